This design comes from an exercise in tuning for small area and a short achievable clock period on the open sky130 flow, not from production work. At most, simulation tests tie the RTL to the original design; equivalence was not proved. Runs are listed by start time; runs that overlapped did not see each other's results, and the first one shown may already differ from the original design. Not every run is shown, and edits may drop behaviour that the tests do not exercise. Only the layout flow was run in runs 5 to 15, 17, 22, 25, 32, 34 and 35; the RTL was not checked for function there. In runs 18 to 36 the design's own scripts or RTL, not TritonCTS, make the clock network. No driver is modelled on the clock port, so clock power and skew are understated where the tree is cut down; a real chip needs a root buffer or a tree. Power figures rest on the tool's default switching activity, not on a simulated workload.

$ cat flow/run.sh
#!/bin/bash
# synth_recipe.tcl (not shown) runs the flow's synth.tcl, then flattens the netlist and writes it again
# the make line also repeats each setting of config.mk as NAME=value (left out here)
make -C /OpenROAD-flow-scripts/flow DESIGN_CONFIG=/design/flow/config.mk WORK_HOME=/design/flow/orfs CLKGATE_MAP_FILE= SYNTH_SCRIPT=/design/flow/synth_recipe.tcl finish
$ cat flow/config.mk
export PLATFORM = sky130hd
export DESIGN_NAME = radix_2_butterfly
export DESIGN_NICKNAME = radix_2_butterfly
export VERILOG_FILES = /design/flow/design.v
export SDC_FILE = /design/flow/constraint.sdc
export NUM_CORES = 4
export LEC_CHECK = 0
export CAP_MARGIN = 20
export CORE_MARGIN = 2
export CORE_UTILIZATION = 40
export SLEW_MARGIN = 20
$ cat flow/constraint.sdc
create_clock -name core_clock -period 3.0 [get_ports {clkIn}]
set_input_delay 0.6000 -clock core_clock [delete_from_list [all_inputs] [get_ports {clkIn}]]
set_output_delay 0.6000 -clock core_clock [all_outputs]
set_load 0.01 [all_outputs]
$ cat flow/design.v
parameter REAL_DATA_WIDTH = 32;
typedef logic[REAL_DATA_WIDTH-1:0] RealDataType;
function automatic RealDataType unpackReal(input RealDataType arg, input int NUM_BITS);
    if (NUM_BITS > REAL_DATA_WIDTH) begin
        $error("Attempted to grab %d bits from %d bit RealDataType", NUM_BITS, REAL_DATA_WIDTH);
    end
    unpackReal = arg >> (REAL_DATA_WIDTH - NUM_BITS);
endfunction
function automatic RealDataType packReal(input RealDataType arg, input int NUM_BITS);
    if (NUM_BITS > REAL_DATA_WIDTH) begin
        $error("Attempted to pack %d bits in %d bit RealDataType", NUM_BITS, REAL_DATA_WIDTH);
    end
    packReal = arg << (REAL_DATA_WIDTH - NUM_BITS);
endfunction
typedef struct packed {
    RealDataType re;
    RealDataType im;
} ComplexType;
typedef logic[2*REAL_DATA_WIDTH-1:0] ComplexLogicType;
function automatic ComplexLogicType complexToLogic(input ComplexType arg);
    complexToLogic = {arg.im, arg.re};
endfunction
function automatic ComplexType logicToComplex(input ComplexLogicType arg);
    logicToComplex = {arg[2*REAL_DATA_WIDTH-1:REAL_DATA_WIDTH], arg[REAL_DATA_WIDTH-1:0]};
endfunction
`timescale 1ns/1ns
module radix_2_butterfly #(
    parameter DATA_WIDTH = 16
) (
    input  logic       clkIn,
    input  logic       rstIn,
    input  logic       enIn,
    input  logic       validIn,
    input  ComplexType dataIn,
    output logic       validOut,
    output ComplexType dataOut
);
    typedef enum {DATA_0, DATA_1} StateType;
    logic [2:0] validR;
    StateType stateR;
    always @(posedge clkIn) begin
        if (rstIn) begin
            stateR <= DATA_0;
            validR <= 3'b000;
        end else begin
            if (enIn) begin
                case (stateR)
                    DATA_0 : begin
                        if (validIn) begin
                            stateR <= DATA_1;
                        end
                    end
                    DATA_1 : begin
                        if (validIn) begin
                            stateR <= DATA_0;
                        end
                    end
                endcase
                validR <= {validR[1:0], validIn};
            end
        end
    end
    logic [DATA_WIDTH-1:0] dataRe;
    logic [DATA_WIDTH-1:0] dataIm;
    assign dataRe = unpackReal(dataIn.re, DATA_WIDTH);
    assign dataIm = unpackReal(dataIn.im, DATA_WIDTH);
    logic signed [DATA_WIDTH:0] dataExtendRe;
    logic signed [DATA_WIDTH:0] dataExtendIm;
    assign dataExtendRe = {dataRe[DATA_WIDTH-1], dataRe};
    assign dataExtendIm = {dataIm[DATA_WIDTH-1], dataIm};
    logic signed [DATA_WIDTH:0] dataExtendReR;
    logic signed [DATA_WIDTH:0] dataExtendImR;
    logic signed [1:0][DATA_WIDTH:0] dataReR;
    logic signed [1:0][DATA_WIDTH:0] dataImR;
    logic signed [DATA_WIDTH:0] dataOutReR;
    logic signed [DATA_WIDTH:0] dataOutImR;
    always @(posedge clkIn) begin
        if (enIn) begin
            case (stateR)
                DATA_0 : begin
                    dataExtendReR   <= dataExtendRe;
                    dataExtendImR   <= dataExtendIm;
                    dataReR[1]      <= -dataReR[1];
                    dataImR[1]      <= -dataImR[1];
                end
                DATA_1 : begin
                    dataReR[0]      <= dataExtendReR;
                    dataImR[0]      <= dataExtendImR;
                    dataReR[1]      <= dataExtendRe;
                    dataImR[1]      <= dataExtendIm;
                end
            endcase
            dataOutReR              <= dataReR[0] + dataReR[1];
            dataOutImR              <= dataImR[0] + dataImR[1];
        end
    end
    assign dataOut.re = packReal($unsigned(dataOutReR), DATA_WIDTH+1);
    assign dataOut.im = packReal($unsigned(dataOutImR), DATA_WIDTH+1);
    assign validOut   = validR[2];
endmodule
==> run summary, run 1 <==
area of the core=around 16000 um^2; r2r worst-path depth=9; Worst-path clk slew=0.06 ns; Final Wtd Congestion=roughly 0.88; Initial Util=0.406; CTS Sinks=about 140; H-tree depth=4; drt pass-1 iters=5; worst r2r src=dataImR[17]; RSZ-0062 raised after global routing=no; ys flop type=edfxtp_1; Distinct cells, synth=between 40 and 50; arrival time at the worst endpoint=between 2 and 3 ns; Max Clock Freq=around 370 MHz; synth warn=1; gr usage total=0.152; Worst setup EP type=flip-flop; initial antenna violation count=0; Hold Fails Final Rpt=0; synth top area cells=edfxtp_1 59%, ha_1 6.4%, xor2_1 4.2%, buf_4 3.4%, xnor2_1 3.3%; first-pass GRT wire length=~21000 um; largest net degree at the start of global routing=between 60 and 70; Worst Hold Launch=dataExtendReR[1]; post-synthesis sequential area ratio=0.607; hold path depth=0; ys async rst share=0; Residual DRC=0; most common cell after layout, fill and taps aside=edfxtp_1; worst hold slack=slightly above 0.4 ns; Synth area leader=edfxtp_1; final setup violation count=0; Tmin final=between 2 and 3 ns; CTS tree=built; drt total wl=about 13000 um; Post-CTS Resized=0; Worst-Skew Late Latency=between 0.4 and 0.5 ns; nets=slightly above 700; remaining global-route overflow=0; Crit. Startpoint=dataImR[17]; post-synthesis cell area=between 6000 and 7000 um^2; Die ar.=between 15000 and 20000 um^2; worst vdd rail ir drop=just under 400 uV; CP Launch Type=flip-flop; Post-CTS Hold Fix Bufs=0; CTS Buf Count=17; width of the die=133 um; pwr dens=roughly 650 nW/um^2; clk_skew=0.00832 ns; number of placement rows=47; Avg Cell Area, Syn=between 10 and 15 um^2; Max FO, Critical Path=5; share of post-route cells with drive strength above 1=0.0754; Hold WC Path Type=reg -> reg; area post-placement=roughly 7500 um^2; ANT nets after route=0; leak pwr=about 3 nW; kind of critical path=reg -> reg; Post-DP HPWL=about 8800 um; synthesized flop and latch total=around 140; Root Driver=clkbuf_16; average wire per standard cell=15.1 um; DR vias/cell=between 4 and 5; Final Max Slew Viols=0; overall power=~5.3 mW; vias=between 4000 and 5000; Slew Limit Headroom=0.429; status=timing/DRC/antenna clean; Port Buffers=70; CTS Buffer Depth=2; number of global-route vias before repair=4118; Post-CTS Setup Bufs=0; Final Cell Area=just over 8000 um^2; Gate Count Post-Synth=approximately 530; Boundary Pins=~130; worst-margin pin slew=0.857 ns; period utilization=0.893; most frequent cells in the layout=132 x edfxtp_1, 69 x clkdlybuf4s50_1, 45 x nand2_1; Chip Height=133 um; area delta synth->final=21.7%; total negative setup slack=0 ns; Synth top area share=0.595; CP required=3.16 ns; Max-Cap Viols=0; diode count=0; Post-synth EDFFs=roughly 130; Iter 0 DRT Violations=between 200 and 250
-- kinds of logic (layout without fill, tap and decap cells) --
family | after synthesis | count (layout) | share of synthesized area
DFF | 136 | 136 | 0.607
buffers and inverters | 56 | 122 | 0.0484
other | 1 | 30 | 0.000563
adders and majority gates | 36 | 36 | 0.0698
AOI/OAI and AO/OA | 106 | 106 | 0.0916
muxes | 4 | 4 | 0.00638
xor gates and xnor gates | 57 | 57 | 0.0749
and+or+nand+nor | 132 | 132 | 0.102
-- worst paths after layout --
| kind | slack (ns) | end |
|---|---|---|
| setup / recovery | 0.32 | dataOutImR[16] |
| hold / removal | 0.41 | dataReR[1] |
| setup reg to reg | 0.32 | dataOutImR[16] |
| hold reg to reg | 0.41 | dataReR[1] |
-- synthesized netlist by cell type, types with 3 or more instances --
cell	number
inv_1	14
nand2b_1	5
buf_4	30
a21o_1	6
nand4_1	7
or4_1	4
xor2_1	32
and2_1	5
a21oi_1	36
nor2b_1	6
or3_1	3
nor4_2	3
xnor2_1	25
o21ai_1	3
nand3_1	5
clkbuf_1	12
nand2_1	45
or4_4	3
nor3_1	13
o21a_1	4
nor2_1	25
nor4_1	3
edfxtp_1	132
o21ai_0	40
a211oi_1	3
ha_1	34
dfxtp_1	4
-- critical path: stages (launching register included) --
cell	delay, ns
edfxtp_1	0.45
ha_1	0.25
fa_1	0.42
a21oi_1	0.23
o21ai_0	0.19
a221oi_1	0.30
buf_4	0.19
nor3_1	0.05
nor3_1	0.23
xnor2_1	0.11
-- sequential cells by signal, indices dropped and copies added (netlist names) --
register,flops
dataReR,33
dataOutImR,17
dataExtendImR,16
dataImR,33
validR,3
dataOutReR,17
dataExtendReR,16
stateR,1
-- through the flow --
step,utilization,worst slack [ns],instances
after floorplan,-,0.528,557
after global placement,0.460,0.373,811
after detailed placement,0.460,0.327,811
after CTS,0.495,0.339,843
after global routing,0.495,0.129,843
final,0.495,0.322,843
-- area by class of cell --
class | count | area [um^2]
inverter | 14 | 52.6
fill | 1434 | 8290
multi-input combinational | 365 | 2410
timing repair buffer | 76 | 753
sequential | 136 | 4050
clock buffer | 30 | 564
clock inverter | 2 | 8.76
tap | 220 | 275
-- where the power goes --
group	internal [mW]	switching (mW)
registers	2.34	0.112
clock network	1.25	0.722
logic	0.419	0.434
total	4.01	1.27
-- metal layers --
layer / track usage / share of wire / up-vias
met5: 0 / 0 / -
li1: - / - / 2053
met2: 0.239 / 0.46 / 118
met1: 0.202 / 0.47 / 1985
met4: 0.0687 / 0.020 / 0
met3: 0.0349 / 0.051 / 15
==> run 2: changes to the inputs <==
==> flow/design.v (replaced) <==
parameter REAL_DATA_WIDTH = 32;
typedef logic[REAL_DATA_WIDTH-1:0] RealDataType;
function automatic RealDataType unpackReal(input RealDataType arg, input int NUM_BITS);
    if (NUM_BITS > REAL_DATA_WIDTH) begin
        $error("Attempted to grab %d bits from %d bit RealDataType", NUM_BITS, REAL_DATA_WIDTH);
    end
    unpackReal = arg >> (REAL_DATA_WIDTH - NUM_BITS);
endfunction
function automatic RealDataType packReal(input RealDataType arg, input int NUM_BITS);
    if (NUM_BITS > REAL_DATA_WIDTH) begin
        $error("Attempted to pack %d bits in %d bit RealDataType", NUM_BITS, REAL_DATA_WIDTH);
    end
    packReal = arg << (REAL_DATA_WIDTH - NUM_BITS);
endfunction
typedef struct packed {
    RealDataType re;
    RealDataType im;
} ComplexType;
typedef logic[2*REAL_DATA_WIDTH-1:0] ComplexLogicType;
function automatic ComplexLogicType complexToLogic(input ComplexType arg);
    complexToLogic = {arg.im, arg.re};
endfunction
function automatic ComplexType logicToComplex(input ComplexLogicType arg);
    logicToComplex = {arg[2*REAL_DATA_WIDTH-1:REAL_DATA_WIDTH], arg[REAL_DATA_WIDTH-1:0]};
endfunction
`timescale 1ns/1ns
module radix_2_butterfly #(
    parameter DATA_WIDTH = 16
) (
    input  logic       clkIn,
    input  logic       rstIn,
    input  logic       enIn,
    input  logic       validIn,
    input  ComplexType dataIn,
    output logic       validOut,
    output ComplexType dataOut
);
    logic       stateR;      
    logic [2:0] validR;
    always_ff @(posedge clkIn) begin
        if (rstIn) begin
            stateR <= 1'b0;
            validR <= 3'b000;
        end else if (enIn) begin
            if (validIn) stateR <= ~stateR;
            validR <= {validR[1:0], validIn};
        end
    end
    logic sumSel;
    assign sumSel = validR[0] & ~stateR;
    logic signed [DATA_WIDTH-1:0] inRe, inIm;
    assign inRe = dataIn[63 -: DATA_WIDTH];
    assign inIm = dataIn[31 -: DATA_WIDTH];
    logic signed [DATA_WIDTH-1:0] x0ReR, x0ImR, x1ReR, x1ImR;
    logic signed [DATA_WIDTH:0]   outReR, outImR;
    always_ff @(posedge clkIn) begin
        if (enIn) begin
            if (stateR) begin
                x1ReR <= inRe;
                x1ImR <= inIm;
            end else begin
                x0ReR <= inRe;
                x0ImR <= inIm;
            end
            if (sumSel) begin
                outReR <= {x0ReR[DATA_WIDTH-1], x0ReR} + {x1ReR[DATA_WIDTH-1], x1ReR};
                outImR <= {x0ImR[DATA_WIDTH-1], x0ImR} + {x1ImR[DATA_WIDTH-1], x1ImR};
            end else begin
                outReR <= {outReR[DATA_WIDTH:1] - x1ReR, outReR[0]};
                outImR <= {outImR[DATA_WIDTH:1] - x1ImR, outImR[0]};
            end
        end
    end
    assign dataOut.re = {outReR, {(32-DATA_WIDTH-1){1'b0}}};
    assign dataOut.im = {outImR, {(32-DATA_WIDTH-1){1'b0}}};
    assign validOut   = validR[2];
endmodule
==> run 2 against run 1 <==
  * Still clean
  * Area after synthesis down 1.5%
  * Sequential power fell by 18%
  * Die area is 1.4% lower
  * Global-route usage up 1.6 points
  * Worst hold slack gained 0.091 ns
  * Wire length is 9.9% higher
  * Total power grew 3.1%
  * Setup slack got worse by 0.18 ns
  * Synthesized cell count increased by 15%
  * Sequential cell count shrank 34
==> run summary, run 2 <==
post-synthesis cell area=6570 um^2 (-1.5%); width of the die=132 um (-0.72%); Max-Cap Viols=0 (unchanged); most frequent cells in the layout=98 x edfxtp_1, 69 x clkdlybuf4s50_1, 62 x ha_1; Post-synth EDFFs=98 (-26%); Commonest cells post-synth=98 x edfxtp_1, 62 x ha_1, 49 x a21oi_1; CTS tree=built; pwr dens=699 nW/um^2 (+7.5%); diode count=0 (unchanged); Max Clock Freq=350 MHz (-6.4%); Chip Height=132 um (-0.72%); final setup violation count=0 (unchanged); Boundary Pins=133 (unchanged); worst r2r src=x1ReR[0]; synth warn=1 (unchanged); Worst setup EP type=flip-flop; Iter 0 DRT Violations=296 (+32%); synthesized flop and latch total=102 (-25%); CP Launch Type=flip-flop; highest routed metal layer=met4; Residual DRC=0 (unchanged); most common cell after layout, fill and taps aside=edfxtp_1; CTS Buf Count=9 (-8); Worst-path clk slew=0.07 ns (about the same); worst vdd rail ir drop=259 uV (-34%); met2 wire length=6390 um (+8.0%); Initial Util=0.412 (+0.00563); Hold WC Path Type=reg -> reg; number of global-route vias before repair=4770 (+16%); post-synthesis sequential area ratio=0.460 (-0.146); r2r endpoint=outReR[12]; average wire per standard cell=15.5 um (+2.1%); leak pwr=3.12 nW (+4.4%); M1 wire length=6730 um (+13%); Worst Hold Launch=validR[1]; share of post-route cells with drive strength above 1=0.0492 (-0.0262); initial antenna violation count=1 (+1); gr usage total=0.168 (+0.0160); arrival time at the worst endpoint=2.96 ns (+0.12 ns); H-tree depth=3 (-1); Avg Cell Area, Syn=10.8 um^2 (-14%); Distinct cells, synth=58 (+26%); drt pass-1 iters=5 (unchanged); Tmin final=2.86 ns (+0.182 ns); status=timing/DRC/antenna clean; top-count cell post-synth=edfxtp_1; largest net degree at the start of global routing=29 (-55%); hold path depth=2 (+2); Final Wtd Congestion=0.872 (-0.74%); clk_skew=0.0119 ns (+0.00357 ns); r2r worst-path depth=9 (unchanged); number of placement rows=46 (-2.1%); remaining global-route overflow=0 (unchanged); Worst-Skew Late Latency=0.35 ns (-0.07 ns); ANT nets after route=0 (unchanged); kind of critical path=reg -> reg; Root Driver=clkbuf_16; period utilization=0.953 (+0.0607); drt total wl=14000 um (+9.9%); Synth top area share=0.448 (-0.147); ys async rst share=0 (unchanged); nets=820 (+15%); area delta synth->final=18.5%; Port Buffers=70 (unchanged); Synth area leader=edfxtp_1; CP required=3.10 ns (-0.06 ns); vias=4725 (+13%); Final Max Slew Viols=0 (unchanged); Max FO, Critical Path=3 (-2); overall power=5.44 mW (+3.1%); worst reg-to-reg setup slack=0.14 ns (-0.18 ns); Hold Fails Final Rpt=0 (unchanged); fin cells=907 (+7.6%); CTS Buffer Depth=2 (unchanged); Die ar.=17500 um^2 (-1.4%); DR vias/cell=5.21 (+5.3%); biggest regs=outImR x17, outReR x17; first-pass GRT wire length=23400 um (+12%); ys flop type=edfxtp_1; Slew Limit Headroom=0.630 (+0.201); total negative setup slack=0 ns (unchanged); area of the core=15900 um^2 (-2.8%); worst-margin pin slew=0.552 ns (-0.304 ns); Hold Path End=validR[2]; metal3 WL=690 um (+5.8%); placed insts=890 (+9.7%); Post-DP HPWL=10700 um (+21%); Gate Count Post-Synth=606 (+15%); CTS Sinks=102 (-25%); synth top area cells=edfxtp_1 45%, ha_1 12%, a21oi_1 3.7%, buf_4 3.4%, xnor2_1 3.3%
## run 2: cell count changes in the layout (fill, tap and decap cells not counted), sizes merged, moves of 8 or more
cell and delta:
nor2 +10, nand2 -11, inv +26, a211oi +8, clkbuf -20, ha +28
edfxtp -34, a21oi +14
## run 2: worst max-delay path, cell delays in order (launching register included)
cell and delay, ns:
edfxtp_1 0.40, ha_1 0.24, fa_2 0.38, a211o_1 0.33, a2111o_1 0.41, a21oi_2 0.19
or2_1 0.14, o21ai_0 0.10, xnor2_1 0.15, mux2_2 0.26
## run 2: timing repair
action	CTS	global route
setup buffers	0	1
hold endpoints to repair	0	0
endpoints found under the setup margin	0	3
gates resized for setup	0	1
hold buffers	0	0
## run 2: cell families (layout without fill, tap and decap cells)
family / Yosys count / in the layout / synth area share
and+or+nand+nor: 128 / 128 / 0.0941
AOI/OAI and AO/OA: 169 / 169 / 0.167
adders and majority gates: 66 / 66 / 0.130
xor gates and xnor gates: 50 / 50 / 0.0667
muxes: 11 / 11 / 0.0179
buffers and inverters: 79 / 135 / 0.0635
other: 1 / 30 / 0.000571
DFF: 102 / 102 / 0.460
## run 2: report_power, final
part / switching, mW / leakage [nW] / internal [mW]
Clock: 0.504 / 0.149 / 0.722
Combinational: 1.11 / 2.01 / 1.09
Sequential: 0.139 / 0.964 / 1.88
Total: 1.75 / 3.12 / 3.69
## run 2: final cells by class
type	count	area, um^2
flip-flops and latches	102	3020
inverters	40	150
multi-input cells	454	3250
well taps	216	270
fillers	1450	8160
clock buffers	10	229
clock inverters	6	76.3
repair buffers	79	788
## run 2: how the worst max path moves through the flow
stage | start | endpoint | slack [ns]
final | x1ReR[0] | outReR[12] | 0.14
after floorplan | x1ReR[0] | outReR[12] | 0.28
after CTS | x1ReR[0] | outReR[12] | 0.07
after detailed placement | x1ReR[0] | outReR[12] | 0.13
after global placement | x1ReR[0] | outReR[12] | 0.15
after global routing | x1ImR[0] | outImR[14] | -0.0007
## run 2: routing by layer
| layer | vias to the layer above | track usage |
|---|---|---|
| li1 | 2348 | - |
| met1 | 2233 | 0.229 |
| met2 | 130 | 0.266 |
| met3 | 14 | 0.0369 |
| met4 | 0 | 0.0574 |
| met5 | - | 0 |
## run 2: metrics by stage
stage | hold slack, ns | worst slack, ns | instance area [um^2] | utilization
floorplan | 0.460 | 0.285 | 6680 | -
global placement | 0.478 | 0.149 | 7470 | 0.468
detailed placement | 0.489 | 0.131 | 7470 | 0.468
CTS | 0.513 | 0.0739 | 7770 | 0.488
global route | 0.539 | -0.000703 | 7780 | 0.488
finish | 0.505 | 0.140 | 7780 | 0.488
==> run 3: changes to the inputs <==
--- a/flow/config.mk
+++ b/flow/config.mk
@@ -10,2 +10,3 @@
 export CORE_UTILIZATION = 40
+export SETUP_SLACK_MARGIN = 1.5
 export SLEW_MARGIN = 20
==> run 3 against run 2 <==
  * Still clean
  * Setup slack better by 0.15 ns
  * Area after synthesis stayed put
  * Core utilization grew 5.5 points
  * Total power rose by 8.2%
  * Largest power group unchanged
==> run summary, run 3 <==
pwr dens=679 nW/um^2 (-2.9%); post-synthesis cell area=6570 um^2 (unchanged); CTS Buffer Depth=2 (unchanged); Max FO, Critical Path=2 (-1); arrival time at the worst endpoint=2.82 ns (-0.14 ns); worst reg-to-reg setup slack=0.29 ns (+0.15 ns); critical-path cell list=ha_2 -> fa_2 -> a211o_1 -> a2111o_1 -> a21oi_2 -> or2_1 -> o21ai_0 -> xnor2_1 -> mux2_2; final setup margin=0.286 ns (+0.146 ns); average wire per standard cell=16.0 um (+3.4%); worst vdd rail ir drop=275 uV (+6.1%); remaining global-route overflow=0 (unchanged); worst-margin pin slew=0.572 ns (+0.0200 ns); CP Buf/Inv Count=0 (unchanged); overall power=5.88 mW (+8.2%); initial antenna violation count=1 (unchanged); Worst-Skew Late Latency=0.35 ns (about the same); CP peak stage delay=0.40 ns (about the same); area delta synth->final=32.0%; Commonest cells post-synth=98 x edfxtp_1, 62 x ha_1, 49 x a21oi_1; Tmin final=2.71 ns (-0.146 ns); Fill cells=1379 (-4.9%); Initial Util=0.412 (unchanged); Synth top area share=0.448 (unchanged); CTS Sinks=102 (unchanged); multi-input combinational cell area=3650 um^2 (+13%); nets=877 (+7.0%); Die ar.=17500 um^2 (unchanged); ys async rst share=0 (unchanged); first-pass GRT wire length=24500 um (+4.9%); synth top area cells=edfxtp_1 45%, ha_1 12%, a21oi_1 3.7%, buf_4 3.4%, xnor2_1 3.3%; period utilization=0.905 (-0.0485); Port Buffers=70 (unchanged); Residual DRC=0 (unchanged); status=timing/DRC/antenna clean; Boundary Pins=133 (unchanged); CP required=3.11 ns (about the same); total negative setup slack=0 ns (unchanged); width of the die=132 um (unchanged); Synth area leader=edfxtp_1; kind of critical path=reg -> reg; final setup violation count=0 (unchanged); sequential cell area=3020 um^2 (unchanged); vias=5023 (+6.3%); most common cell after layout, fill and taps aside=edfxtp_1; Hold Fails Final Rpt=0 (unchanged); Worst setup EP type=flip-flop; CTS tree=built; area of the core=15900 um^2 (unchanged); Avg Cell Area, Syn=10.8 um^2 (unchanged); ANT nets after route=0 (unchanged); largest net degree at the start of global routing=33 (+14%); most frequent cells in the layout=98 x edfxtp_1, 53 x ha_1, 53 x buf_6; biggest regs=outImR x17, outReR x17; DR vias/cell=5.21 (about the same); synth warn=1 (unchanged); Iter 0 DRT Violations=289 (-2.4%); clk_skew=0.00793 ns (-0.00396 ns); Gate Count Post-Synth=606 (unchanged); Root Driver=clkbuf_16; worst hold slack=0.500 ns (-0.00515 ns); number of placement rows=46 (unchanged); ys flop type=edfxtp_1; drt pass-1 iters=4 (-1); Post-DP HPWL=10600 um (-0.94%); Slew Limit Headroom=0.618 (-0.0111); Crit path max-delay family=compound AO/OA/AOI/OAI gates; Hold WC Path Type=reg -> reg; number of global-route vias before repair=4963 (+4.0%); gr usage total=0.177 (+0.00860); Final Wtd Congestion=0.862 (-1.2%); CP Launch Type=flip-flop; synthesized flop and latch total=102 (unchanged); leak pwr=3.55 nW (+14%); top-count cell post-synth=edfxtp_1; Distinct cells, synth=58 (unchanged); Crit-path slowest cell=a2111o_1; Worst-path clk slew=0.07 ns (about the same); share of post-route cells with drive strength above 1=0.261 (+0.211); Max-Cap Viols=0 (unchanged); H-tree depth=3 (unchanged); RSZ-0062 raised after global routing=yes; Final Max Slew Viols=0 (unchanged); drt total wl=15400 um (+10%); CTS Buf Count=9 (unchanged); diode count=0 (unchanged); Post-synth EDFFs=98 (unchanged); Placement Setup Slack=0.210 ns (+0.0789 ns); Chip Height=132 um (unchanged); post-synthesis sequential area ratio=0.460 (unchanged); Max Clock Freq=368 MHz (+5.4%)
## run 3: cell count changes in the layout (fill, tap and decap cells not counted), sizes merged
cell | before | now
buf | 10 | 99
bufinv | 2 | 1
clkbuf | 10 | 14
clkdlybuf4s15 | 0 | 1
clkdlybuf4s50 | 69 | 34
clkinv | 4 | 2
clkinvlp | 0 | 1
## run 3: final cells by class
| type | instances | area share |
|---|---|---|
| clock buffers | 12 | 0.0284 |
| multi-input cells | 454 | 0.422 |
| repair buffers | 136 | 0.147 |
| well taps | 216 | 0.0312 |
| inverters | 40 | 0.0173 |
| clock inverters | 4 | 0.00549 |
| flip-flops and latches | 102 | 0.349 |
## run 3: path summary, 6_finish.rpt
kind	startpoint	to	cells after the start
max	x1ReR[0]	outReR[12]	9
min	validR[1]	validR[1]	2
max reg2reg	x1ReR[0]	outReR[12]	9
min reg2reg	validR[1]	validR[1]	2
## run 3: repair_timing
action / CTS / global route
pin swaps: 29 / 30
setup endpoints to repair: 118 / 65
resized for setup: 205 / 47
setup buffers: 42 / 20
hold buffers: 0 / 0
gates cloned: 0 / 0
## run 3: through the flow
| step | instance area, um^2 | instances | utilization |
|---|---|---|---|
| after global routing | 8670 | 964 | 0.544 |
| final | 8670 | 964 | 0.544 |
| after CTS | 8370 | 944 | 0.525 |
| after detailed placement | 7550 | 886 | 0.474 |
| after floorplan | 6820 | 635 | - |
| after global placement | 7550 | 886 | 0.474 |
## run 3: power breakdown
part	internal (mW)	leakage, nW	switching, mW
logic	1.37	2.44	1.31
registers	1.88	0.964	0.141
clock network	0.668	0.143	0.521
total	3.91	3.55	1.97
## run 3: worst register-to-register path, cell delays in order, from the launching register on
cell and delay [ns]:
edfxtp_1 0.39, ha_2 0.20, fa_2 0.35, a211o_1 0.30, a2111o_1 0.40, a21oi_2 0.18
or2_1 0.14, o21ai_0 0.09, xnor2_1 0.15, mux2_2 0.27
## run 3: cells by family (layout without fill, tap and decap cells)
group	Yosys count	in the layout	share of synthesized area
AO/OA/AOI/OAI	169	169	0.167
XOR/XNOR	50	50	0.0667
adder cells (fa/ha/maj)	66	66	0.130
buffers and inverters	79	192	0.0635
flip-flops	102	102	0.460
multiplexers	11	11	0.0179
other	1	30	0.000571
AND/OR/NAND/NOR	128	128	0.0941
## run 3: layer usage
| layer | global-route usage | share of wire | up-vias |
|---|---|---|---|
| li1 | - | - | 2459 |
| met1 | 0.236 | 0.45 | 2409 |
| met2 | 0.286 | 0.47 | 133 |
| met3 | 0.0296 | 0.052 | 22 |
| met4 | 0.0737 | 0.023 | 0 |
| met5 | 0 | 0 | - |
==> run 4: changes to the inputs <==
--- a/flow/config.mk
+++ b/flow/config.mk
@@ -7,2 +7,3 @@
 export LEC_CHECK = 0
+export ABC_CLOCK_PERIOD_IN_PS = 1500
 export CAP_MARGIN = 20
==> run 4 against run 3 <==
  * Still clean
  * Sequential share of layout area stayed put
  * Global-route usage unchanged
  * Area after synthesis stayed put
  * Clock power hardly changed
  * First-iteration DRC count stayed put
  * Core utilization did not move
  * Sequential power barely moved
  * Combinational power barely moved
  * Worst hold slack is the same
  * Count of clock-buffer cells in the layout stayed put
==> run summary, run 4 <==
Distinct cells, synth=58 (unchanged); multi-input combinational cell area=3650 um^2 (unchanged); Die ar.=17500 um^2 (unchanged); most common cell after layout, fill and taps aside=edfxtp_1; Crit-path slowest cell=a2111o_1; CTS Sinks=102 (unchanged); post-synthesis cell area=6570 um^2 (unchanged); r2r endpoint=outReR[12]; Fill cells=1379 (unchanged); synth warn=1 (unchanged); ys flop type=edfxtp_1; hold path depth=2 (unchanged); vias=5023 (unchanged); Final Max Slew Viols=0 (unchanged); Max Clock Freq=368 MHz (unchanged); ANT nets after route=0 (unchanged); share of post-route cells with drive strength above 1=0.261 (unchanged); CP Buf/Inv Count=0 (unchanged); CTS Buffer Depth=2 (unchanged); Tmin final=2.71 ns (unchanged); leak pwr=3.55 nW (unchanged); critical-path cell list=ha_2 -> fa_2 -> a211o_1 -> a2111o_1 -> a21oi_2 -> or2_1 -> o21ai_0 -> xnor2_1 -> mux2_2; fin cells=964 (unchanged); CTS Buf Count=9 (unchanged); DR vias/cell=5.21 (unchanged); r2r worst-path depth=9 (unchanged); gr usage total=0.177 (unchanged); drt total wl=15400 um (unchanged); most frequent cells in the layout=98 x edfxtp_1, 53 x ha_1, 53 x buf_6; width of the die=132 um (unchanged); final setup violation count=0 (unchanged); post-synthesis sequential area ratio=0.460 (unchanged); clk_skew=0.00793 ns (unchanged); area delta synth->final=32.0% (unchanged); number of global-route vias before repair=4963 (unchanged); worst reg-to-reg setup slack=0.29 ns (about the same); CP required=3.11 ns (about the same); Initial Util=0.412 (unchanged); sequential cell area=3020 um^2 (unchanged); Iter 0 DRT Violations=289 (unchanged); Root Driver=clkbuf_16; period utilization=0.905 (unchanged); ys async rst share=0 (unchanged); CP peak stage delay=0.40 ns (about the same); largest net degree at the start of global routing=33 (unchanged); Hold Path End=validR[1]; Hold WC Path Type=reg -> reg; placed insts=886 (unchanged); Post-DP HPWL=10600 um (unchanged); pwr dens=679 nW/um^2 (unchanged); top-count cell post-synth=edfxtp_1; Port Buffers=70 (unchanged); kind of critical path=reg -> reg; Worst setup EP type=flip-flop; CTS tree=built; Chip Height=132 um (unchanged); worst vdd rail ir drop=275 uV (unchanged); Hold Fails Final Rpt=0 (unchanged); synth top area cells=edfxtp_1 45%, ha_1 12%, a21oi_1 3.7%, buf_4 3.4%, xnor2_1 3.3%; Commonest cells post-synth=98 x edfxtp_1, 62 x ha_1, 49 x a21oi_1; initial antenna violation count=1 (unchanged); Crit. Startpoint=x1ReR[0]; RSZ-0062 raised after global routing=yes; nets=877 (unchanged); Synth top area share=0.448 (unchanged); CP Launch Type=flip-flop; Gate Count Post-Synth=606 (unchanged); Worst Hold Launch=validR[1]; total negative setup slack=0 ns (unchanged); Worst-Skew Late Latency=0.35 ns (about the same); Final Wtd Congestion=0.862 (unchanged); Core Util, Final=0.544 (unchanged); Crit path max-delay family=compound AO/OA/AOI/OAI gates; Residual DRC=0 (unchanged); Boundary Pins=133 (unchanged); number of placement rows=46 (unchanged); status=timing/DRC/antenna clean; synthesized flop and latch total=102 (unchanged); Slew Limit Headroom=0.618 (unchanged); Worst-path clk slew=0.07 ns (about the same); worst-margin pin slew=0.572 ns (unchanged); Max FO, Critical Path=2 (unchanged); Max-Cap Viols=0 (unchanged); arrival time at the worst endpoint=2.82 ns (about the same); worst r2r src=x1ReR[0]; area of the core=15900 um^2 (unchanged); drt pass-1 iters=4 (unchanged); biggest regs=outImR x17, outReR x17; Avg Cell Area, Syn=10.8 um^2 (unchanged); diode count=0 (unchanged); Post-synth EDFFs=98 (unchanged); H-tree depth=3 (unchanged); average wire per standard cell=16.0 um (unchanged); first-pass GRT wire length=24500 um (unchanged); Post-CTS Hold Fix Bufs=0 (unchanged); remaining global-route overflow=0 (unchanged); Synth area leader=edfxtp_1
run 4: cell counts in the layout (fill, tap and decap cells not counted):
Identical to the previous run, type by type.
run 4: metrics by stage:
| stage | area [um^2] | total power, mW | setup slack, ns | hold WS (ns) |
|---|---|---|---|---|
| floorplan | 6820 | 3.62 | 0.389 | 0.460 |
| global placement | 7550 | 4.25 | 0.240 | 0.477 |
| detailed placement | 7550 | 4.29 | 0.210 | 0.488 |
| CTS | 8370 | 5.75 | 0.256 | 0.504 |
| global route | 8670 | 6.25 | 0.176 | 0.548 |
| finish | 8670 | 5.88 | 0.286 | 0.500 |
run 4: worst max-delay path by stage:
stage	end	slack, ns	depth (start not counted)
after floorplan	outReR[12]	0.39	9
final	outReR[12]	0.29	9
after CTS	outReR[12]	0.26	9
after detailed placement	outReR[12]	0.21	9
after global routing	outReR[12]	0.18	9
after global placement	outReR[12]	0.24	9
run 4: repair_timing:
action / CTS / global route
buffers inserted: 42 / 20
pin swaps: 29 / 30
gates resized for setup: 205 / 47
setup endpoints to repair: 118 / 65
run 4: kinds of logic (layout without fill, tap and decap cells):
kind of cell | after synthesis | after routing | share of synthesized area
simple gates | 128 | 128 | 0.0941
buf+inv | 79 | 192 | 0.0635
compound gates | 169 | 169 | 0.167
fa+ha+maj | 66 | 66 | 0.130
mux | 11 | 11 | 0.0179
other cells | 1 | 30 | 0.000571
xor+xnor | 50 | 50 | 0.0667
flops | 102 | 102 | 0.460
run 4: metal layers:
layer  vias to the layer above  track usage  part of all wire
li1                       2459            -                 -
met1                      2409        0.236              0.45
met2                       133        0.286              0.47
met3                        22       0.0296             0.052
met4                         0       0.0737             0.023
met5                         -            0                 0
run 4: power by group:
group | leakage, nW | switching, mW | internal, mW
Combinational | 2.44 | 1.31 | 1.37
Clock | 0.143 | 0.521 | 0.668
Sequential | 0.964 | 0.141 | 1.88
Total | 3.55 | 1.97 | 3.91
run 4: area by class of cell:
cell class | count | share of cell area
multi-input cells | 454 | 0.422
flip-flops and latches | 102 | 0.349
repair buffers | 136 | 0.147
well taps | 216 | 0.0312
clock buffers | 12 | 0.0284
inverters | 40 | 0.0173
clock inverters | 4 | 0.00549
run 4: tightest hold or removal path, stage by stage (launching register included):
cell and delay, ns:
dfxtp_1 0.33, mux2i_1 0.06, nor2_1 0.08
==> run 5: changes to the inputs <==
--- a/flow/design.v
+++ b/flow/design.v
@@ -55,2 +55,31 @@
     logic signed [DATA_WIDTH:0]   outReR, outImR;
+    localparam int AW = DATA_WIDTH + 1;
+    function automatic logic [AW-1:0] prefixAdd(input logic [AW-1:0] a,
+                                                  input logic [AW-1:0] b,
+                                                  input logic cin);
+        logic [AW-1:0] p, g, gg, pp, gn, pn;
+        p  = a ^ b;
+        g  = a & b;
+        gg = g;
+        pp = p;
+        gg[0] = g[0] | (p[0] & cin);
+        for (int l = 0; (1 << l) < AW; l++) begin
+            gn = gg;
+            pn = pp;
+            for (int i = 0; i < AW; i++) begin
+                if ((i >> l) & 1) begin
+                    gn[i] = gg[i] | (pp[i] & gg[((i >> l) << l) - 1]);
+                    pn[i] = pp[i] & pp[((i >> l) << l) - 1];
+                end
+            end
+            gg = gn;
+            pp = pn;
+        end
+        prefixAdd = p ^ {gg[AW-2:0], cin};
+    endfunction
+    logic [DATA_WIDTH:0] opARe, opAIm, opBRe, opBIm;
+    assign opARe = sumSel ? {x0ReR[DATA_WIDTH-1], x0ReR} : outReR;
+    assign opAIm = sumSel ? {x0ImR[DATA_WIDTH-1], x0ImR} : outImR;
+    assign opBRe = sumSel ? {x1ReR[DATA_WIDTH-1], x1ReR} : {~x1ReR, 1'b1};
+    assign opBIm = sumSel ? {x1ImR[DATA_WIDTH-1], x1ImR} : {~x1ImR, 1'b1};
     always_ff @(posedge clkIn) begin
@@ -64,9 +93,4 @@
             end
-            if (sumSel) begin
-                outReR <= {x0ReR[DATA_WIDTH-1], x0ReR} + {x1ReR[DATA_WIDTH-1], x1ReR};
-                outImR <= {x0ImR[DATA_WIDTH-1], x0ImR} + {x1ImR[DATA_WIDTH-1], x1ImR};
-            end else begin
-                outReR <= {outReR[DATA_WIDTH:1] - x1ReR, outReR[0]};
-                outImR <= {outImR[DATA_WIDTH:1] - x1ImR, outImR[0]};
-            end
+            outReR <= prefixAdd(opARe, opBRe, ~sumSel);
+            outImR <= prefixAdd(opAIm, opBIm, ~sumSel);
         end
--- a/flow/config.mk
+++ b/flow/config.mk
@@ -7,3 +7,2 @@
 export LEC_CHECK = 0
-export ABC_CLOCK_PERIOD_IN_PS = 1500
 export CAP_MARGIN = 20
@@ -11,3 +10,2 @@
 export CORE_UTILIZATION = 40
-export SETUP_SLACK_MARGIN = 1.5
 export SLEW_MARGIN = 20
==> run 5 against run 4 <==
  * Still clean
  * Worst hold slack improved by 0.0041 ns
  * Register-to-register slack got worse by 0.22 ns
  * Via count decreased by 29%
  * Design area decreased by 22%
  * Synthesized cell count decreased by 21%
  * Cell count decreased by 21%
  * Largest power group unchanged
==> run summary, run 5 <==
status=timing/DRC/antenna clean; Final Max Slew Viols=0 (unchanged); biggest regs=outImR x17, outReR x17; Residual DRC=0 (unchanged); post-synthesis cell area=5360 um^2 (-18%); Slew Limit Headroom=0.594 (-0.0244); r2r endpoint=outImR[8]; r2r worst-path depth=14 (+5); Post-synth EDFFs=98 (unchanged); CTS Sinks=102 (unchanged); drt total wl=10900 um (-29%); CTS Buf Count=9 (unchanged); fin cells=759 (-21%); CP Launch Type=flip-flop; Initial Util=0.408 (-0.00406); number of placement rows=42 (-8.7%); Max-Cap Viols=0 (unchanged); Worst-path clk slew=0.07 ns (about the same); Iter 0 DRT Violations=192 (-34%); worst-margin pin slew=0.609 ns (+0.0366 ns); CTS Buffer Depth=2 (unchanged); pwr dens=830 nW/um^2 (+22%); placed insts=733 (-17%); largest net degree at the start of global routing=39 (+18%); gr usage total=0.158 (-0.0187); average wire per standard cell=14.3 um (-10%); overall power=5.61 mW (-4.6%); final setup violation count=0 (unchanged); period utilization=0.979 (+0.0747); ys flop type=edfxtp_1; synth top area cells=edfxtp_1 55%, ha_1 7.0%, nand2_1 6.7%, buf_4 4.2%, a21oi_1 3.5%; area of the core=13100 um^2 (-18%); Worst setup EP type=flip-flop; RSZ-0062 raised after global routing=yes; Hold WC Path Type=reg -> reg; arrival time at the worst endpoint=3.16 ns (+0.34 ns); area delta synth->final=26.2%; Boundary Pins=133 (unchanged); Worst-Skew Late Latency=0.36 ns (about the same); Distinct cells, synth=40 (-31%); synthesized flop and latch total=102 (unchanged); Gate Count Post-Synth=477 (-21%); Avg Cell Area, Syn=11.2 um^2 (+3.7%); most common cell after layout, fill and taps aside=edfxtp_1; Placement Setup Slack=-0.0779 ns (-0.288 ns); post-synthesis sequential area ratio=0.564 (+0.104); Port Buffers=70 (unchanged); Root Driver=clkbuf_16; CP required=3.22 ns (+0.11 ns); first-pass GRT wire length=17400 um (-29%); hold path depth=2 (unchanged); Synth top area share=0.549 (+0.101); worst vdd rail ir drop=511 uV (+86%); final setup margin=0.0619 ns (-0.224 ns); top-count cell post-synth=edfxtp_1; Die ar.=14300 um^2 (-18%); Hold Fails Final Rpt=0 (unchanged); Max FO, Critical Path=6 (+4); Commonest cells post-synth=98 x edfxtp_1, 96 x nand2_1, 39 x nor2_1; leak pwr=2.74 nW (-23%); Chip Height=120 um (-9.4%); worst r2r src=stateR; most frequent cells in the layout=98 x edfxtp_1, 94 x nand2_1, 69 x clkdlybuf4s50_1; width of the die=120 um (-9.4%); Core Util, Final=0.515 (-0.0291); ys async rst share=0 (unchanged); worst reg-to-reg setup slack=0.06 ns (-0.22 ns); Tmin final=2.94 ns (+0.224 ns); Post-DP HPWL=7470 um (-29%); DR vias/cell=4.73 (-9.3%); Hold Path End=validR[2]; Final Wtd Congestion=0.770 (-11%); Worst Hold Launch=validR[2]; H-tree depth=3 (unchanged); nets=684 (-22%); share of post-route cells with drive strength above 1=0.134 (-0.127); total negative setup slack=0 ns (unchanged); diode count=0 (unchanged); initial antenna violation count=0 (-1); remaining global-route overflow=0 (unchanged); number of global-route vias before repair=3595 (-28%); drt pass-1 iters=4 (unchanged); Max Clock Freq=340 MHz (-7.6%); clk_skew=0.00816 ns (+0.000228 ns); Synth area leader=edfxtp_1; ANT nets after route=0 (unchanged); kind of critical path=reg -> reg; synth warn=1 (unchanged); vias=3588 (-29%); CTS tree=built
-- run 5: layer usage --
metal  routed length [um]  up-vias  global-route usage
met5                    0        -                   0
met2                 5460       82               0.272
met4                  141        0              0.0588
met1                 4750     1700               0.187
met3                  522        9              0.0475
li1                     -     1797                   -
-- run 5: report_power, final --
group          switching, mW  internal, mW  total, mW  leakage [nW]
combinational           1.15          1.22       2.37          1.64
clock                  0.537         0.572       1.11         0.134
sequential             0.154          1.98       2.14         0.966
total                   1.84          3.78       5.61          2.74
-- run 5: worst max path at each step --
stage                     startpoint        end  slack (ns)  depth (start not counted)
after detailed placement   validR[0]  outImR[8]       -0.08                         13
after global routing          stateR  outImR[8]       -0.08                         13
final                         stateR  outImR[8]        0.06                         14
after global placement     validR[0]  outReR[8]       0.006                         13
after CTS                     stateR  outReR[8]       0.001                         13
after floorplan               stateR  outImR[8]       -0.02                         16
-- run 5: kinds of logic (layout without fill, tap and decap cells) --
kind of cell | Yosys count | count (layout) | synth area share
xor+xnor | 22 | 22 | 0.0360
simple gates | 163 | 164 | 0.127
other cells | 1 | 30 | 0.000700
buf+inv | 66 | 142 | 0.0677
fa+ha+maj | 38 | 38 | 0.100
mux | 6 | 6 | 0.0112
compound gates | 79 | 79 | 0.0932
flops | 102 | 102 | 0.564
-- run 5: timing repair --
| action | 4_1_cts | 5_1_grt |
|---|---|---|
| resized for setup | 3 | 15 |
| endpoints found under the setup margin | 2 | 12 |
| cloned | 0 | 1 |
| buffers inserted | 0 | 9 |
| pin swaps | 1 | 9 |
| hold buffers | 0 | 0 |
-- run 5: metrics by stage --
| stage | cell area [um^2] | hold slack [ns] |
|---|---|---|
| 6_report | 6760 | 0.504 |
| 5_1_grt | 6760 | 0.549 |
| 4_1_cts | 6630 | 0.510 |
| 3_5_place_dp | 6330 | 0.482 |
| 3_3_place_gp | 6330 | 0.476 |
| 2_1_floorplan | 5500 | 0.460 |
-- run 5: final cells by class --
cell class | count | area (um^2)
clock buffer | 9 | 225
clock inverter | 7 | 57.6
fill | 1204 | 6380
inverter | 21 | 78.8
multi-input combinational | 339 | 2160
sequential | 102 | 3030
tap | 176 | 220
timing repair buffer | 105 | 986
-- run 5: worst max-delay path, cell delays in order, from the launching register on --
cell,delay (ns)
dfxtp_4,0.37
nand2b_4,0.19
nand2_2,0.08
nand2_2,0.05
ha_2,0.16
o21bai_4,0.17
fa_2,0.39
a21o_1,0.20
a21oi_2,0.18
o21ai_2,0.10
and2_4,0.14
o21a_1,0.18
nor2_2,0.11
fa_1,0.41
inv_1,0.06
==> run 6: changes to the inputs <==
--- a/flow/design.v
+++ b/flow/design.v
@@ -55,26 +55,2 @@
     logic signed [DATA_WIDTH:0]   outReR, outImR;
-    localparam int AW = DATA_WIDTH + 1;
-    function automatic logic [AW-1:0] prefixAdd(input logic [AW-1:0] a,
-                                                  input logic [AW-1:0] b,
-                                                  input logic cin);
-        logic [AW-1:0] p, g, gg, pp, gn, pn;
-        p  = a ^ b;
-        g  = a & b;
-        gg = g;
-        pp = p;
-        gg[0] = g[0] | (p[0] & cin);
-        for (int l = 0; (1 << l) < AW; l++) begin
-            gn = gg;
-            pn = pp;
-            for (int i = 0; i < AW; i++) begin
-                if ((i >> l) & 1) begin
-                    gn[i] = gg[i] | (pp[i] & gg[((i >> l) << l) - 1]);
-                    pn[i] = pp[i] & pp[((i >> l) << l) - 1];
-                end
-            end
-            gg = gn;
-            pp = pn;
-        end
-        prefixAdd = p ^ {gg[AW-2:0], cin};
-    endfunction
     logic [DATA_WIDTH:0] opARe, opAIm, opBRe, opBIm;
@@ -93,4 +69,4 @@
             end
-            outReR <= prefixAdd(opARe, opBRe, ~sumSel);
-            outImR <= prefixAdd(opAIm, opBIm, ~sumSel);
+            outReR <= opARe + opBRe + {{DATA_WIDTH{1'b0}}, ~sumSel};
+            outImR <= opAIm + opBIm + {{DATA_WIDTH{1'b0}}, ~sumSel};
         end
==> run 6 against run 5 <==
  * Critical path depth down 1
  * Synthesized cell count increased by 11%
  * Via count grew 11%
  * Worst hold slack improved by 0.0061 ns
  * Still clean
  * Core utilization is 1.7 points lower
  * Largest cell class unchanged
  * Sequential power hardly changed
  * Count of clock-buffer cells in the layout increased by 6
  * Critical endpoint is now outImR[16]
  * Cell count grew 5.0%
  * Sequential share of layout area shrank 0.80 points
  * Clock skew decreased by 0.0024 ns
  * Wire length rose by 7.4%
  * Highest routed layer unchanged
  * Design area is 1.7% higher
==> run summary, run 6 <==
status=timing/DRC/antenna clean; Final Max Slew Viols=0 (unchanged); Core Util, Final=0.497 (-0.0173); drt pass-1 iters=4 (unchanged); most frequent cells in the layout=116 x nand2_1, 98 x edfxtp_1, 69 x clkdlybuf4s50_1; final setup violation count=0 (unchanged); Hold WC Path Type=reg -> reg; ys flop type=edfxtp_1; highest routed metal layer=met4; CP Launch Type=flip-flop; initial antenna violation count=0 (unchanged); CP required=3.10 ns (-0.12 ns); Initial Util=0.408 (about the same); width of the die=123 um (+2.5%); Port Buffers=70 (unchanged); Boundary Pins=133 (unchanged); nets=714 (+4.4%); vias=3971 (+11%); Gate Count Post-Synth=529 (+11%); CTS tree=built; Max Clock Freq=353 MHz (+3.8%); total negative setup slack=0 ns (unchanged); number of placement rows=43 (+2.4%); average wire per standard cell=14.7 um (+2.3%); worst hold slack=0.510 ns (+0.00614 ns); kind of critical path=reg -> reg; clk_skew=0.00573 ns (-0.00243 ns); period utilization=0.944 (-0.0354); Post-DP HPWL=8490 um (+14%); synthesized flop and latch total=102 (unchanged); remaining global-route overflow=0 (unchanged); Worst-Skew Late Latency=0.35 ns (about the same); Post-synth EDFFs=98 (unchanged); worst-margin pin slew=0.515 ns (-0.0935 ns); worst vdd rail ir drop=458 uV (-10%); overall power=6.13 mW (+9.1%); gr usage total=0.167 (+0.00889); area delta synth->final=22.0%; Worst setup EP type=flip-flop; Iter 0 DRT Violations=153 (-20%); arrival time at the worst endpoint=2.93 ns (-0.23 ns); metal3 WL=425 um (-19%); CTS Buf Count=9 (unchanged); ys async rst share=0 (unchanged); drt total wl=11700 um (+7.4%); Avg Cell Area, Syn=10.7 um^2 (-5.2%); Max FO, Critical Path=7 (+1); Hold Fails Final Rpt=0 (unchanged); top-count cell post-synth=nand2_1; Commonest cells post-synth=117 x nand2_1, 98 x edfxtp_1, 58 x a21oi_1; Synth area leader=edfxtp_1; fin cells=797 (+5.0%); Slew Limit Headroom=0.656 (+0.0623); RSZ-0062 raised after global routing=no; Max-Cap Viols=0 (unchanged); Worst-path clk slew=0.06 ns (about the same); largest net degree at the start of global routing=60 (+54%); diode count=0 (unchanged); Fill cells=1275 (+5.9%); H-tree depth=3 (unchanged); biggest regs=outImR x17, outReR x17; met2 wire length=5860 um (+7.3%); DR vias/cell=4.98 (+5.4%); Tmin final=2.83 ns (-0.106 ns); most common cell after layout, fill and taps aside=nand2_1; Final Wtd Congestion=0.923 (+20%); pwr dens=891 nW/um^2 (+7.3%); Residual DRC=0 (unchanged); CTS Buffer Depth=2 (unchanged); post-synthesis cell area=5640 um^2 (+5.2%); area of the core=13800 um^2 (+5.2%); Distinct cells, synth=49 (+23%); ANT nets after route=0 (unchanged); synth warn=1 (unchanged); leak pwr=2.70 nW (-1.4%); worst reg-to-reg setup slack=0.17 ns (+0.11 ns); M1 wire length=5130 um (+8.0%); post-synthesis sequential area ratio=0.536 (-0.0278); Die ar.=15100 um^2 (+5.0%); Root Driver=clkbuf_16; share of post-route cells with drive strength above 1=0.0940 (-0.0398); placed insts=781 (+6.5%); synth top area cells=edfxtp_1 52%, nand2_1 7.8%, ha_1 7.1%, a21oi_1 5.2%, buf_4 4.0%; first-pass GRT wire length=19000 um (+9.1%); Synth top area share=0.522 (-0.0271); Chip Height=123 um (+2.5%); CTS Sinks=102 (unchanged); number of global-route vias before repair=3917 (+9.0%); Post-CTS Hold Fix Bufs=0 (unchanged)
run 6: cell count changes after synthesis, sizes merged, moves of 6 or more:
cell	before	now
o21ai	10	16
clkbuf	5	12
a21oi	42	58
buf	40	33
inv	21	3
fa	8	2
nand2	96	117
xor2	5	19
run 6: final timing paths:
kind	from	end	depth (start not counted)
worst max-delay path	validR[0]	outImR[16]	13
worst min-delay path	validR[1]	validR[2]	2
worst max register to register	validR[0]	outImR[16]	13
worst min register to register	validR[1]	validR[2]	2
run 6: metal layers:
layer / up-vias / GRT usage
met2: 98 / 0.282
met1: 1862 / 0.208
met3: 18 / 0.0316
met5: - / 0
met4: 0 / 0.0733
li1: 1993 / -
run 6: worst max-delay path: stages, from the launching register on:
cell and delay (ns):
dfxtp_1 0.33, buf_4 0.13, nand2b_4 0.09, nand2_1 0.08, nand2_1 0.06, ha_1 0.20, o21bai_1 0.17, fa_2 0.37
a211oi_2 0.26, o21ai_2 0.10, o221a_4 0.31, a31oi_4 0.23, o2111a_1 0.21, nor3_2 0.05
run 6: cell type report:
cell class                      count  area [um^2]  share of cell area
Clock buffer                       15          268              0.0389
Clock inverter                      1         30.0             0.00437
Inverter                            3         11.3             0.00164
Multi-Input combinational cell    408         2470               0.360
Sequential cell                   102         3020               0.440
Tap cell                          180          225              0.0328
Timing Repair Buffer               88          843               0.123
run 6: stage by stage:
stage / instance area (um^2) / setup slack, ns
final: 6880 / 0.168
after global routing: 6880 / 0.000344
after CTS: 6850 / 0.0535
after detailed placement: 6540 / 0.00266
after global placement: 6540 / 0.0422
after floorplan: 5780 / 0.00401
run 6: power breakdown:
part | switching (mW) | total [mW] | leakage [nW] | internal [mW]
registers | 0.151 | 2.16 | 0.966 | 2.00
clock network | 0.485 | 1.18 | 0.144 | 0.694
logic | 1.46 | 2.79 | 1.59 | 1.33
run 6: kinds of logic after synthesis:
logic type                 count (synthesis)  share of synthesized area
AOI/OAI and AO/OA                        113                      0.130
xor gates and xnor gates                  33                     0.0513
adders and majority gates                 34                     0.0782
buffers and inverters                     48                     0.0526
DFF                                      102                      0.536
muxes                                      3                    0.00533
other                                      1                   0.000665
and+or+nand+nor                          195                      0.145
run 6: timing repair:
item	CTS	global route
buffers inserted	0	0
pin swaps	0	6
resized for setup	2	7
endpoints found under the setup margin	1	10
==> run 7: changes to the inputs <==
--- a/flow/design.v
+++ b/flow/design.v
@@ -55,2 +55,26 @@
     logic signed [DATA_WIDTH:0]   outReR, outImR;
+    localparam int AW = DATA_WIDTH + 1;
+    function automatic logic [AW-1:0] prefixAdd(input logic [AW-1:0] a,
+                                                  input logic [AW-1:0] b,
+                                                  input logic cin);
+        logic [AW-1:0] p, g, gg, pp, gn, pn;
+        p  = a ^ b;
+        g  = a & b;
+        gg = g;
+        pp = p;
+        gg[0] = g[0] | (p[0] & cin);
+        for (int l = 0; (1 << l) < AW; l++) begin
+            gn = gg;
+            pn = pp;
+            for (int i = 0; i < AW; i++) begin
+                if ((i >> l) & 1) begin
+                    gn[i] = gg[i] | (pp[i] & gg[((i >> l) << l) - 1]);
+                    pn[i] = pp[i] & pp[((i >> l) << l) - 1];
+                end
+            end
+            gg = gn;
+            pp = pn;
+        end
+        prefixAdd = p ^ {gg[AW-2:0], cin};
+    endfunction
     logic [DATA_WIDTH:0] opARe, opAIm, opBRe, opBIm;
@@ -69,4 +93,4 @@
             end
-            outReR <= opARe + opBRe + {{DATA_WIDTH{1'b0}}, ~sumSel};
-            outImR <= opAIm + opBIm + {{DATA_WIDTH{1'b0}}, ~sumSel};
+            outReR <= prefixAdd(opARe, opBRe, ~sumSel);
+            outImR <= prefixAdd(opAIm, opBIm, ~sumSel);
         end
==> flow/flow/run.sh (new file) <==
#!/bin/bash
set -euo pipefail
bash standard.sh ADDER_MAP_FILE= finish > orfs_flow.log 2>&1
==> flow/standard.sh (new file) <==
#!/bin/bash
# synth_recipe.tcl (not shown) runs the flow's synth.tcl, then flattens the netlist and writes it again
# the make line also repeats each setting of config.mk as NAME=value (left out here)
make -C /OpenROAD-flow-scripts/flow DESIGN_CONFIG=/design/flow/config.mk WORK_HOME=/design/flow/orfs CLKGATE_MAP_FILE= SYNTH_SCRIPT=/design/flow/synth_recipe.tcl "${@:-finish}"
removed: flow/run.sh
==> run 7 against run 6 <==
  * Wire length grew 14%
  * Core utilization fell by 1.8 points
  * Design area increased by 9.1%
  * Critical path type unchanged
  * Worst hold slack got worse by 0.014 ns
  * Setup slack gained 0.034 ns
  * Register-to-register slack better by 0.03 ns
  * Sequential power grew 3%
  * Clock power up 8%
  * Non-clock buffer count decreased by 2
  * Cell count increased by 10%
  * Synthesized cell count grew 12%
==> run summary, run 7 <==
status=timing/DRC/antenna clean; remaining global-route overflow=0 (unchanged); number of placement rows=46 (+7.0%); post-synthesis sequential area ratio=0.477 (-0.0594); share of post-route cells with drive strength above 1=0.0830 (-0.0110); Worst-path clk slew=0.07 ns (about the same); CTS tree=built; final setup violation count=0 (unchanged); Max Clock Freq=357 MHz (+1.2%); sequential cell area=3020 um^2 (about the same); drt pass-1 iters=6 (+2); CTS Buf Count=9 (unchanged); largest net degree at the start of global routing=36 (-40%); Chip Height=130 um (+5.8%); Commonest cells post-synth=98 x edfxtp_1, 48 x xnor2_1, 37 x xor2_1; Tmin final=2.80 ns (-0.0343 ns); Hold Fails Final Rpt=0 (unchanged); CTS Buffer Depth=2 (unchanged); Post-synth EDFFs=98 (unchanged); synth warn=1 (unchanged); clk_skew=0.00988 ns (+0.00416 ns); worst vdd rail ir drop=284 uV (-38%); Worst setup EP type=flip-flop; vias=4481 (+13%); Avg Cell Area, Syn=10.7 um^2 (+0.32%); RSZ-0062 raised after global routing=no; Fill cells=1449 (+14%); Max FO, Critical Path=13 (+6); Synth area leader=edfxtp_1; Final Wtd Congestion=0.863 (-6.5%); average wire per standard cell=15.1 um (+3.1%); most frequent cells in the layout=98 x edfxtp_1, 69 x clkdlybuf4s50_1, 48 x xnor2_1; drt total wl=13300 um (+14%); Die ar.=16900 um^2 (+12%); ys async rst share=0 (unchanged); Seq pwr share=0.397 (+0.045); diode count=0 (unchanged); number of global-route vias before repair=4347 (+11%); post-synthesis cell area=6340 um^2 (+12%); total negative setup slack=0 ns (unchanged); Initial Util=0.405 (-0.00275); switch share=0.323 (-0.0192); multi-input combinational cell area=2950 um^2 (+19%); area post-placement=7160 um^2 (+9.4%); Residual DRC=0 (unchanged); Iter 0 DRT Violations=219 (+43%); initial antenna violation count=0 (unchanged); kind of critical path=reg -> reg; Boundary Pins=133 (unchanged); Post-CTS Hold Fix Bufs=0 (unchanged); area delta synth->final=18.3%; nets=726 (+1.7%); Max-Cap Viols=0 (unchanged); synth top area cells=edfxtp_1 46%, xnor2_1 6.6%, xor2_1 5.1%, maj3_1 4.3%, mux2i_1 3.8%; biggest regs=outImR x17, outReR x17; CP peak stage delay=0.52 ns (+0.15 ns); internal power=3.80 mW (-5.7%); Comb pwr share=0.376 (-0.080); synthesized flop and latch total=102 (unchanged); Hold WC Path Type=reg -> reg; Root Driver=clkbuf_16; Gate Count Post-Synth=593 (+12%); leak pwr=2.77 nW (+2.3%); ANT nets after route=0 (unchanged); Crit-path slowest cell=dfxtp_1; critical-path cell list=nand2b_2 -> or3_1 -> o21ai_1 -> o211ai_1 -> a211o_1 -> o22ai_1 -> a31oi_1 -> xnor2_1; pwr dens=748 nW/um^2 (-16%); worst reg-to-reg setup slack=0.20 ns (+0.03 ns); Port Buffers=70 (unchanged); CTS Sinks=102 (unchanged); Synth top area share=0.464 (-0.0578); width of the die=130 um (+5.8%); Final Cell Area=7500 um^2 (+9.1%); gr usage total=0.159 (-0.00847); CP required=3.09 ns (about the same); period utilization=0.932 (-0.0114); Net Switching=1.81 mW (-14%); Distinct cells, synth=52 (+6.1%); Clock power frac=0.228 (+0.035); worst-margin pin slew=0.703 ns (+0.188 ns); first-pass GRT wire length=20900 um (+9.8%); Post-CTS Resized=0 (-2); area of the core=15700 um^2 (+13%); H-tree depth=3 (unchanged); arrival time at the worst endpoint=2.89 ns (-0.04 ns); most common cell after layout, fill and taps aside=edfxtp_1; CP Launch Type=flip-flop; ys flop type=edfxtp_1; Slew Limit Headroom=0.528 (-0.128); Final Max Slew Viols=0 (unchanged); top-count cell post-synth=edfxtp_1; DR vias/cell=5.10 (+2.3%); Worst-Skew Late Latency=0.35 ns (about the same); Post-DP HPWL=9460 um (+11%)
run 7: changes by cell type after synthesis, sizes merged, moves of 14 or more:
cell   previous run  this run
inv               3        29
a21oi            58        32
ha               32         0
nor2             43        29
xor2             19        37
mux2i             3        24
maj3              0        29
xnor2            14        48
nand2           117        29
run 7: layout make-up:
type	count	share of cell area
tap	216	0.0360
sequential	102	0.403
multi-input combinational	430	0.393
timing repair buffer	86	0.110
clock buffer	11	0.0324
clock inverter	5	0.0108
inverter	29	0.0145
run 7: cells by family after synthesis:
logic type | count (synthesis) | share of synthesized area
compound gates | 129 | 0.137
xor+xnor | 85 | 0.117
fa+ha+maj | 29 | 0.0462
buf+inv | 92 | 0.0798
flops | 102 | 0.477
mux | 24 | 0.0379
other cells | 1 | 0.000592
simple gates | 131 | 0.104
run 7: worst max-delay path: cells and delay by family (launching register included):
kind	cells	cell delay [ns]
AOI/OAI and AO/OA	5	1.12
and+or+nand+nor	2	0.75
DFF	1	0.52
xor gates and xnor gates	1	0.14
run 7: metrics by stage:
stage	util	instances	hold WS (ns)	setup slack [ns]	total power, mW
final	0.479	879	0.496	0.203	5.61
after global routing	0.479	879	0.556	0.0457	5.98
after CTS	0.478	877	0.505	0.133	5.67
after detailed placement	0.457	861	0.487	0.164	4.37
after global placement	0.457	861	0.478	0.181	4.33
after floorplan	-	622	0.460	0.528	3.63
run 7: final timing paths:
kind,startpoint,end,cells after the start
setup / recovery,validR[0],outImR[15],8
hold / removal,validR[1],validR[2],2
setup reg to reg,validR[0],outImR[15],8
hold reg to reg,validR[1],validR[2],2
run 7: power groups by stage:
| stage | clock network, mW | logic, mW | registers (mW) |
|---|---|---|---|
| 3_3_place_gp | 0 | 2.08 | 2.25 |
| 6_report | 1.28 | 2.11 | 2.23 |
| 5_1_grt | 1.37 | 2.35 | 2.27 |
| 4_1_cts | 1.32 | 2.12 | 2.23 |
| 3_5_place_dp | 0 | 2.11 | 2.26 |
| 2_1_floorplan | 0 | 1.36 | 2.26 |
run 7: per-layer routing:
| metal | global-route usage | vias up | wire, um |
|---|---|---|---|
| li1 | - | 2211 | - |
| met1 | 0.206 | 2168 | 6130 |
| met2 | 0.258 | 87 | 6360 |
| met3 | 0.0316 | 15 | 527 |
| met4 | 0.0702 | 0 | 258 |
| met5 | 0 | - | 0 |
run 7: timing repair:
item                                    4_1_cts  5_1_grt
endpoints found under the setup margin        0        6
hold endpoints to repair                      0        0
buffers inserted                              0        0
==> run 8: changes to the inputs <==
--- a/flow/config.mk
+++ b/flow/config.mk
@@ -10,2 +10,3 @@
 export CORE_UTILIZATION = 40
+export SETUP_SLACK_MARGIN = 1.4
 export SLEW_MARGIN = 20
==> run 8 against run 7 <==
  * Worst hold slack improved by 0.014 ns
  * Critical path depth stayed put
  * Synthesized cell count unchanged
  * Highest routed layer unchanged
  * Cell count grew 10%
  * Setup slack gained 0.28 ns
  * Design area increased by 17%
  * Global-route usage increased by 1.8 points
  * Clock power fell by 9%
  * Clock skew fell by 0.0043 ns
  * Die area unchanged
==> run summary, run 8 <==
most frequent cells in the layout=98 x edfxtp_1, 64 x buf_6, 60 x buf_4; period utilization=0.839 (-0.0931); ys flop type=edfxtp_1; critical-path cell list=and2_4 -> maj3_2 -> o2111a_1 -> o211ai_1 -> nand2_1 -> maj3_2 -> mux2i_4 -> xnor2_1; Fill cells=1335 (-7.9%); RSZ-0062 raised after global routing=yes; CTS Buf Count=9 (unchanged); total negative setup slack=0 ns (unchanged); Crit-path slowest cell=edfxtp_1; Final Wtd Congestion=0.863 (about the same); kind of critical path=reg -> reg; post-synthesis sequential area ratio=0.477 (unchanged); ys async rst share=0 (unchanged); CP Buf/Inv Count=0 (unchanged); diode count=0 (unchanged); arrival time at the worst endpoint=2.62 ns (-0.27 ns); number of global-route vias before repair=4852 (+12%); biggest regs=outImR x17, outReR x17; remaining global-route overflow=0 (unchanged); Tmin final=2.52 ns (-0.279 ns); Commonest cells post-synth=98 x edfxtp_1, 48 x xnor2_1, 37 x xor2_1; Die ar.=16900 um^2 (unchanged); Final Max Slew Viols=0 (unchanged); Core Util, Final=0.558 (+0.0794); CTS Buffer Depth=2 (unchanged); CP peak stage delay=0.40 ns (-0.12 ns); sequential cell area=3030 um^2 (+0.25%); Net Switching=2.16 mW (+19%); Iter 0 DRT Violations=215 (-1.8%); switch share=0.332 (+0.00947); area of the core=15700 um^2 (unchanged); Gate Count Post-Synth=593 (unchanged); area delta synth->final=37.9%; Post-DP HPWL=9570 um (+1.1%); Worst setup EP type=flip-flop; share of post-route cells with drive strength above 1=0.318 (+0.235); Clock power frac=0.179 (-0.049); leak pwr=3.37 nW (+22%); Residual DRC=0 (unchanged); Boundary Pins=133 (unchanged); Comb pwr share=0.484 (+0.108); H-tree depth=3 (unchanged); multi-input combinational cell area=3330 um^2 (+13%); Crit path top cell by count=maj3_2; Initial Util=0.405 (unchanged); Synth area leader=edfxtp_1; Post-synth EDFFs=98 (unchanged); largest net degree at the start of global routing=36 (unchanged); overall power=6.51 mW (+16%); internal power=4.35 mW (+14%); number of placement rows=46 (unchanged); synth top area cells=edfxtp_1 46%, xnor2_1 6.6%, xor2_1 5.1%, maj3_1 4.3%, mux2i_1 3.8%; average wire per standard cell=15.4 um (+1.7%); CP Launch Type=flip-flop; nets=817 (+13%); CTS Sinks=102 (unchanged); final setup violation count=0 (unchanged); width of the die=130 um (unchanged); Max Clock Freq=397 MHz (+11%); pwr dens=745 nW/um^2 (-0.52%); top-count cell post-synth=edfxtp_1; Seq pwr share=0.337 (-0.060); Final Cell Area=8740 um^2 (+17%); drt pass-1 iters=4 (-2); Post-CTS Hold Fix Bufs=0 (unchanged); Hold WC Path Type=reg -> reg; vias=4891 (+9.1%); Chip Height=130 um (unchanged); Hold Fails Final Rpt=0 (unchanged); ANT nets after route=0 (unchanged); Max-Cap Viols=0 (unchanged); Distinct cells, synth=52 (unchanged); CTS tree=built; area post-placement=7290 um^2 (+1.8%); DR vias/cell=5.04 (-1.1%); status=timing/DRC/antenna clean; CP required=3.10 ns (about the same); most common cell after layout, fill and taps aside=edfxtp_1; Root Driver=clkbuf_16; Worst-path clk slew=0.07 ns (about the same); clk_skew=0.00553 ns (-0.00435 ns); Port Buffers=70 (unchanged); synthesized flop and latch total=102 (unchanged); Avg Cell Area, Syn=10.7 um^2 (unchanged); Worst-Skew Late Latency=0.35 ns (about the same); initial antenna violation count=0 (unchanged); Crit path max-delay family=adder cells; Max FO, Critical Path=3 (-10); worst vdd rail ir drop=298 uV (+4.9%); synth warn=1 (unchanged); drt total wl=14900 um (+12%); first-pass GRT wire length=23300 um (+11%); gr usage total=0.177 (+0.0185); post-synthesis cell area=6340 um^2 (unchanged); Synth top area share=0.464 (unchanged)
==> run 8: cell counts after synthesis <==
No cell type changed its count.
==> run 8: tightest hold or removal path, delay by kind of cell (launching register included) <==
family           cells  cell delay (ns)
flip-flops           1             0.33
AND/OR/NAND/NOR      1             0.08
multiplexers         1             0.07
==> run 8: worst paths after layout <==
| path | startpoint | end | slack [ns] | cells after the start |
|---|---|---|---|---|
| max | x1ReR[0] | outReR[9] | 0.48 | 8 |
| min reg2reg | validR[2] | validR[2] | 0.51 | 2 |
| min | validR[2] | validR[2] | 0.51 | 2 |
| max reg2reg | x1ReR[0] | outReR[9] | 0.48 | 8 |
==> run 8: cell type report <==
type,count,share of cell area
Inverter,29,0.0125
Clock inverter,6,0.00716
Tap cell,216,0.0309
Sequential cell,102,0.347
Clock buffer,10,0.0262
Timing Repair Buffer,178,0.196
Multi-Input combinational cell,429,0.380
==> run 8: power groups by stage <==
stage / Combinational (mW) / Clock [mW] / Sequential (mW)
3_5_place_dp: 2.20 / 0 / 2.27
2_1_floorplan: 1.45 / 0 / 2.27
5_1_grt: 3.42 / 1.26 / 2.23
6_report: 3.15 / 1.17 / 2.19
4_1_cts: 2.83 / 1.20 / 2.18
3_3_place_gp: 2.15 / 0 / 2.26
==> run 8: repair_timing <==
item / CTS / global route
setup endpoints to repair: 107 / 59
pin swaps: 27 / 22
gates resized for setup: 191 / 62
setup buffers: 72 / 25
hold endpoints to repair: 0 / 0
gates cloned: 1 / 0
==> run 8: per-layer routing <==
| metal | routed length (um) | up-vias | global-route usage |
|---|---|---|---|
| met1 | 6630 | 2348 | 0.222 |
| met5 | 0 | - | 0 |
| met2 | 7290 | 122 | 0.297 |
| li1 | - | 2398 | - |
| met3 | 728 | 23 | 0.0406 |
| met4 | 256 | 0 | 0.0708 |
==> run 8: stage by stage <==
step	hold WS [ns]	setup WS [ns]	instances
3_3_place_gp	0.479	0.321	856
3_5_place_dp	0.497	0.253	856
5_1_grt	0.548	0.347	970
2_1_floorplan	0.460	0.550	622
4_1_cts	0.521	0.487	945
6_report	0.510	0.482	970
==> run 8: logic make-up after synthesis <==
logic type / count (synthesis) / share of synthesized area
XOR/XNOR: 85 / 0.117
adder cells (fa/ha/maj): 29 / 0.0462
buffers and inverters: 92 / 0.0798
flip-flops: 102 / 0.477
other: 1 / 0.000592
AND/OR/NAND/NOR: 131 / 0.104
multiplexers: 24 / 0.0379
AO/OA/AOI/OAI: 129 / 0.137
==> run 9: changes to the inputs <==
--- a/flow/design.v
+++ b/flow/design.v
@@ -53,4 +53,2 @@
     assign inIm = dataIn[31 -: DATA_WIDTH];
-    logic signed [DATA_WIDTH-1:0] x0ReR, x0ImR, x1ReR, x1ImR;
-    logic signed [DATA_WIDTH:0]   outReR, outImR;
     localparam int AW = DATA_WIDTH + 1;
@@ -79,7 +77,7 @@
     endfunction
-    logic [DATA_WIDTH:0] opARe, opAIm, opBRe, opBIm;
-    assign opARe = sumSel ? {x0ReR[DATA_WIDTH-1], x0ReR} : outReR;
-    assign opAIm = sumSel ? {x0ImR[DATA_WIDTH-1], x0ImR} : outImR;
-    assign opBRe = sumSel ? {x1ReR[DATA_WIDTH-1], x1ReR} : {~x1ReR, 1'b1};
-    assign opBIm = sumSel ? {x1ImR[DATA_WIDTH-1], x1ImR} : {~x1ImR, 1'b1};
+    logic signed [DATA_WIDTH-1:0] x0ReR, x0ImR, x1ReR, x1ImR;
+    logic signed [DATA_WIDTH:0]   outReR, outImR;
+    logic [DATA_WIDTH:0] subRe, subIm;
+    assign subRe = prefixAdd({1'b0, outReR[DATA_WIDTH:1]}, {1'b0, ~x1ReR}, 1'b1);
+    assign subIm = prefixAdd({1'b0, outImR[DATA_WIDTH:1]}, {1'b0, ~x1ImR}, 1'b1);
     always_ff @(posedge clkIn) begin
@@ -93,4 +91,9 @@
             end
-            outReR <= prefixAdd(opARe, opBRe, ~sumSel);
-            outImR <= prefixAdd(opAIm, opBIm, ~sumSel);
+            if (sumSel) begin
+                outReR <= prefixAdd({x0ReR[DATA_WIDTH-1], x0ReR}, {x1ReR[DATA_WIDTH-1], x1ReR}, 1'b0);
+                outImR <= prefixAdd({x0ImR[DATA_WIDTH-1], x0ImR}, {x1ImR[DATA_WIDTH-1], x1ImR}, 1'b0);
+            end else begin
+                outReR <= {subRe[DATA_WIDTH-1:0], outReR[0]};
+                outImR <= {subIm[DATA_WIDTH-1:0], outImR[0]};
+            end
         end
==> run 9 against run 8 <==
  * Global-route usage is 0.091 points higher
  * Wire length is 6.0% higher
  * Clock power is 8% higher
  * Fmax is 14% lower
  * Die area is 0.65% higher
  * Synthesized cell count is 1.3% higher
  * Sequential cell count stayed put
  * Non-clock buffer count is 25 higher
  * Area after synthesis is 0.67% higher
  * Clock skew is 0.0065 ns higher
  * Cell count is 4.6% higher
  * First-iteration DRC count is 20% higher
  * Critical path type unchanged
  * Highest routed layer is now met5
==> run summary, run 9 <==
grt met3 use=0.0390 (-0.00164); hold path depth=2 (unchanged); synth warn=1 (unchanged); most frequent cells in the layout=98 x edfxtp_1, 80 x buf_6, 73 x buf_4; kind of critical path=reg -> reg; leak pwr=3.65 nW (+8.2%); Initial Util=0.406 (+0.00122); average wire per standard cell=15.6 um (+1.3%); gr usage total=0.178 (+0.000905); CTS Buf Count=9 (unchanged); Root Driver=clkbuf_16; Core Util, Final=0.598 (+0.0398); CTS tree=built; GR Util met2=0.328 (+0.0308); final setup violation count=0 (unchanged); first-pass GRT wire length=23300 um (+0.27%); GRT met1 Usage=0.203 (-0.0195); worst r2r src=x0ReR[7]; H-tree depth=3 (unchanged); Worst-path clk slew=0.07 ns (about the same); Synth area leader=edfxtp_1; Hold Fails Final Rpt=0 (unchanged); Hold WC Path Type=reg -> reg; ys async rst share=0 (unchanged); nets=862 (+5.5%); status=timing/DRC/antenna clean; number of global-route vias before repair=4951 (+2.0%); Worst-Skew Late Latency=0.35 ns (about the same); CP Launch Type=flip-flop; Worst setup EP type=flip-flop; initial antenna violation count=1 (+1); final setup margin=0.0882 ns (-0.394 ns); ys flop type=edfxtp_1; post-synthesis cell area=6380 um^2 (+0.67%); Boundary Pins=133 (unchanged); Commonest cells post-synth=98 x edfxtp_1, 76 x xnor2_1, 40 x nor2_1; Final Wtd Congestion=0.813 (-5.8%); Post-synth EDFFs=98 (unchanged); pwr dens=623 nW/um^2 (-16%); Chip Height=130 um (+0.32%); Synth top area share=0.461 (-0.00310); area of the core=15700 um^2 (+0.37%); Slew Limit Headroom=0.507; Tmin final=2.91 ns (+0.394 ns); number of placement rows=46 (unchanged); GRT busiest layer=met2; share of post-route cells with drive strength above 1=0.388 (+0.0697); drt pass-1 iters=4 (unchanged); CTS Sinks=102 (unchanged); area post-placement=7490 um^2 (+2.7%); area delta synth->final=47.3%; r2r endpoint=outReR[14]; Avg Cell Area, Syn=10.6 um^2 (-0.67%); Final Max Slew Viols=0 (unchanged); Residual DRC=0 (unchanged); DR vias/cell=5.00 (-0.94%); post-synthesis sequential area ratio=0.474 (-0.00318); biggest regs=outImR x17, outReR x17; Post-DP HPWL=9430 um (-1.4%); top-count cell post-synth=edfxtp_1; Fill cells=1272 (-4.7%); ANT nets after route=0 (unchanged); Iter 0 DRT Violations=257 (+20%); CP required=3.09 ns (about the same); worst-margin pin slew=0.732 ns; most common cell after layout, fill and taps aside=edfxtp_1; drt total wl=15800 um (+6.0%); total negative setup slack=0 ns (unchanged); clk_skew=0.0120 ns (+0.00650 ns); Hold Path End=validR[2]; period utilization=0.971 (+0.131); Worst Hold Launch=validR[2]; vias=5070 (+3.7%); RSZ-0062 raised after global routing=yes; worst hold slack=0.508 ns (-0.00205 ns); Max-Cap Viols=0 (unchanged); Gate Count Post-Synth=601 (+1.3%); remaining global-route overflow=0 (unchanged); Die ar.=17000 um^2 (+0.65%); diode count=0 (unchanged); synth top area cells=edfxtp_1 46%, xnor2_1 10%, xor2_1 4.7%, buf_4 3.5%, maj3_1 3.5%; Distinct cells, synth=65 (+25%); Max FO, Critical Path=4 (+1); width of the die=130 um (+0.32%); worst vdd rail ir drop=303 uV (+1.5%); Final Cell Area=9400 um^2 (+7.5%); r2r worst-path depth=11 (+3); Port Buffers=70 (unchanged); worst reg-to-reg setup slack=0.09 ns (-0.39 ns); Placement Setup Slack=0.0416 ns (-0.211 ns); CTS Buffer Depth=2 (unchanged); Max Clock Freq=343 MHz (-14%); arrival time at the worst endpoint=3.00 ns (+0.38 ns); largest net degree at the start of global routing=38 (+5.6%); synthesized flop and latch total=102 (unchanged)
==> run 9: changes by cell type after synthesis, sizes merged, moves of 4 or more <==
cell / change
and2: +7
nand2: +9
a21oi: +6
o221ai: -4
buf: -4
o22ai: -5
nor3: -10
o21ai: +7
mux2i: -21
clkbuf: -9
or2: -4
nor2: +11
xnor2: +30
a31oi: -5
==> run 9: worst max-delay path by stage <==
stage          startpoint    endpoint  slack [ns]  cells after the start
2_1_floorplan    x1ReR[4]  outReR[16]        0.21                     11
3_3_place_gp     x1ReR[4]  outReR[16]         0.1                     10
3_5_place_dp     x1ReR[4]  outReR[16]        0.04                     10
4_1_cts          x1ReR[4]  outReR[14]        0.16                     12
5_1_grt          x1ImR[4]  outImR[16]       -0.02                     12
6_report         x0ReR[7]  outReR[14]        0.09                     11
==> run 9: logic make-up (layout without fill, tap and decap cells) <==
group | Yosys count | after routing | synth area share
simple gates | 148 | 148 | 0.116
compound gates | 126 | 126 | 0.135
xor+xnor | 112 | 112 | 0.156
flops | 102 | 102 | 0.474
buf+inv | 80 | 249 | 0.0669
fa+ha+maj | 29 | 29 | 0.0469
mux | 3 | 3 | 0.00471
other cells | 1 | 30 | 0.000588
==> run 9: power by group <==
group | leakage, nW | internal [mW] | switching [mW] | total, mW
Clock | 0.142 | 0.729 | 0.530 | 1.26
Combinational | 2.54 | 1.45 | 1.14 | 2.59
Sequential | 0.965 | 1.83 | 0.178 | 2.01
==> run 9: metrics by stage <==
| stage | power, mW | cells |
|---|---|---|
| CTS | 5.46 | 981 |
| detailed placement | 3.75 | 887 |
| floorplan | 3.20 | 630 |
| global placement | 3.70 | 887 |
| finish | 5.86 | 1015 |
| global route | 6.17 | 1015 |
==> run 9: final cells by class <==
type	count	area, um^2	area share
multi-input cells	448	3770	0.401
flip-flops and latches	102	3020	0.322
repair buffers	203	1910	0.203
well taps	216	270	0.0288
clock buffers	10	229	0.0244
inverters	30	113	0.0120
clock inverters	6	86.3	0.00919
==> run 9: critical path, stage by stage (launching register included) <==
cell and delay, ns:
edfxtp_1 0.48, xnor2_2 0.32, nor4_4 0.08, buf_4 0.17, a2111oi_4 0.44, o41ai_2 0.09, buf_4 0.15, a211oi_4 0.28
o21ai_2 0.10, maj3_2 0.34, xnor2_2 0.13, o21ai_1 0.07
==> run 9: layer usage <==
metal  share of wire  vias up
li1                -     2462
met4           0.033        2
met2            0.53      123
met1            0.40     2446
met3           0.040       37
met5         0.00089        -
==> run 9: what timing repair did <==
item                                   in CTS  in global routing
hold buffers                                0                  0
buffers inserted                           78                 34
pin swaps                                  49                 46
endpoints found under the hold margin       0                  0
gates resized for setup                   203                107
setup endpoints to repair                 112                 58
==> run 10: changes to the inputs <==
==> flow/flow/run.sh (replaced) <==
#!/bin/bash
# The standard layout with different knobs: no full/half adder
# extraction before ABC, ABC's delay-driven mapping script, resizing not
# limited to the same cell footprint, and a setup margin for repair_timing.
set -euo pipefail
bash standard.sh ADDER_MAP_FILE= ABC_AREA=1 MATCH_CELL_FOOTPRINT=0 SETUP_SLACK_MARGIN=1.10 finish > orfs_flow.log 2>&1
--- a/flow/config.mk
+++ b/flow/config.mk
@@ -10,3 +10,2 @@
 export CORE_UTILIZATION = 40
-export SETUP_SLACK_MARGIN = 1.4
 export SLEW_MARGIN = 20
==> run 10 against run 9 <==
  * Clock power decreased by 3%
  * Clock skew down 0.0051 ns
  * Area after synthesis up 3.4%
  * First-iteration DRC count grew 15%
  * Core utilization is 8.3 points lower
  * Register-to-register slack better by 1.1 ns
  * Non-clock buffer count down 109
  * Global-route usage is 1.9 points lower
  * Via count up 11%
  * Synthesized cell count rose by 49%
  * Highest routed layer is now met4
==> run summary, run 10 <==
Gate Count Post-Synth=897 (+49%); Distinct cells, synth=32 (-51%); Hold Fails Final Rpt=0 (unchanged); Post-DP HPWL=9910 um (+5.0%); Initial Util=0.412 (+0.00607); period utilization=0.618 (-0.352); placed insts=1182 (+33%); Synth top area share=0.446 (-0.0150); area delta synth->final=25.0%; Crit path max-delay family=buffers and inverters; Port Buffers=70 (unchanged); Max-Cap Viols=0 (unchanged); critical-path cell list=clkdlybuf4s50_1; Max FO, Critical Path=3 (-1); Final Wtd Congestion=0.822 (+1.1%); ys flop type=edfxtp_1; first-pass GRT wire length=22400 um (-3.9%); clk_skew=0.00697 ns (-0.00506 ns); largest net degree at the start of global routing=37 (-2.6%); Final Max Slew Viols=0 (unchanged); Residual DRC=0 (unchanged); number of placement rows=46 (unchanged); total negative setup slack=0 ns (unchanged); Synth Area in XOR/XNOR=0.0266 (-0.130); synth top area cells=edfxtp_1 45%, nand2_1 17%, inv_1 8.1%, nand3_1 5.7%, nor2_1 5.2%; diode count=0 (unchanged); Commonest cells post-synth=306 x nand2_1, 142 x inv_1, 98 x edfxtp_1; gr usage total=0.159 (-0.0191); RSZ-0062 raised after global routing=yes; Max Clock Freq=539 MHz (+57%); Post-CTS Hold Fix Bufs=0 (unchanged); multi-input combinational cell area=3140 um^2 (-17%); final setup margin=1.15 ns (+1.06 ns); Avg Cell Area, Syn=7.35 um^2 (-31%); Synth area leader=edfxtp_1; most common cell after layout, fill and taps aside=nand2_1; synthesized flop and latch total=102 (unchanged); average wire per standard cell=11.6 um (-26%); top-count cell post-synth=nand2_1; Worst setup EP type=output port; Placement Setup Slack=1.04 ns (+0.996 ns); Slew Limit Headroom=0.647 (+0.141); ys async rst share=0 (unchanged); share of post-route cells with drive strength above 1=0.132 (-0.256); remaining global-route overflow=0 (unchanged); post-synthesis mux area share=0 (-0.00471); CTS Buf Count=9 (unchanged); synth warn=1 (unchanged); worst vdd rail ir drop=268 uV (-12%); Iter 0 DRT Violations=295 (+15%); fin cells=1219 (+20%); Post-synth EDFFs=98 (unchanged); CP Launch Type=flip-flop; Compound-Gate Fraction of Synth Area=0.0708 (-0.0640); DR vias/cell=4.60 (-7.8%); vias=5613 (+11%); Post-Synth Adder-Cell Area=0 (-0.0469); nets=1066 (+24%); Chip Height=132 um (+1.6%); CP required=2.40 ns (-0.69 ns); worst-margin pin slew=0.529 ns (-0.203 ns); post-synthesis cell area=6590 um^2 (+3.4%); CTS Buffer Depth=2 (unchanged); number of global-route vias before repair=4797 (-3.1%); most frequent cells in the layout=288 x nand2_1, 141 x inv_1, 98 x edfxtp_1; largest family of logic cells by synthesized area=simple AND/OR/NAND/NOR gates; arrival time at the worst endpoint=1.25 ns (-1.75 ns); CTS tree=built; ANT nets after route=0 (unchanged); H-tree depth=3 (unchanged); drt pass-1 iters=5 (+1); status=timing/DRC/antenna clean; Tmin final=1.85 ns (-1.06 ns); leak pwr=4.22 nW (+16%); pwr dens=503 nW/um^2 (-19%); kind of critical path=reg -> out; sequential cell area=3020 um^2 (unchanged); CTS Sinks=102 (unchanged); overall power=4.14 mW (-29%); Root Driver=clkbuf_16; Worst-Skew Late Latency=0.35 ns (about the same); drt total wl=14100 um (-11%); simple-gate share of the synthesized area=0.323 (+0.206); post-synthesis sequential area ratio=0.458 (-0.0154); final setup violation count=0 (unchanged); Fill cells=1546 (+22%); biggest regs=outImR x17, outReR x17; initial antenna violation count=0 (-1); CP Buf/Inv Count=1 (-1); area of the core=16000 um^2 (+1.8%); Crit-path slowest cell=clkdlybuf4s50_1; Die ar.=17500 um^2 (+3.2%); Core Util, Final=0.515 (-0.0832); Boundary Pins=133 (unchanged); Worst-path clk slew=0.06 ns (about the same); Hold WC Path Type=reg -> reg; CP peak stage delay=0.54 ns (+0.06 ns); width of the die=132 um (+1.6%)
## run 10: kinds of logic after synthesis
family          count (synthesis)
simple gates                  509
flops                         102
buf+inv                       181
compound gates                 84
xor+xnor                       20
other cells                     1
## run 10: stage by stage
step	instance area (um^2)	hold slack [ns]
3_3_place_gp	7470	0.452
3_5_place_dp	7470	0.458
4_1_cts	7840	0.469
2_1_floorplan	6710	0.434
5_1_grt	8240	0.505
6_report	8240	0.464
## run 10: final timing paths
path / endpoint / cells after the start / start / slack (ns)
hold / removal: validR[2] / 2 / validR[2] / 0.46
hold reg to reg: validR[2] / 2 / validR[2] / 0.46
setup reg to reg: outImR[10] / 12 / x1ImR[5] / 1.18
setup / recovery: dataOut[29] / 1 / outImR[14] / 1.15
## run 10: layer usage
metal	vias to the layer above	routed length, um	part of all wire	track usage
met2	114	6750	0.48	0.261
li1	2999	-	-	-
met1	2483	6620	0.47	0.212
met3	17	514	0.036	0.0277
met4	0	235	0.017	0.0556
met5	-	0	0	0
## run 10: layout make-up
cell class / instances / area share
tap: 216 / 0.0328
multi-input combinational: 646 / 0.381
timing repair buffer: 94 / 0.115
inverter: 145 / 0.0665
clock inverter: 6 / 0.00926
clock buffer: 10 / 0.0278
sequential: 102 / 0.367
## run 10: what timing repair did
action                                  in CTS  in global routing
buffers inserted                             3                 15
gates resized for setup                     18                 76
cloned                                       0                  3
endpoints found under the setup margin      20                 30
pin swaps                                    0                 18
## run 10: report_power, final
| part | total [mW] | internal, mW | switching [mW] |
|---|---|---|---|
| combinational | 1.11 | 0.466 | 0.642 |
| clock | 1.22 | 0.722 | 0.502 |
| sequential | 1.81 | 1.72 | 0.0885 |
==> run 11: changes to the inputs <==
--- a/flow/flow/run.sh
+++ b/flow/flow/run.sh
@@ -5,2 +5,2 @@
 set -euo pipefail
-bash standard.sh ADDER_MAP_FILE= ABC_AREA=1 MATCH_CELL_FOOTPRINT=0 SETUP_SLACK_MARGIN=1.10 finish > orfs_flow.log 2>&1
+bash standard.sh ADDER_MAP_FILE= ABC_AREA=1 MATCH_CELL_FOOTPRINT=0 SETUP_SLACK_MARGIN=1.13 finish > orfs_flow.log 2>&1
==> run 11 against run 10 <==
  * Sequential share of layout area decreased by 0.93 points
  * Combinational power grew 5%
  * First-iteration DRC count is 2.7% higher
  * Clock skew up 0.0024 ns
  * Register-to-register slack barely moved
  * Worst hold slack about the same
  * Total power grew 1.4%
  * Still clean
  * Setup slack gained 0.031 ns
==> run summary, run 11 <==
top-count cell post-synth=nand2_1; synth top area cells=edfxtp_1 45%, nand2_1 17%, inv_1 8.1%, nand3_1 5.7%, nor2_1 5.2%; final setup margin=1.18 ns (+0.0306 ns); Chip Height=132 um (unchanged); Tmin final=1.82 ns (-0.0306 ns); ys flop type=edfxtp_1; r2r endpoint=outImR[10]; CTS Buf Count=9 (unchanged); area delta synth->final=28.2%; gr usage total=0.159 (+0.000492); initial antenna violation count=0 (unchanged); nets=1070 (+0.38%); switch share=0.302 (+0.00460); leak pwr=4.33 nW (+2.7%); Post-synth EDFFs=98 (unchanged); Iter 0 DRT Violations=303 (+2.7%); CP Launch Type=flip-flop; Seq pwr share=0.432 (-0.005); number of stages on the worst setup path=1 (unchanged); average wire per standard cell=11.7 um (+0.60%); width of the die=132 um (unchanged); Synth top area share=0.446 (unchanged); worst-margin pin slew=0.521 ns (-0.00831 ns); Clock power frac=0.291 (-0.004); worst r2r src=x1ImR[5]; Die ar.=17500 um^2 (unchanged); Synth area leader=edfxtp_1; CTS Sinks=102 (unchanged); share of post-route cells with drive strength above 1=0.168 (+0.0362); period utilization=0.608 (-0.0102); worst reg-to-reg setup slack=1.19 ns (about the same); arrival time at the worst endpoint=1.22 ns (-0.03 ns); Comb pwr share=0.277 (+0.009); Worst setup EP type=output port; Placement Setup Slack=1.04 ns (unchanged); critical-path cell list=clkdlybuf4s50_1; Slew Limit Headroom=0.653 (+0.00554); ys async rst share=0 (unchanged); vias=5588 (-0.45%); biggest regs=outImR x17, outReR x17; CP peak stage delay=0.53 ns (about the same); drt pass-1 iters=5 (unchanged); synth warn=1 (unchanged); Post-DP HPWL=9910 um (unchanged); Max FO, Critical Path=1 (-2); Crit. Startpoint=outReR[0]; pwr dens=497 nW/um^2 (-1.1%); worst vdd rail ir drop=268 uV (+0.27%); Distinct cells, synth=32 (unchanged); H-tree depth=3 (unchanged); Commonest cells post-synth=306 x nand2_1, 142 x inv_1, 98 x edfxtp_1; Worst-path clk slew=0.07 ns (about the same); Residual DRC=0 (unchanged); status=timing/DRC/antenna clean; most frequent cells in the layout=271 x nand2_1, 140 x inv_1, 98 x edfxtp_1; RSZ-0062 raised after global routing=yes; CTS tree=built; first-pass GRT wire length=22500 um (+0.31%); Crit-path slowest cell=clkdlybuf4s50_1; drt total wl=14300 um (+0.93%); Port Buffers=70 (unchanged); Initial Util=0.412 (unchanged); post-synthesis sequential area ratio=0.458 (unchanged); ANT nets after route=0 (unchanged); kind of critical path=reg -> out; Final Max Slew Viols=0 (unchanged); clk_skew=0.00937 ns (+0.00240 ns); DR vias/cell=4.57 (-0.77%); post-synthesis cell area=6590 um^2 (unchanged); Max-Cap Viols=0 (unchanged); Boundary Pins=133 (unchanged); CP Buf/Inv Count=1 (unchanged); number of placement rows=46 (unchanged); internal power=2.93 mW (+0.78%); Worst-Skew Late Latency=0.35 ns (about the same); Gate Count Post-Synth=897 (unchanged); diode count=0 (unchanged); total negative setup slack=0 ns (unchanged); Root Driver=clkbuf_16; CTS Buffer Depth=2 (unchanged); Hold WC Path Type=reg -> reg; Fill cells=1537 (-0.58%); Worst Setup EP=dataOut[47]; most common cell after layout, fill and taps aside=nand2_1; remaining global-route overflow=0 (unchanged); Max Clock Freq=548 MHz (+1.7%); r2r worst-path depth=12 (unchanged); Crit path max-delay family=buffers and inverters; area of the core=16000 um^2 (unchanged); Avg Cell Area, Syn=7.35 um^2 (unchanged); Net Switching=1.27 mW (+3.0%); final setup violation count=0 (unchanged); Post-CTS Hold Fix Bufs=0 (unchanged); largest net degree at the start of global routing=37 (unchanged); CP required=2.40 ns (about the same); synthesized flop and latch total=102 (unchanged); Final Wtd Congestion=0.822 (unchanged); Hold Fails Final Rpt=0 (unchanged); number of global-route vias before repair=4798 (+0.021%)
run 11: how the worst min path moves through the flow:
stage                    from         to  slack, ns  cells past startpoint
finish              validR[2]  validR[2]       0.46                      2
floorplan           validR[1]  validR[1]       0.43                      2
global placement    validR[1]  validR[1]       0.45                      2
CTS                 validR[1]  validR[1]       0.47                      2
global route        validR[2]  validR[2]       0.51                      2
detailed placement  validR[1]  validR[2]       0.46                      2
run 11: through the flow:
stage                     std cells  power, mW   util  area (um^2)  hold WS (ns)
final                          1223       4.20  0.528         8450         0.464
after global routing           1223       4.47  0.528         8450         0.505
after CTS                      1201       4.08  0.492         7870         0.469
after detailed placement       1182       2.86  0.467         7470         0.458
after global placement         1182       2.85  0.467         7470         0.452
after floorplan                 926       2.54      -         6710         0.434
run 11: routing by layer:
| metal | wire [um] | part of all wire | GRT usage |
|---|---|---|---|
| met3 | 595 | 0.042 | 0.0273 |
| met4 | 218 | 0.015 | 0.0556 |
| met1 | 6610 | 0.46 | 0.213 |
| met5 | 0 | 0 | 0 |
| met2 | 6840 | 0.48 | 0.262 |
run 11: power groups by stage:
stage,clock [mW],combinational (mW),sequential (mW)
floorplan,0,0.680,1.86
global placement,0,1.00,1.84
detailed placement,0,1.02,1.84
CTS,1.26,1.02,1.81
global route,1.33,1.32,1.83
finish,1.22,1.17,1.81
run 11: cells by family (layout without fill, tap and decap cells):
kind of cell           Yosys count  after routing  synth area share
flip-flops                     102            102             0.458
AO/OA/AOI/OAI                   84             84            0.0708
buffers and inverters          181            259             0.121
XOR/XNOR                        20             20            0.0266
AND/OR/NAND/NOR                509            512             0.323
other                            1             30          0.000569
run 11: layout make-up:
class	count	area (um^2)	share of cell area
inverter	145	548	0.0648
clock buffer	10	229	0.0271
sequential	102	3020	0.358
multi-input combinational	646	3320	0.393
timing repair buffer	98	986	0.117
clock inverter	6	76.3	0.00903
tap	216	270	0.0320
run 11: timing repair:
item,in CTS,in global routing
gates cloned,0,3
setup buffers,3,19
pin swaps,0,33
resized for setup,30,117
endpoints found under the setup margin,32,23
==> run 12: changes to the inputs <==
--- a/flow/design.v
+++ b/flow/design.v
@@ -38,2 +38,3 @@
     logic       stateR;      
+    logic       bInvR;       
     logic [2:0] validR;
@@ -48,4 +49,2 @@
     end
-    logic sumSel;
-    assign sumSel = validR[0] & ~stateR;
     logic signed [DATA_WIDTH-1:0] inRe, inIm;
@@ -77,7 +76,4 @@
     endfunction
-    logic signed [DATA_WIDTH-1:0] x0ReR, x0ImR, x1ReR, x1ImR;
+    logic signed [DATA_WIDTH-1:0] x0ReR, x0ImR, aReR, aImR, bReR, bImR;
     logic signed [DATA_WIDTH:0]   outReR, outImR;
-    logic [DATA_WIDTH:0] subRe, subIm;
-    assign subRe = prefixAdd({1'b0, outReR[DATA_WIDTH:1]}, {1'b0, ~x1ReR}, 1'b1);
-    assign subIm = prefixAdd({1'b0, outImR[DATA_WIDTH:1]}, {1'b0, ~x1ImR}, 1'b1);
     always_ff @(posedge clkIn) begin
@@ -85,4 +81,7 @@
             if (stateR) begin
-                x1ReR <= inRe;
-                x1ImR <= inIm;
+                aReR  <= x0ReR;
+                aImR  <= x0ImR;
+                bReR  <= inRe;
+                bImR  <= inIm;
+                bInvR <= 1'b0;
             end else begin
@@ -90,10 +89,8 @@
                 x0ImR <= inIm;
+                bReR  <= ~bReR;
+                bImR  <= ~bImR;
+                bInvR <= ~bInvR;
             end
-            if (sumSel) begin
-                outReR <= prefixAdd({x0ReR[DATA_WIDTH-1], x0ReR}, {x1ReR[DATA_WIDTH-1], x1ReR}, 1'b0);
-                outImR <= prefixAdd({x0ImR[DATA_WIDTH-1], x0ImR}, {x1ImR[DATA_WIDTH-1], x1ImR}, 1'b0);
-            end else begin
-                outReR <= {subRe[DATA_WIDTH-1:0], outReR[0]};
-                outImR <= {subIm[DATA_WIDTH-1:0], outImR[0]};
-            end
+            outReR <= prefixAdd({aReR[DATA_WIDTH-1], aReR}, {bReR[DATA_WIDTH-1], bReR}, bInvR);
+            outImR <= prefixAdd({aImR[DATA_WIDTH-1], aImR}, {bImR[DATA_WIDTH-1], bImR}, bInvR);
         end
==> flow/flow/run.sh (replaced) <==
#!/bin/bash
set -euo pipefail
bash standard.sh ADDER_MAP_FILE= ABC_AREA=1 MATCH_CELL_FOOTPRINT=0 SETUP_SLACK_MARGIN=1.2 finish > orfs_flow.log 2>&1
==> run 12 against run 11 <==
  * Critical path depth is 7 higher
  * Worst hold slack got worse by 0.052 ns
  * Critical endpoint is now outReR[14]
  * Combinational power is 46% lower
  * Highest routed layer unchanged
  * Via count is 30% lower
  * Setup slack gained 0.11 ns
  * Largest power group unchanged
  * Fmax up 6.7%
  * Die area decreased by 5.7%
  * Synthesized cell count down 36%
==> run summary, run 12 <==
final setup violation count=0 (unchanged); Crit path max-delay family=compound AO/OA/AOI/OAI gates; Worst-Skew Late Latency=0.42 ns (+0.07 ns); kind of critical path=reg -> reg; ys async rst share=0 (unchanged); Comb pwr share=0.130 (-0.147); largest family of logic cells by synthesized area=simple AND/OR/NAND/NOR gates; Clock power frac=0.397 (+0.106); average wire per standard cell=12.4 um (+6.5%); largest net degree at the start of global routing=45 (+22%); ANT nets after route=0 (unchanged); final setup margin=1.29 ns (+0.115 ns); switch share=0.236 (-0.0659); area of the core=15200 um^2 (-5.0%); area delta synth->final=27.0%; simple-gate share of the synthesized area=0.186 (-0.137); most common cell after layout, fill and taps aside=nand2_1; Final Max Slew Viols=0 (unchanged); leak pwr=3.54 nW (-18%); Residual DRC=0 (unchanged); CTS Sinks=135 (+32%); Boundary Pins=133 (unchanged); post-synthesis mux area share=0 (unchanged); sequential cell area=4020 um^2 (+33%); clk_skew=0.00609 ns (-0.00328 ns); Max FO, Critical Path=4 (+3); Max Clock Freq=585 MHz (+6.7%); Worst-path clk slew=0.06 ns (about the same); worst-margin pin slew=0.574 ns (+0.0528 ns); H-tree depth=4 (+1); number of placement rows=45 (-2.2%); Gate Count Post-Synth=576 (-36%); Fill cells=1346 (-12%); Root Driver=clkbuf_16; Compound-Gate Fraction of Synth Area=0.0574 (-0.0134); worst vdd rail ir drop=333 uV (+24%); worst r2r src=bReR[9]; Post-CTS Hold Fix Bufs=0 (unchanged); Hold Fails Final Rpt=0 (unchanged); area post-placement=7050 um^2 (-5.5%); CP peak stage delay=0.42 ns (-0.11 ns); CTS Buf Count=17 (+8); total negative setup slack=0 ns (unchanged); post-synthesis cell area=6210 um^2 (-5.8%); number of global-route vias before repair=3795 (-21%); initial antenna violation count=0 (unchanged); share of post-route cells with drive strength above 1=0.182 (+0.0137); first-pass GRT wire length=17500 um (-22%); Chip Height=129 um (-2.9%); post-synthesis sequential area ratio=0.646 (+0.188); Post-Synth Adder-Cell Area=0 (unchanged); arrival time at the worst endpoint=1.88 ns (+0.66 ns); Iter 0 DRT Violations=182 (-40%); DR vias/cell=4.52 (-1.0%); Distinct cells, synth=31 (-3.1%); multi-input combinational cell area=1970 um^2 (-41%); Avg Cell Area, Syn=10.8 um^2 (+47%); Synth Area in XOR/XNOR=0.0334 (+0.00688); Final Wtd Congestion=0.785 (-4.4%); synth warn=1 (unchanged); remaining global-route overflow=0 (unchanged); width of the die=129 um (-2.9%); Net Switching=1.16 mW (-8.7%); Synth top area share=0.633 (+0.187); Post-DP HPWL=7430 um (-25%); Commonest cells post-synth=136 x nand2_1, 131 x edfxtp_1, 63 x nor2_1; synthesized flop and latch total=135 (+32%); Crit path top cell by count=nand2_1; Worst setup EP type=flip-flop; CP Buf/Inv Count=0 (-1); vias=3938 (-30%); Placement Setup Slack=0.918 ns (-0.120 ns); top-count cell post-synth=nand2_1; Crit-path slowest cell=edfxtp_1; ys flop type=edfxtp_1; CP Launch Type=flip-flop; Port Buffers=70 (unchanged); Post-synth EDFFs=131 (+34%); Max-Cap Viols=0 (unchanged); nets=738 (-31%); CTS tree=built; Hold WC Path Type=reg -> reg; Seq pwr share=0.473 (+0.041); CP required=3.17 ns (+0.77 ns); Crit. Startpoint=bReR[9]; Initial Util=0.408 (-0.00363); biggest regs=outImR x17, outReR x17; RSZ-0062 raised after global routing=yes; status=timing/DRC/antenna clean; synth top area cells=edfxtp_1 63%, nand2_1 8.2%, nor2_1 3.8%, buf_4 3.6%, o21ai_0 2.8%; Die ar.=16500 um^2 (-5.7%); worst hold slack=0.412 ns (-0.0516 ns); diode count=0 (unchanged); drt total wl=10800 um (-24%); pwr dens=623 nW/um^2 (+25%); gr usage total=0.139 (-0.0209); Tmin final=1.71 ns (-0.115 ns); critical-path cell list=nor2_1 -> nor2_4 -> a21oi_2 -> o21ai_2 -> a21boi_1 -> nand2_1 -> nand2_1 -> nand2_1; Slew Limit Headroom=0.618 (-0.0352); most frequent cells in the layout=133 x nand2_1, 131 x edfxtp_1, 48 x nor2_1; Synth area leader=edfxtp_1; CTS Buffer Depth=2 (unchanged); drt pass-1 iters=4 (-1); Final Cell Area=7890 um^2 (-6.7%); internal power=3.75 mW (+28%); period utilization=0.570 (-0.0383); Worst Hold Launch=x0ReR[15]
-- run 12: path summary, 6_finish.rpt --
path / endpoint / depth (start not counted) / slack [ns]
worst max-delay path: outReR[14] / 8 / 1.29
worst min-delay path: aReR[15] / 0 / 0.41
worst max register to register: outReR[14] / 8 / 1.29
worst min register to register: aReR[15] / 0 / 0.41
-- run 12: layout make-up --
class                   count  share of cell area
clock buffers              23              0.0619
inverters                  59              0.0281
well taps                 188              0.0298
clock inverters             9             0.00952
flip-flops and latches    135               0.509
repair buffers             83               0.112
multi-input cells         374               0.250
-- run 12: per-layer routing --
layer	GRT usage	vias up	routed length (um)
met3	0.0353	17	423
met4	0.0710	0	220
met1	0.157	1795	4540
li1	-	2034	-
met2	0.243	92	5630
met5	0	-	0
-- run 12: cell families (layout without fill, tap and decap cells) --
group                  count (synthesis)  in the layout
flip-flops                           135            135
other                                  1             30
XOR/XNOR                              22             22
buffers and inverters                 96            174
AO/OA/AOI/OAI                         67             67
AND/OR/NAND/NOR                      255            255
-- run 12: worst reg2reg max path: cells and delay by family, from the launching register on --
| kind | cells | cell delay, ns |
|---|---|---|
| AO/OA/AOI/OAI | 3 | 0.56 |
| flip-flops | 1 | 0.42 |
| AND/OR/NAND/NOR | 5 | 0.49 |
-- run 12: what timing repair did --
| action | in CTS | in global routing |
|---|---|---|
| endpoints found under the setup margin | 37 | 16 |
| pin swaps | 0 | 6 |
| resized for setup | 36 | 34 |
| setup buffers | 0 | 7 |
-- run 12: through the flow --
step | total power [mW] | util | std cells
6_report | 4.91 | 0.519 | 871
5_1_grt | 5.11 | 0.519 | 871
4_1_cts | 4.91 | 0.507 | 864
3_5_place_dp | 2.98 | 0.464 | 832
3_3_place_gp | 2.95 | 0.464 | 832
2_1_floorplan | 2.74 | - | 605
-- run 12: power groups by stage --
stage	combinational (mW)	clock (mW)	sequential, mW
floorplan	0.370	0	2.37
global placement	0.597	0	2.36
detailed placement	0.615	0	2.36
CTS	0.604	1.99	2.32
global route	0.714	2.05	2.34
finish	0.637	1.95	2.32
==> run 13: changes to the inputs <==
==> flow/flow/run.sh (replaced) <==
#!/bin/bash
set -euo pipefail
bash standard.sh ADDER_MAP_FILE= ABC_AREA=1 MATCH_CELL_FOOTPRINT=0 SETUP_SLACK_MARGIN=1.2 BUFFER_PORTS_ARGS=-buffer_cell\ sky130_fd_sc_hd__buf_2 finish > orfs_flow.log 2>&1
==> run 13 against run 12 <==
  * Synthesized cell count unchanged
  * Sequential cell count unchanged
  * Setup slack improved by 0.0099 ns
  * Core utilization decreased by 3.3 points
  * Critical path type unchanged
  * Clock skew increased by 0.0023 ns
  * Total power decreased by 3.4%
  * Non-clock buffer count increased by 1
  * Wire length increased by 0.64%
  * Critical endpoint is now outReR[15]
  * Global-route usage decreased by 0.085 points
==> run summary, run 13 <==
status=timing/DRC/antenna clean; share of post-route cells with drive strength above 1=0.273 (+0.0912); CP Buf/Inv Count=1 (+1); worst vdd rail ir drop=341 uV (+2.5%); Placement Setup Slack=0.981 ns (+0.0638 ns); Commonest cells post-synth=136 x nand2_1, 131 x edfxtp_1, 63 x nor2_1; arrival time at the worst endpoint=1.87 ns (about the same); Avg Cell Area, Syn=10.8 um^2 (unchanged); period utilization=0.566 (-0.00331); Compound-Gate Fraction of Synth Area=0.0574 (unchanged); Crit path top cell by count=nand2_1; Post-Synth Adder-Cell Area=0 (unchanged); H-tree depth=4 (unchanged); gr usage total=0.138 (-0.000845); final setup violation count=0 (unchanged); synth warn=1 (unchanged); post-synthesis mux area share=0 (unchanged); initial antenna violation count=0 (unchanged); Port Buffers=70 (unchanged); vias=3977 (+0.99%); Worst Hold Launch=dataIn[24]; post-synthesis sequential area ratio=0.646 (unchanged); synth top area cells=edfxtp_1 63%, nand2_1 8.2%, nor2_1 3.8%, buf_4 3.6%, o21ai_0 2.8%; ys flop type=edfxtp_1; biggest regs=outImR x17, outReR x17; Crit-path slowest cell=edfxtp_1; Worst setup EP type=flip-flop; total negative setup slack=0 ns (unchanged); largest net degree at the start of global routing=40 (-11%); CTS Buf Count=17 (unchanged); r2r worst-path depth=10 (+2); clk_skew=0.00843 ns (+0.00233 ns); DR vias/cell=4.57 (+1.1%); kind of critical path=reg -> reg; Worst-Skew Late Latency=0.41 ns (about the same); final setup margin=1.30 ns (+0.00994 ns); pwr dens=642 nW/um^2 (+3.1%); overall power=4.74 mW (-3.4%); CP Launch Type=flip-flop; number of global-route vias before repair=3732 (-1.7%); number of placement rows=45 (unchanged); Core Util, Final=0.486 (-0.0325); Post-synth EDFFs=131 (unchanged); Root Driver=clkbuf_16; Chip Height=129 um (unchanged); Residual DRC=0 (unchanged); CTS Buffer Depth=2 (unchanged); ys async rst share=0 (unchanged); drt pass-1 iters=4 (unchanged); CP peak stage delay=0.42 ns (about the same); Synth top area share=0.633 (unchanged); Synth Area in XOR/XNOR=0.0334 (unchanged); CTS Sinks=135 (unchanged); Final Wtd Congestion=0.775 (-1.2%); worst-margin pin slew=0.693 ns (+0.120 ns); Gate Count Post-Synth=576 (unchanged); placed insts=832 (unchanged); critical-path cell list=nand2_1 -> inv_2 -> nor2_1 -> nand2_1 -> nor2_2 -> nand2_1 -> nor2_1 -> nand2_2 -> nand3_1 -> nand2_1; Synth area leader=edfxtp_1; Worst-path clk slew=0.06 ns (about the same); Max FO, Critical Path=3 (-1); Initial Util=0.408 (unchanged); fin cells=870 (-0.11%); Slew Limit Headroom=0.538 (-0.0797); post-synthesis cell area=6210 um^2 (unchanged); width of the die=129 um (unchanged); area of the core=15200 um^2 (unchanged); Max Clock Freq=588 MHz (+0.58%); synthesized flop and latch total=135 (unchanged); hold path depth=1 (+1); diode count=0 (unchanged); Hold WC Path Type=in -> reg; Fill cells=1374 (+2.1%); most common cell after layout, fill and taps aside=nand2_1; RSZ-0062 raised after global routing=yes; Crit. Startpoint=bReR[10]; Post-DP HPWL=7490 um (+0.78%); worst r2r src=bReR[10]; CTS tree=built; ANT nets after route=0 (unchanged); Max-Cap Viols=0 (unchanged); remaining global-route overflow=0 (unchanged); largest family of logic cells by synthesized area=simple AND/OR/NAND/NOR gates; Distinct cells, synth=31 (unchanged); Boundary Pins=133 (unchanged); Die ar.=16500 um^2 (unchanged); leak pwr=3.19 nW (-9.9%); average wire per standard cell=12.5 um (+0.75%); Post-CTS Hold Fix Bufs=0 (unchanged); top-count cell post-synth=nand2_1; drt total wl=10900 um (+0.64%); number of stages on the worst setup path=10 (+2); Tmin final=1.70 ns (-0.00994 ns); first-pass GRT wire length=17400 um (-0.36%); simple-gate share of the synthesized area=0.186 (unchanged); Iter 0 DRT Violations=201 (+10%); Final Max Slew Viols=0 (unchanged); CP required=3.17 ns (about the same); area delta synth->final=19.0%; Crit path max-delay family=simple AND/OR/NAND/NOR gates; Hold Fails Final Rpt=0 (unchanged); most frequent cells in the layout=133 x nand2_1, 131 x edfxtp_1, 69 x buf_2; nets=739 (+0.14%)
-- run 13: layout make-up --
cell class              instances  area (um^2)  area share
flip-flops and latches        135         4020       0.543
multi-input cells             374         1930       0.261
repair buffers                 84          470      0.0636
clock buffers                  18          429      0.0581
well taps                     188          235      0.0318
inverters                      59          221      0.0300
clock inverters                12         88.8      0.0120
-- run 13: final timing paths --
kind	endpoint	slack, ns
worst max register to register	outReR[15]	1.30
worst min register to register	aImR[13]	0.41
worst max-delay path	outReR[15]	1.30
worst min-delay path	x0ImR[8]	0.37
-- run 13: through the flow --
step | area, um^2 | hold slack (ns)
floorplan | 6330 | 0.400
global placement | 6720 | 0.401
detailed placement | 6720 | 0.405
CTS | 7240 | 0.350
global route | 7390 | 0.354
finish | 7390 | 0.368
-- run 13: per-layer routing --
| metal | global-route usage | part of all wire | vias up |
|---|---|---|---|
| met1 | 0.162 | 0.43 | 1831 |
| met4 | 0.0627 | 0.020 | 0 |
| met2 | 0.234 | 0.51 | 94 |
| met3 | 0.0407 | 0.040 | 18 |
| li1 | - | - | 2034 |
| met5 | 0 | 0 | - |
-- run 13: what timing repair did --
action / CTS / global route
buffers inserted: 0 / 8
setup endpoints to repair: 1 / 16
pin swaps: 0 / 4
gates resized for setup: 1 / 25
-- run 13: worst register-to-register path, delay by kind of cell (launching register included) --
family        cells  cell delay, ns
simple gates      9            1.01
buf+inv           1            0.04
flops             1            0.42
-- run 13: kinds of logic after synthesis --
group           count (synthesis)
xor+xnor                       22
flops                         135
other cells                     1
buf+inv                        96
compound gates                 67
simple gates                  255
-- run 13: power breakdown --
part,internal (mW),leakage (nW),switching (mW)
Clock,1.11,0.258,0.732
Combinational,0.216,1.64,0.359
Sequential,2.26,1.29,0.0684
==> run 14: changes to the inputs <==
==> flow/flow/run.sh (replaced) <==
#!/bin/bash
set -euo pipefail
bash standard.sh ADDER_MAP_FILE= ABC_AREA=1 MATCH_CELL_FOOTPRINT=0 SETUP_SLACK_MARGIN=1.4 BUFFER_PORTS_ARGS=-buffer_cell\ sky130_fd_sc_hd__buf_2 finish > orfs_flow.log 2>&1
==> run 14 against run 13 <==
  * Sequential cell count is the same
  * Critical path depth stayed put
  * Design area is 7.2% higher
  * Global-route usage is 0.46 points higher
  * Area after synthesis unchanged
  * Register-to-register slack is essentially flat
  * First-iteration DRC count shrank 12%
  * Clock power increased by 21%
  * Fmax shrank 0.52%
  * Combinational power rose by 16%
==> run summary, run 14 <==
hold path depth=1 (unchanged); largest family of logic cells by synthesized area=simple AND/OR/NAND/NOR gates; CP Launch Type=flip-flop; Crit path top cell by count=nand2_2; Tmin final=1.71 ns (+0.00889 ns); synth warn=1 (unchanged); Gate Count Post-Synth=576 (unchanged); Worst setup EP type=flip-flop; Synth area leader=edfxtp_1; final setup violation count=0 (unchanged); drt total wl=11500 um (+6.0%); largest net degree at the start of global routing=68 (+70%); biggest regs=outImR x17, outReR x17; nets=760 (+2.8%); kind of critical path=reg -> reg; arrival time at the worst endpoint=1.88 ns (about the same); Boundary Pins=133 (unchanged); r2r endpoint=outImR[10]; fin cells=893 (+2.6%); Initial Util=0.408 (unchanged); period utilization=0.569 (+0.00296); Distinct cells, synth=31 (unchanged); ys flop type=edfxtp_1; Post-DP HPWL=7100 um (-5.2%); post-synthesis cell area=6210 um^2 (unchanged); Residual DRC=0 (unchanged); Synth Area in XOR/XNOR=0.0334 (unchanged); worst reg-to-reg setup slack=1.29 ns (about the same); Root Driver=clkbuf_16; ANT nets after route=0 (unchanged); CTS Buffer Depth=2 (unchanged); Worst-path clk slew=0.06 ns (about the same); Synth top area share=0.633 (unchanged); Iter 0 DRT Violations=176 (-12%); Post-Synth Adder-Cell Area=0 (unchanged); clk_skew=0.00482 ns (-0.00360 ns); first-pass GRT wire length=18100 um (+3.8%); Commonest cells post-synth=136 x nand2_1, 131 x edfxtp_1, 63 x nor2_1; Compound-Gate Fraction of Synth Area=0.0574 (unchanged); CTS Sinks=135 (unchanged); Slew Limit Headroom=0.405 (-0.133); Final Max Slew Viols=0 (unchanged); synthesized flop and latch total=135 (unchanged); status=timing/DRC/antenna clean; CP peak stage delay=0.46 ns (+0.04 ns); critical-path cell list=nand2_2 -> inv_2 -> nor2_4 -> nand2_2 -> nor3_4 -> nand2_4 -> nand2_8 -> nand2_2 -> nand3_1 -> nand2_1; Hold Fails Final Rpt=0 (unchanged); diode count=0 (unchanged); share of post-route cells with drive strength above 1=0.367 (+0.0946); top-count cell post-synth=nand2_1; Worst Hold Launch=dataIn[24]; synth top area cells=edfxtp_1 63%, nand2_1 8.2%, nor2_1 3.8%, buf_4 3.6%, o21ai_0 2.8%; width of the die=129 um (unchanged); most frequent cells in the layout=131 x edfxtp_1, 120 x nand2_1, 69 x buf_2; Max FO, Critical Path=8 (+5); average wire per standard cell=12.9 um (+3.3%); most common cell after layout, fill and taps aside=edfxtp_1; vias=4077 (+2.5%); worst r2r src=bImR[5]; worst-margin pin slew=0.893 ns (+0.200 ns); pwr dens=659 nW/um^2 (+2.7%); total negative setup slack=0 ns (unchanged); Hold WC Path Type=in -> reg; initial antenna violation count=0 (unchanged); CTS Buf Count=17 (unchanged); remaining global-route overflow=0 (unchanged); Die ar.=16500 um^2 (unchanged); number of placement rows=45 (unchanged); worst vdd rail ir drop=348 uV (+2.0%); post-synthesis sequential area ratio=0.646 (unchanged); Avg Cell Area, Syn=10.8 um^2 (unchanged); gr usage total=0.142 (+0.00456); area delta synth->final=27.6%; Worst-Skew Late Latency=0.41 ns (about the same); Hold Path End=x0ImR[8]; RSZ-0062 raised after global routing=yes; Crit-path slowest cell=edfxtp_1; post-synthesis mux area share=0 (unchanged); placed insts=830 (-0.24%); number of global-route vias before repair=3940 (+5.6%); drt pass-1 iters=7 (+3); Port Buffers=70 (unchanged); r2r worst-path depth=10 (unchanged); Final Wtd Congestion=0.785 (+1.3%); Chip Height=129 um (unchanged); Max Clock Freq=585 MHz (-0.52%); Post-synth EDFFs=131 (unchanged); area of the core=15200 um^2 (unchanged); CTS tree=built; Max-Cap Viols=0 (unchanged); leak pwr=3.43 nW (+7.5%); H-tree depth=4 (unchanged); ys async rst share=0 (unchanged); simple-gate share of the synthesized area=0.186 (unchanged); DR vias/cell=4.57 (-0.13%); CP required=3.17 ns (about the same)
==> run 14: worst max path at each step <==
stage	start	to	slack [ns]	cells after the start
after CTS	bImR[8]	outImR[16]	1.33	10
after global routing	bImR[5]	outImR[16]	1.19	10
after global placement	enIn	aImR[9]	0.98	4
after floorplan	stateR	aImR[0]	1.43	3
final	bImR[5]	outImR[10]	1.29	10
after detailed placement	enIn	aImR[9]	0.96	4
==> run 14: cells by family (layout without fill, tap and decap cells) <==
family	Yosys count	count (layout)
simple gates	255	255
flops	135	135
buf+inv	96	196
compound gates	67	67
xor+xnor	22	22
other cells	1	30
==> run 14: critical path, delay by kind of cell, from the launching register on <==
| family | cells | cell delay, ns |
|---|---|---|
| buffers and inverters | 1 | 0.05 |
| AND/OR/NAND/NOR | 9 | 0.96 |
| flip-flops | 1 | 0.46 |
==> run 14: area by class of cell <==
class / instances / area (um^2)
inverter: 59 / 225
tap: 188 / 235
timing repair inverter: 1 / 7.51
sequential: 135 / 4020
multi-input combinational: 374 / 2180
clock inverter: 15 / 208
timing repair buffer: 104 / 628
fill: 1287 / 7280
clock buffer: 17 / 425
==> run 14: timing repair <==
item	in CTS	in global routing
endpoints found under the setup margin	50	24
resized for setup	44	54
setup buffers	16	14
hold buffers	0	0
gates cloned	1	0
pin swaps	21	29
==> run 14: metal layers <==
| metal | up-vias | global-route usage | wire length (um) |
|---|---|---|---|
| li1 | 2080 | - | - |
| met2 | 88 | 0.245 | 5980 |
| met1 | 1884 | 0.163 | 4850 |
| met3 | 25 | 0.0370 | 390 |
| met4 | 0 | 0.0767 | 312 |
| met5 | - | 0 | 0 |
==> run 14: power breakdown <==
part / leakage, nW / switching [mW] / internal, mW
clock network: 0.303 / 0.767 / 1.46
logic: 1.83 / 0.404 / 0.262
registers: 1.29 / 0.0676 / 2.26
==> run 14: stage by stage <==
| step | util | hold WS, ns | power [mW] | cell area (um^2) | setup WS, ns |
|---|---|---|---|---|---|
| final | 0.521 | 0.373 | 5.22 | 7920 | 1.29 |
| after global placement | 0.441 | 0.401 | 2.88 | 6710 | 0.981 |
| after detailed placement | 0.441 | 0.406 | 2.90 | 6710 | 0.962 |
| after floorplan | - | 0.400 | 2.74 | 6330 | 1.43 |
| after global routing | 0.521 | 0.350 | 5.43 | 7920 | 1.19 |
| after CTS | 0.502 | 0.353 | 5.20 | 7620 | 1.33 |
==> run 15: changes to the inputs <==
==> flow/flow/run.sh (replaced) <==
#!/bin/bash
set -euo pipefail
bash standard.sh ADDER_MAP_FILE= ABC_AREA=1 MATCH_CELL_FOOTPRINT=0 SETUP_SLACK_MARGIN=1.55 BUFFER_PORTS_ARGS=-buffer_cell\ sky130_fd_sc_hd__buf_2 finish > orfs_flow.log 2>&1
==> run 15 against run 14 <==
  * Register-to-register slack lost 0.03 ns
  * Largest power group unchanged
  * Non-clock buffer count grew 6
  * Still clean
  * Combinational power grew 5.9%
  * Via count grew 0.47%
==> run summary, run 15 <==
width of the die=129 um (unchanged); Boundary Pins=133 (unchanged); pwr dens=627 nW/um^2 (-4.9%); leak pwr=3.49 nW (+1.9%); placed insts=830 (unchanged); gr usage total=0.138 (-0.00441); Worst-path clk slew=0.05 ns (about the same); post-synthesis mux area share=0 (unchanged); Final Cell Area=7990 um^2 (+0.88%); worst r2r src=aReR[7]; biggest regs=outImR x17, outReR x17; final setup margin=1.27 ns (-0.0253 ns); final setup violation count=0 (unchanged); post-synthesis sequential area ratio=0.646 (unchanged); M1 wire length=4580 um (-5.5%); average wire per standard cell=12.4 um (-3.8%); kind of critical path=reg -> reg; Synth area leader=edfxtp_1; overall power=5.01 mW (-4.1%); met2 wire length=5890 um (-1.6%); Hold WC Path Type=in -> reg; CTS Buf Count=17 (unchanged); Die ar.=16500 um^2 (unchanged); first-pass GRT wire length=17400 um (-3.4%); arrival time at the worst endpoint=1.89 ns (about the same); Residual DRC=0 (unchanged); clk_skew=0.00720 ns (+0.00238 ns); area of the core=15200 um^2 (unchanged); Hold Fails Final Rpt=0 (unchanged); synth warn=1 (unchanged); CTS Buffer Depth=2 (unchanged); CTS Sinks=135 (unchanged); Placement Setup Slack=0.949 ns (-0.0127 ns); Compound-Gate Fraction of Synth Area=0.0574 (unchanged); area delta synth->final=28.7%; Max Clock Freq=577 MHz (-1.5%); CP Launch Type=flip-flop; fin cells=899 (+0.67%); CTS tree=built; Initial Util=0.408 (unchanged); Worst Hold Launch=dataIn[50]; hold path depth=1 (unchanged); Iter 0 DRT Violations=153 (-13%); Chip Height=129 um (unchanged); most frequent cells in the layout=131 x edfxtp_1, 119 x nand2_1, 68 x buf_2; total negative setup slack=0 ns (unchanged); Hold Path End=x0ReR[2]; ANT nets after route=0 (unchanged); metal3 WL=462 um (+18%); initial antenna violation count=1 (+1); Max FO, Critical Path=8 (unchanged); DR vias/cell=4.56 (-0.20%); worst vdd rail ir drop=317 uV (-9.0%); Max-Cap Viols=0 (unchanged); nets=765 (+0.66%); share of post-route cells with drive strength above 1=0.366 (-0.00118); Post-Synth Adder-Cell Area=0 (unchanged); Tmin final=1.73 ns (+0.0253 ns); H-tree depth=4 (unchanged); Final Wtd Congestion=0.758 (-3.5%); largest family of logic cells by synthesized area=simple AND/OR/NAND/NOR gates; Gate Count Post-Synth=576 (unchanged); vias=4096 (+0.47%); most common cell after layout, fill and taps aside=edfxtp_1; Root Driver=clkbuf_16; Distinct cells, synth=31 (unchanged); Fill cells=1321 (+2.6%); post-synthesis cell area=6210 um^2 (unchanged); Synth Area in XOR/XNOR=0.0334 (unchanged); simple-gate share of the synthesized area=0.186 (unchanged); RSZ-0062 raised after global routing=yes; number of placement rows=45 (unchanged); ys async rst share=0 (unchanged); synth top area cells=edfxtp_1 63%, nand2_1 8.2%, nor2_1 3.8%, buf_4 3.6%, o21ai_0 2.8%; Port Buffers=70 (unchanged); status=timing/DRC/antenna clean; CP required=3.16 ns (about the same); highest routed metal layer=met4; Post-synth EDFFs=131 (unchanged); worst reg-to-reg setup slack=1.27 ns (-0.03 ns); Final Max Slew Viols=0 (unchanged); Commonest cells post-synth=136 x nand2_1, 131 x edfxtp_1, 63 x nor2_1; drt total wl=11200 um (-3.2%); drt pass-1 iters=4 (-3); Worst-Skew Late Latency=0.41 ns (about the same); ys flop type=edfxtp_1; largest net degree at the start of global routing=69 (+1.5%); Worst setup EP type=flip-flop; period utilization=0.578 (+0.00845); Post-DP HPWL=7150 um (+0.58%); Synth top area share=0.633 (unchanged); r2r endpoint=outReR[8]; synthesized flop and latch total=135 (unchanged); number of global-route vias before repair=3768 (-4.4%); r2r worst-path depth=6 (-4); Avg Cell Area, Syn=10.8 um^2 (unchanged); area post-placement=6770 um^2 (+0.84%); remaining global-route overflow=0 (unchanged); top-count cell post-synth=nand2_1
-- run 15: kinds of logic after synthesis --
group,Yosys count
AO/OA/AOI/OAI,67
XOR/XNOR,22
buffers and inverters,96
flip-flops,135
other,1
AND/OR/NAND/NOR,255
-- run 15: how the worst max path moves through the flow --
stage          startpoint    endpoint  cells after the start  slack (ns)
5_1_grt           aReR[7]   outReR[8]                      6        1.18
4_1_cts           bImR[8]  outImR[15]                     10        1.32
6_report          aReR[7]   outReR[8]                      6        1.27
3_3_place_gp         enIn     aReR[3]                      4        1.01
3_5_place_dp         enIn    x0ReR[8]                      4        0.95
2_1_floorplan        enIn    x0ImR[0]                      2        1.44
-- run 15: stage by stage --
| stage | utilization | hold slack (ns) |
|---|---|---|
| global placement | 0.445 | 0.401 |
| finish | 0.526 | 0.380 |
| floorplan | - | 0.400 |
| detailed placement | 0.445 | 0.405 |
| CTS | 0.502 | 0.361 |
| global route | 0.526 | 0.359 |
-- run 15: what timing repair did --
action                                  4_1_cts  5_1_grt
endpoints found under the setup margin      159      156
gates resized for setup                      44       58
pin swaps                                    13       33
buffers inserted                             19       17
hold endpoints to repair                      0        0
hold buffers                                  0        0
-- run 15: critical path: stages, from the launching register on --
cell and delay (ns):
edfxtp_1 0.43, xnor2_2 0.27, nor2_1 0.09, a21oi_2 0.26, nand2_8 0.15, buf_6 0.15
xor2_1 0.13
-- run 15: layout make-up --
| type | count | area, um^2 | area share |
|---|---|---|---|
| inverters | 59 | 228 | 0.0285 |
| multi-input cells | 374 | 2240 | 0.281 |
| repair buffers | 110 | 702 | 0.0878 |
| clock buffers | 28 | 497 | 0.0621 |
| diodes | 1 | 2.50 | 0.000313 |
| clock inverters | 4 | 70.1 | 0.00877 |
| flip-flops and latches | 135 | 4020 | 0.503 |
| well taps | 188 | 235 | 0.0294 |
-- run 15: routing by layer --
layer  track usage  vias up
met5             0        -
li1              -     2089
met2         0.249       91
met3        0.0420       18
met1         0.152     1898
met4        0.0556        0
-- run 15: where the power goes --
group	total (mW)	switching (mW)	internal [mW]
registers	2.32	0.0587	2.26
logic	0.705	0.425	0.280
clock network	1.99	0.699	1.29
==> run 16: changes to the inputs <==
--- a/flow/design.v
+++ b/flow/design.v
@@ -37,2 +37,4 @@
 );
+    localparam int LW = DATA_WIDTH / 2;          
+    localparam int HW = DATA_WIDTH + 1 - LW;     
     logic       stateR;      
@@ -52,7 +54,6 @@
     assign inIm = dataIn[31 -: DATA_WIDTH];
-    localparam int AW = DATA_WIDTH + 1;
-    function automatic logic [AW-1:0] prefixAdd(input logic [AW-1:0] a,
-                                                  input logic [AW-1:0] b,
-                                                  input logic cin);
-        logic [AW-1:0] p, g, gg, pp, gn, pn;
+    function automatic logic [HW:0] prefixAdd(input logic [HW-1:0] a,
+                                              input logic [HW-1:0] b,
+                                              input logic cin);
+        logic [HW-1:0] p, g, gg, pp, gn, pn;
         p  = a ^ b;
@@ -62,6 +63,6 @@
         gg[0] = g[0] | (p[0] & cin);
-        for (int l = 0; (1 << l) < AW; l++) begin
+        for (int l = 0; (1 << l) < HW; l++) begin
             gn = gg;
             pn = pp;
-            for (int i = 0; i < AW; i++) begin
+            for (int i = 0; i < HW; i++) begin
                 if ((i >> l) & 1) begin
@@ -74,6 +75,21 @@
         end
-        prefixAdd = p ^ {gg[AW-2:0], cin};
+        prefixAdd = {gg[HW-1], p ^ {gg[HW-2:0], cin}};
+    endfunction
+    function automatic logic lowCarry(input logic [LW-1:0] a,
+                                      input logic [LW-1:0] b,
+                                      input logic cin);
+        logic [HW:0] s;
+        s = prefixAdd(HW'(a), HW'(b), cin);
+        lowCarry = s[LW];
     endfunction
     logic signed [DATA_WIDTH-1:0] x0ReR, x0ImR, aReR, aImR, bReR, bImR;
+    logic                         cReR, cImR;
     logic signed [DATA_WIDTH:0]   outReR, outImR;
+    logic [HW:0] lowRe, lowIm, highRe, highIm;
+    assign lowRe  = prefixAdd(HW'(aReR[LW-1:0]), HW'(bReR[LW-1:0]), bInvR);
+    assign lowIm  = prefixAdd(HW'(aImR[LW-1:0]), HW'(bImR[LW-1:0]), bInvR);
+    assign highRe = prefixAdd({aReR[DATA_WIDTH-1], aReR[DATA_WIDTH-1:LW]},
+                              {bReR[DATA_WIDTH-1], bReR[DATA_WIDTH-1:LW]}, cReR);
+    assign highIm = prefixAdd({aImR[DATA_WIDTH-1], aImR[DATA_WIDTH-1:LW]},
+                              {bImR[DATA_WIDTH-1], bImR[DATA_WIDTH-1:LW]}, cImR);
     always_ff @(posedge clkIn) begin
@@ -86,2 +102,4 @@
                 bInvR <= 1'b0;
+                cReR  <= lowCarry(x0ReR[LW-1:0], inRe[LW-1:0], 1'b0);
+                cImR  <= lowCarry(x0ImR[LW-1:0], inIm[LW-1:0], 1'b0);
             end else begin
@@ -92,5 +110,7 @@
                 bInvR <= ~bInvR;
+                cReR  <= lowCarry(aReR[LW-1:0], ~bReR[LW-1:0], ~bInvR);
+                cImR  <= lowCarry(aImR[LW-1:0], ~bImR[LW-1:0], ~bInvR);
             end
-            outReR <= prefixAdd({aReR[DATA_WIDTH-1], aReR}, {bReR[DATA_WIDTH-1], bReR}, bInvR);
-            outImR <= prefixAdd({aImR[DATA_WIDTH-1], aImR}, {bImR[DATA_WIDTH-1], bImR}, bInvR);
+            outReR <= {highRe[HW-1:0], lowRe[LW-1:0]};
+            outImR <= {highIm[HW-1:0], lowIm[LW-1:0]};
         end
==> flow/flow/run.sh (replaced) <==
#!/bin/bash
set -euo pipefail
bash standard.sh ADDER_MAP_FILE= ABC_AREA=1 MATCH_CELL_FOOTPRINT=0 SETUP_SLACK_MARGIN=1.45 BUFFER_PORTS_ARGS=-buffer_cell\ sky130_fd_sc_hd__buf_2 finish > orfs_flow.log 2>&1
==> run 16 against run 15 <==
  * Combinational power shrank about 10%
  * Sequential cell count grew 2
  * Die area grew 5.1%
  * Still clean on timing, DRC and antenna
  * Critical path depth shrank 5
  * Via count grew 10%
  * Synthesized cell count grew 16%
  * Largest cell class unchanged
  * Cell count grew 12%
  * Register-to-register slack gained 0.22 ns
  * Design area grew 0.70%
  * Wire length grew 8.3%
  * Highest routed layer unchanged
==> run summary, run 16 <==
critical-path cell list=buf_2; number of placement rows=46 (+2.2%); Crit path max-delay family=flip-flops; gr usage total=0.141 (+0.00342); Synth Area in XOR/XNOR=0.0281 (-0.00531); internal power=3.93 mW (+2.7%); CTS Sinks=137 (+1.5%); Initial Util=0.410 (+0.00151); Iter 0 DRT Violations=223 (+46%); Final Max Slew Viols=0 (unchanged); first-pass GRT wire length=19600 um (+12%); Max FO, Critical Path=1 (-7); diode count=0 (-1); top-count cell post-synth=nand2_1; leak pwr=3.56 nW (+2.0%); CP peak stage delay=0.41 ns (-0.02 ns); Commonest cells post-synth=194 x nand2_1, 133 x edfxtp_1, 70 x inv_1; CTS tree=built; Worst setup EP type=output port; status=timing/DRC/antenna clean; H-tree depth=4 (unchanged); number of global-route vias before repair=4278 (+14%); Port Buffers=70 (unchanged); ANT nets after route=0 (unchanged); Synth top area share=0.611 (-0.0225); kind of critical path=reg -> out; worst reg-to-reg setup slack=1.49 ns (+0.22 ns); CP Buf/Inv Count=1 (unchanged); Worst-Skew Late Latency=0.41 ns (about the same); remaining global-route overflow=0 (unchanged); Die ar.=17400 um^2 (+5.1%); DR vias/cell=4.49 (-1.6%); Compound-Gate Fraction of Synth Area=0.0580 (+0.000577); CTS Buffer Depth=2 (unchanged); Post-DP HPWL=8090 um (+13%); initial antenna violation count=0 (-1); Post-Synth Adder-Cell Area=0 (unchanged); RSZ-0062 raised after global routing=yes; Tmin final=1.58 ns (-0.149 ns); arrival time at the worst endpoint=0.98 ns (-0.91 ns); area of the core=15900 um^2 (+4.9%); CTS Buf Count=17 (unchanged); synthesized flop and latch total=137 (+1.5%); worst vdd rail ir drop=393 uV (+24%); average wire per standard cell=12.0 um (-3.4%); largest family of logic cells by synthesized area=simple AND/OR/NAND/NOR gates; final setup violation count=0 (unchanged); Crit-path slowest cell=edfxtp_1; pwr dens=640 nW/um^2 (+2.1%); width of the die=132 um (+2.5%); Seq pwr share=0.461 (-0.002); area delta synth->final=23.1%; CP required=2.40 ns (-0.76 ns); Comb pwr share=0.123 (-0.018); Max-Cap Viols=0 (unchanged); synth warn=1 (unchanged); Boundary Pins=133 (unchanged); ys async rst share=0 (unchanged); placed insts=949 (+14%); biggest regs=outImR x17, outReR x17; Clock power frac=0.416 (+0.019); Gate Count Post-Synth=667 (+16%); ys flop type=edfxtp_1; Worst-path clk slew=0.06 ns (about the same); simple-gate share of the synthesized area=0.208 (+0.0219); Distinct cells, synth=27 (-13%); post-synthesis cell area=6540 um^2 (+5.3%); share of post-route cells with drive strength above 1=0.256 (-0.110); worst-margin pin slew=~0.91 ns; Avg Cell Area, Syn=9.80 um^2 (-9.1%); Chip Height=132 um (+2.5%); CP Launch Type=flip-flop; Post-synth EDFFs=133 (+1.5%); largest net degree at the start of global routing=68 (-1.4%); synth top area cells=edfxtp_1 61%, nand2_1 11%, inv_1 4.0%, o21ai_0 3.7%, buf_4 3.4%; post-synthesis sequential area ratio=0.623 (-0.0231); Slew Limit Headroom=0.390; period utilization=0.528 (-0.0497); most frequent cells in the layout=183 x nand2_1, 133 x edfxtp_1, 68 x buf_2; drt total wl=12100 um (+8.3%); Max Clock Freq=631 MHz (+9.4%); drt pass-1 iters=4 (unchanged); most common cell after layout, fill and taps aside=nand2_1; Hold Fails Final Rpt=0 (unchanged); switch share=0.237 (+0.00116); vias=4521 (+10%); Synth area leader=edfxtp_1; Final Wtd Congestion=0.797 (+5.2%); Net Switching=1.22 mW (+3.3%); total negative setup slack=0 ns (unchanged); Residual DRC=0 (unchanged); fin cells=1008 (+12%); nets=847 (+11%); Hold WC Path Type=in -> reg; post-synthesis mux area share=0 (unchanged); Root Driver=clkbuf_16; clk_skew=0.00717 ns (-0.0000370 ns)
==> run 16: cell count changes in the layout (fill, tap and decap cells not counted), sizes merged, moves of 5 or more <==
cell    change
clkinv      +5
clkbuf     -10
or2         +8
a21oi       -8
inv        +17
nand3       +6
o21ai      +14
buf         -8
nand2      +52
==> run 16: path summary, 6_finish.rpt <==
kind              startpoint  cells past startpoint     endpoint
hold / removal    dataIn[57]                      1     x0ReR[9]
setup reg to reg     bImR[2]                     10    outImR[7]
setup / recovery   outImR[0]                      1  dataOut[15]
hold reg to reg    x0ReR[14]                      0     aReR[14]
==> run 16: metal layers <==
layer  up-vias  global-route usage  wire length (um)
met4         0              0.0580               166
li1       2349                   -                 -
met5         -                   0                 0
met1      2090               0.161              5240
met3        14              0.0361               382
met2        68               0.253              6310
==> run 16: power by group through the flow <==
stage	Combinational [mW]	Sequential (mW)	Clock (mW)
2_1_floorplan	0.376	2.42	0
3_3_place_gp	0.538	2.41	0
3_5_place_dp	0.557	2.42	0
4_1_cts	0.560	2.38	2.19
5_1_grt	0.717	2.39	2.27
6_report	0.634	2.38	2.14
==> run 16: logic make-up (layout without fill, tap and decap cells) <==
| group | count (synthesis) | after routing |
|---|---|---|
| other | 1 | 30 |
| buffers and inverters | 113 | 209 |
| DFF | 137 | 137 |
| AOI/OAI and AO/OA | 74 | 74 |
| and+or+nand+nor | 321 | 321 |
| xor gates and xnor gates | 21 | 21 |
==> run 16: area by class of cell <==
type | instances | area (um^2)
Clock inverter | 14 | 180
Timing Repair Buffer | 102 | 628
Tap cell | 216 | 270
Multi-Input combinational cell | 446 | 2180
Clock buffer | 18 | 429
Sequential cell | 137 | 4080
Fill cell | 1428 | 7890
Inverter | 75 | 285
==> run 16: what timing repair did <==
item                                    CTS  global route
gates resized for setup                   1            45
endpoints found under the hold margin     0             0
setup buffers                             0            27
hold buffers                              0             0
endpoints found under the setup margin   41            55
pin swaps                                 0            20
==> run 16: metrics by stage <==
step           hold slack, ns  utilization  setup slack, ns  power (mW)  cell area [um^2]
5_1_grt                 0.363        0.505             1.38        5.38              8050
6_report                0.382        0.505             1.42        5.15              8050
4_1_cts                 0.360        0.482             1.39        5.13              7690
3_5_place_dp            0.406        0.444             1.10        2.97              7080
3_3_place_gp            0.401        0.444             1.12        2.95              7080
2_1_floorplan           0.400            -             1.44        2.80              6660
==> run 17: changes to the inputs <==
==> flow/design.v: back to that of run 12 <==
==> flow/flow/run.sh (replaced) <==
#!/bin/bash
set -euo pipefail
bash standard.sh ADDER_MAP_FILE= ABC_AREA=1 MATCH_CELL_FOOTPRINT=0 SETUP_SLACK_MARGIN=1.25 BUFFER_PORTS_ARGS=-buffer_cell\ sky130_fd_sc_hd__buf_2 CTS_CLUSTER_SIZE=40 CTS_BUF_LIST=sky130_fd_sc_hd__clkbuf_8 finish > orfs_flow.log 2>&1
==> run 17 against run 16 <==
  * Count of clock-buffer cells in the layout shrank 1
  * Sequential power down 3%
  * Total power decreased by 18%
  * Fmax is 7.1% lower
  * Critical path depth rose by 5
  * Area after synthesis is 5.0% lower
==> run summary, run 17 <==
status=timing/DRC/antenna clean; DR vias/cell=4.62 (+3.1%); synth top area cells=edfxtp_1 63%, nand2_1 8.2%, nor2_1 3.8%, buf_4 3.6%, o21ai_0 2.8%; biggest regs=outImR x17, outReR x17; final setup violation count=0 (unchanged); H-tree depth=4 (unchanged); final setup margin=1.29 ns (-0.121 ns); nets=747 (-12%); Crit-path slowest cell=edfxtp_1; ys async rst share=0 (unchanged); gr usage total=0.136 (-0.00527); Hold WC Path Type=in -> reg; synth warn=1 (unchanged); Post-DP HPWL=7490 um (-7.4%); drt pass-1 iters=4 (unchanged); synthesized flop and latch total=135 (-1.5%); Slew Limit Headroom=0.620 (+0.230); post-synthesis cell area=6210 um^2 (-5.0%); Worst-Skew Late Latency=0.43 ns (+0.02 ns); Die ar.=16500 um^2 (-4.8%); worst-margin pin slew=0.569 ns (-0.346 ns); placed insts=832 (-12%); Max FO, Critical Path=8 (+7); average wire per standard cell=12.7 um (+5.7%); CTS Sinks=135 (-1.5%); ys flop type=edfxtp_1; Placement Setup Slack=0.981 ns (-0.118 ns); Hold Fails Final Rpt=0 (unchanged); CP Launch Type=flip-flop; leak pwr=3.21 nW (-9.9%); kind of critical path=reg -> reg; drt total wl=11100 um (-8.0%); worst vdd rail ir drop=217 uV (-45%); Crit path max-delay family=flip-flops; Max-Cap Viols=0 (unchanged); CP peak stage delay=0.49 ns (+0.08 ns); vias=4059 (-10%); CTS Buffer Depth=2 (unchanged); total negative setup slack=0 ns (unchanged); Post-synth EDFFs=131 (-1.5%); worst hold slack=0.350 ns (-0.0315 ns); Chip Height=129 um (-2.5%); Synth area leader=edfxtp_1; Post-CTS Hold Fix Bufs=0 (unchanged); top-count cell post-synth=nand2_1; critical-path cell list=xnor2_4 -> nor2_2 -> a21oi_4 -> nand2_8 -> buf_4 -> xor2_1; arrival time at the worst endpoint=1.89 ns (+0.91 ns); most frequent cells in the layout=131 x edfxtp_1, 128 x nand2_1, 69 x buf_2; Root Driver=clkbuf_8; Core Util, Final=0.487 (-0.0179); Max Clock Freq=586 MHz (-7.1%); Final Wtd Congestion=0.775 (-2.7%); remaining global-route overflow=0 (unchanged); Synth top area share=0.633 (+0.0225); area of the core=15200 um^2 (-4.6%); period utilization=0.568 (+0.0402); CTS Buf Count=17 (unchanged); Residual DRC=0 (unchanged); first-pass GRT wire length=17200 um (-12%); largest net degree at the start of global routing=40 (-41%); number of placement rows=45 (-2.2%); diode count=0 (unchanged); Commonest cells post-synth=136 x nand2_1, 131 x edfxtp_1, 63 x nor2_1; Iter 0 DRT Violations=187 (-16%); clk_skew=0.00862 ns (+0.00145 ns); Worst-path clk slew=0.07 ns (about the same); RSZ-0062 raised after global routing=yes; pwr dens=571 nW/um^2 (-11%); CTS tree=built; CP required=3.18 ns (+0.78 ns); Distinct cells, synth=31 (+15%); post-synthesis sequential area ratio=0.646 (+0.0231); width of the die=129 um (-2.5%); fin cells=878 (-13%); Final Max Slew Viols=0 (unchanged); area delta synth->final=19.2%; Initial Util=0.408 (-0.00151); ANT nets after route=0 (unchanged); share of post-route cells with drive strength above 1=0.322 (+0.0654); number of global-route vias before repair=3720 (-13%); Gate Count Post-Synth=576 (-14%); most common cell after layout, fill and taps aside=edfxtp_1; Avg Cell Area, Syn=10.8 um^2 (+10%); Tmin final=1.71 ns (+0.121 ns); Boundary Pins=133 (unchanged); Worst setup EP type=flip-flop; initial antenna violation count=0 (unchanged); CP Buf/Inv Count=1 (unchanged); Port Buffers=70 (unchanged)
-- run 17: cell count changes after synthesis, moves of 3 or more --
cell / change
a21oi_1: +6
clkbuf_1: -3
inv_1: -25
inv_2: +8
nand2_1: -58
nand2_4: +6
nand3_1: -6
nor2_1: +3
o21ai_0: -13
o21ai_1: -3
or2_1: -7
-- run 17: what timing repair did --
action | 4_1_cts | 5_1_grt
setup endpoints to repair | 3 | 36
gates resized for setup | 3 | 61
setup buffers | 0 | 16
pin swaps | 0 | 8
gates cloned | 0 | 0
-- run 17: layout make-up --
cell class,count,area (um^2)
Sequential cell,135,4020
Clock inverter,13,92.6
Inverter,59,221
Fill cell,1383,7800
Clock buffer,17,234
Tap cell,188,235
Multi-Input combinational cell,374,2070
Timing Repair Buffer,92,531
-- run 17: path summary, 6_finish.rpt --
check,start,end,slack [ns],cells past startpoint
setup reg to reg,bReR[7],outReR[8],1.29,6
hold / removal,dataIn[24],x0ImR[8],0.35,1
hold reg to reg,x0ReR[14],aReR[14],0.42,0
setup / recovery,bReR[7],outReR[8],1.29,6
-- run 17: cells by family (layout without fill, tap and decap cells) --
logic type,Yosys count,after routing,share of synthesized area
xor+xnor,22,22,0.0334
simple gates,255,255,0.186
buf+inv,96,181,0.0762
other cells,1,30,0.000604
compound gates,67,67,0.0574
flops,135,135,0.646
-- run 17: report_power, final --
part | switching, mW | internal [mW]
Sequential | 0.0698 | 2.25
Clock | 0.664 | 0.624
Combinational | 0.381 | 0.236
-- run 17: routing by layer --
metal | vias up | part of all wire | GRT usage
li1 | 2050 | - | -
met1 | 1906 | 0.42 | 0.161
met2 | 90 | 0.52 | 0.230
met3 | 13 | 0.043 | 0.0383
met4 | 0 | 0.018 | 0.0665
met5 | - | 0 | 0
-- run 17: metrics by stage --
stage               power [mW]  instance area (um^2)
global placement          2.88                  6720
detailed placement        2.91                  6720
finish                    4.23                  7400
floorplan                 2.74                  6330
global route              4.43                  7400
CTS                       4.19                  7060
==> run 18: changes to the inputs <==
==> flow/design.v: back to that of run 16 <==
==> flow/flow/run.sh (replaced) <==
#!/bin/bash
# Layout flow: the standard ORFS flow (standard.sh) with these changes:
#  - synthesis: no full/half adder cell extraction before ABC (ADDER_MAP_FILE
#    empty) and ABC's delay-driven mapping script (ABC_AREA=1);
#  - resizing may change a cell's footprint (MATCH_CELL_FOOTPRINT=0);
#  - ports buffered with buf_2;
#  - repair_timing aims for SETUP_SLACK_MARGIN of slack;
#  - the clock tree is built by flow/cts_manual.tcl (the clock port drives
#    4 clkbuf_16, each driving the flip-flops of one quarter of the core)
#    instead of TritonCTS.
# Each step's output goes to a log file of its own in this folder.
set -euo pipefail
K=(ADDER_MAP_FILE= ABC_AREA=1 MATCH_CELL_FOOTPRINT=0 SETUP_SLACK_MARGIN=1.4 CORE_UTILIZATION=60
   "BUFFER_PORTS_ARGS=-buffer_cell sky130_fd_sc_hd__buf_2")
bash standard.sh "${K[@]}" place > 1_synth_place.log 2>&1
bash standard.sh "${K[@]}" run RUN_SCRIPT="$PWD/flow/cts_manual.tcl" > 2_cts_manual.log 2>&1
bash standard.sh "${K[@]}" finish > 3_route_finish.log 2>&1
==> flow/flow/cts_manual.tcl (new file) <==
utl::set_metrics_stage "cts__{}"
source $::env(SCRIPTS_DIR)/load.tcl
erase_non_stage_variables cts
load_design 3_place.odb 3_place.sdc

set_dont_use $::env(DONT_USE_CELLS)

set nbuf 4
if { [info exists ::env(CLK_NBUF)] } { set nbuf $::env(CLK_NBUF) }
set bufCell sky130_fd_sc_hd__clkbuf_16
if { [info exists ::env(CLK_BUF_CELL)] } { set bufCell $::env(CLK_BUF_CELL) }

set db [ord::get_db]
set block [ord::get_db_block]
set clkNet [$block findNet clkIn]
set master [$db findMaster $bufCell]

# sinks: every instance pin on the clock net
set sinks {}
foreach it [$clkNet getITerms] {
  set inst [$it getInst]
  set bb [$inst getBBox]
  set x [expr {([$bb xMin] + [$bb xMax]) / 2}]
  set y [expr {([$bb yMin] + [$bb yMax]) / 2}]
  lappend sinks [list $x $y $it]
}
puts "manual cts: [llength $sinks] sinks, $nbuf buffers of $bufCell"

proc split_groups { groups axis } {
  set out {}
  foreach g $groups {
    set s [lsort -integer -index $axis $g]
    set h [expr {[llength $s] / 2}]
    lappend out [lrange $s 0 [expr {$h - 1}]] [lrange $s $h end]
  }
  return $out
}

set groups [list $sinks]
set axis 0
while { [llength $groups] < $nbuf } {
  set groups [split_groups $groups $axis]
  set axis [expr {1 - $axis}]
}

set k 0
foreach g $groups {
  set sx 0
  set sy 0
  foreach s $g {
    set sx [expr {$sx + [lindex $s 0]}]
    set sy [expr {$sy + [lindex $s 1]}]
  }
  set n [llength $g]
  set cx [expr {$sx / $n}]
  set cy [expr {$sy / $n}]
  set inst [odb::dbInst_create $block $master "clkbuf_man_$k"]
  set net [odb::dbNet_create $block "clknet_man_$k"]
  $net setSigType CLOCK
  [$inst findITerm A] connect $clkNet
  [$inst findITerm X] connect $net
  foreach s $g {
    set it [lindex $s 2]
    $it disconnect
    $it connect $net
  }
  $inst setLocation [expr {$cx - [$master getWidth] / 2}] [expr {$cy - [$master getHeight] / 2}]
  $inst setPlacementStatus PLACED
  puts "manual cts: clkbuf_man_$k drives $n sinks around ($cx, $cy)"
  incr k
}
$clkNet setSigType CLOCK

set_propagated_clock [all_clocks]
estimate_parasitics -placement

set_placement_padding -global \
  -left $::env(CELL_PAD_IN_SITES_DETAIL_PLACEMENT) \
  -right $::env(CELL_PAD_IN_SITES_DETAIL_PLACEMENT)
detailed_placement
estimate_parasitics -placement
report_clock_latency
report_clock_skew

if { !$::env(SKIP_CTS_REPAIR_TIMING) } {
  repair_timing_helper
  detailed_placement
  check_placement -verbose
}

report_metrics 4 "cts final"

orfs_write_db $::env(RESULTS_DIR)/4_1_cts.odb
orfs_write_sdc $::env(RESULTS_DIR)/4_cts.sdc
==> run 18 against run 17 <==
  * Still clean on timing, DRC and antenna
  * Wire length fell by 3.2%
  * Synthesized cell count is 16% higher
  * Setup slack gained 0.18 ns
  * Global-route usage is 4.5 points higher
  * Sequential power grew 2%
  * Largest power group unchanged
==> run summary, run 18 <==
synth top area cells=edfxtp_1 61%, nand2_1 11%, inv_1 4.0%, o21ai_0 3.7%, buf_4 3.4%; Worst Hold Launch=x0ReR[8]; Net Switching=885 uW (-21%); Residual DRC=0 (unchanged); diode count=0 (unchanged); DR vias/cell=4.90 (+5.9%); synth warn=1 (unchanged); Final Wtd Congestion=0.748 (-3.6%); Placement Setup Slack=0.907 ns (-0.0748 ns); average wire per standard cell=12.1 um (-4.6%); Worst-Skew Late Latency=0.18 ns (-0.25 ns); area of the core=10700 um^2 (-29%); Die ar.=11700 um^2 (-29%); Post-synth EDFFs=133 (+1.5%); arrival time at the worst endpoint=1.47 ns (-0.42 ns); Synth top area share=0.611 (-0.0225); switch share=0.242 (-0.0213); period utilization=0.509 (-0.0597); pwr dens=502 nW/um^2 (-12%); Tmin final=1.53 ns (-0.179 ns); Crit. Startpoint=bImR[1]; width of the die=108 um (-16%); most common cell after layout, fill and taps aside=nand2_1; gr usage total=0.181 (+0.0451); vias=4363 (+7.5%); most frequent cells in the layout=185 x nand2_1, 133 x edfxtp_1, 69 x inv_1, 69 x buf_2, 56 x nor2_1; internal power=2.77 mW (-11%); Avg Cell Area, Syn=9.80 um^2 (-9.1%); share of post-route cells with drive strength above 1=0.194 (-0.127); Chip Height=108 um (-16%); CP Launch Type=flip-flop; Gate Count Post-Synth=667 (+16%); total negative setup slack=0 ns (unchanged); Hold WC Path Type=reg -> reg; Synth area leader=edfxtp_1; Commonest cells post-synth=194 x nand2_1, 133 x edfxtp_1, 70 x inv_1; Hold Fails Final Rpt=0 (unchanged); biggest regs=outImR x17, outReR x17; Max Clock Freq=655 MHz (+12%); post-synthesis sequential area ratio=0.623 (-0.0231); Post-DP HPWL=7690 um (+2.7%); Iter 0 DRT Violations=197 (+5.3%); Initial Util=0.608 (+0.200); Distinct cells, synth=27 (-13%); largest net degree at the start of global routing=61 (+53%); ys async rst share=0 (unchanged); Clock power frac=0.190 (-0.115); post-synthesis cell area=6540 um^2 (+5.3%); drt total wl=10800 um (-3.2%); worst r2r src=bImR[1]; RSZ-0062 raised after global routing=yes; number of placement rows=38 (-16%); Comb pwr share=0.162 (+0.016); area delta synth->final=11.3%; ANT nets after route=0 (unchanged); Max-Cap Viols=0 (unchanged); final setup margin=1.47 ns (+0.179 ns); Boundary Pins=133 (unchanged); worst vdd rail ir drop=403 uV (+86%); top-count cell post-synth=nand2_1; first-pass GRT wire length=17400 um (+1.3%); Port Buffers=70 (unchanged); nets=821 (+9.9%); status=timing/DRC/antenna clean; final setup violation count=0 (unchanged); synthesized flop and latch total=137 (+1.5%); Core Util, Final=0.677 (+0.190); leak pwr=3.23 nW (+0.63%); Worst setup EP type=flip-flop; initial antenna violation count=0 (unchanged); Worst-path clk slew=0.12 ns (+0.05 ns); CP required=2.94 ns (-0.24 ns); Seq pwr share=0.648 (+0.099); number of global-route vias before repair=4081 (+9.7%); worst hold slack=0.431 ns (+0.0810 ns); drt pass-1 iters=5 (+1); overall power=3.65 mW (-14%); Max FO, Critical Path=4 (-4); kind of critical path=reg -> reg; ys flop type=edfxtp_1; remaining global-route overflow=0 (unchanged); Final Max Slew Viols=0 (unchanged); clk_skew=0.0116 ns (+0.00296 ns)
-- run 18: cell count changes after synthesis, sizes merged, moves of 3 or more --
| cell | before | now |
|---|---|---|
| or2 | 5 | 13 |
| xnor2 | 8 | 5 |
| nand3 | 16 | 22 |
| nand2 | 162 | 214 |
| a21oi | 25 | 17 |
| o21ai | 41 | 55 |
| inv | 58 | 75 |
| clkbuf | 5 | 8 |
-- run 18: metrics by stage --
stage / area (um^2) / std cells
after floorplan: 6650 / 696
after global placement: 6970 / 872
after detailed placement: 6970 / 872
after global routing: 7270 / 891
final: 7270 / 891
-- run 18: layout make-up --
class	instances	area, um^2
Sequential cell	137	4080
Fill cell	866	3470
Multi-Input combinational cell	446	2100
Timing Repair Buffer	88	527
Inverter	75	285
Tap cell	140	175
Buffer	4	100
Timing Repair inverter	1	7.51
-- run 18: power by group through the flow --
stage	Sequential, mW	Combinational, mW	Clock (mW)
floorplan	2.42	0.375	0
global placement	2.41	0.531	0
detailed placement	2.41	0.554	0
CTS	2.37	0.559	0.704
global route	2.39	0.678	0.756
finish	2.37	0.590	0.695
-- run 18: cells by family after synthesis --
| family | Yosys count | synth area share |
|---|---|---|
| compound gates | 74 | 0.0580 |
| flops | 137 | 0.623 |
| simple gates | 321 | 0.208 |
| xor+xnor | 21 | 0.0281 |
| buf+inv | 113 | 0.0821 |
| other cells | 1 | 0.000574 |
-- run 18: worst paths after layout --
kind               endpoint  slack (ns)  depth (start not counted)
setup reg to reg  outImR[7]        1.47                         10
hold / removal      aReR[8]        0.43                          0
hold reg to reg     aReR[8]        0.43                          0
setup / recovery  outImR[7]        1.47                         10
-- run 18: per-layer routing --
| layer | routed length, um | vias to the layer above | track usage |
|---|---|---|---|
| met5 | 0 | - | 0 |
| met2 | 5500 | 85 | 0.344 |
| met1 | 4650 | 1985 | 0.234 |
| li1 | - | 2277 | - |
| met3 | 397 | 16 | 0.00784 |
| met4 | 227 | 0 | 0.0311 |
-- run 18: critical path, stage by stage (launching register included) --
cell and delay, ns:
edfxtp_1 0.45, inv_1 0.10, nand2_2 0.06, nand2_2 0.08
nand3_1 0.08, nand2_2 0.11, nand2_1 0.07, nand2_2 0.12
nand2_2 0.06, nand3b_1 0.08, nand2_1 0.06
==> run 19: changes to the inputs <==
--- a/flow/flow/run.sh
+++ b/flow/flow/run.sh
@@ -12,3 +12,3 @@
 set -euo pipefail
-K=(ADDER_MAP_FILE= ABC_AREA=1 MATCH_CELL_FOOTPRINT=0 SETUP_SLACK_MARGIN=1.4 CORE_UTILIZATION=60
+K=(ADDER_MAP_FILE= ABC_AREA=1 MATCH_CELL_FOOTPRINT=0 SETUP_SLACK_MARGIN=1.4 CORE_UTILIZATION=70
    "BUFFER_PORTS_ARGS=-buffer_cell sky130_fd_sc_hd__buf_2")
==> run 19 against run 18 <==
  * Synthesized cell count unchanged
  * Worst hold slack better by 0.0010 ns
  * Fmax down 0.59%
  * Critical endpoint is now x0ReR[8]
  * Critical path type is now in -> reg
  * Sequential share of layout area rose by 0.40 points
  * Still clean on timing, DRC and antenna
  * Total power shrank 0.53%
  * Wire length decreased by 0.49%
==> run summary, run 19 <==
status=timing/DRC/antenna clean; ys flop type=edfxtp_1; top-count cell post-synth=nand2_1; Final Cell Area=7220 um^2 (-0.71%); overall power=3.63 mW (-0.53%); nets=819 (-0.24%); most common cell after layout, fill and taps aside=nand2_1; Hold WC Path Type=reg -> reg; total negative setup slack=0 ns (unchanged); Fill cells=587 (-32%); remaining global-route overflow=0 (unchanged); period utilization=0.512 (+0.00301); drt total wl=10700 um (-0.49%); fin cells=860 (-3.5%); Residual DRC=0 (unchanged); placed insts=842 (-3.4%); drt pass-1 iters=4 (-1); Die ar.=10100 um^2 (-14%); Max-Cap Viols=0 (unchanged); ANT nets after route=0 (unchanged); Worst setup EP type=flip-flop; Iter 0 DRT Violations=170 (-14%); Distinct cells, synth=27 (unchanged); Tmin final=1.54 ns (+0.00903 ns); ys async rst share=0 (unchanged); Post-synth EDFFs=133 (unchanged); clk_skew=0.0101 ns (-0.00151 ns); Synth top area share=0.611 (unchanged); area delta synth->final=10.5%; diode count=0 (unchanged); number of global-route vias before repair=4097 (+0.39%); Hold Fails Final Rpt=0 (unchanged); Avg Cell Area, Syn=9.80 um^2 (unchanged); worst vdd rail ir drop=473 uV (+17%); area of the core=9150 um^2 (-15%); CP Launch Type=input pin; Worst-path clk slew=0.12 ns (about the same); number of placement rows=35 (-7.9%); leak pwr=3.22 nW (-0.36%); kind of critical path=in -> reg; synth top area cells=edfxtp_1 61%, nand2_1 11%, inv_1 4.0%, o21ai_0 3.7%, buf_4 3.4%; Synth area leader=edfxtp_1; width of the die=101 um (-7.1%); post-synthesis sequential area ratio=0.623 (unchanged); Chip Height=101 um (-7.1%); biggest regs=outImR x17, outReR x17; largest net degree at the start of global routing=69 (+13%); multi-input combinational cell area=2110 um^2 (+0.48%); most frequent cells in the layout=190 x nand2_1, 133 x edfxtp_1, 70 x buf_2; first-pass GRT wire length=17200 um (-0.87%); Commonest cells post-synth=194 x nand2_1, 133 x edfxtp_1, 70 x inv_1; Post-DP HPWL=7590 um (-1.3%); share of post-route cells with drive strength above 1=0.195 (+0.000519); DR vias/cell=5.13 (+4.8%); area post-placement=6910 um^2 (-0.81%); RSZ-0062 raised after global routing=yes; Final Wtd Congestion=0.796 (+6.5%); Final Max Slew Viols=0 (unchanged); Gate Count Post-Synth=667 (unchanged); CP required=2.87 ns (-0.07 ns); initial antenna violation count=0 (unchanged); arrival time at the worst endpoint=1.40 ns (-0.07 ns); vias=4412 (+1.1%); worst reg-to-reg setup slack=1.48 ns (about the same); average wire per standard cell=12.5 um (+3.1%); sequential cell area=4080 um^2 (unchanged); gr usage total=0.207 (+0.0256); Boundary Pins=133 (unchanged); pwr dens=503 nW/um^2 (+0.18%); worst hold slack=0.432 ns (+0.00101 ns); Max FO, Critical Path=32 (+28); synth warn=1 (unchanged); Initial Util=0.714 (+0.106); post-synthesis cell area=6540 um^2 (unchanged); Worst-Skew Late Latency=0.18 ns (about the same); Port Buffers=70 (unchanged); synthesized flop and latch total=137 (unchanged); Max Clock Freq=651 MHz (-0.59%); final setup violation count=0 (unchanged)
[run 19: cell count changes in the layout (fill, tap and decap cells not counted), sizes merged]
cell / previous run / this run
clkbuf: 6 / 4
[run 19: logic make-up after synthesis]
group / Yosys count / share of synthesized area
AO/OA/AOI/OAI: 74 / 0.0580
XOR/XNOR: 21 / 0.0281
buffers and inverters: 113 / 0.0821
flip-flops: 137 / 0.623
other: 1 / 0.000574
AND/OR/NAND/NOR: 321 / 0.208
[run 19: worst max-delay path: stages]
cell,delay [ns]
buf_2,0.25
inv_1,0.16
nor2_4,0.12
buf_8,0.27
[run 19: power by group]
group / total (mW) / internal (mW) / switching [mW] / leakage (nW)
Sequential: 2.36 / 2.29 / 0.0731 / 1.31
Combinational: 0.592 / 0.223 / 0.369 / 1.86
Clock: 0.677 / 0.250 / 0.427 / 0.0493
Total: 3.63 / 2.76 / 0.869 / 3.22
[run 19: worst paths after layout]
kind                                   end  depth (start not counted)       from
worst min-delay path              aImR[14]                          0  x0ImR[14]
worst max-delay path              x0ReR[8]                          4       enIn
worst min register to register    aImR[14]                          0  x0ImR[14]
worst max register to register  outImR[14]                          9   bImR[11]
[run 19: routing by layer]
metal,vias to the layer above,global-route usage,part of all wire
met5,-,0,0
met4,0,0.0432,0.017
met3,14,0.0125,0.053
met2,118,0.391,0.52
met1,2002,0.263,0.41
li1,2278,-,-
[run 19: through the flow]
stage,utilization,setup slack (ns)
2_1_floorplan,-,1.10
3_3_place_gp,0.755,0.975
3_5_place_dp,0.755,0.944
5_1_grt,0.789,1.38
6_report,0.789,1.46
[run 19: cell type report]
class,instances,area share
Timing Repair Buffer,86,0.0695
Timing Repair inverter,1,0.00104
Tap cell,111,0.0192
Sequential cell,137,0.564
Inverter,75,0.0395
Multi-Input combinational cell,446,0.292
Buffer,4,0.0139
==> run 20: changes to the inputs <==
--- a/flow/flow/run.sh
+++ b/flow/flow/run.sh
@@ -12,3 +12,3 @@
 set -euo pipefail
-K=(ADDER_MAP_FILE= ABC_AREA=1 MATCH_CELL_FOOTPRINT=0 SETUP_SLACK_MARGIN=1.4 CORE_UTILIZATION=70
+K=(ADDER_MAP_FILE= ABC_AREA=1 MATCH_CELL_FOOTPRINT=0 SETUP_SLACK_MARGIN=1.4
    "BUFFER_PORTS_ARGS=-buffer_cell sky130_fd_sc_hd__buf_2")
==> run 20 against run 19 <==
  * Worst hold slack improved by 0.0012 ns
  * Sequential power about the same
  * Area after synthesis unchanged
  * Die area increased by 72%
  * Synthesized cell count unchanged
  * Largest cell class unchanged
==> run summary, run 20 <==
Synth area leader=edfxtp_1; Worst-Skew Late Latency=0.18 ns (about the same); kind of critical path=reg -> reg; Residual DRC=0 (unchanged); first-pass GRT wire length=18400 um (+6.4%); worst-margin pin slew=approximately 0.65 ns; Die ar.=17400 um^2 (+72%); clk_skew=0.0105 ns (+0.000383 ns); area post-placement=7080 um^2 (+2.3%); Net Switching=899 uW (+3.4%); most common cell after layout, fill and taps aside=nand2_1; Post-synth EDFFs=133 (unchanged); Hold WC Path Type=reg -> reg; area delta synth->final=12.2%; area of the core=15900 um^2 (+74%); worst r2r src=bImR[11]; vias=4394 (-0.41%); Chip Height=132 um (+31%); final setup margin=1.51 ns (+0.0455 ns); CP required=2.96 ns (+0.09 ns); Max FO, Critical Path=4 (-88%); Core Util, Final=0.460 (-0.329); Gate Count Post-Synth=667 (unchanged); drt total wl=11600 um (+8.5%); M1 wire length=4880 um (+11%); synthesized flop and latch total=137 (unchanged); Worst Hold Launch=x0ImR[15]; final setup violation count=0 (unchanged); largest net degree at the start of global routing=68 (-1.4%); Synth top area share=0.611 (unchanged); Final Max Slew Viols=0 (unchanged); post-synthesis cell area=6540 um^2 (unchanged); biggest regs=outImR x17, outReR x17; average wire per standard cell=12.0 um (-3.4%); nets=820 (+0.12%); synth warn=1 (unchanged); post-synthesis sequential area ratio=0.623 (unchanged); number of global-route vias before repair=4114 (+0.41%); ANT nets after route=0 (unchanged); Avg Cell Area, Syn=9.80 um^2 (unchanged); Hold Path End=aImR[15]; hold path depth=0 (unchanged); status=timing/DRC/antenna clean; total negative setup slack=0 ns (unchanged); CP Launch Type=flip-flop; internal power=2.77 mW (about the same); Clock power frac=0.193 (+0.007); Boundary Pins=133 (unchanged); critical-path cell list=nand2_1 -> inv_1 -> or2_1 -> nor2_1 -> nand2_2 -> nand2_4 -> nand2_2 -> nand3_1 -> nand2_1; Max Clock Freq=671 MHz (+3.1%); pwr dens=500 nW/um^2 (-0.71%); ys flop type=edfxtp_1; Slew Limit Headroom=0.567; initial antenna violation count=0 (unchanged); DR vias/cell=4.55 (-11%); top-count cell post-synth=nand2_1; Commonest cells post-synth=194 x nand2_1, 133 x edfxtp_1, 70 x inv_1; Seq pwr share=0.647 (-0.004); metal3 WL=375 um (-34%); Final Wtd Congestion=0.800 (+0.41%); number of placement rows=46 (+31%); Initial Util=0.410 (-0.304); width of the die=132 um (+31%); Fill cells=1513 (+160%); arrival time at the worst endpoint=1.45 ns (+0.05 ns); r2r worst-path depth=9 (unchanged); ys async rst share=0 (unchanged); share of post-route cells with drive strength above 1=0.185 (-0.00959); highest routed metal layer=met4; remaining global-route overflow=0 (unchanged); Worst setup EP type=flip-flop; Iter 0 DRT Violations=189 (+11%); met2 wire length=6200 um (+11%); gr usage total=0.123 (-0.0835); Port Buffers=70 (unchanged); r2r endpoint=outImR[16]; Tmin final=1.49 ns (-0.0455 ns); Final Cell Area=7330 um^2 (+1.6%); CP peak stage delay=0.44 ns (+0.17 ns); Post-DP HPWL=8160 um (+7.5%); switch share=0.245 (+0.00597); worst reg-to-reg setup slack=1.51 ns (+0.03 ns); diode count=0 (unchanged); Placement Setup Slack=1.09 ns (+0.145 ns); Distinct cells, synth=27 (unchanged); Comb pwr share=0.160 (-0.003); most frequent cells in the layout=187 x nand2_1, 133 x edfxtp_1, 69 x inv_1, 69 x buf_2, 57 x nor2_1; leak pwr=3.23 nW (+0.20%); Worst-path clk slew=0.12 ns (about the same); Max-Cap Viols=0 (unchanged); synth top area cells=edfxtp_1 61%, nand2_1 11%, inv_1 4.0%, o21ai_0 3.7%, buf_4 3.4%; RSZ-0062 raised after global routing=yes; period utilization=0.496 (-0.0152); Crit-path slowest cell=edfxtp_1; worst vdd rail ir drop=312 uV (-34%); drt pass-1 iters=4 (unchanged); Hold Fails Final Rpt=0 (unchanged)
run 20: cell types whose count changed in the layout (fill, tap and decap cells not counted), sizes merged:
cell	change
buf	+2
clkinvlp	-1
run 20: cells by family (layout without fill, tap and decap cells):
kind of cell,Yosys count,in the layout,synth area share
buffers and inverters,113,167,0.0821
AO/OA/AOI/OAI,74,74,0.0580
other,1,30,0.000574
AND/OR/NAND/NOR,321,321,0.208
XOR/XNOR,21,21,0.0281
flip-flops,137,137,0.623
run 20: per-stage QoR:
stage               hold slack [ns]  total power [mW]  std cells
global route                  0.441              3.83        966
detailed placement            0.405              2.97        949
floorplan                     0.400              2.80        696
global placement              0.401              2.95        949
finish                        0.433              3.66        966
run 20: routing by layer:
layer  track usage  vias to the layer above
met5             0                        -
met4        0.0187                        0
met3        0.0104                       11
met2         0.242                       64
met1         0.149                     2049
li1              -                     2270
run 20: worst max path at each step:
stage,from,end,slack [ns],cells past startpoint
2_1_floorplan,enIn,x0ImR[0],1.10,2
3_3_place_gp,enIn,outImR[16],1.11,2
3_5_place_dp,enIn,x0ImR[15],1.09,4
4_1_cts,stateR,aImR[7],1.44,3
5_1_grt,bImR[2],outImR[5],1.38,10
6_report,bImR[11],outImR[16],1.51,9
run 20: layout make-up:
class	count	area, um^2	area share
Timing Repair Buffer	88	520	0.0710
Inverter	75	285	0.0389
Buffer	4	100	0.0136
Sequential cell	137	4080	0.556
Multi-Input combinational cell	446	2080	0.284
Tap cell	216	270	0.0369
run 20: power groups by stage:
stage	sequential, mW	clock, mW	combinational (mW)
after floorplan	2.42	0	0.375
after global placement	2.41	0	0.536
after detailed placement	2.42	0	0.556
after CTS	2.37	0.727	0.563
after global routing	2.39	0.781	0.666
final	2.37	0.707	0.587
run 20: worst max-delay path, delay by kind of cell, from the launching register on:
kind          cells  cell delay [ns]
simple gates      8             0.79
buf+inv           1             0.04
flops             1             0.44
==> run 21: changes to the inputs <==
--- a/flow/flow/run.sh
+++ b/flow/flow/run.sh
@@ -12,3 +12,3 @@
 set -euo pipefail
-K=(ADDER_MAP_FILE= ABC_AREA=1 MATCH_CELL_FOOTPRINT=0 SETUP_SLACK_MARGIN=1.4
+K=(ADDER_MAP_FILE= ABC_AREA=1 MATCH_CELL_FOOTPRINT=0 SETUP_SLACK_MARGIN=1.6
    "BUFFER_PORTS_ARGS=-buffer_cell sky130_fd_sc_hd__buf_2")
==> run 21 against run 20 <==
  * Setup slack lost 0.0074 ns
  * Sequential cell count unchanged
  * Die area unchanged
  * Fmax down 0.49%
  * Sequential share of layout area down 5.3 points
  * Sequential power hardly changed
  * Cell count is 5.5% higher
  * Clock skew down 0.0061 ns
  * Core utilization rose by 4.9 points
  * Worst hold slack barely moved
  * Critical endpoint is now outReR[12]
  * Largest cell class unchanged
==> run summary, run 21 <==
drt pass-1 iters=4 (unchanged); Crit path top cell by count=nand2_2; ANT nets after route=0 (unchanged); arrival time at the worst endpoint=1.44 ns (about the same); RSZ-0062 raised after global routing=yes; Port Buffers=70 (unchanged); Hold Fails Final Rpt=0 (unchanged); synth warn=1 (unchanged); Tmin final=1.50 ns (+0.00740 ns); kind of critical path=reg -> reg; Worst Hold Launch=x0ImR[10]; Max FO, Critical Path=4 (unchanged); CP peak stage delay=0.43 ns (about the same); Final Max Slew Viols=0 (unchanged); diode count=0 (unchanged); switch share=0.253 (+0.00758); area delta synth->final=24.1%; Placement Setup Slack=1.12 ns (+0.0280 ns); Post-synth EDFFs=133 (unchanged); area of the core=15900 um^2 (unchanged); worst hold slack=0.434 ns (+0.000332 ns); Die ar.=17400 um^2 (unchanged); most common cell after layout, fill and taps aside=nand2_1; nets=873 (+6.5%); final setup margin=1.50 ns (-0.00740 ns); post-synthesis sequential area ratio=0.623 (unchanged); pwr dens=473 nW/um^2 (-5.3%); total negative setup slack=0 ns (unchanged); Max-Cap Viols=0 (unchanged); Final Wtd Congestion=0.839 (+4.9%); synth top area cells=edfxtp_1 61%, nand2_1 11%, inv_1 4.0%, o21ai_0 3.7%, buf_4 3.4%; top-count cell post-synth=nand2_1; internal power=2.87 mW (+3.7%); Initial Util=0.410 (unchanged); leak pwr=3.58 nW (+11%); Net Switching=970 uW (+8.0%); worst vdd rail ir drop=338 uV (+8.2%); Crit. Startpoint=aReR[8]; width of the die=132 um (unchanged); number of global-route vias before repair=4542 (+10%); Synth area leader=edfxtp_1; biggest regs=outImR x17, outReR x17; Worst-path clk slew=0.12 ns (about the same); Comb pwr share=0.200 (+0.040); Crit-path slowest cell=edfxtp_1; Synth top area share=0.611 (unchanged); most frequent cells in the layout=163 x nand2_1, 133 x edfxtp_1, 68 x buf_2; Worst-Skew Late Latency=0.18 ns (about the same); first-pass GRT wire length=21000 um (+14%); placed insts=950 (+0.11%); Commonest cells post-synth=194 x nand2_1, 133 x edfxtp_1, 70 x inv_1; CP Buf/Inv Count=1 (unchanged); drt total wl=13200 um (+13%); ys flop type=edfxtp_1; critical-path cell list=nor2_2 -> o21ai_2 -> nand2_1 -> nand2_2 -> nand2_2 -> nand2_4 -> buf_4 -> xor2_1; remaining global-route overflow=0 (unchanged); number of placement rows=46 (unchanged); post-synthesis cell area=6540 um^2 (unchanged); Clock power frac=0.183 (-0.010); Residual DRC=0 (unchanged); Chip Height=132 um (unchanged); average wire per standard cell=12.9 um (+7.5%); synthesized flop and latch total=137 (unchanged); Boundary Pins=133 (unchanged); share of post-route cells with drive strength above 1=0.339 (+0.153); gr usage total=0.142 (+0.0184); Seq pwr share=0.617 (-0.030); CP Launch Type=flip-flop; vias=4717 (+7.4%); Distinct cells, synth=27 (unchanged); Gate Count Post-Synth=667 (unchanged); Max Clock Freq=668 MHz (-0.49%); initial antenna violation count=0 (unchanged); ys async rst share=0 (unchanged); status=timing/DRC/antenna clean; Post-DP HPWL=8430 um (+3.3%); final setup violation count=0 (unchanged); Hold WC Path Type=reg -> reg; CP required=2.95 ns (about the same); largest net degree at the start of global routing=36 (-47%); clk_skew=0.00432 ns (-0.00613 ns); Worst setup EP type=flip-flop; worst r2r src=aReR[8]; Crit path max-delay family=simple AND/OR/NAND/NOR gates; DR vias/cell=4.63 (+1.8%); Avg Cell Area, Syn=9.80 um^2 (unchanged); fin cells=1019 (+5.5%); Iter 0 DRT Violations=246 (+30%); period utilization=0.499 (+0.00247)
run 21: layer usage:
layer | vias up | track usage | wire length (um) | share of wire
met4 | 0 | 0.0205 | 193 | 0.015
met3 | 11 | 0.00884 | 361 | 0.027
li1 | 2371 | - | - | -
met5 | - | 0 | 0 | 0
met2 | 73 | 0.282 | 7210 | 0.55
met1 | 2262 | 0.170 | 5430 | 0.41
run 21: power groups by stage:
| stage | sequential (mW) | clock (mW) | combinational [mW] |
|---|---|---|---|
| 2_1_floorplan | 2.42 | 0 | 0.381 |
| 3_3_place_gp | 2.41 | 0 | 0.542 |
| 3_5_place_dp | 2.42 | 0 | 0.562 |
| 4_1_cts | 2.36 | 0.734 | 0.666 |
| 5_1_grt | 2.39 | 0.792 | 0.852 |
| 6_report | 2.37 | 0.701 | 0.768 |
run 21: kinds of logic after synthesis:
family | share of synthesized area
AND/OR/NAND/NOR | 0.208
flip-flops | 0.623
AO/OA/AOI/OAI | 0.0580
other | 0.000574
XOR/XNOR | 0.0281
buffers and inverters | 0.0821
run 21: final timing paths:
check	to	slack, ns	cells after the start
hold reg to reg	aImR[10]	0.43	0
hold / removal	aImR[10]	0.43	0
setup reg to reg	outReR[12]	1.50	8
setup / recovery	outReR[12]	1.50	8
run 21: layout make-up:
cell class              count  area [um^2]
fillers                  1431         7830
flip-flops and latches    137         4080
multi-input cells         446         2420
repair buffers            141          955
inverters                  75          285
well taps                 216          270
plain buffers               4          100
run 21: stage by stage:
| stage | power, mW | cell area, um^2 | utilization |
|---|---|---|---|
| 2_1_floorplan | 2.80 | 6690 | - |
| 3_3_place_gp | 2.95 | 7110 | 0.446 |
| 3_5_place_dp | 2.98 | 7110 | 0.446 |
| 5_1_grt | 4.03 | 8110 | 0.509 |
| 6_report | 3.84 | 8110 | 0.509 |
run 21: worst register-to-register path, stage by stage, from the launching register on:
cell,delay (ns)
edfxtp_1,0.43
nor2_2,0.16
o21ai_2,0.08
nand2_1,0.07
nand2_2,0.07
nand2_2,0.08
nand2_4,0.09
buf_4,0.15
xor2_1,0.14
==> run 22: changes to the inputs <==
--- a/flow/design.v
+++ b/flow/design.v
@@ -37,4 +37,5 @@
 );
-    localparam int LW = DATA_WIDTH / 2;          
-    localparam int HW = DATA_WIDTH + 1 - LW;     
+    localparam int W  = DATA_WIDTH + 1;          
+    localparam int C1 = 6;
+    localparam int C2 = 12;
     logic       stateR;      
@@ -54,6 +55,6 @@
     assign inIm = dataIn[31 -: DATA_WIDTH];
-    function automatic logic [HW:0] prefixAdd(input logic [HW-1:0] a,
-                                              input logic [HW-1:0] b,
-                                              input logic cin);
-        logic [HW-1:0] p, g, gg, pp, gn, pn;
+    function automatic logic [2*W-1:0] prefixAdd(input logic [W-1:0] a,
+                                                 input logic [W-1:0] b,
+                                                 input logic cin);
+        logic [W-1:0] p, g, gg, pp, gn, pn;
         p  = a ^ b;
@@ -63,6 +64,6 @@
         gg[0] = g[0] | (p[0] & cin);
-        for (int l = 0; (1 << l) < HW; l++) begin
+        for (int l = 0; (1 << l) < W; l++) begin
             gn = gg;
             pn = pp;
-            for (int i = 0; i < HW; i++) begin
+            for (int i = 0; i < W; i++) begin
                 if ((i >> l) & 1) begin
@@ -75,21 +76,27 @@
         end
-        prefixAdd = {gg[HW-1], p ^ {gg[HW-2:0], cin}};
+        prefixAdd = {gg, p ^ {gg[W-2:0], cin}};
     endfunction
-    function automatic logic lowCarry(input logic [LW-1:0] a,
-                                      input logic [LW-1:0] b,
-                                      input logic cin);
-        logic [HW:0] s;
-        s = prefixAdd(HW'(a), HW'(b), cin);
-        lowCarry = s[LW];
+    function automatic logic [1:0] splitCarries(input logic [DATA_WIDTH-1:0] a,
+                                                input logic [DATA_WIDTH-1:0] b,
+                                                input logic cin);
+        logic [2*W-1:0] s;
+        s = prefixAdd({a[DATA_WIDTH-1], a}, {b[DATA_WIDTH-1], b}, cin);
+        splitCarries = {s[W+C2-1], s[W+C1-1]};
     endfunction
     logic signed [DATA_WIDTH-1:0] x0ReR, x0ImR, aReR, aImR, bReR, bImR;
-    logic                         cReR, cImR;
+    logic [1:0]                   cReR, cImR;
     logic signed [DATA_WIDTH:0]   outReR, outImR;
-    logic [HW:0] lowRe, lowIm, highRe, highIm;
-    assign lowRe  = prefixAdd(HW'(aReR[LW-1:0]), HW'(bReR[LW-1:0]), bInvR);
-    assign lowIm  = prefixAdd(HW'(aImR[LW-1:0]), HW'(bImR[LW-1:0]), bInvR);
-    assign highRe = prefixAdd({aReR[DATA_WIDTH-1], aReR[DATA_WIDTH-1:LW]},
-                              {bReR[DATA_WIDTH-1], bReR[DATA_WIDTH-1:LW]}, cReR);
-    assign highIm = prefixAdd({aImR[DATA_WIDTH-1], aImR[DATA_WIDTH-1:LW]},
-                              {bImR[DATA_WIDTH-1], bImR[DATA_WIDTH-1:LW]}, cImR);
+    function automatic logic [W-1:0] splitSum(input logic [DATA_WIDTH-1:0] a,
+                                              input logic [DATA_WIDTH-1:0] b,
+                                              input logic cin,
+                                              input logic [1:0] c);
+        logic [W-1:0]   ae, be;
+        logic [2*W-1:0] s0, s1, s2;
+        ae = {a[DATA_WIDTH-1], a};
+        be = {b[DATA_WIDTH-1], b};
+        s0 = prefixAdd({{(W-C1){1'b0}}, ae[C1-1:0]}, {{(W-C1){1'b0}}, be[C1-1:0]}, cin);
+        s1 = prefixAdd({{(W-C2+C1){1'b0}}, ae[C2-1:C1]}, {{(W-C2+C1){1'b0}}, be[C2-1:C1]}, c[0]);
+        s2 = prefixAdd({{C2{1'b0}}, ae[W-1:C2]}, {{C2{1'b0}}, be[W-1:C2]}, c[1]);
+        splitSum = {s2[W-C2-1:0], s1[C2-C1-1:0], s0[C1-1:0]};
+    endfunction
     always_ff @(posedge clkIn) begin
@@ -102,4 +109,4 @@
                 bInvR <= 1'b0;
-                cReR  <= lowCarry(x0ReR[LW-1:0], inRe[LW-1:0], 1'b0);
-                cImR  <= lowCarry(x0ImR[LW-1:0], inIm[LW-1:0], 1'b0);
+                cReR  <= splitCarries(x0ReR, inRe, 1'b0);
+                cImR  <= splitCarries(x0ImR, inIm, 1'b0);
             end else begin
@@ -110,7 +117,7 @@
                 bInvR <= ~bInvR;
-                cReR  <= lowCarry(aReR[LW-1:0], ~bReR[LW-1:0], ~bInvR);
-                cImR  <= lowCarry(aImR[LW-1:0], ~bImR[LW-1:0], ~bInvR);
+                cReR  <= splitCarries(aReR, ~bReR, ~bInvR);
+                cImR  <= splitCarries(aImR, ~bImR, ~bInvR);
             end
-            outReR <= {highRe[HW-1:0], lowRe[LW-1:0]};
-            outImR <= {highIm[HW-1:0], lowIm[LW-1:0]};
+            outReR <= splitSum(aReR, bReR, bInvR, cReR);
+            outImR <= splitSum(aImR, bImR, bInvR, cImR);
         end
--- a/flow/flow/run.sh
+++ b/flow/flow/run.sh
@@ -12,3 +12,3 @@
 set -euo pipefail
-K=(ADDER_MAP_FILE= ABC_AREA=1 MATCH_CELL_FOOTPRINT=0 SETUP_SLACK_MARGIN=1.6
+K=(ADDER_MAP_FILE= ABC_AREA=1 MATCH_CELL_FOOTPRINT=0 SETUP_SLACK_MARGIN=1.4
    "BUFFER_PORTS_ARGS=-buffer_cell sky130_fd_sc_hd__buf_2")
==> run 22 against run 21 <==
  * Still clean
  * Cell count down 4.2%
  * Sequential share of layout area up 4.9 points
  * Area after synthesis up 4.0%
  * Core utilization fell by 5.7 points
  * Setup slack got worse by 0.062 ns
  * Clock skew rose by 0.0086 ns
  * Critical endpoint is now cReR[1]
  * Largest power group unchanged
==> run summary, run 22 <==
post-synthesis sequential area ratio=0.608 (-0.0151); Synth area leader=edfxtp_1; Post-DP HPWL=9020 um (+7.0%); arrival time at the worst endpoint=1.50 ns (+0.06 ns); drt pass-1 iters=5 (+1); Worst Hold Launch=x0ReR[12]; r2r endpoint=outReR[11]; post-synthesis mux area share=0 (unchanged); Chip Height=134 um (+1.9%); simple-gate share of the synthesized area=0.193 (-0.0152); period utilization=0.520 (+0.0208); vias=4520 (-4.2%); area delta synth->final=10.2%; number of global-route vias before repair=4237 (-6.7%); top-count cell post-synth=nand2_1; worst vdd rail ir drop=318 uV (-6.0%); number of placement rows=47 (+2.2%); first-pass GRT wire length=19800 um (-5.6%); Hold Fails Final Rpt=0 (unchanged); largest net degree at the start of global routing=60 (+67%); average wire per standard cell=12.5 um (-3.2%); Compound-Gate Fraction of Synth Area=0.0760 (+0.0180); Die ar.=18100 um^2 (+3.9%); most common cell after layout, fill and taps aside=nand2_1; final setup violation count=0 (unchanged); Boundary Pins=133 (unchanged); Post-Synth Adder-Cell Area=0 (unchanged); post-synthesis cell area=6800 um^2 (+4.0%); area of the core=16600 um^2 (+4.0%); Placement Setup Slack=0.836 ns (-0.281 ns); worst reg-to-reg setup slack=1.51 ns (about the same); leak pwr=3.18 nW (-11%); gr usage total=0.132 (-0.00995); ANT nets after route=0 (unchanged); CP Launch Type=input pin; pwr dens=498 nW/um^2 (+5.4%); Fill cells=1593 (+11%); Max FO, Critical Path=5 (+1); r2r worst-path depth=8 (unchanged); Worst setup EP type=flip-flop; hold path depth=0 (unchanged); Post-synth EDFFs=135 (+1.5%); biggest regs=outImR x17, outReR x17; synthesized flop and latch total=139 (+1.5%); clk_skew=0.0129 ns (+0.00862 ns); ys flop type=edfxtp_1; RSZ-0062 raised after global routing=yes; Distinct cells, synth=34 (+26%); Slew Limit Headroom=0.663; Avg Cell Area, Syn=9.95 um^2 (+1.6%); Final Wtd Congestion=0.748 (-11%); total negative setup slack=0 ns (unchanged); worst r2r src=bReR[9]; remaining global-route overflow=0 (unchanged); Iter 0 DRT Violations=314 (+28%); worst hold slack=0.432 ns (-0.00152 ns); Gate Count Post-Synth=683 (+2.4%); most frequent cells in the layout=198 x nand2_1, 135 x edfxtp_1, 69 x buf_2; Max Clock Freq=641 MHz (-4.0%); worst-margin pin slew=0.505 ns; Tmin final=1.56 ns (+0.0625 ns); status=timing/DRC/antenna clean; Commonest cells post-synth=200 x nand2_1, 135 x edfxtp_1, 60 x inv_1; share of post-route cells with drive strength above 1=0.175 (-0.164); Max-Cap Viols=0 (unchanged); Synth top area share=0.596 (-0.0147); Hold Path End=aReR[12]; Initial Util=0.410 (about the same); Port Buffers=70 (unchanged); DR vias/cell=4.63 (about the same); nets=825 (-5.5%); ys async rst share=0 (unchanged); Final Max Slew Viols=0 (unchanged); initial antenna violation count=1 (+1); synth warn=1 (unchanged); Worst-path clk slew=0.12 ns (about the same); Crit. Startpoint=dataIn[54]; width of the die=134 um (+1.9%); final setup margin=1.44 ns (-0.0625 ns); sequential cell area=4140 um^2 (+1.4%); Worst-Skew Late Latency=0.19 ns (about the same); Hold WC Path Type=reg -> reg; largest family of logic cells by synthesized area=simple AND/OR/NAND/NOR gates; CP required=2.94 ns (about the same); drt total wl=12200 um (-7.3%); synth top area cells=edfxtp_1 60%, nand2_1 11%, xor2_1 4.1%, buf_4 3.3%, inv_1 3.3%; Residual DRC=0 (unchanged); multi-input combinational cell area=2310 um^2 (-4.8%); Synth Area in XOR/XNOR=0.0490 (+0.0208); kind of critical path=in -> reg
## run 22: cell count changes after synthesis, sizes merged, moves of 3 or more
cell	previous run	this run
a31oi	0	5
buf	30	33
clkbuf	8	5
inv	75	65
nand2	214	220
nand3	22	17
nand4	0	3
nor2	67	59
o21a	0	7
o21ai	55	52
xor2	16	32
## run 22: area by class of cell
class	count	area share
diodes	1	0.000334
plain buffers	4	0.0134
inverters	65	0.0331
multi-input cells	470	0.308
flip-flops and latches	139	0.552
well taps	220	0.0367
repair buffers	77	0.0565
## run 22: through the flow
step / util / instance area (um^2) / instances / total power [mW]
floorplan: - / 6920 / 712 / 2.88
global placement: 0.442 / 7330 / 969 / 3.05
detailed placement: 0.442 / 7330 / 969 / 3.07
global route: 0.452 / 7490 / 975 / 3.94
finish: 0.452 / 7490 / 976 / 3.73
## run 22: kinds of logic after synthesis
family,count (synthesis)
compound gates,88
xor+xnor,38
buf+inv,103
simple gates,314
flops,139
other cells,1
## run 22: where the power goes
part	leakage (nW)	switching (mW)	internal [mW]
Combinational	1.80	0.389	0.227
Clock	0.0493	0.455	0.251
Sequential	1.33	0.0796	2.33
Total	3.18	0.924	2.81
## run 22: worst max path at each step
stage,end,cells past startpoint
5_1_grt,cImR[1],8
3_3_place_gp,x0ImR[3],4
6_report,cReR[1],8
2_1_floorplan,aImR[0],4
4_1_cts,cReR[1],8
3_5_place_dp,x0ImR[11],4
## run 22: per-layer routing
metal / up-vias / GRT usage / part of all wire
met4: 0 / 0.00702 / 0.0060
met5: - / 0 / 0
met2: 74 / 0.239 / 0.50
met3: 7 / 0.0132 / 0.045
met1: 2098 / 0.180 / 0.45
li1: 2341 / - / -
## run 22: critical path, stage by stage
cell,delay [ns]
buf_2,0.14
or2_4,0.25
nand2_1,0.05
nor2_1,0.03
a21oi_1,0.11
nand2_1,0.10
a21oi_2,0.18
a21oi_2,0.04
==> run 23: changes to the inputs <==
==> flow/design.v: back to that of run 16 <==
--- a/flow/flow/run.sh
+++ b/flow/flow/run.sh
@@ -12,3 +12,3 @@
 set -euo pipefail
-K=(ADDER_MAP_FILE= ABC_AREA=1 MATCH_CELL_FOOTPRINT=0 SETUP_SLACK_MARGIN=1.4
+K=(ADDER_MAP_FILE= ABC_AREA=1 MATCH_CELL_FOOTPRINT=0 SETUP_SLACK_MARGIN=1.2
    "BUFFER_PORTS_ARGS=-buffer_cell sky130_fd_sc_hd__buf_2")
==> run 23 against run 22 <==
  * Via count is 3.6% lower
  * Setup slack worse by 0.13 ns
  * First-iteration DRC count is 8.0% lower
  * Die area is 3.7% lower
  * Clock skew hardly changed
  * Wire length is 6.7% lower
  * Core utilization is 0.16 points lower
  * Worst hold slack worse by 0.017 ns
  * Combinational power is about 10% lower
  * Sequential share of layout area is 1.6 points higher
  * Critical path type unchanged
  * Largest power group unchanged
  * Highest routed layer unchanged
==> run summary, run 23 <==
worst-margin pin slew=0.911 ns (+0.406 ns); hold path depth=0 (unchanged); CP peak stage delay=0.72 ns (+0.47 ns); period utilization=0.562 (+0.0419); worst vdd rail ir drop=341 uV (+7.3%); Crit path max-delay family=buffers and inverters; most frequent cells in the layout=194 x nand2_1, 133 x edfxtp_1, 69 x inv_1, 69 x buf_2, 59 x nor2_1; drt total wl=11400 um (-6.7%); Slew Limit Headroom=0.393 (-0.271); biggest regs=outImR x17, outReR x17; DR vias/cell=4.57 (-1.3%); Chip Height=132 um (-1.9%); Synth area leader=edfxtp_1; Crit path top cell by count=buf_4; area delta synth->final=9.78%; Distinct cells, synth=27 (-21%); kind of critical path=in -> reg; Hold Path End=aImR[9]; final setup margin=1.31 ns (-0.126 ns); Gate Count Post-Synth=667 (-2.3%); r2r worst-path depth=3 (-5); initial antenna violation count=0 (-1); Comb pwr share=0.153 (-0.012); Fill cells=1529 (-4.0%); RSZ-0062 raised after global routing=no; CP Buf/Inv Count=2 (+1); worst r2r src=stateR; Worst setup EP type=flip-flop; diode count=0 (-1); synth warn=1 (unchanged); clk_skew=0.0133 ns (+0.000315 ns); area post-placement=7080 um^2 (-3.4%); number of global-route vias before repair=4143 (-2.2%); remaining global-route overflow=0 (unchanged); Hold WC Path Type=reg -> reg; post-synthesis cell area=6540 um^2 (-3.8%); switch share=0.243 (-0.00441); Iter 0 DRT Violations=289 (-8.0%); Final Max Slew Viols=0 (unchanged); Hold Fails Final Rpt=0 (unchanged); synthesized flop and latch total=137 (-1.4%); Core Util, Final=0.450 (-0.00163); r2r endpoint=aImR[4]; ys flop type=edfxtp_1; Boundary Pins=133 (unchanged); most common cell after layout, fill and taps aside=nand2_1; Max-Cap Viols=0 (unchanged); Worst-Skew Late Latency=0.18 ns (about the same); first-pass GRT wire length=18800 um (-5.4%); Crit-path slowest cell=buf_4; Post-synth EDFFs=133 (-1.5%); Max FO, Critical Path=67 (+62); top-count cell post-synth=nand2_1; overall power=3.62 mW (-3.0%); Synth top area share=0.611 (+0.0147); Commonest cells post-synth=194 x nand2_1, 133 x edfxtp_1, 70 x inv_1; Worst Hold Launch=x0ImR[9]; Final Wtd Congestion=0.826 (+10%); leak pwr=3.15 nW (-0.99%); final setup violation count=0 (unchanged); ANT nets after route=0 (unchanged); area of the core=15900 um^2 (-3.9%); Worst-path clk slew=0.12 ns (about the same); Placement Setup Slack=1.08 ns (+0.239 ns); total negative setup slack=0 ns (unchanged); Final Cell Area=7180 um^2 (-4.2%); CP required=2.81 ns (-0.13 ns); nets=807 (-2.2%); drt pass-1 iters=7 (+2); Seq pwr share=0.654 (+0.008); status=timing/DRC/antenna clean; share of post-route cells with drive strength above 1=0.159 (-0.0161); vias=4358 (-3.6%); Initial Util=0.410 (about the same); number of placement rows=46 (-2.1%); internal power=2.74 mW (-2.4%); critical-path cell list=buf_4 -> buf_4; Net Switching=880 uW (-4.7%); Max Clock Freq=593 MHz (-7.5%); Tmin final=1.69 ns (+0.126 ns); Residual DRC=0 (unchanged); ys async rst share=0 (unchanged); Clock power frac=0.193 (+0.004); Die ar.=17400 um^2 (-3.7%); arrival time at the worst endpoint=1.50 ns (about the same); Post-DP HPWL=8340 um (-7.5%); largest net degree at the start of global routing=68 (+13%); synth top area cells=edfxtp_1 61%, nand2_1 11%, inv_1 4.0%, o21ai_0 3.7%, buf_4 3.4%; Avg Cell Area, Syn=9.80 um^2 (-1.5%); Port Buffers=70 (unchanged); pwr dens=505 nW/um^2 (+1.3%); CP Launch Type=input pin; average wire per standard cell=12.0 um (-4.4%); gr usage total=0.127 (-0.00479); worst reg-to-reg setup slack=1.43 ns (-0.08 ns); post-synthesis sequential area ratio=0.623 (+0.0151); width of the die=132 um (-1.9%)
-- run 23: final cells by class --
class	count	area, um^2	area share
sequential	137	4080	0.568
multi-input combinational	446	2040	0.285
timing repair buffer	75	403	0.0561
inverter	75	285	0.0398
tap	216	270	0.0377
buffer	4	100	0.0139
-- run 23: kinds of logic after synthesis --
family,count (synthesis),synth area share
AO/OA/AOI/OAI,74,0.0580
XOR/XNOR,21,0.0281
buffers and inverters,113,0.0821
flip-flops,137,0.623
other,1,0.000574
AND/OR/NAND/NOR,321,0.208
-- run 23: per-layer routing --
layer | track usage | vias to the layer above | share of wire
met1 | 0.155 | 2015 | 0.43
li1 | - | 2245 | -
met2 | 0.249 | 84 | 0.53
met4 | 0.0145 | 0 | 0.014
met5 | 0 | - | 0
met3 | 0.0104 | 14 | 0.033
-- run 23: how the worst max path moves through the flow --
stage	from	end	slack [ns]	depth (start not counted)
2_1_floorplan	stateR	x0ImR[0]	1.09	3
3_3_place_gp	enIn	bImR[15]	1.11	2
3_5_place_dp	enIn	outImR[16]	1.08	2
4_1_cts	enIn	bImR[9]	1.29	2
5_1_grt	bInvR	outImR[6]	1.22	10
6_report	enIn	bImR[9]	1.31	2
-- run 23: power groups by stage --
| stage | clock [mW] | combinational, mW | sequential, mW |
|---|---|---|---|
| 6_report | 0.700 | 0.553 | 2.37 |
| 5_1_grt | 0.788 | 0.634 | 2.39 |
| 4_1_cts | 0.730 | 0.562 | 2.37 |
| 3_5_place_dp | 0 | 0.561 | 2.42 |
| 3_3_place_gp | 0 | 0.537 | 2.41 |
| 2_1_floorplan | 0 | 0.375 | 2.42 |
-- run 23: through the flow --
stage,cells,hold slack (ns)
floorplan,696,0.400
global placement,949,0.402
detailed placement,949,0.405
global route,953,0.423
finish,953,0.415
==> run 24: changes to the inputs <==
--- a/flow/flow/run.sh
+++ b/flow/flow/run.sh
@@ -12,3 +12,3 @@
 set -euo pipefail
-K=(ADDER_MAP_FILE= ABC_AREA=1 MATCH_CELL_FOOTPRINT=0 SETUP_SLACK_MARGIN=1.2
+K=(ADDER_MAP_FILE= ABC_AREA=1 MATCH_CELL_FOOTPRINT=0 SETUP_SLACK_MARGIN=1.3
    "BUFFER_PORTS_ARGS=-buffer_cell sky130_fd_sc_hd__buf_2")
==> run 24 against run 23 <==
  * Still clean
  * Sequential cell count did not move
  * Combinational power is 2% higher
  * Design area rose by 0.63%
  * Area after synthesis is the same
  * Sequential power about the same
  * Clock skew rose by 0.0017 ns
  * Setup slack better by 0.12 ns
  * Clock power about the same
  * Global-route usage unchanged
  * Critical path type is now reg -> reg
  * Critical endpoint is now outReR[16]
==> run summary, run 24 <==
Synth top area share=0.611 (unchanged); Comb pwr share=0.155 (+0.002); Chip Height=132 um (unchanged); largest family of logic cells by synthesized area=simple AND/OR/NAND/NOR gates; Residual DRC=0 (unchanged); worst-margin pin slew=0.650 ns (-0.261 ns); Seq pwr share=0.653 (about the same); RSZ-0062 raised after global routing=yes; diode count=0 (unchanged); CP Launch Type=flip-flop; total negative setup slack=0 ns (unchanged); ys flop type=edfxtp_1; initial antenna violation count=0 (unchanged); final setup violation count=0 (unchanged); Die ar.=17400 um^2 (unchanged); gr usage total=0.127 (unchanged); fin cells=958 (+0.52%); pwr dens=503 nW/um^2 (-0.44%); Compound-Gate Fraction of Synth Area=0.0580 (unchanged); Core Util, Final=0.453 (+0.00283); Placement Setup Slack=1.08 ns (unchanged); worst hold slack=0.414 ns (-0.00128 ns); width of the die=132 um (unchanged); Slew Limit Headroom=0.567 (+0.174); nets=812 (+0.62%); worst vdd rail ir drop=341 uV (about the same); first-pass GRT wire length=18800 um (unchanged); leak pwr=3.18 nW (+0.82%); largest net degree at the start of global routing=68 (unchanged); number of global-route vias before repair=4143 (unchanged); switch share=0.243 (-0.000385); Commonest cells post-synth=194 x nand2_1, 133 x edfxtp_1, 70 x inv_1; sequential cell area=4080 um^2 (unchanged); Iter 0 DRT Violations=273 (-5.5%); share of post-route cells with drive strength above 1=0.164 (+0.00567); final setup margin=1.44 ns (+0.121 ns); Max-Cap Viols=0 (unchanged); ANT nets after route=0 (unchanged); Boundary Pins=133 (unchanged); Final Cell Area=7220 um^2 (+0.63%); post-synthesis sequential area ratio=0.623 (unchanged); Synth Area in XOR/XNOR=0.0281 (unchanged); vias=4359 (+0.023%); Final Wtd Congestion=0.826 (unchanged); ys async rst share=0 (unchanged); post-synthesis cell area=6540 um^2 (unchanged); worst r2r src=bReR[11]; Initial Util=0.410 (unchanged); synth top area cells=edfxtp_1 61%, nand2_1 11%, inv_1 4.0%, o21ai_0 3.7%, buf_4 3.4%; Worst-Skew Late Latency=0.18 ns (about the same); internal power=2.75 mW (+0.23%); Hold Fails Final Rpt=0 (unchanged); Avg Cell Area, Syn=9.80 um^2 (unchanged); simple-gate share of the synthesized area=0.208 (unchanged); remaining global-route overflow=0 (unchanged); overall power=3.63 mW (+0.18%); average wire per standard cell=11.9 um (-0.26%); area of the core=15900 um^2 (unchanged); biggest regs=outImR x17, outReR x17; Distinct cells, synth=27 (unchanged); Synth area leader=edfxtp_1; Post-synth EDFFs=133 (unchanged); Clock power frac=0.192 (about the same); Post-Synth Adder-Cell Area=0 (unchanged); Worst Hold Launch=x0ImR[9]; most frequent cells in the layout=194 x nand2_1, 133 x edfxtp_1, 69 x inv_1, 69 x buf_2, 59 x nor2_1; post-synthesis mux area share=0 (unchanged); kind of critical path=reg -> reg; multi-input combinational cell area=2040 um^2 (unchanged); Worst setup EP type=flip-flop; period utilization=0.522 (-0.0402); drt pass-1 iters=4 (-3); Net Switching=880 uW (about the same); Port Buffers=70 (unchanged); arrival time at the worst endpoint=1.52 ns (+0.02 ns); Gate Count Post-Synth=667 (unchanged); Crit. Startpoint=bReR[11]; Max FO, Critical Path=4 (-94%); clk_skew=0.0150 ns (+0.00172 ns); top-count cell post-synth=nand2_1; status=timing/DRC/antenna clean; synth warn=1 (unchanged); CP required=2.95 ns (+0.14 ns); Final Max Slew Viols=0 (unchanged); synthesized flop and latch total=137 (unchanged); Fill cells=1524 (-0.33%); DR vias/cell=4.55 (-0.50%); Post-DP HPWL=8340 um (unchanged); Hold WC Path Type=reg -> reg; drt total wl=11400 um (+0.26%); Worst-path clk slew=0.12 ns (about the same); Max Clock Freq=639 MHz (+7.7%); number of placement rows=46 (unchanged); area post-placement=7080 um^2 (unchanged); Tmin final=1.56 ns (-0.121 ns); area delta synth->final=10.5%; most common cell after layout, fill and taps aside=nand2_1; placed insts=949 (unchanged)
run 24: cell types whose count changed in the layout (fill, tap and decap cells not counted), sizes merged:
cell	delta
buf	+5
run 24: critical path, cell delays in order (launching register included):
cell and delay [ns]:
edfxtp_1 0.44, nand2_1 0.08, inv_1 0.04, or2_1 0.23
nor2_1 0.15, nand2_2 0.09, nand2_4 0.09, nand2_2 0.06
nand3_1 0.08, nand2_1 0.06
run 24: routing by layer:
metal / wire length, um / global-route usage / vias to the layer above
li1: - / - / 2257
met1: 4870 / 0.155 / 2023
met2: 6070 / 0.249 / 69
met3: 357 / 0.0104 / 10
met4: 146 / 0.0145 / 0
met5: 0 / 0 / -
run 24: power by group through the flow:
stage	Combinational (mW)	Sequential [mW]	Clock, mW
floorplan	0.375	2.42	0
global placement	0.537	2.41	0
detailed placement	0.561	2.42	0
CTS	0.562	2.37	0.730
global route	0.643	2.39	0.788
finish	0.562	2.37	0.698
run 24: cell families after synthesis:
group	count (synthesis)
AOI/OAI and AO/OA	74
xor gates and xnor gates	21
buffers and inverters	113
DFF	137
other	1
and+or+nand+nor	321
run 24: final timing paths:
check	slack, ns	cells after the start	to
hold reg to reg	0.41	0	aImR[9]
hold / removal	0.41	0	aImR[9]
setup reg to reg	1.44	9	outReR[16]
setup / recovery	1.44	9	outReR[16]
run 24: layout make-up:
class / count / area share
sequential: 137 / 0.564
multi-input combinational: 446 / 0.283
timing repair buffer: 80 / 0.0620
inverter: 75 / 0.0395
tap: 216 / 0.0374
buffer: 4 / 0.0139
==> run 25: changes to the inputs <==
--- a/flow/design.v
+++ b/flow/design.v
@@ -63,10 +63,8 @@
         gg[0] = g[0] | (p[0] & cin);
-        for (int l = 0; (1 << l) < HW; l++) begin
+        for (int d = 1; d < HW; d = d * 2) begin
             gn = gg;
             pn = pp;
-            for (int i = 0; i < HW; i++) begin
-                if ((i >> l) & 1) begin
-                    gn[i] = gg[i] | (pp[i] & gg[((i >> l) << l) - 1]);
-                    pn[i] = pp[i] & pp[((i >> l) << l) - 1];
-                end
+            for (int i = d; i < HW; i++) begin
+                gn[i] = gg[i] | (pp[i] & gg[i - d]);
+                pn[i] = pp[i] & pp[i - d];
             end
--- a/flow/flow/run.sh
+++ b/flow/flow/run.sh
@@ -12,3 +12,3 @@
 set -euo pipefail
-K=(ADDER_MAP_FILE= ABC_AREA=1 MATCH_CELL_FOOTPRINT=0 SETUP_SLACK_MARGIN=1.3
+K=(ADDER_MAP_FILE= ABC_AREA=1 MATCH_CELL_FOOTPRINT=0 SETUP_SLACK_MARGIN=1.4
    "BUFFER_PORTS_ARGS=-buffer_cell sky130_fd_sc_hd__buf_2")
==> run 25 against run 24 <==
  * Cell count increased by 4.4%
  * Total power increased by 3.1%
  * Sequential share of layout area decreased by 3.0 points
  * Critical path type unchanged
  * Design area increased by 5.7%
  * Global-route usage increased by 0.60 points
  * Still clean on timing, DRC and antenna
==> run summary, run 25 <==
post-synthesis cell area=6630 um^2 (+1.5%); top-count cell post-synth=nand2_1; Distinct cells, synth=35 (+30%); synth warn=1 (unchanged); CP required=3.02 ns (+0.07 ns); RSZ-0062 raised after global routing=yes; Max-Cap Viols=0 (unchanged); critical-path cell list=inv_4 -> a21oi_4 -> nand2_2 -> nand2_4 -> buf_4 -> a21oi_1 -> xor2_1; post-synthesis sequential area ratio=0.614 (-0.00917); metal3 WL=553 um (+55%); Synth top area share=0.602 (-0.00899); Iter 0 DRT Violations=288 (+5.5%); largest net degree at the start of global routing=68 (unchanged); arrival time at the worst endpoint=1.60 ns (+0.08 ns); Final Cell Area=7630 um^2 (+5.7%); area delta synth->final=15.0%; Worst-path clk slew=0.12 ns (about the same); number of global-route vias before repair=4135 (-0.19%); Avg Cell Area, Syn=9.63 um^2 (-1.7%); Residual DRC=0 (unchanged); highest routed metal layer=met5; area post-placement=7170 um^2 (+1.3%); Initial Util=0.404 (-0.00565); first-pass GRT wire length=19500 um (+4.1%); Synth area leader=edfxtp_1; worst-margin pin slew=0.656 ns (+0.00610 ns); Comb pwr share=0.178 (+0.023); Clock power frac=0.189 (-0.003); gr usage total=0.133 (+0.00603); period utilization=0.524 (+0.00238); Hold Fails Final Rpt=0 (unchanged); status=timing/DRC/antenna clean; final setup violation count=0 (unchanged); CP Launch Type=flip-flop; area of the core=16400 um^2 (+2.9%); Commonest cells post-synth=187 x nand2_1, 133 x edfxtp_1, 86 x nor2_1; remaining global-route overflow=0 (unchanged); average wire per standard cell=12.6 um (+5.1%); Net Switching=946 uW (+7.5%); DR vias/cell=4.65 (+2.2%); Crit-path slowest cell=edfxtp_1; biggest regs=outImR x17, outReR x17; Boundary Pins=133 (unchanged); ANT nets after route=0 (unchanged); number of placement rows=47 (+2.2%); total negative setup slack=0 ns (unchanged); initial antenna violation count=1 (+1); Die ar.=17600 um^2 (+1.4%); met2 wire length=6290 um (+3.7%); clk_skew=0.00696 ns (-0.00801 ns); Tmin final=1.57 ns (+0.00715 ns); Gate Count Post-Synth=689 (+3.3%); Post-DP HPWL=8650 um (+3.8%); vias=4651 (+6.7%); CP peak stage delay=0.54 ns (+0.10 ns); Seq pwr share=0.633 (-0.020); Max Clock Freq=636 MHz (-0.45%); leak pwr=3.28 nW (+3.2%); nets=850 (+4.7%); most frequent cells in the layout=178 x nand2_1, 133 x edfxtp_1, 69 x buf_2; drt total wl=12600 um (+9.7%); most common cell after layout, fill and taps aside=nand2_1; M1 wire length=5470 um (+12%); worst vdd rail ir drop=343 uV (+0.66%); Max FO, Critical Path=6 (+2); kind of critical path=reg -> reg; synth top area cells=edfxtp_1 60%, nand2_1 11%, nor2_1 4.9%, o21ai_0 3.5%, buf_4 3.4%; drt pass-1 iters=4 (unchanged); Hold WC Path Type=reg -> reg; diode count=0 (unchanged); Port Buffers=70 (unchanged); ys async rst share=0 (unchanged); Slew Limit Headroom=0.563 (-0.00407); synthesized flop and latch total=137 (unchanged); Worst-Skew Late Latency=0.18 ns (about the same); width of the die=133 um (+0.72%); switch share=0.253 (+0.0101); Fill cells=1555 (+2.0%); Chip Height=133 um (+0.72%); ys flop type=edfxtp_1; internal power=2.80 mW (+1.8%); Worst setup EP type=flip-flop; pwr dens=491 nW/um^2 (-2.4%); Core Util, Final=0.465 (+0.0122); Post-synth EDFFs=133 (unchanged); Final Max Slew Viols=0 (unchanged); Final Wtd Congestion=0.834 (+0.97%); share of post-route cells with drive strength above 1=0.235 (+0.0702)
## run 25: cell count changes after synthesis, moves of 8 or more
cell     before  now
inv_1        70   53
inv_2         5   24
nand2_2      18    5
nor2_1       60   86
or2_1         9    1
a21oi_1      16   26
## run 25: path summary, 6_finish.rpt
path	start	to	slack [ns]	depth (start not counted)
worst max register to register	bInvR	outReR[4]	1.43	7
worst max-delay path	bInvR	outReR[4]	1.43	7
worst min-delay path	x0ReR[13]	aReR[13]	0.43	0
worst min register to register	x0ReR[13]	aReR[13]	0.43	0
## run 25: cells by family after synthesis
logic type	count (synthesis)	share of synthesized area
buffers and inverters	116	0.0832
XOR/XNOR	21	0.0277
AND/OR/NAND/NOR	325	0.202
other	1	0.000565
flip-flops	137	0.614
AO/OA/AOI/OAI	89	0.0728
## run 25: per-layer routing
metal | GRT usage | vias up
li1 | - | 2397
met1 | 0.178 | 2121
met2 | 0.241 | 115
met3 | 0.00920 | 16
met4 | 0.0221 | 2
met5 | 0 | -
## run 25: power by group through the flow
stage               combinational [mW]  sequential (mW)  clock (mW)
floorplan                        0.399             2.42           0
global placement                 0.567             2.41           0
detailed placement               0.584             2.42           0
CTS                              0.603             2.37       0.724
global route                     0.752             2.39       0.788
finish                           0.668             2.37       0.706
## run 25: critical path: cells and delay by family (launching register included)
family	cells	cell delay, ns
flip-flops	1	0.54
buffers and inverters	2	0.28
AO/OA/AOI/OAI	2	0.23
XOR/XNOR	1	0.22
AND/OR/NAND/NOR	2	0.15
## run 25: layout make-up
type                       count  area (um^2)  area share
sequential                   137         4080       0.534
timing repair buffer          96          588      0.0771
tap                          220          275      0.0361
buffer                         4          100      0.0131
multi-input combinational    465         2290       0.300
inverter                      78          299      0.0392
## run 25: metrics by stage
step	setup WS, ns	hold WS [ns]	total power [mW]	std cells
after floorplan	1.41	0.400	2.82	718
after global placement	1.06	0.401	2.98	974
final	1.43	0.431	3.74	1000
after detailed placement	1.02	0.405	3.00	974
after global routing	1.34	0.440	3.93	1000
==> run 26: changes to the inputs <==
--- a/flow/design.v
+++ b/flow/design.v
@@ -63,8 +63,10 @@
         gg[0] = g[0] | (p[0] & cin);
-        for (int d = 1; d < HW; d = d * 2) begin
+        for (int l = 0; (1 << l) < HW; l++) begin
             gn = gg;
             pn = pp;
-            for (int i = d; i < HW; i++) begin
-                gn[i] = gg[i] | (pp[i] & gg[i - d]);
-                pn[i] = pp[i] & pp[i - d];
+            for (int i = 0; i < HW; i++) begin
+                if ((i >> l) & 1) begin
+                    gn[i] = gg[i] | (pp[i] & gg[((i >> l) << l) - 1]);
+                    pn[i] = pp[i] & pp[((i >> l) << l) - 1];
+                end
             end
--- a/flow/flow/run.sh
+++ b/flow/flow/run.sh
@@ -7,5 +7,5 @@
 #  - repair_timing aims for SETUP_SLACK_MARGIN of slack;
-#  - the clock tree is built by flow/cts_manual.tcl (the clock port drives
-#    4 clkbuf_16, each driving the flip-flops of one quarter of the core)
-#    instead of TritonCTS.
+#  - the clock tree is built by flow/cts_manual.tcl instead of TritonCTS:
+#    the clock port drives 2 clkbuf_16, each driving 4 clkbuf_8, each
+#    driving the flip-flops of one eighth of the core.
 # Each step's output goes to a log file of its own in this folder.
@@ -13,3 +13,4 @@
 K=(ADDER_MAP_FILE= ABC_AREA=1 MATCH_CELL_FOOTPRINT=0 SETUP_SLACK_MARGIN=1.4
-   "BUFFER_PORTS_ARGS=-buffer_cell sky130_fd_sc_hd__buf_2")
+   "BUFFER_PORTS_ARGS=-buffer_cell sky130_fd_sc_hd__buf_2"
+   CLK_NLEAF=8 CLK_NROOT=2 CLK_LEAF_CELL=sky130_fd_sc_hd__clkbuf_8)
 bash standard.sh "${K[@]}" place > 1_synth_place.log 2>&1
==> flow/flow/cts_manual.tcl (replaced) <==
utl::set_metrics_stage "cts__{}"
source $::env(SCRIPTS_DIR)/load.tcl
erase_non_stage_variables cts
load_design 3_place.odb 3_place.sdc

set_dont_use $::env(DONT_USE_CELLS)

proc env_or { name default } {
  if { [info exists ::env($name)] } { return $::env($name) }
  return $default
}
set nleaf [env_or CLK_NLEAF 4]
set nroot [env_or CLK_NROOT 0]
set leafCell [env_or CLK_LEAF_CELL sky130_fd_sc_hd__clkbuf_16]
set rootCell [env_or CLK_ROOT_CELL sky130_fd_sc_hd__clkbuf_16]

set db [ord::get_db]
set block [ord::get_db_block]
set clkNet [$block findNet clkIn]

# split a list of {x y payload} into n groups of equal size
proc split_groups { items n } {
  set groups [list $items]
  set axis 0
  while { [llength $groups] < $n } {
    set out {}
    foreach g $groups {
      set s [lsort -integer -index $axis $g]
      set h [expr {[llength $s] / 2}]
      lappend out [lrange $s 0 [expr {$h - 1}]] [lrange $s $h end]
    }
    set groups $out
    set axis [expr {1 - $axis}]
  }
  return $groups
}

proc centre { g } {
  set sx 0
  set sy 0
  foreach s $g {
    set sx [expr {$sx + [lindex $s 0]}]
    set sy [expr {$sy + [lindex $s 1]}]
  }
  set n [llength $g]
  return [list [expr {$sx / $n}] [expr {$sy / $n}]]
}

# make buffer name of cell at (x, y) driving the pins in items from net in
proc make_buffer { name cell x y items inNet } {
  set db [ord::get_db]
  set block [ord::get_db_block]
  set master [$db findMaster $cell]
  set inst [odb::dbInst_create $block $master $name]
  set net [odb::dbNet_create $block "net_$name"]
  $net setSigType CLOCK
  [$inst findITerm A] connect $inNet
  [$inst findITerm X] connect $net
  foreach s $items {
    set it [lindex $s 2]
    $it disconnect
    $it connect $net
  }
  $inst setLocation [expr {$x - [$master getWidth] / 2}] [expr {$y - [$master getHeight] / 2}]
  $inst setPlacementStatus PLACED
  puts "manual cts: $name ($cell) drives [llength $items] pins around ($x, $y)"
  return [$inst findITerm A]
}

set sinks {}
foreach it [$clkNet getITerms] {
  set bb [[$it getInst] getBBox]
  lappend sinks [list [expr {([$bb xMin] + [$bb xMax]) / 2}] \
                      [expr {([$bb yMin] + [$bb yMax]) / 2}] $it]
}
puts "manual cts: [llength $sinks] sinks, $nleaf leaf buffers, $nroot root buffers"

set leaves {}
set k 0
foreach g [split_groups $sinks $nleaf] {
  lassign [centre $g] cx cy
  set a [make_buffer "clkbuf_leaf_$k" $leafCell $cx $cy $g $clkNet]
  lappend leaves [list $cx $cy $a]
  incr k
}
if { $nroot > 0 } {
  set k 0
  foreach g [split_groups $leaves $nroot] {
    lassign [centre $g] cx cy
    make_buffer "clkbuf_root_$k" $rootCell $cx $cy $g $clkNet
    incr k
  }
}
$clkNet setSigType CLOCK

set_propagated_clock [all_clocks]
estimate_parasitics -placement

set_placement_padding -global \
  -left $::env(CELL_PAD_IN_SITES_DETAIL_PLACEMENT) \
  -right $::env(CELL_PAD_IN_SITES_DETAIL_PLACEMENT)
detailed_placement
estimate_parasitics -placement
report_clock_latency
report_clock_skew

if { !$::env(SKIP_CTS_REPAIR_TIMING) } {
  repair_timing_helper
  detailed_placement
  check_placement -verbose
}

report_metrics 4 "cts final"

orfs_write_db $::env(RESULTS_DIR)/4_1_cts.odb
orfs_write_sdc $::env(RESULTS_DIR)/4_cts.sdc
==> run 26 against run 25 <==
  * Still clean on timing, DRC and antenna
  * Design area decreased by 3.3%
  * Wire length down 7.2%
  * Clock power is 27% higher
==> run summary, run 26 <==
Synth top area share=0.611 (+0.00899); Placement Setup Slack=1.09 ns (+0.0698 ns); area of the core=15900 um^2 (-2.8%); Tmin final=1.50 ns (-0.0750 ns); final setup margin=1.50 ns (+0.0750 ns); Net Switching=969 uW (+2.5%); ys flop type=edfxtp_1; Port Buffers=70 (unchanged); period utilization=0.499 (-0.0250); Max Clock Freq=668 MHz (+5.0%); Slew Limit Headroom=0.570 (+0.00713); switch share=0.252 (-0.000632); width of the die=132 um (-0.72%); synthesized flop and latch total=137 (unchanged); Hold WC Path Type=reg -> reg; total negative setup slack=0 ns (unchanged); internal power=2.88 mW (+2.8%); Distinct cells, synth=27 (-23%); most frequent cells in the layout=190 x nand2_1, 133 x edfxtp_1, 69 x inv_1, 69 x buf_2, 58 x nor2_1; initial antenna violation count=0 (-1); Final Wtd Congestion=0.800 (-4.1%); Seq pwr share=0.616 (-0.017); Initial Util=0.410 (+0.00565); Die ar.=17400 um^2 (-1.4%); Worst-path clk slew=0.11 ns (about the same); pwr dens=521 nW/um^2 (+6.3%); Worst setup EP type=flip-flop; Final Max Slew Viols=0 (unchanged); overall power=3.85 mW (+2.7%); vias=4392 (-5.6%); drt total wl=11700 um (-7.2%); top-count cell post-synth=nand2_1; CP Launch Type=flip-flop; Chip Height=132 um (-0.72%); post-synthesis sequential area ratio=0.623 (+0.00917); synth warn=1 (unchanged); Synth area leader=edfxtp_1; clk_skew=0.00937 ns (+0.00241 ns); status=timing/DRC/antenna clean; kind of critical path=reg -> reg; average wire per standard cell=12.0 um (-4.4%); Max FO, Critical Path=6 (unchanged); Gate Count Post-Synth=667 (-3.2%); Clock power frac=0.233 (+0.044); nets=825 (-2.9%); worst-margin pin slew=0.645 ns (-0.0107 ns); Comb pwr share=0.151 (-0.027); Max-Cap Viols=0 (unchanged); post-synthesis cell area=6540 um^2 (-1.5%); worst vdd rail ir drop=205 uV (-40%); ys async rst share=0 (unchanged); Iter 0 DRT Violations=154 (-47%); diode count=0 (unchanged); DR vias/cell=4.52 (-2.7%); gr usage total=0.126 (-0.00709); Fill cells=1511 (-2.8%); leak pwr=3.25 nW (-0.82%); number of global-route vias before repair=4190 (+1.3%); Post-DP HPWL=8160 um (-5.7%); Post-synth EDFFs=133 (unchanged); RSZ-0062 raised after global routing=yes; biggest regs=outImR x17, outReR x17; Worst-Skew Late Latency=0.30 ns (+0.12 ns); largest net degree at the start of global routing=68 (unchanged); remaining global-route overflow=0 (unchanged); Hold Fails Final Rpt=0 (unchanged); arrival time at the worst endpoint=1.57 ns (-0.03 ns); CP required=3.07 ns (+0.05 ns); final setup violation count=0 (unchanged); first-pass GRT wire length=18600 um (-4.6%); most common cell after layout, fill and taps aside=nand2_1; share of post-route cells with drive strength above 1=0.185 (-0.0492); number of placement rows=46 (-2.1%); Avg Cell Area, Syn=9.80 um^2 (+1.8%); Residual DRC=0 (unchanged); Commonest cells post-synth=194 x nand2_1, 133 x edfxtp_1, 70 x inv_1; ANT nets after route=0 (unchanged); drt pass-1 iters=4 (unchanged); Boundary Pins=133 (unchanged); area delta synth->final=12.8%; synth top area cells=edfxtp_1 61%, nand2_1 11%, inv_1 4.0%, o21ai_0 3.7%, buf_4 3.4%
[run 26: worst paths after layout]
| path | from | slack [ns] | depth (start not counted) | endpoint |
|---|---|---|---|---|
| setup / recovery | bInvR | 1.50 | 10 | outImR[6] |
| hold / removal | x0ImR[15] | 0.42 | 0 | aImR[15] |
| setup reg to reg | bInvR | 1.50 | 10 | outImR[6] |
| hold reg to reg | x0ImR[15] | 0.42 | 0 | aImR[15] |
[run 26: cell families (layout without fill, tap and decap cells)]
kind of cell,after synthesis,in the layout,share of synthesized area
buffers and inverters,113,172,0.0821
AO/OA/AOI/OAI,74,74,0.0580
XOR/XNOR,21,21,0.0281
other,1,30,0.000574
AND/OR/NAND/NOR,321,321,0.208
flip-flops,137,137,0.623
[run 26: area by class of cell]
| cell class | instances | area (um^2) | share of cell area |
|---|---|---|---|
| flip-flops and latches | 137 | 4080 | 0.553 |
| multi-input cells | 446 | 2070 | 0.281 |
| repair buffers | 87 | 513 | 0.0696 |
| inverters | 75 | 285 | 0.0387 |
| well taps | 216 | 270 | 0.0366 |
| plain buffers | 10 | 160 | 0.0217 |
[run 26: through the flow]
stage               hold slack, ns   util  std cells  instance area [um^2]
global placement             0.401  0.444        949                  7080
global route                 0.441  0.463        971                  7380
detailed placement           0.405  0.444        949                  7080
floorplan                    0.400      -        696                  6650
finish                       0.425  0.463        971                  7380
[run 26: power by group through the flow]
stage / Clock (mW) / Combinational, mW / Sequential, mW
final: 0.894 / 0.581 / 2.37
after global routing: 0.993 / 0.661 / 2.39
after CTS: 0.941 / 0.556 / 2.37
after detailed placement: 0 / 0.556 / 2.42
after global placement: 0 / 0.536 / 2.41
after floorplan: 0 / 0.375 / 2.42
[run 26: metal layers]
| layer | up-vias | share of wire | track usage |
|---|---|---|---|
| li1 | 2276 | - | - |
| met1 | 2035 | 0.41 | 0.146 |
| met2 | 70 | 0.53 | 0.248 |
| met3 | 11 | 0.039 | 0.0161 |
| met4 | 0 | 0.018 | 0.0223 |
| met5 | - | 0 | 0 |
[run 26: worst max-delay path, cell delays in order, from the launching register on]
cell,delay (ns)
edfxtp_1,0.44
inv_2,0.15
nand2_1,0.09
nand3_1,0.10
nand2_2,0.07
nand2_1,0.07
nand2_2,0.08
nand2_1,0.09
nand2_1,0.06
nand2_1,0.06
nand2_1,0.05
==> run 27: changes to the inputs <==
--- a/flow/flow/run.sh
+++ b/flow/flow/run.sh
@@ -2,4 +2,6 @@
 # Layout flow: the standard ORFS flow (standard.sh) with these changes:
-#  - synthesis: no full/half adder cell extraction before ABC (ADDER_MAP_FILE
-#    empty) and ABC's delay-driven mapping script (ABC_AREA=1);
+#  - synthesis (flow/synth.tcl): synth_recipe.tcl, but ABC maps with
+#    flow/abc_delay.script (ORFS's area script with a delay target of
+#    ABC_DELAY_PS, so that paths shorter than that are mapped for area);
+#    no full/half adder cell extraction before ABC (ADDER_MAP_FILE empty);
 #  - resizing may change a cell's footprint (MATCH_CELL_FOOTPRINT=0);
@@ -14,2 +16,4 @@
    "BUFFER_PORTS_ARGS=-buffer_cell sky130_fd_sc_hd__buf_2"
+   SYNTH_SCRIPT="$PWD/flow/synth.tcl" FLOW_SYNTH_TCL="$PWD/synth_recipe.tcl"
+   ABC_SCRIPT_FILE="$PWD/flow/abc_delay.script" ABC_DELAY_PS=1000
    CLK_NLEAF=8 CLK_NROOT=2 CLK_LEAF_CELL=sky130_fd_sc_hd__clkbuf_8)
==> flow/flow/abc_delay.script (new file) <==
strash
dch
map -D {D} -B 0.9
topo
stime -c
buffer -c
upsize -c -D {D}
dnsize -c -D {D}
==> flow/flow/synth.tcl (new file) <==
# The standard flow's synthesis script (synth_recipe.tcl), with ABC run on the script
# ABC_SCRIPT_FILE (if set; {D} in it stands for ABC_DELAY_PS) instead of
# ORFS's. Everything else, including synth -nofsm -noshare, the flattening
# and the renaming, is synth_recipe.tcl's.
proc abc {args} {
  if { [info exists ::env(ABC_SCRIPT_FILE)] } {
    set i [lsearch -exact $args -script]
    if { $i >= 0 } {
      set f [open $::env(ABC_SCRIPT_FILE)]
      set text [string map [list "{D}" $::env(ABC_DELAY_PS)] [read $f]]
      close $f
      set out $::env(OBJECTS_DIR)/abc_custom.script
      set f [open $out w]
      puts -nonewline $f $text
      close $f
      lset args [expr {$i + 1}] $out
    }
  }
  yosys abc {*}$args
}
source $::env(FLOW_SYNTH_TCL)
==> run 27 against run 26 <==
  * Clock power up 0.7%
  * Wire length fell by 0.48%
  * Setup slack got worse by 0.063 ns
  * Critical path depth decreased by 3
  * Global-route usage up 0.14 points
  * Total power up 0.28%
  * First-iteration DRC count fell by 0.65%
  * Core utilization is 0.67 points higher
  * Critical endpoint is now outImR[12]
  * Die area fell by 1.3%
  * Sequential power is essentially flat
  * Combinational power is 1% higher
  * Critical path type unchanged
  * Design area rose by 0.71%
==> run summary, run 27 <==
Post-DP HPWL=7830 um (-4.0%); diode count=0 (unchanged); ANT nets after route=0 (unchanged); Clock power frac=0.233 (about the same); Distinct cells, synth=18 (-33%); Chip Height=131 um (-0.64%); Synth top area share=0.619 (+0.00818); DR vias/cell=4.50 (-0.56%); most common cell after layout, fill and taps aside=nand2_1; number of global-route vias before repair=3892 (-7.1%); nets=832 (+0.85%); status=timing/DRC/antenna clean; Slew Limit Headroom=0.560 (-0.00973); remaining global-route overflow=0 (unchanged); fin cells=978 (+0.72%); initial antenna violation count=0 (unchanged); Avg Cell Area, Syn=9.67 um^2 (-1.3%); period utilization=0.520 (+0.0210); Worst-Skew Late Latency=0.31 ns (about the same); synth top area cells=edfxtp_1 62%, nand2_1 12%, inv_1 4.4%, o21ai_0 4.3%, nor2_1 3.9%; Die ar.=17200 um^2 (-1.3%); average wire per standard cell=11.9 um (-1.2%); Post-synth EDFFs=133 (unchanged); synthesized flop and latch total=137 (unchanged); Gate Count Post-Synth=667 (unchanged); ys async rst share=0 (unchanged); synth warn=1 (unchanged); number of placement rows=46 (unchanged); Iter 0 DRT Violations=153 (-0.65%); kind of critical path=reg -> reg; width of the die=131 um (-0.64%); most frequent cells in the layout=200 x nand2_1, 133 x edfxtp_1, 73 x inv_1; Worst-path clk slew=0.11 ns (about the same); top-count cell post-synth=nand2_1; gr usage total=0.127 (+0.00135); RSZ-0062 raised after global routing=yes; placed insts=947 (-0.21%); Final Wtd Congestion=0.740 (-7.4%); Port Buffers=70 (unchanged); vias=4399 (+0.16%); ys flop type=edfxtp_1; drt pass-1 iters=4 (unchanged); area of the core=15800 um^2 (-0.72%); Fill cells=1505 (-0.40%); Max FO, Critical Path=4 (-2); pwr dens=519 nW/um^2 (-0.43%); share of post-route cells with drive strength above 1=0.201 (+0.0154); switch share=0.252 (+0.000298); CP Launch Type=flip-flop; Residual DRC=0 (unchanged); Net Switching=973 uW (+0.40%); Comb pwr share=0.152 (about the same); internal power=2.88 mW (+0.24%); worst vdd rail ir drop=185 uV (-9.5%); Final Max Slew Viols=0 (unchanged); Initial Util=0.408 (-0.00247); Boundary Pins=133 (unchanged); Tmin final=1.56 ns (+0.0631 ns); Hold WC Path Type=reg -> reg; biggest regs=outImR x17, outReR x17; area delta synth->final=15.2%; clk_skew=0.0104 ns (+0.00106 ns); Worst setup EP type=flip-flop; arrival time at the worst endpoint=1.63 ns (+0.06 ns); Seq pwr share=0.614 (-0.002); CP required=3.07 ns (about the same); Max Clock Freq=641 MHz (-4.0%); multi-input combinational cell area=2070 um^2 (+0.12%); largest net degree at the start of global routing=70 (+2.9%); Commonest cells post-synth=214 x nand2_1, 133 x edfxtp_1, 75 x inv_1; first-pass GRT wire length=17800 um (-4.6%); Hold Fails Final Rpt=0 (unchanged); post-synthesis cell area=6450 um^2 (-1.3%); Synth area leader=edfxtp_1; total negative setup slack=0 ns (unchanged); final setup violation count=0 (unchanged); Max-Cap Viols=0 (unchanged); post-synthesis sequential area ratio=0.632 (+0.00834); sequential cell area=4080 um^2 (unchanged); worst-margin pin slew=0.660 ns (+0.0146 ns); drt total wl=11600 um (-0.48%); leak pwr=3.30 nW (+1.3%)
-- run 27: cell type report --
cell class / instances / share of cell area
flip-flops and latches: 137 / 0.549
inverters: 75 / 0.0384
plain buffers: 10 / 0.0216
repair inverters: 1 / 0.00101
repair buffers: 93 / 0.0748
well taps: 216 / 0.0364
multi-input cells: 446 / 0.279
-- run 27: final timing paths --
check,from,to,slack [ns],cells past startpoint
max,bImR[10],outImR[12],1.44,7
min reg2reg,x0ImR[12],aImR[12],0.42,0
max reg2reg,bImR[10],outImR[12],1.44,7
min,x0ImR[12],aImR[12],0.42,0
-- run 27: per-layer routing --
metal  routed length [um]  track usage  vias up
met5                    0            0        -
met4                  192       0.0194        0
met3                  444       0.0147       11
met2                 5920        0.237       73
met1                 5040        0.162     2027
li1                     -            -     2288
-- run 27: kinds of logic after synthesis --
| logic type | synth area share |
|---|---|
| other cells | 0.000581 |
| flops | 0.632 |
| simple gates | 0.198 |
| buf+inv | 0.0832 |
| compound gates | 0.0582 |
| xor+xnor | 0.0285 |
-- run 27: power by group through the flow --
stage	clock network, mW	registers (mW)	logic, mW
after global routing	0.990	2.39	0.674
final	0.900	2.37	0.588
after detailed placement	0	2.42	0.531
after CTS	0.943	2.37	0.540
after floorplan	0	2.42	0.353
after global placement	0	2.41	0.513
-- run 27: through the flow --
| step | util | hold slack (ns) | setup slack [ns] | area [um^2] | power, mW |
|---|---|---|---|---|---|
| after floorplan | - | 0.400 | 1.10 | 6570 | 2.77 |
| after global routing | 0.469 | 0.433 | 1.35 | 7430 | 4.05 |
| after detailed placement | 0.440 | 0.405 | 0.930 | 6970 | 2.95 |
| final | 0.469 | 0.419 | 1.44 | 7430 | 3.86 |
| after global placement | 0.440 | 0.401 | 0.948 | 6970 | 2.92 |
-- run 27: worst max-delay path, stage by stage (launching register included) --
cell and delay, ns:
edfxtp_1 0.42, or2_2 0.31, nand2_1 0.10, nor2_2 0.05, nand2_1 0.07, nand2_2 0.10
buf_4 0.15, xor2_1 0.13
==> run 28: changes to the inputs <==
--- a/flow/flow/run.sh
+++ b/flow/flow/run.sh
@@ -17,3 +17,3 @@
    SYNTH_SCRIPT="$PWD/flow/synth.tcl" FLOW_SYNTH_TCL="$PWD/synth_recipe.tcl"
-   ABC_SCRIPT_FILE="$PWD/flow/abc_delay.script" ABC_DELAY_PS=1000
+   ABC_SCRIPT_FILE="$PWD/flow/abc_delay.script" ABC_DELAY_PS=2500
    CLK_NLEAF=8 CLK_NROOT=2 CLK_LEAF_CELL=sky130_fd_sc_hd__clkbuf_8)
==> run 28 against run 27 <==
  * Still clean
  * Wire length hardly changed
  * Area after synthesis is 4.2% lower
  * Design area is 0.54% lower
  * Sequential share of layout area is 0.30 points higher
  * Critical path depth is 4 higher
  * Fmax is 12% lower
  * Clock skew is 0.0033 ns lower
  * Critical path type unchanged
  * Critical endpoint is now outImR[14]
  * Largest power group unchanged
  * Highest routed layer is now met5
==> run summary, run 28 <==
switch share=0.248 (-0.00425); ys async rst share=0 (unchanged); largest net degree at the start of global routing=57 (-19%); Commonest cells post-synth=138 x nand2_1, 133 x edfxtp_1, 51 x nor2_1; drt total wl=11600 um (about the same); Final Wtd Congestion=0.807 (+9.0%); Placement Setup Slack=0.869 ns (-0.0607 ns); Post-DP HPWL=7610 um (-2.8%); Residual DRC=0 (unchanged); diode count=0 (unchanged); Initial Util=0.408 (+0.000421); biggest regs=outImR x17, outReR x17; kind of critical path=reg -> reg; worst r2r src=bImR[8]; area delta synth->final=19.6%; synthesized flop and latch total=137 (unchanged); Hold Path End=aReR[11]; Max FO, Critical Path=4 (unchanged); Net Switching=970 uW (-0.34%); Max-Cap Viols=0 (unchanged); period utilization=0.594 (+0.0740); worst reg-to-reg setup slack=1.22 ns (-0.22 ns); ANT nets after route=0 (unchanged); Avg Cell Area, Syn=11.0 um^2 (+13%); Worst-path clk slew=0.10 ns (about the same); Chip Height=128 um (-2.1%); most frequent cells in the layout=133 x edfxtp_1, 120 x nand2_1, 69 x buf_2; area of the core=15100 um^2 (-4.3%); worst vdd rail ir drop=283 uV (+53%); number of global-route vias before repair=3849 (-1.1%); Hold WC Path Type=reg -> reg; r2r worst-path depth=11 (+4); DR vias/cell=4.70 (+4.6%); clk_skew=0.00715 ns (-0.00328 ns); ys flop type=edfxtp_1; internal power=2.94 mW (+1.9%); leak pwr=3.08 nW (-6.7%); most common cell after layout, fill and taps aside=edfxtp_1; CP Launch Type=flip-flop; post-synthesis cell area=6180 um^2 (-4.2%); Gate Count Post-Synth=563 (-16%); gr usage total=0.134 (+0.00659); arrival time at the worst endpoint=1.84 ns (+0.21 ns); Iter 0 DRT Violations=190 (+24%); pwr dens=529 nW/um^2 (+1.9%); initial antenna violation count=1 (+1); Clock power frac=0.228 (-0.005); Seq pwr share=0.608 (-0.006); hold path depth=0 (unchanged); Worst setup EP type=flip-flop; first-pass GRT wire length=17800 um (+0.19%); r2r endpoint=outImR[14]; top-count cell post-synth=nand2_1; Post-synth EDFFs=133 (unchanged); Synth top area share=0.646 (+0.0272); status=timing/DRC/antenna clean; vias=4088 (-7.1%); Boundary Pins=133 (unchanged); nets=751 (-9.7%); Synth area leader=edfxtp_1; drt pass-1 iters=6 (+2); Worst Hold Launch=x0ReR[11]; Worst-Skew Late Latency=0.30 ns (about the same); Port Buffers=70 (unchanged); share of post-route cells with drive strength above 1=0.261 (+0.0606); Tmin final=1.78 ns (+0.222 ns); total negative setup slack=0 ns (unchanged); average wire per standard cell=13.3 um (+13%); Die ar.=16500 um^2 (-4.1%); number of placement rows=45 (-2.2%); CP required=3.06 ns (about the same); Hold Fails Final Rpt=0 (unchanged); Fill cells=1359 (-9.7%); width of the die=128 um (-2.1%); Max Clock Freq=561 MHz (-12%); worst-margin pin slew=0.528 ns (-0.131 ns); Final Max Slew Viols=0 (unchanged); synth top area cells=edfxtp_1 65%, nand2_1 8.4%, xor2_1 4.4%, o21ai_0 3.8%, buf_4 3.6%; RSZ-0062 raised after global routing=yes; synth warn=1 (unchanged); remaining global-route overflow=0 (unchanged); final setup violation count=0 (unchanged); worst hold slack=0.425 ns (+0.00608 ns); post-synthesis sequential area ratio=0.659 (+0.0278); Comb pwr share=0.164 (+0.012); Distinct cells, synth=28 (+10); final setup margin=1.22 ns (-0.222 ns); Slew Limit Headroom=0.648 (+0.0875)
[run 28: cell count changes in the layout (fill, tap and decap cells not counted), sizes merged, moves of 6 or more]
cell and delta:
or2 -6, xor2 +15, inv -25, o21ai -8, o211ai +7, nand2 -76, buf +23, nor2 -16
nand3 -7
[run 28: metal layers]
| layer | routed length (um) | up-vias | GRT usage |
|---|---|---|---|
| met5 | 13 | - | 0 |
| met1 | 4860 | 1906 | 0.164 |
| met3 | 459 | 22 | 0.0159 |
| li1 | - | 2077 | - |
| met4 | 235 | 2 | 0.0278 |
| met2 | 6030 | 81 | 0.253 |
[run 28: worst max path at each step]
| stage | start | to | cells after the start |
|---|---|---|---|
| after detailed placement | enIn | aImR[4] | 3 |
| after CTS | aImR[8] | outImR[15] | 9 |
| final | bImR[8] | outImR[14] | 11 |
| after floorplan | enIn | x0ImR[0] | 2 |
| after global placement | enIn | aReR[0] | 3 |
| after global routing | bImR[0] | outImR[7] | 12 |
[run 28: metrics by stage]
step | instance area [um^2] | cells | power (mW) | util
after global routing | 7390 | 869 | 4.10 | 0.488
after floorplan | 6390 | 592 | 2.78 | -
after global placement | 6760 | 815 | 2.93 | 0.446
after detailed placement | 6760 | 815 | 2.95 | 0.446
final | 7390 | 869 | 3.91 | 0.488
[run 28: cells by family (layout without fill, tap and decap cells)]
logic type / count (synthesis) / after routing / synth area share
AND/OR/NAND/NOR: 220 / 220 / 0.143
flip-flops: 137 / 137 / 0.659
buffers and inverters: 88 / 177 / 0.0717
AO/OA/AOI/OAI: 80 / 80 / 0.0729
XOR/XNOR: 37 / 37 / 0.0525
other: 1 / 30 / 0.000607
[run 28: layout make-up]
| class | instances | area [um^2] | area share |
|---|---|---|---|
| plain buffers | 10 | 160 | 0.0217 |
| inverters | 50 | 191 | 0.0259 |
| multi-input cells | 367 | 1960 | 0.265 |
| flip-flops and latches | 137 | 4080 | 0.552 |
| well taps | 188 | 235 | 0.0318 |
| repair buffers | 116 | 759 | 0.103 |
| repair inverters | 1 | 7.51 | 0.00102 |
[run 28: critical path, cell delays in order (launching register included)]
cell	delay [ns]
edfxtp_1	0.45
xnor2_2	0.22
o21ai_2	0.08
nand2_1	0.07
nand2_2	0.06
nand3_2	0.05
o211ai_1	0.08
buf_4	0.16
buf_6	0.11
nand2_2	0.07
nand2_2	0.05
xor2_1	0.14
[run 28: power by group through the flow]
stage / combinational (mW) / sequential (mW) / clock, mW
floorplan: 0.345 / 2.43 / 0
global placement: 0.512 / 2.42 / 0
detailed placement: 0.527 / 2.42 / 0
CTS: 0.586 / 2.38 / 0.933
global route: 0.713 / 2.40 / 0.994
finish: 0.640 / 2.38 / 0.892
==> run 29: changes to the inputs <==
==> flow/flow/run.sh (replaced) <==
#!/bin/bash
# Layout flow: the standard ORFS flow (standard.sh) with these changes:
#  - synthesis: no full/half adder cell extraction before ABC (ADDER_MAP_FILE
#    empty) and ABC's delay-driven mapping script (ABC_AREA=1);
#  - resizing may change a cell's footprint (MATCH_CELL_FOOTPRINT=0);
#  - ports buffered with buf_2;
#  - repair_timing aims for SETUP_SLACK_MARGIN of slack;
#  - the clock tree is built by flow/cts_manual.tcl instead of TritonCTS:
#    the clock port drives 2 clkbuf_16, each driving 4 clkbuf_8, each
#    driving the flip-flops of one eighth of the core.
# Each step's output goes to a log file of its own in this folder.
set -euo pipefail
K=(ADDER_MAP_FILE= ABC_AREA=1 MATCH_CELL_FOOTPRINT=0 SETUP_SLACK_MARGIN=1.4 CORE_UTILIZATION=70
   "BUFFER_PORTS_ARGS=-buffer_cell sky130_fd_sc_hd__buf_2"
   CLK_NLEAF=8 CLK_NROOT=2 CLK_LEAF_CELL=sky130_fd_sc_hd__clkbuf_8)
bash standard.sh "${K[@]}" place > 1_synth_place.log 2>&1
bash standard.sh "${K[@]}" run RUN_SCRIPT="$PWD/flow/cts_manual.tcl" > 2_cts_manual.log 2>&1
bash standard.sh "${K[@]}" finish > 3_route_finish.log 2>&1
removed: flow/flow/abc_delay.script
removed: flow/flow/synth.tcl
==> run 29 against run 28 <==
  * Still clean
  * Via count grew 7.9%
  * Register-to-register slack gained 0.25 ns
  * Cell count shrank 0.92%
  * Sequential cell count is the same
  * Die area shrank 38%
  * Clock skew grew 0.0049 ns
  * Global-route usage grew 8.1 points
  * Setup slack gained 0.25 ns
  * Fmax grew 16%
  * Total power shrank 2.1%
  * Worst hold slack lost 0.0049 ns
  * Largest power group unchanged
==> run summary, run 29 <==
vias=4411 (+7.9%); most common cell after layout, fill and taps aside=nand2_1; critical-path cell list=nand2_1 -> inv_2 -> nor2_2 -> a21oi_2 -> o21ai_0 -> inv_1 -> nand3_2 -> nand2_1; CP Launch Type=flip-flop; Max Clock Freq=652 MHz (+16%); Tmin final=1.53 ns (-0.248 ns); worst vdd rail ir drop=454 uV (+60%); Chip Height=101 um (-22%); Core Util, Final=0.790 (+0.302); first-pass GRT wire length=17800 um (-0.31%); overall power=3.82 mW (-2.1%); hold path depth=0 (unchanged); Initial Util=0.714 (+0.306); Avg Cell Area, Syn=9.80 um^2 (-11%); status=timing/DRC/antenna clean; internal power=2.87 mW (-2.3%); synth top area cells=edfxtp_1 61%, nand2_1 11%, inv_1 4.0%, o21ai_0 3.7%, buf_4 3.4%; Hold Fails Final Rpt=0 (unchanged); final setup margin=1.47 ns (+0.248 ns); Slew Limit Headroom=0.607 (-0.0411); leak pwr=3.22 nW (+4.8%); largest net degree at the start of global routing=69 (+21%); nets=820 (+9.2%); post-synthesis cell area=6540 um^2 (+5.8%); Die ar.=10100 um^2 (-38%); Residual DRC=0 (unchanged); clk_skew=0.0120 ns (+0.00487 ns); area delta synth->final=10.6%; met2 wire length=5770 um (-4.3%); Fill cells=582 (-57%); post-synthesis sequential area ratio=0.623 (-0.0361); Hold WC Path Type=reg -> reg; Commonest cells post-synth=194 x nand2_1, 133 x edfxtp_1, 70 x inv_1; switch share=0.249 (+0.00125); Boundary Pins=133 (unchanged); most frequent cells in the layout=190 x nand2_1, 133 x edfxtp_1, 70 x buf_2; Final Cell Area=7230 um^2 (-2.2%); ys flop type=edfxtp_1; M1 wire length=4470 um (-8.0%); number of placement rows=35 (-22%); number of global-route vias before repair=4215 (+9.5%); Crit-path slowest cell=edfxtp_1; average wire per standard cell=12.8 um (-3.7%); Worst Hold Launch=x0ImR[14]; total negative setup slack=0 ns (unchanged); diode count=0 (unchanged); period utilization=0.511 (-0.0827); Clock power frac=0.228 (about the same); Distinct cells, synth=27 (-3.6%); worst r2r src=bImR[13]; share of post-route cells with drive strength above 1=0.195 (-0.0667); Worst-Skew Late Latency=0.30 ns (about the same); worst-margin pin slew=0.590 ns (+0.0616 ns); biggest regs=outImR x17, outReR x17; Placement Setup Slack=0.944 ns (+0.0750 ns); worst hold slack=0.420 ns (-0.00493 ns); Worst-path clk slew=0.10 ns (about the same); Crit path top cell by count=nand2_1; ANT nets after route=0 (unchanged); gr usage total=0.214 (+0.0807); Comb pwr share=0.153 (-0.011); initial antenna violation count=0 (-1); fin cells=861 (-0.92%); area of the core=9150 um^2 (-40%); Gate Count Post-Synth=667 (+18%); Final Wtd Congestion=0.796 (-1.3%); drt total wl=11100 um (-4.6%); Iter 0 DRT Violations=154 (-19%); Max-Cap Viols=0 (unchanged); drt pass-1 iters=4 (-2); Post-DP HPWL=7590 um (-0.25%); ys async rst share=0 (unchanged); width of the die=101 um (-22%); placed insts=842 (+3.3%); highest routed metal layer=met4; CP peak stage delay=0.44 ns (about the same); r2r worst-path depth=8 (-3); Port Buffers=70 (unchanged); CP required=3.07 ns (about the same); Seq pwr share=0.619 (+0.011); pwr dens=529 nW/um^2 (about the same); Final Max Slew Viols=0 (unchanged); Post-synth EDFFs=133 (unchanged); worst reg-to-reg setup slack=1.47 ns (+0.25 ns); Max FO, Critical Path=4 (unchanged); arrival time at the worst endpoint=1.60 ns (-0.24 ns); synth warn=1 (unchanged); Worst setup EP type=flip-flop; top-count cell post-synth=nand2_1; RSZ-0062 raised after global routing=yes; DR vias/cell=5.12 (+8.9%); Synth area leader=edfxtp_1; Hold Path End=aImR[14]; area post-placement=6910 um^2 (+2.3%); synthesized flop and latch total=137 (unchanged); metal3 WL=554 um (+21%); remaining global-route overflow=0 (unchanged); Net Switching=954 uW (-1.7%); kind of critical path=reg -> reg; final setup violation count=0 (unchanged); Synth top area share=0.611 (-0.0354); r2r endpoint=outImR[16]
run 29: changes by cell type in the layout (fill, tap and decap cells not counted), sizes merged, moves of 6 or more:
cell	before	now
buf	116	81
inv	49	74
nand2	138	214
nand3	15	22
nor2	51	67
o211ai	7	0
o21ai	47	55
or2	7	13
xor2	31	16
run 29: routing by layer:
| metal | vias to the layer above | GRT usage |
|---|---|---|
| met5 | - | 0 |
| met2 | 117 | 0.403 |
| li1 | 2272 | - |
| met4 | 0 | 0.0622 |
| met1 | 2003 | 0.261 |
| met3 | 19 | 0.0222 |
run 29: worst max-delay path, delay by kind of cell (launching register included):
| kind | cells | cell delay (ns) |
|---|---|---|
| DFF | 1 | 0.44 |
| and+or+nand+nor | 4 | 0.41 |
| AOI/OAI and AO/OA | 2 | 0.31 |
| buffers and inverters | 2 | 0.14 |
run 29: worst max path at each step:
stage / from / end / slack (ns) / cells after the start
global route: bReR[6] / cReR / 1.37 / 10
global placement: enIn / aImR[8] / 0.97 / 3
finish: bImR[13] / outImR[16] / 1.47 / 8
CTS: stateR / x0ImR[15] / 1.41 / 3
floorplan: enIn / x0ImR[0] / 1.10 / 2
detailed placement: enIn / aReR[11] / 0.94 / 3
run 29: power groups by stage:
stage | clock network [mW] | registers [mW] | logic, mW
2_1_floorplan | 0 | 2.42 | 0.375
3_3_place_gp | 0 | 2.40 | 0.525
3_5_place_dp | 0 | 2.41 | 0.552
4_1_cts | 0.893 | 2.37 | 0.556
5_1_grt | 0.936 | 2.39 | 0.668
6_report | 0.873 | 2.37 | 0.586
run 29: logic make-up (layout without fill, tap and decap cells):
kind of cell           after synthesis  in the layout  synth area share
XOR/XNOR                            21             21            0.0281
other                                1             30          0.000574
buffers and inverters              113            167            0.0821
flip-flops                         137            137             0.623
AND/OR/NAND/NOR                    321            321             0.208
AO/OA/AOI/OAI                       74             74            0.0580
run 29: area by class of cell:
cell class	instances	area, um^2	share of cell area
Timing Repair inverter	1	7.51	0.00104
Buffer	10	160	0.0222
Timing Repair Buffer	81	444	0.0615
Sequential cell	137	4080	0.564
Inverter	75	285	0.0395
Multi-Input combinational cell	446	2120	0.293
Tap cell	111	139	0.0192
==> run 30: changes to the inputs <==
--- a/flow/flow/run.sh
+++ b/flow/flow/run.sh
@@ -12,5 +12,5 @@
 set -euo pipefail
-K=(ADDER_MAP_FILE= ABC_AREA=1 MATCH_CELL_FOOTPRINT=0 SETUP_SLACK_MARGIN=1.4 CORE_UTILIZATION=70
+K=(ADDER_MAP_FILE= ABC_AREA=1 MATCH_CELL_FOOTPRINT=0 SETUP_SLACK_MARGIN=1.4
    "BUFFER_PORTS_ARGS=-buffer_cell sky130_fd_sc_hd__buf_2"
-   CLK_NLEAF=8 CLK_NROOT=2 CLK_LEAF_CELL=sky130_fd_sc_hd__clkbuf_8)
+   CLK_NLEAF=8 CLK_NROOT=4 CLK_LEAF_CELL=sky130_fd_sc_hd__clkbuf_8)
 bash standard.sh "${K[@]}" place > 1_synth_place.log 2>&1
==> run 30 against run 29 <==
  * Area after synthesis unchanged
  * Die area increased by 72%
  * Sequential power about the same
  * Register-to-register slack improved by 0.04 ns
  * Sequential share of layout area decreased by 1.5 points
  * Core utilization decreased by 32 points
  * Cell count increased by 13%
  * Still clean
==> run summary, run 30 <==
final setup violation count=0 (unchanged); vias=4397 (-0.32%); synth top area cells=edfxtp_1 61%, nand2_1 11%, inv_1 4.0%, o21ai_0 3.7%, buf_4 3.4%; Crit path max-delay family=simple AND/OR/NAND/NOR gates; internal power=2.99 mW (+4.1%); Fill cells=1505 (+160%); Crit path top cell by count=nand2_1; CP peak stage delay=0.43 ns (about the same); r2r endpoint=outImR[6]; most frequent cells in the layout=190 x nand2_1, 133 x edfxtp_1, 69 x inv_1, 69 x buf_2, 57 x nor2_1; Final Max Slew Viols=0 (unchanged); Commonest cells post-synth=194 x nand2_1, 133 x edfxtp_1, 70 x inv_1; biggest regs=outImR x17, outReR x17; Distinct cells, synth=27 (unchanged); Port Buffers=70 (unchanged); critical-path cell list=inv_2 -> nand2_1 -> nand3_1 -> nand2_2 -> nand2_1 -> nand2_2 -> nand2_1 -> nand2_1 -> nand2_1 -> nand2_1; Tmin final=1.49 ns (-0.0427 ns); Post-Synth Adder-Cell Area=0 (unchanged); Max-Cap Viols=0 (unchanged); Iter 0 DRT Violations=165 (+7.1%); drt pass-1 iters=6 (+2); average wire per standard cell=12.0 um (-6.5%); clk_skew=0.0119 ns (-0.000167 ns); worst r2r src=bInvR; initial antenna violation count=0 (unchanged); status=timing/DRC/antenna clean; nets=827 (+0.85%); Worst setup EP type=flip-flop; Final Cell Area=7430 um^2 (+2.8%); Chip Height=132 um (+31%); Synth area leader=edfxtp_1; width of the die=132 um (+31%); RSZ-0062 raised after global routing=yes; Gate Count Post-Synth=667 (unchanged); Worst-Skew Late Latency=0.28 ns (-0.02 ns); period utilization=0.497 (-0.0142); post-synthesis mux area share=0 (unchanged); switch share=0.242 (-0.00712); largest net degree at the start of global routing=68 (-1.4%); worst-margin pin slew=0.644 ns (+0.0538 ns); synth warn=1 (unchanged); hold path depth=0 (unchanged); r2r worst-path depth=10 (+2); Residual DRC=0 (unchanged); Hold WC Path Type=reg -> reg; CP Launch Type=flip-flop; worst vdd rail ir drop=290 uV (-36%); Synth Area in XOR/XNOR=0.0281 (unchanged); CP Buf/Inv Count=1 (-1); Net Switching=955 uW (+0.17%); area of the core=15900 um^2 (+74%); Final Wtd Congestion=0.800 (+0.41%); Worst Hold Launch=x0ImR[15]; worst reg-to-reg setup slack=1.51 ns (+0.04 ns); Seq pwr share=0.601 (-0.018); leak pwr=3.28 nW (+1.7%); drt total wl=11700 um (+5.7%); remaining global-route overflow=0 (unchanged); ANT nets after route=0 (unchanged); share of post-route cells with drive strength above 1=0.189 (-0.00576); first-pass GRT wire length=18700 um (+5.2%); arrival time at the worst endpoint=1.54 ns (-0.06 ns); number of placement rows=46 (+31%); Synth top area share=0.611 (unchanged); Die ar.=17400 um^2 (+72%); pwr dens=531 nW/um^2 (+0.31%); overall power=3.94 mW (+3.1%); Boundary Pins=133 (unchanged); Max Clock Freq=671 MHz (+2.9%); area post-placement=7080 um^2 (+2.3%); kind of critical path=reg -> reg; Core Util, Final=0.466 (-0.324); Hold Fails Final Rpt=0 (unchanged); area delta synth->final=13.6%; Compound-Gate Fraction of Synth Area=0.0580 (unchanged); CP required=3.05 ns (-0.02 ns); synthesized flop and latch total=137 (unchanged); worst hold slack=0.424 ns (+0.00382 ns); Comb pwr share=0.148 (-0.005); total negative setup slack=0 ns (unchanged); post-synthesis sequential area ratio=0.623 (unchanged); largest family of logic cells by synthesized area=simple AND/OR/NAND/NOR gates; Avg Cell Area, Syn=9.80 um^2 (unchanged); simple-gate share of the synthesized area=0.208 (unchanged); Max FO, Critical Path=6 (+2); post-synthesis cell area=6540 um^2 (unchanged); Crit-path slowest cell=edfxtp_1; most common cell after layout, fill and taps aside=nand2_1; Post-synth EDFFs=133 (unchanged); Post-DP HPWL=8160 um (+7.5%); ys flop type=edfxtp_1; diode count=0 (unchanged); ys async rst share=0 (unchanged); top-count cell post-synth=nand2_1; Hold Path End=aImR[15]; Initial Util=0.410 (-0.304); DR vias/cell=4.52 (-12%); number of global-route vias before repair=4206 (-0.21%); gr usage total=0.126 (-0.0886); Clock power frac=0.252 (+0.024); Slew Limit Headroom=0.571 (-0.0359); Worst-path clk slew=0.11 ns (about the same)
run 30: cell counts after synthesis:
Identical to the previous run, type by type.
run 30: layout make-up:
class	instances	area, um^2	area share
Buffer	12	210	0.0283
Multi-Input combinational cell	446	2070	0.279
Timing Repair Buffer	87	513	0.0691
Tap cell	216	270	0.0364
Sequential cell	137	4080	0.549
Inverter	75	285	0.0384
run 30: worst max path at each step:
stage	depth (start not counted)	startpoint	to	slack, ns
floorplan	2	enIn	x0ImR[0]	1.10
global placement	2	enIn	outImR[16]	1.11
detailed placement	4	enIn	x0ImR[15]	1.09
CTS	2	enIn	bImR[0]	1.40
global route	10	bImR[2]	outImR[7]	1.37
finish	10	bInvR	outImR[6]	1.51
run 30: logic make-up (layout without fill, tap and decap cells):
logic type / after synthesis / in the layout
compound gates: 74 / 74
xor+xnor: 21 / 21
buf+inv: 113 / 174
flops: 137 / 137
other cells: 1 / 30
simple gates: 321 / 321
run 30: per-layer routing:
metal | GRT usage | vias up | part of all wire
li1 | - | 2285 | -
met1 | 0.147 | 2020 | 0.40
met2 | 0.248 | 81 | 0.54
met3 | 0.0165 | 11 | 0.046
met4 | 0.0211 | 0 | 0.015
met5 | 0 | - | 0
run 30: power by group through the flow:
| stage | sequential [mW] | combinational, mW | clock, mW |
|---|---|---|---|
| after CTS | 2.37 | 0.562 | 1.03 |
| after detailed placement | 2.42 | 0.556 | 0 |
| after floorplan | 2.42 | 0.375 | 0 |
| after global routing | 2.39 | 0.661 | 1.09 |
| final | 2.37 | 0.582 | 0.992 |
| after global placement | 2.41 | 0.536 | 0 |
run 30: per-stage QoR:
stage	worst slack, ns	instances
5_1_grt	1.37	973
6_report	1.51	973
3_3_place_gp	1.11	949
3_5_place_dp	1.09	949
2_1_floorplan	1.10	696
run 30: worst register-to-register path, cell delays in order (launching register included):
cell and delay, ns:
edfxtp_1 0.43, inv_2 0.15, nand2_1 0.09, nand3_1 0.10, nand2_2 0.07, nand2_1 0.07
nand2_2 0.08, nand2_1 0.10, nand2_1 0.06, nand2_1 0.06, nand2_1 0.05
==> run 31: changes to the inputs <==
--- a/flow/flow/run.sh
+++ b/flow/flow/run.sh
@@ -14,3 +14,3 @@
    "BUFFER_PORTS_ARGS=-buffer_cell sky130_fd_sc_hd__buf_2"
-   CLK_NLEAF=8 CLK_NROOT=4 CLK_LEAF_CELL=sky130_fd_sc_hd__clkbuf_8)
+   CLK_NLEAF=8 CLK_NROOT=4 CLK_LEAF_CELL=sky130_fd_sc_hd__clkbuf_16)
 bash standard.sh "${K[@]}" place > 1_synth_place.log 2>&1
==> run 31 against run 30 <==
  * Fmax grew 0.81%
  * Highest routed layer unchanged
  * Area after synthesis unchanged
  * Worst hold slack got worse by 0.0065 ns
  * Cell count fell by 0.41%
  * Critical path depth unchanged
  * Sequential cell count unchanged
  * Still clean
  * First-iteration DRC count increased by 1.2%
  * Register-to-register slack about the same
==> run summary, run 31 <==
status=timing/DRC/antenna clean; top-count cell post-synth=nand2_1; Synth area leader=edfxtp_1; clk_skew=0.0140 ns (+0.00211 ns); most frequent cells in the layout=190 x nand2_1, 133 x edfxtp_1, 69 x inv_1, 69 x buf_2, 57 x nor2_1; post-synthesis cell area=6540 um^2 (unchanged); CP required=3.03 ns (-0.02 ns); synthesized flop and latch total=137 (unchanged); most common cell after layout, fill and taps aside=nand2_1; Crit. Startpoint=bImR[2]; vias=4377 (-0.45%); RSZ-0062 raised after global routing=yes; area delta synth->final=14.6%; Max FO, Critical Path=4 (-2); initial antenna violation count=0 (unchanged); number of global-route vias before repair=4213 (+0.17%); Tmin final=1.48 ns (-0.0120 ns); sequential cell area=4080 um^2 (unchanged); Iter 0 DRT Violations=167 (+1.2%); Final Max Slew Viols=0 (unchanged); Worst-path clk slew=0.07 ns (-0.04 ns); ys flop type=edfxtp_1; Worst setup EP type=flip-flop; width of the die=132 um (unchanged); Distinct cells, synth=27 (unchanged); drt pass-1 iters=4 (-2); Boundary Pins=133 (unchanged); average wire per standard cell=12.0 um (about the same); synth warn=1 (unchanged); biggest regs=outImR x17, outReR x17; Residual DRC=0 (unchanged); Hold Fails Final Rpt=0 (unchanged); Die ar.=17400 um^2 (unchanged); Commonest cells post-synth=194 x nand2_1, 133 x edfxtp_1, 70 x inv_1; leak pwr=3.30 nW (+0.67%); Final Wtd Congestion=0.800 (unchanged); nets=823 (-0.48%); Final Cell Area=7490 um^2 (+0.81%); worst hold slack=0.418 ns (-0.00654 ns); r2r endpoint=outImR[6]; Post-DP HPWL=8160 um (unchanged); Fill cells=1492 (-0.86%); overall power=4.21 mW (+6.6%); Placement Setup Slack=1.09 ns (unchanged); period utilization=0.493 (-0.00400); area post-placement=7080 um^2 (unchanged); arrival time at the worst endpoint=1.51 ns (-0.03 ns); Slew Limit Headroom=0.570 (-0.000848); worst reg-to-reg setup slack=1.52 ns (about the same); DR vias/cell=4.52 (about the same); Core Util, Final=0.470 (+0.00377); ys async rst share=0 (unchanged); ANT nets after route=0 (unchanged); total negative setup slack=0 ns (unchanged); Worst Setup EP=outImR[6]; r2r worst-path depth=10 (unchanged); Synth top area share=0.611 (unchanged); diode count=0 (unchanged); share of post-route cells with drive strength above 1=0.185 (-0.00431); pwr dens=562 nW/um^2 (+5.8%); first-pass GRT wire length=18700 um (about the same); post-synthesis sequential area ratio=0.623 (unchanged); Initial Util=0.410 (unchanged); area of the core=15900 um^2 (unchanged); Max Clock Freq=676 MHz (+0.81%); kind of critical path=reg -> reg; Chip Height=132 um (unchanged); Avg Cell Area, Syn=9.80 um^2 (unchanged); Hold WC Path Type=reg -> reg; Port Buffers=70 (unchanged); drt total wl=11600 um (-0.50%); gr usage total=0.126 (about the same); CP Launch Type=flip-flop; number of placement rows=46 (unchanged); Worst-Skew Late Latency=0.27 ns (about the same); multi-input combinational cell area=2070 um^2 (unchanged); worst vdd rail ir drop=331 uV (+14%); Post-synth EDFFs=133 (unchanged); synth top area cells=edfxtp_1 61%, nand2_1 11%, inv_1 4.0%, o21ai_0 3.7%, buf_4 3.4%; worst r2r src=bImR[2]; placed insts=949 (unchanged); Gate Count Post-Synth=667 (unchanged); Max-Cap Viols=0 (unchanged); final setup margin=1.52 ns (+0.0120 ns); largest net degree at the start of global routing=68 (unchanged); remaining global-route overflow=0 (unchanged); fin cells=969 (-0.41%); final setup violation count=0 (unchanged); worst-margin pin slew=0.645 ns (+0.00127 ns)
-- run 31: cell counts after synthesis --
No cell type changed its count.
-- run 31: worst max-delay path: stages, from the launching register on --
cell	delay, ns
edfxtp_1	0.45
nor2_1	0.21
nor2_4	0.07
nand2_1	0.06
inv_1	0.04
nand2_1	0.06
nand2_2	0.08
nand2_1	0.09
nand2_1	0.06
nand2_1	0.06
nand2_1	0.05
-- run 31: layer usage --
layer,global-route usage,share of wire
met5,0,0
met4,0.0229,0.017
met3,0.0165,0.040
met2,0.248,0.53
met1,0.146,0.41
-- run 31: worst min-delay path by stage --
stage              start        to  slack [ns]  depth (start not counted)
2_1_floorplan  x0ImR[10]  aImR[10]        0.40                          0
3_3_place_gp   x0ImR[15]  aImR[15]        0.40                          0
3_5_place_dp   x0ReR[15]  aReR[15]        0.41                          0
4_1_cts        x0ImR[15]  aImR[15]        0.42                          0
5_1_grt        x0ImR[14]  aImR[14]        0.43                          0
6_report       x0ImR[15]  aImR[15]        0.42                          0
-- run 31: kinds of logic after synthesis --
family	after synthesis	share of synthesized area
AOI/OAI and AO/OA	74	0.0580
xor gates and xnor gates	21	0.0281
buffers and inverters	113	0.0821
DFF	137	0.623
other	1	0.000574
and+or+nand+nor	321	0.208
-- run 31: report_power, final --
part	leakage (nW)	internal (mW)	switching, mW
combinational	1.84	0.216	0.359
clock	0.148	0.710	0.550
sequential	1.31	2.29	0.0776
total	3.30	3.22	0.987
-- run 31: cell type report --
cell class / count / area share
inverters: 75 / 0.0381
flip-flops and latches: 137 / 0.545
well taps: 216 / 0.0361
multi-input cells: 446 / 0.277
repair buffers: 83 / 0.0645
plain buffers: 12 / 0.0401
==> run 32: changes to the inputs <==
==> flow/design.v (replaced) <==
parameter REAL_DATA_WIDTH = 32;
typedef logic[REAL_DATA_WIDTH-1:0] RealDataType;
function automatic RealDataType unpackReal(input RealDataType arg, input int NUM_BITS);
    if (NUM_BITS > REAL_DATA_WIDTH) begin
        $error("Attempted to grab %d bits from %d bit RealDataType", NUM_BITS, REAL_DATA_WIDTH);
    end
    unpackReal = arg >> (REAL_DATA_WIDTH - NUM_BITS);
endfunction
function automatic RealDataType packReal(input RealDataType arg, input int NUM_BITS);
    if (NUM_BITS > REAL_DATA_WIDTH) begin
        $error("Attempted to pack %d bits in %d bit RealDataType", NUM_BITS, REAL_DATA_WIDTH);
    end
    packReal = arg << (REAL_DATA_WIDTH - NUM_BITS);
endfunction
typedef struct packed {
    RealDataType re;
    RealDataType im;
} ComplexType;
typedef logic[2*REAL_DATA_WIDTH-1:0] ComplexLogicType;
function automatic ComplexLogicType complexToLogic(input ComplexType arg);
    complexToLogic = {arg.im, arg.re};
endfunction
function automatic ComplexType logicToComplex(input ComplexLogicType arg);
    logicToComplex = {arg[2*REAL_DATA_WIDTH-1:REAL_DATA_WIDTH], arg[REAL_DATA_WIDTH-1:0]};
endfunction
`timescale 1ns/1ns
module radix_2_butterfly #(
    parameter DATA_WIDTH = 16
) (
    input  logic       clkIn,
    input  logic       rstIn,
    input  logic       enIn,
    input  logic       validIn,
    input  ComplexType dataIn,
    output logic       validOut,
    output ComplexType dataOut
);
    localparam int W  = DATA_WIDTH + 1;          
    localparam int LS = 10;                      
    localparam int HS = W - LS;                  
    logic       stateR;      
    logic       bInvR;       
    logic [2:0] validR;
    always_ff @(posedge clkIn) begin
        if (rstIn) begin
            stateR <= 1'b0;
            validR <= 3'b000;
        end else if (enIn) begin
            if (validIn) stateR <= ~stateR;
            validR <= {validR[1:0], validIn};
        end
    end
    logic signed [DATA_WIDTH-1:0] inRe, inIm;
    assign inRe = dataIn[63 -: DATA_WIDTH];
    assign inIm = dataIn[31 -: DATA_WIDTH];
    function automatic logic [2*W-1:0] prefixAdd(input logic [W-1:0] a,
                                                 input logic [W-1:0] b,
                                                 input logic cin);
        logic [W-1:0] p, g, gg, pp, gn, pn;
        p  = a ^ b;
        g  = a & b;
        gg = g;
        pp = p;
        gg[0] = g[0] | (p[0] & cin);
        for (int l = 0; (1 << l) < W; l++) begin
            gn = gg;
            pn = pp;
            for (int i = 0; i < W; i++) begin
                if ((i >> l) & 1) begin
                    gn[i] = gg[i] | (pp[i] & gg[((i >> l) << l) - 1]);
                    pn[i] = pp[i] & pp[((i >> l) << l) - 1];
                end
            end
            gg = gn;
            pp = pn;
        end
        prefixAdd = {gg, p ^ {gg[W-2:0], cin}};
    endfunction
    function automatic logic [LS:0] lowAdd(input logic [LS-1:0] a,
                                           input logic [LS-1:0] b,
                                           input logic cin);
        logic [2*W-1:0] s;
        s = prefixAdd({{(W-LS){1'b0}}, a}, {{(W-LS){1'b0}}, b}, cin);
        lowAdd = {s[W+LS-1], s[LS-1:0]};
    endfunction
    function automatic logic [HS-1:0] highAdd(input logic [HS-1:0] a,
                                              input logic [HS-1:0] b,
                                              input logic cin);
        logic [2*W-1:0] s;
        s = prefixAdd({{LS{1'b0}}, a}, {{LS{1'b0}}, b}, cin);
        highAdd = s[HS-1:0];
    endfunction
    logic signed [DATA_WIDTH-1:0]  x0ReR, x0ImR;
    logic [LS-1:0]                 sumLoReR, sumLoImR, difLoReR, difLoImR;
    logic [HS-2:0]                 aHiReR, aHiImR, bHiReR, bHiImR;
    logic                          cReR, cImR, cDifReR, cDifImR;
    logic signed [DATA_WIDTH:0]    outReR, outImR;
    logic [LS:0] sumLoRe, sumLoIm, difLoRe, difLoIm;
    assign sumLoRe = lowAdd(x0ReR[LS-1:0], inRe[LS-1:0], 1'b0);
    assign sumLoIm = lowAdd(x0ImR[LS-1:0], inIm[LS-1:0], 1'b0);
    assign difLoRe = lowAdd(x0ReR[LS-1:0], ~inRe[LS-1:0], 1'b1);
    assign difLoIm = lowAdd(x0ImR[LS-1:0], ~inIm[LS-1:0], 1'b1);
    always_ff @(posedge clkIn) begin
        if (enIn) begin
            if (stateR) begin
                sumLoReR <= sumLoRe[LS-1:0];
                sumLoImR <= sumLoIm[LS-1:0];
                difLoReR <= difLoRe[LS-1:0];
                difLoImR <= difLoIm[LS-1:0];
                cDifReR  <= difLoRe[LS];
                cDifImR  <= difLoIm[LS];
                cReR     <= sumLoRe[LS];
                cImR     <= sumLoIm[LS];
                aHiReR   <= x0ReR[DATA_WIDTH-1:LS];
                aHiImR   <= x0ImR[DATA_WIDTH-1:LS];
                bHiReR   <= inRe[DATA_WIDTH-1:LS];
                bHiImR   <= inIm[DATA_WIDTH-1:LS];
                bInvR    <= 1'b0;
            end else begin
                x0ReR    <= inRe;
                x0ImR    <= inIm;
                cReR     <= cDifReR;
                cImR     <= cDifImR;
                bHiReR   <= ~bHiReR;
                bHiImR   <= ~bHiImR;
                bInvR    <= ~bInvR;
            end
            outReR <= {highAdd({aHiReR[HS-2], aHiReR}, {bHiReR[HS-2], bHiReR}, cReR),
                       bInvR ? difLoReR : sumLoReR};
            outImR <= {highAdd({aHiImR[HS-2], aHiImR}, {bHiImR[HS-2], bHiImR}, cImR),
                       bInvR ? difLoImR : sumLoImR};
        end
    end
    assign dataOut.re = {outReR, {(32-DATA_WIDTH-1){1'b0}}};
    assign dataOut.im = {outImR, {(32-DATA_WIDTH-1){1'b0}}};
    assign validOut   = validR[2];
endmodule
--- a/flow/flow/run.sh
+++ b/flow/flow/run.sh
@@ -14,3 +14,3 @@
    "BUFFER_PORTS_ARGS=-buffer_cell sky130_fd_sc_hd__buf_2"
-   CLK_NLEAF=8 CLK_NROOT=4 CLK_LEAF_CELL=sky130_fd_sc_hd__clkbuf_16)
+   CLK_NLEAF=8 CLK_NROOT=2 CLK_LEAF_CELL=sky130_fd_sc_hd__clkbuf_8)
 bash standard.sh "${K[@]}" place > 1_synth_place.log 2>&1
==> run 32 against run 31 <==
  * Worst hold slack improved by 0.013 ns
  * Global-route usage decreased by 0.19 points
  * Sequential cell count unchanged
  * Core utilization increased by 0.075 points
  * Critical path type unchanged
  * Clock power decreased by 28%
  * Combinational power increased by 11%
  * Total power decreased by 8.1%
  * Via count decreased by 5.4%
==> run summary, run 32 <==
status=timing/DRC/antenna clean; pwr dens=503 nW/um^2 (-10%); Worst-path clk slew=0.10 ns (+0.03 ns); drt pass-1 iters=4 (unchanged); first-pass GRT wire length=18300 um (-2.0%); Post-DP HPWL=7840 um (-4.0%); Chip Height=133 um (+0.57%); width of the die=133 um (+0.57%); number of global-route vias before repair=3913 (-7.1%); most frequent cells in the layout=134 x nand2_1, 133 x edfxtp_1, 70 x buf_2; nets=778 (-5.5%); Tmin final=1.62 ns (+0.142 ns); drt total wl=11400 um (-2.1%); Avg Cell Area, Syn=10.8 um^2 (+11%); Net Switching=980 uW (-0.73%); Final Wtd Congestion=0.819 (+2.5%); synth warn=1 (unchanged); Commonest cells post-synth=150 x nand2_1, 133 x edfxtp_1, 65 x inv_1; ys async rst share=0 (unchanged); Hold Fails Final Rpt=0 (unchanged); synth top area cells=edfxtp_1 60%, nand2_1 8.5%, xor2_1 5.3%, inv_1 3.7%, buf_4 3.4%; Seq pwr share=0.601 (+0.037); Iter 0 DRT Violations=164 (-1.8%); largest net degree at the start of global routing=53 (-22%); number of placement rows=47 (+2.2%); post-synthesis cell area=6610 um^2 (+1.2%); period utilization=0.540 (+0.0474); Core Util, Final=0.470 (+0.000752); ys flop type=edfxtp_1; Boundary Pins=133 (unchanged); Final Cell Area=7690 um^2 (+2.7%); area delta synth->final=16.3%; arrival time at the worst endpoint=1.70 ns (+0.19 ns); Residual DRC=0 (unchanged); kind of critical path=reg -> reg; final setup violation count=0 (unchanged); internal power=2.89 mW (-10%); Synth area leader=edfxtp_1; DR vias/cell=4.46 (-1.3%); leak pwr=3.30 nW (about the same); area of the core=16300 um^2 (+2.5%); worst hold slack=0.431 ns (+0.0134 ns); remaining global-route overflow=0 (unchanged); average wire per standard cell=12.2 um (+2.1%); Distinct cells, synth=31 (+15%); CP Launch Type=flip-flop; area post-placement=7220 um^2 (+2.1%); total negative setup slack=0 ns (unchanged); initial antenna violation count=1 (+1); worst-margin pin slew=0.609 ns (-0.0362 ns); ANT nets after route=0 (unchanged); placed insts=899 (-5.3%); Comb pwr share=0.166 (+0.029); Post-synth EDFFs=133 (unchanged); gr usage total=0.124 (-0.00188); Port Buffers=70 (unchanged); Fill cells=1559 (+4.5%); switch share=0.253 (+0.0187); Gate Count Post-Synth=610 (-8.5%); Max-Cap Viols=0 (unchanged); Die ar.=17600 um^2 (+1.1%); Max FO, Critical Path=4 (unchanged); share of post-route cells with drive strength above 1=0.302 (+0.118); top-count cell post-synth=nand2_1; vias=4141 (-5.4%); worst vdd rail ir drop=230 uV (-31%); synthesized flop and latch total=137 (unchanged); clk_skew=0.0125 ns (-0.00149 ns); Worst setup EP type=flip-flop; sequential cell area=4080 um^2 (about the same); RSZ-0062 raised after global routing=yes; most common cell after layout, fill and taps aside=nand2_1; Final Max Slew Viols=0 (unchanged); Initial Util=0.404 (-0.00550); biggest regs=outImR x17, outReR x17; Synth top area share=0.604 (-0.00705); Max Clock Freq=617 MHz (-8.8%); fin cells=929 (-4.1%); Worst-Skew Late Latency=0.31 ns (+0.04 ns); Clock power frac=0.234 (-0.066); post-synthesis sequential area ratio=0.616 (-0.00719); CP required=3.08 ns (+0.05 ns); Slew Limit Headroom=0.592 (+0.0219); Hold WC Path Type=reg -> reg; multi-input combinational cell area=2320 um^2 (+12%)
run 32: worst max-delay path, stage by stage (launching register included):
cell and delay, ns:
edfxtp_1 0.50, nand2_4 0.11, inv_4 0.04, nor2_4 0.12, inv_2 0.07, nand2_2 0.08
nor2_2 0.04, nor2_2 0.11, nand2_2 0.10, nand2_2 0.08, nand2_1 0.05, nand2_1 0.05
nand2_1 0.04
run 32: kinds of logic after synthesis:
family / share of synthesized area
other: 0.000567
flip-flops: 0.616
AO/OA/AOI/OAI: 0.0403
AND/OR/NAND/NOR: 0.162
buffers and inverters: 0.0810
multiplexers: 0.0307
adder cells (fa/ha/maj): 0.00303
XOR/XNOR: 0.0662
run 32: worst paths after layout:
kind              slack, ns      start           to  cells past startpoint
hold reg to reg        0.43  x0ImR[11]    aHiImR[1]                      0
setup reg to reg       1.38   x0ImR[6]  difLoImR[9]                     12
setup / recovery       1.38   x0ImR[6]  difLoImR[9]                     12
hold / removal         0.43  x0ImR[11]    aHiImR[1]                      0
run 32: area by class of cell:
type                    count  area share
diodes                      1    0.000325
plain buffers              10      0.0208
inverters                  77      0.0387
multi-input cells         390       0.301
flip-flops and latches    137       0.530
well taps                 220      0.0358
repair buffers             93      0.0727
repair inverters            1    0.000651
run 32: layer usage:
| metal | wire, um | share of wire | vias to the layer above | global-route usage |
|---|---|---|---|---|
| met1 | 4870 | 0.43 | 1903 | 0.155 |
| met5 | 0 | 0 | - | 0 |
| met2 | 5760 | 0.51 | 100 | 0.234 |
| met3 | 562 | 0.049 | 16 | 0.0149 |
| met4 | 187 | 0.016 | 0 | 0.0185 |
| li1 | - | - | 2122 | - |
run 32: per-stage QoR:
step	power (mW)	setup WS [ns]
2_1_floorplan	2.80	1.25
3_3_place_gp	2.93	0.961
3_5_place_dp	2.96	0.934
5_1_grt	4.06	1.26
6_report	3.87	1.38
run 32: power by group through the flow:
stage / Combinational [mW] / Clock (mW) / Sequential, mW
2_1_floorplan: 0.423 / 0 / 2.38
3_3_place_gp: 0.564 / 0 / 2.37
3_5_place_dp: 0.581 / 0 / 2.37
4_1_cts: 0.607 / 0.946 / 2.32
5_1_grt: 0.719 / 1.00 / 2.34
6_report: 0.641 / 0.903 / 2.32
==> run 33: changes to the inputs <==
==> flow/design.v (replaced) <==
parameter REAL_DATA_WIDTH = 32;
typedef logic[REAL_DATA_WIDTH-1:0] RealDataType;
function automatic RealDataType unpackReal(input RealDataType arg, input int NUM_BITS);
    if (NUM_BITS > REAL_DATA_WIDTH) begin
        $error("Attempted to grab %d bits from %d bit RealDataType", NUM_BITS, REAL_DATA_WIDTH);
    end
    unpackReal = arg >> (REAL_DATA_WIDTH - NUM_BITS);
endfunction
function automatic RealDataType packReal(input RealDataType arg, input int NUM_BITS);
    if (NUM_BITS > REAL_DATA_WIDTH) begin
        $error("Attempted to pack %d bits in %d bit RealDataType", NUM_BITS, REAL_DATA_WIDTH);
    end
    packReal = arg << (REAL_DATA_WIDTH - NUM_BITS);
endfunction
typedef struct packed {
    RealDataType re;
    RealDataType im;
} ComplexType;
typedef logic[2*REAL_DATA_WIDTH-1:0] ComplexLogicType;
function automatic ComplexLogicType complexToLogic(input ComplexType arg);
    complexToLogic = {arg.im, arg.re};
endfunction
function automatic ComplexType logicToComplex(input ComplexLogicType arg);
    logicToComplex = {arg[2*REAL_DATA_WIDTH-1:REAL_DATA_WIDTH], arg[REAL_DATA_WIDTH-1:0]};
endfunction
`timescale 1ns/1ns
module radix_2_butterfly #(
    parameter DATA_WIDTH = 16
) (
    input  logic       clkIn,
    input  logic       rstIn,
    input  logic       enIn,
    input  logic       validIn,
    input  ComplexType dataIn,
    output logic       validOut,
    output ComplexType dataOut
);
    localparam int LW = DATA_WIDTH / 2;          
    localparam int HW = DATA_WIDTH + 1 - LW;     
    logic       stateR;      
    logic       bInvR;       
    logic       bNotInvR;    
    logic [2:0] validR;
    always_ff @(posedge clkIn) begin
        if (rstIn) begin
            stateR <= 1'b0;
            validR <= 3'b000;
        end else if (enIn) begin
            if (validIn) stateR <= ~stateR;
            validR <= {validR[1:0], validIn};
        end
    end
    logic signed [DATA_WIDTH-1:0] inRe, inIm;
    assign inRe = dataIn[63 -: DATA_WIDTH];
    assign inIm = dataIn[31 -: DATA_WIDTH];
    function automatic logic [HW:0] prefixAdd(input logic [HW-1:0] a,
                                              input logic [HW-1:0] b,
                                              input logic cin);
        logic [HW-1:0] p, g, gg, pp, gn, pn;
        p  = a ^ b;
        g  = a & b;
        gg = g;
        pp = p;
        gg[0] = g[0] | (p[0] & cin);
        for (int l = 0; (1 << l) < HW; l++) begin
            gn = gg;
            pn = pp;
            for (int i = 0; i < HW; i++) begin
                if ((i >> l) & 1) begin
                    gn[i] = gg[i] | (pp[i] & gg[((i >> l) << l) - 1]);
                    pn[i] = pp[i] & pp[((i >> l) << l) - 1];
                end
            end
            gg = gn;
            pp = pn;
        end
        prefixAdd = {gg[HW-1], p ^ {gg[HW-2:0], cin}};
    endfunction
    function automatic logic lowCarry(input logic [LW-1:0] a,
                                      input logic [LW-1:0] b,
                                      input logic cin);
        logic [HW:0] s;
        s = prefixAdd(HW'(a), HW'(b), cin);
        lowCarry = s[LW];
    endfunction
    logic signed [DATA_WIDTH-1:0] x0ReR, x0ImR, aReR, aImR, bReR, bImR;
    logic                         cReR, cImR;
    logic signed [DATA_WIDTH:0]   outReR, outImR;
    logic [HW:0] lowRe, lowIm, highRe, highIm;
    assign lowRe  = prefixAdd(HW'(aReR[LW-1:0]), HW'(bReR[LW-1:0]), bInvR);
    assign lowIm  = prefixAdd(HW'(aImR[LW-1:0]), HW'(bImR[LW-1:0]), ~bNotInvR);
    assign highRe = prefixAdd({aReR[DATA_WIDTH-1], aReR[DATA_WIDTH-1:LW]},
                              {bReR[DATA_WIDTH-1], bReR[DATA_WIDTH-1:LW]}, cReR);
    assign highIm = prefixAdd({aImR[DATA_WIDTH-1], aImR[DATA_WIDTH-1:LW]},
                              {bImR[DATA_WIDTH-1], bImR[DATA_WIDTH-1:LW]}, cImR);
    always_ff @(posedge clkIn) begin
        if (enIn) begin
            if (stateR) begin
                aReR  <= x0ReR;
                aImR  <= x0ImR;
                bReR  <= inRe;
                bImR  <= inIm;
                bInvR <= 1'b0;
                bNotInvR <= 1'b1;
                cReR  <= lowCarry(x0ReR[LW-1:0], inRe[LW-1:0], 1'b0);
                cImR  <= lowCarry(x0ImR[LW-1:0], inIm[LW-1:0], 1'b0);
            end else begin
                x0ReR <= inRe;
                x0ImR <= inIm;
                bReR  <= ~bReR;
                bImR  <= ~bImR;
                bInvR <= ~bInvR;
                bNotInvR <= ~bNotInvR;
                cReR  <= lowCarry(aReR[LW-1:0], ~bReR[LW-1:0], ~bInvR);
                cImR  <= lowCarry(aImR[LW-1:0], ~bImR[LW-1:0], bNotInvR);
            end
            outReR <= {highRe[HW-1:0], lowRe[LW-1:0]};
            outImR <= {highIm[HW-1:0], lowIm[LW-1:0]};
        end
    end
    assign dataOut.re = {outReR, {(32-DATA_WIDTH-1){1'b0}}};
    assign dataOut.im = {outImR, {(32-DATA_WIDTH-1){1'b0}}};
    assign validOut   = validR[2];
endmodule
==> run 33 against run 32 <==
  * Sequential share of layout area grew 2.9 points
  * Sequential cell count grew 1
  * Critical endpoint is now dataOut[15]
  * Still clean on timing, DRC and antenna
  * Via count grew 4.4%
  * Total power shrank 0.22%
  * Critical path depth shrank 11
  * Setup slack gained 0.11 ns
  * Sequential power grew 3%
  * Area after synthesis shrank 0.83%
  * Cell count grew 4.1%
==> run summary, run 33 <==
Worst Hold Launch=x0ImR[13]; vias=4322 (+4.4%); Post-DP HPWL=7750 um (-1.1%); Synth area leader=edfxtp_1; Compound-Gate Fraction of Synth Area=0.0546 (+0.0143); width of the die=132 um (-0.40%); DR vias/cell=4.47 (+0.27%); Post-Synth Adder-Cell Area=0 (-0.00303); fin cells=967 (+4.1%); Worst-path clk slew=0.11 ns (about the same); Final Max Slew Viols=0 (unchanged); Iter 0 DRT Violations=227 (+38%); post-synthesis cell area=6560 um^2 (-0.83%); total negative setup slack=0 ns (unchanged); Crit-path slowest cell=edfxtp_1; nets=820 (+5.4%); ys async rst share=0 (unchanged); Hold WC Path Type=reg -> reg; ys flop type=edfxtp_1; Synth Area in XOR/XNOR=0.0280 (-0.0382); CP Buf/Inv Count=1 (-1); Worst setup EP type=output port; pwr dens=525 nW/um^2 (+4.5%); Chip Height=132 um (-0.40%); Max-Cap Viols=0 (unchanged); internal power=2.88 mW (-0.10%); Clock power frac=0.235 (about the same); Slew Limit Headroom=0.562 (-0.0299); switch share=0.253 (-0.000863); Gate Count Post-Synth=668 (+9.5%); synth top area cells=edfxtp_1 61%, nand2_1 12%, inv_1 4.2%, o21ai_0 3.7%, nor2_1 3.5%; clk_skew=0.0102 ns (-0.00224 ns); RSZ-0062 raised after global routing=yes; average wire per standard cell=11.9 um (-3.0%); drt pass-1 iters=5 (+1); worst vdd rail ir drop=221 uV (-3.9%); ANT nets after route=0 (unchanged); number of placement rows=46 (-2.1%); Max FO, Critical Path=1 (-3); Net Switching=974 uW (-0.56%); Die ar.=17400 um^2 (-0.81%); post-synthesis mux area share=0 (-0.0307); Residual DRC=0 (unchanged); CP required=2.40 ns (-0.68 ns); simple-gate share of the synthesized area=0.209 (+0.0468); final setup margin=1.49 ns (+0.115 ns); post-synthesis sequential area ratio=0.626 (+0.00975); Seq pwr share=0.617 (+0.016); Fill cells=1521 (-2.4%); first-pass GRT wire length=18900 um (+3.3%); initial antenna violation count=2 (+1); arrival time at the worst endpoint=0.91 ns (-0.79 ns); remaining global-route overflow=0 (unchanged); area of the core=15900 um^2 (-2.5%); Max Clock Freq=664 MHz (+7.6%); leak pwr=3.24 nW (-2.0%); area post-placement=7080 um^2 (-2.0%); largest family of logic cells by synthesized area=simple AND/OR/NAND/NOR gates; Crit path max-delay family=flip-flops; final setup violation count=0 (unchanged); biggest regs=outImR x17, outReR x17; worst hold slack=0.423 ns (-0.00771 ns); Final Cell Area=7350 um^2 (-4.5%); Tmin final=1.51 ns (-0.115 ns); share of post-route cells with drive strength above 1=0.185 (-0.117); overall power=3.86 mW (-0.22%); critical-path cell list=buf_2; sequential cell area=4110 um^2 (+0.74%); synth warn=1 (unchanged); most frequent cells in the layout=196 x nand2_1, 134 x edfxtp_1, 73 x inv_1; Final Wtd Congestion=0.777 (-5.2%); Port Buffers=70 (unchanged); CP peak stage delay=0.43 ns (-0.07 ns); synthesized flop and latch total=138 (+0.73%); period utilization=0.502 (-0.0383); status=timing/DRC/antenna clean; Worst-Skew Late Latency=0.31 ns (about the same); Core Util, Final=0.461 (-0.00962); Post-synth EDFFs=134 (+0.75%); worst-margin pin slew=0.657 ns (+0.0482 ns); worst r2r src=bReR[14]; gr usage total=0.129 (+0.00530); Commonest cells post-synth=201 x nand2_1, 134 x edfxtp_1, 74 x inv_1; placed insts=948 (+5.5%); drt total wl=11500 um (+0.99%); area delta synth->final=12.0%; Initial Util=0.411 (+0.00683); CP Launch Type=flip-flop; number of global-route vias before repair=4138 (+5.8%); most common cell after layout, fill and taps aside=nand2_1; Boundary Pins=133 (unchanged); Distinct cells, synth=29 (-6.5%); Synth top area share=0.614 (+0.00965); largest net degree at the start of global routing=70 (+32%); Avg Cell Area, Syn=9.82 um^2 (-9.4%); top-count cell post-synth=nand2_1; Crit. Startpoint=outImR[0]; Hold Fails Final Rpt=0 (unchanged); Placement Setup Slack=0.930 ns (-0.00392 ns); kind of critical path=reg -> out; Comb pwr share=0.148 (-0.018); multi-input combinational cell area=2070 um^2 (-11%)
-- run 33: power by group through the flow --
stage               Sequential [mW]  Clock, mW  Combinational [mW]
finish                         2.38      0.905               0.573
global route                   2.40       1.01               0.657
CTS                            2.38      0.954               0.562
detailed placement             2.43          0               0.559
global placement               2.42          0               0.541
floorplan                      2.44          0               0.376
-- run 33: per-layer routing --
layer / GRT usage / vias up / share of wire / wire (um)
li1: - / 2268 / - / -
met4: 0.0217 / 2 / 0.019 / 221
met2: 0.255 / 79 / 0.52 / 6020
met1: 0.147 / 1957 / 0.41 / 4720
met3: 0.0219 / 16 / 0.046 / 525
met5: 0 / - / 0.00087 / 10
-- run 33: layout make-up --
class / count / area share
flip-flops and latches: 138 / 0.559
multi-input cells: 446 / 0.282
repair buffers: 80 / 0.0610
inverters: 75 / 0.0388
well taps: 216 / 0.0368
plain buffers: 10 / 0.0218
repair inverters: 1 / 0.00102
diodes: 1 / 0.000341
-- run 33: path summary, 6_finish.rpt --
kind         slack, ns  cells past startpoint           to
min reg2reg       0.42                      0     aImR[13]
min               0.42                      0     aImR[13]
max               1.49                      1  dataOut[15]
max reg2reg       1.52                      7   outReR[15]
-- run 33: cells by family after synthesis --
logic type | count (synthesis)
simple gates | 327
flops | 138
buf+inv | 113
compound gates | 68
xor+xnor | 21
other cells | 1
==> run 34: changes to the inputs <==
--- a/flow/design.v
+++ b/flow/design.v
@@ -37,7 +37,8 @@
 );
-    localparam int LW = DATA_WIDTH / 2;          
-    localparam int HW = DATA_WIDTH + 1 - LW;     
+    localparam int W  = DATA_WIDTH + 1;          
+    localparam int LW = 9;                       
+    localparam int HW = W - LW;                  
     logic       stateR;      
-    logic       bInvR;       
-    logic       bNotInvR;    
+    logic       bNegReR;     
+    logic       bNegImNR;    
     logic [2:0] validR;
@@ -55,6 +56,6 @@
     assign inIm = dataIn[31 -: DATA_WIDTH];
-    function automatic logic [HW:0] prefixAdd(input logic [HW-1:0] a,
-                                              input logic [HW-1:0] b,
-                                              input logic cin);
-        logic [HW-1:0] p, g, gg, pp, gn, pn;
+    function automatic logic [2*W-1:0] prefixAdd(input logic [W-1:0] a,
+                                                 input logic [W-1:0] b,
+                                                 input logic cin);
+        logic [W-1:0] p, g, gg, pp, gn, pn;
         p  = a ^ b;
@@ -64,6 +65,6 @@
         gg[0] = g[0] | (p[0] & cin);
-        for (int l = 0; (1 << l) < HW; l++) begin
+        for (int l = 0; (1 << l) < W; l++) begin
             gn = gg;
             pn = pp;
-            for (int i = 0; i < HW; i++) begin
+            for (int i = 0; i < W; i++) begin
                 if ((i >> l) & 1) begin
@@ -76,3 +77,3 @@
         end
-        prefixAdd = {gg[HW-1], p ^ {gg[HW-2:0], cin}};
+        prefixAdd = {gg, p ^ {gg[W-2:0], cin}};
     endfunction
@@ -81,16 +82,29 @@
                                       input logic cin);
-        logic [HW:0] s;
-        s = prefixAdd(HW'(a), HW'(b), cin);
-        lowCarry = s[LW];
+        logic [2*W-1:0] s;
+        s = prefixAdd({{(W-LW){1'b0}}, a}, {{(W-LW){1'b0}}, b}, cin);
+        lowCarry = s[W+LW-1];
     endfunction
-    logic signed [DATA_WIDTH-1:0] x0ReR, x0ImR, aReR, aImR, bReR, bImR;
+    function automatic logic [LW-1:0] lowSum(input logic [LW-1:0] a,
+                                             input logic [LW-1:0] b);
+        logic [2*W-1:0] s;
+        s = prefixAdd({{(W-LW){1'b0}}, a}, {{(W-LW){1'b0}}, b}, 1'b0);
+        lowSum = s[LW-1:0];
+    endfunction
+    function automatic logic [HW-1:0] highSum(input logic [HW-1:0] a,
+                                              input logic [HW-1:0] b,
+                                              input logic cin);
+        logic [2*W-1:0] s;
+        s = prefixAdd({{LW{1'b0}}, a}, {{LW{1'b0}}, b}, cin);
+        highSum = s[HW-1:0];
+    endfunction
+    logic signed [DATA_WIDTH-1:0] x0ReR, x0ImR, aReR, aImR;
+    logic [LW-1:0]                bLoReR, bLoImR;
+    logic [DATA_WIDTH-LW-1:0]     bHiReR, bHiImR;
     logic                         cReR, cImR;
     logic signed [DATA_WIDTH:0]   outReR, outImR;
-    logic [HW:0] lowRe, lowIm, highRe, highIm;
-    assign lowRe  = prefixAdd(HW'(aReR[LW-1:0]), HW'(bReR[LW-1:0]), bInvR);
-    assign lowIm  = prefixAdd(HW'(aImR[LW-1:0]), HW'(bImR[LW-1:0]), ~bNotInvR);
-    assign highRe = prefixAdd({aReR[DATA_WIDTH-1], aReR[DATA_WIDTH-1:LW]},
-                              {bReR[DATA_WIDTH-1], bReR[DATA_WIDTH-1:LW]}, cReR);
-    assign highIm = prefixAdd({aImR[DATA_WIDTH-1], aImR[DATA_WIDTH-1:LW]},
-                              {bImR[DATA_WIDTH-1], bImR[DATA_WIDTH-1:LW]}, cImR);
+    function automatic logic negCarry(input logic [LW-1:0] a,
+                                      input logic [LW-1:0] bLo,
+                                      input logic bNeg);
+        negCarry = lowCarry(a, ~bLo, 1'b1) & ~(bNeg & (bLo == '0));
+    endfunction
     always_ff @(posedge clkIn) begin
@@ -98,22 +112,30 @@
             if (stateR) begin
-                aReR  <= x0ReR;
-                aImR  <= x0ImR;
-                bReR  <= inRe;
-                bImR  <= inIm;
-                bInvR <= 1'b0;
-                bNotInvR <= 1'b1;
-                cReR  <= lowCarry(x0ReR[LW-1:0], inRe[LW-1:0], 1'b0);
-                cImR  <= lowCarry(x0ImR[LW-1:0], inIm[LW-1:0], 1'b0);
+                aReR     <= x0ReR;
+                aImR     <= x0ImR;
+                bLoReR   <= inRe[LW-1:0];
+                bLoImR   <= inIm[LW-1:0];
+                bHiReR   <= inRe[DATA_WIDTH-1:LW];
+                bHiImR   <= inIm[DATA_WIDTH-1:LW];
+                bNegReR  <= 1'b0;
+                bNegImNR <= 1'b1;
+                cReR     <= lowCarry(x0ReR[LW-1:0], inRe[LW-1:0], 1'b0);
+                cImR     <= lowCarry(x0ImR[LW-1:0], inIm[LW-1:0], 1'b0);
             end else begin
-                x0ReR <= inRe;
-                x0ImR <= inIm;
-                bReR  <= ~bReR;
-                bImR  <= ~bImR;
-                bInvR <= ~bInvR;
-                bNotInvR <= ~bNotInvR;
-                cReR  <= lowCarry(aReR[LW-1:0], ~bReR[LW-1:0], ~bInvR);
-                cImR  <= lowCarry(aImR[LW-1:0], ~bImR[LW-1:0], bNotInvR);
+                x0ReR    <= inRe;
+                x0ImR    <= inIm;
+                bLoReR   <= ~bLoReR + 1'b1;
+                bLoImR   <= ~bLoImR + 1'b1;
+                bHiReR   <= ~bHiReR;
+                bHiImR   <= ~bHiImR;
+                bNegReR  <= ~bNegReR;
+                bNegImNR <= ~bNegImNR;
+                cReR     <= negCarry(aReR[LW-1:0], bLoReR, bNegReR);
+                cImR     <= negCarry(aImR[LW-1:0], bLoImR, ~bNegImNR);
             end
-            outReR <= {highRe[HW-1:0], lowRe[LW-1:0]};
-            outImR <= {highIm[HW-1:0], lowIm[LW-1:0]};
+            outReR <= {highSum({aReR[DATA_WIDTH-1], aReR[DATA_WIDTH-1:LW]},
+                               {bHiReR[DATA_WIDTH-LW-1], bHiReR}, cReR),
+                       lowSum(aReR[LW-1:0], bLoReR)};
+            outImR <= {highSum({aImR[DATA_WIDTH-1], aImR[DATA_WIDTH-1:LW]},
+                               {bHiImR[DATA_WIDTH-LW-1], bHiImR}, cImR),
+                       lowSum(aImR[LW-1:0], bLoImR)};
         end
==> run 34 against run 33 <==
  * Clock skew grew 0.013 ns
  * Sequential share of layout area shrank 3.2 points
  * Register-to-register slack lost 0.07 ns
  * Synthesized cell count grew 5.1%
  * Highest routed layer unchanged
==> run summary, run 34 <==
status=timing/DRC/antenna clean; Commonest cells post-synth=210 x nand2_1, 134 x edfxtp_1, 65 x inv_1, 65 x nor2_1, 32 x nand3_1; DR vias/cell=4.58 (+2.4%); Comb pwr share=0.171 (+0.023); drt pass-1 iters=5 (unchanged); width of the die=134 um (+1.8%); Crit path top cell by count=nor2_2; area of the core=16600 um^2 (+4.0%); Max Clock Freq=646 MHz (-2.7%); pwr dens=509 nW/um^2 (-3.0%); Port Buffers=70 (unchanged); Chip Height=134 um (+1.8%); vias=4686 (+8.4%); kind of critical path=reg -> reg; Final Wtd Congestion=0.768 (-1.2%); remaining global-route overflow=0 (unchanged); Avg Cell Area, Syn=9.69 um^2 (-1.3%); Hold WC Path Type=reg -> reg; RSZ-0062 raised after global routing=yes; switch share=0.262 (+0.00931); most common cell after layout, fill and taps aside=nand2_1; internal power=2.93 mW (+1.7%); worst hold slack=0.420 ns (-0.00326 ns); leak pwr=3.46 nW (+7.0%); synth warn=1 (unchanged); Seq pwr share=0.599 (-0.018); post-synthesis cell area=6800 um^2 (+3.7%); number of global-route vias before repair=4092 (-1.1%); Core Util, Final=0.470 (+0.00943); top-count cell post-synth=nand2_1; diode count=0 (-1); Worst setup EP type=flip-flop; clk_skew=0.0237 ns (+0.0134 ns); share of post-route cells with drive strength above 1=0.236 (+0.0510); Post-synth EDFFs=134 (unchanged); biggest regs=outImR x17, outReR x17; final setup violation count=0 (unchanged); Max-Cap Viols=0 (unchanged); initial antenna violation count=1 (-1); Gate Count Post-Synth=702 (+5.1%); number of placement rows=47 (+2.2%); gr usage total=0.132 (+0.00313); largest net degree at the start of global routing=72 (+2.9%); area delta synth->final=14.7%; Initial Util=0.410 (-0.00125); drt total wl=12700 um (+10%); first-pass GRT wire length=19800 um (+4.5%); Final Max Slew Viols=0 (unchanged); Hold Fails Final Rpt=0 (unchanged); Clock power frac=0.230 (-0.005); synth top area cells=edfxtp_1 59%, nand2_1 12%, inv_1 3.6%, nor2_1 3.6%, buf_4 3.3%; Net Switching=1.04 mW (+6.7%); CP Launch Type=flip-flop; arrival time at the worst endpoint=1.63 ns (+0.72 ns); CP peak stage delay=0.46 ns (+0.03 ns); Crit-path slowest cell=edfxtp_1; Synth area leader=edfxtp_1; Max FO, Critical Path=4 (+3); Die ar.=18100 um^2 (+3.6%); Residual DRC=0 (unchanged); Post-DP HPWL=8200 um (+5.8%); Synth top area share=0.592 (-0.0219); Iter 0 DRT Violations=221 (-2.6%); ys async rst share=0 (unchanged); Tmin final=1.55 ns (+0.0421 ns); post-synthesis sequential area ratio=0.603 (-0.0223); most frequent cells in the layout=203 x nand2_1, 134 x edfxtp_1, 69 x buf_2; period utilization=0.516 (+0.0140); critical-path cell list=inv_1 -> nor2_2 -> nor2_4 -> nor2_2 -> a21oi_2 -> nand2_4 -> buf_4 -> xor2_1; Slew Limit Headroom=0.539 (-0.0226); worst-margin pin slew=0.691 ns (+0.0339 ns); average wire per standard cell=12.4 um (+4.3%); nets=874 (+6.6%); ys flop type=edfxtp_1; Worst-Skew Late Latency=0.32 ns (about the same); synthesized flop and latch total=138 (unchanged); worst vdd rail ir drop=307 uV (+39%); ANT nets after route=0 (unchanged); Worst-path clk slew=0.11 ns (about the same); Distinct cells, synth=38 (+31%); CP required=3.08 ns (+0.68 ns); total negative setup slack=0 ns (unchanged); Fill cells=1619 (+6.4%); Boundary Pins=133 (unchanged)
## run 34: cell count changes in the layout (fill, tap and decap cells not counted), moves of 7 or more
cell / before / now
a21oi_1: 11 / 20
nand3_1: 23 / 32
inv_2: 1 / 16
buf_4: 8 / 27
nand2_1: 196 / 203
inv_1: 73 / 60
o21ai_0: 48 / 30
## run 34: per-stage QoR
stage | setup WS (ns) | total power, mW | instances | cell area, um^2
2_1_floorplan | 1.41 | 2.87 | 731 | 6920
6_report | 1.45 | 3.97 | 1024 | 7800
5_1_grt | 1.30 | 4.18 | 1024 | 7800
3_3_place_gp | 0.904 | 3.03 | 986 | 7320
3_5_place_dp | 0.867 | 3.04 | 986 | 7320
## run 34: metal layers
metal | track usage | vias up | share of wire
li1 | - | 2449 | -
met1 | 0.185 | 2132 | 0.47
met2 | 0.226 | 92 | 0.47
met3 | 0.0189 | 11 | 0.049
met4 | 0.0158 | 2 | 0.012
met5 | 0 | - | 0.00055
## run 34: cell type report
class                           instances  area (um^2)  share of cell area
Timing Repair Buffer                   99          591              0.0757
Sequential cell                       138         4110               0.526
Timing Repair inverter                  2         15.0             0.00193
Buffer                                 10          160              0.0205
Inverter                               78          300              0.0385
Tap cell                              220          275              0.0353
Multi-Input combinational cell        477         2350               0.302
## run 34: cell families (layout without fill, tap and decap cells)
| kind of cell | after synthesis | after routing | share of synthesized area |
|---|---|---|---|
| AOI/OAI and AO/OA | 72 | 72 | 0.0592 |
| xor gates and xnor gates | 25 | 25 | 0.0355 |
| buffers and inverters | 116 | 189 | 0.0808 |
| DFF | 138 | 138 | 0.603 |
| other | 1 | 30 | 0.000551 |
| and+or+nand+nor | 350 | 350 | 0.220 |
## run 34: power by group through the flow
stage | combinational, mW | clock (mW) | sequential (mW)
6_report | 0.679 | 0.912 | 2.38
5_1_grt | 0.774 | 1.01 | 2.40
4_1_cts | 0.625 | 0.954 | 2.38
3_5_place_dp | 0.613 | 0 | 2.43
3_3_place_gp | 0.603 | 0 | 2.43
2_1_floorplan | 0.425 | 0 | 2.44
## run 34: critical path: cells and delay by family (launching register included)
family	cells	cell delay, ns
xor gates and xnor gates	1	0.13
and+or+nand+nor	4	0.35
buffers and inverters	2	0.25
AOI/OAI and AO/OA	1	0.15
DFF	1	0.46
## run 34: final timing paths
kind	from	end	slack, ns	depth (start not counted)
setup / recovery	aImR[3]	outImR[4]	1.45	8
hold / removal	x0ReR[12]	aReR[12]	0.42	0
setup reg to reg	aImR[3]	outImR[4]	1.45	8
hold reg to reg	x0ReR[12]	aReR[12]	0.42	0
==> run 35: changes to the inputs <==
--- a/flow/flow/run.sh
+++ b/flow/flow/run.sh
@@ -12,3 +12,3 @@
 set -euo pipefail
-K=(ADDER_MAP_FILE= ABC_AREA=1 MATCH_CELL_FOOTPRINT=0 SETUP_SLACK_MARGIN=1.4
+K=(ADDER_MAP_FILE= ABC_AREA=1 MATCH_CELL_FOOTPRINT=0 SETUP_SLACK_MARGIN=1.5
    "BUFFER_PORTS_ARGS=-buffer_cell sky130_fd_sc_hd__buf_2"
==> run 35 against run 34 <==
  * Cell count up 1.8%
  * Core utilization up 2.1 points
  * Design area up 4.5%
  * Worst hold slack better by 0.0041 ns
  * Die area unchanged
  * Setup slack worse by 0.023 ns
  * Clock skew down 0.0060 ns
  * Via count up 1.8%
  * Critical path type unchanged
  * Largest power group unchanged
  * Highest routed layer is now met4
==> run summary, run 35 <==
Hold Fails Final Rpt=0 (unchanged); Final Wtd Congestion=0.792 (+3.2%); initial antenna violation count=0 (-1); Slew Limit Headroom=0.557 (+0.0178); CP Buf/Inv Count=2 (unchanged); width of the die=134 um (unchanged); ys flop type=edfxtp_1; r2r worst-path depth=8 (unchanged); worst r2r src=bLoImR[3]; number of global-route vias before repair=4218 (+3.1%); kind of critical path=reg -> reg; nets=892 (+2.1%); Worst-path clk slew=0.11 ns (about the same); Crit path top cell by count=nor2_4; Final Max Slew Viols=0 (unchanged); Crit path max-delay family=flip-flops; clk_skew=0.0177 ns (-0.00599 ns); RSZ-0062 raised after global routing=yes; diode count=0 (unchanged); Hold WC Path Type=reg -> reg; Worst Setup EP=outImR[4]; largest net degree at the start of global routing=69 (-4.2%); ANT nets after route=0 (unchanged); hold path depth=0 (unchanged); Gate Count Post-Synth=702 (unchanged); pwr dens=497 nW/um^2 (-2.4%); Port Buffers=70 (unchanged); ys async rst share=0 (unchanged); worst vdd rail ir drop=358 uV (+16%); CP peak stage delay=0.47 ns (about the same); Crit-path slowest cell=edfxtp_1; Initial Util=0.410 (unchanged); worst reg-to-reg setup slack=1.43 ns (-0.02 ns); top-count cell post-synth=nand2_1; Distinct cells, synth=38 (unchanged); DR vias/cell=4.58 (about the same); Commonest cells post-synth=210 x nand2_1, 134 x edfxtp_1, 65 x inv_1, 65 x nor2_1, 32 x nand3_1; vias=4771 (+1.8%); CP Launch Type=flip-flop; share of post-route cells with drive strength above 1=0.288 (+0.0520); synth warn=1 (unchanged); number of stages on the worst setup path=8 (unchanged); area delta synth->final=19.9%; post-synthesis sequential area ratio=0.603 (unchanged); biggest regs=outImR x17, outReR x17; final setup violation count=0 (unchanged); r2r endpoint=outImR[4]; Chip Height=134 um (unchanged); remaining global-route overflow=0 (unchanged); Worst-Skew Late Latency=0.32 ns (about the same); Post-DP HPWL=8470 um (+3.2%); synth top area cells=edfxtp_1 59%, nand2_1 12%, inv_1 3.6%, nor2_1 3.6%, buf_4 3.3%; post-synthesis cell area=6800 um^2 (unchanged); Worst setup EP type=flip-flop; Max-Cap Viols=0 (unchanged); drt total wl=13000 um (+2.3%); Synth area leader=edfxtp_1; Synth top area share=0.592 (unchanged); total negative setup slack=0 ns (unchanged); period utilization=0.524 (+0.00769); Residual DRC=0 (unchanged); status=timing/DRC/antenna clean; Post-synth EDFFs=134 (unchanged); first-pass GRT wire length=19800 um (+0.35%); Max Clock Freq=636 MHz (-1.5%); most common cell after layout, fill and taps aside=nand2_1; drt pass-1 iters=5 (unchanged); Avg Cell Area, Syn=9.69 um^2 (unchanged); Max FO, Critical Path=4 (unchanged); Core Util, Final=0.492 (+0.0214); CP required=3.09 ns (about the same); Die ar.=18100 um^2 (unchanged); Iter 0 DRT Violations=250 (+13%); synthesized flop and latch total=138 (unchanged); Tmin final=1.57 ns (+0.0231 ns); most frequent cells in the layout=187 x nand2_1, 134 x edfxtp_1, 68 x buf_2; worst-margin pin slew=0.664 ns (-0.0267 ns); gr usage total=0.134 (+0.00127); arrival time at the worst endpoint=1.66 ns (+0.03 ns); area of the core=16600 um^2 (unchanged); leak pwr=3.64 nW (+5.2%); number of placement rows=47 (unchanged); Crit. Startpoint=bLoImR[3]; critical-path cell list=inv_2 -> nor2_4 -> nor2_4 -> nor2_2 -> a21oi_2 -> nand2_4 -> buf_4 -> xor2_1; average wire per standard cell=12.5 um (+0.58%); Boundary Pins=133 (unchanged)
==> run 35: where the power goes <==
part / switching (mW) / internal, mW / leakage [nW]
clock network: 0.552 / 0.364 / 0.0822
registers: 0.0855 / 2.31 / 1.32
logic: 0.443 / 0.299 / 2.24
total: 1.08 / 2.97 / 3.64
==> run 35: per-stage QoR <==
step                hold slack, ns  area [um^2]  total power [mW]  worst slack (ns)  std cells
global route                 0.435         8150              4.26              1.35       1042
floorplan                    0.400         6940              2.87              1.44        731
global placement             0.402         7340              3.04             0.945        987
finish                       0.424         8150              4.05              1.43       1042
detailed placement           0.405         7340              3.05             0.928        987
==> run 35: cells by family (layout without fill, tap and decap cells) <==
logic type             after synthesis  count (layout)  share of synthesized area
AND/OR/NAND/NOR                    350             350                      0.220
flip-flops                         138             138                      0.603
buffers and inverters              116             207                     0.0808
AO/OA/AOI/OAI                       72              72                     0.0592
XOR/XNOR                            25              25                     0.0355
other                                1              30                   0.000551
==> run 35: worst register-to-register path, stage by stage, from the launching register on <==
cell and delay, ns:
edfxtp_1 0.47, inv_2 0.11, nor2_4 0.04, nor2_4 0.12, nor2_2 0.05, a21oi_2 0.15, nand2_4 0.11, buf_4 0.16
xor2_1 0.13
==> run 35: worst min-delay path by stage <==
stage	from	to	slack, ns
2_1_floorplan	x0ImR[10]	aImR[10]	0.40
3_3_place_gp	x0ReR[15]	aReR[15]	0.40
3_5_place_dp	x0ReR[15]	aReR[15]	0.40
4_1_cts	x0ReR[15]	aReR[15]	0.43
5_1_grt	x0ReR[14]	aReR[14]	0.43
6_report	x0ReR[15]	aReR[15]	0.42
==> run 35: layout make-up <==
cell class,count,area [um^2]
timing repair buffer,118,774
timing repair inverter,1,7.51
inverter,78,303
buffer,10,160
fill,1599,8430
tap,220,275
sequential,138,4110
multi-input combinational,477,2520
==> run 35: layer usage <==
layer / vias to the layer above / track usage / part of all wire
met3: 14 / 0.0170 / 0.056
met1: 2160 / 0.185 / 0.45
met2: 115 / 0.229 / 0.47
met5: - / 0 / 0
met4: 0 / 0.0246 / 0.018
li1: 2482 / - / -
==> run 36: changes to the inputs <==
==> flow/design.v: back to that of run 33 <==
--- a/flow/flow/run.sh
+++ b/flow/flow/run.sh
@@ -12,5 +12,5 @@
 set -euo pipefail
-K=(ADDER_MAP_FILE= ABC_AREA=1 MATCH_CELL_FOOTPRINT=0 SETUP_SLACK_MARGIN=1.5
+K=(ADDER_MAP_FILE= ABC_AREA=1 MATCH_CELL_FOOTPRINT=0 SETUP_SLACK_MARGIN=1.4
    "BUFFER_PORTS_ARGS=-buffer_cell sky130_fd_sc_hd__buf_2"
-   CLK_NLEAF=8 CLK_NROOT=2 CLK_LEAF_CELL=sky130_fd_sc_hd__clkbuf_8)
+   CLK_NLEAF=8 CLK_NROOT=2 CLK_LEAF_CELL=sky130_fd_sc_hd__clkbuf_8 CLK_ROOT_CELL=sky130_fd_sc_hd__clkbuf_8)
 bash standard.sh "${K[@]}" place > 1_synth_place.log 2>&1
==> run 36 against run 35 <==
  * Global-route usage fell by 0.47 points
  * Combinational power fell by 23%
  * Wire length fell by 12%
  * Clock skew fell by 0.0083 ns
  * Cell count fell by 7.2%
  * Area after synthesis fell by 3.6%
  * Fmax rose by 2.7%
  * Core utilization fell by 3.2 points
  * Setup slack improved by 0.041 ns
  * First-iteration DRC count rose by 0.80%
  * Die area fell by 3.5%
  * Largest cell class unchanged
  * Largest power group unchanged
==> run summary, run 36 <==
post-synthesis sequential area ratio=0.626 (+0.0223); Distinct cells, synth=29 (-24%); number of global-route vias before repair=4141 (-1.8%); drt total wl=11500 um (-12%); CP required=2.40 ns (-0.69 ns); Final Max Slew Viols=0 (unchanged); pwr dens=519 nW/um^2 (+4.5%); Crit. Startpoint=outImR[0]; Max-Cap Viols=0 (unchanged); Worst-path clk slew=0.11 ns (about the same); ys async rst share=0 (unchanged); most frequent cells in the layout=196 x nand2_1, 134 x edfxtp_1, 73 x inv_1; status=timing/DRC/antenna clean; largest net degree at the start of global routing=70 (+1.4%); ANT nets after route=0 (unchanged); width of the die=132 um (-1.7%); synth top area cells=edfxtp_1 61%, nand2_1 12%, inv_1 4.2%, o21ai_0 3.7%, nor2_1 3.5%; simple-gate share of the synthesized area=0.209 (-0.0115); Crit path max-delay family=flip-flops; kind of critical path=reg -> out; Iter 0 DRT Violations=252 (+0.80%); average wire per standard cell=11.9 um (-4.7%); ys flop type=edfxtp_1; Worst-Skew Late Latency=0.33 ns (about the same); CP Launch Type=flip-flop; worst reg-to-reg setup slack=1.52 ns (+0.09 ns); largest family of logic cells by synthesized area=simple AND/OR/NAND/NOR gates; worst-margin pin slew=0.657 ns (-0.00716 ns); r2r worst-path depth=7 (-1); critical-path cell list=buf_2; Tmin final=1.53 ns (-0.0412 ns); CP peak stage delay=0.43 ns (-0.04 ns); top-count cell post-synth=nand2_1; gr usage total=0.129 (-0.00466); DR vias/cell=4.46 (-2.7%); first-pass GRT wire length=18900 um (-4.7%); post-synthesis mux area share=0 (unchanged); Avg Cell Area, Syn=9.82 um^2 (+1.3%); Port Buffers=70 (unchanged); Fill cells=1523 (-4.8%); synthesized flop and latch total=138 (unchanged); Post-synth EDFFs=134 (unchanged); Commonest cells post-synth=201 x nand2_1, 134 x edfxtp_1, 74 x inv_1; vias=4308 (-9.7%); Residual DRC=0 (unchanged); RSZ-0062 raised after global routing=yes; r2r endpoint=outReR[15]; area of the core=15900 um^2 (-3.9%); Worst setup EP type=output port; leak pwr=3.23 nW (-11%); biggest regs=outImR x17, outReR x17; placed insts=948 (-4.0%); Crit-path slowest cell=edfxtp_1; Post-Synth Adder-Cell Area=0 (unchanged); Final Cell Area=7320 um^2 (-10%); share of post-route cells with drive strength above 1=0.185 (-0.103); Compound-Gate Fraction of Synth Area=0.0546 (-0.00468); fin cells=967 (-7.2%); arrival time at the worst endpoint=0.93 ns (-0.73 ns); Final Wtd Congestion=0.777 (-2.0%); final setup violation count=0 (unchanged); Max FO, Critical Path=1 (-3); Die ar.=17400 um^2 (-3.5%); multi-input combinational cell area=2070 um^2 (-18%); Worst Hold Launch=x0ImR[13]; post-synthesis cell area=6560 um^2 (-3.6%); Hold WC Path Type=reg -> reg; area post-placement=7080 um^2 (-3.6%); sequential cell area=4110 um^2 (about the same); number of placement rows=46 (-2.1%); area delta synth->final=11.7%; initial antenna violation count=2 (+2); CP Buf/Inv Count=1 (-1); total negative setup slack=0 ns (unchanged); Max Clock Freq=653 MHz (+2.7%); drt pass-1 iters=6 (+1); most common cell after layout, fill and taps aside=nand2_1; Synth area leader=edfxtp_1; Synth Area in XOR/XNOR=0.0280 (-0.00746); worst vdd rail ir drop=198 uV (-45%); Chip Height=132 um (-1.7%); nets=820 (-8.1%); Post-DP HPWL=7750 um (-8.4%); Synth top area share=0.614 (+0.0219); synth warn=1 (unchanged); Slew Limit Headroom=0.562 (+0.00478); Hold Fails Final Rpt=0 (unchanged); Hold Path End=aImR[13]; remaining global-route overflow=0 (unchanged); Initial Util=0.411 (+0.00125); Boundary Pins=133 (unchanged); Gate Count Post-Synth=668 (-4.8%); worst r2r src=bReR[14]; clk_skew=0.00934 ns (-0.00833 ns); period utilization=0.510 (-0.0137); hold path depth=0 (unchanged)
-- run 36: cell types whose count changed after synthesis, sizes merged, moves of 5 or more --
cell   delta
nand2     -6
o21ai    +15
or2       +7
nand4     -6
a21oi    -13
xor2      -5
nand3    -11
-- run 36: how the worst max path moves through the flow --
stage               depth (start not counted)     endpoint
floorplan                                   2     x0ImR[0]
global placement                            3     aImR[15]
detailed placement                          3     aImR[14]
CTS                                         2     bReR[12]
global route                               10    outReR[7]
finish                                      1  dataOut[15]
-- run 36: final cells by class --
class                           instances  share of cell area
Inverter                               75              0.0389
Antenna cell                            1            0.000342
Buffer                                 10              0.0188
Sequential cell                       138               0.560
Multi-Input combinational cell        446               0.282
Timing Repair inverter                  1             0.00102
Timing Repair Buffer                   80              0.0612
Tap cell                              216              0.0369
-- run 36: power breakdown --
part           internal (mW)  switching [mW]  total, mW  leakage [nW]
registers               2.31          0.0718       2.38          1.32
logic                  0.212           0.361      0.572          1.83
clock network          0.305           0.546      0.851        0.0719
total                   2.83           0.978       3.80          3.23
-- run 36: worst reg2reg max path, stage by stage (launching register included) --
cell and delay [ns]:
edfxtp_1 0.42, nand2_1 0.09, inv_1 0.03, or2_2 0.30, o21ai_0 0.18, inv_1 0.07
nand3_1 0.10, nand2_1 0.06
-- run 36: routing by layer --
layer  global-route usage  share of wire  vias up
met3               0.0219          0.045       16
met1                0.147           0.41     1951
met4               0.0217          0.019        2
met5                    0        0.00061        -
met2                0.254           0.52       71
li1                     -              -     2268
-- run 36: logic make-up after synthesis --
kind of cell           Yosys count
flip-flops                     138
AO/OA/AOI/OAI                   68
other                            1
buffers and inverters          113
AND/OR/NAND/NOR                327
XOR/XNOR                        21
-- run 36: stage by stage --
| stage | worst slack [ns] | util | hold slack, ns | total power [mW] |
|---|---|---|---|---|
| final | 1.47 | 0.459 | 0.424 | 3.80 |
| after global routing | 1.37 | 0.459 | 0.430 | 4.01 |
| after detailed placement | 0.930 | 0.444 | 0.405 | 2.99 |
| after global placement | 0.975 | 0.444 | 0.401 | 2.96 |
| after floorplan | 1.44 | - | 0.400 | 2.81 |

==> re-timing with driven ports <==
No port has a modelled driver above. Below, the same layouts with a new extraction and two added sets of constraints. Step 1 assumes that a clkbuf_16 drives the clock port and a buf_2 every other input. Step 2 times the ports against the registers' clock, not the clock port: input delays grow and output delays shrink by t, the midpoint of the rising clock arrivals with the driver on. Three values: ideal, step 1, step 2; two values: the first two.
run | shift t [ns] | setup WS [ns] | worst setup path after step 2 | slew at the worst register clock pin (ns) | pins driven straight from the clock port
run 1 | 0.451 | 0.322 / 0.322 / 0.322 | register to register | 0.06 / 0.06 | 1
run 2 | 0.387 | 0.140 / 0.140 / 0.140 | register to register | 0.07 / 0.07 | 1
run 3 | 0.393 | 0.286 / 0.286 / 0.286 | register to register | 0.07 / 0.07 | 1
run 4 | 0.393 | 0.286 / 0.286 / 0.286 | register to register | 0.07 / 0.07 | 1
run 5 | 0.392 | 0.062 / 0.062 / 0.062 | register to register | 0.07 / 0.07 | 1
run 6 | 0.389 | 0.168 / 0.168 / 0.168 | register to register | 0.07 / 0.07 | 1
run 7 | 0.384 | 0.203 / 0.203 / 0.203 | register to register | 0.07 / 0.07 | 1
run 8 | 0.389 | 0.482 / 0.482 / 0.482 | register to register | 0.07 / 0.07 | 1
run 9 | 0.389 | 0.088 / 0.088 / 0.088 | register to register | 0.08 / 0.08 | 1
run 10 | 0.389 | 1.145 / 1.106 / 1.068 | input to register | 0.07 / 0.07 | 1
run 11 | 0.389 | 1.176 / 1.135 / 1.072 | input to register | 0.07 / 0.07 | 1
run 12 | 0.455 | 1.291 / 1.291 / 0.975 | input to register | 0.06 / 0.06 | 1
run 13 | 0.450 | 1.301 / 1.301 / 1.016 | input to register | 0.06 / 0.06 | 1
run 14 | 0.450 | 1.292 / 1.292 / 1.089 | input to register | 0.06 / 0.06 | 1
run 15 | 0.448 | 1.266 / 1.266 / 1.210 | input to register | 0.06 / 0.06 | 1
run 16 | 0.447 | 1.416 / 1.375 / 1.095 | input to register | 0.06 / 0.06 | 1
run 17 | 0.462 | 1.295 / 1.295 / 1.022 | input to register | 0.07 / 0.07 | 1
run 18 | 0.262 | 1.474 / 1.474 / 1.275 | input to register | 0.12 / 0.12 | 4
run 19 | 0.252 | 1.465 / 1.481 / 1.272 | input to register | 0.12 / 0.12 | 4
run 20 | 0.266 | 1.511 / 1.511 / 1.306 | input to register | 0.12 / 0.12 | 4
run 21 | 0.265 | 1.503 / 1.503 / 1.343 | input to register | 0.12 / 0.12 | 4
run 22 | 0.268 | 1.441 / 1.504 / 1.237 | input to register | 0.12 / 0.12 | 4
run 23 | 0.260 | 1.315 / 1.373 / 1.113 | input to register | 0.12 / 0.12 | 4
run 24 | 0.260 | 1.435 / 1.435 / 1.289 | input to register | 0.12 / 0.12 | 4
run 25 | 0.270 | 1.428 / 1.428 / 1.225 | input to register | 0.12 / 0.12 | 4
run 26 | 0.352 | 1.503 / 1.451 / 1.306 | input to register | 0.11 / 0.11 | 2
run 27 | 0.353 | 1.440 / 1.440 / 1.146 | input to register | 0.11 / 0.11 | 2
run 28 | 0.359 | 1.218 / 1.218 / 1.169 | input to register | 0.11 / 0.11 | 2
run 29 | 0.350 | 1.466 / 1.466 / 1.168 | input to register | 0.10 / 0.10 | 2
run 30 | 0.362 | 1.509 / 1.445 / 1.297 | input to register | 0.11 / 0.11 | 4
run 31 | 0.352 | 1.521 / 1.466 / 1.294 | input to register | 0.07 / 0.07 | 4
run 32 | 0.357 | 1.379 / 1.379 / 1.138 | input to register | 0.10 / 0.10 | 2
run 33 | 0.360 | 1.494 / 1.437 / 1.174 | input to register | 0.11 / 0.11 | 2
run 34 | 0.363 | 1.451 / 1.415 / 1.170 | input to register | 0.12 / 0.12 | 2
run 35 | 0.364 | 1.428 / 1.428 / 1.290 | input to register | 0.11 / 0.11 | 2
run 36 | 0.372 | 1.470 / 1.423 / 1.164 | input to register | 0.11 / 0.11 | 2
After both steps every run listed still meets setup and hold. The setup slack of run 16, which loses most, moves by -0.041 ns with the drivers and by -0.321 ns with both steps.
